This is an optimization exercise on Yosys and OpenROAD, whose aim is small area, not a production implementation.
The RTL was checked by simulation tests, not by an equivalence proof against the original design.
The runs stand in the order in which they began. Some may have run side by side, so a run need not build on the results above it, and the first need not be the original design.
Not every run is shown, and edits may drop behaviour that the tests do not exercise.
Power and IR drop assume default switching activity.

## flow/design.v

```verilog
module adder(
	input clk,
	input [3:0] control,
	input [31:0]a,
	input [31:0]b,
	input [31:0]c,
	input [31:0]d,
	output [1:0] status,
	output [31:0] ketqua
);
reg [1:0] status_r;
reg [31:0] ketqua_r;
assign status = control[2] ? status_r : 2'h0;
assign ketqua = control[2] ? ketqua_r : 32'h0;
always@(posedge clk)
	begin
		if(~control[2])
			begin 
			ketqua_r<= 32'h0;
			status_r<= 2'h0;
			end
		else 
			begin
				if (control[3])
					begin
						if(control[1:0]==2'b00)
							begin
							ketqua_r <= a[3:0]*c[3:0]+b[3:0]*d[3:0];
							status_r <= 2'b11;
							end
						else if (control[1:0]==2'b01)
								begin
								ketqua_r <= a[7:0]*c[7:0]+b[7:0]*d[7:0];
								status_r <= 2'b11;
								end
								else if (control[1:0]==2'b11)
										begin
										status_r <= 2'b10;
										ketqua_r <= a[15:0]*c[15:0]+b[15:0]*d[15:0];
										status_r <= 2'b11;
										end
					end
				else
					begin
					status_r <= 2'b00;
					ketqua_r <= 32'h0;
					end
			end
		end
endmodule
module multiple(
 input iClk,
 input iReset_n,
 input iChipSelect_n,
 input iWrite_n,
 input iRead_n,
 input [3:0] iAddress,
 input [31:0] iData,
 output reg [31:0] oData
 );
	reg [31:0]a , b, c, d;
	reg [3:0] control;
	wire [31:0] kt;
	wire [1:0] status;
	always@(posedge iClk, negedge iReset_n)
	begin
		if(~iReset_n)
			begin
			oData <= 32'd0;
			a <= 32'd0;
			b <= 32'd0;
			c <= 32'd0;
			d <= 32'd0;
			control<=4'd0;
			end
		else 		
			begin 
				if( ~iChipSelect_n & ~iWrite_n)
					begin
						case (iAddress)
						4'd0: a[31:0] <= iData[31:0];
						4'd1: b[31:0] <= iData[31:0];
						4'd2: c[31:0] <= iData[31:0];
						4'd3: d[31:0] <= iData[31:0];
						4'd4: control[3:0]<= iData[3:0];
						endcase 
					end
					if (~iChipSelect_n & ~iRead_n)
						 begin
							case (iAddress)
							 4'd0: oData <= a;
							 4'd1: oData <= b;
							 4'd2: oData <= c;
							 4'd3: oData <= d;
							 4'd4: oData[3:0] <= control[3:0];
							 4'd5: oData <= kt;
							 4'd6: oData[1:0] <= status[1:0];
							endcase
						 end
			end
	end
	adder adder1(
	.clk(iClk),
	.control(control),
	.a(a),
	.b(b),
	.c(c),
	.d(d),
	.status(status),
	.ketqua(kt)
	);
	endmodule
```

## flow/run.sh

```bash
#!/bin/bash
# synth_recipe.tcl (not shown) runs the flow's synth.tcl, then flattens the netlist and writes it again
# the make line also repeats each setting of config.mk as NAME=value (left out here)
make -C /OpenROAD-flow-scripts/flow DESIGN_CONFIG=/design/flow/config.mk WORK_HOME=/design/flow/orfs CLKGATE_MAP_FILE= SYNTH_SCRIPT=/design/flow/synth_recipe.tcl finish
```

## flow/config.mk

```make
export PLATFORM = sky130hd
export DESIGN_NAME = multiple
export DESIGN_NICKNAME = multiple
export VERILOG_FILES = /design/flow/design.v
export SDC_FILE = /design/flow/constraint.sdc
export NUM_CORES = 4
export LEC_CHECK = 0
export CAP_MARGIN = 20
export CORE_MARGIN = 2
export CORE_UTILIZATION = 40
export SLEW_MARGIN = 20
```

## flow/constraint.sdc

```tcl
create_clock -name core_clock -period 9.0 [get_ports {iClk}]
set_input_delay 1.8000 -clock core_clock [delete_from_list [all_inputs] [get_ports {iClk}]]
set_output_delay 1.8000 -clock core_clock [all_outputs]
set_load 0.01 [all_outputs]
```

==> results of run 1 <==
## layer usage
| metal | global-route usage (%) | vias to the layer above | part of all wire, % |
|---|---|---|---|
| met1 | 29.12 | 11060 | 43 |
| met4 | 5.183 | 0 | 2.3 |
| met3 | 2.167 | 99 | 4.9 |
| li1 | - | 9678 | - |
| met2 | 37.45 | 513 | 49 |
| met5 | 0 | - | 0 |
## state kept, by name, indices dropped and copies added (netlist names)
register and count:
a 32, d 32, b 32, adder1.ketqua_r 32
oData 32, c 32, adder1.status_r 1, control 4
## critical path: stages (launching register included)
cell       delay, ns
dfrtp_1         0.90
nand2_1         0.29
fa_1            0.60
inv_1           0.05
fa_1            0.49
inv_1           0.05
fa_1            0.53
inv_1           0.05
fa_1            0.49
fa_1            0.43
fa_1            0.40
fa_1            0.56
fa_1            0.45
ha_1            0.43
a21oi_4         0.22
o2111ai_1       0.14
a221o_1         0.35
a311oi_2        0.42
o31ai_1         0.20
a41oi_1         0.30
xor2_1          0.17
o21ai_0         0.08
## layout make-up
type / count / area (um^2)
Tap cell: 969 / 1212
Fill cell: 7198 / 42170
Clock buffer: 17 / 425.4
Clock inverter: 15 / 175.2
Timing Repair Buffer: 94 / 877.1
Multi-Input combinational cell: 2115 / 22540
Inverter: 674 / 2530
Sequential cell: 197 / 4765
## synth_stat cells, types with 7 or more instances
| library cell | number |
|---|---|
| nor2_1 | 73 |
| nand2b_1 | 7 |
| fa_1 | 512 |
| a21oi_1 | 92 |
| o21bai_1 | 9 |
| and2_1 | 290 |
| nand3_1 | 11 |
| dfxtp_1 | 33 |
| buf_1 | 13 |
| a222oi_1 | 28 |
| a31oi_1 | 10 |
| a211oi_1 | 12 |
| o21ai_0 | 32 |
| clkbuf_1 | 105 |
| a21o_1 | 30 |
| nor2b_1 | 19 |
| a41oi_1 | 7 |
| nand3b_1 | 7 |
| and3_1 | 9 |
| xnor2_1 | 52 |
| mux2i_1 | 11 |
| a22o_1 | 32 |
| inv_1 | 674 |
| nor3_1 | 16 |
| mux2_2 | 165 |
| ha_1 | 298 |
| xor2_1 | 19 |
| nand2_1 | 289 |
| or3_1 | 8 |
| o21a_1 | 7 |
| dfrtp_1 | 164 |
| a22oi_1 | 8 |
## how the worst min path moves through the flow
| stage | start | to | slack (ns) | cells past startpoint |
|---|---|---|---|---|
| 2_1_floorplan | adder1.ketqua_r[24] | adder1.ketqua_r[24] | 0.42 | 2 |
| 3_3_place_gp | adder1.ketqua_r[0] | adder1.ketqua_r[0] | 0.44 | 2 |
| 3_5_place_dp | adder1.ketqua_r[0] | adder1.ketqua_r[0] | 0.44 | 2 |
| 4_1_cts | adder1.ketqua_r[0] | adder1.ketqua_r[0] | 0.46 | 2 |
| 5_1_grt | adder1.ketqua_r[0] | adder1.ketqua_r[0] | 0.48 | 2 |
| 6_report | adder1.ketqua_r[0] | adder1.ketqua_r[0] | 0.46 | 2 |
## layout by cell type, fill, tap and decap left out, types with 18 or more instances in the layout
cell type,Yosys,layout
nor2b_1,19,18
fa_1,512,512
a222oi_1,28,28
ha_1,298,298
nand2_1,289,289
a22o_1,32,32
dfxtp_1,33,33
xor2_1,19,19
and2_1,290,290
o21ai_0,32,32
mux2_2,165,165
buf_4,0,22
a21oi_1,92,92
dfrtp_1,164,164
xnor2_1,52,52
inv_1,674,674
a21o_1,30,30
nor2_1,73,71
clkdlybuf4s50_1,0,69
## stage by stage
stage | util, % | std cells | setup slack (ns)
after global placement | 42.74 | 4049 | 1.353
after floorplan | - | 3111 | 2.087
after CTS | 43.55 | 4081 | 1.294
final | 43.55 | 4081 | 1.287
after detailed placement | 42.74 | 4049 | 1.323
after global routing | 43.55 | 4081 | 1.032
## logic make-up (layout without fill, tap and decap cells)
family / after synthesis / after routing / synth area share [%]
AO/OA/AOI/OAI: 305 / 305 / 7.039
XOR/XNOR: 71 / 71 / 2.052
adder cells (fa/ha/maj): 810 / 810 / 46.12
buffers and inverters: 799 / 800 / 9.941
flip-flops: 197 / 197 / 15.72
multiplexers: 178 / 178 / 6.643
AND/OR/NAND/NOR: 751 / 751 / 12.48
==> run notes, run 1 <==
* Setup TNS at 0 ns
* Vias per inst at ~5.2
* Count of TritonRoute iterations in the first routing pass at 9
* Synth async-reset ratio at 83.25%
* Antenna violations before repair at 2
* Reg2Reg Depth at 21
* CTS max path bufs at 2
* RR Startpoint: b[7]
* Mapped Avg Cell Area at roughly 9.7 um^2
* Die Ht at around 280 um
* Hold-fix buffers, CTS at 0
* Antenna Nets Post-Route at 0
* Largest net degree at the start of global routing at 92
* WL final at 80510 um
* Number of port buffers at 72
* R2r endpoint: adder1.ketqua_r[30]
* Final Critical Period at a little under 8 ns
* # Max-Cap Violations at 0
* DRC at 0
* RSZ-0062 raised after global routing: false
* Die Width at 279.3 um
* I/O pin cnt at 73
* Area Overhead vs Synth at 7.332%
* Fmax at between 100 and 150 MHz
* Die area at slightly below 80000 um^2
* Cts repair resizes at 0
* H-tree Lvls at 4
* Initial Util at 40.57%
* Cell Area, Synth at just over 30000 um^2
* Clk Latency, worst-skew pair at around 0.46 ns
* Clock root cell: clkbuf_16
* Syn Nets at 3962
* Yosys top cell area share at 33.82%
* Ys flop type: dfrtp_1
* Total track usage at ~22%
* Tcrit/Tclk final at between 80 and 90%
* Post-synth EDFFs at 0
* NumNets Final at approximately 4000
* Synthesized flop and latch total at just under 200
* Core area at around 75000 um^2
* CP required at approximately 9.3 ns
* Slew @ Worst Pin at 1.059 ns
* Final hold vios at 0
* Sink Count at about 200
* Total gr overflow at 0
* Synth area leaders: fa_1 34%, dfrtp_1 14%, ha_1 12%, inv_1 8.3%, mux2_2 6.1%
* Wire per inst at ~20 um
* FF-to-FF setup slack at between 1 and 1.5 ns
* Relative slew slack at between 20% and 30%
* GP Congestion at 0.9031
* Finished Cell Area at approximately 33000 um^2
* YS warnings at 2
* FP Rows at 100
* Crit Path Max Fanout at 18
* CP Data Arrival Time at around 8 ns
* Clock-pin slew on the worst setup and hold paths at around 0.080 ns
* Setup Viol. Count Final at 0
* Worst setup path endpoint: adder1.ketqua_r[30]
* Post-synthesis instance total at 3111
* Number of antenna diodes at 0
* Seq/Total Area, Yosys at between 10% and 20%
* Clock Skew at 0.009500 ns
* Via count at about 21000
* DP Wirelength at around 64000 um
* Worst setup path category: flop to flop
* Crit end category: flop
* First-pass GRT wire length at approximately 130000 um
* Max Slew Vio Count at 0
* Area leader, netlist: fa_1
* Hold Slack at 0.4551 ns
* Hold crit path type: flop to flop
* CP Launch Point: b[7]
* Crit path launch type: flop
* DRT iter0 DRCs at between 1000 and 1500
* Count of different cell masters after synthesis at between 60 and 70
* TritonCTS clock tree: yes
* Status: no timing/DRC/antenna violations
* Layout cells sized above 1 at about 7.6%
* Num CTS Buffers at 17
* Buffers inserted during post-CTS setup optimization at 0
* Vias in the first global route at approximately 23000
* Dpl cell area at about 32000 um^2
Power of run 1 is not shown: default switching activity piles up to over one toggle a cycle in this logic, so the estimate is an artifact.
==> run 2: changes to the inputs <==
--- a/flow/design.v
+++ b/flow/design.v
@@ -2,50 +2,29 @@
 	input clk,
 	input [3:0] control,
-	input [31:0]a,
-	input [31:0]b,
-	input [31:0]c,
-	input [31:0]d,
+	input [31:0] a,
+	input [31:0] b,
+	input [31:0] c,
+	input [31:0] d,
 	output [1:0] status,
 	output [31:0] ketqua
 );
-reg [1:0] status_r;
+reg status_r;
 reg [31:0] ketqua_r;
-assign status = control[2] ? status_r : 2'h0;
+wire [15:0] m = {{8{control[1]}}, {4{control[0]}}, 4'hf};
+wire [15:0] am = a[15:0] & m;
+wire [15:0] bm = b[15:0] & m;
+wire [15:0] cm = c[15:0] & m;
+wire [15:0] dm = d[15:0] & m;
+assign status = {2{control[2] & status_r}};
 assign ketqua = control[2] ? ketqua_r : 32'h0;
-always@(posedge clk)
-	begin
-		if(~control[2])
-			begin 
-			ketqua_r<= 32'h0;
-			status_r<= 2'h0;
-			end
-		else 
-			begin
-				if (control[3])
-					begin
-						if(control[1:0]==2'b00)
-							begin
-							ketqua_r <= a[3:0]*c[3:0]+b[3:0]*d[3:0];
-							status_r <= 2'b11;
-							end
-						else if (control[1:0]==2'b01)
-								begin
-								ketqua_r <= a[7:0]*c[7:0]+b[7:0]*d[7:0];
-								status_r <= 2'b11;
-								end
-								else if (control[1:0]==2'b11)
-										begin
-										status_r <= 2'b10;
-										ketqua_r <= a[15:0]*c[15:0]+b[15:0]*d[15:0];
-										status_r <= 2'b11;
-										end
-					end
-				else
-					begin
-					status_r <= 2'b00;
-					ketqua_r <= 32'h0;
-					end
-			end
-		end
+always @(posedge clk) begin
+	if (~control[2] | ~control[3]) begin
+		ketqua_r <= 32'h0;
+		status_r <= 1'b0;
+	end else if (control[1:0] != 2'b10) begin
+		ketqua_r <= am * cm + bm * dm;
+		status_r <= 1'b1;
+	end
+end
 endmodule
 module multiple(
==> run 2 against run 1 <==
Net effect:
- still clean
- clock skew up 0.014 ns
- worst hold slack better by 0.012 ns
- register-to-register slack worse by 0.60 ns
- die area down 14%
- global-route usage up 3.2 points
- routed wire length up 0.11%
- non-clock buffer count up 21
- largest cell class unchanged
==> run notes, run 2 <==
* Status: no timing/DRC/antenna violations
* Vias per inst at 5.539 (+5.9%)
* CP Data Arrival Time at 8.67 ns (+0.63 ns)
* NumNets Final at 3319 (-16%)
* Seq/Total Area, Yosys at 18.33% (+2.6 points)
* Final Util at 43.65% (+0.10 points)
* Crit end category: flop
* Die area at 67030 um^2 (-14%)
* Worst setup path category: flop to flop
* Layout cells sized above 1 at 9.649% (+2.0 points)
* Clock root cell: clkbuf_16
* Cell Area, Synth at 25990 um^2 (-14%)
* Pre-CTS WS at 0.8001 ns (-0.5227 ns)
* Clock share of power at roughly 17%
* Total gr overflow at 0 (unchanged)
* Die Ht at 258.9 um (-7.3%)
* Commonest cells after routing, fill and taps aside: 491 x inv_1, 446 x fa_1, 277 x nand2_1, 199 x and3_1, 192 x ha_1
* Int Power at 2.368 mW
* Initial Util at 40.39% (-0.18 points)
* Synth top cells by count: 491 x inv_1, 446 x fa_1, 277 x nand2_1
* Area Overhead vs Synth at 8.068%
* DRC at 0 (unchanged)
* CP required at 9.36 ns (+0.03 ns)
* Yosys top cell area share at 34.35% (+0.53 points)
* R2r endpoint: adder1.ketqua_r[28]
* CP Launch Point: control[1]
* Sequential share of power at between 30% and 40%
* DRT iter0 DRCs at 1568 (+29%)
* Setup TNS at 0 ns (unchanged)
* Setup Viol. Count Final at 0 (unchanged)
* Vias in the first global route at 20960 (-8.2%)
* YS warnings at 2 (unchanged)
* CTS max path bufs at 2 (unchanged)
* Sink Count at 197 (unchanged)
* Synth area leaders: fa_1 34%, dfrtp_1 16%, ha_1 9.2%, inv_1 7.1%, mux2_2 6.9%
* Crit Path Max Fanout at 96 (+78)
* CP delay by family, top: adder cells
* First-pass GRT wire length at 126800 um (-2.8%)
* Hold Path Stages at 2 (unchanged)
* Placed cell count at 3476 (-14%)
* Number of antenna diodes at 0 (unchanged)
* Tcrit/Tclk final at 92.33% (+6.6 points)
* Post-synthesis instance total at 2678 (-14%)
* Synthesized flop and latch total at 197 (unchanged)
* Area leader, netlist: fa_1
* Reg2Reg Depth at 22 (+4.8%)
* Maximum VDD drop at approximately 110 uV
* Most used cell, CP: fa_1
* Worst setup margin at 0.6899 ns (-0.5969 ns)
* Count of different cell masters after synthesis at 64 (+4.9%)
* Via count at 19430 (-9.0%)
* Die Width at 258.9 um (-7.3%)
* Count of TritonRoute iterations in the first routing pass at 7 (-2)
* Worst-path cell chain: and2_1, nand3_1, fa_1, inv_1, fa_1, inv_1, fa_1, inv_1, fa_1, fa_1, fa_1, fa_1, fa_1, ha_1, a21o_1, a31o_2, a31oi_1, nor2_1, o311ai_1, o311ai_2, xnor2_1, a211oi_2
* RR Startpoint: control[1]
* Antenna Nets Post-Route at 0 (unchanged)
* Clock-pin slew on the worst setup and hold paths at 0.08 ns (about the same)
* Number of port buffers at 72 (unchanged)
* CP max stage delay at 1.03 ns (+0.13 ns)
* Slew @ Worst Pin at 1.077 ns (+0.01791 ns)
* Switch share at 48.29%
* Total track usage at 24.87% (+3.2 points)
* Post-synth EDFFs at 0 (unchanged)
* Largest net degree at the start of global routing at 100 (+8.7%)
* Synth async-reset ratio at 83.25% (unchanged)
* Ys flop type: dfrtp_1
* Clk Latency, worst-skew pair at 0.45 ns (about the same)
* Crit path launch type: flop
* I/O pin cnt at 73 (unchanged)
* DP Wirelength at 63500 um (-0.38%)
* Most frequent cell after synthesis: inv_1
* Syn Nets at 3357 (-15%)
* Relative slew slack at 28.19% (-1.2 points)
* FF-to-FF setup slack at 0.69 ns (-0.60 ns)
* Pwr per Cell Area at roughly 160 nW/um^2
* Commonest non-fill, non-tap cell in the layout: inv_1
* # Max-Cap Violations at 0 (unchanged)
* Non-Filler Instances at 3508 (-14%)
* Num CTS Buffers at 17 (unchanged)
* Fmax at 120.3 MHz (-7.2%)
* Crit-path slowest cell: dfrtp_4
* WP buf/inv at 3 (unchanged)
* GP Congestion at 0.9197 (+1.8%)
* Final hold vios at 0 (unchanged)
* Hold crit path type: flop to flop
* Max Slew Vio Count at 0 (unchanged)
* H-tree Lvls at 4 (unchanged)
* P_leak at ~14 nW
* Worst Hold Launch: adder1.ketqua_r[0]
* Antenna violations before repair at 11 (+9)
* TritonCTS clock tree: yes
* Wire per inst at 22.98 um (+16%)
* Core area at 64350 um^2 (-14%)
* Hold-fix buffers, CTS at 0 (unchanged)
* Clock Skew at 0.02388 ns (+0.01438 ns)
* Mapped Avg Cell Area at 9.705 um^2 (-0.37%)
* RSZ-0062 raised after global routing: false
* FP Rows at 93 (-7.0%)
* Net Sw Power at ~2.2 mW
* WL final at 80600 um (+0.11%)
* Hold Path Sink: adder1.ketqua_r[0]
* Cts repair resizes at 0 (unchanged)
* Buffers inserted during post-CTS setup optimization at 0 (unchanged)
* Combinational Power Share at approximately 52%
* Final Critical Period at 8.310 ns (+0.5969 ns)
==> run 2: routing by layer <==
| metal | track usage [%] | up-vias | routed length (um) |
|---|---|---|---|
| met5 | 0 | - | 33 |
| met4 | 7.033 | 4 | 2581 |
| met3 | 3.691 | 134 | 6273 |
| met2 | 40.57 | 830 | 37550 |
| met1 | 34.51 | 10070 | 34160 |
| li1 | - | 8399 | - |
==> run 2: stage by stage <==
stage               total power [mW]  instance area (um^2)  hold WS [ns]
finish                         4.580                 28090        0.4667
global route                   4.888                 28090        0.4918
CTS                            4.576                 28090        0.4683
detailed placement             3.764                 27480        0.4528
global placement               3.754                 27480        0.4426
floorplan                      2.759                 25990        0.4217
==> run 2: worst max-delay path by stage <==
stage | end | slack, ns | cells after the start
4_1_cts | adder1.ketqua_r[28] | 0.72 | 22
5_1_grt | adder1.ketqua_r[29] | 0.25 | 24
3_5_place_dp | adder1.ketqua_r[28] | 0.80 | 22
2_1_floorplan | adder1.ketqua_r[31] | 1.78 | 25
3_3_place_gp | adder1.ketqua_r[26] | 0.75 | 19
6_report | adder1.ketqua_r[28] | 0.69 | 22
==> run 2: cells by family after synthesis <==
| family | Yosys count | share of synthesized area (%) |
|---|---|---|
| xor+xnor | 28 | 0.9435 |
| flops | 197 | 18.33 |
| fa+ha+maj | 638 | 43.60 |
| simple gates | 766 | 14.30 |
| buf+inv | 663 | 9.628 |
| mux | 167 | 7.202 |
| compound gates | 219 | 6.003 |
==> run 2: worst register-to-register path, cell delays in order (launching register included) <==
cell and delay [ns]:
dfrtp_4 1.03, and2_1 0.81, nand3_1 0.19, fa_1 0.51
inv_1 0.06, fa_1 0.52, inv_1 0.06, fa_1 0.54
inv_1 0.06, fa_1 0.38, fa_1 0.57, fa_1 0.44
fa_1 0.53, fa_1 0.46, ha_1 0.38, a21o_1 0.22
a31o_2 0.23, a31oi_1 0.36, nor2_1 0.08, o311ai_1 0.30
o311ai_2 0.16, xnor2_1 0.16, a211oi_2 0.21
==> run 2: power groups by stage <==
stage / registers (mW) / logic [mW] / clock network (mW)
6_report: 1.42 / 2.37 / 0.785
4_1_cts: 1.41 / 2.37 / 0.794
3_5_place_dp: 1.43 / 2.33 / 0
5_1_grt: 1.44 / 2.62 / 0.829
3_3_place_gp: 1.42 / 2.33 / 0
2_1_floorplan: 1.16 / 1.60 / 0
==> run 2: final cells by class <==
cell class / count / area (um^2)
inverters: 491 / 1843
repair buffers: 115 / 1047
clock buffers: 18 / 429.2
clock inverters: 14 / 178.9
fillers: 6213 / 36260
flip-flops and latches: 197 / 4772
well taps: 855 / 1070
multi-input cells: 1818 / 18750
==> run 3: changes to the inputs <==
==> flow/design.v (replaced) <==
module fa(input a, input b, input c, output s, output co);
  assign s = a ^ b ^ c;
  assign co = (a & b) | (a & c) | (b & c);
endmodule
module dotprod(
  input [15:0] nx0, input [15:0] ny0,
  input [15:0] nx1, input [15:0] ny1,
  output [31:0] r
);
wire pp1;
wire pp2;
wire pp3;
wire pp4;
wire pp5;
wire pp6;
wire pp7;
wire pp8;
wire pp9;
wire pp10;
wire pp11;
wire pp12;
wire pp13;
wire pp14;
wire pp15;
wire pp16;
wire pp17;
wire pp18;
wire pp19;
wire pp20;
wire pp21;
wire pp22;
wire pp23;
wire pp24;
wire pp25;
wire pp26;
wire pp27;
wire pp28;
wire pp29;
wire pp30;
wire pp31;
wire pp32;
wire pp33;
wire pp34;
wire pp35;
wire pp36;
wire pp37;
wire pp38;
wire pp39;
wire pp40;
wire pp41;
wire pp42;
wire pp43;
wire pp44;
wire pp45;
wire pp46;
wire pp47;
wire pp48;
wire pp49;
wire pp50;
wire pp51;
wire pp52;
wire pp53;
wire pp54;
wire pp55;
wire pp56;
wire pp57;
wire pp58;
wire pp59;
wire pp60;
wire pp61;
wire pp62;
wire pp63;
wire pp64;
wire pp65;
wire pp66;
wire pp67;
wire pp68;
wire pp69;
wire pp70;
wire pp71;
wire pp72;
wire pp73;
wire pp74;
wire pp75;
wire pp76;
wire pp77;
wire pp78;
wire pp79;
wire pp80;
wire pp81;
wire pp82;
wire pp83;
wire pp84;
wire pp85;
wire pp86;
wire pp87;
wire pp88;
wire pp89;
wire pp90;
wire pp91;
wire pp92;
wire pp93;
wire pp94;
wire pp95;
wire pp96;
wire pp97;
wire pp98;
wire pp99;
wire pp100;
wire pp101;
wire pp102;
wire pp103;
wire pp104;
wire pp105;
wire pp106;
wire pp107;
wire pp108;
wire pp109;
wire pp110;
wire pp111;
wire pp112;
wire pp113;
wire pp114;
wire pp115;
wire pp116;
wire pp117;
wire pp118;
wire pp119;
wire pp120;
wire pp121;
wire pp122;
wire pp123;
wire pp124;
wire pp125;
wire pp126;
wire pp127;
wire pp128;
wire pp129;
wire pp130;
wire pp131;
wire pp132;
wire pp133;
wire pp134;
wire pp135;
wire pp136;
wire pp137;
wire pp138;
wire pp139;
wire pp140;
wire pp141;
wire pp142;
wire pp143;
wire pp144;
wire pp145;
wire pp146;
wire pp147;
wire pp148;
wire pp149;
wire pp150;
wire pp151;
wire pp152;
wire pp153;
wire pp154;
wire pp155;
wire pp156;
wire pp157;
wire pp158;
wire pp159;
wire pp160;
wire pp161;
wire pp162;
wire pp163;
wire pp164;
wire pp165;
wire pp166;
wire pp167;
wire pp168;
wire pp169;
wire pp170;
wire pp171;
wire pp172;
wire pp173;
wire pp174;
wire pp175;
wire pp176;
wire pp177;
wire pp178;
wire pp179;
wire pp180;
wire pp181;
wire pp182;
wire pp183;
wire pp184;
wire pp185;
wire pp186;
wire pp187;
wire pp188;
wire pp189;
wire pp190;
wire pp191;
wire pp192;
wire pp193;
wire pp194;
wire pp195;
wire pp196;
wire pp197;
wire pp198;
wire pp199;
wire pp200;
wire pp201;
wire pp202;
wire pp203;
wire pp204;
wire pp205;
wire pp206;
wire pp207;
wire pp208;
wire pp209;
wire pp210;
wire pp211;
wire pp212;
wire pp213;
wire pp214;
wire pp215;
wire pp216;
wire pp217;
wire pp218;
wire pp219;
wire pp220;
wire pp221;
wire pp222;
wire pp223;
wire pp224;
wire pp225;
wire pp226;
wire pp227;
wire pp228;
wire pp229;
wire pp230;
wire pp231;
wire pp232;
wire pp233;
wire pp234;
wire pp235;
wire pp236;
wire pp237;
wire pp238;
wire pp239;
wire pp240;
wire pp241;
wire pp242;
wire pp243;
wire pp244;
wire pp245;
wire pp246;
wire pp247;
wire pp248;
wire pp249;
wire pp250;
wire pp251;
wire pp252;
wire pp253;
wire pp254;
wire pp255;
wire pp256;
wire pp257;
wire pp258;
wire pp259;
wire pp260;
wire pp261;
wire pp262;
wire pp263;
wire pp264;
wire pp265;
wire pp266;
wire pp267;
wire pp268;
wire pp269;
wire pp270;
wire pp271;
wire pp272;
wire pp273;
wire pp274;
wire pp275;
wire pp276;
wire pp277;
wire pp278;
wire pp279;
wire pp280;
wire pp281;
wire pp282;
wire pp283;
wire pp284;
wire pp285;
wire pp286;
wire pp287;
wire pp288;
wire pp289;
wire pp290;
wire pp291;
wire pp292;
wire pp293;
wire pp294;
wire pp295;
wire pp296;
wire pp297;
wire pp298;
wire pp299;
wire pp300;
wire pp301;
wire pp302;
wire pp303;
wire pp304;
wire pp305;
wire pp306;
wire pp307;
wire pp308;
wire pp309;
wire pp310;
wire pp311;
wire pp312;
wire pp313;
wire pp314;
wire pp315;
wire pp316;
wire pp317;
wire pp318;
wire pp319;
wire pp320;
wire pp321;
wire pp322;
wire pp323;
wire pp324;
wire pp325;
wire pp326;
wire pp327;
wire pp328;
wire pp329;
wire pp330;
wire pp331;
wire pp332;
wire pp333;
wire pp334;
wire pp335;
wire pp336;
wire pp337;
wire pp338;
wire pp339;
wire pp340;
wire pp341;
wire pp342;
wire pp343;
wire pp344;
wire pp345;
wire pp346;
wire pp347;
wire pp348;
wire pp349;
wire pp350;
wire pp351;
wire pp352;
wire pp353;
wire pp354;
wire pp355;
wire pp356;
wire pp357;
wire pp358;
wire pp359;
wire pp360;
wire pp361;
wire pp362;
wire pp363;
wire pp364;
wire pp365;
wire pp366;
wire pp367;
wire pp368;
wire pp369;
wire pp370;
wire pp371;
wire pp372;
wire pp373;
wire pp374;
wire pp375;
wire pp376;
wire pp377;
wire pp378;
wire pp379;
wire pp380;
wire pp381;
wire pp382;
wire pp383;
wire pp384;
wire pp385;
wire pp386;
wire pp387;
wire pp388;
wire pp389;
wire pp390;
wire pp391;
wire pp392;
wire pp393;
wire pp394;
wire pp395;
wire pp396;
wire pp397;
wire pp398;
wire pp399;
wire pp400;
wire pp401;
wire pp402;
wire pp403;
wire pp404;
wire pp405;
wire pp406;
wire pp407;
wire pp408;
wire pp409;
wire pp410;
wire pp411;
wire pp412;
wire pp413;
wire pp414;
wire pp415;
wire pp416;
wire pp417;
wire pp418;
wire pp419;
wire pp420;
wire pp421;
wire pp422;
wire pp423;
wire pp424;
wire pp425;
wire pp426;
wire pp427;
wire pp428;
wire pp429;
wire pp430;
wire pp431;
wire pp432;
wire pp433;
wire pp434;
wire pp435;
wire pp436;
wire pp437;
wire pp438;
wire pp439;
wire pp440;
wire pp441;
wire pp442;
wire pp443;
wire pp444;
wire pp445;
wire pp446;
wire pp447;
wire pp448;
wire pp449;
wire pp450;
wire pp451;
wire pp452;
wire pp453;
wire pp454;
wire pp455;
wire pp456;
wire pp457;
wire pp458;
wire pp459;
wire pp460;
wire pp461;
wire pp462;
wire pp463;
wire pp464;
wire pp465;
wire pp466;
wire pp467;
wire pp468;
wire pp469;
wire pp470;
wire pp471;
wire pp472;
wire pp473;
wire pp474;
wire pp475;
wire pp476;
wire pp477;
wire pp478;
wire pp479;
wire pp480;
wire pp481;
wire pp482;
wire pp483;
wire pp484;
wire pp485;
wire pp486;
wire pp487;
wire pp488;
wire pp489;
wire pp490;
wire pp491;
wire pp492;
wire pp493;
wire pp494;
wire pp495;
wire pp496;
wire pp497;
wire pp498;
wire pp499;
wire pp500;
wire pp501;
wire pp502;
wire pp503;
wire pp504;
wire pp505;
wire pp506;
wire pp507;
wire pp508;
wire pp509;
wire pp510;
wire pp511;
wire pp512;
wire s513;
wire c514;
wire s515;
wire c516;
wire s517;
wire c518;
wire s519;
wire c520;
wire s521;
wire c522;
wire s523;
wire c524;
wire s525;
wire c526;
wire s527;
wire c528;
wire s529;
wire c530;
wire s531;
wire c532;
wire s533;
wire c534;
wire s535;
wire c536;
wire s537;
wire c538;
wire s539;
wire c540;
wire s541;
wire c542;
wire s543;
wire c544;
wire s545;
wire c546;
wire s547;
wire c548;
wire s549;
wire c550;
wire s551;
wire c552;
wire s553;
wire c554;
wire s555;
wire c556;
wire s557;
wire c558;
wire s559;
wire c560;
wire s561;
wire c562;
wire s563;
wire c564;
wire s565;
wire c566;
wire s567;
wire c568;
wire s569;
wire c570;
wire s571;
wire c572;
wire s573;
wire c574;
wire s575;
wire c576;
wire s577;
wire c578;
wire s579;
wire c580;
wire s581;
wire c582;
wire s583;
wire c584;
wire s585;
wire c586;
wire s587;
wire c588;
wire s589;
wire c590;
wire s591;
wire c592;
wire s593;
wire c594;
wire s595;
wire c596;
wire s597;
wire c598;
wire s599;
wire c600;
wire s601;
wire c602;
wire s603;
wire c604;
wire s605;
wire c606;
wire s607;
wire c608;
wire s609;
wire c610;
wire s611;
wire c612;
wire s613;
wire c614;
wire s615;
wire c616;
wire s617;
wire c618;
wire s619;
wire c620;
wire s621;
wire c622;
wire s623;
wire c624;
wire s625;
wire c626;
wire s627;
wire c628;
wire s629;
wire c630;
wire s631;
wire c632;
wire s633;
wire c634;
wire s635;
wire c636;
wire s637;
wire c638;
wire s639;
wire c640;
wire s641;
wire c642;
wire s643;
wire c644;
wire s645;
wire c646;
wire s647;
wire c648;
wire s649;
wire c650;
wire s651;
wire c652;
wire s653;
wire c654;
wire s655;
wire c656;
wire s657;
wire c658;
wire s659;
wire c660;
wire s661;
wire c662;
wire s663;
wire c664;
wire s665;
wire c666;
wire s667;
wire c668;
wire s669;
wire c670;
wire s671;
wire c672;
wire s673;
wire c674;
wire s675;
wire c676;
wire s677;
wire c678;
wire s679;
wire c680;
wire s681;
wire c682;
wire s683;
wire c684;
wire s685;
wire c686;
wire s687;
wire c688;
wire s689;
wire c690;
wire s691;
wire c692;
wire s693;
wire c694;
wire s695;
wire c696;
wire s697;
wire c698;
wire s699;
wire c700;
wire s701;
wire c702;
wire s703;
wire c704;
wire s705;
wire c706;
wire s707;
wire c708;
wire s709;
wire c710;
wire s711;
wire c712;
wire s713;
wire c714;
wire s715;
wire c716;
wire s717;
wire c718;
wire s719;
wire c720;
wire s721;
wire c722;
wire s723;
wire c724;
wire s725;
wire c726;
wire s727;
wire c728;
wire s729;
wire c730;
wire s731;
wire c732;
wire s733;
wire c734;
wire s735;
wire c736;
wire s737;
wire c738;
wire s739;
wire c740;
wire s741;
wire c742;
wire s743;
wire c744;
wire s745;
wire c746;
wire s747;
wire c748;
wire s749;
wire c750;
wire s751;
wire c752;
wire s753;
wire c754;
wire s755;
wire c756;
wire s757;
wire c758;
wire s759;
wire c760;
wire s761;
wire c762;
wire s763;
wire c764;
wire s765;
wire c766;
wire s767;
wire c768;
wire s769;
wire c770;
wire s771;
wire c772;
wire s773;
wire c774;
wire s775;
wire c776;
wire s777;
wire c778;
wire s779;
wire c780;
wire s781;
wire c782;
wire s783;
wire c784;
wire s785;
wire c786;
wire s787;
wire c788;
wire s789;
wire c790;
wire s791;
wire c792;
wire s793;
wire c794;
wire s795;
wire c796;
wire s797;
wire c798;
wire s799;
wire c800;
wire s801;
wire c802;
wire s803;
wire c804;
wire s805;
wire c806;
wire s807;
wire c808;
wire s809;
wire c810;
wire s811;
wire c812;
wire s813;
wire c814;
wire s815;
wire c816;
wire s817;
wire c818;
wire s819;
wire c820;
wire s821;
wire c822;
wire s823;
wire c824;
wire s825;
wire c826;
wire s827;
wire c828;
wire s829;
wire c830;
wire s831;
wire c832;
wire s833;
wire c834;
wire s835;
wire c836;
wire s837;
wire c838;
wire s839;
wire c840;
wire s841;
wire c842;
wire s843;
wire c844;
wire s845;
wire c846;
wire s847;
wire c848;
wire s849;
wire c850;
wire s851;
wire c852;
wire s853;
wire c854;
wire s855;
wire c856;
wire s857;
wire c858;
wire s859;
wire c860;
wire s861;
wire c862;
wire s863;
wire c864;
wire s865;
wire c866;
wire s867;
wire c868;
wire s869;
wire c870;
wire s871;
wire c872;
wire s873;
wire c874;
wire s875;
wire c876;
wire s877;
wire c878;
wire s879;
wire c880;
wire s881;
wire c882;
wire s883;
wire c884;
wire s885;
wire c886;
wire s887;
wire c888;
wire s889;
wire c890;
wire s891;
wire c892;
wire s893;
wire c894;
wire s895;
wire c896;
wire s897;
wire c898;
wire s899;
wire c900;
wire s901;
wire c902;
wire s903;
wire c904;
wire s905;
wire c906;
wire s907;
wire c908;
wire s909;
wire c910;
wire s911;
wire c912;
wire s913;
wire c914;
wire s915;
wire c916;
wire s917;
wire c918;
wire s919;
wire c920;
wire s921;
wire c922;
wire s923;
wire c924;
wire s925;
wire c926;
wire s927;
wire c928;
wire s929;
wire c930;
wire s931;
wire c932;
wire s933;
wire c934;
wire s935;
wire c936;
wire s937;
wire c938;
wire s939;
wire c940;
wire s941;
wire c942;
wire s943;
wire c944;
wire s945;
wire c946;
wire s947;
wire c948;
wire s949;
wire c950;
wire s951;
wire c952;
wire s953;
wire c954;
wire s955;
wire c956;
wire s957;
wire c958;
wire s959;
wire c960;
wire s961;
wire c962;
wire s963;
wire c964;
wire s965;
wire c966;
wire s967;
wire c968;
wire s969;
wire c970;
wire s971;
wire c972;
wire s973;
wire c974;
wire s975;
wire c976;
wire s977;
wire c978;
wire s979;
wire c980;
wire s981;
wire c982;
wire s983;
wire c984;
wire s985;
wire c986;
wire s987;
wire c988;
wire s989;
wire c990;
wire s991;
wire c992;
wire s993;
wire c994;
wire s995;
wire c996;
wire s997;
wire c998;
wire s999;
wire c1000;
wire s1001;
wire c1002;
wire s1003;
wire c1004;
wire s1005;
wire c1006;
wire s1007;
wire c1008;
wire s1009;
wire c1010;
wire s1011;
wire c1012;
wire s1013;
wire c1014;
wire s1015;
wire c1016;
wire s1017;
wire c1018;
wire s1019;
wire c1020;
wire s1021;
wire c1022;
wire s1023;
wire c1024;
wire s1025;
wire c1026;
wire s1027;
wire c1028;
wire s1029;
wire c1030;
wire s1031;
wire c1032;
wire s1033;
wire c1034;
wire s1035;
wire c1036;
wire s1037;
wire c1038;
wire s1039;
wire c1040;
wire s1041;
wire c1042;
wire s1043;
wire c1044;
wire s1045;
wire c1046;
wire s1047;
wire c1048;
wire s1049;
wire c1050;
wire s1051;
wire c1052;
wire s1053;
wire c1054;
wire s1055;
wire c1056;
wire s1057;
wire c1058;
wire s1059;
wire c1060;
wire s1061;
wire c1062;
wire s1063;
wire c1064;
wire s1065;
wire c1066;
wire s1067;
wire c1068;
wire s1069;
wire c1070;
wire s1071;
wire c1072;
wire s1073;
wire c1074;
wire s1075;
wire c1076;
wire s1077;
wire c1078;
wire s1079;
wire c1080;
wire s1081;
wire c1082;
wire s1083;
wire c1084;
wire s1085;
wire c1086;
wire s1087;
wire c1088;
wire s1089;
wire c1090;
wire s1091;
wire c1092;
wire s1093;
wire c1094;
wire s1095;
wire c1096;
wire s1097;
wire c1098;
wire s1099;
wire c1100;
wire s1101;
wire c1102;
wire s1103;
wire c1104;
wire s1105;
wire c1106;
wire s1107;
wire c1108;
wire s1109;
wire c1110;
wire s1111;
wire c1112;
wire s1113;
wire c1114;
wire s1115;
wire c1116;
wire s1117;
wire c1118;
wire s1119;
wire c1120;
wire s1121;
wire c1122;
wire s1123;
wire c1124;
wire s1125;
wire c1126;
wire s1127;
wire c1128;
wire s1129;
wire c1130;
wire s1131;
wire c1132;
wire s1133;
wire c1134;
wire s1135;
wire c1136;
wire s1137;
wire c1138;
wire s1139;
wire c1140;
wire s1141;
wire c1142;
wire s1143;
wire c1144;
wire s1145;
wire c1146;
wire s1147;
wire c1148;
wire s1149;
wire c1150;
wire s1151;
wire c1152;
wire s1153;
wire c1154;
wire s1155;
wire c1156;
wire s1157;
wire c1158;
wire s1159;
wire c1160;
wire s1161;
wire c1162;
wire s1163;
wire c1164;
wire s1165;
wire c1166;
wire s1167;
wire c1168;
wire s1169;
wire c1170;
wire s1171;
wire c1172;
wire s1173;
wire c1174;
wire s1175;
wire c1176;
wire s1177;
wire c1178;
wire s1179;
wire c1180;
wire s1181;
wire c1182;
wire s1183;
wire c1184;
wire s1185;
wire c1186;
wire s1187;
wire c1188;
wire s1189;
wire c1190;
wire s1191;
wire c1192;
wire s1193;
wire c1194;
wire s1195;
wire c1196;
wire s1197;
wire c1198;
wire s1199;
wire c1200;
wire s1201;
wire c1202;
wire s1203;
wire c1204;
wire s1205;
wire c1206;
wire s1207;
wire c1208;
wire s1209;
wire c1210;
wire s1211;
wire c1212;
wire s1213;
wire c1214;
wire s1215;
wire c1216;
wire s1217;
wire c1218;
wire s1219;
wire c1220;
wire s1221;
wire c1222;
wire s1223;
wire c1224;
wire s1225;
wire c1226;
wire s1227;
wire c1228;
wire s1229;
wire c1230;
wire s1231;
wire c1232;
wire s1233;
wire c1234;
wire s1235;
wire c1236;
wire s1237;
wire c1238;
wire s1239;
wire c1240;
wire s1241;
wire c1242;
wire s1243;
wire c1244;
wire s1245;
wire c1246;
wire s1247;
wire c1248;
wire s1249;
wire c1250;
wire s1251;
wire c1252;
wire s1253;
wire c1254;
wire s1255;
wire c1256;
wire s1257;
wire c1258;
wire s1259;
wire c1260;
wire s1261;
wire c1262;
wire s1263;
wire c1264;
wire s1265;
wire c1266;
wire s1267;
wire c1268;
wire s1269;
wire c1270;
wire s1271;
wire c1272;
wire s1273;
wire c1274;
wire s1275;
wire c1276;
wire s1277;
wire c1278;
wire s1279;
wire c1280;
wire s1281;
wire c1282;
wire s1283;
wire c1284;
wire s1285;
wire c1286;
wire s1287;
wire c1288;
wire s1289;
wire c1290;
wire s1291;
wire c1292;
wire s1293;
wire c1294;
wire s1295;
wire c1296;
wire s1297;
wire c1298;
wire s1299;
wire c1300;
wire s1301;
wire c1302;
wire s1303;
wire c1304;
wire s1305;
wire c1306;
wire s1307;
wire c1308;
wire s1309;
wire c1310;
wire s1311;
wire c1312;
wire s1313;
wire c1314;
wire s1315;
wire c1316;
wire s1317;
wire c1318;
wire s1319;
wire c1320;
wire s1321;
wire c1322;
wire s1323;
wire c1324;
wire s1325;
wire c1326;
wire s1327;
wire c1328;
wire s1329;
wire c1330;
wire s1331;
wire c1332;
wire s1333;
wire c1334;
wire s1335;
wire c1336;
wire s1337;
wire c1338;
wire s1339;
wire c1340;
wire s1341;
wire c1342;
wire s1343;
wire c1344;
wire s1345;
wire c1346;
wire s1347;
wire c1348;
wire s1349;
wire c1350;
wire s1351;
wire c1352;
wire s1353;
wire c1354;
wire s1355;
wire c1356;
wire s1357;
wire c1358;
wire s1359;
wire c1360;
wire s1361;
wire c1362;
wire s1363;
wire c1364;
wire s1365;
wire c1366;
wire s1367;
wire c1368;
wire s1369;
wire c1370;
wire s1371;
wire c1372;
wire s1373;
wire c1374;
wire s1375;
wire c1376;
wire s1377;
wire c1378;
wire s1379;
wire c1380;
wire s1381;
wire c1382;
wire s1383;
wire c1384;
wire s1385;
wire c1386;
wire s1387;
wire c1388;
wire s1389;
wire c1390;
wire s1391;
wire c1392;
wire s1393;
wire c1394;
wire s1395;
wire c1396;
wire s1397;
wire c1398;
wire s1399;
wire c1400;
wire s1401;
wire c1402;
wire s1403;
wire c1404;
wire s1405;
wire c1406;
wire s1407;
wire c1408;
wire s1409;
wire c1410;
wire s1411;
wire c1412;
wire s1413;
wire c1414;
wire s1415;
wire c1416;
wire s1417;
wire c1418;
wire s1419;
wire c1420;
wire s1421;
wire c1422;
wire s1423;
wire c1424;
wire s1425;
wire c1426;
wire s1427;
wire c1428;
wire s1429;
wire c1430;
wire s1431;
wire c1432;
wire s1433;
wire c1434;
wire s1435;
wire c1436;
wire s1437;
wire c1438;
wire s1439;
wire c1440;
wire s1441;
wire c1442;
wire s1443;
wire c1444;
wire s1445;
wire c1446;
wire s1447;
wire c1448;
wire s1449;
wire c1450;
wire s1451;
wire c1452;
wire s1453;
wire c1454;
wire g1455;
wire p1456;
wire g1457;
wire p1458;
wire g1459;
wire p1460;
wire g1461;
wire p1462;
wire g1463;
wire p1464;
wire g1465;
wire p1466;
wire g1467;
wire p1468;
wire g1469;
wire p1470;
wire g1471;
wire p1472;
wire g1473;
wire p1474;
wire g1475;
wire p1476;
wire g1477;
wire p1478;
wire g1479;
wire p1480;
wire g1481;
wire p1482;
wire g1483;
wire p1484;
wire g1485;
wire p1486;
wire g1487;
wire p1488;
wire g1489;
wire p1490;
wire g1491;
wire p1492;
wire g1493;
wire p1494;
wire g1495;
wire p1496;
wire g1497;
wire p1498;
wire g1499;
wire p1500;
wire g1501;
wire p1502;
wire g1503;
wire p1504;
wire G1505;
wire P1506;
wire G1507;
wire P1508;
wire G1509;
wire P1510;
wire G1511;
wire P1512;
wire G1513;
wire P1514;
wire G1515;
wire P1516;
wire G1517;
wire P1518;
wire G1519;
wire P1520;
wire G1521;
wire P1522;
wire G1523;
wire P1524;
wire G1525;
wire P1526;
wire G1527;
wire P1528;
wire G1529;
wire P1530;
wire G1531;
wire P1532;
wire G1533;
wire P1534;
wire G1535;
wire P1536;
wire G1537;
wire P1538;
wire G1539;
wire P1540;
wire G1541;
wire P1542;
wire G1543;
wire P1544;
wire G1545;
wire P1546;
wire G1547;
wire P1548;
wire G1549;
wire P1550;
wire G1551;
wire P1552;
wire G1553;
wire P1554;
wire G1555;
wire P1556;
wire G1557;
wire P1558;
wire G1559;
wire P1560;
wire G1561;
wire P1562;
wire G1563;
wire P1564;
wire G1565;
wire P1566;
wire G1567;
wire P1568;
wire G1569;
wire P1570;
wire G1571;
wire P1572;
wire G1573;
wire P1574;
wire G1575;
wire P1576;
wire G1577;
wire P1578;
wire G1579;
wire P1580;
wire G1581;
wire P1582;
wire G1583;
wire P1584;
wire G1585;
wire P1586;
wire G1587;
wire P1588;
wire G1589;
wire P1590;
wire G1591;
wire P1592;
wire r1593;
wire r1594;
wire r1595;
wire r1596;
wire r1597;
wire r1598;
wire r1599;
wire r1600;
wire r1601;
wire r1602;
wire r1603;
wire r1604;
wire r1605;
wire r1606;
wire r1607;
wire r1608;
wire r1609;
wire r1610;
wire r1611;
wire r1612;
wire r1613;
wire r1614;
wire r1615;
wire r1616;
wire r1617;
wire r1618;
assign pp1 = ~(nx0[0] | ny0[0]);
assign pp2 = ~(nx0[0] | ny0[1]);
assign pp3 = ~(nx0[0] | ny0[2]);
assign pp4 = ~(nx0[0] | ny0[3]);
assign pp5 = ~(nx0[0] | ny0[4]);
assign pp6 = ~(nx0[0] | ny0[5]);
assign pp7 = ~(nx0[0] | ny0[6]);
assign pp8 = ~(nx0[0] | ny0[7]);
assign pp9 = ~(nx0[0] | ny0[8]);
assign pp10 = ~(nx0[0] | ny0[9]);
assign pp11 = ~(nx0[0] | ny0[10]);
assign pp12 = ~(nx0[0] | ny0[11]);
assign pp13 = ~(nx0[0] | ny0[12]);
assign pp14 = ~(nx0[0] | ny0[13]);
assign pp15 = ~(nx0[0] | ny0[14]);
assign pp16 = ~(nx0[0] | ny0[15]);
assign pp17 = ~(nx0[1] | ny0[0]);
assign pp18 = ~(nx0[1] | ny0[1]);
assign pp19 = ~(nx0[1] | ny0[2]);
assign pp20 = ~(nx0[1] | ny0[3]);
assign pp21 = ~(nx0[1] | ny0[4]);
assign pp22 = ~(nx0[1] | ny0[5]);
assign pp23 = ~(nx0[1] | ny0[6]);
assign pp24 = ~(nx0[1] | ny0[7]);
assign pp25 = ~(nx0[1] | ny0[8]);
assign pp26 = ~(nx0[1] | ny0[9]);
assign pp27 = ~(nx0[1] | ny0[10]);
assign pp28 = ~(nx0[1] | ny0[11]);
assign pp29 = ~(nx0[1] | ny0[12]);
assign pp30 = ~(nx0[1] | ny0[13]);
assign pp31 = ~(nx0[1] | ny0[14]);
assign pp32 = ~(nx0[1] | ny0[15]);
assign pp33 = ~(nx0[2] | ny0[0]);
assign pp34 = ~(nx0[2] | ny0[1]);
assign pp35 = ~(nx0[2] | ny0[2]);
assign pp36 = ~(nx0[2] | ny0[3]);
assign pp37 = ~(nx0[2] | ny0[4]);
assign pp38 = ~(nx0[2] | ny0[5]);
assign pp39 = ~(nx0[2] | ny0[6]);
assign pp40 = ~(nx0[2] | ny0[7]);
assign pp41 = ~(nx0[2] | ny0[8]);
assign pp42 = ~(nx0[2] | ny0[9]);
assign pp43 = ~(nx0[2] | ny0[10]);
assign pp44 = ~(nx0[2] | ny0[11]);
assign pp45 = ~(nx0[2] | ny0[12]);
assign pp46 = ~(nx0[2] | ny0[13]);
assign pp47 = ~(nx0[2] | ny0[14]);
assign pp48 = ~(nx0[2] | ny0[15]);
assign pp49 = ~(nx0[3] | ny0[0]);
assign pp50 = ~(nx0[3] | ny0[1]);
assign pp51 = ~(nx0[3] | ny0[2]);
assign pp52 = ~(nx0[3] | ny0[3]);
assign pp53 = ~(nx0[3] | ny0[4]);
assign pp54 = ~(nx0[3] | ny0[5]);
assign pp55 = ~(nx0[3] | ny0[6]);
assign pp56 = ~(nx0[3] | ny0[7]);
assign pp57 = ~(nx0[3] | ny0[8]);
assign pp58 = ~(nx0[3] | ny0[9]);
assign pp59 = ~(nx0[3] | ny0[10]);
assign pp60 = ~(nx0[3] | ny0[11]);
assign pp61 = ~(nx0[3] | ny0[12]);
assign pp62 = ~(nx0[3] | ny0[13]);
assign pp63 = ~(nx0[3] | ny0[14]);
assign pp64 = ~(nx0[3] | ny0[15]);
assign pp65 = ~(nx0[4] | ny0[0]);
assign pp66 = ~(nx0[4] | ny0[1]);
assign pp67 = ~(nx0[4] | ny0[2]);
assign pp68 = ~(nx0[4] | ny0[3]);
assign pp69 = ~(nx0[4] | ny0[4]);
assign pp70 = ~(nx0[4] | ny0[5]);
assign pp71 = ~(nx0[4] | ny0[6]);
assign pp72 = ~(nx0[4] | ny0[7]);
assign pp73 = ~(nx0[4] | ny0[8]);
assign pp74 = ~(nx0[4] | ny0[9]);
assign pp75 = ~(nx0[4] | ny0[10]);
assign pp76 = ~(nx0[4] | ny0[11]);
assign pp77 = ~(nx0[4] | ny0[12]);
assign pp78 = ~(nx0[4] | ny0[13]);
assign pp79 = ~(nx0[4] | ny0[14]);
assign pp80 = ~(nx0[4] | ny0[15]);
assign pp81 = ~(nx0[5] | ny0[0]);
assign pp82 = ~(nx0[5] | ny0[1]);
assign pp83 = ~(nx0[5] | ny0[2]);
assign pp84 = ~(nx0[5] | ny0[3]);
assign pp85 = ~(nx0[5] | ny0[4]);
assign pp86 = ~(nx0[5] | ny0[5]);
assign pp87 = ~(nx0[5] | ny0[6]);
assign pp88 = ~(nx0[5] | ny0[7]);
assign pp89 = ~(nx0[5] | ny0[8]);
assign pp90 = ~(nx0[5] | ny0[9]);
assign pp91 = ~(nx0[5] | ny0[10]);
assign pp92 = ~(nx0[5] | ny0[11]);
assign pp93 = ~(nx0[5] | ny0[12]);
assign pp94 = ~(nx0[5] | ny0[13]);
assign pp95 = ~(nx0[5] | ny0[14]);
assign pp96 = ~(nx0[5] | ny0[15]);
assign pp97 = ~(nx0[6] | ny0[0]);
assign pp98 = ~(nx0[6] | ny0[1]);
assign pp99 = ~(nx0[6] | ny0[2]);
assign pp100 = ~(nx0[6] | ny0[3]);
assign pp101 = ~(nx0[6] | ny0[4]);
assign pp102 = ~(nx0[6] | ny0[5]);
assign pp103 = ~(nx0[6] | ny0[6]);
assign pp104 = ~(nx0[6] | ny0[7]);
assign pp105 = ~(nx0[6] | ny0[8]);
assign pp106 = ~(nx0[6] | ny0[9]);
assign pp107 = ~(nx0[6] | ny0[10]);
assign pp108 = ~(nx0[6] | ny0[11]);
assign pp109 = ~(nx0[6] | ny0[12]);
assign pp110 = ~(nx0[6] | ny0[13]);
assign pp111 = ~(nx0[6] | ny0[14]);
assign pp112 = ~(nx0[6] | ny0[15]);
assign pp113 = ~(nx0[7] | ny0[0]);
assign pp114 = ~(nx0[7] | ny0[1]);
assign pp115 = ~(nx0[7] | ny0[2]);
assign pp116 = ~(nx0[7] | ny0[3]);
assign pp117 = ~(nx0[7] | ny0[4]);
assign pp118 = ~(nx0[7] | ny0[5]);
assign pp119 = ~(nx0[7] | ny0[6]);
assign pp120 = ~(nx0[7] | ny0[7]);
assign pp121 = ~(nx0[7] | ny0[8]);
assign pp122 = ~(nx0[7] | ny0[9]);
assign pp123 = ~(nx0[7] | ny0[10]);
assign pp124 = ~(nx0[7] | ny0[11]);
assign pp125 = ~(nx0[7] | ny0[12]);
assign pp126 = ~(nx0[7] | ny0[13]);
assign pp127 = ~(nx0[7] | ny0[14]);
assign pp128 = ~(nx0[7] | ny0[15]);
assign pp129 = ~(nx0[8] | ny0[0]);
assign pp130 = ~(nx0[8] | ny0[1]);
assign pp131 = ~(nx0[8] | ny0[2]);
assign pp132 = ~(nx0[8] | ny0[3]);
assign pp133 = ~(nx0[8] | ny0[4]);
assign pp134 = ~(nx0[8] | ny0[5]);
assign pp135 = ~(nx0[8] | ny0[6]);
assign pp136 = ~(nx0[8] | ny0[7]);
assign pp137 = ~(nx0[8] | ny0[8]);
assign pp138 = ~(nx0[8] | ny0[9]);
assign pp139 = ~(nx0[8] | ny0[10]);
assign pp140 = ~(nx0[8] | ny0[11]);
assign pp141 = ~(nx0[8] | ny0[12]);
assign pp142 = ~(nx0[8] | ny0[13]);
assign pp143 = ~(nx0[8] | ny0[14]);
assign pp144 = ~(nx0[8] | ny0[15]);
assign pp145 = ~(nx0[9] | ny0[0]);
assign pp146 = ~(nx0[9] | ny0[1]);
assign pp147 = ~(nx0[9] | ny0[2]);
assign pp148 = ~(nx0[9] | ny0[3]);
assign pp149 = ~(nx0[9] | ny0[4]);
assign pp150 = ~(nx0[9] | ny0[5]);
assign pp151 = ~(nx0[9] | ny0[6]);
assign pp152 = ~(nx0[9] | ny0[7]);
assign pp153 = ~(nx0[9] | ny0[8]);
assign pp154 = ~(nx0[9] | ny0[9]);
assign pp155 = ~(nx0[9] | ny0[10]);
assign pp156 = ~(nx0[9] | ny0[11]);
assign pp157 = ~(nx0[9] | ny0[12]);
assign pp158 = ~(nx0[9] | ny0[13]);
assign pp159 = ~(nx0[9] | ny0[14]);
assign pp160 = ~(nx0[9] | ny0[15]);
assign pp161 = ~(nx0[10] | ny0[0]);
assign pp162 = ~(nx0[10] | ny0[1]);
assign pp163 = ~(nx0[10] | ny0[2]);
assign pp164 = ~(nx0[10] | ny0[3]);
assign pp165 = ~(nx0[10] | ny0[4]);
assign pp166 = ~(nx0[10] | ny0[5]);
assign pp167 = ~(nx0[10] | ny0[6]);
assign pp168 = ~(nx0[10] | ny0[7]);
assign pp169 = ~(nx0[10] | ny0[8]);
assign pp170 = ~(nx0[10] | ny0[9]);
assign pp171 = ~(nx0[10] | ny0[10]);
assign pp172 = ~(nx0[10] | ny0[11]);
assign pp173 = ~(nx0[10] | ny0[12]);
assign pp174 = ~(nx0[10] | ny0[13]);
assign pp175 = ~(nx0[10] | ny0[14]);
assign pp176 = ~(nx0[10] | ny0[15]);
assign pp177 = ~(nx0[11] | ny0[0]);
assign pp178 = ~(nx0[11] | ny0[1]);
assign pp179 = ~(nx0[11] | ny0[2]);
assign pp180 = ~(nx0[11] | ny0[3]);
assign pp181 = ~(nx0[11] | ny0[4]);
assign pp182 = ~(nx0[11] | ny0[5]);
assign pp183 = ~(nx0[11] | ny0[6]);
assign pp184 = ~(nx0[11] | ny0[7]);
assign pp185 = ~(nx0[11] | ny0[8]);
assign pp186 = ~(nx0[11] | ny0[9]);
assign pp187 = ~(nx0[11] | ny0[10]);
assign pp188 = ~(nx0[11] | ny0[11]);
assign pp189 = ~(nx0[11] | ny0[12]);
assign pp190 = ~(nx0[11] | ny0[13]);
assign pp191 = ~(nx0[11] | ny0[14]);
assign pp192 = ~(nx0[11] | ny0[15]);
assign pp193 = ~(nx0[12] | ny0[0]);
assign pp194 = ~(nx0[12] | ny0[1]);
assign pp195 = ~(nx0[12] | ny0[2]);
assign pp196 = ~(nx0[12] | ny0[3]);
assign pp197 = ~(nx0[12] | ny0[4]);
assign pp198 = ~(nx0[12] | ny0[5]);
assign pp199 = ~(nx0[12] | ny0[6]);
assign pp200 = ~(nx0[12] | ny0[7]);
assign pp201 = ~(nx0[12] | ny0[8]);
assign pp202 = ~(nx0[12] | ny0[9]);
assign pp203 = ~(nx0[12] | ny0[10]);
assign pp204 = ~(nx0[12] | ny0[11]);
assign pp205 = ~(nx0[12] | ny0[12]);
assign pp206 = ~(nx0[12] | ny0[13]);
assign pp207 = ~(nx0[12] | ny0[14]);
assign pp208 = ~(nx0[12] | ny0[15]);
assign pp209 = ~(nx0[13] | ny0[0]);
assign pp210 = ~(nx0[13] | ny0[1]);
assign pp211 = ~(nx0[13] | ny0[2]);
assign pp212 = ~(nx0[13] | ny0[3]);
assign pp213 = ~(nx0[13] | ny0[4]);
assign pp214 = ~(nx0[13] | ny0[5]);
assign pp215 = ~(nx0[13] | ny0[6]);
assign pp216 = ~(nx0[13] | ny0[7]);
assign pp217 = ~(nx0[13] | ny0[8]);
assign pp218 = ~(nx0[13] | ny0[9]);
assign pp219 = ~(nx0[13] | ny0[10]);
assign pp220 = ~(nx0[13] | ny0[11]);
assign pp221 = ~(nx0[13] | ny0[12]);
assign pp222 = ~(nx0[13] | ny0[13]);
assign pp223 = ~(nx0[13] | ny0[14]);
assign pp224 = ~(nx0[13] | ny0[15]);
assign pp225 = ~(nx0[14] | ny0[0]);
assign pp226 = ~(nx0[14] | ny0[1]);
assign pp227 = ~(nx0[14] | ny0[2]);
assign pp228 = ~(nx0[14] | ny0[3]);
assign pp229 = ~(nx0[14] | ny0[4]);
assign pp230 = ~(nx0[14] | ny0[5]);
assign pp231 = ~(nx0[14] | ny0[6]);
assign pp232 = ~(nx0[14] | ny0[7]);
assign pp233 = ~(nx0[14] | ny0[8]);
assign pp234 = ~(nx0[14] | ny0[9]);
assign pp235 = ~(nx0[14] | ny0[10]);
assign pp236 = ~(nx0[14] | ny0[11]);
assign pp237 = ~(nx0[14] | ny0[12]);
assign pp238 = ~(nx0[14] | ny0[13]);
assign pp239 = ~(nx0[14] | ny0[14]);
assign pp240 = ~(nx0[14] | ny0[15]);
assign pp241 = ~(nx0[15] | ny0[0]);
assign pp242 = ~(nx0[15] | ny0[1]);
assign pp243 = ~(nx0[15] | ny0[2]);
assign pp244 = ~(nx0[15] | ny0[3]);
assign pp245 = ~(nx0[15] | ny0[4]);
assign pp246 = ~(nx0[15] | ny0[5]);
assign pp247 = ~(nx0[15] | ny0[6]);
assign pp248 = ~(nx0[15] | ny0[7]);
assign pp249 = ~(nx0[15] | ny0[8]);
assign pp250 = ~(nx0[15] | ny0[9]);
assign pp251 = ~(nx0[15] | ny0[10]);
assign pp252 = ~(nx0[15] | ny0[11]);
assign pp253 = ~(nx0[15] | ny0[12]);
assign pp254 = ~(nx0[15] | ny0[13]);
assign pp255 = ~(nx0[15] | ny0[14]);
assign pp256 = ~(nx0[15] | ny0[15]);
assign pp257 = ~(nx1[0] | ny1[0]);
assign pp258 = ~(nx1[0] | ny1[1]);
assign pp259 = ~(nx1[0] | ny1[2]);
assign pp260 = ~(nx1[0] | ny1[3]);
assign pp261 = ~(nx1[0] | ny1[4]);
assign pp262 = ~(nx1[0] | ny1[5]);
assign pp263 = ~(nx1[0] | ny1[6]);
assign pp264 = ~(nx1[0] | ny1[7]);
assign pp265 = ~(nx1[0] | ny1[8]);
assign pp266 = ~(nx1[0] | ny1[9]);
assign pp267 = ~(nx1[0] | ny1[10]);
assign pp268 = ~(nx1[0] | ny1[11]);
assign pp269 = ~(nx1[0] | ny1[12]);
assign pp270 = ~(nx1[0] | ny1[13]);
assign pp271 = ~(nx1[0] | ny1[14]);
assign pp272 = ~(nx1[0] | ny1[15]);
assign pp273 = ~(nx1[1] | ny1[0]);
assign pp274 = ~(nx1[1] | ny1[1]);
assign pp275 = ~(nx1[1] | ny1[2]);
assign pp276 = ~(nx1[1] | ny1[3]);
assign pp277 = ~(nx1[1] | ny1[4]);
assign pp278 = ~(nx1[1] | ny1[5]);
assign pp279 = ~(nx1[1] | ny1[6]);
assign pp280 = ~(nx1[1] | ny1[7]);
assign pp281 = ~(nx1[1] | ny1[8]);
assign pp282 = ~(nx1[1] | ny1[9]);
assign pp283 = ~(nx1[1] | ny1[10]);
assign pp284 = ~(nx1[1] | ny1[11]);
assign pp285 = ~(nx1[1] | ny1[12]);
assign pp286 = ~(nx1[1] | ny1[13]);
assign pp287 = ~(nx1[1] | ny1[14]);
assign pp288 = ~(nx1[1] | ny1[15]);
assign pp289 = ~(nx1[2] | ny1[0]);
assign pp290 = ~(nx1[2] | ny1[1]);
assign pp291 = ~(nx1[2] | ny1[2]);
assign pp292 = ~(nx1[2] | ny1[3]);
assign pp293 = ~(nx1[2] | ny1[4]);
assign pp294 = ~(nx1[2] | ny1[5]);
assign pp295 = ~(nx1[2] | ny1[6]);
assign pp296 = ~(nx1[2] | ny1[7]);
assign pp297 = ~(nx1[2] | ny1[8]);
assign pp298 = ~(nx1[2] | ny1[9]);
assign pp299 = ~(nx1[2] | ny1[10]);
assign pp300 = ~(nx1[2] | ny1[11]);
assign pp301 = ~(nx1[2] | ny1[12]);
assign pp302 = ~(nx1[2] | ny1[13]);
assign pp303 = ~(nx1[2] | ny1[14]);
assign pp304 = ~(nx1[2] | ny1[15]);
assign pp305 = ~(nx1[3] | ny1[0]);
assign pp306 = ~(nx1[3] | ny1[1]);
assign pp307 = ~(nx1[3] | ny1[2]);
assign pp308 = ~(nx1[3] | ny1[3]);
assign pp309 = ~(nx1[3] | ny1[4]);
assign pp310 = ~(nx1[3] | ny1[5]);
assign pp311 = ~(nx1[3] | ny1[6]);
assign pp312 = ~(nx1[3] | ny1[7]);
assign pp313 = ~(nx1[3] | ny1[8]);
assign pp314 = ~(nx1[3] | ny1[9]);
assign pp315 = ~(nx1[3] | ny1[10]);
assign pp316 = ~(nx1[3] | ny1[11]);
assign pp317 = ~(nx1[3] | ny1[12]);
assign pp318 = ~(nx1[3] | ny1[13]);
assign pp319 = ~(nx1[3] | ny1[14]);
assign pp320 = ~(nx1[3] | ny1[15]);
assign pp321 = ~(nx1[4] | ny1[0]);
assign pp322 = ~(nx1[4] | ny1[1]);
assign pp323 = ~(nx1[4] | ny1[2]);
assign pp324 = ~(nx1[4] | ny1[3]);
assign pp325 = ~(nx1[4] | ny1[4]);
assign pp326 = ~(nx1[4] | ny1[5]);
assign pp327 = ~(nx1[4] | ny1[6]);
assign pp328 = ~(nx1[4] | ny1[7]);
assign pp329 = ~(nx1[4] | ny1[8]);
assign pp330 = ~(nx1[4] | ny1[9]);
assign pp331 = ~(nx1[4] | ny1[10]);
assign pp332 = ~(nx1[4] | ny1[11]);
assign pp333 = ~(nx1[4] | ny1[12]);
assign pp334 = ~(nx1[4] | ny1[13]);
assign pp335 = ~(nx1[4] | ny1[14]);
assign pp336 = ~(nx1[4] | ny1[15]);
assign pp337 = ~(nx1[5] | ny1[0]);
assign pp338 = ~(nx1[5] | ny1[1]);
assign pp339 = ~(nx1[5] | ny1[2]);
assign pp340 = ~(nx1[5] | ny1[3]);
assign pp341 = ~(nx1[5] | ny1[4]);
assign pp342 = ~(nx1[5] | ny1[5]);
assign pp343 = ~(nx1[5] | ny1[6]);
assign pp344 = ~(nx1[5] | ny1[7]);
assign pp345 = ~(nx1[5] | ny1[8]);
assign pp346 = ~(nx1[5] | ny1[9]);
assign pp347 = ~(nx1[5] | ny1[10]);
assign pp348 = ~(nx1[5] | ny1[11]);
assign pp349 = ~(nx1[5] | ny1[12]);
assign pp350 = ~(nx1[5] | ny1[13]);
assign pp351 = ~(nx1[5] | ny1[14]);
assign pp352 = ~(nx1[5] | ny1[15]);
assign pp353 = ~(nx1[6] | ny1[0]);
assign pp354 = ~(nx1[6] | ny1[1]);
assign pp355 = ~(nx1[6] | ny1[2]);
assign pp356 = ~(nx1[6] | ny1[3]);
assign pp357 = ~(nx1[6] | ny1[4]);
assign pp358 = ~(nx1[6] | ny1[5]);
assign pp359 = ~(nx1[6] | ny1[6]);
assign pp360 = ~(nx1[6] | ny1[7]);
assign pp361 = ~(nx1[6] | ny1[8]);
assign pp362 = ~(nx1[6] | ny1[9]);
assign pp363 = ~(nx1[6] | ny1[10]);
assign pp364 = ~(nx1[6] | ny1[11]);
assign pp365 = ~(nx1[6] | ny1[12]);
assign pp366 = ~(nx1[6] | ny1[13]);
assign pp367 = ~(nx1[6] | ny1[14]);
assign pp368 = ~(nx1[6] | ny1[15]);
assign pp369 = ~(nx1[7] | ny1[0]);
assign pp370 = ~(nx1[7] | ny1[1]);
assign pp371 = ~(nx1[7] | ny1[2]);
assign pp372 = ~(nx1[7] | ny1[3]);
assign pp373 = ~(nx1[7] | ny1[4]);
assign pp374 = ~(nx1[7] | ny1[5]);
assign pp375 = ~(nx1[7] | ny1[6]);
assign pp376 = ~(nx1[7] | ny1[7]);
assign pp377 = ~(nx1[7] | ny1[8]);
assign pp378 = ~(nx1[7] | ny1[9]);
assign pp379 = ~(nx1[7] | ny1[10]);
assign pp380 = ~(nx1[7] | ny1[11]);
assign pp381 = ~(nx1[7] | ny1[12]);
assign pp382 = ~(nx1[7] | ny1[13]);
assign pp383 = ~(nx1[7] | ny1[14]);
assign pp384 = ~(nx1[7] | ny1[15]);
assign pp385 = ~(nx1[8] | ny1[0]);
assign pp386 = ~(nx1[8] | ny1[1]);
assign pp387 = ~(nx1[8] | ny1[2]);
assign pp388 = ~(nx1[8] | ny1[3]);
assign pp389 = ~(nx1[8] | ny1[4]);
assign pp390 = ~(nx1[8] | ny1[5]);
assign pp391 = ~(nx1[8] | ny1[6]);
assign pp392 = ~(nx1[8] | ny1[7]);
assign pp393 = ~(nx1[8] | ny1[8]);
assign pp394 = ~(nx1[8] | ny1[9]);
assign pp395 = ~(nx1[8] | ny1[10]);
assign pp396 = ~(nx1[8] | ny1[11]);
assign pp397 = ~(nx1[8] | ny1[12]);
assign pp398 = ~(nx1[8] | ny1[13]);
assign pp399 = ~(nx1[8] | ny1[14]);
assign pp400 = ~(nx1[8] | ny1[15]);
assign pp401 = ~(nx1[9] | ny1[0]);
assign pp402 = ~(nx1[9] | ny1[1]);
assign pp403 = ~(nx1[9] | ny1[2]);
assign pp404 = ~(nx1[9] | ny1[3]);
assign pp405 = ~(nx1[9] | ny1[4]);
assign pp406 = ~(nx1[9] | ny1[5]);
assign pp407 = ~(nx1[9] | ny1[6]);
assign pp408 = ~(nx1[9] | ny1[7]);
assign pp409 = ~(nx1[9] | ny1[8]);
assign pp410 = ~(nx1[9] | ny1[9]);
assign pp411 = ~(nx1[9] | ny1[10]);
assign pp412 = ~(nx1[9] | ny1[11]);
assign pp413 = ~(nx1[9] | ny1[12]);
assign pp414 = ~(nx1[9] | ny1[13]);
assign pp415 = ~(nx1[9] | ny1[14]);
assign pp416 = ~(nx1[9] | ny1[15]);
assign pp417 = ~(nx1[10] | ny1[0]);
assign pp418 = ~(nx1[10] | ny1[1]);
assign pp419 = ~(nx1[10] | ny1[2]);
assign pp420 = ~(nx1[10] | ny1[3]);
assign pp421 = ~(nx1[10] | ny1[4]);
assign pp422 = ~(nx1[10] | ny1[5]);
assign pp423 = ~(nx1[10] | ny1[6]);
assign pp424 = ~(nx1[10] | ny1[7]);
assign pp425 = ~(nx1[10] | ny1[8]);
assign pp426 = ~(nx1[10] | ny1[9]);
assign pp427 = ~(nx1[10] | ny1[10]);
assign pp428 = ~(nx1[10] | ny1[11]);
assign pp429 = ~(nx1[10] | ny1[12]);
assign pp430 = ~(nx1[10] | ny1[13]);
assign pp431 = ~(nx1[10] | ny1[14]);
assign pp432 = ~(nx1[10] | ny1[15]);
assign pp433 = ~(nx1[11] | ny1[0]);
assign pp434 = ~(nx1[11] | ny1[1]);
assign pp435 = ~(nx1[11] | ny1[2]);
assign pp436 = ~(nx1[11] | ny1[3]);
assign pp437 = ~(nx1[11] | ny1[4]);
assign pp438 = ~(nx1[11] | ny1[5]);
assign pp439 = ~(nx1[11] | ny1[6]);
assign pp440 = ~(nx1[11] | ny1[7]);
assign pp441 = ~(nx1[11] | ny1[8]);
assign pp442 = ~(nx1[11] | ny1[9]);
assign pp443 = ~(nx1[11] | ny1[10]);
assign pp444 = ~(nx1[11] | ny1[11]);
assign pp445 = ~(nx1[11] | ny1[12]);
assign pp446 = ~(nx1[11] | ny1[13]);
assign pp447 = ~(nx1[11] | ny1[14]);
assign pp448 = ~(nx1[11] | ny1[15]);
assign pp449 = ~(nx1[12] | ny1[0]);
assign pp450 = ~(nx1[12] | ny1[1]);
assign pp451 = ~(nx1[12] | ny1[2]);
assign pp452 = ~(nx1[12] | ny1[3]);
assign pp453 = ~(nx1[12] | ny1[4]);
assign pp454 = ~(nx1[12] | ny1[5]);
assign pp455 = ~(nx1[12] | ny1[6]);
assign pp456 = ~(nx1[12] | ny1[7]);
assign pp457 = ~(nx1[12] | ny1[8]);
assign pp458 = ~(nx1[12] | ny1[9]);
assign pp459 = ~(nx1[12] | ny1[10]);
assign pp460 = ~(nx1[12] | ny1[11]);
assign pp461 = ~(nx1[12] | ny1[12]);
assign pp462 = ~(nx1[12] | ny1[13]);
assign pp463 = ~(nx1[12] | ny1[14]);
assign pp464 = ~(nx1[12] | ny1[15]);
assign pp465 = ~(nx1[13] | ny1[0]);
assign pp466 = ~(nx1[13] | ny1[1]);
assign pp467 = ~(nx1[13] | ny1[2]);
assign pp468 = ~(nx1[13] | ny1[3]);
assign pp469 = ~(nx1[13] | ny1[4]);
assign pp470 = ~(nx1[13] | ny1[5]);
assign pp471 = ~(nx1[13] | ny1[6]);
assign pp472 = ~(nx1[13] | ny1[7]);
assign pp473 = ~(nx1[13] | ny1[8]);
assign pp474 = ~(nx1[13] | ny1[9]);
assign pp475 = ~(nx1[13] | ny1[10]);
assign pp476 = ~(nx1[13] | ny1[11]);
assign pp477 = ~(nx1[13] | ny1[12]);
assign pp478 = ~(nx1[13] | ny1[13]);
assign pp479 = ~(nx1[13] | ny1[14]);
assign pp480 = ~(nx1[13] | ny1[15]);
assign pp481 = ~(nx1[14] | ny1[0]);
assign pp482 = ~(nx1[14] | ny1[1]);
assign pp483 = ~(nx1[14] | ny1[2]);
assign pp484 = ~(nx1[14] | ny1[3]);
assign pp485 = ~(nx1[14] | ny1[4]);
assign pp486 = ~(nx1[14] | ny1[5]);
assign pp487 = ~(nx1[14] | ny1[6]);
assign pp488 = ~(nx1[14] | ny1[7]);
assign pp489 = ~(nx1[14] | ny1[8]);
assign pp490 = ~(nx1[14] | ny1[9]);
assign pp491 = ~(nx1[14] | ny1[10]);
assign pp492 = ~(nx1[14] | ny1[11]);
assign pp493 = ~(nx1[14] | ny1[12]);
assign pp494 = ~(nx1[14] | ny1[13]);
assign pp495 = ~(nx1[14] | ny1[14]);
assign pp496 = ~(nx1[14] | ny1[15]);
assign pp497 = ~(nx1[15] | ny1[0]);
assign pp498 = ~(nx1[15] | ny1[1]);
assign pp499 = ~(nx1[15] | ny1[2]);
assign pp500 = ~(nx1[15] | ny1[3]);
assign pp501 = ~(nx1[15] | ny1[4]);
assign pp502 = ~(nx1[15] | ny1[5]);
assign pp503 = ~(nx1[15] | ny1[6]);
assign pp504 = ~(nx1[15] | ny1[7]);
assign pp505 = ~(nx1[15] | ny1[8]);
assign pp506 = ~(nx1[15] | ny1[9]);
assign pp507 = ~(nx1[15] | ny1[10]);
assign pp508 = ~(nx1[15] | ny1[11]);
assign pp509 = ~(nx1[15] | ny1[12]);
assign pp510 = ~(nx1[15] | ny1[13]);
assign pp511 = ~(nx1[15] | ny1[14]);
assign pp512 = ~(nx1[15] | ny1[15]);
fa u514 (.a(pp105), .b(pp120), .c(pp135), .s(s513), .co(c514));
fa u516 (.a(pp106), .b(pp121), .c(pp136), .s(s515), .co(c516));
fa u518 (.a(pp151), .b(pp16), .c(pp166), .s(s517), .co(c518));
assign s519 = pp181 ^ pp196;
assign c520 = pp181 & pp196;
fa u522 (.a(pp107), .b(pp122), .c(pp137), .s(s521), .co(c522));
fa u524 (.a(pp152), .b(pp167), .c(pp182), .s(s523), .co(c524));
assign s525 = pp197 ^ pp212;
assign c526 = pp197 & pp212;
fa u528 (.a(pp108), .b(pp123), .c(pp138), .s(s527), .co(c528));
assign s529 = pp153 ^ pp168;
assign c530 = pp153 & pp168;
assign s531 = pp10 ^ pp100;
assign c532 = pp10 & pp100;
fa u534 (.a(pp101), .b(pp11), .c(pp116), .s(s533), .co(c534));
fa u536 (.a(pp131), .b(pp146), .c(pp161), .s(s535), .co(c536));
fa u538 (.a(pp102), .b(pp117), .c(pp12), .s(s537), .co(c538));
fa u540 (.a(pp132), .b(pp147), .c(pp162), .s(s539), .co(c540));
fa u542 (.a(pp177), .b(pp268), .c(pp27), .s(s541), .co(c542));
assign s543 = pp283 ^ pp298;
assign c544 = pp283 & pp298;
fa u546 (.a(pp103), .b(pp118), .c(pp13), .s(s545), .co(c546));
fa u548 (.a(pp133), .b(pp148), .c(pp163), .s(s547), .co(c548));
fa u550 (.a(pp178), .b(pp193), .c(pp269), .s(s549), .co(c550));
fa u552 (.a(pp28), .b(pp284), .c(pp299), .s(s551), .co(c552));
fa u554 (.a(pp314), .b(pp329), .c(pp344), .s(s553), .co(c554));
assign s555 = pp359 ^ pp374;
assign c556 = pp359 & pp374;
fa u558 (.a(pp104), .b(pp119), .c(pp134), .s(s557), .co(c558));
fa u560 (.a(pp14), .b(pp149), .c(pp164), .s(s559), .co(c560));
fa u562 (.a(pp179), .b(pp194), .c(pp209), .s(s561), .co(c562));
fa u564 (.a(pp270), .b(pp285), .c(pp29), .s(s563), .co(c564));
fa u566 (.a(pp300), .b(pp315), .c(pp330), .s(s565), .co(c566));
fa u568 (.a(pp345), .b(pp360), .c(pp375), .s(s567), .co(c568));
fa u570 (.a(pp390), .b(pp405), .c(pp420), .s(s569), .co(c570));
assign s571 = pp435 ^ pp44;
assign c572 = pp435 & pp44;
fa u574 (.a(pp15), .b(pp150), .c(pp165), .s(s573), .co(c574));
fa u576 (.a(pp180), .b(pp195), .c(pp210), .s(s575), .co(c576));
fa u578 (.a(pp225), .b(pp271), .c(pp286), .s(s577), .co(c578));
fa u580 (.a(pp30), .b(pp301), .c(pp316), .s(s579), .co(c580));
fa u582 (.a(pp331), .b(pp346), .c(pp361), .s(s581), .co(c582));
fa u584 (.a(pp376), .b(pp391), .c(pp406), .s(s583), .co(c584));
fa u586 (.a(pp421), .b(pp436), .c(pp45), .s(s585), .co(c586));
fa u588 (.a(pp451), .b(pp466), .c(pp481), .s(s587), .co(c588));
assign s589 = pp60 ^ pp75;
assign c590 = pp60 & pp75;
fa u592 (.a(pp211), .b(pp226), .c(pp241), .s(s591), .co(c592));
fa u594 (.a(pp272), .b(pp287), .c(pp302), .s(s593), .co(c594));
fa u596 (.a(pp31), .b(pp317), .c(pp332), .s(s595), .co(c596));
fa u598 (.a(pp347), .b(pp362), .c(pp377), .s(s597), .co(c598));
fa u600 (.a(pp392), .b(pp407), .c(pp422), .s(s599), .co(c600));
fa u602 (.a(pp437), .b(pp452), .c(pp46), .s(s601), .co(c602));
fa u604 (.a(pp467), .b(pp482), .c(pp497), .s(s603), .co(c604));
fa u606 (.a(pp61), .b(pp76), .c(pp91), .s(s605), .co(c606));
fa u608 (.a(s519), .b(c514), .c(s515), .s(s607), .co(c608));
fa u610 (.a(pp227), .b(pp242), .c(pp288), .s(s609), .co(c610));
fa u612 (.a(pp303), .b(pp318), .c(pp32), .s(s611), .co(c612));
fa u614 (.a(pp333), .b(pp348), .c(pp363), .s(s613), .co(c614));
fa u616 (.a(pp378), .b(pp393), .c(pp408), .s(s615), .co(c616));
fa u618 (.a(pp423), .b(pp438), .c(pp453), .s(s617), .co(c618));
fa u620 (.a(pp468), .b(pp47), .c(pp483), .s(s619), .co(c620));
fa u622 (.a(pp498), .b(pp62), .c(pp77), .s(s621), .co(c622));
fa u624 (.a(pp92), .b(c520), .c(s525), .s(s623), .co(c624));
fa u626 (.a(c516), .b(c518), .c(s521), .s(s625), .co(c626));
fa u628 (.a(pp183), .b(pp198), .c(pp213), .s(s627), .co(c628));
fa u630 (.a(pp228), .b(pp243), .c(pp304), .s(s629), .co(c630));
fa u632 (.a(pp319), .b(pp334), .c(pp349), .s(s631), .co(c632));
fa u634 (.a(pp364), .b(pp379), .c(pp394), .s(s633), .co(c634));
fa u636 (.a(pp409), .b(pp424), .c(pp439), .s(s635), .co(c636));
fa u638 (.a(pp454), .b(pp469), .c(pp48), .s(s637), .co(c638));
fa u640 (.a(pp484), .b(pp499), .c(pp63), .s(s639), .co(c640));
fa u642 (.a(pp78), .b(pp93), .c(c526), .s(s641), .co(c642));
fa u644 (.a(s529), .b(c522), .c(c524), .s(s643), .co(c644));
fa u646 (.a(pp109), .b(pp124), .c(pp139), .s(s645), .co(c646));
fa u648 (.a(pp154), .b(pp169), .c(pp184), .s(s647), .co(c648));
fa u650 (.a(pp199), .b(pp214), .c(pp229), .s(s649), .co(c650));
fa u652 (.a(pp244), .b(pp320), .c(pp335), .s(s651), .co(c652));
fa u654 (.a(pp350), .b(pp365), .c(pp380), .s(s653), .co(c654));
fa u656 (.a(pp395), .b(pp410), .c(pp425), .s(s655), .co(c656));
fa u658 (.a(pp440), .b(pp455), .c(pp470), .s(s657), .co(c658));
fa u660 (.a(pp485), .b(pp500), .c(pp64), .s(s659), .co(c660));
fa u662 (.a(pp79), .b(pp94), .c(c530), .s(s661), .co(c662));
fa u664 (.a(pp110), .b(pp125), .c(pp140), .s(s663), .co(c664));
fa u666 (.a(pp155), .b(pp170), .c(pp185), .s(s665), .co(c666));
fa u668 (.a(pp200), .b(pp215), .c(pp230), .s(s667), .co(c668));
fa u670 (.a(pp245), .b(pp336), .c(pp351), .s(s669), .co(c670));
fa u672 (.a(pp366), .b(pp381), .c(pp396), .s(s671), .co(c672));
fa u674 (.a(pp411), .b(pp426), .c(pp441), .s(s673), .co(c674));
fa u676 (.a(pp456), .b(pp471), .c(pp486), .s(s675), .co(c676));
fa u678 (.a(pp111), .b(pp126), .c(pp141), .s(s677), .co(c678));
fa u680 (.a(pp156), .b(pp171), .c(pp186), .s(s679), .co(c680));
fa u682 (.a(pp201), .b(pp216), .c(pp231), .s(s681), .co(c682));
fa u684 (.a(pp246), .b(pp352), .c(pp367), .s(s683), .co(c684));
fa u686 (.a(pp382), .b(pp397), .c(pp412), .s(s685), .co(c686));
fa u688 (.a(pp112), .b(pp127), .c(pp142), .s(s687), .co(c688));
fa u690 (.a(pp157), .b(pp172), .c(pp187), .s(s689), .co(c690));
fa u692 (.a(pp202), .b(pp217), .c(pp232), .s(s691), .co(c692));
fa u694 (.a(pp128), .b(pp143), .c(pp158), .s(s693), .co(c694));
assign s695 = pp22 ^ pp263;
assign c696 = pp22 & pp263;
fa u698 (.a(pp113), .b(pp23), .c(pp264), .s(s697), .co(c698));
fa u700 (.a(pp279), .b(pp294), .c(pp309), .s(s699), .co(c700));
fa u702 (.a(pp114), .b(pp129), .c(pp24), .s(s701), .co(c702));
fa u704 (.a(pp265), .b(pp280), .c(pp295), .s(s703), .co(c704));
fa u706 (.a(pp310), .b(pp325), .c(pp340), .s(s705), .co(c706));
assign s707 = pp355 ^ pp370;
assign c708 = pp355 & pp370;
fa u710 (.a(pp115), .b(pp130), .c(pp145), .s(s709), .co(c710));
fa u712 (.a(pp25), .b(pp266), .c(pp281), .s(s711), .co(c712));
fa u714 (.a(pp296), .b(pp311), .c(pp326), .s(s713), .co(c714));
fa u716 (.a(pp341), .b(pp356), .c(pp371), .s(s715), .co(c716));
fa u718 (.a(pp386), .b(pp40), .c(pp401), .s(s717), .co(c718));
fa u720 (.a(pp26), .b(pp267), .c(pp282), .s(s719), .co(c720));
fa u722 (.a(pp297), .b(pp312), .c(pp327), .s(s721), .co(c722));
fa u724 (.a(pp342), .b(pp357), .c(pp372), .s(s723), .co(c724));
fa u726 (.a(pp387), .b(pp402), .c(pp41), .s(s725), .co(c726));
fa u728 (.a(pp417), .b(pp56), .c(pp71), .s(s727), .co(c728));
assign s729 = pp86 ^ c532;
assign c730 = pp86 & c532;
fa u732 (.a(pp313), .b(pp328), .c(pp343), .s(s731), .co(c732));
fa u734 (.a(pp358), .b(pp373), .c(pp388), .s(s733), .co(c734));
fa u736 (.a(pp403), .b(pp418), .c(pp42), .s(s735), .co(c736));
fa u738 (.a(pp433), .b(pp57), .c(pp72), .s(s737), .co(c738));
fa u740 (.a(pp87), .b(s543), .c(c534), .s(s739), .co(c740));
fa u742 (.a(c536), .b(s537), .c(s539), .s(s741), .co(c742));
fa u744 (.a(pp389), .b(pp404), .c(pp419), .s(s743), .co(c744));
fa u746 (.a(pp43), .b(pp434), .c(pp449), .s(s745), .co(c746));
fa u748 (.a(pp58), .b(pp73), .c(pp88), .s(s747), .co(c748));
fa u750 (.a(c544), .b(s555), .c(c538), .s(s749), .co(c750));
fa u752 (.a(c540), .b(c542), .c(s545), .s(s751), .co(c752));
fa u754 (.a(s547), .b(s549), .c(s551), .s(s753), .co(c754));
fa u756 (.a(pp450), .b(pp465), .c(pp59), .s(s755), .co(c756));
fa u758 (.a(pp74), .b(pp89), .c(c556), .s(s757), .co(c758));
fa u760 (.a(s571), .b(c546), .c(c548), .s(s759), .co(c760));
fa u762 (.a(c550), .b(c552), .c(c554), .s(s761), .co(c762));
fa u764 (.a(s557), .b(s559), .c(s561), .s(s763), .co(c764));
fa u766 (.a(s563), .b(s565), .c(s567), .s(s765), .co(c766));
fa u768 (.a(pp90), .b(c572), .c(s589), .s(s767), .co(c768));
fa u770 (.a(c558), .b(c560), .c(c562), .s(s769), .co(c770));
fa u772 (.a(c564), .b(c566), .c(c568), .s(s771), .co(c772));
fa u774 (.a(c570), .b(s513), .c(s573), .s(s773), .co(c774));
fa u776 (.a(s575), .b(s577), .c(s579), .s(s775), .co(c776));
fa u778 (.a(s581), .b(s583), .c(s585), .s(s777), .co(c778));
fa u780 (.a(c590), .b(c574), .c(c576), .s(s779), .co(c780));
fa u782 (.a(c578), .b(c580), .c(c582), .s(s781), .co(c782));
fa u784 (.a(c584), .b(c586), .c(c588), .s(s783), .co(c784));
fa u786 (.a(s517), .b(s591), .c(s593), .s(s785), .co(c786));
fa u788 (.a(s595), .b(s597), .c(s599), .s(s787), .co(c788));
fa u790 (.a(s601), .b(s603), .c(s605), .s(s789), .co(c790));
fa u792 (.a(c592), .b(c594), .c(c596), .s(s791), .co(c792));
fa u794 (.a(c598), .b(c600), .c(c602), .s(s793), .co(c794));
fa u796 (.a(c604), .b(c606), .c(s523), .s(s795), .co(c796));
fa u798 (.a(s609), .b(s611), .c(s613), .s(s797), .co(c798));
fa u800 (.a(s615), .b(s617), .c(s619), .s(s799), .co(c800));
fa u802 (.a(s621), .b(s623), .c(c608), .s(s801), .co(c802));
fa u804 (.a(c610), .b(c612), .c(c614), .s(s803), .co(c804));
fa u806 (.a(c616), .b(c618), .c(c620), .s(s805), .co(c806));
fa u808 (.a(c622), .b(s527), .c(s627), .s(s807), .co(c808));
fa u810 (.a(s629), .b(s631), .c(s633), .s(s809), .co(c810));
fa u812 (.a(s635), .b(s637), .c(s639), .s(s811), .co(c812));
fa u814 (.a(c624), .b(s641), .c(c626), .s(s813), .co(c814));
fa u816 (.a(c528), .b(c628), .c(c630), .s(s815), .co(c816));
fa u818 (.a(c632), .b(c634), .c(c636), .s(s817), .co(c818));
fa u820 (.a(c638), .b(c640), .c(s645), .s(s819), .co(c820));
fa u822 (.a(s647), .b(s649), .c(s651), .s(s821), .co(c822));
fa u824 (.a(s653), .b(s655), .c(s657), .s(s823), .co(c824));
fa u826 (.a(s659), .b(c642), .c(s661), .s(s825), .co(c826));
fa u828 (.a(pp501), .b(pp80), .c(pp95), .s(s827), .co(c828));
fa u830 (.a(c646), .b(c648), .c(c650), .s(s829), .co(c830));
fa u832 (.a(c652), .b(c654), .c(c656), .s(s831), .co(c832));
fa u834 (.a(c658), .b(c660), .c(s663), .s(s833), .co(c834));
fa u836 (.a(s665), .b(s667), .c(s669), .s(s835), .co(c836));
fa u838 (.a(s671), .b(s673), .c(s675), .s(s837), .co(c838));
fa u840 (.a(pp427), .b(pp442), .c(pp457), .s(s839), .co(c840));
fa u842 (.a(pp472), .b(pp487), .c(pp502), .s(s841), .co(c842));
fa u844 (.a(pp96), .b(c664), .c(c666), .s(s843), .co(c844));
fa u846 (.a(c668), .b(c670), .c(c672), .s(s845), .co(c846));
fa u848 (.a(c674), .b(c676), .c(s677), .s(s847), .co(c848));
fa u850 (.a(s679), .b(s681), .c(s683), .s(s849), .co(c850));
fa u852 (.a(pp247), .b(pp368), .c(pp383), .s(s851), .co(c852));
fa u854 (.a(pp398), .b(pp413), .c(pp428), .s(s853), .co(c854));
fa u856 (.a(pp443), .b(pp458), .c(pp473), .s(s855), .co(c856));
fa u858 (.a(pp488), .b(pp503), .c(c678), .s(s857), .co(c858));
fa u860 (.a(c680), .b(c682), .c(c684), .s(s859), .co(c860));
fa u862 (.a(c686), .b(s687), .c(s689), .s(s861), .co(c862));
fa u864 (.a(pp173), .b(pp188), .c(pp203), .s(s863), .co(c864));
fa u866 (.a(pp218), .b(pp233), .c(pp248), .s(s865), .co(c866));
fa u868 (.a(pp384), .b(pp399), .c(pp414), .s(s867), .co(c868));
fa u870 (.a(pp429), .b(pp444), .c(pp459), .s(s869), .co(c870));
fa u872 (.a(pp474), .b(pp489), .c(pp504), .s(s871), .co(c872));
fa u874 (.a(c688), .b(c690), .c(c692), .s(s873), .co(c874));
fa u876 (.a(pp144), .b(pp159), .c(pp174), .s(s875), .co(c876));
fa u878 (.a(pp189), .b(pp204), .c(pp219), .s(s877), .co(c878));
fa u880 (.a(pp234), .b(pp249), .c(pp400), .s(s879), .co(c880));
fa u882 (.a(pp415), .b(pp430), .c(pp445), .s(s881), .co(c882));
fa u884 (.a(pp460), .b(pp475), .c(pp490), .s(s883), .co(c884));
fa u886 (.a(pp160), .b(pp175), .c(pp190), .s(s885), .co(c886));
fa u888 (.a(pp205), .b(pp220), .c(pp235), .s(s887), .co(c888));
fa u890 (.a(pp250), .b(pp416), .c(pp431), .s(s889), .co(c890));
fa u892 (.a(pp176), .b(pp191), .c(pp206), .s(s891), .co(c892));
assign s893 = pp20 ^ pp261;
assign c894 = pp20 & pp261;
fa u896 (.a(pp21), .b(pp262), .c(pp277), .s(s895), .co(c896));
fa u898 (.a(pp292), .b(pp307), .c(pp322), .s(s897), .co(c898));
fa u900 (.a(pp278), .b(pp293), .c(pp308), .s(s899), .co(c900));
fa u902 (.a(pp323), .b(pp338), .c(pp353), .s(s901), .co(c902));
fa u904 (.a(pp37), .b(pp52), .c(pp67), .s(s903), .co(c904));
fa u906 (.a(pp324), .b(pp339), .c(pp354), .s(s905), .co(c906));
fa u908 (.a(pp369), .b(pp38), .c(pp53), .s(s907), .co(c908));
fa u910 (.a(pp68), .b(pp8), .c(pp83), .s(s909), .co(c910));
assign s911 = pp98 ^ c696;
assign c912 = pp98 & c696;
fa u914 (.a(pp385), .b(pp39), .c(pp54), .s(s913), .co(c914));
fa u916 (.a(pp69), .b(pp84), .c(pp9), .s(s915), .co(c916));
fa u918 (.a(pp99), .b(s707), .c(c698), .s(s917), .co(c918));
fa u920 (.a(c700), .b(s701), .c(s703), .s(s919), .co(c920));
fa u922 (.a(pp55), .b(pp70), .c(pp85), .s(s921), .co(c922));
fa u924 (.a(c708), .b(s531), .c(c702), .s(s923), .co(c924));
fa u926 (.a(c704), .b(c706), .c(s709), .s(s925), .co(c926));
fa u928 (.a(s711), .b(s713), .c(s715), .s(s927), .co(c928));
fa u930 (.a(c710), .b(c712), .c(c714), .s(s929), .co(c930));
fa u932 (.a(c716), .b(c718), .c(s533), .s(s931), .co(c932));
fa u934 (.a(s535), .b(s719), .c(s721), .s(s933), .co(c934));
fa u936 (.a(s723), .b(s725), .c(s727), .s(s935), .co(c936));
fa u938 (.a(c720), .b(c722), .c(c724), .s(s937), .co(c938));
fa u940 (.a(c726), .b(c728), .c(c730), .s(s939), .co(c940));
fa u942 (.a(s541), .b(s731), .c(s733), .s(s941), .co(c942));
fa u944 (.a(s735), .b(s737), .c(s739), .s(s943), .co(c944));
fa u946 (.a(c732), .b(c734), .c(c736), .s(s945), .co(c946));
fa u948 (.a(c738), .b(s553), .c(s743), .s(s947), .co(c948));
fa u950 (.a(s745), .b(s747), .c(c740), .s(s949), .co(c950));
fa u952 (.a(c742), .b(s749), .c(s751), .s(s951), .co(c952));
fa u954 (.a(c744), .b(c746), .c(c748), .s(s953), .co(c954));
fa u956 (.a(s569), .b(s755), .c(s757), .s(s955), .co(c956));
fa u958 (.a(c750), .b(c752), .c(c754), .s(s957), .co(c958));
fa u960 (.a(s759), .b(s761), .c(s763), .s(s959), .co(c960));
fa u962 (.a(c756), .b(s587), .c(c758), .s(s961), .co(c962));
fa u964 (.a(c760), .b(c762), .c(s767), .s(s963), .co(c964));
fa u966 (.a(c764), .b(c766), .c(s769), .s(s965), .co(c966));
fa u968 (.a(s771), .b(s773), .c(s775), .s(s967), .co(c968));
fa u970 (.a(c768), .b(c770), .c(c772), .s(s969), .co(c970));
fa u972 (.a(c774), .b(c776), .c(c778), .s(s971), .co(c972));
fa u974 (.a(s779), .b(s781), .c(s783), .s(s973), .co(c974));
fa u976 (.a(s607), .b(s785), .c(s787), .s(s975), .co(c976));
fa u978 (.a(c780), .b(c782), .c(c784), .s(s977), .co(c978));
fa u980 (.a(c786), .b(c788), .c(c790), .s(s979), .co(c980));
fa u982 (.a(s791), .b(s793), .c(s625), .s(s981), .co(c982));
fa u984 (.a(s795), .b(s797), .c(s799), .s(s983), .co(c984));
fa u986 (.a(c792), .b(c794), .c(c796), .s(s985), .co(c986));
fa u988 (.a(c798), .b(c800), .c(s643), .s(s987), .co(c988));
fa u990 (.a(s803), .b(s805), .c(s807), .s(s989), .co(c990));
fa u992 (.a(s809), .b(s811), .c(c802), .s(s991), .co(c992));
fa u994 (.a(c644), .b(c804), .c(c806), .s(s993), .co(c994));
fa u996 (.a(c808), .b(c810), .c(c812), .s(s995), .co(c996));
fa u998 (.a(s815), .b(s817), .c(s819), .s(s997), .co(c998));
fa u1000 (.a(s821), .b(s823), .c(s825), .s(s999), .co(c1000));
fa u1002 (.a(s827), .b(c662), .c(c816), .s(s1001), .co(c1002));
fa u1004 (.a(c818), .b(c820), .c(c822), .s(s1003), .co(c1004));
fa u1006 (.a(c824), .b(s829), .c(s831), .s(s1005), .co(c1006));
fa u1008 (.a(s833), .b(s835), .c(s837), .s(s1007), .co(c1008));
fa u1010 (.a(c828), .b(s685), .c(s839), .s(s1009), .co(c1010));
fa u1012 (.a(s841), .b(c830), .c(c832), .s(s1011), .co(c1012));
fa u1014 (.a(c834), .b(c836), .c(c838), .s(s1013), .co(c1014));
fa u1016 (.a(s843), .b(s845), .c(s847), .s(s1015), .co(c1016));
fa u1018 (.a(c840), .b(c842), .c(s691), .s(s1017), .co(c1018));
fa u1020 (.a(s851), .b(s853), .c(s855), .s(s1019), .co(c1020));
fa u1022 (.a(c844), .b(c846), .c(c848), .s(s1021), .co(c1022));
fa u1024 (.a(c850), .b(s857), .c(s859), .s(s1023), .co(c1024));
fa u1026 (.a(c852), .b(c854), .c(c856), .s(s1025), .co(c1026));
fa u1028 (.a(s693), .b(s863), .c(s865), .s(s1027), .co(c1028));
fa u1030 (.a(s867), .b(s869), .c(s871), .s(s1029), .co(c1030));
fa u1032 (.a(c858), .b(c860), .c(c862), .s(s1031), .co(c1032));
fa u1034 (.a(pp505), .b(c694), .c(c864), .s(s1033), .co(c1034));
fa u1036 (.a(c866), .b(c868), .c(c870), .s(s1035), .co(c1036));
fa u1038 (.a(c872), .b(s875), .c(s877), .s(s1037), .co(c1038));
fa u1040 (.a(s879), .b(s881), .c(s883), .s(s1039), .co(c1040));
fa u1042 (.a(pp446), .b(pp461), .c(pp476), .s(s1041), .co(c1042));
fa u1044 (.a(pp491), .b(pp506), .c(c876), .s(s1043), .co(c1044));
fa u1046 (.a(c878), .b(c880), .c(c882), .s(s1045), .co(c1046));
fa u1048 (.a(c884), .b(s885), .c(s887), .s(s1047), .co(c1048));
fa u1050 (.a(pp221), .b(pp236), .c(pp251), .s(s1049), .co(c1050));
fa u1052 (.a(pp432), .b(pp447), .c(pp462), .s(s1051), .co(c1052));
fa u1054 (.a(pp477), .b(pp492), .c(pp507), .s(s1053), .co(c1054));
fa u1056 (.a(c886), .b(c888), .c(c890), .s(s1055), .co(c1056));
fa u1058 (.a(pp192), .b(pp207), .c(pp222), .s(s1057), .co(c1058));
fa u1060 (.a(pp237), .b(pp252), .c(pp448), .s(s1059), .co(c1060));
fa u1062 (.a(pp463), .b(pp478), .c(pp493), .s(s1061), .co(c1062));
fa u1064 (.a(pp208), .b(pp223), .c(pp238), .s(s1063), .co(c1064));
fa u1066 (.a(pp19), .b(pp260), .c(pp275), .s(s1065), .co(c1066));
fa u1068 (.a(pp276), .b(pp291), .c(pp306), .s(s1067), .co(c1068));
fa u1070 (.a(pp321), .b(pp35), .c(pp5), .s(s1069), .co(c1070));
fa u1072 (.a(pp337), .b(pp36), .c(pp51), .s(s1071), .co(c1072));
fa u1074 (.a(pp6), .b(pp66), .c(pp81), .s(s1073), .co(c1074));
assign s1075 = c894 ^ s895;
assign c1076 = c894 & s895;
fa u1078 (.a(pp7), .b(pp82), .c(pp97), .s(s1077), .co(c1078));
fa u1080 (.a(s695), .b(c896), .c(c898), .s(s1079), .co(c1080));
fa u1082 (.a(s899), .b(s901), .c(s903), .s(s1081), .co(c1082));
fa u1084 (.a(c900), .b(c902), .c(c904), .s(s1083), .co(c1084));
fa u1086 (.a(s697), .b(s699), .c(s905), .s(s1085), .co(c1086));
fa u1088 (.a(s907), .b(s909), .c(s911), .s(s1087), .co(c1088));
fa u1090 (.a(c906), .b(c908), .c(c910), .s(s1089), .co(c1090));
fa u1092 (.a(c912), .b(s705), .c(s913), .s(s1091), .co(c1092));
fa u1094 (.a(s915), .b(s917), .c(s919), .s(s1093), .co(c1094));
fa u1096 (.a(c914), .b(c916), .c(s717), .s(s1095), .co(c1096));
fa u1098 (.a(s921), .b(c918), .c(c920), .s(s1097), .co(c1098));
fa u1100 (.a(s923), .b(s925), .c(s927), .s(s1099), .co(c1100));
fa u1102 (.a(c922), .b(s729), .c(c924), .s(s1101), .co(c1102));
fa u1104 (.a(c926), .b(c928), .c(s929), .s(s1103), .co(c1104));
fa u1106 (.a(s931), .b(s933), .c(s935), .s(s1105), .co(c1106));
fa u1108 (.a(c930), .b(c932), .c(c934), .s(s1107), .co(c1108));
fa u1110 (.a(c936), .b(s937), .c(s741), .s(s1109), .co(c1110));
fa u1112 (.a(s939), .b(s941), .c(s943), .s(s1111), .co(c1112));
fa u1114 (.a(c938), .b(c940), .c(c942), .s(s1113), .co(c1114));
fa u1116 (.a(s945), .b(s753), .c(s947), .s(s1115), .co(c1116));
fa u1118 (.a(c944), .b(s949), .c(s951), .s(s1117), .co(c1118));
fa u1120 (.a(c946), .b(c948), .c(s953), .s(s1119), .co(c1120));
fa u1122 (.a(s765), .b(c950), .c(s955), .s(s1121), .co(c1122));
fa u1124 (.a(c952), .b(s957), .c(s959), .s(s1123), .co(c1124));
fa u1126 (.a(c954), .b(s777), .c(c956), .s(s1125), .co(c1126));
fa u1128 (.a(s961), .b(c958), .c(s963), .s(s1127), .co(c1128));
fa u1130 (.a(c960), .b(s965), .c(s967), .s(s1129), .co(c1130));
fa u1132 (.a(s789), .b(c962), .c(c964), .s(s1131), .co(c1132));
fa u1134 (.a(c966), .b(s969), .c(c968), .s(s1133), .co(c1134));
fa u1136 (.a(s971), .b(s973), .c(s975), .s(s1135), .co(c1136));
fa u1138 (.a(c970), .b(c972), .c(c974), .s(s1137), .co(c1138));
fa u1140 (.a(s977), .b(c976), .c(s801), .s(s1139), .co(c1140));
fa u1142 (.a(s979), .b(s981), .c(s983), .s(s1141), .co(c1142));
fa u1144 (.a(c978), .b(c980), .c(c982), .s(s1143), .co(c1144));
fa u1146 (.a(c984), .b(s813), .c(s985), .s(s1145), .co(c1146));
fa u1148 (.a(s987), .b(s989), .c(s991), .s(s1147), .co(c1148));
fa u1150 (.a(c814), .b(c986), .c(c988), .s(s1149), .co(c1150));
fa u1152 (.a(s993), .b(c990), .c(s995), .s(s1151), .co(c1152));
fa u1154 (.a(s997), .b(c992), .c(s999), .s(s1153), .co(c1154));
fa u1156 (.a(c826), .b(c994), .c(c996), .s(s1155), .co(c1156));
fa u1158 (.a(s1001), .b(c998), .c(s1003), .s(s1157), .co(c1158));
fa u1160 (.a(s1005), .b(s1007), .c(c1000), .s(s1159), .co(c1160));
fa u1162 (.a(s1009), .b(s849), .c(c1002), .s(s1161), .co(c1162));
fa u1164 (.a(c1004), .b(c1006), .c(s1011), .s(s1163), .co(c1164));
fa u1166 (.a(c1008), .b(s1013), .c(s1015), .s(s1165), .co(c1166));
fa u1168 (.a(c1010), .b(s1017), .c(s1019), .s(s1167), .co(c1168));
fa u1170 (.a(s861), .b(c1012), .c(c1014), .s(s1169), .co(c1170));
fa u1172 (.a(c1016), .b(s1021), .c(s1023), .s(s1171), .co(c1172));
fa u1174 (.a(c1018), .b(c1020), .c(s1025), .s(s1173), .co(c1174));
fa u1176 (.a(s873), .b(s1027), .c(s1029), .s(s1175), .co(c1176));
fa u1178 (.a(c1022), .b(c1024), .c(s1031), .s(s1177), .co(c1178));
fa u1180 (.a(c1026), .b(c874), .c(c1028), .s(s1179), .co(c1180));
fa u1182 (.a(c1030), .b(s1033), .c(s1035), .s(s1181), .co(c1182));
fa u1184 (.a(s1037), .b(s1039), .c(c1032), .s(s1183), .co(c1184));
fa u1186 (.a(s1041), .b(s889), .c(c1034), .s(s1185), .co(c1186));
fa u1188 (.a(c1036), .b(c1038), .c(c1040), .s(s1187), .co(c1188));
fa u1190 (.a(s1043), .b(s1045), .c(s1047), .s(s1189), .co(c1190));
fa u1192 (.a(c1042), .b(s1049), .c(s1051), .s(s1191), .co(c1192));
fa u1194 (.a(s1053), .b(s891), .c(c1044), .s(s1193), .co(c1194));
fa u1196 (.a(c1046), .b(c1048), .c(s1055), .s(s1195), .co(c1196));
fa u1198 (.a(pp508), .b(c1050), .c(c1052), .s(s1197), .co(c1198));
fa u1200 (.a(c1054), .b(c892), .c(s1057), .s(s1199), .co(c1200));
fa u1202 (.a(s1059), .b(s1061), .c(c1056), .s(s1201), .co(c1202));
fa u1204 (.a(pp253), .b(pp464), .c(pp479), .s(s1203), .co(c1204));
fa u1206 (.a(pp494), .b(pp509), .c(c1058), .s(s1205), .co(c1206));
fa u1208 (.a(c1060), .b(c1062), .c(s1063), .s(s1207), .co(c1208));
fa u1210 (.a(pp224), .b(pp239), .c(pp254), .s(s1209), .co(c1210));
fa u1212 (.a(pp480), .b(pp495), .c(pp510), .s(s1211), .co(c1212));
fa u1214 (.a(pp18), .b(pp259), .c(pp274), .s(s1213), .co(c1214));
fa u1216 (.a(pp290), .b(pp305), .c(pp34), .s(s1215), .co(c1216));
assign s1217 = pp4 ^ pp49;
assign c1218 = pp4 & pp49;
fa u1220 (.a(pp50), .b(pp65), .c(s893), .s(s1219), .co(c1220));
fa u1222 (.a(c1066), .b(s1067), .c(s1069), .s(s1221), .co(c1222));
fa u1224 (.a(c1068), .b(c1070), .c(s1071), .s(s1223), .co(c1224));
fa u1226 (.a(s1073), .b(s897), .c(s1075), .s(s1225), .co(c1226));
fa u1228 (.a(c1072), .b(c1074), .c(s1077), .s(s1227), .co(c1228));
fa u1230 (.a(c1076), .b(s1079), .c(s1081), .s(s1229), .co(c1230));
fa u1232 (.a(c1078), .b(c1080), .c(c1082), .s(s1231), .co(c1232));
fa u1234 (.a(s1083), .b(s1085), .c(s1087), .s(s1233), .co(c1234));
fa u1236 (.a(c1084), .b(c1086), .c(s1089), .s(s1235), .co(c1236));
fa u1238 (.a(c1088), .b(s1091), .c(s1093), .s(s1237), .co(c1238));
fa u1240 (.a(c1090), .b(c1092), .c(s1095), .s(s1239), .co(c1240));
fa u1242 (.a(c1094), .b(s1097), .c(s1099), .s(s1241), .co(c1242));
fa u1244 (.a(c1096), .b(c1098), .c(s1101), .s(s1243), .co(c1244));
fa u1246 (.a(c1100), .b(s1103), .c(s1105), .s(s1245), .co(c1246));
fa u1248 (.a(c1102), .b(c1104), .c(c1106), .s(s1247), .co(c1248));
fa u1250 (.a(s1107), .b(s1109), .c(s1111), .s(s1249), .co(c1250));
fa u1252 (.a(c1108), .b(c1110), .c(s1113), .s(s1251), .co(c1252));
fa u1254 (.a(s1115), .b(c1112), .c(s1117), .s(s1253), .co(c1254));
fa u1256 (.a(c1114), .b(c1116), .c(s1119), .s(s1255), .co(c1256));
fa u1258 (.a(s1121), .b(c1118), .c(s1123), .s(s1257), .co(c1258));
fa u1260 (.a(c1120), .b(c1122), .c(s1125), .s(s1259), .co(c1260));
fa u1262 (.a(s1127), .b(c1124), .c(s1129), .s(s1261), .co(c1262));
fa u1264 (.a(c1126), .b(c1128), .c(s1131), .s(s1263), .co(c1264));
fa u1266 (.a(c1130), .b(s1133), .c(s1135), .s(s1265), .co(c1266));
fa u1268 (.a(c1132), .b(c1134), .c(s1137), .s(s1267), .co(c1268));
fa u1270 (.a(c1136), .b(s1139), .c(s1141), .s(s1269), .co(c1270));
fa u1272 (.a(c1138), .b(c1140), .c(c1142), .s(s1271), .co(c1272));
fa u1274 (.a(s1143), .b(s1145), .c(s1147), .s(s1273), .co(c1274));
fa u1276 (.a(c1144), .b(c1146), .c(s1149), .s(s1275), .co(c1276));
fa u1278 (.a(s1151), .b(c1148), .c(s1153), .s(s1277), .co(c1278));
fa u1280 (.a(c1150), .b(c1152), .c(s1155), .s(s1279), .co(c1280));
fa u1282 (.a(s1157), .b(c1154), .c(s1159), .s(s1281), .co(c1282));
fa u1284 (.a(c1156), .b(s1161), .c(c1158), .s(s1283), .co(c1284));
fa u1286 (.a(s1163), .b(s1165), .c(c1160), .s(s1285), .co(c1286));
fa u1288 (.a(s1167), .b(c1162), .c(c1164), .s(s1287), .co(c1288));
fa u1290 (.a(s1169), .b(c1166), .c(s1171), .s(s1289), .co(c1290));
fa u1292 (.a(c1168), .b(s1173), .c(s1175), .s(s1291), .co(c1292));
fa u1294 (.a(c1170), .b(c1172), .c(s1177), .s(s1293), .co(c1294));
fa u1296 (.a(c1174), .b(c1176), .c(s1179), .s(s1295), .co(c1296));
fa u1298 (.a(s1181), .b(c1178), .c(s1183), .s(s1297), .co(c1298));
fa u1300 (.a(c1180), .b(c1182), .c(s1185), .s(s1299), .co(c1300));
fa u1302 (.a(s1187), .b(s1189), .c(c1184), .s(s1301), .co(c1302));
fa u1304 (.a(s1191), .b(c1186), .c(c1188), .s(s1303), .co(c1304));
fa u1306 (.a(s1193), .b(c1190), .c(s1195), .s(s1305), .co(c1306));
fa u1308 (.a(c1192), .b(s1197), .c(s1199), .s(s1307), .co(c1308));
fa u1310 (.a(c1194), .b(c1196), .c(s1201), .s(s1309), .co(c1310));
fa u1312 (.a(s1203), .b(c1198), .c(c1200), .s(s1311), .co(c1312));
fa u1314 (.a(s1205), .b(s1207), .c(c1202), .s(s1313), .co(c1314));
fa u1316 (.a(c1064), .b(c1204), .c(s1209), .s(s1315), .co(c1316));
fa u1318 (.a(s1211), .b(c1206), .c(c1208), .s(s1317), .co(c1318));
fa u1320 (.a(pp240), .b(pp255), .c(pp496), .s(s1319), .co(c1320));
fa u1322 (.a(pp511), .b(c1210), .c(c1212), .s(s1321), .co(c1322));
assign s1323 = pp17 ^ pp2;
assign c1324 = pp17 & pp2;
fa u1326 (.a(pp289), .b(pp3), .c(pp33), .s(s1325), .co(c1326));
fa u1328 (.a(s1217), .b(c1214), .c(s1065), .s(s1327), .co(c1328));
fa u1330 (.a(c1218), .b(c1216), .c(s1219), .s(s1329), .co(c1330));
fa u1332 (.a(c1220), .b(c1222), .c(s1223), .s(s1331), .co(c1332));
fa u1334 (.a(c1224), .b(s1227), .c(c1226), .s(s1333), .co(c1334));
fa u1336 (.a(c1228), .b(c1230), .c(s1231), .s(s1335), .co(c1336));
fa u1338 (.a(c1232), .b(s1235), .c(c1234), .s(s1337), .co(c1338));
fa u1340 (.a(c1236), .b(s1239), .c(c1238), .s(s1339), .co(c1340));
fa u1342 (.a(c1240), .b(s1243), .c(c1242), .s(s1341), .co(c1342));
fa u1344 (.a(c1244), .b(c1246), .c(s1247), .s(s1343), .co(c1344));
fa u1346 (.a(c1248), .b(s1251), .c(c1250), .s(s1345), .co(c1346));
fa u1348 (.a(c1252), .b(s1255), .c(c1254), .s(s1347), .co(c1348));
fa u1350 (.a(c1256), .b(s1259), .c(c1258), .s(s1349), .co(c1350));
fa u1352 (.a(c1260), .b(s1263), .c(c1262), .s(s1351), .co(c1352));
fa u1354 (.a(c1264), .b(s1267), .c(c1266), .s(s1353), .co(c1354));
fa u1356 (.a(c1268), .b(c1270), .c(s1271), .s(s1355), .co(c1356));
fa u1358 (.a(c1272), .b(s1275), .c(c1274), .s(s1357), .co(c1358));
fa u1360 (.a(c1276), .b(s1279), .c(c1278), .s(s1359), .co(c1360));
fa u1362 (.a(c1280), .b(s1283), .c(c1282), .s(s1361), .co(c1362));
fa u1364 (.a(c1284), .b(s1287), .c(s1289), .s(s1363), .co(c1364));
fa u1366 (.a(s1291), .b(c1288), .c(c1290), .s(s1365), .co(c1366));
fa u1368 (.a(c1292), .b(s1295), .c(c1294), .s(s1367), .co(c1368));
fa u1370 (.a(c1296), .b(s1299), .c(c1298), .s(s1369), .co(c1370));
fa u1372 (.a(c1300), .b(s1303), .c(s1305), .s(s1371), .co(c1372));
fa u1374 (.a(s1307), .b(c1304), .c(c1306), .s(s1373), .co(c1374));
fa u1376 (.a(c1308), .b(s1311), .c(c1310), .s(s1375), .co(c1376));
fa u1378 (.a(s1315), .b(c1312), .c(s1317), .s(s1377), .co(c1378));
fa u1380 (.a(s1319), .b(c1316), .c(s1321), .s(s1379), .co(c1380));
fa u1382 (.a(pp256), .b(pp512), .c(c1320), .s(s1381), .co(c1382));
assign s1383 = pp258 ^ pp273;
assign c1384 = pp258 & pp273;
fa u1386 (.a(c1324), .b(s1213), .c(s1325), .s(s1385), .co(c1386));
fa u1388 (.a(c1326), .b(s1215), .c(s1327), .s(s1387), .co(c1388));
fa u1390 (.a(c1328), .b(s1221), .c(s1329), .s(s1389), .co(c1390));
fa u1392 (.a(c1330), .b(s1225), .c(s1331), .s(s1391), .co(c1392));
fa u1394 (.a(c1332), .b(s1229), .c(s1333), .s(s1393), .co(c1394));
fa u1396 (.a(s1233), .b(c1334), .c(s1335), .s(s1395), .co(c1396));
fa u1398 (.a(c1336), .b(s1337), .c(s1237), .s(s1397), .co(c1398));
fa u1400 (.a(c1338), .b(s1241), .c(s1339), .s(s1399), .co(c1400));
fa u1402 (.a(s1245), .b(c1340), .c(s1341), .s(s1401), .co(c1402));
fa u1404 (.a(c1342), .b(s1249), .c(s1343), .s(s1403), .co(c1404));
fa u1406 (.a(c1344), .b(s1253), .c(s1345), .s(s1405), .co(c1406));
fa u1408 (.a(s1257), .b(c1346), .c(s1347), .s(s1407), .co(c1408));
fa u1410 (.a(s1261), .b(c1348), .c(s1349), .s(s1409), .co(c1410));
fa u1412 (.a(s1265), .b(c1350), .c(s1351), .s(s1411), .co(c1412));
fa u1414 (.a(s1269), .b(c1352), .c(s1353), .s(s1413), .co(c1414));
fa u1416 (.a(c1354), .b(s1273), .c(s1355), .s(s1415), .co(c1416));
fa u1418 (.a(s1277), .b(c1356), .c(s1357), .s(s1417), .co(c1418));
fa u1420 (.a(s1281), .b(c1358), .c(s1359), .s(s1419), .co(c1420));
fa u1422 (.a(s1285), .b(c1360), .c(s1361), .s(s1421), .co(c1422));
fa u1424 (.a(c1286), .b(s1363), .c(c1362), .s(s1423), .co(c1424));
fa u1426 (.a(s1293), .b(c1364), .c(s1365), .s(s1425), .co(c1426));
fa u1428 (.a(s1297), .b(c1366), .c(s1367), .s(s1427), .co(c1428));
fa u1430 (.a(s1301), .b(c1368), .c(s1369), .s(s1429), .co(c1430));
fa u1432 (.a(c1302), .b(s1371), .c(c1370), .s(s1431), .co(c1432));
fa u1434 (.a(s1309), .b(c1372), .c(s1373), .s(s1433), .co(c1434));
fa u1436 (.a(s1313), .b(c1374), .c(s1375), .s(s1435), .co(c1436));
fa u1438 (.a(c1314), .b(s1377), .c(c1376), .s(s1437), .co(c1438));
fa u1440 (.a(c1318), .b(s1379), .c(c1378), .s(s1439), .co(c1440));
fa u1442 (.a(c1322), .b(s1381), .c(c1380), .s(s1441), .co(c1442));
assign s1443 = pp1 ^ pp257;
assign c1444 = pp1 & pp257;
fa u1446 (.a(s1323), .b(s1383), .c(c1444), .s(s1445), .co(c1446));
fa u1448 (.a(c1384), .b(s1385), .c(c1446), .s(s1447), .co(c1448));
fa u1450 (.a(c1386), .b(s1387), .c(c1448), .s(s1449), .co(c1450));
fa u1452 (.a(c1388), .b(s1389), .c(c1450), .s(s1451), .co(c1452));
fa u1454 (.a(c1390), .b(s1391), .c(c1452), .s(s1453), .co(c1454));
assign g1455 = s1393 & c1392;
assign p1456 = s1393 ^ c1392;
assign g1457 = s1395 & c1394;
assign p1458 = s1395 ^ c1394;
assign g1459 = s1397 & c1396;
assign p1460 = s1397 ^ c1396;
assign g1461 = s1399 & c1398;
assign p1462 = s1399 ^ c1398;
assign g1463 = s1401 & c1400;
assign p1464 = s1401 ^ c1400;
assign g1465 = s1403 & c1402;
assign p1466 = s1403 ^ c1402;
assign g1467 = s1405 & c1404;
assign p1468 = s1405 ^ c1404;
assign g1469 = s1407 & c1406;
assign p1470 = s1407 ^ c1406;
assign g1471 = s1409 & c1408;
assign p1472 = s1409 ^ c1408;
assign g1473 = s1411 & c1410;
assign p1474 = s1411 ^ c1410;
assign g1475 = s1413 & c1412;
assign p1476 = s1413 ^ c1412;
assign g1477 = s1415 & c1414;
assign p1478 = s1415 ^ c1414;
assign g1479 = s1417 & c1416;
assign p1480 = s1417 ^ c1416;
assign g1481 = s1419 & c1418;
assign p1482 = s1419 ^ c1418;
assign g1483 = s1421 & c1420;
assign p1484 = s1421 ^ c1420;
assign g1485 = s1423 & c1422;
assign p1486 = s1423 ^ c1422;
assign g1487 = s1425 & c1424;
assign p1488 = s1425 ^ c1424;
assign g1489 = s1427 & c1426;
assign p1490 = s1427 ^ c1426;
assign g1491 = s1429 & c1428;
assign p1492 = s1429 ^ c1428;
assign g1493 = s1431 & c1430;
assign p1494 = s1431 ^ c1430;
assign g1495 = s1433 & c1432;
assign p1496 = s1433 ^ c1432;
assign g1497 = s1435 & c1434;
assign p1498 = s1435 ^ c1434;
assign g1499 = s1437 & c1436;
assign p1500 = s1437 ^ c1436;
assign g1501 = s1439 & c1438;
assign p1502 = s1439 ^ c1438;
assign g1503 = s1441 & c1440;
assign p1504 = s1441 ^ c1440;
assign G1505 = g1455 | (p1456 & c1454);
assign P1506 = p1456 & 1'b0;
assign G1507 = g1459 | (p1460 & g1457);
assign P1508 = p1460 & p1458;
assign G1509 = g1463 | (p1464 & g1461);
assign P1510 = p1464 & p1462;
assign G1511 = g1467 | (p1468 & g1465);
assign P1512 = p1468 & p1466;
assign G1513 = g1471 | (p1472 & g1469);
assign P1514 = p1472 & p1470;
assign G1515 = g1475 | (p1476 & g1473);
assign P1516 = p1476 & p1474;
assign G1517 = g1479 | (p1480 & g1477);
assign P1518 = p1480 & p1478;
assign G1519 = g1483 | (p1484 & g1481);
assign P1520 = p1484 & p1482;
assign G1521 = g1487 | (p1488 & g1485);
assign P1522 = p1488 & p1486;
assign G1523 = g1491 | (p1492 & g1489);
assign P1524 = p1492 & p1490;
assign G1525 = g1495 | (p1496 & g1493);
assign P1526 = p1496 & p1494;
assign G1527 = g1499 | (p1500 & g1497);
assign P1528 = p1500 & p1498;
assign G1529 = g1503 | (p1504 & g1501);
assign P1530 = p1504 & p1502;
assign G1531 = G1507 | (P1508 & G1505);
assign P1532 = P1508 & P1506;
assign G1533 = G1511 | (P1512 & G1509);
assign P1534 = P1512 & P1510;
assign G1535 = G1515 | (P1516 & G1513);
assign P1536 = P1516 & P1514;
assign G1537 = G1519 | (P1520 & G1517);
assign P1538 = P1520 & P1518;
assign G1539 = G1523 | (P1524 & G1521);
assign P1540 = P1524 & P1522;
assign G1541 = G1527 | (P1528 & G1525);
assign P1542 = P1528 & P1526;
assign G1543 = G1533 | (P1534 & G1531);
assign P1544 = P1534 & P1532;
assign G1545 = G1537 | (P1538 & G1535);
assign P1546 = P1538 & P1536;
assign G1547 = G1541 | (P1542 & G1539);
assign P1548 = P1542 & P1540;
assign G1549 = G1545 | (P1546 & G1543);
assign P1550 = P1546 & P1544;
assign G1551 = G1547 | (P1548 & G1549);
assign P1552 = P1548 & P1550;
assign G1553 = G1535 | (P1536 & G1543);
assign P1554 = P1536 & P1544;
assign G1555 = G1539 | (P1540 & G1549);
assign P1556 = P1540 & P1550;
assign G1557 = G1509 | (P1510 & G1531);
assign P1558 = P1510 & P1532;
assign G1559 = G1513 | (P1514 & G1543);
assign P1560 = P1514 & P1544;
assign G1561 = G1517 | (P1518 & G1553);
assign P1562 = P1518 & P1554;
assign G1563 = G1521 | (P1522 & G1549);
assign P1564 = P1522 & P1550;
assign G1565 = G1525 | (P1526 & G1555);
assign P1566 = P1526 & P1556;
assign G1567 = G1529 | (P1530 & G1551);
assign P1568 = P1530 & P1552;
assign G1569 = g1457 | (p1458 & G1505);
assign P1570 = p1458 & P1506;
assign G1571 = g1461 | (p1462 & G1531);
assign P1572 = p1462 & P1532;
assign G1573 = g1465 | (p1466 & G1557);
assign P1574 = p1466 & P1558;
assign G1575 = g1469 | (p1470 & G1543);
assign P1576 = p1470 & P1544;
assign G1577 = g1473 | (p1474 & G1559);
assign P1578 = p1474 & P1560;
assign G1579 = g1477 | (p1478 & G1553);
assign P1580 = p1478 & P1554;
assign G1581 = g1481 | (p1482 & G1561);
assign P1582 = p1482 & P1562;
assign G1583 = g1485 | (p1486 & G1549);
assign P1584 = p1486 & P1550;
assign G1585 = g1489 | (p1490 & G1563);
assign P1586 = p1490 & P1564;
assign G1587 = g1493 | (p1494 & G1555);
assign P1588 = p1494 & P1556;
assign G1589 = g1497 | (p1498 & G1565);
assign P1590 = p1498 & P1566;
assign G1591 = g1501 | (p1502 & G1551);
assign P1592 = p1502 & P1552;
assign r1593 = p1456 ^ c1454;
assign r1594 = p1458 ^ G1505;
assign r1595 = p1460 ^ G1569;
assign r1596 = p1462 ^ G1531;
assign r1597 = p1464 ^ G1571;
assign r1598 = p1466 ^ G1557;
assign r1599 = p1468 ^ G1573;
assign r1600 = p1470 ^ G1543;
assign r1601 = p1472 ^ G1575;
assign r1602 = p1474 ^ G1559;
assign r1603 = p1476 ^ G1577;
assign r1604 = p1478 ^ G1553;
assign r1605 = p1480 ^ G1579;
assign r1606 = p1482 ^ G1561;
assign r1607 = p1484 ^ G1581;
assign r1608 = p1486 ^ G1549;
assign r1609 = p1488 ^ G1583;
assign r1610 = p1490 ^ G1563;
assign r1611 = p1492 ^ G1585;
assign r1612 = p1494 ^ G1555;
assign r1613 = p1496 ^ G1587;
assign r1614 = p1498 ^ G1565;
assign r1615 = p1500 ^ G1589;
assign r1616 = p1502 ^ G1551;
assign r1617 = p1504 ^ G1591;
assign r1618 = c1382 ^ c1442 ^ G1567;
assign r = {r1618, r1617, r1616, r1615, r1614, r1613, r1612, r1611, r1610, r1609, r1608, r1607, r1606, r1605, r1604, r1603, r1602, r1601, r1600, r1599, r1598, r1597, r1596, r1595, r1594, r1593, s1453, s1451, s1449, s1447, s1445, s1443};
endmodule
module multiple(
 input iClk,
 input iReset_n,
 input iChipSelect_n,
 input iWrite_n,
 input iRead_n,
 input [3:0] iAddress,
 input [31:0] iData,
 output reg [31:0] oData
 );
	reg [31:0] a, b, c, d;
	reg za, zb, zc, zd;
	reg [3:0] control;
	reg [31:0] r;
	reg v;
	wire wr = ~iChipSelect_n & ~iWrite_n;
	wire rd = ~iChipSelect_n & ~iRead_n;
	always @(posedge iClk, negedge iReset_n)
		if (~iReset_n) begin
			za <= 1'b1; zb <= 1'b1; zc <= 1'b1; zd <= 1'b1;
			control <= 4'd0;
		end else if (wr) begin
			case (iAddress)
			4'd0: za <= 1'b0;
			4'd1: zb <= 1'b0;
			4'd2: zc <= 1'b0;
			4'd3: zd <= 1'b0;
			4'd4: control <= iData[3:0];
			default: ;
			endcase
		end
	always @(posedge iClk)
		if (wr) begin
			case (iAddress)
			4'd0: a <= iData;
			4'd1: b <= iData;
			4'd2: c <= iData;
			4'd3: d <= iData;
			default: ;
			endcase
		end
	wire [15:0] mlo = {{8{control[1]}}, {4{control[0]}}, 4'hf};
	wire [15:0] na = ~(a[15:0] & mlo & {16{~za}});
	wire [15:0] nb = ~(b[15:0] & mlo & {16{~zb}});
	wire [15:0] nc = ~(c[15:0] & mlo & {16{~zc}});
	wire [15:0] nd = ~(d[15:0] & mlo & {16{~zd}});
	wire [31:0] sum;
	dotprod dp(.nx0(na), .ny0(nc), .nx1(nb), .ny1(nd), .r(sum));
	wire hold = control[1] & ~control[0];
	wire run = control[2] & control[3];
	always @(posedge iClk) begin
		if (~hold)
			r <= sum;
		if (~run)
			v <= 1'b0;
		else if (~hold)
			v <= 1'b1;
	end
	wire vis = control[2] & v;
	always @(posedge iClk, negedge iReset_n)
		if (~iReset_n)
			oData <= 32'd0;
		else if (rd) begin
			case (iAddress)
			4'd0: oData <= za ? 32'd0 : a;
			4'd1: oData <= zb ? 32'd0 : b;
			4'd2: oData <= zc ? 32'd0 : c;
			4'd3: oData <= zd ? 32'd0 : d;
			4'd4: oData[3:0] <= control;
			4'd5: oData <= vis ? r : 32'd0;
			4'd6: oData[1:0] <= {2{vis}};
			default: ;
			endcase
		end
endmodule
--- a/flow/config.mk
+++ b/flow/config.mk
@@ -10,2 +10,3 @@
 export CORE_UTILIZATION = 40
 export SLEW_MARGIN = 20
+export SYNTH_HIERARCHICAL = 1
==> run 3 against run 2 <==
Net effect:
- area after synthesis shrank 19%
- cell count decreased by 28%
- sequential share of layout area up 8.2 points
- still clean
==> run notes, run 3 <==
* GP Congestion at 0.9780 (+6.3%)
* CP required at 9.25 ns (-0.11 ns)
* Crit end category: flop
* Total track usage at 26.55% (+1.7 points)
* Clock-pin slew on the worst setup and hold paths at 0.06 ns (-0.02 ns)
* # Max-Cap Violations at 0 (unchanged)
* DRC at 0 (unchanged)
* Number of antenna diodes at 0 (unchanged)
* Clk Latency, worst-skew pair at 0.51 ns (+0.06 ns)
* DP Wirelength at 50670 um (-20%)
* Syn Nets at 2390 (-29%)
* DRT iter0 DRCs at 1486 (-5.2%)
* Routed wl met3 at 7109 um (+13%)
* Pre-CTS WS at 1.066 ns (+0.2654 ns)
* Initial Util at 40.32% (-0.070 points)
* Non-Filler Instances at 2518 (-28%)
* Vias per inst at 5.890 (+6.3%)
* Number of port buffers at 72 (unchanged)
* Max Slew Vio Count at 0 (unchanged)
* Tcrit/Tclk final at 89.34% (-3.0 points)
* Wire per inst at 27.84 um (+21%)
* Pwr per Cell Area at 179.0 nW/um^2 (+9.7%)
* Sink Count at 201 (+2.0%)
* Num CTS Buffers at 24 (+7)
* Final Critical Period at 8.041 ns (-0.2691 ns)
* Cell Area, Synth at 21150 um^2 (-19%)
* Synth async-reset ratio at 19.90% (-63 points)
* Total gr overflow at 0 (unchanged)
* WL final at 70090 um (-13%)
* FP Rows at 84 (-9.7%)
* Worst setup margin at 0.9590 ns (+0.2691 ns)
* Antenna violations before repair at 0 (-11)
* Worst setup path category: flop to flop
* Synth area leaders: fa_1 44%, edfxtp_1 23%, nor2_1 9.7%, dfrtp_1 4.3%, clkbuf_1 2.5%
* Fill count at 4823 (-22%)
* Via count at 14830 (-24%)
* Hold-fix buffers, CTS at 0 (unchanged)
* P_leak at 10.36 nW (-28%)
* Yosys top cell area share at 44.12% (+9.8 points)
* Maximum VDD drop at 140.0 uV (+23%)
* Wire length on met2 at 33210 um (-12%)
* Antenna Nets Post-Route at 0 (unchanged)
* Dpl cell area at 22420 um^2 (-18%)
* Mapped Avg Cell Area at 11.49 um^2 (+18%)
* Most frequent cell after synthesis: nor2_1
* Synth top cells by count: 547 x nor2_1, 466 x fa_1, 160 x edfxtp_1
* Die Width at 233.9 um (-9.6%)
* Fmax at 124.4 MHz (+3.3%)
* Slew @ Worst Pin at 1.198 ns (+0.1212 ns)
* Clock root cell: clkbuf_16
* Core area at 52450 um^2 (-18%)
* Setup Viol. Count Final at 0 (unchanged)
* Finished Cell Area at 23190 um^2 (-17%)
* Clock Skew at 0.01027 ns (-0.01361 ns)
* Ys flop type: edfxtp_1
* Area leader, netlist: fa_1
* Crit path launch type: flop
* Met1 Wirelength at 26980 um (-21%)
* Synthesized flop and latch total at 201 (+2.0%)
* Setup TNS at 0 ns (unchanged)
* Count of different cell masters after synthesis at 57 (-11%)
* Commonest non-fill, non-tap cell in the layout: nor2_1
* H-tree Lvls at 1 (-3)
* Post-synth EDFFs at 160 (+160)
* Buffers inserted during post-CTS setup optimization at 0 (unchanged)
* Placed cell count at 2474 (-29%)
* CTS max path bufs at 3 (+1)
* Die area at 54720 um^2 (-18%)
* Cts repair resizes at 0 (unchanged)
* RSZ-0062 raised after global routing: false
* Uppermost layer routed: met4
* Post-synthesis instance total at 1841 (-31%)
* Relative slew slack at 19.91% (-8.3 points)
* Seq/Total Area, Yosys at 27.57% (+9.2 points)
* YS warnings at 7 (+5)
* TritonCTS clock tree: yes
* Status: no timing/DRC/antenna violations
* Vias in the first global route at 16150 (-23%)
* Layout cells sized above 1 at 7.760% (-1.9 points)
* First-pass GRT wire length at 105600 um (-17%)
* Commonest cells after routing, fill and taps aside: 547 x nor2_1, 466 x fa_1, 160 x edfxtp_1, 71 x clkdlybuf4s50_1
* Count of TritonRoute iterations in the first routing pass at 6 (-1)
* CP Data Arrival Time at 8.29 ns (-0.38 ns)
* Final hold vios at 0 (unchanged)
* Largest net degree at the start of global routing at 34 (-66%)
* Area Overhead vs Synth at 9.650%
* Die Ht at 233.9 um (-9.6%)
* Crit Path Max Fanout at 20 (-79%)
* NumNets Final at 2361 (-29%)
* Hold crit path type: flop to flop
* I/O pin cnt at 73 (unchanged)
-- run 3: cell count changes after synthesis, sizes merged, moves of 150 or more --
cell    before  now
inv        491   19
nor2       135  548
nand2      277   70
and3       200    3
edfxtp       0  160
mux2       160    4
ha         192   42
-- run 3: cell type report --
class                   count  area [um^2]  area share (%)
clock buffers              36        706.9           3.049
well taps                 688        860.8           3.713
clock inverters             8        65.06          0.2806
multi-input cells        1421        14380           62.03
repair buffers            143         1261           5.439
inverters                  21        78.83          0.3400
flip-flops and latches    201         5831           25.15
-- run 3: final timing paths --
path / slack (ns) / endpoint / from / cells after the start
max: 0.96 / r[24] / control[1] / 20
min: 0.49 / oData[8] / oData[8] / 2
max reg2reg: 0.96 / r[24] / control[1] / 20
min reg2reg: 0.49 / oData[8] / oData[8] / 2
max in group asynchronous: 7.06 / zc / iReset_n / 2
min in group asynchronous: 1.31 / oData[21] / iReset_n / 1
-- run 3: power by group --
| group | leakage (nW) | total (mW) | internal, mW | switching (mW) |
|---|---|---|---|---|
| registers | 1.98 | 1.29 | 1.19 | 0.100 |
| logic | 7.99 | 1.92 | 0.738 | 1.18 |
| clock network | 0.380 | 0.940 | 0.570 | 0.370 |
| total | 10.4 | 4.15 | 2.50 | 1.65 |
-- run 3: stage by stage --
step | util (%) | hold WS (ns) | total power [mW]
after global placement | 42.68 | 0.4739 | 3.158
after floorplan | - | 0.4867 | 2.715
after CTS | 44.21 | 0.4936 | 4.145
after global routing | 44.21 | 0.5075 | 4.347
final | 44.21 | 0.4892 | 4.150
after detailed placement | 42.74 | 0.4810 | 3.205
-- run 3: critical path, cell delays in order, from the launching register on --
cell and delay [ns]:
dfrtp_1 0.74, buf_4 0.27, nor2b_1 0.48, nand2_1 0.65, nor2_1 0.36, fa_1 0.45, fa_1 0.54, fa_1 0.46
fa_1 0.48, fa_1 0.39, fa_1 0.50, fa_1 0.42, ha_1 0.35, a21oi_1 0.20, o21ai_0 0.13, a21oi_1 0.25
nand2_1 0.17, a21o_1 0.21, a21o_1 0.18, fa_1 0.37, xor2_1 0.17
-- run 3: kinds of logic (layout without fill, tap and decap cells) --
kind of cell,count (synthesis),in the layout,synth area share [%]
AOI/OAI and AO/OA,168,168,5.769
xor gates and xnor gates,14,14,0.5799
adders and majority gates,508,508,46.60
buffers and inverters,219,208,4.615
DFF,201,201,27.57
muxes,4,4,0.2130
and+or+nand+nor,727,727,14.65
-- run 3: metal layers --
metal	GRT usage, %	vias to the layer above
met5	0	-
met4	8.663	0
li1	-	5885
met3	6.651	208
met1	35.01	7871
met2	43.16	866
-- run 3: Yosys stat by module (local to each module, per instance) --
module	cell area (um^2)	copies in the design	cells
fa	20.02	453	1
multiple	8154	1	578
dotprod	3924	1	810
==> run 4: changes to the inputs <==
--- a/flow/config.mk
+++ b/flow/config.mk
@@ -9,4 +9,6 @@
 export CORE_MARGIN = 2
 export CORE_UTILIZATION = 40
+export CTS_BUF_LIST = sky130_fd_sc_hd__clkbuf_4
+export GPL_TIMING_DRIVEN = 0
 export SLEW_MARGIN = 20
 export SYNTH_HIERARCHICAL = 1
==> run 4 against run 3 <==
Net effect:
- critical path type unchanged
- die area did not move
- flip-flop and latch count is the same
- sequential share of layout area decreased by 0.47 points
- fmax is 8.2% lower
==> run notes, run 4 <==
* TritonCTS clock tree: yes
* Largest family of logic cells by synthesized area: adder cells
* FP Rows at 84 (unchanged)
* Initial Util at 40.32% (unchanged)
* Reg2Reg Depth at 23 (+15%)
* Ys flop type: edfxtp_1
* DP Wirelength at 55940 um (+10%)
* Hold Path Stages at 2 (unchanged)
* Most frequent cell after synthesis: nor2_1
* Num CTS Buffers at 51 (+110%)
* Synth area leaders: fa_1 44%, edfxtp_1 23%, nor2_1 9.7%, dfrtp_1 4.3%, clkbuf_1 2.5%
* CP required at 9.39 ns (+0.14 ns)
* Fmax at 114.2 MHz (-8.2%)
* Slew @ Worst Pin at 0.9146 ns (-0.2838 ns)
* Crit Path Max Fanout at 10 (-50%)
* Final hold vios at 0 (unchanged)
* Commonest non-fill, non-tap cell in the layout: nor2_1
* FF-to-FF setup slack at 0.24 ns (-0.72 ns)
* Die area at 54720 um^2 (unchanged)
* Largest net degree at the start of global routing at 26 (-24%)
* Mapped Avg Cell Area at 11.49 um^2 (unchanged)
* Crit end category: flop
* Number of port buffers at 72 (unchanged)
* Synthesized flop and latch total at 201 (unchanged)
* Hold crit path type: flop to flop
* Total gr overflow at 0 (unchanged)
* Vias per inst at 5.711 (-3.0%)
* Compound-gate portion of the synthesized area at 5.769% (unchanged)
* Synth top cells by count: 547 x nor2_1, 466 x fa_1, 160 x edfxtp_1
* Area Overhead vs Synth at 11.72%
* Via count at 15450 (+4.2%)
* Pwr per Cell Area at 187.8 nW/um^2 (+4.9%)
* Worst Hold Launch: b[29]
* CP Launch Point: zd
* Maximum VDD drop at 186.2 uV (+33%)
* Total power at 4.436 mW (+6.9%)
* Die Ht at 233.9 um (unchanged)
* YS warnings at 7 (unchanged)
* Mux share of post-synthesis cell area at 0.2130% (unchanged)
* Sink Count at 201 (unchanged)
* DRT iter0 DRCs at 1617 (+8.8%)
* Syn Nets at 2390 (unchanged)
* Crit path launch type: flop
* Post-Synth Adder-Cell Area at 46.60% (unchanged)
* Total track usage at 26.76% (+0.21 points)
* Die Width at 233.9 um (unchanged)
* Synth async-reset ratio at 19.90% (unchanged)
* Commonest cells after routing, fill and taps aside: 547 x nor2_1, 466 x fa_1, 160 x edfxtp_1, 111 x clkbuf_1, 79 x clkbuf_4
* # Max-Cap Violations at 0 (unchanged)
* Post-synthesis instance total at 1841 (unchanged)
* Count of TritonRoute iterations in the first routing pass at 5 (-1)
* Core area at 52450 um^2 (unchanged)
* Area leader, netlist: fa_1
* Post-Synth XOR/XNOR Area at 0.5798% (unchanged)
* Clock Skew at 0.1005 ns (+0.09019 ns)
* Setup TNS at 0 ns (unchanged)
* Clock-pin slew on the worst setup and hold paths at 0.07 ns (about the same)
* Seq/Total Area, Yosys at 27.57% (unchanged)
* Buffers inserted during post-CTS setup optimization at 0 (unchanged)
* Clock root cell: clkbuf_4
* NumNets Final at 2525 (+6.9%)
* CTS max path bufs at 3 (unchanged)
* Status: no timing/DRC/antenna violations
* Max Slew Vio Count at 0 (unchanged)
* Cell Area, Synth at 21150 um^2 (unchanged)
* Antenna violations before repair at 2 (+2)
* Hold Path Sink: oData[29]
* Clk Latency, worst-skew pair at 0.69 ns (+0.18 ns)
* Setup Viol. Count Final at 0 (unchanged)
* Yosys top cell area share at 44.12% (unchanged)
* Wire per inst at 26.11 um (-6.2%)
* Worst setup path category: flop to flop
* Count of different cell masters after synthesis at 57 (unchanged)
* DRC at 0 (unchanged)
* First-pass GRT wire length at 106800 um (+1.1%)
* RR Startpoint: zd
* GP Congestion at 0.9331 (-4.6%)
* Hold-fix buffers, CTS at 0 (unchanged)
* P_leak at 10.63 nW (+2.6%)
* Post-synth EDFFs at 160 (unchanged)
* WL final at 70630 um (+0.77%)
* Relative slew slack at 39.03% (+19 points)
* R2r endpoint: r[29]
* Antenna Nets Post-Route at 0 (unchanged)
* CP Data Arrival Time at 9.15 ns (+0.86 ns)
* I/O pin cnt at 73 (unchanged)
* Layout cells sized above 1 at 10.63% (+2.9 points)
* Simple-Gate Fraction of Synth Area at 14.65% (unchanged)
* Fill count at 4883 (+1.2%)
* Vias in the first global route at 16920 (+4.8%)
* Tcrit/Tclk final at 97.30% (+8.0 points)
* Final Critical Period at 8.757 ns (+0.7156 ns)
* H-tree Lvls at 2 (+1)
* RSZ-0062 raised after global routing: false
-- run 4: cell counts after synthesis --
No cell type changed its count.
-- run 4: final cells by class --
class,instances,area [um^2],share of cell area (%)
diodes,3,7.507,0.03178
plain buffers,193,912.1,3.861
clock buffers,79,593.1,2.510
clock inverters,12,108.9,0.4608
inverters,21,80.08,0.3389
multi-input cells,1421,14360,60.79
flip-flops and latches,201,5831,24.68
well taps,688,860.8,3.644
repair buffers,87,869.6,3.681
-- run 4: through the flow --
stage                     std cells  worst slack (ns)  utilization (%)  instance area (um^2)  hold WS, ns
final                          2705            0.2434            45.05                 23630       0.5146
after global routing           2704          0.006948            45.04                 23620       0.5391
after CTS                      2705          0.001917            45.01                 23610       0.5043
after detailed placement       2616           -0.3530            43.66                 22900       0.5043
after global placement         2601           -0.3304            43.34                 22730       0.4932
after floorplan                1841             1.846                -                 21150       0.4867
-- run 4: worst max-delay path by stage --
stage | end | slack, ns | depth (start not counted)
3_5_place_dp | r[24] | -0.35 | 23
5_1_grt | r[29] | 0.007 | 22
4_1_cts | r[24] | 0.002 | 23
3_3_place_gp | r[24] | -0.33 | 23
2_1_floorplan | r[24] | 1.85 | 24
6_report | r[29] | 0.24 | 23
-- run 4: modules after synthesis, one instance, submodules excluded --
| module | area [um^2] | flip-flops and latches | cells inside |
|---|---|---|---|
| fa | 20.02 | 0 | 1 |
| dotprod | 3924 | 0 | 810 |
| multiple | 8154 | 201 | 578 |
-- run 4: metal layers --
layer / global-route usage [%] / share of wire [%] / up-vias / wire length, um
met3: 5.022 / 9.3 / 142 / 6555
met1: 38.22 / 41 / 8164 / 29260
li1: - / - / 6264 / -
met4: 7.971 / 2.8 / 0 / 1999
met2: 41.77 / 46 / 877 / 32810
met5: 0 / 0 / - / 0
-- run 4: critical path, stage by stage (launching register included) --
cell       delay, ns
dfstp_2         0.62
clkbuf_1        0.33
clkbuf_1        0.37
nor2b_1         0.16
nand2_1         0.10
clkbuf_1        0.47
buf_2           0.48
nor2_1          0.12
fa_1            0.57
fa_1            0.45
fa_1            0.55
fa_1            0.46
fa_1            0.40
fa_1            0.58
fa_1            0.53
ha_1            0.32
nand2_1         0.09
nor3_1          0.28
o2111ai_2       0.33
nand2_1         0.22
inv_1           0.09
o21ai_0         0.32
fa_1            0.49
buf_4           0.14
-- run 4: kinds of logic (layout without fill, tap and decap cells) --
| logic type | Yosys count | count (layout) |
|---|---|---|
| simple gates | 727 | 727 |
| fa+ha+maj | 508 | 508 |
| buf+inv | 219 | 392 |
| flops | 201 | 201 |
| compound gates | 168 | 168 |
| xor+xnor | 14 | 14 |
| mux | 4 | 4 |
| other cells | 0 | 3 |
-- run 4: power breakdown --
| group | internal (mW) | total [mW] | switching (mW) | leakage, nW |
|---|---|---|---|---|
| clock network | 0.457 | 0.832 | 0.375 | 0.419 |
| registers | 1.19 | 1.27 | 0.0837 | 1.98 |
| logic | 0.992 | 2.33 | 1.34 | 8.23 |
| total | 2.64 | 4.44 | 1.80 | 10.6 |
-- run 4: timing repair --
action	in CTS	in global routing
endpoints found under the hold margin	0	0
gates resized for setup	14	33
endpoints found under the setup margin	8	10
==> run 5: changes to the inputs <==
--- a/flow/config.mk
+++ b/flow/config.mk
@@ -9,5 +9,6 @@
 export CORE_MARGIN = 2
 export CORE_UTILIZATION = 40
-export CTS_BUF_LIST = sky130_fd_sc_hd__clkbuf_4
+export CTS_BUF_LIST = sky130_fd_sc_hd__clkbuf_8
+export CTS_CLUSTER_SIZE = 30
 export GPL_TIMING_DRIVEN = 0
 export SLEW_MARGIN = 20
==> run 5 against run 4 <==
Net effect:
- critical path depth stayed put
- synthesized cell count stayed put
- area after synthesis stayed put
- die area stayed put
- fmax is 0.23% higher
- worst setup slack better by 0.020 ns
- clock-buffer cell count is 40 lower
- critical path type unchanged
==> run notes, run 5 <==
* Initial Util at 40.32% (unchanged)
* Hold Slack at 0.5160 ns (+0.001433 ns)
* Synth top cells by count: 547 x nor2_1, 466 x fa_1, 160 x edfxtp_1
* Dpl cell area at 22900 um^2 (unchanged)
* Post-synth EDFFs at 160 (unchanged)
* RR Startpoint: zd
* CP Data Arrival Time at 9.02 ns (-0.13 ns)
* Antenna violations before repair at 0 (-2)
* Worst-path cell chain: clkbuf_1, clkbuf_1, nor2b_1, nand2_1, clkbuf_1, nor2_1, fa_1, fa_1, fa_1, fa_1, fa_1, fa_1, fa_1, ha_1, a21oi_1, o21ai_0, a21oi_2, nand2_1, a21o_1, a21o_1, fa_1, xor2_1, buf_4
* P_leak at 10.62 nW (-0.16%)
* Reg area at 5831 um^2 (unchanged)
* WL final at 70420 um (-0.30%)
* Mux share of post-synthesis cell area at 0.2130% (unchanged)
* Post-synthesis instance total at 1841 (unchanged)
* GRT met2 Usage at 41.83% (+0.055 points)
* Hold Path Sink: oData[30]
* Cell Area, Synth at 21150 um^2 (unchanged)
* Commonest cells after routing, fill and taps aside: 547 x nor2_1, 466 x fa_1, 160 x edfxtp_1, 113 x clkbuf_1, 71 x clkdlybuf4s50_1
* Clock-pin slew on the worst setup and hold paths at 0.06 ns (about the same)
* Post-Synth XOR/XNOR Area at 0.5798% (unchanged)
* Maximum VDD drop at 197.4 uV (+6.0%)
* I/O pin cnt at 73 (unchanged)
* Global Route met3 Usage at 5.168% (+0.15 points)
* Count of TritonRoute iterations in the first routing pass at 8 (+3)
* Num CTS Buffers at 35 (-31%)
* Clock root cell: clkbuf_8
* H-tree Lvls at 2 (unchanged)
* Worst setup margin at 0.2630 ns (+0.01966 ns)
* Die Ht at 233.9 um (unchanged)
* Syn Nets at 2390 (unchanged)
* DRT iter0 DRCs at 1764 (+9.1%)
* Fmax at 114.5 MHz (+0.23%)
* Synth area leaders: fa_1 44%, edfxtp_1 23%, nor2_1 9.7%, dfrtp_1 4.3%, clkbuf_1 2.5%
* TritonCTS clock tree: yes
* Antenna Nets Post-Route at 0 (unchanged)
* Hold Path Stages at 2 (unchanged)
* Crit end category: flop
* Seq/Total Area, Yosys at 27.57% (unchanged)
* FF-to-FF setup slack at 0.26 ns (+0.02 ns)
* Total track usage at 26.76% (about the same)
* Clock Skew at 0.04467 ns (-0.05579 ns)
* GP Congestion at 0.9331 (unchanged)
* DRC at 0 (unchanged)
* Crit Path Max Fanout at 10 (unchanged)
* Tcrit/Tclk final at 97.08% (-0.22 points)
* Synth async-reset ratio at 19.90% (unchanged)
* Area Overhead vs Synth at 11.74% (about the same)
* Via count at 15240 (-1.4%)
* Final Critical Period at 8.737 ns (-0.01966 ns)
* CP max stage delay at 0.62 ns (about the same)
* Largest family of logic cells by synthesized area: adder cells
* YS warnings at 7 (unchanged)
* Sink Count at 201 (unchanged)
* Most frequent cell after synthesis: nor2_1
* CP required at 9.28 ns (-0.11 ns)
* Wire per inst at 26.31 um (+0.78%)
* Crit-path slowest cell: dfstp_2
* Met1 usage at 38.15% (-0.074 points)
* Vias per inst at 5.694 (-0.28%)
* Relative slew slack at 40.04% (+1.0 points)
* Compound-gate portion of the synthesized area at 5.769% (unchanged)
* Die Width at 233.9 um (unchanged)
* Number of port buffers at 72 (unchanged)
* Count of different cell masters after synthesis at 57 (unchanged)
* Setup Viol. Count Final at 0 (unchanged)
* Simple-Gate Fraction of Synth Area at 14.65% (unchanged)
* Slew @ Worst Pin at 0.8994 ns (-0.01518 ns)
* NumNets Final at 2509 (-0.63%)
* Gr busiest metal: met2
* Clk Latency, worst-skew pair at 0.54 ns (-0.15 ns)
* Most used cell, CP: fa_1
* RSZ-0062 raised after global routing: false
* Vias in the first global route at 16780 (-0.85%)
* Largest net degree at the start of global routing at 26 (unchanged)
* Status: no timing/DRC/antenna violations
* Fill count at 4870 (-0.27%)
* DP Wirelength at 55940 um (unchanged)
* Area leader, netlist: fa_1
* Max Slew Vio Count at 0 (unchanged)
* Die area at 54720 um^2 (unchanged)
* Commonest non-fill, non-tap cell in the layout: nor2_1
* Layout cells sized above 1 at 8.807% (-1.8 points)
* Crit path launch type: flop
* Mapped Avg Cell Area at 11.49 um^2 (unchanged)
* # Max-Cap Violations at 0 (unchanged)
* First-pass GRT wire length at 106700 um (about the same)
* Reg2Reg Depth at 23 (unchanged)
* Synthesized flop and latch total at 201 (unchanged)
* Finished Cell Area at 23630 um^2 (about the same)
* Final hold vios at 0 (unchanged)
* Pre-CTS WS at -0.3530 ns (unchanged)
* Total gr overflow at 0 (unchanged)
* R2r endpoint: r[24]
* Ys flop type: edfxtp_1
* CTS max path bufs at 3 (unchanged)
* Worst Hold Launch: b[30]
* Worst setup path category: flop to flop
* Hold crit path type: flop to flop
* FP Rows at 84 (unchanged)
* Core area at 52450 um^2 (unchanged)
* Pwr per Cell Area at 188.2 nW/um^2 (+0.26%)
* Post-Synth Adder-Cell Area at 46.60% (unchanged)
* Multi-input gate area at 14360 um^2 (unchanged)
* Yosys top cell area share at 44.12% (unchanged)
run 5: worst max-delay path by stage:
stage	start	to	cells past startpoint
2_1_floorplan	za	r[24]	24
3_3_place_gp	za	r[24]	23
5_1_grt	zd	r[24]	23
3_5_place_dp	za	r[24]	23
6_report	zd	r[24]	23
4_1_cts	zb	r[24]	24
run 5: repair_timing:
action,CTS,global route
endpoints found under the setup margin,8,10
buffers inserted,0,0
gates resized for setup,13,31
hold buffers,0,0
run 5: routing by layer:
layer	vias to the layer above	share of wire (%)
li1	6201	-
met1	8017	41
met2	871	46
met3	149	9.4
met4	0	3.0
met5	-	0
run 5: per-module statistics from Yosys (local to each module, per instance):
module / area (um^2) / times used / flip-flops and latches / cells
multiple: 8154 / 1 / 201 / 578
dotprod: 3924 / 1 / 0 / 810
fa: 20.02 / 453 / 0 / 1
run 5: kinds of logic after synthesis:
logic type / after synthesis
xor gates and xnor gates: 14
DFF: 201
muxes: 4
AOI/OAI and AO/OA: 168
adders and majority gates: 508
buffers and inverters: 219
and+or+nand+nor: 727
run 5: power breakdown:
| group | internal [mW] | switching (mW) | total (mW) |
|---|---|---|---|
| logic | 0.992 | 1.34 | 2.33 |
| clock network | 0.461 | 0.378 | 0.839 |
| registers | 1.19 | 0.0846 | 1.28 |
| total | 2.64 | 1.80 | 4.45 |
run 5: worst max-delay path: cells and delay by family, from the launching register on:
family | cells | cell delay (ns)
adder cells (fa/ha/maj) | 9 | 4.15
buffers and inverters | 4 | 1.43
AO/OA/AOI/OAI | 5 | 1.07
AND/OR/NAND/NOR | 4 | 1.03
flip-flops | 1 | 0.62
XOR/XNOR | 1 | 0.20
run 5: cell type report:
type / instances / share of cell area (%)
Multi-Input combinational cell: 1421 / 60.78
Inverter: 21 / 0.3389
Buffer: 193 / 3.850
Clock inverter: 25 / 0.7466
Clock buffer: 39 / 2.272
Timing Repair Buffer: 87 / 3.680
Tap cell: 688 / 3.643
Sequential cell: 201 / 24.68
Antenna cell: 1 / 0.01059
run 5: through the flow:
stage / instances / TNS, ns / util (%) / power [mW]
final: 2676 / 0 / 45.05 / 4.448
after global routing: 2675 / 0 / 45.05 / 4.685
after CTS: 2679 / 0 / 45.04 / 4.448
after detailed placement: 2616 / -1.687 / 43.66 / 3.591
after global placement: 2601 / -1.567 / 43.34 / 3.566
after floorplan: 1841 / 0 / - / 2.715
==> run 6: changes to the inputs <==
==> flow/design.v (replaced) <==
module fa(input a, input b, input c, output s, output co);
  assign s = a ^ b ^ c;
  assign co = (a & b) | (a & c) | (b & c);
endmodule
module mul3(
  input [15:0] nx, input [15:0] ny,
  output [31:0] p16, output [7:0] p8h, output [3:0] p4h
);
wire pp1;
wire pp2;
wire pp3;
wire pp4;
wire pp5;
wire pp6;
wire pp7;
wire pp8;
wire pp9;
wire pp10;
wire pp11;
wire pp12;
wire pp13;
wire pp14;
wire pp15;
wire pp16;
wire pp17;
wire pp18;
wire pp19;
wire pp20;
wire pp21;
wire pp22;
wire pp23;
wire pp24;
wire pp25;
wire pp26;
wire pp27;
wire pp28;
wire pp29;
wire pp30;
wire pp31;
wire pp32;
wire pp33;
wire pp34;
wire pp35;
wire pp36;
wire pp37;
wire pp38;
wire pp39;
wire pp40;
wire pp41;
wire pp42;
wire pp43;
wire pp44;
wire pp45;
wire pp46;
wire pp47;
wire pp48;
wire pp49;
wire pp50;
wire pp51;
wire pp52;
wire pp53;
wire pp54;
wire pp55;
wire pp56;
wire pp57;
wire pp58;
wire pp59;
wire pp60;
wire pp61;
wire pp62;
wire pp63;
wire pp64;
wire pp65;
wire pp66;
wire pp67;
wire pp68;
wire pp69;
wire pp70;
wire pp71;
wire pp72;
wire pp73;
wire pp74;
wire pp75;
wire pp76;
wire pp77;
wire pp78;
wire pp79;
wire pp80;
wire pp81;
wire pp82;
wire pp83;
wire pp84;
wire pp85;
wire pp86;
wire pp87;
wire pp88;
wire pp89;
wire pp90;
wire pp91;
wire pp92;
wire pp93;
wire pp94;
wire pp95;
wire pp96;
wire pp97;
wire pp98;
wire pp99;
wire pp100;
wire pp101;
wire pp102;
wire pp103;
wire pp104;
wire pp105;
wire pp106;
wire pp107;
wire pp108;
wire pp109;
wire pp110;
wire pp111;
wire pp112;
wire pp113;
wire pp114;
wire pp115;
wire pp116;
wire pp117;
wire pp118;
wire pp119;
wire pp120;
wire pp121;
wire pp122;
wire pp123;
wire pp124;
wire pp125;
wire pp126;
wire pp127;
wire pp128;
wire pp129;
wire pp130;
wire pp131;
wire pp132;
wire pp133;
wire pp134;
wire pp135;
wire pp136;
wire pp137;
wire pp138;
wire pp139;
wire pp140;
wire pp141;
wire pp142;
wire pp143;
wire pp144;
wire pp145;
wire pp146;
wire pp147;
wire pp148;
wire pp149;
wire pp150;
wire pp151;
wire pp152;
wire pp153;
wire pp154;
wire pp155;
wire pp156;
wire pp157;
wire pp158;
wire pp159;
wire pp160;
wire pp161;
wire pp162;
wire pp163;
wire pp164;
wire pp165;
wire pp166;
wire pp167;
wire pp168;
wire pp169;
wire pp170;
wire pp171;
wire pp172;
wire pp173;
wire pp174;
wire pp175;
wire pp176;
wire pp177;
wire pp178;
wire pp179;
wire pp180;
wire pp181;
wire pp182;
wire pp183;
wire pp184;
wire pp185;
wire pp186;
wire pp187;
wire pp188;
wire pp189;
wire pp190;
wire pp191;
wire pp192;
wire pp193;
wire pp194;
wire pp195;
wire pp196;
wire pp197;
wire pp198;
wire pp199;
wire pp200;
wire pp201;
wire pp202;
wire pp203;
wire pp204;
wire pp205;
wire pp206;
wire pp207;
wire pp208;
wire pp209;
wire pp210;
wire pp211;
wire pp212;
wire pp213;
wire pp214;
wire pp215;
wire pp216;
wire pp217;
wire pp218;
wire pp219;
wire pp220;
wire pp221;
wire pp222;
wire pp223;
wire pp224;
wire pp225;
wire pp226;
wire pp227;
wire pp228;
wire pp229;
wire pp230;
wire pp231;
wire pp232;
wire pp233;
wire pp234;
wire pp235;
wire pp236;
wire pp237;
wire pp238;
wire pp239;
wire pp240;
wire pp241;
wire pp242;
wire pp243;
wire pp244;
wire pp245;
wire pp246;
wire pp247;
wire pp248;
wire pp249;
wire pp250;
wire pp251;
wire pp252;
wire pp253;
wire pp254;
wire pp255;
wire pp256;
wire s257;
wire c258;
wire s259;
wire c260;
wire s261;
wire c262;
wire s263;
wire c264;
wire s265;
wire c266;
wire s267;
wire c268;
wire s269;
wire c270;
wire s271;
wire c272;
wire s273;
wire c274;
wire s275;
wire c276;
wire s277;
wire c278;
wire s279;
wire c280;
wire s281;
wire c282;
wire s283;
wire c284;
wire s285;
wire c286;
wire s287;
wire c288;
wire s289;
wire c290;
wire s291;
wire c292;
wire s293;
wire c294;
wire s295;
wire c296;
wire s297;
wire c298;
wire s299;
wire c300;
wire s301;
wire c302;
wire s303;
wire c304;
wire s305;
wire c306;
wire s307;
wire c308;
wire s309;
wire c310;
wire s311;
wire c312;
wire s313;
wire c314;
wire s315;
wire c316;
wire s317;
wire c318;
wire s319;
wire c320;
wire s321;
wire c322;
wire s323;
wire c324;
wire s325;
wire c326;
wire s327;
wire c328;
wire s329;
wire c330;
wire s331;
wire c332;
wire s333;
wire c334;
wire s335;
wire c336;
wire s337;
wire c338;
wire s339;
wire c340;
wire s341;
wire c342;
wire s343;
wire c344;
wire s345;
wire c346;
wire s347;
wire c348;
wire s349;
wire c350;
wire s351;
wire c352;
wire s353;
wire c354;
wire s355;
wire c356;
wire s357;
wire c358;
wire s359;
wire c360;
wire s361;
wire c362;
wire g363;
wire p364;
wire g365;
wire p366;
wire g367;
wire p368;
wire g369;
wire p370;
wire g371;
wire p372;
wire g373;
wire p374;
wire g375;
wire p376;
wire G377;
wire P378;
wire G379;
wire P380;
wire G381;
wire P382;
wire G383;
wire P384;
wire G385;
wire P386;
wire G387;
wire P388;
wire G389;
wire P390;
wire G391;
wire P392;
wire G393;
wire P394;
wire G395;
wire P396;
wire G397;
wire P398;
wire r399;
wire r400;
wire r401;
wire r402;
wire r403;
wire r404;
wire r405;
wire r406;
wire s407;
wire c408;
wire s409;
wire c410;
wire s411;
wire c412;
wire s413;
wire c414;
wire s415;
wire c416;
wire s417;
wire c418;
wire s419;
wire c420;
wire s421;
wire c422;
wire s423;
wire c424;
wire s425;
wire c426;
wire s427;
wire c428;
wire s429;
wire c430;
wire s431;
wire c432;
wire s433;
wire c434;
wire s435;
wire c436;
wire s437;
wire c438;
wire s439;
wire c440;
wire s441;
wire c442;
wire s443;
wire c444;
wire s445;
wire c446;
wire s447;
wire c448;
wire s449;
wire c450;
wire s451;
wire c452;
wire s453;
wire c454;
wire s455;
wire c456;
wire s457;
wire c458;
wire s459;
wire c460;
wire s461;
wire c462;
wire s463;
wire c464;
wire s465;
wire c466;
wire s467;
wire c468;
wire s469;
wire c470;
wire s471;
wire c472;
wire s473;
wire c474;
wire s475;
wire c476;
wire s477;
wire c478;
wire s479;
wire c480;
wire s481;
wire c482;
wire s483;
wire c484;
wire s485;
wire c486;
wire s487;
wire c488;
wire s489;
wire c490;
wire s491;
wire c492;
wire s493;
wire c494;
wire s495;
wire c496;
wire s497;
wire c498;
wire s499;
wire c500;
wire s501;
wire c502;
wire s503;
wire c504;
wire s505;
wire c506;
wire s507;
wire c508;
wire s509;
wire c510;
wire s511;
wire c512;
wire s513;
wire c514;
wire s515;
wire c516;
wire s517;
wire c518;
wire s519;
wire c520;
wire s521;
wire c522;
wire s523;
wire c524;
wire s525;
wire c526;
wire s527;
wire c528;
wire s529;
wire c530;
wire s531;
wire c532;
wire s533;
wire c534;
wire s535;
wire c536;
wire s537;
wire c538;
wire s539;
wire c540;
wire s541;
wire c542;
wire s543;
wire c544;
wire s545;
wire c546;
wire s547;
wire c548;
wire s549;
wire c550;
wire s551;
wire c552;
wire s553;
wire c554;
wire s555;
wire c556;
wire s557;
wire c558;
wire s559;
wire c560;
wire s561;
wire c562;
wire s563;
wire c564;
wire s565;
wire c566;
wire s567;
wire c568;
wire s569;
wire c570;
wire s571;
wire c572;
wire s573;
wire c574;
wire s575;
wire c576;
wire s577;
wire c578;
wire s579;
wire c580;
wire s581;
wire c582;
wire s583;
wire c584;
wire s585;
wire c586;
wire s587;
wire c588;
wire s589;
wire c590;
wire s591;
wire c592;
wire s593;
wire c594;
wire s595;
wire c596;
wire s597;
wire c598;
wire s599;
wire c600;
wire s601;
wire c602;
wire s603;
wire c604;
wire s605;
wire c606;
wire s607;
wire c608;
wire s609;
wire c610;
wire s611;
wire c612;
wire s613;
wire c614;
wire s615;
wire c616;
wire s617;
wire c618;
wire s619;
wire c620;
wire s621;
wire c622;
wire s623;
wire c624;
wire s625;
wire c626;
wire s627;
wire c628;
wire s629;
wire c630;
wire s631;
wire c632;
wire s633;
wire c634;
wire s635;
wire c636;
wire s637;
wire c638;
wire s639;
wire c640;
wire s641;
wire c642;
wire s643;
wire c644;
wire s645;
wire c646;
wire s647;
wire c648;
wire s649;
wire c650;
wire s651;
wire c652;
wire s653;
wire c654;
wire s655;
wire c656;
wire s657;
wire c658;
wire s659;
wire c660;
wire s661;
wire c662;
wire s663;
wire c664;
wire s665;
wire c666;
wire s667;
wire c668;
wire s669;
wire c670;
wire s671;
wire c672;
wire s673;
wire c674;
wire s675;
wire c676;
wire s677;
wire c678;
wire s679;
wire c680;
wire s681;
wire c682;
wire s683;
wire c684;
wire s685;
wire c686;
wire s687;
wire c688;
wire s689;
wire c690;
wire s691;
wire c692;
wire s693;
wire c694;
wire s695;
wire c696;
wire s697;
wire c698;
wire s699;
wire c700;
wire s701;
wire c702;
wire s703;
wire c704;
wire s705;
wire c706;
wire s707;
wire c708;
wire s709;
wire c710;
wire s711;
wire c712;
wire s713;
wire c714;
wire s715;
wire c716;
wire s717;
wire c718;
wire s719;
wire c720;
wire s721;
wire c722;
wire s723;
wire c724;
wire s725;
wire c726;
wire s727;
wire c728;
wire s729;
wire c730;
wire s731;
wire c732;
wire s733;
wire c734;
wire s735;
wire c736;
wire s737;
wire c738;
wire s739;
wire c740;
wire s741;
wire c742;
wire s743;
wire c744;
wire g745;
wire p746;
wire g747;
wire p748;
wire g749;
wire p750;
wire g751;
wire p752;
wire g753;
wire p754;
wire g755;
wire p756;
wire g757;
wire p758;
wire g759;
wire p760;
wire g761;
wire p762;
wire g763;
wire p764;
wire g765;
wire p766;
wire g767;
wire p768;
wire g769;
wire p770;
wire g771;
wire p772;
wire g773;
wire p774;
wire g775;
wire p776;
wire g777;
wire p778;
wire g779;
wire p780;
wire g781;
wire p782;
wire g783;
wire p784;
wire g785;
wire p786;
wire g787;
wire p788;
wire g789;
wire p790;
wire G791;
wire P792;
wire G793;
wire P794;
wire G795;
wire P796;
wire G797;
wire P798;
wire G799;
wire P800;
wire G801;
wire P802;
wire G803;
wire P804;
wire G805;
wire P806;
wire G807;
wire P808;
wire G809;
wire P810;
wire G811;
wire P812;
wire G813;
wire P814;
wire G815;
wire P816;
wire G817;
wire P818;
wire G819;
wire P820;
wire G821;
wire P822;
wire G823;
wire P824;
wire G825;
wire P826;
wire G827;
wire P828;
wire G829;
wire P830;
wire G831;
wire P832;
wire G833;
wire P834;
wire G835;
wire P836;
wire G837;
wire P838;
wire G839;
wire P840;
wire G841;
wire P842;
wire G843;
wire P844;
wire G845;
wire P846;
wire G847;
wire P848;
wire G849;
wire P850;
wire G851;
wire P852;
wire G853;
wire P854;
wire G855;
wire P856;
wire G857;
wire P858;
wire G859;
wire P860;
wire G861;
wire P862;
wire G863;
wire P864;
wire G865;
wire P866;
wire G867;
wire P868;
wire G869;
wire P870;
wire G871;
wire P872;
wire r873;
wire r874;
wire r875;
wire r876;
wire r877;
wire r878;
wire r879;
wire r880;
wire r881;
wire r882;
wire r883;
wire r884;
wire r885;
wire r886;
wire r887;
wire r888;
wire r889;
wire r890;
wire r891;
wire r892;
wire r893;
wire r894;
wire r895;
wire r896;
assign pp1 = ~(nx[0] | ny[0]);
assign pp2 = ~(nx[0] | ny[1]);
assign pp3 = ~(nx[0] | ny[2]);
assign pp4 = ~(nx[0] | ny[3]);
assign pp5 = ~(nx[0] | ny[4]);
assign pp6 = ~(nx[0] | ny[5]);
assign pp7 = ~(nx[0] | ny[6]);
assign pp8 = ~(nx[0] | ny[7]);
assign pp9 = ~(nx[0] | ny[8]);
assign pp10 = ~(nx[0] | ny[9]);
assign pp11 = ~(nx[0] | ny[10]);
assign pp12 = ~(nx[0] | ny[11]);
assign pp13 = ~(nx[0] | ny[12]);
assign pp14 = ~(nx[0] | ny[13]);
assign pp15 = ~(nx[0] | ny[14]);
assign pp16 = ~(nx[0] | ny[15]);
assign pp17 = ~(nx[1] | ny[0]);
assign pp18 = ~(nx[1] | ny[1]);
assign pp19 = ~(nx[1] | ny[2]);
assign pp20 = ~(nx[1] | ny[3]);
assign pp21 = ~(nx[1] | ny[4]);
assign pp22 = ~(nx[1] | ny[5]);
assign pp23 = ~(nx[1] | ny[6]);
assign pp24 = ~(nx[1] | ny[7]);
assign pp25 = ~(nx[1] | ny[8]);
assign pp26 = ~(nx[1] | ny[9]);
assign pp27 = ~(nx[1] | ny[10]);
assign pp28 = ~(nx[1] | ny[11]);
assign pp29 = ~(nx[1] | ny[12]);
assign pp30 = ~(nx[1] | ny[13]);
assign pp31 = ~(nx[1] | ny[14]);
assign pp32 = ~(nx[1] | ny[15]);
assign pp33 = ~(nx[2] | ny[0]);
assign pp34 = ~(nx[2] | ny[1]);
assign pp35 = ~(nx[2] | ny[2]);
assign pp36 = ~(nx[2] | ny[3]);
assign pp37 = ~(nx[2] | ny[4]);
assign pp38 = ~(nx[2] | ny[5]);
assign pp39 = ~(nx[2] | ny[6]);
assign pp40 = ~(nx[2] | ny[7]);
assign pp41 = ~(nx[2] | ny[8]);
assign pp42 = ~(nx[2] | ny[9]);
assign pp43 = ~(nx[2] | ny[10]);
assign pp44 = ~(nx[2] | ny[11]);
assign pp45 = ~(nx[2] | ny[12]);
assign pp46 = ~(nx[2] | ny[13]);
assign pp47 = ~(nx[2] | ny[14]);
assign pp48 = ~(nx[2] | ny[15]);
assign pp49 = ~(nx[3] | ny[0]);
assign pp50 = ~(nx[3] | ny[1]);
assign pp51 = ~(nx[3] | ny[2]);
assign pp52 = ~(nx[3] | ny[3]);
assign pp53 = ~(nx[3] | ny[4]);
assign pp54 = ~(nx[3] | ny[5]);
assign pp55 = ~(nx[3] | ny[6]);
assign pp56 = ~(nx[3] | ny[7]);
assign pp57 = ~(nx[3] | ny[8]);
assign pp58 = ~(nx[3] | ny[9]);
assign pp59 = ~(nx[3] | ny[10]);
assign pp60 = ~(nx[3] | ny[11]);
assign pp61 = ~(nx[3] | ny[12]);
assign pp62 = ~(nx[3] | ny[13]);
assign pp63 = ~(nx[3] | ny[14]);
assign pp64 = ~(nx[3] | ny[15]);
assign pp65 = ~(nx[4] | ny[0]);
assign pp66 = ~(nx[4] | ny[1]);
assign pp67 = ~(nx[4] | ny[2]);
assign pp68 = ~(nx[4] | ny[3]);
assign pp69 = ~(nx[4] | ny[4]);
assign pp70 = ~(nx[4] | ny[5]);
assign pp71 = ~(nx[4] | ny[6]);
assign pp72 = ~(nx[4] | ny[7]);
assign pp73 = ~(nx[4] | ny[8]);
assign pp74 = ~(nx[4] | ny[9]);
assign pp75 = ~(nx[4] | ny[10]);
assign pp76 = ~(nx[4] | ny[11]);
assign pp77 = ~(nx[4] | ny[12]);
assign pp78 = ~(nx[4] | ny[13]);
assign pp79 = ~(nx[4] | ny[14]);
assign pp80 = ~(nx[4] | ny[15]);
assign pp81 = ~(nx[5] | ny[0]);
assign pp82 = ~(nx[5] | ny[1]);
assign pp83 = ~(nx[5] | ny[2]);
assign pp84 = ~(nx[5] | ny[3]);
assign pp85 = ~(nx[5] | ny[4]);
assign pp86 = ~(nx[5] | ny[5]);
assign pp87 = ~(nx[5] | ny[6]);
assign pp88 = ~(nx[5] | ny[7]);
assign pp89 = ~(nx[5] | ny[8]);
assign pp90 = ~(nx[5] | ny[9]);
assign pp91 = ~(nx[5] | ny[10]);
assign pp92 = ~(nx[5] | ny[11]);
assign pp93 = ~(nx[5] | ny[12]);
assign pp94 = ~(nx[5] | ny[13]);
assign pp95 = ~(nx[5] | ny[14]);
assign pp96 = ~(nx[5] | ny[15]);
assign pp97 = ~(nx[6] | ny[0]);
assign pp98 = ~(nx[6] | ny[1]);
assign pp99 = ~(nx[6] | ny[2]);
assign pp100 = ~(nx[6] | ny[3]);
assign pp101 = ~(nx[6] | ny[4]);
assign pp102 = ~(nx[6] | ny[5]);
assign pp103 = ~(nx[6] | ny[6]);
assign pp104 = ~(nx[6] | ny[7]);
assign pp105 = ~(nx[6] | ny[8]);
assign pp106 = ~(nx[6] | ny[9]);
assign pp107 = ~(nx[6] | ny[10]);
assign pp108 = ~(nx[6] | ny[11]);
assign pp109 = ~(nx[6] | ny[12]);
assign pp110 = ~(nx[6] | ny[13]);
assign pp111 = ~(nx[6] | ny[14]);
assign pp112 = ~(nx[6] | ny[15]);
assign pp113 = ~(nx[7] | ny[0]);
assign pp114 = ~(nx[7] | ny[1]);
assign pp115 = ~(nx[7] | ny[2]);
assign pp116 = ~(nx[7] | ny[3]);
assign pp117 = ~(nx[7] | ny[4]);
assign pp118 = ~(nx[7] | ny[5]);
assign pp119 = ~(nx[7] | ny[6]);
assign pp120 = ~(nx[7] | ny[7]);
assign pp121 = ~(nx[7] | ny[8]);
assign pp122 = ~(nx[7] | ny[9]);
assign pp123 = ~(nx[7] | ny[10]);
assign pp124 = ~(nx[7] | ny[11]);
assign pp125 = ~(nx[7] | ny[12]);
assign pp126 = ~(nx[7] | ny[13]);
assign pp127 = ~(nx[7] | ny[14]);
assign pp128 = ~(nx[7] | ny[15]);
assign pp129 = ~(nx[8] | ny[0]);
assign pp130 = ~(nx[8] | ny[1]);
assign pp131 = ~(nx[8] | ny[2]);
assign pp132 = ~(nx[8] | ny[3]);
assign pp133 = ~(nx[8] | ny[4]);
assign pp134 = ~(nx[8] | ny[5]);
assign pp135 = ~(nx[8] | ny[6]);
assign pp136 = ~(nx[8] | ny[7]);
assign pp137 = ~(nx[8] | ny[8]);
assign pp138 = ~(nx[8] | ny[9]);
assign pp139 = ~(nx[8] | ny[10]);
assign pp140 = ~(nx[8] | ny[11]);
assign pp141 = ~(nx[8] | ny[12]);
assign pp142 = ~(nx[8] | ny[13]);
assign pp143 = ~(nx[8] | ny[14]);
assign pp144 = ~(nx[8] | ny[15]);
assign pp145 = ~(nx[9] | ny[0]);
assign pp146 = ~(nx[9] | ny[1]);
assign pp147 = ~(nx[9] | ny[2]);
assign pp148 = ~(nx[9] | ny[3]);
assign pp149 = ~(nx[9] | ny[4]);
assign pp150 = ~(nx[9] | ny[5]);
assign pp151 = ~(nx[9] | ny[6]);
assign pp152 = ~(nx[9] | ny[7]);
assign pp153 = ~(nx[9] | ny[8]);
assign pp154 = ~(nx[9] | ny[9]);
assign pp155 = ~(nx[9] | ny[10]);
assign pp156 = ~(nx[9] | ny[11]);
assign pp157 = ~(nx[9] | ny[12]);
assign pp158 = ~(nx[9] | ny[13]);
assign pp159 = ~(nx[9] | ny[14]);
assign pp160 = ~(nx[9] | ny[15]);
assign pp161 = ~(nx[10] | ny[0]);
assign pp162 = ~(nx[10] | ny[1]);
assign pp163 = ~(nx[10] | ny[2]);
assign pp164 = ~(nx[10] | ny[3]);
assign pp165 = ~(nx[10] | ny[4]);
assign pp166 = ~(nx[10] | ny[5]);
assign pp167 = ~(nx[10] | ny[6]);
assign pp168 = ~(nx[10] | ny[7]);
assign pp169 = ~(nx[10] | ny[8]);
assign pp170 = ~(nx[10] | ny[9]);
assign pp171 = ~(nx[10] | ny[10]);
assign pp172 = ~(nx[10] | ny[11]);
assign pp173 = ~(nx[10] | ny[12]);
assign pp174 = ~(nx[10] | ny[13]);
assign pp175 = ~(nx[10] | ny[14]);
assign pp176 = ~(nx[10] | ny[15]);
assign pp177 = ~(nx[11] | ny[0]);
assign pp178 = ~(nx[11] | ny[1]);
assign pp179 = ~(nx[11] | ny[2]);
assign pp180 = ~(nx[11] | ny[3]);
assign pp181 = ~(nx[11] | ny[4]);
assign pp182 = ~(nx[11] | ny[5]);
assign pp183 = ~(nx[11] | ny[6]);
assign pp184 = ~(nx[11] | ny[7]);
assign pp185 = ~(nx[11] | ny[8]);
assign pp186 = ~(nx[11] | ny[9]);
assign pp187 = ~(nx[11] | ny[10]);
assign pp188 = ~(nx[11] | ny[11]);
assign pp189 = ~(nx[11] | ny[12]);
assign pp190 = ~(nx[11] | ny[13]);
assign pp191 = ~(nx[11] | ny[14]);
assign pp192 = ~(nx[11] | ny[15]);
assign pp193 = ~(nx[12] | ny[0]);
assign pp194 = ~(nx[12] | ny[1]);
assign pp195 = ~(nx[12] | ny[2]);
assign pp196 = ~(nx[12] | ny[3]);
assign pp197 = ~(nx[12] | ny[4]);
assign pp198 = ~(nx[12] | ny[5]);
assign pp199 = ~(nx[12] | ny[6]);
assign pp200 = ~(nx[12] | ny[7]);
assign pp201 = ~(nx[12] | ny[8]);
assign pp202 = ~(nx[12] | ny[9]);
assign pp203 = ~(nx[12] | ny[10]);
assign pp204 = ~(nx[12] | ny[11]);
assign pp205 = ~(nx[12] | ny[12]);
assign pp206 = ~(nx[12] | ny[13]);
assign pp207 = ~(nx[12] | ny[14]);
assign pp208 = ~(nx[12] | ny[15]);
assign pp209 = ~(nx[13] | ny[0]);
assign pp210 = ~(nx[13] | ny[1]);
assign pp211 = ~(nx[13] | ny[2]);
assign pp212 = ~(nx[13] | ny[3]);
assign pp213 = ~(nx[13] | ny[4]);
assign pp214 = ~(nx[13] | ny[5]);
assign pp215 = ~(nx[13] | ny[6]);
assign pp216 = ~(nx[13] | ny[7]);
assign pp217 = ~(nx[13] | ny[8]);
assign pp218 = ~(nx[13] | ny[9]);
assign pp219 = ~(nx[13] | ny[10]);
assign pp220 = ~(nx[13] | ny[11]);
assign pp221 = ~(nx[13] | ny[12]);
assign pp222 = ~(nx[13] | ny[13]);
assign pp223 = ~(nx[13] | ny[14]);
assign pp224 = ~(nx[13] | ny[15]);
assign pp225 = ~(nx[14] | ny[0]);
assign pp226 = ~(nx[14] | ny[1]);
assign pp227 = ~(nx[14] | ny[2]);
assign pp228 = ~(nx[14] | ny[3]);
assign pp229 = ~(nx[14] | ny[4]);
assign pp230 = ~(nx[14] | ny[5]);
assign pp231 = ~(nx[14] | ny[6]);
assign pp232 = ~(nx[14] | ny[7]);
assign pp233 = ~(nx[14] | ny[8]);
assign pp234 = ~(nx[14] | ny[9]);
assign pp235 = ~(nx[14] | ny[10]);
assign pp236 = ~(nx[14] | ny[11]);
assign pp237 = ~(nx[14] | ny[12]);
assign pp238 = ~(nx[14] | ny[13]);
assign pp239 = ~(nx[14] | ny[14]);
assign pp240 = ~(nx[14] | ny[15]);
assign pp241 = ~(nx[15] | ny[0]);
assign pp242 = ~(nx[15] | ny[1]);
assign pp243 = ~(nx[15] | ny[2]);
assign pp244 = ~(nx[15] | ny[3]);
assign pp245 = ~(nx[15] | ny[4]);
assign pp246 = ~(nx[15] | ny[5]);
assign pp247 = ~(nx[15] | ny[6]);
assign pp248 = ~(nx[15] | ny[7]);
assign pp249 = ~(nx[15] | ny[8]);
assign pp250 = ~(nx[15] | ny[9]);
assign pp251 = ~(nx[15] | ny[10]);
assign pp252 = ~(nx[15] | ny[11]);
assign pp253 = ~(nx[15] | ny[12]);
assign pp254 = ~(nx[15] | ny[13]);
assign pp255 = ~(nx[15] | ny[14]);
assign pp256 = ~(nx[15] | ny[15]);
assign s257 = pp19 ^ pp34;
assign c258 = pp19 & pp34;
assign s259 = pp20 ^ pp35;
assign c260 = pp20 & pp35;
assign s261 = pp18 ^ pp3;
assign c262 = pp18 & pp3;
fa u264 (.a(pp4), .b(pp49), .c(s257), .s(s263), .co(c264));
fa u266 (.a(pp50), .b(c258), .c(s259), .s(s265), .co(c266));
fa u268 (.a(pp36), .b(pp51), .c(c260), .s(s267), .co(c268));
assign s269 = pp17 ^ pp2;
assign c270 = pp17 & pp2;
fa u272 (.a(s261), .b(pp33), .c(c270), .s(s271), .co(c272));
fa u274 (.a(s263), .b(c262), .c(c272), .s(s273), .co(c274));
fa u276 (.a(s265), .b(c264), .c(c274), .s(s275), .co(c276));
fa u278 (.a(s267), .b(c266), .c(c276), .s(s277), .co(c278));
fa u280 (.a(pp52), .b(c268), .c(c278), .s(s279), .co(c280));
fa u282 (.a(pp22), .b(pp37), .c(pp52), .s(s281), .co(c282));
fa u284 (.a(pp113), .b(pp23), .c(pp38), .s(s283), .co(c284));
assign s285 = pp53 ^ pp68;
assign c286 = pp53 & pp68;
fa u288 (.a(pp114), .b(pp24), .c(pp39), .s(s287), .co(c288));
assign s289 = pp54 ^ pp69;
assign c290 = pp54 & pp69;
fa u292 (.a(pp100), .b(pp115), .c(pp40), .s(s291), .co(c292));
fa u294 (.a(pp21), .b(pp6), .c(pp66), .s(s293), .co(c294));
fa u296 (.a(pp67), .b(pp7), .c(pp82), .s(s295), .co(c296));
assign s297 = pp97 ^ s281;
assign c298 = pp97 & s281;
fa u300 (.a(pp8), .b(pp83), .c(pp98), .s(s299), .co(c300));
fa u302 (.a(s285), .b(c282), .c(s283), .s(s301), .co(c302));
fa u304 (.a(pp84), .b(pp99), .c(c286), .s(s303), .co(c304));
fa u306 (.a(s289), .b(c284), .c(s287), .s(s305), .co(c306));
fa u308 (.a(pp55), .b(pp70), .c(pp85), .s(s307), .co(c308));
fa u310 (.a(c290), .b(c288), .c(s291), .s(s309), .co(c310));
fa u312 (.a(pp101), .b(pp116), .c(pp56), .s(s311), .co(c312));
fa u314 (.a(pp71), .b(pp86), .c(c292), .s(s313), .co(c314));
fa u316 (.a(pp102), .b(pp117), .c(pp72), .s(s315), .co(c316));
assign s317 = pp5 ^ pp65;
assign c318 = pp5 & pp65;
fa u320 (.a(pp81), .b(s293), .c(c266), .s(s319), .co(c320));
fa u322 (.a(c294), .b(s295), .c(c268), .s(s321), .co(c322));
fa u324 (.a(c296), .b(s299), .c(c298), .s(s323), .co(c324));
fa u326 (.a(c300), .b(s303), .c(c302), .s(s325), .co(c326));
fa u328 (.a(s307), .b(c304), .c(c306), .s(s327), .co(c328));
fa u330 (.a(c308), .b(s311), .c(c310), .s(s329), .co(c330));
fa u332 (.a(pp87), .b(c312), .c(s315), .s(s331), .co(c332));
fa u334 (.a(pp103), .b(pp118), .c(pp88), .s(s333), .co(c334));
assign s335 = s317 ^ c264;
assign c336 = s317 & c264;
fa u338 (.a(c318), .b(s267), .c(s319), .s(s337), .co(c338));
fa u340 (.a(s297), .b(c320), .c(s321), .s(s339), .co(c340));
fa u342 (.a(s301), .b(c322), .c(s323), .s(s341), .co(c342));
fa u344 (.a(s305), .b(c324), .c(s325), .s(s343), .co(c344));
fa u346 (.a(s309), .b(c326), .c(s327), .s(s345), .co(c346));
fa u348 (.a(s313), .b(c328), .c(s329), .s(s347), .co(c348));
fa u350 (.a(c314), .b(s331), .c(c330), .s(s349), .co(c350));
fa u352 (.a(c316), .b(s333), .c(c332), .s(s351), .co(c352));
fa u354 (.a(pp104), .b(pp119), .c(c334), .s(s353), .co(c354));
fa u356 (.a(s335), .b(s265), .c(c274), .s(s355), .co(c356));
fa u358 (.a(s337), .b(c336), .c(c356), .s(s357), .co(c358));
fa u360 (.a(s339), .b(c338), .c(c358), .s(s359), .co(c360));
fa u362 (.a(s341), .b(c340), .c(c360), .s(s361), .co(c362));
assign g363 = s343 & c342;
assign p364 = s343 ^ c342;
assign g365 = s345 & c344;
assign p366 = s345 ^ c344;
assign g367 = s347 & c346;
assign p368 = s347 ^ c346;
assign g369 = s349 & c348;
assign p370 = s349 ^ c348;
assign g371 = s351 & c350;
assign p372 = s351 ^ c350;
assign g373 = s353 & c352;
assign p374 = s353 ^ c352;
assign g375 = pp120 & c354;
assign p376 = pp120 ^ c354;
assign G377 = g363 | (p364 & c362);
assign P378 = p364 & 1'b0;
assign G379 = g367 | (p368 & g365);
assign P380 = p368 & p366;
assign G381 = g371 | (p372 & g369);
assign P382 = p372 & p370;
assign G383 = g375 | (p376 & g373);
assign P384 = p376 & p374;
assign G385 = G379 | (P380 & G377);
assign P386 = P380 & P378;
assign G387 = G383 | (P384 & G381);
assign P388 = P384 & P382;
assign G389 = G387 | (P388 & G385);
assign P390 = P388 & P386;
assign G391 = G381 | (P382 & G385);
assign P392 = P382 & P386;
assign G393 = g365 | (p366 & G377);
assign P394 = p366 & P378;
assign G395 = g369 | (p370 & G385);
assign P396 = p370 & P386;
assign G397 = g373 | (p374 & G391);
assign P398 = p374 & P392;
assign r399 = p364 ^ c362;
assign r400 = p366 ^ G377;
assign r401 = p368 ^ G393;
assign r402 = p370 ^ G385;
assign r403 = p372 ^ G395;
assign r404 = p374 ^ G391;
assign r405 = p376 ^ G397;
assign r406 = 1'b0 ^ G389;
assign s407 = pp134 ^ pp14;
assign c408 = pp134 & pp14;
fa u410 (.a(pp105), .b(pp120), .c(pp135), .s(s409), .co(c410));
fa u412 (.a(pp15), .b(pp150), .c(pp165), .s(s411), .co(c412));
fa u414 (.a(pp106), .b(pp121), .c(pp136), .s(s413), .co(c414));
fa u416 (.a(pp151), .b(pp16), .c(pp166), .s(s415), .co(c416));
assign s417 = pp181 ^ pp196;
assign c418 = pp181 & pp196;
fa u420 (.a(pp107), .b(pp122), .c(pp137), .s(s419), .co(c420));
fa u422 (.a(pp152), .b(pp167), .c(pp182), .s(s421), .co(c422));
assign s423 = pp197 ^ pp212;
assign c424 = pp197 & pp212;
fa u426 (.a(pp108), .b(pp123), .c(pp138), .s(s425), .co(c426));
fa u428 (.a(pp153), .b(pp168), .c(pp183), .s(s427), .co(c428));
fa u430 (.a(pp109), .b(pp124), .c(pp139), .s(s429), .co(c430));
assign s431 = pp12 ^ pp132;
assign c432 = pp12 & pp132;
fa u434 (.a(pp13), .b(pp133), .c(pp148), .s(s433), .co(c434));
fa u436 (.a(pp163), .b(pp178), .c(pp193), .s(s435), .co(c436));
fa u438 (.a(pp149), .b(pp164), .c(pp179), .s(s437), .co(c438));
fa u440 (.a(pp194), .b(pp209), .c(pp29), .s(s439), .co(c440));
fa u442 (.a(pp44), .b(pp59), .c(pp74), .s(s441), .co(c442));
fa u444 (.a(pp180), .b(pp195), .c(pp210), .s(s443), .co(c444));
fa u446 (.a(pp225), .b(pp30), .c(pp45), .s(s445), .co(c446));
fa u448 (.a(pp60), .b(pp75), .c(pp90), .s(s447), .co(c448));
assign s449 = c408 ^ s409;
assign c450 = c408 & s409;
fa u452 (.a(pp211), .b(pp226), .c(pp241), .s(s451), .co(c452));
fa u454 (.a(pp31), .b(pp46), .c(pp61), .s(s453), .co(c454));
fa u456 (.a(pp76), .b(pp91), .c(s417), .s(s455), .co(c456));
fa u458 (.a(c410), .b(c412), .c(s413), .s(s457), .co(c458));
fa u460 (.a(pp227), .b(pp242), .c(pp32), .s(s459), .co(c460));
fa u462 (.a(pp47), .b(pp62), .c(pp77), .s(s461), .co(c462));
fa u464 (.a(pp92), .b(c418), .c(s423), .s(s463), .co(c464));
fa u466 (.a(c414), .b(c416), .c(s419), .s(s465), .co(c466));
fa u468 (.a(pp198), .b(pp213), .c(pp228), .s(s467), .co(c468));
fa u470 (.a(pp243), .b(pp48), .c(pp63), .s(s469), .co(c470));
fa u472 (.a(pp78), .b(pp93), .c(c424), .s(s471), .co(c472));
fa u474 (.a(c420), .b(c422), .c(s425), .s(s473), .co(c474));
fa u476 (.a(pp154), .b(pp169), .c(pp184), .s(s475), .co(c476));
fa u478 (.a(pp199), .b(pp214), .c(pp229), .s(s477), .co(c478));
fa u480 (.a(pp244), .b(pp64), .c(pp79), .s(s479), .co(c480));
fa u482 (.a(pp94), .b(c426), .c(c428), .s(s481), .co(c482));
fa u484 (.a(pp110), .b(pp125), .c(pp140), .s(s483), .co(c484));
fa u486 (.a(pp155), .b(pp170), .c(pp185), .s(s485), .co(c486));
fa u488 (.a(pp200), .b(pp215), .c(pp230), .s(s487), .co(c488));
fa u490 (.a(pp245), .b(pp80), .c(pp95), .s(s489), .co(c490));
fa u492 (.a(pp111), .b(pp126), .c(pp141), .s(s491), .co(c492));
fa u494 (.a(pp156), .b(pp171), .c(pp186), .s(s493), .co(c494));
fa u496 (.a(pp201), .b(pp216), .c(pp231), .s(s495), .co(c496));
fa u498 (.a(pp112), .b(pp127), .c(pp142), .s(s497), .co(c498));
fa u500 (.a(pp157), .b(pp172), .c(pp187), .s(s499), .co(c500));
fa u502 (.a(pp128), .b(pp143), .c(pp158), .s(s501), .co(c502));
fa u504 (.a(pp11), .b(pp131), .c(pp146), .s(s503), .co(c504));
fa u506 (.a(pp147), .b(pp162), .c(pp177), .s(s505), .co(c506));
fa u508 (.a(pp27), .b(pp42), .c(pp57), .s(s507), .co(c508));
fa u510 (.a(pp28), .b(pp43), .c(pp58), .s(s509), .co(c510));
fa u512 (.a(pp73), .b(c432), .c(s433), .s(s511), .co(c512));
assign s513 = s435 ^ s351;
assign c514 = s435 & s351;
fa u516 (.a(pp89), .b(s407), .c(c434), .s(s515), .co(c516));
fa u518 (.a(c436), .b(s437), .c(s439), .s(s517), .co(c518));
fa u520 (.a(s441), .b(s353), .c(c352), .s(s519), .co(c520));
fa u522 (.a(c438), .b(c440), .c(c442), .s(s521), .co(c522));
fa u524 (.a(s411), .b(s443), .c(s445), .s(s523), .co(c524));
fa u526 (.a(s447), .b(c354), .c(s449), .s(s525), .co(c526));
fa u528 (.a(c444), .b(c446), .c(c448), .s(s527), .co(c528));
fa u530 (.a(s415), .b(s451), .c(s453), .s(s529), .co(c530));
fa u532 (.a(c450), .b(s455), .c(s457), .s(s531), .co(c532));
fa u534 (.a(c452), .b(c454), .c(s421), .s(s533), .co(c534));
fa u536 (.a(s459), .b(s461), .c(c456), .s(s535), .co(c536));
fa u538 (.a(s463), .b(c458), .c(s465), .s(s537), .co(c538));
fa u540 (.a(c460), .b(c462), .c(s427), .s(s539), .co(c540));
fa u542 (.a(s467), .b(s469), .c(c464), .s(s541), .co(c542));
fa u544 (.a(s471), .b(c466), .c(s473), .s(s543), .co(c544));
fa u546 (.a(c468), .b(c470), .c(s429), .s(s545), .co(c546));
fa u548 (.a(s475), .b(s477), .c(s479), .s(s547), .co(c548));
fa u550 (.a(c472), .b(c474), .c(s481), .s(s549), .co(c550));
fa u552 (.a(c430), .b(c476), .c(c478), .s(s551), .co(c552));
fa u554 (.a(c480), .b(s483), .c(s485), .s(s553), .co(c554));
fa u556 (.a(s487), .b(s489), .c(c482), .s(s555), .co(c556));
fa u558 (.a(pp246), .b(pp96), .c(c484), .s(s557), .co(c558));
fa u560 (.a(c486), .b(c488), .c(c490), .s(s559), .co(c560));
fa u562 (.a(s491), .b(s493), .c(s495), .s(s561), .co(c562));
fa u564 (.a(pp202), .b(pp217), .c(pp232), .s(s563), .co(c564));
fa u566 (.a(pp247), .b(c492), .c(c494), .s(s565), .co(c566));
fa u568 (.a(c496), .b(s497), .c(s499), .s(s567), .co(c568));
fa u570 (.a(pp173), .b(pp188), .c(pp203), .s(s569), .co(c570));
fa u572 (.a(pp218), .b(pp233), .c(pp248), .s(s571), .co(c572));
fa u574 (.a(c498), .b(c500), .c(s501), .s(s573), .co(c574));
fa u576 (.a(pp144), .b(pp159), .c(pp174), .s(s575), .co(c576));
fa u578 (.a(pp189), .b(pp204), .c(pp219), .s(s577), .co(c578));
fa u580 (.a(pp234), .b(pp249), .c(c502), .s(s579), .co(c580));
fa u582 (.a(pp160), .b(pp175), .c(pp190), .s(s581), .co(c582));
fa u584 (.a(pp205), .b(pp220), .c(pp235), .s(s583), .co(c584));
fa u586 (.a(pp176), .b(pp191), .c(pp206), .s(s585), .co(c586));
fa u588 (.a(pp10), .b(pp130), .c(pp145), .s(s587), .co(c588));
fa u590 (.a(pp161), .b(pp26), .c(pp41), .s(s589), .co(c590));
assign s591 = s503 ^ c346;
assign c592 = s503 & c346;
fa u594 (.a(s431), .b(c504), .c(s505), .s(s593), .co(c594));
fa u596 (.a(s507), .b(c348), .c(s349), .s(s595), .co(c596));
fa u598 (.a(c506), .b(c508), .c(s509), .s(s597), .co(c598));
fa u600 (.a(s511), .b(c350), .c(s513), .s(s599), .co(c600));
fa u602 (.a(c510), .b(c512), .c(s515), .s(s601), .co(c602));
fa u604 (.a(s517), .b(c514), .c(s519), .s(s603), .co(c604));
fa u606 (.a(c516), .b(c518), .c(s521), .s(s605), .co(c606));
fa u608 (.a(s523), .b(s525), .c(c520), .s(s607), .co(c608));
fa u610 (.a(c522), .b(c524), .c(s527), .s(s609), .co(c610));
fa u612 (.a(s529), .b(c526), .c(s531), .s(s611), .co(c612));
fa u614 (.a(c528), .b(c530), .c(s533), .s(s613), .co(c614));
fa u616 (.a(s535), .b(c532), .c(s537), .s(s615), .co(c616));
fa u618 (.a(c534), .b(s539), .c(c536), .s(s617), .co(c618));
fa u620 (.a(s541), .b(c538), .c(s543), .s(s619), .co(c620));
fa u622 (.a(c540), .b(s545), .c(s547), .s(s621), .co(c622));
fa u624 (.a(c542), .b(c544), .c(s549), .s(s623), .co(c624));
fa u626 (.a(c546), .b(c548), .c(s551), .s(s625), .co(c626));
fa u628 (.a(s553), .b(c550), .c(s555), .s(s627), .co(c628));
fa u630 (.a(c552), .b(c554), .c(s557), .s(s629), .co(c630));
fa u632 (.a(s559), .b(s561), .c(c556), .s(s631), .co(c632));
fa u634 (.a(s563), .b(c558), .c(c560), .s(s633), .co(c634));
fa u636 (.a(c562), .b(s565), .c(s567), .s(s635), .co(c636));
fa u638 (.a(c564), .b(s569), .c(s571), .s(s637), .co(c638));
fa u640 (.a(c566), .b(c568), .c(s573), .s(s639), .co(c640));
fa u642 (.a(c570), .b(c572), .c(s575), .s(s641), .co(c642));
fa u644 (.a(s577), .b(c574), .c(s579), .s(s643), .co(c644));
fa u646 (.a(pp250), .b(c576), .c(c578), .s(s645), .co(c646));
fa u648 (.a(s581), .b(s583), .c(c580), .s(s647), .co(c648));
fa u650 (.a(pp221), .b(pp236), .c(pp251), .s(s649), .co(c650));
fa u652 (.a(c582), .b(c584), .c(s585), .s(s651), .co(c652));
fa u654 (.a(pp192), .b(pp207), .c(pp222), .s(s653), .co(c654));
fa u656 (.a(pp237), .b(pp252), .c(c586), .s(s655), .co(c656));
fa u658 (.a(pp208), .b(pp223), .c(pp238), .s(s657), .co(c658));
assign s659 = pp129 ^ pp9;
assign c660 = pp129 & pp9;
fa u662 (.a(pp25), .b(s587), .c(c344), .s(s661), .co(c662));
fa u664 (.a(c588), .b(s589), .c(s347), .s(s663), .co(c664));
fa u666 (.a(c590), .b(s593), .c(c592), .s(s665), .co(c666));
fa u668 (.a(c594), .b(s597), .c(c596), .s(s667), .co(c668));
fa u670 (.a(c598), .b(s601), .c(c600), .s(s669), .co(c670));
fa u672 (.a(c602), .b(s605), .c(c604), .s(s671), .co(c672));
fa u674 (.a(c606), .b(s609), .c(s611), .s(s673), .co(c674));
fa u676 (.a(c610), .b(s613), .c(c612), .s(s675), .co(c676));
fa u678 (.a(c614), .b(s617), .c(c616), .s(s677), .co(c678));
fa u680 (.a(c618), .b(s621), .c(c620), .s(s679), .co(c680));
fa u682 (.a(c622), .b(s625), .c(c624), .s(s681), .co(c682));
fa u684 (.a(c626), .b(s629), .c(c628), .s(s683), .co(c684));
fa u686 (.a(c630), .b(s633), .c(s635), .s(s685), .co(c686));
fa u688 (.a(s637), .b(c634), .c(c636), .s(s687), .co(c688));
fa u690 (.a(c638), .b(s641), .c(c640), .s(s689), .co(c690));
fa u692 (.a(c642), .b(s645), .c(c644), .s(s691), .co(c692));
fa u694 (.a(s649), .b(c646), .c(s651), .s(s693), .co(c694));
fa u696 (.a(c650), .b(s653), .c(c652), .s(s695), .co(c696));
fa u698 (.a(pp253), .b(c654), .c(s657), .s(s697), .co(c698));
fa u700 (.a(pp224), .b(pp239), .c(pp254), .s(s699), .co(c700));
assign s701 = s659 ^ c342;
assign c702 = s659 & c342;
fa u704 (.a(c660), .b(s345), .c(s661), .s(s703), .co(c704));
fa u706 (.a(s591), .b(c662), .c(s663), .s(s705), .co(c706));
fa u708 (.a(c664), .b(s595), .c(s665), .s(s707), .co(c708));
fa u710 (.a(s599), .b(c666), .c(s667), .s(s709), .co(c710));
fa u712 (.a(s603), .b(c668), .c(s669), .s(s711), .co(c712));
fa u714 (.a(s607), .b(c670), .c(s671), .s(s713), .co(c714));
fa u716 (.a(c608), .b(s673), .c(c672), .s(s715), .co(c716));
fa u718 (.a(s615), .b(c674), .c(s675), .s(s717), .co(c718));
fa u720 (.a(s619), .b(c676), .c(s677), .s(s719), .co(c720));
fa u722 (.a(s623), .b(c678), .c(s679), .s(s721), .co(c722));
fa u724 (.a(s627), .b(c680), .c(s681), .s(s723), .co(c724));
fa u726 (.a(s631), .b(c682), .c(s683), .s(s725), .co(c726));
fa u728 (.a(c632), .b(s685), .c(c684), .s(s727), .co(c728));
fa u730 (.a(s639), .b(c686), .c(s687), .s(s729), .co(c730));
fa u732 (.a(s643), .b(c688), .c(s689), .s(s731), .co(c732));
fa u734 (.a(s647), .b(c690), .c(s691), .s(s733), .co(c734));
fa u736 (.a(c648), .b(s693), .c(c692), .s(s735), .co(c736));
fa u738 (.a(s655), .b(c694), .c(s695), .s(s737), .co(c738));
fa u740 (.a(c656), .b(s697), .c(c696), .s(s739), .co(c740));
fa u742 (.a(c658), .b(s699), .c(c698), .s(s741), .co(c742));
fa u744 (.a(pp240), .b(pp255), .c(c700), .s(s743), .co(c744));
assign g745 = s701 & s343;
assign p746 = s701 ^ s343;
assign g747 = s703 & c702;
assign p748 = s703 ^ c702;
assign g749 = s705 & c704;
assign p750 = s705 ^ c704;
assign g751 = s707 & c706;
assign p752 = s707 ^ c706;
assign g753 = s709 & c708;
assign p754 = s709 ^ c708;
assign g755 = s711 & c710;
assign p756 = s711 ^ c710;
assign g757 = s713 & c712;
assign p758 = s713 ^ c712;
assign g759 = s715 & c714;
assign p760 = s715 ^ c714;
assign g761 = s717 & c716;
assign p762 = s717 ^ c716;
assign g763 = s719 & c718;
assign p764 = s719 ^ c718;
assign g765 = s721 & c720;
assign p766 = s721 ^ c720;
assign g767 = s723 & c722;
assign p768 = s723 ^ c722;
assign g769 = s725 & c724;
assign p770 = s725 ^ c724;
assign g771 = s727 & c726;
assign p772 = s727 ^ c726;
assign g773 = s729 & c728;
assign p774 = s729 ^ c728;
assign g775 = s731 & c730;
assign p776 = s731 ^ c730;
assign g777 = s733 & c732;
assign p778 = s733 ^ c732;
assign g779 = s735 & c734;
assign p780 = s735 ^ c734;
assign g781 = s737 & c736;
assign p782 = s737 ^ c736;
assign g783 = s739 & c738;
assign p784 = s739 ^ c738;
assign g785 = s741 & c740;
assign p786 = s741 ^ c740;
assign g787 = s743 & c742;
assign p788 = s743 ^ c742;
assign g789 = pp256 & c744;
assign p790 = pp256 ^ c744;
assign G791 = g745 | (p746 & c362);
assign P792 = p746 & 1'b0;
assign G793 = g749 | (p750 & g747);
assign P794 = p750 & p748;
assign G795 = g753 | (p754 & g751);
assign P796 = p754 & p752;
assign G797 = g757 | (p758 & g755);
assign P798 = p758 & p756;
assign G799 = g761 | (p762 & g759);
assign P800 = p762 & p760;
assign G801 = g765 | (p766 & g763);
assign P802 = p766 & p764;
assign G803 = g769 | (p770 & g767);
assign P804 = p770 & p768;
assign G805 = g773 | (p774 & g771);
assign P806 = p774 & p772;
assign G807 = g777 | (p778 & g775);
assign P808 = p778 & p776;
assign G809 = g781 | (p782 & g779);
assign P810 = p782 & p780;
assign G811 = g785 | (p786 & g783);
assign P812 = p786 & p784;
assign G813 = g789 | (p790 & g787);
assign P814 = p790 & p788;
assign G815 = G793 | (P794 & G791);
assign P816 = P794 & P792;
assign G817 = G797 | (P798 & G795);
assign P818 = P798 & P796;
assign G819 = G801 | (P802 & G799);
assign P820 = P802 & P800;
assign G821 = G805 | (P806 & G803);
assign P822 = P806 & P804;
assign G823 = G809 | (P810 & G807);
assign P824 = P810 & P808;
assign G825 = G813 | (P814 & G811);
assign P826 = P814 & P812;
assign G827 = G817 | (P818 & G815);
assign P828 = P818 & P816;
assign G829 = G821 | (P822 & G819);
assign P830 = P822 & P820;
assign G831 = G825 | (P826 & G823);
assign P832 = P826 & P824;
assign G833 = G829 | (P830 & G827);
assign P834 = P830 & P828;
assign G835 = G831 | (P832 & G833);
assign P836 = P832 & P834;
assign G837 = G819 | (P820 & G827);
assign P838 = P820 & P828;
assign G839 = G823 | (P824 & G833);
assign P840 = P824 & P834;
assign G841 = G795 | (P796 & G815);
assign P842 = P796 & P816;
assign G843 = G799 | (P800 & G827);
assign P844 = P800 & P828;
assign G845 = G803 | (P804 & G837);
assign P846 = P804 & P838;
assign G847 = G807 | (P808 & G833);
assign P848 = P808 & P834;
assign G849 = G811 | (P812 & G839);
assign P850 = P812 & P840;
assign G851 = g747 | (p748 & G791);
assign P852 = p748 & P792;
assign G853 = g751 | (p752 & G815);
assign P854 = p752 & P816;
assign G855 = g755 | (p756 & G841);
assign P856 = p756 & P842;
assign G857 = g759 | (p760 & G827);
assign P858 = p760 & P828;
assign G859 = g763 | (p764 & G843);
assign P860 = p764 & P844;
assign G861 = g767 | (p768 & G837);
assign P862 = p768 & P838;
assign G863 = g771 | (p772 & G845);
assign P864 = p772 & P846;
assign G865 = g775 | (p776 & G833);
assign P866 = p776 & P834;
assign G867 = g779 | (p780 & G847);
assign P868 = p780 & P848;
assign G869 = g783 | (p784 & G839);
assign P870 = p784 & P840;
assign G871 = g787 | (p788 & G849);
assign P872 = p788 & P850;
assign r873 = p746 ^ c362;
assign r874 = p748 ^ G791;
assign r875 = p750 ^ G851;
assign r876 = p752 ^ G815;
assign r877 = p754 ^ G853;
assign r878 = p756 ^ G841;
assign r879 = p758 ^ G855;
assign r880 = p760 ^ G827;
assign r881 = p762 ^ G857;
assign r882 = p764 ^ G843;
assign r883 = p766 ^ G859;
assign r884 = p768 ^ G837;
assign r885 = p770 ^ G861;
assign r886 = p772 ^ G845;
assign r887 = p774 ^ G863;
assign r888 = p776 ^ G833;
assign r889 = p778 ^ G865;
assign r890 = p780 ^ G847;
assign r891 = p782 ^ G867;
assign r892 = p784 ^ G839;
assign r893 = p786 ^ G869;
assign r894 = p788 ^ G849;
assign r895 = p790 ^ G871;
assign r896 = 1'b0 ^ G835;
assign p16 = {r896, r895, r894, r893, r892, r891, r890, r889, r888, r887, r886, r885, r884, r883, r882, r881, r880, r879, r878, r877, r876, r875, r874, r873, s361, s359, s357, s355, s273, s271, s269, pp1};
assign p8h = {r406, r405, r404, r403, r402, r401, r400, r399};
assign p4h = {c280, s279, s277, s275};
endmodule
module add32(
  input [31:0] x, input [31:0] y,
  output [31:0] s
);
wire s1;
wire c2;
wire s3;
wire c4;
wire s5;
wire c6;
wire s7;
wire c8;
wire s9;
wire c10;
wire s11;
wire c12;
wire g13;
wire p14;
wire g15;
wire p16;
wire g17;
wire p18;
wire g19;
wire p20;
wire g21;
wire p22;
wire g23;
wire p24;
wire g25;
wire p26;
wire g27;
wire p28;
wire g29;
wire p30;
wire g31;
wire p32;
wire g33;
wire p34;
wire g35;
wire p36;
wire g37;
wire p38;
wire g39;
wire p40;
wire g41;
wire p42;
wire g43;
wire p44;
wire g45;
wire p46;
wire g47;
wire p48;
wire g49;
wire p50;
wire g51;
wire p52;
wire g53;
wire p54;
wire g55;
wire p56;
wire g57;
wire p58;
wire g59;
wire p60;
wire g61;
wire p62;
wire g63;
wire p64;
wire G65;
wire P66;
wire G67;
wire P68;
wire G69;
wire P70;
wire G71;
wire P72;
wire G73;
wire P74;
wire G75;
wire P76;
wire G77;
wire P78;
wire G79;
wire P80;
wire G81;
wire P82;
wire G83;
wire P84;
wire G85;
wire P86;
wire G87;
wire P88;
wire G89;
wire P90;
wire G91;
wire P92;
wire G93;
wire P94;
wire G95;
wire P96;
wire G97;
wire P98;
wire G99;
wire P100;
wire G101;
wire P102;
wire G103;
wire P104;
wire G105;
wire P106;
wire G107;
wire P108;
wire G109;
wire P110;
wire G111;
wire P112;
wire G113;
wire P114;
wire G115;
wire P116;
wire G117;
wire P118;
wire G119;
wire P120;
wire G121;
wire P122;
wire G123;
wire P124;
wire G125;
wire P126;
wire G127;
wire P128;
wire G129;
wire P130;
wire G131;
wire P132;
wire G133;
wire P134;
wire G135;
wire P136;
wire G137;
wire P138;
wire G139;
wire P140;
wire G141;
wire P142;
wire G143;
wire P144;
wire G145;
wire P146;
wire G147;
wire P148;
wire G149;
wire P150;
wire G151;
wire P152;
wire r153;
wire r154;
wire r155;
wire r156;
wire r157;
wire r158;
wire r159;
wire r160;
wire r161;
wire r162;
wire r163;
wire r164;
wire r165;
wire r166;
wire r167;
wire r168;
wire r169;
wire r170;
wire r171;
wire r172;
wire r173;
wire r174;
wire r175;
wire r176;
wire r177;
wire r178;
assign s1 = x[0] ^ y[0];
assign c2 = x[0] & y[0];
fa u4 (.a(x[1]), .b(y[1]), .c(c2), .s(s3), .co(c4));
fa u6 (.a(x[2]), .b(y[2]), .c(c4), .s(s5), .co(c6));
fa u8 (.a(x[3]), .b(y[3]), .c(c6), .s(s7), .co(c8));
fa u10 (.a(x[4]), .b(y[4]), .c(c8), .s(s9), .co(c10));
fa u12 (.a(x[5]), .b(y[5]), .c(c10), .s(s11), .co(c12));
assign g13 = x[6] & y[6];
assign p14 = x[6] ^ y[6];
assign g15 = x[7] & y[7];
assign p16 = x[7] ^ y[7];
assign g17 = x[8] & y[8];
assign p18 = x[8] ^ y[8];
assign g19 = x[9] & y[9];
assign p20 = x[9] ^ y[9];
assign g21 = x[10] & y[10];
assign p22 = x[10] ^ y[10];
assign g23 = x[11] & y[11];
assign p24 = x[11] ^ y[11];
assign g25 = x[12] & y[12];
assign p26 = x[12] ^ y[12];
assign g27 = x[13] & y[13];
assign p28 = x[13] ^ y[13];
assign g29 = x[14] & y[14];
assign p30 = x[14] ^ y[14];
assign g31 = x[15] & y[15];
assign p32 = x[15] ^ y[15];
assign g33 = x[16] & y[16];
assign p34 = x[16] ^ y[16];
assign g35 = x[17] & y[17];
assign p36 = x[17] ^ y[17];
assign g37 = x[18] & y[18];
assign p38 = x[18] ^ y[18];
assign g39 = x[19] & y[19];
assign p40 = x[19] ^ y[19];
assign g41 = x[20] & y[20];
assign p42 = x[20] ^ y[20];
assign g43 = x[21] & y[21];
assign p44 = x[21] ^ y[21];
assign g45 = x[22] & y[22];
assign p46 = x[22] ^ y[22];
assign g47 = x[23] & y[23];
assign p48 = x[23] ^ y[23];
assign g49 = x[24] & y[24];
assign p50 = x[24] ^ y[24];
assign g51 = x[25] & y[25];
assign p52 = x[25] ^ y[25];
assign g53 = x[26] & y[26];
assign p54 = x[26] ^ y[26];
assign g55 = x[27] & y[27];
assign p56 = x[27] ^ y[27];
assign g57 = x[28] & y[28];
assign p58 = x[28] ^ y[28];
assign g59 = x[29] & y[29];
assign p60 = x[29] ^ y[29];
assign g61 = x[30] & y[30];
assign p62 = x[30] ^ y[30];
assign g63 = x[31] & y[31];
assign p64 = x[31] ^ y[31];
assign G65 = g13 | (p14 & c12);
assign P66 = p14 & 1'b0;
assign G67 = g17 | (p18 & g15);
assign P68 = p18 & p16;
assign G69 = g21 | (p22 & g19);
assign P70 = p22 & p20;
assign G71 = g25 | (p26 & g23);
assign P72 = p26 & p24;
assign G73 = g29 | (p30 & g27);
assign P74 = p30 & p28;
assign G75 = g33 | (p34 & g31);
assign P76 = p34 & p32;
assign G77 = g37 | (p38 & g35);
assign P78 = p38 & p36;
assign G79 = g41 | (p42 & g39);
assign P80 = p42 & p40;
assign G81 = g45 | (p46 & g43);
assign P82 = p46 & p44;
assign G83 = g49 | (p50 & g47);
assign P84 = p50 & p48;
assign G85 = g53 | (p54 & g51);
assign P86 = p54 & p52;
assign G87 = g57 | (p58 & g55);
assign P88 = p58 & p56;
assign G89 = g61 | (p62 & g59);
assign P90 = p62 & p60;
assign G91 = G67 | (P68 & G65);
assign P92 = P68 & P66;
assign G93 = G71 | (P72 & G69);
assign P94 = P72 & P70;
assign G95 = G75 | (P76 & G73);
assign P96 = P76 & P74;
assign G97 = G79 | (P80 & G77);
assign P98 = P80 & P78;
assign G99 = G83 | (P84 & G81);
assign P100 = P84 & P82;
assign G101 = G87 | (P88 & G85);
assign P102 = P88 & P86;
assign G103 = G93 | (P94 & G91);
assign P104 = P94 & P92;
assign G105 = G97 | (P98 & G95);
assign P106 = P98 & P96;
assign G107 = G101 | (P102 & G99);
assign P108 = P102 & P100;
assign G109 = G105 | (P106 & G103);
assign P110 = P106 & P104;
assign G111 = G107 | (P108 & G109);
assign P112 = P108 & P110;
assign G113 = G95 | (P96 & G103);
assign P114 = P96 & P104;
assign G115 = G99 | (P100 & G109);
assign P116 = P100 & P110;
assign G117 = G69 | (P70 & G91);
assign P118 = P70 & P92;
assign G119 = G73 | (P74 & G103);
assign P120 = P74 & P104;
assign G121 = G77 | (P78 & G113);
assign P122 = P78 & P114;
assign G123 = G81 | (P82 & G109);
assign P124 = P82 & P110;
assign G125 = G85 | (P86 & G115);
assign P126 = P86 & P116;
assign G127 = G89 | (P90 & G111);
assign P128 = P90 & P112;
assign G129 = g15 | (p16 & G65);
assign P130 = p16 & P66;
assign G131 = g19 | (p20 & G91);
assign P132 = p20 & P92;
assign G133 = g23 | (p24 & G117);
assign P134 = p24 & P118;
assign G135 = g27 | (p28 & G103);
assign P136 = p28 & P104;
assign G137 = g31 | (p32 & G119);
assign P138 = p32 & P120;
assign G139 = g35 | (p36 & G113);
assign P140 = p36 & P114;
assign G141 = g39 | (p40 & G121);
assign P142 = p40 & P122;
assign G143 = g43 | (p44 & G109);
assign P144 = p44 & P110;
assign G145 = g47 | (p48 & G123);
assign P146 = p48 & P124;
assign G147 = g51 | (p52 & G115);
assign P148 = p52 & P116;
assign G149 = g55 | (p56 & G125);
assign P150 = p56 & P126;
assign G151 = g59 | (p60 & G111);
assign P152 = p60 & P112;
assign r153 = p14 ^ c12;
assign r154 = p16 ^ G65;
assign r155 = p18 ^ G129;
assign r156 = p20 ^ G91;
assign r157 = p22 ^ G131;
assign r158 = p24 ^ G117;
assign r159 = p26 ^ G133;
assign r160 = p28 ^ G103;
assign r161 = p30 ^ G135;
assign r162 = p32 ^ G119;
assign r163 = p34 ^ G137;
assign r164 = p36 ^ G113;
assign r165 = p38 ^ G139;
assign r166 = p40 ^ G121;
assign r167 = p42 ^ G141;
assign r168 = p44 ^ G109;
assign r169 = p46 ^ G143;
assign r170 = p48 ^ G123;
assign r171 = p50 ^ G145;
assign r172 = p52 ^ G115;
assign r173 = p54 ^ G147;
assign r174 = p56 ^ G125;
assign r175 = p58 ^ G149;
assign r176 = p60 ^ G111;
assign r177 = p62 ^ G151;
assign r178 = p64 ^ G127;
assign s = {r178, r177, r176, r175, r174, r173, r172, r171, r170, r169, r168, r167, r166, r165, r164, r163, r162, r161, r160, r159, r158, r157, r156, r155, r154, r153, s11, s9, s7, s5, s3, s1};
endmodule
module multiple(
 input iClk,
 input iReset_n,
 input iChipSelect_n,
 input iWrite_n,
 input iRead_n,
 input [3:0] iAddress,
 input [31:0] iData,
 output reg [31:0] oData
 );
	reg [31:0] a, b, c, d;
	reg za, zb, zc, zd;
	reg [3:0] control;
	wire wr = ~iChipSelect_n & ~iWrite_n;
	wire rd = ~iChipSelect_n & ~iRead_n;
	always @(posedge iClk, negedge iReset_n)
		if (~iReset_n) begin
			za <= 1'b1; zb <= 1'b1; zc <= 1'b1; zd <= 1'b1;
			control <= 4'd0;
		end else if (wr) begin
			case (iAddress)
			4'd0: za <= 1'b0;
			4'd1: zb <= 1'b0;
			4'd2: zc <= 1'b0;
			4'd3: zd <= 1'b0;
			4'd4: control <= iData[3:0];
			default: ;
			endcase
		end
	reg pac;
	always @(posedge iClk)
		if (wr) begin
			case (iAddress)
			4'd0: begin a <= iData; pac <= 1'b1; end
			4'd1: begin b <= iData; pac <= 1'b0; end
			4'd2: begin c <= iData; pac <= 1'b1; end
			4'd3: begin d <= iData; pac <= 1'b0; end
			default: ;
			endcase
		end
	wire [15:0] nx = ~(pac ? a[15:0] : b[15:0]);
	wire [15:0] ny = ~(pac ? c[15:0] : d[15:0]);
	wire [31:0] m16;
	wire [7:0] m8h;
	wire [3:0] m4h;
	mul3 mul(.nx(nx), .ny(ny), .p16(m16), .p8h(m8h), .p4h(m4h));
	reg [31:0] ac16, bd16;
	reg [7:0] ac8h, bd8h;
	reg [3:0] ac4h, bd4h;
	reg zac, zbd;
	always @(posedge iClk) begin
		if (pac) begin
			ac16 <= m16; ac8h <= m8h; ac4h <= m4h;
		end else begin
			bd16 <= m16; bd8h <= m8h; bd4h <= m4h;
		end
	end
	always @(posedge iClk, negedge iReset_n)
		if (~iReset_n) begin
			zac <= 1'b1; zbd <= 1'b1;
		end else begin
			zac <= za | zc; zbd <= zb | zd;
		end
	reg hd, rn, md1, md0;
	always @(posedge iClk) begin
		hd <= control[2] & control[3] & control[1] & ~control[0];
		rn <= control[2] & control[3];
		md1 <= control[1];
		md0 <= control[0];
	end
	function [31:0] msel(input [31:0] p16, input [7:0] p8h, input [3:0] p4h, input z);
		msel = z ? 32'd0 : {p16[31:16] & {16{md1}},
		                    md0 ? (md1 ? p16[15:8] : p8h) : 8'd0,
		                    md0 ? p16[7:4] : p4h,
		                    p16[3:0]};
	endfunction
	wire [31:0] sum;
	add32 add(.x(msel(ac16, ac8h, ac4h, zac)), .y(msel(bd16, bd8h, bd4h, zbd)), .s(sum));
	reg [31:0] rst;
	reg vst;
	wire [31:0] res = hd ? rst : sum;
	wire val = hd ? vst : rn;
	always @(posedge iClk) begin
		rst <= res;
		vst <= val;
	end
	wire vis = control[2] & val;
	always @(posedge iClk, negedge iReset_n)
		if (~iReset_n)
			oData <= 32'd0;
		else if (rd) begin
			case (iAddress)
			4'd0: oData <= za ? 32'd0 : a;
			4'd1: oData <= zb ? 32'd0 : b;
			4'd2: oData <= zc ? 32'd0 : c;
			4'd3: oData <= zd ? 32'd0 : d;
			4'd4: oData[3:0] <= control;
			4'd5: oData <= vis ? res : 32'd0;
			4'd6: oData[1:0] <= {2{vis}};
			default: ;
			endcase
		end
endmodule
--- a/flow/config.mk
+++ b/flow/config.mk
@@ -9,7 +9,4 @@
 export CORE_MARGIN = 2
 export CORE_UTILIZATION = 40
-export CTS_BUF_LIST = sky130_fd_sc_hd__clkbuf_8
-export CTS_CLUSTER_SIZE = 30
-export GPL_TIMING_DRIVEN = 0
 export SLEW_MARGIN = 20
 export SYNTH_HIERARCHICAL = 1
==> run 6 against run 5 <==
Net effect:
- fmax rose by 17%
- largest cell class unchanged
- non-clock buffer count fell by 160
- clock skew fell by 0.020 ns
- clock-buffer cell count rose by 1
- global-route usage fell by 7.1 points
- sequential power rose by 54%
- via count fell by 22%
- power rose by 18%
==> run notes, run 6 <==
* Die Width at 225.9 um (-3.4%)
* Wire per inst at 21.90 um (-17%)
* Count of TritonRoute iterations in the first routing pass at 5 (-3)
* Synth top cells by count: 327 x nor2_1, 238 x fa_1, 217 x edfxtp_1
* CP required at 9.31 ns (+0.03 ns)
* Final Util at 44.39% (-0.66 points)
* WP buf/inv at 1 (-3)
* CP max stage delay at 0.72 ns (+0.10 ns)
* Synthesized flop and latch total at 296 (+47%)
* Reg2Reg Depth at 19 (-17%)
* H-tree Lvls at 1 (-1)
* Max Slew Vio Count at 0 (unchanged)
* Clock Skew at 0.02510 ns (-0.01956 ns)
* FP Rows at 81 (-3.6%)
* CTS max path bufs at 3 (unchanged)
* Synth async-reset ratio at 14.19% (-5.7 points)
* Clk Latency, worst-skew pair at 0.58 ns (+0.04 ns)
* Hold Path Stages at 0 (-2)
* Post-synth EDFFs at 217 (+36%)
* Syn Nets at 1921 (-20%)
* Vias per inst at 5.353 (-6.0%)
* Count of different cell masters after synthesis at 65 (+14%)
* Core area at 48750 um^2 (-7.0%)
* DP Wirelength at 35930 um (-36%)
* Seq/Total Area, Yosys at 42.23% (+15 points)
* Total gr overflow at 0 (unchanged)
* DRT iter0 DRCs at 864 (-51%)
* Cts repair resizes at 0 (-13)
* YS warnings at 7 (unchanged)
* Hold crit path type: flop to flop
* DRC at 0 (unchanged)
* Ys flop type: edfxtp_1
* Final hold vios at 0 (unchanged)
* Pre-CTS WS at 1.545 ns (+1.898 ns)
* Die area at 51020 um^2 (-6.8%)
* Initial Util at 40.39% (+0.073 points)
* Area Overhead vs Synth at 9.893%
* Relative slew slack at 22.68% (-17 points)
* Slew @ Worst Pin at 1.127 ns (+0.2281 ns)
* First-pass GRT wire length at 74660 um (-30%)
* Setup Viol. Count Final at 0 (unchanged)
* Cell Area, Synth at 19690 um^2 (-6.9%)
* Yosys top cell area share at 33.09% (-11 points)
* NumNets Final at 1890 (-25%)
* Clock root cell: clkbuf_16
* Status: no timing/DRC/antenna violations
* Crit-path slowest cell: mux2i_1
* Most used cell, CP: fa_1
* Placed cell count at 2171 (-17%)
* Most frequent cell after synthesis: nor2_1
* Area leader, netlist: edfxtp_1
* Via count at 11930 (-22%)
* P_leak at 8.562 nW (-19%)
* Tcrit/Tclk final at 83.07% (-14 points)
* Crit path launch type: flop
* CP Data Arrival Time at 7.79 ns (-1.23 ns)
* CP delay by family, top: adder cells
* Die Ht at 225.9 um (-3.4%)
* Worst setup margin at 1.523 ns (+1.260 ns)
* Crit Path Max Fanout at 10 (unchanged)
* Num CTS Buffers at 30 (-14%)
* Total track usage at 19.63% (-7.1 points)
* Antenna Nets Post-Route at 0 (unchanged)
* Maximum VDD drop at 201.4 uV (+2.0%)
* WL final at 48810 um (-31%)
* Setup TNS at 0 ns (unchanged)
* Fmax at 133.8 MHz (+17%)
* Post-synthesis instance total at 1571 (-15%)
* Largest net degree at the start of global routing at 46 (+77%)
* Final Critical Period at 7.477 ns (-1.260 ns)
* Worst-path cell chain: mux2i_1, buf_4, nor2_1, ha_1, fa_1, fa_1, fa_1, fa_1, fa_1, fa_1, fa_1, a211oi_2, o21ai_1, o2111ai_1, o21ai_2, a211oi_1, o31ai_1, fa_1, xor2_1
* GP Congestion at 0.9129 (-2.2%)
* Sink Count at 296 (+47%)
* Worst setup path category: flop to flop
* Clock-pin slew on the worst setup and hold paths at 0.06 ns (about the same)
* Hold Slack at 0.4554 ns (-0.06056 ns)
* Non-Filler Instances at 2229 (-17%)
* Buffers inserted during post-CTS setup optimization at 0 (unchanged)
* Crit end category: flop
* TritonCTS clock tree: yes
* Vias in the first global route at 12410 (-26%)
* Layout cells sized above 1 at 11.51% (+2.7 points)
* # Max-Cap Violations at 0 (unchanged)
* RSZ-0062 raised after global routing: false
* Commonest cells after routing, fill and taps aside: 324 x nor2_1, 238 x fa_1, 217 x edfxtp_1, 71 x ha_1, 71 x clkdlybuf4s50_1
* Synth area leaders: edfxtp_1 33%, fa_1 24%, nor2_1 6.2%, dfrtp_1 4.6%, ha_1 4.5%
* Commonest non-fill, non-tap cell in the layout: nor2_1
* Hold-fix buffers, CTS at 0 (unchanged)
* Levels on crit path at 19 (-17%)
* Pwr per Cell Area at 241.8 nW/um^2 (+28%)
* I/O pin cnt at 73 (unchanged)
* Mapped Avg Cell Area at 12.53 um^2 (+9.1%)
* Number of port buffers at 72 (unchanged)
* Antenna violations before repair at 2 (+2)
## run 6: cell count changes after synthesis, sizes merged, moves of 50 or more
cell,delta
nor2,-221
buf,+50
edfxtp,+57
fa,-228
clkbuf,-65
mux2i,+56
## run 6: cell type report
cell class | instances | area, um^2
clock inverters | 16 | 202.7
fillers | 4454 | 27110
diodes | 1 | 2.502
well taps | 664 | 830.8
clock buffers | 40 | 829.5
multi-input cells | 1054 | 10220
flip-flops and latches | 296 | 8317
inverters | 38 | 142.6
repair buffers | 120 | 1092
## run 6: worst reg2reg max path, cell delays in order (launching register included)
cell and delay (ns):
edfxtp_1 0.71, mux2i_1 0.73, buf_4 0.31, nor2_1 0.07, ha_1 0.33, fa_1 0.44
fa_1 0.52, fa_1 0.44, fa_1 0.45, fa_1 0.40, fa_1 0.43, fa_1 0.44
a211oi_2 0.21, o21ai_1 0.17, o2111ai_1 0.31, o21ai_2 0.17, a211oi_1 0.35, o31ai_1 0.14
fa_1 0.44, xor2_1 0.16
## run 6: power breakdown
part	internal (mW)	switching, mW
clock network	0.764	0.516
registers	1.88	0.0929
logic	0.806	1.18
total	3.45	1.79
## run 6: path summary, 6_finish.rpt
check	slack, ns	to	startpoint
min reg2reg	0.46	md1	control[1]
max	1.52	bd16[28]	pac
min	0.46	md1	control[1]
max in group asynchronous	7.17	oData[9]	iReset_n
min in group asynchronous	1.34	oData[23]	iReset_n
max reg2reg	1.52	bd16[28]	pac
## run 6: logic make-up (layout without fill, tap and decap cells)
kind of cell | Yosys count | in the layout | share of synthesized area [%]
mux | 93 | 93 | 4.963
buf+inv | 221 | 214 | 6.049
compound gates | 203 | 203 | 7.587
other cells | 0 | 1 | 0
xor+xnor | 28 | 28 | 1.245
flops | 296 | 296 | 42.23
simple gates | 421 | 421 | 9.220
fa+ha+maj | 309 | 309 | 28.71
## run 6: modules after synthesis, one instance, submodules excluded
| module | times used | flops+latches | cells | cell area (um^2) |
|---|---|---|---|---|
| fa | 209 | 0 | 1 | 20.02 |
| multiple | 1 | 296 | 705 | 11270 |
| mul3 | 1 | 0 | 502 | 2914 |
| add32 | 1 | 0 | 155 | 1325 |
## run 6: routing by layer
| layer | track usage, % | up-vias | part of all wire (%) |
|---|---|---|---|
| met4 | 4.678 | 0 | 2.1 |
| li1 | - | 5238 | - |
| met3 | 4.320 | 75 | 7.4 |
| met2 | 31.64 | 444 | 47 |
| met5 | 0 | - | 0 |
| met1 | 27.08 | 6175 | 43 |
## run 6: through the flow
stage                     cell area, um^2  power, mW
after floorplan                     19690      3.638
after global placement              20590      3.905
after detailed placement            20590      3.964
after CTS                           21620      5.254
after global routing                21640      5.567
final                               21640      5.233
==> run 7: changes to the inputs <==
--- a/flow/design.v
+++ b/flow/design.v
@@ -1615,16 +1615,16 @@
 wire s11;
 wire c12;
-wire g13;
-wire p14;
-wire g15;
-wire p16;
-wire g17;
-wire p18;
-wire g19;
-wire p20;
-wire g21;
-wire p22;
-wire g23;
-wire p24;
+wire s13;
+wire c14;
+wire s15;
+wire c16;
+wire s17;
+wire c18;
+wire s19;
+wire c20;
+wire s21;
+wire c22;
+wire s23;
+wire c24;
 wire g25;
 wire p26;
@@ -1733,52 +1733,24 @@
 wire G129;
 wire P130;
-wire G131;
-wire P132;
-wire G133;
-wire P134;
-wire G135;
-wire P136;
-wire G137;
-wire P138;
-wire G139;
-wire P140;
-wire G141;
-wire P142;
-wire G143;
-wire P144;
-wire G145;
-wire P146;
-wire G147;
-wire P148;
-wire G149;
-wire P150;
-wire G151;
-wire P152;
-wire r153;
-wire r154;
-wire r155;
-wire r156;
-wire r157;
-wire r158;
-wire r159;
-wire r160;
-wire r161;
-wire r162;
-wire r163;
-wire r164;
-wire r165;
-wire r166;
-wire r167;
-wire r168;
-wire r169;
-wire r170;
-wire r171;
-wire r172;
-wire r173;
-wire r174;
-wire r175;
-wire r176;
-wire r177;
-wire r178;
+wire r131;
+wire r132;
+wire r133;
+wire r134;
+wire r135;
+wire r136;
+wire r137;
+wire r138;
+wire r139;
+wire r140;
+wire r141;
+wire r142;
+wire r143;
+wire r144;
+wire r145;
+wire r146;
+wire r147;
+wire r148;
+wire r149;
+wire r150;
 assign s1 = x[0] ^ y[0];
 assign c2 = x[0] & y[0];
@@ -1788,16 +1760,10 @@
 fa u10 (.a(x[4]), .b(y[4]), .c(c8), .s(s9), .co(c10));
 fa u12 (.a(x[5]), .b(y[5]), .c(c10), .s(s11), .co(c12));
-assign g13 = x[6] & y[6];
-assign p14 = x[6] ^ y[6];
-assign g15 = x[7] & y[7];
-assign p16 = x[7] ^ y[7];
-assign g17 = x[8] & y[8];
-assign p18 = x[8] ^ y[8];
-assign g19 = x[9] & y[9];
-assign p20 = x[9] ^ y[9];
-assign g21 = x[10] & y[10];
-assign p22 = x[10] ^ y[10];
-assign g23 = x[11] & y[11];
-assign p24 = x[11] ^ y[11];
+fa u14 (.a(x[6]), .b(y[6]), .c(c12), .s(s13), .co(c14));
+fa u16 (.a(x[7]), .b(y[7]), .c(c14), .s(s15), .co(c16));
+fa u18 (.a(x[8]), .b(y[8]), .c(c16), .s(s17), .co(c18));
+fa u20 (.a(x[9]), .b(y[9]), .c(c18), .s(s19), .co(c20));
+fa u22 (.a(x[10]), .b(y[10]), .c(c20), .s(s21), .co(c22));
+fa u24 (.a(x[11]), .b(y[11]), .c(c22), .s(s23), .co(c24));
 assign g25 = x[12] & y[12];
 assign p26 = x[12] ^ y[12];
@@ -1840,119 +1806,91 @@
 assign g63 = x[31] & y[31];
 assign p64 = x[31] ^ y[31];
-assign G65 = g13 | (p14 & c12);
-assign P66 = p14 & 1'b0;
-assign G67 = g17 | (p18 & g15);
-assign P68 = p18 & p16;
-assign G69 = g21 | (p22 & g19);
-assign P70 = p22 & p20;
-assign G71 = g25 | (p26 & g23);
-assign P72 = p26 & p24;
-assign G73 = g29 | (p30 & g27);
-assign P74 = p30 & p28;
-assign G75 = g33 | (p34 & g31);
-assign P76 = p34 & p32;
-assign G77 = g37 | (p38 & g35);
-assign P78 = p38 & p36;
-assign G79 = g41 | (p42 & g39);
-assign P80 = p42 & p40;
-assign G81 = g45 | (p46 & g43);
-assign P82 = p46 & p44;
-assign G83 = g49 | (p50 & g47);
-assign P84 = p50 & p48;
-assign G85 = g53 | (p54 & g51);
-assign P86 = p54 & p52;
-assign G87 = g57 | (p58 & g55);
-assign P88 = p58 & p56;
-assign G89 = g61 | (p62 & g59);
-assign P90 = p62 & p60;
-assign G91 = G67 | (P68 & G65);
-assign P92 = P68 & P66;
-assign G93 = G71 | (P72 & G69);
-assign P94 = P72 & P70;
-assign G95 = G75 | (P76 & G73);
-assign P96 = P76 & P74;
-assign G97 = G79 | (P80 & G77);
-assign P98 = P80 & P78;
-assign G99 = G83 | (P84 & G81);
-assign P100 = P84 & P82;
-assign G101 = G87 | (P88 & G85);
-assign P102 = P88 & P86;
-assign G103 = G93 | (P94 & G91);
-assign P104 = P94 & P92;
-assign G105 = G97 | (P98 & G95);
-assign P106 = P98 & P96;
-assign G107 = G101 | (P102 & G99);
-assign P108 = P102 & P100;
-assign G109 = G105 | (P106 & G103);
-assign P110 = P106 & P104;
-assign G111 = G107 | (P108 & G109);
-assign P112 = P108 & P110;
-assign G113 = G95 | (P96 & G103);
-assign P114 = P96 & P104;
-assign G115 = G99 | (P100 & G109);
-assign P116 = P100 & P110;
-assign G117 = G69 | (P70 & G91);
-assign P118 = P70 & P92;
-assign G119 = G73 | (P74 & G103);
-assign P120 = P74 & P104;
-assign G121 = G77 | (P78 & G113);
-assign P122 = P78 & P114;
-assign G123 = G81 | (P82 & G109);
-assign P124 = P82 & P110;
-assign G125 = G85 | (P86 & G115);
-assign P126 = P86 & P116;
-assign G127 = G89 | (P90 & G111);
-assign P128 = P90 & P112;
-assign G129 = g15 | (p16 & G65);
-assign P130 = p16 & P66;
-assign G131 = g19 | (p20 & G91);
-assign P132 = p20 & P92;
-assign G133 = g23 | (p24 & G117);
-assign P134 = p24 & P118;
-assign G135 = g27 | (p28 & G103);
-assign P136 = p28 & P104;
-assign G137 = g31 | (p32 & G119);
-assign P138 = p32 & P120;
-assign G139 = g35 | (p36 & G113);
-assign P140 = p36 & P114;
-assign G141 = g39 | (p40 & G121);
-assign P142 = p40 & P122;
-assign G143 = g43 | (p44 & G109);
-assign P144 = p44 & P110;
-assign G145 = g47 | (p48 & G123);
-assign P146 = p48 & P124;
-assign G147 = g51 | (p52 & G115);
-assign P148 = p52 & P116;
-assign G149 = g55 | (p56 & G125);
-assign P150 = p56 & P126;
-assign G151 = g59 | (p60 & G111);
-assign P152 = p60 & P112;
-assign r153 = p14 ^ c12;
-assign r154 = p16 ^ G65;
-assign r155 = p18 ^ G129;
-assign r156 = p20 ^ G91;
-assign r157 = p22 ^ G131;
-assign r158 = p24 ^ G117;
-assign r159 = p26 ^ G133;
-assign r160 = p28 ^ G103;
-assign r161 = p30 ^ G135;
-assign r162 = p32 ^ G119;
-assign r163 = p34 ^ G137;
-assign r164 = p36 ^ G113;
-assign r165 = p38 ^ G139;
-assign r166 = p40 ^ G121;
-assign r167 = p42 ^ G141;
-assign r168 = p44 ^ G109;
-assign r169 = p46 ^ G143;
-assign r170 = p48 ^ G123;
-assign r171 = p50 ^ G145;
-assign r172 = p52 ^ G115;
-assign r173 = p54 ^ G147;
-assign r174 = p56 ^ G125;
-assign r175 = p58 ^ G149;
-assign r176 = p60 ^ G111;
-assign r177 = p62 ^ G151;
-assign r178 = p64 ^ G127;
-assign s = {r178, r177, r176, r175, r174, r173, r172, r171, r170, r169, r168, r167, r166, r165, r164, r163, r162, r161, r160, r159, r158, r157, r156, r155, r154, r153, s11, s9, s7, s5, s3, s1};
+assign G65 = g25 | (p26 & c24);
+assign P66 = p26 & 1'b0;
+assign G67 = g29 | (p30 & g27);
+assign P68 = p30 & p28;
+assign G69 = g33 | (p34 & g31);
+assign P70 = p34 & p32;
+assign G71 = g37 | (p38 & g35);
+assign P72 = p38 & p36;
+assign G73 = g41 | (p42 & g39);
+assign P74 = p42 & p40;
+assign G75 = g45 | (p46 & g43);
+assign P76 = p46 & p44;
+assign G77 = g49 | (p50 & g47);
+assign P78 = p50 & p48;
+assign G79 = g53 | (p54 & g51);
+assign P80 = p54 & p52;
+assign G81 = g57 | (p58 & g55);
+assign P82 = p58 & p56;
+assign G83 = g61 | (p62 & g59);
+assign P84 = p62 & p60;
+assign G85 = G67 | (P68 & G65);
+assign P86 = P68 & P66;
+assign G87 = G71 | (P72 & G69);
+assign P88 = P72 & P70;
+assign G89 = G75 | (P76 & G73);
+assign P90 = P76 & P74;
+assign G91 = G79 | (P80 & G77);
+assign P92 = P80 & P78;
+assign G93 = G83 | (P84 & G81);
+assign P94 = P84 & P82;
+assign G95 = G87 | (P88 & G85);
+assign P96 = P88 & P86;
+assign G97 = G91 | (P92 & G89);
+assign P98 = P92 & P90;
+assign G99 = G97 | (P98 & G95);
+assign P100 = P98 & P96;
+assign G101 = G89 | (P90 & G95);
+assign P102 = P90 & P96;
+assign G103 = G93 | (P94 & G99);
+assign P104 = P94 & P100;
+assign G105 = G69 | (P70 & G85);
+assign P106 = P70 & P86;
+assign G107 = G73 | (P74 & G95);
+assign P108 = P74 & P96;
+assign G109 = G77 | (P78 & G101);
+assign P110 = P78 & P102;
+assign G111 = G81 | (P82 & G99);
+assign P112 = P82 & P100;
+assign G113 = g27 | (p28 & G65);
+assign P114 = p28 & P66;
+assign G115 = g31 | (p32 & G85);
+assign P116 = p32 & P86;
+assign G117 = g35 | (p36 & G105);
+assign P118 = p36 & P106;
+assign G119 = g39 | (p40 & G95);
+assign P120 = p40 & P96;
+assign G121 = g43 | (p44 & G107);
+assign P122 = p44 & P108;
+assign G123 = g47 | (p48 & G101);
+assign P124 = p48 & P102;
+assign G125 = g51 | (p52 & G109);
+assign P126 = p52 & P110;
+assign G127 = g55 | (p56 & G99);
+assign P128 = p56 & P100;
+assign G129 = g59 | (p60 & G111);
+assign P130 = p60 & P112;
+assign r131 = p26 ^ c24;
+assign r132 = p28 ^ G65;
+assign r133 = p30 ^ G113;
+assign r134 = p32 ^ G85;
+assign r135 = p34 ^ G115;
+assign r136 = p36 ^ G105;
+assign r137 = p38 ^ G117;
+assign r138 = p40 ^ G95;
+assign r139 = p42 ^ G119;
+assign r140 = p44 ^ G107;
+assign r141 = p46 ^ G121;
+assign r142 = p48 ^ G101;
+assign r143 = p50 ^ G123;
+assign r144 = p52 ^ G109;
+assign r145 = p54 ^ G125;
+assign r146 = p56 ^ G99;
+assign r147 = p58 ^ G127;
+assign r148 = p60 ^ G111;
+assign r149 = p62 ^ G129;
+assign r150 = p64 ^ G103;
+assign s = {r150, r149, r148, r147, r146, r145, r144, r143, r142, r141, r140, r139, r138, r137, r136, r135, r134, r133, r132, r131, s23, s21, s19, s17, s15, s13, s11, s9, s7, s5, s3, s1};
 endmodule
 module multiple(
@@ -2002,20 +1940,23 @@
 	wire [3:0] m4h;
 	mul3 mul(.nx(nx), .ny(ny), .p16(m16), .p8h(m8h), .p4h(m4h));
-	reg [31:0] ac16, bd16;
-	reg [7:0] ac8h, bd8h;
-	reg [3:0] ac4h, bd4h;
-	reg zac, zbd;
+	reg pacd;
+	reg [31:0] l16, o16;
+	reg [7:0] l8h, o8h;
+	reg [3:0] l4h, o4h;
+	wire sw = pac ^ pacd;
 	always @(posedge iClk) begin
-		if (pac) begin
-			ac16 <= m16; ac8h <= m8h; ac4h <= m4h;
-		end else begin
-			bd16 <= m16; bd8h <= m8h; bd4h <= m4h;
+		pacd <= pac;
+		l16 <= m16; l8h <= m8h; l4h <= m4h;
+		if (sw) begin
+			o16 <= l16; o8h <= l8h; o4h <= l4h;
 		end
 	end
+	reg zl, zo;
 	always @(posedge iClk, negedge iReset_n)
 		if (~iReset_n) begin
-			zac <= 1'b1; zbd <= 1'b1;
+			zl <= 1'b1; zo <= 1'b1;
 		end else begin
-			zac <= za | zc; zbd <= zb | zd;
+			zl <= pac ? (za | zc) : (zb | zd);
+			zo <= pac ? (zb | zd) : (za | zc);
 		end
 	reg hd, rn, md1, md0;
@@ -2032,9 +1973,8 @@
 		                    p16[3:0]};
 	endfunction
-	wire [31:0] sum;
-	add32 add(.x(msel(ac16, ac8h, ac4h, zac)), .y(msel(bd16, bd8h, bd4h, zbd)), .s(sum));
 	reg [31:0] rst;
 	reg vst;
-	wire [31:0] res = hd ? rst : sum;
+	wire [31:0] res;
+	add32 add(.x(hd ? rst : msel(l16, l8h, l4h, zl)), .y(msel(o16, o8h, o4h, zo | hd)), .s(res));
 	wire val = hd ? vst : rn;
 	always @(posedge iClk) begin
==> run 7 against run 6 <==
Net effect:
- combinational power is 16% lower
- die area down 3.9%
- largest cell class unchanged
- non-clock buffer count up 3
- critical endpoint is now oData[26]
- sequential power fell by 8%
- still clean on timing, DRC and antenna
==> run notes, run 7 <==
* Clock root cell: clkbuf_16
* Pwr per Cell Area at 228.3 nW/um^2 (-5.6%)
* CP Data Arrival Time at 8.36 ns (+0.57 ns)
* NumNets Final at 1839 (-2.7%)
* Total gr overflow at 0 (unchanged)
* Yosys top cell area share at 27.48% (-5.6 points)
* YS warnings at 7 (unchanged)
* Cts repair resizes at 0 (unchanged)
* Crit end category: flop
* Sink Count at 297 (+0.34%)
* Post-synth EDFFs at 173 (-20%)
* Number of antenna diodes at 0 (-1)
* I/O pin cnt at 73 (unchanged)
* Clk Latency, worst-skew pair at 0.55 ns (-0.03 ns)
* Relative slew slack at 34.98% (+12 points)
* Commonest cells after routing, fill and taps aside: 306 x nor2_1, 241 x fa_1, 173 x edfxtp_1, 82 x dfxtp_1, 71 x clkdlybuf4s50_1
* Initial Util at 40.61% (+0.21 points)
* Vias per inst at 5.510 (+2.9%)
* Buffers inserted during post-CTS setup optimization at 0 (unchanged)
* Die area at 49020 um^2 (-3.9%)
* Slew @ Worst Pin at 0.9482 ns (-0.1792 ns)
* Most frequent cell after synthesis: nor2_1
* Antenna violations before repair at 2 (unchanged)
* Setup TNS at 0 ns (unchanged)
* CP required at 9.39 ns (+0.08 ns)
* Synth async-reset ratio at 14.14% (-0.048 points)
* Largest net degree at the start of global routing at 57 (+24%)
* Max Slew Vio Count at 0 (unchanged)
* Synth top cells by count: 311 x nor2_1, 241 x fa_1, 173 x edfxtp_1
* Reg2Reg Depth at 26 (+7)
* Crit path launch type: flop
* Non-Filler Instances at 2123 (-4.8%)
* CTS max path bufs at 3 (unchanged)
* First-pass GRT wire length at 76190 um (+2.1%)
* Seq/Total Area, Yosys at 41.76% (-0.47 points)
* Crit Path Max Fanout at 21 (+11)
* Tcrit/Tclk final at 88.49% (+5.4 points)
* Total track usage at 20.09% (+0.47 points)
* Core area at 46560 um^2 (-4.5%)
* Commonest non-fill, non-tap cell in the layout: nor2_1
* RSZ-0062 raised after global routing: false
* Worst setup path category: flop to flop
* Synth area leaders: edfxtp_1 27%, fa_1 26%, dfxtp_1 8.7%, nor2_1 6.2%, dfrtp_1 4.8%
* Clock Skew at 0.01675 ns (-0.008355 ns)
* Area Overhead vs Synth at 10.10%
* Synthesized flop and latch total at 297 (+0.34%)
* Mapped Avg Cell Area at 12.47 um^2 (-0.51%)
* Area leader, netlist: edfxtp_1
* TritonCTS clock tree: yes
* Fmax at 125.6 MHz (-6.1%)
* Count of TritonRoute iterations in the first routing pass at 6 (+1)
* Hold crit path type: flop to flop
* DP Wirelength at 35360 um (-1.6%)
* P_leak at 8.403 nW (-1.9%)
* H-tree Lvls at 1 (unchanged)
* Final Critical Period at 7.964 ns (+0.4879 ns)
* DRT iter0 DRCs at 802 (-7.2%)
* Placed cell count at 2067 (-4.8%)
* Maximum VDD drop at 173.7 uV (-14%)
* Hold Path Stages at 0 (unchanged)
* Post-synthesis instance total at 1516 (-3.5%)
* Layout cells sized above 1 at 9.499% (-2.0 points)
* Num CTS Buffers at 30 (unchanged)
* Syn Nets at 1863 (-3.0%)
* Clock-pin slew on the worst setup and hold paths at 0.06 ns (about the same)
* Via count at 11700 (-2.0%)
* Hold-fix buffers, CTS at 0 (unchanged)
* Vias in the first global route at 12960 (+4.4%)
* Ys flop type: edfxtp_1
* Die Ht at 221.4 um (-2.0%)
* GP Congestion at 0.8343 (-8.6%)
* Die Width at 221.4 um (-2.0%)
* Status: no timing/DRC/antenna violations
* Count of different cell masters after synthesis at 63 (-3.1%)
* # Max-Cap Violations at 0 (unchanged)
* Number of port buffers at 72 (unchanged)
* WL final at 47910 um (-1.9%)
* Wire per inst at 22.57 um (+3.0%)
* Antenna Nets Post-Route at 0 (unchanged)
* Setup Viol. Count Final at 0 (unchanged)
* DRC at 0 (unchanged)
* Final hold vios at 0 (unchanged)
* Cell Area, Synth at 18900 um^2 (-4.0%)
* FP Rows at 79 (-2.5%)
==> run 7: cell types whose count changed in the layout (fill, tap and decap cells not counted), sizes merged, moves of 16 or more <==
cell / delta
a22o: +20
and2: -28
nor2: -16
dfxtp: +45
a21oi: -26
mux2: -33
a22oi: -25
edfxtp: -44
a222oi: +27
==> run 7: cell families after synthesis <==
kind of cell             Yosys count  synth area share (%)
multiplexers                      61                 3.256
buffers and inverters            219                 6.347
AND/OR/NAND/NOR                  402                 9.173
AO/OA/AOI/OAI                    206                 8.478
adder cells (fa/ha/maj)          306                 29.82
flip-flops                       297                 41.76
XOR/XNOR                          25                 1.158
==> run 7: cell type report <==
class / count / area, um^2
fill: 4191 / 25740
multi-input combinational: 1000 / 9874
sequential: 297 / 7895
timing repair buffer: 123 / 1099
clock buffer: 46 / 912.1
tap: 607 / 759.5
inverter: 40 / 150.1
clock inverter: 10 / 123.9
==> run 7: through the flow <==
| step | util (%) | instance area (um^2) | worst slack, ns | hold slack (ns) | power (mW) |
|---|---|---|---|---|---|
| after CTS | 44.70 | 20810 | 0.8799 | 0.4192 | 4.807 |
| after floorplan | - | 18900 | 1.470 | 0.3462 | 3.316 |
| after detailed placement | 42.48 | 19780 | 0.8813 | 0.4068 | 3.520 |
| after global routing | 44.71 | 20810 | 0.6883 | 0.4214 | 5.060 |
| final | 44.71 | 20810 | 1.036 | 0.4190 | 4.751 |
| after global placement | 42.48 | 19780 | 1.049 | 0.4136 | 3.478 |
==> run 7: where the power goes <==
group	switching (mW)	internal (mW)	total (mW)
Combinational	0.951	0.705	1.66
Clock	0.510	0.779	1.29
Sequential	0.116	1.69	1.81
Total	1.58	3.17	4.75
==> run 7: layer usage <==
metal	routed length (um)	global-route usage (%)	share of wire, %
met5	38	0	0.079
met4	1610	6.149	3.4
met3	2658	2.483	5.5
met2	23420	34.26	49
met1	20180	26.86	42
==> run 7: worst max-delay path, cell delays in order (launching register included) <==
cell	delay [ns]
dfxtp_1	0.33
buf_4	0.26
nor2_2	0.20
and2_1	0.21
ha_1	0.20
fa_1	0.38
fa_1	0.40
fa_1	0.40
fa_1	0.40
fa_1	0.40
fa_1	0.39
fa_1	0.38
fa_1	0.39
fa_1	0.39
fa_1	0.39
fa_1	0.39
fa_1	0.44
a211oi_2	0.29
o211ai_1	0.15
nand2_1	0.11
o21ai_1	0.10
a21o_1	0.21
a21o_1	0.19
fa_1	0.37
xor2_1	0.16
a22oi_1	0.18
a31oi_1	0.12
==> run 7: final timing paths <==
| kind | startpoint | to | slack (ns) |
|---|---|---|---|
| max | hd | oData[26] | 1.04 |
| min | control[0] | md0 | 0.42 |
| max reg2reg | hd | oData[26] | 1.04 |
| min reg2reg | control[0] | md0 | 0.42 |
| max in group asynchronous | iReset_n | oData[12] | 7.19 |
| min in group asynchronous | iReset_n | oData[31] | 1.38 |
==> run 7: Yosys stat by module, one instance, submodules excluded <==
module | cell area [um^2] | times used | cells
add32 | 1121 | 1 | 131
fa | 20.02 | 215 | 1
mul3 | 2938 | 1 | 505
multiple | 10540 | 1 | 665
==> run 8: changes to the inputs <==
--- a/flow/config.mk
+++ b/flow/config.mk
@@ -9,4 +9,6 @@
 export CORE_MARGIN = 2
 export CORE_UTILIZATION = 40
+export CTS_CLUSTER_DIAMETER = 100
+export CTS_CLUSTER_SIZE = 20
 export SLEW_MARGIN = 20
 export SYNTH_HIERARCHICAL = 1
==> run 8 against run 7 <==
Net effect:
- sequential power is essentially flat
- largest power group unchanged
- still clean
- via count decreased by 0.37%
- worst hold slack improved by 0.0063 ns
- sequential share of layout area grew 0.95 points
- clock skew about the same
- highest routed layer unchanged
- synthesized cell count unchanged
- cell area down 2.5%
- combinational power is essentially flat
==> run notes, run 8 <==
* Status: no timing/DRC/antenna violations
* GP Congestion at 0.8343 (unchanged)
* Mux share of post-synthesis cell area at 3.256% (unchanged)
* H-tree Lvls at 1 (unchanged)
* Layout cells sized above 1 at 7.976% (-1.5 points)
* Clk Latency, worst-skew pair at 0.51 ns (-0.04 ns)
* Largest net degree at the start of global routing at 57 (unchanged)
* Commonest non-fill, non-tap cell in the layout: nor2_1
* Number of port buffers at 72 (unchanged)
* Synth area leaders: edfxtp_1 27%, fa_1 26%, dfxtp_1 8.7%, nor2_1 6.2%, dfrtp_1 4.8%
* Commonest cells after routing, fill and taps aside: 306 x nor2_1, 241 x fa_1, 173 x edfxtp_1, 82 x dfxtp_1, 71 x clkdlybuf4s50_1
* Post-synth EDFFs at 173 (unchanged)
* Synth top cells by count: 311 x nor2_1, 241 x fa_1, 173 x edfxtp_1
* Antenna violations before repair at 2 (unchanged)
* Cts repair resizes at 0 (unchanged)
* FF-to-FF setup slack at 1.06 ns (+0.02 ns)
* CP required at 9.36 ns (-0.03 ns)
* Clock-pin slew on the worst setup and hold paths at 0.09 ns (+0.03 ns)
* Yosys top cell area share at 27.48% (unchanged)
* Largest family of logic cells by synthesized area: adder cells
* DRC at 0 (unchanged)
* Hold Path Stages at 0 (unchanged)
* YS warnings at 7 (unchanged)
* Fmax at 125.9 MHz (+0.27%)
* Mapped Avg Cell Area at 12.47 um^2 (unchanged)
* RSZ-0062 raised after global routing: false
* WL final at 47630 um (-0.59%)
* # Max-Cap Violations at 0 (unchanged)
* Vias per inst at 5.552 (+0.77%)
* Hold Path Sink: md0
* Maximum VDD drop at 153.9 uV (-11%)
* Clock Skew at 0.01699 ns (+0.0002358 ns)
* P_leak at 8.147 nW (-3.0%)
* Number of antenna diodes at 0 (unchanged)
* Syn Nets at 1863 (unchanged)
* Pwr per Cell Area at 211.8 nW/um^2 (-7.2%)
* Ys flop type: edfxtp_1
* Final Critical Period at 7.943 ns (-0.02122 ns)
* Post-synthesis instance total at 1516 (unchanged)
* Max Slew Vio Count at 0 (unchanged)
* Core area at 46560 um^2 (unchanged)
* FP Rows at 79 (unchanged)
* Count of different cell masters after synthesis at 63 (unchanged)
* Compound-gate portion of the synthesized area at 8.478% (unchanged)
* Pre-CTS WS at 0.8813 ns (unchanged)
* NumNets Final at 1827 (-0.65%)
* Die Ht at 221.4 um (unchanged)
* Wire per inst at 22.69 um (+0.55%)
* Sink Count at 297 (unchanged)
* Relative slew slack at 34.05% (-0.93 points)
* Via count at 11650 (-0.37%)
* Total gr overflow at 0 (unchanged)
* Num CTS Buffers at 18 (-40%)
* Total track usage at 20.00% (-0.095 points)
* CTS max path bufs at 3 (unchanged)
* Worst Hold Launch: control[0]
* Crit path launch type: flop
* CP Data Arrival Time at 8.31 ns (-0.05 ns)
* Die Width at 221.4 um (unchanged)
* CP Launch Point: hd
* Final hold vios at 0 (unchanged)
* Crit Path Max Fanout at 21 (unchanged)
* DRT iter0 DRCs at 947 (+18%)
* RR Startpoint: hd
* Antenna Nets Post-Route at 0 (unchanged)
* Cell Area, Synth at 18900 um^2 (unchanged)
* Hold-fix buffers, CTS at 0 (unchanged)
* Reg2Reg Depth at 26 (unchanged)
* Worst setup margin at 1.057 ns (+0.02122 ns)
* Tcrit/Tclk final at 88.26% (-0.24 points)
* Worst setup path category: flop to flop
* Area Overhead vs Synth at 7.399%
* Hold crit path type: flop to flop
* Post-Synth Adder-Cell Area at 29.82% (unchanged)
* Setup Viol. Count Final at 0 (unchanged)
* R2r endpoint: oData[26]
* Crit end category: flop
* Count of TritonRoute iterations in the first routing pass at 5 (-1)
* Setup TNS at 0 ns (unchanged)
* Die area at 49020 um^2 (unchanged)
* Buffers inserted during post-CTS setup optimization at 0 (unchanged)
* Post-Synth XOR/XNOR Area at 1.158% (unchanged)
* Synthesized flop and latch total at 297 (unchanged)
* Synth async-reset ratio at 14.14% (unchanged)
* Seq/Total Area, Yosys at 41.76% (unchanged)
* Clock root cell: clkbuf_16
* TritonCTS clock tree: yes
* Simple-Gate Fraction of Synth Area at 9.173% (unchanged)
* Most frequent cell after synthesis: nor2_1
* I/O pin cnt at 73 (unchanged)
* Vias in the first global route at 12930 (-0.23%)
* First-pass GRT wire length at 75950 um (-0.32%)
* Slew @ Worst Pin at 0.9871 ns (+0.03881 ns)
* Area leader, netlist: edfxtp_1
* DP Wirelength at 35360 um (unchanged)
* Initial Util at 40.61% (unchanged)
==> run 8: how the worst max path moves through the flow <==
stage,slack [ns],endpoint
5_1_grt,0.69,oData[26]
3_5_place_dp,0.88,oData[26]
2_1_floorplan,1.47,oData[26]
4_1_cts,0.88,oData[26]
3_3_place_gp,1.05,oData[26]
6_report,1.06,oData[26]
==> run 8: final cells by class <==
class                   count  area (um^2)
fillers                  4243        26250
multi-input cells        1000         9874
flip-flops and latches    297         7895
repair buffers            123         1099
well taps                 607        759.5
clock buffers              31        520.5
inverters                  40        150.1
clock inverters             1        5.005
==> run 8: Yosys stat by module (local to each module, per instance) <==
module | area (um^2) | cells inside | copies in the design | flip-flops and latches
add32 | 1121 | 131 | 1 | 0
mul3 | 2938 | 505 | 1 | 0
multiple | 10540 | 665 | 1 | 297
fa | 20.02 | 1 | 215 | 0
==> run 8: through the flow <==
| step | cells | area, um^2 | power [mW] | util (%) | hold slack (ns) |
|---|---|---|---|---|---|
| final | 2099 | 20300 | 4.300 | 43.61 | 0.4253 |
| after global routing | 2099 | 20300 | 4.596 | 43.61 | 0.4342 |
| after CTS | 2099 | 20300 | 4.354 | 43.61 | 0.4258 |
| after detailed placement | 2067 | 19780 | 3.520 | 42.48 | 0.4068 |
| after global placement | 2067 | 19780 | 3.478 | 42.48 | 0.4136 |
| after floorplan | 1516 | 18900 | 3.316 | - | 0.3462 |
==> run 8: cell families after synthesis <==
family / Yosys count
fa+ha+maj: 306
compound gates: 206
buf+inv: 219
simple gates: 402
mux: 61
flops: 297
xor+xnor: 25
==> run 8: report_power, final <==
group / internal, mW / switching (mW) / total [mW] / leakage, nW
sequential: 1.69 / 0.116 / 1.80 / 2.75
clock: 0.397 / 0.440 / 0.838 / 0.252
combinational: 0.705 / 0.955 / 1.66 / 5.15
==> run 8: critical path, cell delays in order (launching register included) <==
cell,delay [ns]
dfxtp_1,0.34
buf_4,0.26
nor2_2,0.20
and2_1,0.21
ha_1,0.20
fa_1,0.38
fa_1,0.40
fa_1,0.39
fa_1,0.40
fa_1,0.39
fa_1,0.39
fa_1,0.38
fa_1,0.39
fa_1,0.39
fa_1,0.39
fa_1,0.39
fa_1,0.44
a211oi_2,0.28
o211ai_1,0.15
nand2_1,0.11
o21ai_1,0.10
a21o_1,0.21
a21o_1,0.18
fa_1,0.37
xor2_1,0.16
a22oi_1,0.18
a31oi_1,0.12
==> run 8: metal layers <==
| metal | track usage [%] | share of wire [%] | up-vias |
|---|---|---|---|
| met2 | 34.23 | 49 | 376 |
| li1 | - | - | 5042 |
| met3 | 2.390 | 5.4 | 99 |
| met4 | 5.845 | 3.2 | 6 |
| met5 | 0 | 0.067 | - |
| met1 | 26.79 | 42 | 6131 |
==> run 9: changes to the inputs <==
--- a/flow/config.mk
+++ b/flow/config.mk
@@ -9,6 +9,6 @@
 export CORE_MARGIN = 2
 export CORE_UTILIZATION = 40
-export CTS_CLUSTER_DIAMETER = 100
-export CTS_CLUSTER_SIZE = 20
+export CTS_CLUSTER_DIAMETER = 120
+export CTS_CLUSTER_SIZE = 26
 export SLEW_MARGIN = 20
 export SYNTH_HIERARCHICAL = 1
==> run 9 against run 8 <==
Net effect:
- worst setup slack got worse by 0.032 ns
- register-to-register slack got worse by 0.03 ns
- worst hold slack improved by 0.0020 ns
- flip-flop and latch count did not move
- area after synthesis did not move
- global-route usage fell by 0.075 points
- clock power fell by 11%
- critical endpoint unchanged
- die area did not move
- highest routed layer unchanged
- sequential power barely moved
- clock skew fell by 0.0069 ns
==> run notes, run 9 <==
* Hold Path Sink: md0
* Maximum VDD drop at 155.0 uV (+0.76%)
* Hold Path Stages at 0 (unchanged)
* DP Wirelength at 35360 um (unchanged)
* Number of antenna diodes at 0 (unchanged)
* Via count at 11610 (-0.36%)
* Die Width at 221.4 um (unchanged)
* Post-synth EDFFs at 173 (unchanged)
* Yosys top cell area share at 27.48% (unchanged)
* Status: no timing/DRC/antenna violations
* Fill count at 4233 (-0.24%)
* Die area at 49020 um^2 (unchanged)
* RSZ-0062 raised after global routing: false
* Crit Path Max Fanout at 21 (unchanged)
* Hold Slack at 0.4273 ns (+0.002026 ns)
* R2r endpoint: oData[26]
* Tcrit/Tclk final at 88.62% (+0.36 points)
* YS warnings at 7 (unchanged)
* Wire per inst at 22.66 um (-0.12%)
* Reg2Reg Depth at 26 (unchanged)
* Non-Filler Instances at 2092 (-0.33%)
* Num CTS Buffers at 15 (-3)
* Largest net degree at the start of global routing at 57 (unchanged)
* Final Util at 43.40% (-0.21 points)
* RR Startpoint: hd
* Cell Area, Synth at 18900 um^2 (unchanged)
* Buffers inserted during post-CTS setup optimization at 0 (unchanged)
* Crit end category: flop
* Sink Count at 297 (unchanged)
* Post-synthesis instance total at 1516 (unchanged)
* CP Data Arrival Time at 8.38 ns (+0.07 ns)
* Total track usage at 19.92% (-0.075 points)
* NumNets Final at 1824 (-0.16%)
* Syn Nets at 1863 (unchanged)
* Vias in the first global route at 12830 (-0.81%)
* Crit path launch type: flop
* Most frequent cell after synthesis: nor2_1
* Setup TNS at 0 ns (unchanged)
* # Max-Cap Violations at 0 (unchanged)
* Synth area leaders: edfxtp_1 27%, fa_1 26%, dfxtp_1 8.7%, nor2_1 6.2%, dfrtp_1 4.8%
* Vias per inst at 5.551 (about the same)
* First-pass GRT wire length at 75600 um (-0.45%)
* Slew @ Worst Pin at 0.9761 ns (-0.01097 ns)
* Area Overhead vs Synth at 6.870%
* GP Congestion at 0.8343 (unchanged)
* DRT iter0 DRCs at 776 (-18%)
* Initial Util at 40.61% (unchanged)
* Commonest cells after routing, fill and taps aside: 306 x nor2_1, 241 x fa_1, 173 x edfxtp_1, 82 x dfxtp_1, 71 x clkdlybuf4s50_1
* Seq/Total Area, Yosys at 41.76% (unchanged)
* Hold-fix buffers, CTS at 0 (unchanged)
* WL final at 47410 um (-0.45%)
* Area leader, netlist: edfxtp_1
* Mapped Avg Cell Area at 12.47 um^2 (unchanged)
* Synthesized flop and latch total at 297 (unchanged)
* Pwr per Cell Area at 208.1 nW/um^2 (-1.8%)
* Die Ht at 221.4 um (unchanged)
* Worst setup margin at 1.024 ns (-0.03235 ns)
* FF-to-FF setup slack at 1.02 ns (-0.03 ns)
* Antenna violations before repair at 3 (+1)
* Pre-CTS WS at 0.8813 ns (unchanged)
* CP required at 9.41 ns (+0.05 ns)
* H-tree Lvls at 1 (unchanged)
* Placed cell count at 2067 (unchanged)
* Clk Latency, worst-skew pair at 0.49 ns (-0.02 ns)
* DRC at 0 (unchanged)
* Clock-pin slew on the worst setup and hold paths at 0.10 ns (about the same)
* Fmax at 125.4 MHz (-0.41%)
* Cts repair resizes at 0 (unchanged)
* Layout cells sized above 1 at 7.811% (-0.16 points)
* Relative slew slack at 34.78% (+0.73 points)
* Count of different cell masters after synthesis at 63 (unchanged)
* Total gr overflow at 0 (unchanged)
* Synth top cells by count: 311 x nor2_1, 241 x fa_1, 173 x edfxtp_1
* Count of TritonRoute iterations in the first routing pass at 8 (+3)
* Final hold vios at 0 (unchanged)
* Final Critical Period at 7.976 ns (+0.03235 ns)
* Core area at 46560 um^2 (unchanged)
* Clock root cell: clkbuf_16
* Worst Hold Launch: control[0]
* Synth async-reset ratio at 14.14% (unchanged)
* Max Slew Vio Count at 0 (unchanged)
* Antenna Nets Post-Route at 0 (unchanged)
* TritonCTS clock tree: yes
* Ys flop type: edfxtp_1
* Hold crit path type: flop to flop
* Clock Skew at 0.01008 ns (-0.006903 ns)
* Setup Viol. Count Final at 0 (unchanged)
* Commonest non-fill, non-tap cell in the layout: nor2_1
* Worst setup path category: flop to flop
* FP Rows at 79 (unchanged)
* Number of port buffers at 72 (unchanged)
* I/O pin cnt at 73 (unchanged)
* P_leak at 8.099 nW (-0.59%)
* CTS max path bufs at 3 (unchanged)
run 9: how the worst max path moves through the flow:
| stage | from | endpoint | slack, ns | cells after the start |
|---|---|---|---|---|
| 3_3_place_gp | hd | oData[26] | 1.05 | 26 |
| 4_1_cts | hd | oData[26] | 0.87 | 26 |
| 6_report | hd | oData[26] | 1.02 | 26 |
| 5_1_grt | hd | oData[26] | 0.66 | 26 |
| 2_1_floorplan | zo | oData[26] | 1.47 | 27 |
| 3_5_place_dp | hd | oData[26] | 0.88 | 26 |
run 9: logic make-up (layout without fill, tap and decap cells):
logic type,count (synthesis),count (layout),share of synthesized area (%)
AOI/OAI and AO/OA,206,206,8.478
xor gates and xnor gates,25,25,1.158
adders and majority gates,306,306,29.82
buffers and inverters,219,188,6.347
DFF,297,297,41.76
muxes,61,61,3.256
and+or+nand+nor,402,402,9.173
run 9: critical path: stages (launching register included):
cell and delay [ns]:
dfxtp_1 0.34, buf_4 0.26, nor2_2 0.20, and2_1 0.21, ha_1 0.20, fa_1 0.39, fa_1 0.40, fa_1 0.40
fa_1 0.40, fa_1 0.39, fa_1 0.39, fa_1 0.38, fa_1 0.39, fa_1 0.39, fa_1 0.39, fa_1 0.39
fa_1 0.44, a211oi_2 0.28, o211ai_1 0.15, nand2_1 0.11, o21ai_1 0.10, a21o_1 0.21, a21o_1 0.18, fa_1 0.37
xor2_1 0.17, a22oi_1 0.11, a31oi_1 0.24
run 9: Yosys stat by module (local to each module, per instance):
module    cells inside  flip-flops and latches
add32              131                       0
fa                   1                       0
multiple           665                     297
mul3               505                       0
run 9: through the flow:
stage	power, mW	cell area [um^2]
final	4.204	20200
after global routing	4.504	20200
after CTS	4.256	20200
after detailed placement	3.520	19780
after global placement	3.478	19780
after floorplan	3.316	18900
run 9: layout make-up:
cell class | count | area (um^2) | area share (%)
well taps | 607 | 759.5 | 3.759
inverters | 40 | 150.1 | 0.7432
flip-flops and latches | 297 | 7895 | 39.08
clock buffers | 23 | 405.4 | 2.007
repair buffers | 123 | 1099 | 5.438
multi-input cells | 1000 | 9874 | 48.88
clock inverters | 2 | 20.02 | 0.09909
run 9: layer usage:
layer	global-route usage [%]	routed length [um]	vias to the layer above
met5	0	38	-
met4	5.369	1374	6
met3	2.218	2471	86
met2	34.14	23370	356
met1	26.95	20160	6127
li1	-	-	5037
run 9: where the power goes:
part / switching, mW / internal (mW)
sequential: 0.117 / 1.69
clock: 0.424 / 0.320
combinational: 0.951 / 0.704
total: 1.49 / 2.71
==> run 10: changes to the inputs <==
--- a/flow/config.mk
+++ b/flow/config.mk
@@ -8,7 +8,8 @@
 export CAP_MARGIN = 20
 export CORE_MARGIN = 2
-export CORE_UTILIZATION = 40
+export CORE_UTILIZATION = 60
 export CTS_CLUSTER_DIAMETER = 120
 export CTS_CLUSTER_SIZE = 26
+export PLACE_DENSITY = 0.72
 export SLEW_MARGIN = 20
 export SYNTH_HIERARCHICAL = 1
==> run 10 against run 9 <==
Net effect:
- via count up 1.3%
- worst hold slack better by 0.010 ns
- die area down 33%
- clock-buffer cell count up 1
- routed wire length down 3.8%
- non-clock buffer count down 2
- sequential share of layout area up 0.44 points
- worst setup slack worse by 0.073 ns
- largest power group unchanged
==> run notes, run 10 <==
* I/O pin cnt at 73 (unchanged)
* DRT iter0 DRCs at 1068 (+38%)
* FF-to-FF setup slack at 0.95 ns (-0.07 ns)
* Wire per inst at 24.26 um (+7.0%)
* Switch share at 35.39% (-0.11 points)
* Hold-fix buffers, CTS at 0 (unchanged)
* Die Ht at 181.5 um (-18%)
* Largest net degree at the start of global routing at 57 (unchanged)
* Clk Latency, worst-skew pair at 0.50 ns (about the same)
* Ys flop type: edfxtp_1
* Area leader, netlist: edfxtp_1
* NumNets Final at 1822 (-0.11%)
* Setup Viol. Count Final at 0 (unchanged)
* CP Data Arrival Time at 8.47 ns (+0.09 ns)
* Net Sw Power at 1.486 mW (-0.38%)
* YS warnings at 7 (unchanged)
* Reg2Reg Depth at 26 (unchanged)
* Worst setup path category: flop to flop
* Crit end category: flop
* FP Rows at 64 (-19%)
* Hold Path Stages at 0 (unchanged)
* GP Congestion at 0.9241 (+11%)
* Clock-pin slew on the worst setup and hold paths at 0.11 ns (about the same)
* Vias in the first global route at 12940 (+0.87%)
* Syn Nets at 1863 (unchanged)
* Crit-path slowest cell: dfstp_2
* Cts repair resizes at 0 (unchanged)
* Antenna violations before repair at 2 (-1)
* Buffers inserted during post-CTS setup optimization at 0 (unchanged)
* Vias per inst at 6.260 (+13%)
* Hold Path Sink: md0
* Post-synthesis instance total at 1516 (unchanged)
* Pre-CTS WS at 0.9650 ns (+0.08378 ns)
* Tcrit/Tclk final at 89.43% (+0.81 points)
* Num CTS Buffers at 15 (unchanged)
* CP required at 9.42 ns (about the same)
* DP Wirelength at 33170 um (-6.2%)
* Final Critical Period at 8.049 ns (+0.07306 ns)
* Max Slew Vio Count at 0 (unchanged)
* Clock Skew at 0.01334 ns (+0.003255 ns)
* Int Power at 2.714 mW (about the same)
* Die area at 32940 um^2 (-33%)
* Combinational Power Share at 39.3% (about the same)
* Count of different cell masters after synthesis at 63 (unchanged)
* Sink Count at 297 (unchanged)
* Antenna Nets Post-Route at 0 (unchanged)
* Area Overhead vs Synth at 5.679%
* Setup TNS at 0 ns (unchanged)
* Most frequent cell after synthesis: nor2_1
* Finished Cell Area at 19980 um^2 (-1.1%)
* CP max stage delay at 0.58 ns (+0.14 ns)
* Final Util at 64.80% (+21 points)
* Layout cells sized above 1 at 7.620% (-0.19 points)
* Synth top cells by count: 311 x nor2_1, 241 x fa_1, 173 x edfxtp_1
* Relative slew slack at 28.43% (-6.4 points)
* Status: no timing/DRC/antenna violations
* Hold crit path type: flop to flop
* Initial Util at 61.32% (+21 points)
* Synthesized flop and latch total at 297 (unchanged)
* R2r endpoint: oData[26]
* P_leak at 8.097 nW (about the same)
* Count of TritonRoute iterations in the first routing pass at 6 (-2)
* Number of port buffers at 72 (unchanged)
* H-tree Lvls at 1 (unchanged)
* Levels on crit path at 26 (unchanged)
* CP delay by family, top: adder cells
* Crit path launch type: flop
* Fmax at 124.2 MHz (-0.91%)
* Clock share of power at 17.7% (about the same)
* WL final at 45610 um (-3.8%)
* Seq/Total Area, Yosys at 41.76% (unchanged)
* Total power at 4.200 mW (about the same)
* Synth async-reset ratio at 14.14% (unchanged)
* Synth area leaders: edfxtp_1 27%, fa_1 26%, dfxtp_1 8.7%, nor2_1 6.2%, dfrtp_1 4.8%
* Worst Hold Launch: control[0]
* Commonest cells after routing, fill and taps aside: 307 x nor2_1, 241 x fa_1, 173 x edfxtp_1, 82 x dfxtp_1, 71 x clkdlybuf4s50_1
* WP buf/inv at 1 (unchanged)
* Crit Path Max Fanout at 17 (-19%)
* CTS max path bufs at 3 (unchanged)
* DRC at 0 (unchanged)
* Worst setup margin at 0.9514 ns (-0.07306 ns)
* Slew @ Worst Pin at 1.044 ns (+0.06758 ns)
* Total track usage at 29.11% (+9.2 points)
* Die Width at 181.5 um (-18%)
* Mapped Avg Cell Area at 12.47 um^2 (unchanged)
* Maximum VDD drop at 152.8 uV (-1.5%)
* Post-synth EDFFs at 173 (unchanged)
* RSZ-0062 raised after global routing: false
* Sequential share of power at 43.0% (about the same)
* # Max-Cap Violations at 0 (unchanged)
* Core area at 30830 um^2 (-34%)
* Yosys top cell area share at 27.48% (unchanged)
* TritonCTS clock tree: yes
* Clock root cell: clkbuf_16
* Via count at 11770 (+1.3%)
* Total gr overflow at 0 (unchanged)
* Final hold vios at 0 (unchanged)
* RR Startpoint: zo
* Pwr per Cell Area at 210.2 nW/um^2 (+1.0%)
* Cell Area, Synth at 18900 um^2 (unchanged)
* First-pass GRT wire length at 72770 um (-3.8%)
* Dpl cell area at 19520 um^2 (-1.3%)
* Commonest non-fill, non-tap cell in the layout: nor2_1
* Most used cell, CP: fa_1
[run 10: cell counts after synthesis]
Identical to the previous run, type by type.
[run 10: metal layers]
layer | global-route usage (%) | up-vias | part of all wire, %
li1 | - | 5044 | -
met1 | 40.35 | 6070 | 40
met2 | 47.46 | 549 | 48
met3 | 5.676 | 103 | 8.5
met4 | 8.423 | 2 | 2.9
met5 | 0 | - | 0.029
[run 10: area by class of cell]
class,instances,area [um^2]
diodes,1,2.502
repair buffers,121,1134
inverters,40,150.1
flip-flops and latches,297,7895
fillers,2241,10850
well taps,396,495.5
clock buffers,24,409.1
multi-input cells,1000,9876
clock inverters,1,16.27
[run 10: power by group through the flow]
stage / registers, mW / clock network [mW] / logic [mW]
final: 1.81 / 0.743 / 1.65
after CTS: 1.81 / 0.748 / 1.65
after detailed placement: 1.83 / 0 / 1.64
after global placement: 1.83 / 0 / 1.61
after global routing: 1.82 / 0.796 / 1.87
after floorplan: 1.79 / 0 / 1.52
[run 10: worst max path at each step]
stage	startpoint	endpoint	slack [ns]
2_1_floorplan	zo	oData[26]	1.47
3_3_place_gp	zo	oData[26]	1.15
3_5_place_dp	zo	oData[26]	0.97
4_1_cts	zo	oData[26]	0.96
5_1_grt	zo	oData[26]	0.64
6_report	zo	oData[26]	0.95
[run 10: kinds of logic after synthesis]
family	after synthesis	share of synthesized area (%)
AO/OA/AOI/OAI	206	8.478
XOR/XNOR	25	1.158
adder cells (fa/ha/maj)	306	29.82
buffers and inverters	219	6.347
flip-flops	297	41.76
multiplexers	61	3.256
AND/OR/NAND/NOR	402	9.173
[run 10: through the flow]
| step | std cells | hold slack (ns) |
|---|---|---|
| after floorplan | 1516 | 0.3462 |
| after global placement | 1849 | 0.4080 |
| after detailed placement | 1852 | 0.4044 |
| after CTS | 1877 | 0.4336 |
| after global routing | 1880 | 0.4392 |
| final | 1880 | 0.4375 |
[run 10: modules after synthesis, one instance, submodules excluded]
module,copies in the design,cells
multiple,1,665
mul3,1,505
add32,1,131
fa,215,1
==> run 11: changes to the inputs <==
--- a/flow/config.mk
+++ b/flow/config.mk
@@ -8,8 +8,8 @@
 export CAP_MARGIN = 20
 export CORE_MARGIN = 2
-export CORE_UTILIZATION = 60
+export CORE_UTILIZATION = 40
 export CTS_CLUSTER_DIAMETER = 120
 export CTS_CLUSTER_SIZE = 26
-export PLACE_DENSITY = 0.72
+export GPL_TIMING_DRIVEN = 0
 export SLEW_MARGIN = 20
 export SYNTH_HIERARCHICAL = 1
==> run 11 against run 10 <==
Net effect:
- via count increased by 3.0%
- first-iteration DRC count decreased by 11%
- routed wire length increased by 8.9%
- combinational power increased by 26%
- area after synthesis unchanged
- sequential power about the same
- clock power about the same
- largest power group is now combinational cells
==> run notes, run 11 <==
* Status: no timing/DRC/antenna violations
* GRT met2 Usage at 34.99% (-12 points)
* Area Overhead vs Synth at 11.09%
* FF-to-FF setup slack at 0.54 ns (-0.41 ns)
* Total power at 4.618 mW (+10%)
* Clock-pin slew on the worst setup and hold paths at 0.10 ns (about the same)
* Core area at 46560 um^2 (+51%)
* Crit path launch type: flop
* Synth top cells by count: 311 x nor2_1, 241 x fa_1, 173 x edfxtp_1
* Syn Nets at 1863 (unchanged)
* Total track usage at 20.54% (-8.6 points)
* Num CTS Buffers at 15 (unchanged)
* Cts repair resizes at 0 (unchanged)
* Global Route met3 Usage at 2.457% (-3.2 points)
* Seq/Total Area, Yosys at 41.76% (unchanged)
* GP Congestion at 0.8860 (-4.1%)
* H-tree Lvls at 1 (unchanged)
* CTS max path bufs at 3 (unchanged)
* Antenna Nets Post-Route at 0 (unchanged)
* CP required at 9.41 ns (about the same)
* Count of TritonRoute iterations in the first routing pass at 8 (+2)
* Die Width at 221.4 um (+22%)
* R2r endpoint: l16[30]
* Setup Viol. Count Final at 0 (unchanged)
* WL final at 49670 um (+8.9%)
* Gr busiest metal: met2
* NumNets Final at 1957 (+7.4%)
* RSZ-0062 raised after global routing: false
* Fmax at 118.3 MHz (-4.8%)
* Cell Area, Synth at 18900 um^2 (unchanged)
* Number of antenna diodes at 0 (-1)
* Final hold vios at 0 (unchanged)
* Initial Util at 40.61% (-21 points)
* Sequential share of power at 38.8% (-4.2 points)
* Layout cells sized above 1 at 10.75% (+3.1 points)
* Non-Filler Instances at 2225 (+18%)
* Int Power at 3.075 mW (+13%)
* Area leader, netlist: edfxtp_1
* Hold crit path type: flop to flop
* Switch share at 33.41% (-2.0 points)
* # Max-Cap Violations at 0 (unchanged)
* Crit Path Max Fanout at 11 (-6)
* Commonest cells after routing, fill and taps aside: 307 x nor2_1, 241 x fa_1, 173 x edfxtp_1, 82 x dfxtp_1, 80 x clkbuf_1
* Synth async-reset ratio at 14.14% (unchanged)
* Post-synth EDFFs at 173 (unchanged)
* Sink Count at 297 (unchanged)
* Slew @ Worst Pin at 0.7836 ns (-0.2601 ns)
* Number of port buffers at 71 (-1.4%)
* Vias in the first global route at 13360 (+3.2%)
* Antenna violations before repair at 0 (-2)
* Count of different cell masters after synthesis at 63 (unchanged)
* Crit end category: flop
* Net Sw Power at 1.543 mW (+3.8%)
* Worst Hold Launch: l16[10]
* Tcrit/Tclk final at 93.96% (+4.5 points)
* Max Slew Vio Count at 0 (unchanged)
* TritonCTS clock tree: yes
* Worst setup path category: flop to flop
* Yosys top cell area share at 27.48% (unchanged)
* Maximum VDD drop at 138.7 uV (-9.2%)
* DP Wirelength at 38850 um (+17%)
* Relative slew slack at 47.76% (+19 points)
* Most frequent cell after synthesis: nor2_1
* Largest net degree at the start of global routing at 43 (-25%)
* RR Startpoint: pac
* Reg2Reg Depth at 22 (-15%)
* Hold Path Stages at 0 (unchanged)
* Wire per inst at 22.32 um (-8.0%)
* Clock root cell: clkbuf_16
* Hold Slack at 0.4358 ns (-0.001677 ns)
* Clock Skew at 0.01456 ns (+0.001222 ns)
* Synthesized flop and latch total at 297 (unchanged)
* Vias per inst at 5.448 (-13%)
* Placed cell count at 2201 (+19%)
* Combinational Power Share at 45.1% (+5.8 points)
* I/O pin cnt at 73 (unchanged)
* Via count at 12120 (+3.0%)
* Post-synthesis instance total at 1516 (unchanged)
* Buffers inserted during post-CTS setup optimization at 0 (unchanged)
* DRT iter0 DRCs at 952 (-11%)
* First-pass GRT wire length at 77490 um (+6.5%)
* P_leak at 8.513 nW (+5.1%)
* Setup TNS at 0 ns (unchanged)
* Die area at 49020 um^2 (+49%)
* Clock share of power at 16.1% (-1.6 points)
* YS warnings at 7 (unchanged)
* CP Data Arrival Time at 8.87 ns (+0.40 ns)
* Met1 usage at 27.41% (-13 points)
* Mapped Avg Cell Area at 12.47 um^2 (unchanged)
* Pwr per Cell Area at 219.9 nW/um^2 (+4.6%)
* Final Critical Period at 8.456 ns (+0.4077 ns)
* Die Ht at 221.4 um (+22%)
* FP Rows at 79 (+23%)
* Total gr overflow at 0 (unchanged)
* Hold Path Sink: o16[10]
* DRC at 0 (unchanged)
* Commonest non-fill, non-tap cell in the layout: nor2_1
* Ys flop type: edfxtp_1
* Clk Latency, worst-skew pair at 0.50 ns (about the same)
* Hold-fix buffers, CTS at 0 (unchanged)
* Synth area leaders: edfxtp_1 27%, fa_1 26%, dfxtp_1 8.7%, nor2_1 6.2%, dfrtp_1 4.8%
[run 11: cell types whose count changed in the layout (fill, tap and decap cells not counted), moves of 3 or more]
cell / before / now
buf_2: 1 / 17
buf_6: 0 / 9
buf_1: 0 / 3
buf_4: 44 / 78
buf_16: 0 / 3
clkbuf_1: 9 / 80
[run 11: how the worst max path moves through the flow]
stage	startpoint	endpoint	slack, ns	depth (start not counted)
2_1_floorplan	zo	oData[26]	1.47	27
3_3_place_gp	pac	l16[30]	0.45	23
3_5_place_dp	pac	l16[30]	0.34	23
4_1_cts	pac	l16[30]	0.29	23
5_1_grt	pac	l16[30]	0.17	22
6_report	pac	l16[30]	0.54	22
[run 11: cell families after synthesis]
| group | synth area share [%] |
|---|---|
| AND/OR/NAND/NOR | 9.173 |
| adder cells (fa/ha/maj) | 29.82 |
| flip-flops | 41.76 |
| buffers and inverters | 6.347 |
| AO/OA/AOI/OAI | 8.478 |
| multiplexers | 3.256 |
| XOR/XNOR | 1.158 |
[run 11: worst max-delay path: stages (launching register included)]
cell	delay, ns
edfxtp_1	0.86
buf_2	0.56
mux2i_1	0.37
clkbuf_1	0.47
clkbuf_1	0.56
nor2_1	0.15
fa_1	0.51
fa_1	0.39
fa_1	0.46
fa_1	0.49
fa_1	0.45
fa_1	0.52
fa_1	0.42
ha_1	0.33
a21oi_1	0.18
o21ai_2	0.12
o2111ai_2	0.25
o21ai_2	0.14
a211oi_2	0.32
o21ai_1	0.14
fa_1	0.38
xor2_1	0.16
buf_4	0.13
[run 11: final cells by class]
| class | instances | area (um^2) |
|---|---|---|
| timing repair buffer | 78 | 865.8 |
| clock buffer | 23 | 405.4 |
| clock inverter | 2 | 20.02 |
| buffer | 178 | 1046 |
| inverter | 40 | 150.1 |
| sequential | 297 | 7895 |
| fill | 4171 | 25560 |
| multi-input combinational | 1000 | 9858 |
| tap | 607 | 759.5 |
[run 11: power groups by stage]
stage / registers (mW) / logic [mW] / clock network [mW]
2_1_floorplan: 1.79 / 1.52 / 0
3_3_place_gp: 1.82 / 2.08 / 0
3_5_place_dp: 1.82 / 2.11 / 0
4_1_cts: 1.79 / 2.12 / 0.763
5_1_grt: 1.81 / 2.33 / 0.809
6_report: 1.79 / 2.08 / 0.744
[run 11: per-module statistics from Yosys, one instance, submodules excluded]
module    flops+latches  cells inside  area [um^2]
add32                 0           131         1121
mul3                  0           505         2938
fa                    0             1        20.02
multiple            297           665        10540
[run 11: through the flow]
stage	instance area (um^2)	utilization, %	worst slack (ns)
after floorplan	18900	-	1.470
after global placement	20370	43.76	0.4544
after detailed placement	20580	44.20	0.3355
after CTS	21000	45.12	0.2872
after global routing	21000	45.11	0.1657
final	21000	45.11	0.5437
[run 11: routing by layer]
layer	wire length, um	share of wire (%)
met1	21200	43
met2	24630	50
met3	2288	4.6
met4	1544	3.1
met5	0	0
==> run 12: changes to the inputs <==
--- a/flow/design.v
+++ b/flow/design.v
@@ -751,10 +751,10 @@
 wire s743;
 wire c744;
-wire g745;
-wire p746;
-wire g747;
-wire p748;
-wire g749;
-wire p750;
+wire s745;
+wire c746;
+wire s747;
+wire c748;
+wire s749;
+wire c750;
 wire g751;
 wire p752;
@@ -865,18 +865,18 @@
 wire G857;
 wire P858;
-wire G859;
-wire P860;
-wire G861;
-wire P862;
-wire G863;
-wire P864;
-wire G865;
-wire P866;
-wire G867;
-wire P868;
-wire G869;
-wire P870;
-wire G871;
-wire P872;
+wire r859;
+wire r860;
+wire r861;
+wire r862;
+wire r863;
+wire r864;
+wire r865;
+wire r866;
+wire r867;
+wire r868;
+wire r869;
+wire r870;
+wire r871;
+wire r872;
 wire r873;
 wire r874;
@@ -886,21 +886,4 @@
 wire r878;
 wire r879;
-wire r880;
-wire r881;
-wire r882;
-wire r883;
-wire r884;
-wire r885;
-wire r886;
-wire r887;
-wire r888;
-wire r889;
-wire r890;
-wire r891;
-wire r892;
-wire r893;
-wire r894;
-wire r895;
-wire r896;
 assign pp1 = ~(nx[0] | ny[0]);
 assign pp2 = ~(nx[0] | ny[1]);
@@ -1443,10 +1426,7 @@
 fa u742 (.a(c658), .b(s699), .c(c698), .s(s741), .co(c742));
 fa u744 (.a(pp240), .b(pp255), .c(c700), .s(s743), .co(c744));
-assign g745 = s701 & s343;
-assign p746 = s701 ^ s343;
-assign g747 = s703 & c702;
-assign p748 = s703 ^ c702;
-assign g749 = s705 & c704;
-assign p750 = s705 ^ c704;
+fa u746 (.a(s701), .b(s343), .c(c362), .s(s745), .co(c746));
+fa u748 (.a(s703), .b(c702), .c(c746), .s(s747), .co(c748));
+fa u750 (.a(s705), .b(c704), .c(c748), .s(s749), .co(c750));
 assign g751 = s707 & c706;
 assign p752 = s707 ^ c706;
@@ -1489,111 +1469,94 @@
 assign g789 = pp256 & c744;
 assign p790 = pp256 ^ c744;
-assign G791 = g745 | (p746 & c362);
-assign P792 = p746 & 1'b0;
-assign G793 = g749 | (p750 & g747);
-assign P794 = p750 & p748;
-assign G795 = g753 | (p754 & g751);
-assign P796 = p754 & p752;
-assign G797 = g757 | (p758 & g755);
-assign P798 = p758 & p756;
-assign G799 = g761 | (p762 & g759);
-assign P800 = p762 & p760;
-assign G801 = g765 | (p766 & g763);
-assign P802 = p766 & p764;
-assign G803 = g769 | (p770 & g767);
-assign P804 = p770 & p768;
-assign G805 = g773 | (p774 & g771);
-assign P806 = p774 & p772;
-assign G807 = g777 | (p778 & g775);
-assign P808 = p778 & p776;
-assign G809 = g781 | (p782 & g779);
-assign P810 = p782 & p780;
-assign G811 = g785 | (p786 & g783);
-assign P812 = p786 & p784;
-assign G813 = g789 | (p790 & g787);
-assign P814 = p790 & p788;
-assign G815 = G793 | (P794 & G791);
-assign P816 = P794 & P792;
-assign G817 = G797 | (P798 & G795);
-assign P818 = P798 & P796;
-assign G819 = G801 | (P802 & G799);
-assign P820 = P802 & P800;
-assign G821 = G805 | (P806 & G803);
-assign P822 = P806 & P804;
-assign G823 = G809 | (P810 & G807);
-assign P824 = P810 & P808;
-assign G825 = G813 | (P814 & G811);
-assign P826 = P814 & P812;
-assign G827 = G817 | (P818 & G815);
-assign P828 = P818 & P816;
-assign G829 = G821 | (P822 & G819);
-assign P830 = P822 & P820;
-assign G831 = G825 | (P826 & G823);
-assign P832 = P826 & P824;
-assign G833 = G829 | (P830 & G827);
-assign P834 = P830 & P828;
-assign G835 = G831 | (P832 & G833);
-assign P836 = P832 & P834;
-assign G837 = G819 | (P820 & G827);
-assign P838 = P820 & P828;
-assign G839 = G823 | (P824 & G833);
-assign P840 = P824 & P834;
-assign G841 = G795 | (P796 & G815);
-assign P842 = P796 & P816;
-assign G843 = G799 | (P800 & G827);
-assign P844 = P800 & P828;
-assign G845 = G803 | (P804 & G837);
-assign P846 = P804 & P838;
-assign G847 = G807 | (P808 & G833);
-assign P848 = P808 & P834;
-assign G849 = G811 | (P812 & G839);
-assign P850 = P812 & P840;
-assign G851 = g747 | (p748 & G791);
-assign P852 = p748 & P792;
-assign G853 = g751 | (p752 & G815);
-assign P854 = p752 & P816;
-assign G855 = g755 | (p756 & G841);
-assign P856 = p756 & P842;
-assign G857 = g759 | (p760 & G827);
-assign P858 = p760 & P828;
-assign G859 = g763 | (p764 & G843);
-assign P860 = p764 & P844;
-assign G861 = g767 | (p768 & G837);
-assign P862 = p768 & P838;
-assign G863 = g771 | (p772 & G845);
-assign P864 = p772 & P846;
-assign G865 = g775 | (p776 & G833);
-assign P866 = p776 & P834;
-assign G867 = g779 | (p780 & G847);
-assign P868 = p780 & P848;
-assign G869 = g783 | (p784 & G839);
-assign P870 = p784 & P840;
-assign G871 = g787 | (p788 & G849);
-assign P872 = p788 & P850;
-assign r873 = p746 ^ c362;
-assign r874 = p748 ^ G791;
-assign r875 = p750 ^ G851;
-assign r876 = p752 ^ G815;
-assign r877 = p754 ^ G853;
-assign r878 = p756 ^ G841;
-assign r879 = p758 ^ G855;
-assign r880 = p760 ^ G827;
-assign r881 = p762 ^ G857;
-assign r882 = p764 ^ G843;
-assign r883 = p766 ^ G859;
-assign r884 = p768 ^ G837;
-assign r885 = p770 ^ G861;
-assign r886 = p772 ^ G845;
-assign r887 = p774 ^ G863;
-assign r888 = p776 ^ G833;
-assign r889 = p778 ^ G865;
-assign r890 = p780 ^ G847;
-assign r891 = p782 ^ G867;
-assign r892 = p784 ^ G839;
-assign r893 = p786 ^ G869;
-assign r894 = p788 ^ G849;
-assign r895 = p790 ^ G871;
-assign r896 = 1'b0 ^ G835;
-assign p16 = {r896, r895, r894, r893, r892, r891, r890, r889, r888, r887, r886, r885, r884, r883, r882, r881, r880, r879, r878, r877, r876, r875, r874, r873, s361, s359, s357, s355, s273, s271, s269, pp1};
+assign G791 = g751 | (p752 & c750);
+assign P792 = p752 & 1'b0;
+assign G793 = g755 | (p756 & g753);
+assign P794 = p756 & p754;
+assign G795 = g759 | (p760 & g757);
+assign P796 = p760 & p758;
+assign G797 = g763 | (p764 & g761);
+assign P798 = p764 & p762;
+assign G799 = g767 | (p768 & g765);
+assign P800 = p768 & p766;
+assign G801 = g771 | (p772 & g769);
+assign P802 = p772 & p770;
+assign G803 = g775 | (p776 & g773);
+assign P804 = p776 & p774;
+assign G805 = g779 | (p780 & g777);
+assign P806 = p780 & p778;
+assign G807 = g783 | (p784 & g781);
+assign P808 = p784 & p782;
+assign G809 = g787 | (p788 & g785);
+assign P810 = p788 & p786;
+assign G811 = G793 | (P794 & G791);
+assign P812 = P794 & P792;
+assign G813 = G797 | (P798 & G795);
+assign P814 = P798 & P796;
+assign G815 = G801 | (P802 & G799);
+assign P816 = P802 & P800;
+assign G817 = G805 | (P806 & G803);
+assign P818 = P806 & P804;
+assign G819 = G809 | (P810 & G807);
+assign P820 = P810 & P808;
+assign G821 = G813 | (P814 & G811);
+assign P822 = P814 & P812;
+assign G823 = G817 | (P818 & G815);
+assign P824 = P818 & P816;
+assign G825 = G823 | (P824 & G821);
+assign P826 = P824 & P822;
+assign G827 = G815 | (P816 & G821);
+assign P828 = P816 & P822;
+assign G829 = G819 | (P820 & G825);
+assign P830 = P820 & P826;
+assign G831 = G795 | (P796 & G811);
+assign P832 = P796 & P812;
+assign G833 = G799 | (P800 & G821);
+assign P834 = P800 & P822;
+assign G835 = G803 | (P804 & G827);
+assign P836 = P804 & P828;
+assign G837 = G807 | (P808 & G825);
+assign P838 = P808 & P826;
+assign G839 = g753 | (p754 & G791);
+assign P840 = p754 & P792;
+assign G841 = g757 | (p758 & G811);
+assign P842 = p758 & P812;
+assign G843 = g761 | (p762 & G831);
+assign P844 = p762 & P832;
+assign G845 = g765 | (p766 & G821);
+assign P846 = p766 & P822;
+assign G847 = g769 | (p770 & G833);
+assign P848 = p770 & P834;
+assign G849 = g773 | (p774 & G827);
+assign P850 = p774 & P828;
+assign G851 = g777 | (p778 & G835);
+assign P852 = p778 & P836;
+assign G853 = g781 | (p782 & G825);
+assign P854 = p782 & P826;
+assign G855 = g785 | (p786 & G837);
+assign P856 = p786 & P838;
+assign G857 = g789 | (p790 & G829);
+assign P858 = p790 & P830;
+assign r859 = p752 ^ c750;
+assign r860 = p754 ^ G791;
+assign r861 = p756 ^ G839;
+assign r862 = p758 ^ G811;
+assign r863 = p760 ^ G841;
+assign r864 = p762 ^ G831;
+assign r865 = p764 ^ G843;
+assign r866 = p766 ^ G821;
+assign r867 = p768 ^ G845;
+assign r868 = p770 ^ G833;
+assign r869 = p772 ^ G847;
+assign r870 = p774 ^ G827;
+assign r871 = p776 ^ G849;
+assign r872 = p778 ^ G835;
+assign r873 = p780 ^ G851;
+assign r874 = p782 ^ G825;
+assign r875 = p784 ^ G853;
+assign r876 = p786 ^ G837;
+assign r877 = p788 ^ G855;
+assign r878 = p790 ^ G829;
+assign r879 = 1'b0 ^ G857;
+assign p16 = {r879, r878, r877, r876, r875, r874, r873, r872, r871, r870, r869, r868, r867, r866, r865, r864, r863, r862, r861, r860, r859, s749, s747, s745, s361, s359, s357, s355, s273, s271, s269, pp1};
 assign p8h = {r406, r405, r404, r403, r402, r401, r400, r399};
 assign p4h = {c280, s279, s277, s275};
@@ -1627,6 +1590,6 @@
 wire s23;
 wire c24;
-wire g25;
-wire p26;
+wire s25;
+wire c26;
 wire g27;
 wire p28;
@@ -1727,10 +1690,10 @@
 wire G123;
 wire P124;
-wire G125;
-wire P126;
-wire G127;
-wire P128;
-wire G129;
-wire P130;
+wire r125;
+wire r126;
+wire r127;
+wire r128;
+wire r129;
+wire r130;
 wire r131;
 wire r132;
@@ -1746,11 +1709,4 @@
 wire r142;
 wire r143;
-wire r144;
-wire r145;
-wire r146;
-wire r147;
-wire r148;
-wire r149;
-wire r150;
 assign s1 = x[0] ^ y[0];
 assign c2 = x[0] & y[0];
@@ -1766,6 +1722,5 @@
 fa u22 (.a(x[10]), .b(y[10]), .c(c20), .s(s21), .co(c22));
 fa u24 (.a(x[11]), .b(y[11]), .c(c22), .s(s23), .co(c24));
-assign g25 = x[12] & y[12];
-assign p26 = x[12] ^ y[12];
+fa u26 (.a(x[12]), .b(y[12]), .c(c24), .s(s25), .co(c26));
 assign g27 = x[13] & y[13];
 assign p28 = x[13] ^ y[13];
@@ -1806,91 +1761,84 @@
 assign g63 = x[31] & y[31];
 assign p64 = x[31] ^ y[31];
-assign G65 = g25 | (p26 & c24);
-assign P66 = p26 & 1'b0;
-assign G67 = g29 | (p30 & g27);
-assign P68 = p30 & p28;
-assign G69 = g33 | (p34 & g31);
-assign P70 = p34 & p32;
-assign G71 = g37 | (p38 & g35);
-assign P72 = p38 & p36;
-assign G73 = g41 | (p42 & g39);
-assign P74 = p42 & p40;
-assign G75 = g45 | (p46 & g43);
-assign P76 = p46 & p44;
-assign G77 = g49 | (p50 & g47);
-assign P78 = p50 & p48;
-assign G79 = g53 | (p54 & g51);
-assign P80 = p54 & p52;
-assign G81 = g57 | (p58 & g55);
-assign P82 = p58 & p56;
-assign G83 = g61 | (p62 & g59);
-assign P84 = p62 & p60;
-assign G85 = G67 | (P68 & G65);
-assign P86 = P68 & P66;
-assign G87 = G71 | (P72 & G69);
-assign P88 = P72 & P70;
-assign G89 = G75 | (P76 & G73);
-assign P90 = P76 & P74;
-assign G91 = G79 | (P80 & G77);
-assign P92 = P80 & P78;
-assign G93 = G83 | (P84 & G81);
-assign P94 = P84 & P82;
-assign G95 = G87 | (P88 & G85);
-assign P96 = P88 & P86;
-assign G97 = G91 | (P92 & G89);
-assign P98 = P92 & P90;
-assign G99 = G97 | (P98 & G95);
-assign P100 = P98 & P96;
-assign G101 = G89 | (P90 & G95);
-assign P102 = P90 & P96;
-assign G103 = G93 | (P94 & G99);
-assign P104 = P94 & P100;
-assign G105 = G69 | (P70 & G85);
-assign P106 = P70 & P86;
-assign G107 = G73 | (P74 & G95);
-assign P108 = P74 & P96;
-assign G109 = G77 | (P78 & G101);
-assign P110 = P78 & P102;
-assign G111 = G81 | (P82 & G99);
-assign P112 = P82 & P100;
-assign G113 = g27 | (p28 & G65);
-assign P114 = p28 & P66;
-assign G115 = g31 | (p32 & G85);
-assign P116 = p32 & P86;
-assign G117 = g35 | (p36 & G105);
-assign P118 = p36 & P106;
-assign G119 = g39 | (p40 & G95);
-assign P120 = p40 & P96;
-assign G121 = g43 | (p44 & G107);
-assign P122 = p44 & P108;
-assign G123 = g47 | (p48 & G101);
-assign P124 = p48 & P102;
-assign G125 = g51 | (p52 & G109);
-assign P126 = p52 & P110;
-assign G127 = g55 | (p56 & G99);
-assign P128 = p56 & P100;
-assign G129 = g59 | (p60 & G111);
-assign P130 = p60 & P112;
-assign r131 = p26 ^ c24;
-assign r132 = p28 ^ G65;
-assign r133 = p30 ^ G113;
-assign r134 = p32 ^ G85;
-assign r135 = p34 ^ G115;
-assign r136 = p36 ^ G105;
-assign r137 = p38 ^ G117;
-assign r138 = p40 ^ G95;
-assign r139 = p42 ^ G119;
-assign r140 = p44 ^ G107;
-assign r141 = p46 ^ G121;
-assign r142 = p48 ^ G101;
-assign r143 = p50 ^ G123;
-assign r144 = p52 ^ G109;
-assign r145 = p54 ^ G125;
-assign r146 = p56 ^ G99;
-assign r147 = p58 ^ G127;
-assign r148 = p60 ^ G111;
-assign r149 = p62 ^ G129;
-assign r150 = p64 ^ G103;
-assign s = {r150, r149, r148, r147, r146, r145, r144, r143, r142, r141, r140, r139, r138, r137, r136, r135, r134, r133, r132, r131, s23, s21, s19, s17, s15, s13, s11, s9, s7, s5, s3, s1};
+assign G65 = g27 | (p28 & c26);
+assign P66 = p28 & 1'b0;
+assign G67 = g31 | (p32 & g29);
+assign P68 = p32 & p30;
+assign G69 = g35 | (p36 & g33);
+assign P70 = p36 & p34;
+assign G71 = g39 | (p40 & g37);
+assign P72 = p40 & p38;
+assign G73 = g43 | (p44 & g41);
+assign P74 = p44 & p42;
+assign G75 = g47 | (p48 & g45);
+assign P76 = p48 & p46;
+assign G77 = g51 | (p52 & g49);
+assign P78 = p52 & p50;
+assign G79 = g55 | (p56 & g53);
+assign P80 = p56 & p54;
+assign G81 = g59 | (p60 & g57);
+assign P82 = p60 & p58;
+assign G83 = G67 | (P68 & G65);
+assign P84 = P68 & P66;
+assign G85 = G71 | (P72 & G69);
+assign P86 = P72 & P70;
+assign G87 = G75 | (P76 & G73);
+assign P88 = P76 & P74;
+assign G89 = G79 | (P80 & G77);
+assign P90 = P80 & P78;
+assign G91 = G85 | (P86 & G83);
+assign P92 = P86 & P84;
+assign G93 = G89 | (P90 & G87);
+assign P94 = P90 & P88;
+assign G95 = G93 | (P94 & G91);
+assign P96 = P94 & P92;
+assign G97 = G87 | (P88 & G91);
+assign P98 = P88 & P92;
+assign G99 = G69 | (P70 & G83);
+assign P100 = P70 & P84;
+assign G101 = G73 | (P74 & G91);
+assign P102 = P74 & P92;
+assign G103 = G77 | (P78 & G97);
+assign P104 = P78 & P98;
+assign G105 = G81 | (P82 & G95);
+assign P106 = P82 & P96;
+assign G107 = g29 | (p30 & G65);
+assign P108 = p30 & P66;
+assign G109 = g33 | (p34 & G83);
+assign P110 = p34 & P84;
+assign G111 = g37 | (p38 & G99);
+assign P112 = p38 & P100;
+assign G113 = g41 | (p42 & G91);
+assign P114 = p42 & P92;
+assign G115 = g45 | (p46 & G101);
+assign P116 = p46 & P102;
+assign G117 = g49 | (p50 & G97);
+assign P118 = p50 & P98;
+assign G119 = g53 | (p54 & G103);
+assign P120 = p54 & P104;
+assign G121 = g57 | (p58 & G95);
+assign P122 = p58 & P96;
+assign G123 = g61 | (p62 & G105);
+assign P124 = p62 & P106;
+assign r125 = p28 ^ c26;
+assign r126 = p30 ^ G65;
+assign r127 = p32 ^ G107;
+assign r128 = p34 ^ G83;
+assign r129 = p36 ^ G109;
+assign r130 = p38 ^ G99;
+assign r131 = p40 ^ G111;
+assign r132 = p42 ^ G91;
+assign r133 = p44 ^ G113;
+assign r134 = p46 ^ G101;
+assign r135 = p48 ^ G115;
+assign r136 = p50 ^ G97;
+assign r137 = p52 ^ G117;
+assign r138 = p54 ^ G103;
+assign r139 = p56 ^ G119;
+assign r140 = p58 ^ G95;
+assign r141 = p60 ^ G121;
+assign r142 = p62 ^ G105;
+assign r143 = p64 ^ G123;
+assign s = {r143, r142, r141, r140, r139, r138, r137, r136, r135, r134, r133, r132, r131, r130, r129, r128, r127, r126, r125, s25, s23, s21, s19, s17, s15, s13, s11, s9, s7, s5, s3, s1};
 endmodule
 module multiple(
--- a/flow/config.mk
+++ b/flow/config.mk
@@ -11,5 +11,4 @@
 export CTS_CLUSTER_DIAMETER = 120
 export CTS_CLUSTER_SIZE = 26
-export GPL_TIMING_DRIVEN = 0
 export SLEW_MARGIN = 20
 export SYNTH_HIERARCHICAL = 1
==> run 12 against run 11 <==
Net effect:
- clock power increased by 1%
- register-to-register slack better by 0.26 ns
- die area is 0.80% lower
- area after synthesis is 0.81% lower
- worst setup slack improved by 0.26 ns
- global-route usage fell by 0.35 points
- largest power group is now sequential cells
- highest routed layer is now met5
==> run notes, run 12 <==
* Net Sw Power at 1.436 mW (-7.0%)
* Max Slew Vio Count at 0 (unchanged)
* Area Overhead vs Synth at 6.900%
* Via count at 11350 (-6.4%)
* GP Congestion at 0.8800 (-0.68%)
* Fill count at 4341 (+4.1%)
* DRT iter0 DRCs at 916 (-3.8%)
* I/O pin cnt at 73 (unchanged)
* Syn Nets at 1849 (-0.75%)
* Total track usage at 20.19% (-0.35 points)
* Dpl cell area at 19610 um^2 (-4.7%)
* Status: no timing/DRC/antenna violations
* Number of port buffers at 72 (+1.4%)
* Tcrit/Tclk final at 91.11% (-2.8 points)
* Final Critical Period at 8.200 ns (-0.2562 ns)
* Relative slew slack at 23.11% (-25 points)
* CP required at 9.44 ns (+0.03 ns)
* Number of antenna diodes at 0 (unchanged)
* Seq/Total Area, Yosys at 42.11% (+0.34 points)
* Hold Path Stages at 0 (unchanged)
* YS warnings at 7 (unchanged)
* DRC at 0 (unchanged)
* R2r endpoint: oData[31]
* Cts repair resizes at 0 (unchanged)
* Total gr overflow at 0 (unchanged)
* Buffers inserted during post-CTS setup optimization at 0 (unchanged)
* Count of different cell masters after synthesis at 61 (-3.2%)
* Yosys top cell area share at 27.71% (+0.23 points)
* Ys flop type: edfxtp_1
* Synthesized flop and latch total at 297 (unchanged)
* Final hold vios at 0 (unchanged)
* Post-synthesis instance total at 1505 (-0.73%)
* Synth area leaders: edfxtp_1 28%, fa_1 26%, dfxtp_1 8.8%, nor2_1 6.2%, dfrtp_1 4.8%
* CTS max path bufs at 3 (unchanged)
* Layout cells sized above 1 at 6.852% (-3.9 points)
* Setup Viol. Count Final at 0 (unchanged)
* Wire per inst at 22.57 um (+1.1%)
* Maximum VDD drop at 195.2 uV (+41%)
* Largest net degree at the start of global routing at 45 (+4.7%)
* Antenna Nets Post-Route at 0 (unchanged)
* H-tree Lvls at 1 (unchanged)
* Clk Latency, worst-skew pair at 0.51 ns (about the same)
* Pwr per Cell Area at 207.0 nW/um^2 (-5.9%)
* Hold Path Sink: o16[12]
* Die Width at 220.5 um (-0.40%)
* Finished Cell Area at 20040 um^2 (-4.6%)
* RR Startpoint: zo
* Area leader, netlist: edfxtp_1
* Count of TritonRoute iterations in the first routing pass at 6 (-2)
* First-pass GRT wire length at 73370 um (-5.3%)
* Crit path launch type: flop
* DP Wirelength at 34990 um (-9.9%)
* Int Power at 2.713 mW (-12%)
* Initial Util at 40.36% (-0.24 points)
* Mapped Avg Cell Area at 12.46 um^2 (about the same)
* Worst setup path category: flop to flop
* Post-synth EDFFs at 173 (unchanged)
* Die area at 48620 um^2 (-0.80%)
* P_leak at 8.051 nW (-5.4%)
* Switch share at 34.61% (+1.2 points)
* Fmax at 122.0 MHz (+3.1%)
* Num CTS Buffers at 15 (unchanged)
* Reg2Reg Depth at 25 (+14%)
* Vias per inst at 5.454 (+0.11%)
* Sink Count at 297 (unchanged)
* WL final at 46970 um (-5.4%)
* Clock-pin slew on the worst setup and hold paths at 0.10 ns (about the same)
* Antenna violations before repair at 2 (+2)
* Combinational Power Share at 38.3% (-6.8 points)
* FF-to-FF setup slack at 0.80 ns (+0.26 ns)
* Hold-fix buffers, CTS at 0 (unchanged)
* Synth async-reset ratio at 14.14% (unchanged)
* Vias in the first global route at 12210 (-8.6%)
* RSZ-0062 raised after global routing: false
* Crit Path Max Fanout at 20 (+9)
* Commonest non-fill, non-tap cell in the layout: nor2_1
* Clock Skew at 0.02747 ns (+0.01292 ns)
* # Max-Cap Violations at 0 (unchanged)
* Setup TNS at 0 ns (unchanged)
* Die Ht at 220.5 um (-0.40%)
* Worst Hold Launch: l16[12]
* Commonest cells after routing, fill and taps aside: 306 x nor2_1, 244 x fa_1, 173 x edfxtp_1, 82 x dfxtp_1, 71 x clkdlybuf4s50_1
* FP Rows at 79 (unchanged)
* NumNets Final at 1809 (-7.6%)
* Crit end category: flop
* Hold Slack at 0.4213 ns (-0.01457 ns)
* Synth top cells by count: 310 x nor2_1, 244 x fa_1, 173 x edfxtp_1
* Core area at 46460 um^2 (-0.21%)
* Hold crit path type: flop to flop
* Slew @ Worst Pin at 1.145 ns (+0.3612 ns)
* Most frequent cell after synthesis: nor2_1
* Clock root cell: clkbuf_16
* Clock share of power at 18.1% (+2.0 points)
* CP Data Arrival Time at 8.64 ns (-0.23 ns)
* Sequential share of power at 43.5% (+4.7 points)
* TritonCTS clock tree: yes
* Cell Area, Synth at 18750 um^2 (-0.81%)
-- run 12: cell types whose count changed in the layout (fill, tap and decap cells not counted), moves of 9 or more --
| cell | before | now |
|---|---|---|
| clkbuf_1 | 80 | 9 |
| buf_4 | 78 | 48 |
| buf_2 | 17 | 1 |
| inv_1 | 40 | 50 |
| buf_6 | 9 | 0 |
-- run 12: critical path, cell delays in order, from the launching register on --
cell and delay, ns:
dfstp_2 0.58, nor2_1 0.06, buf_4 0.21, and2_1 0.19
fa_1 0.40, fa_1 0.40, fa_1 0.39, fa_1 0.39
fa_1 0.38, fa_1 0.39, fa_1 0.39, fa_1 0.40
fa_1 0.39, fa_1 0.38, fa_1 0.40, fa_1 0.39
fa_1 0.43, a211oi_2 0.32, o211ai_2 0.16, a31oi_1 0.27
a32oi_1 0.16, fa_1 0.39, xnor2_1 0.14, xnor2_1 0.20
a22oi_1 0.12, a31oi_1 0.21
-- run 12: per-layer routing --
layer / vias to the layer above / wire [um] / track usage, %
met2: 338 / 23670 / 35.34
met3: 81 / 2404 / 2.818
met4: 4 / 1624 / 6.200
li1: 4984 / - / -
met1: 5942 / 19240 / 26.05
met5: - / 27 / 0
-- run 12: worst max path at each step --
stage | slack, ns | start | to
floorplan | 1.14 | zo | oData[31]
global placement | 0.88 | zo | oData[31]
detailed placement | 0.71 | zo | oData[31]
CTS | 0.76 | zo | oData[31]
global route | 0.36 | hd | oData[31]
finish | 0.80 | zo | oData[31]
-- run 12: final cells by class --
class	instances	area, um^2	share of cell area, %
repair buffers	120	1076	5.368
multi-input cells	981	9692	48.35
clock inverters	2	25.02	0.1248
inverters	50	187.7	0.9363
well taps	607	759.5	3.789
clock buffers	24	409.1	2.041
flip-flops and latches	297	7895	39.39
-- run 12: logic make-up (layout without fill, tap and decap cells) --
group / count (synthesis) / in the layout / synth area share, %
multiplexers: 61 / 61 / 3.283
AND/OR/NAND/NOR: 405 / 405 / 9.416
buffers and inverters: 227 / 196 / 6.559
AO/OA/AOI/OAI: 189 / 189 / 7.574
flip-flops: 297 / 297 / 42.11
XOR/XNOR: 23 / 23 / 1.074
adder cells (fa/ha/maj): 303 / 303 / 29.99
-- run 12: power groups by stage --
| stage | logic, mW | clock network [mW] | registers (mW) |
|---|---|---|---|
| floorplan | 1.49 | 0 | 1.79 |
| global placement | 1.60 | 0 | 1.84 |
| detailed placement | 1.62 | 0 | 1.84 |
| CTS | 1.62 | 0.773 | 1.81 |
| global route | 1.80 | 0.818 | 1.83 |
| finish | 1.59 | 0.752 | 1.81 |
-- run 12: per-module statistics from Yosys (local to each module, per instance) --
module    cells  cell area [um^2]  times used  flip-flops and latches
add32       116             982.2           1                       0
fa            1             20.02         219                       0
mul3        505              2843           1                       0
multiple    665             10540           1                     297
-- run 12: metrics by stage --
stage          utilization, %  power (mW)  worst slack [ns]  std cells
2_1_floorplan               -       3.280             1.143       1505
3_3_place_gp            42.21       3.431            0.8787       2055
3_5_place_dp            42.21       3.457            0.7053       2055
4_1_cts                 43.15       4.206            0.7552       2081
5_1_grt                 43.15       4.444            0.3614       2081
6_report                43.15       4.148            0.7999       2081
==> run 13: changes to the inputs <==
==> flow/flow/run.sh (new file) <==
#!/bin/bash
# The standard layout, with the input and output port buffers made of the
# smallest buffer cell (every port still gets its own buffer).
set -euo pipefail
export BUFFER_PORTS_ARGS="-buffer_cell sky130_fd_sc_hd__buf_1"
bash standard.sh > standard_flow.log 2>&1
==> flow/standard.sh (new file) <==
#!/bin/bash
# synth_recipe.tcl (not shown) runs the flow's synth.tcl, then flattens the netlist and writes it again
# the make line also repeats each setting of config.mk as NAME=value (left out here)
make -C /OpenROAD-flow-scripts/flow DESIGN_CONFIG=/design/flow/config.mk WORK_HOME=/design/flow/orfs CLKGATE_MAP_FILE= SYNTH_SCRIPT=/design/flow/synth_recipe.tcl "${@:-finish}"
removed: flow/run.sh
==> run 13 against run 12 <==
Net effect:
- non-clock buffer count down 1
- combinational power hardly changed
- still clean on timing, DRC and antenna
- largest cell class unchanged
- sequential power hardly changed
- routed wire length rose by 0.82%
- sequential share of layout area up 0.93 points
==> run notes, run 13 <==
* Status: no timing/DRC/antenna violations
* Placed cell count at 2054 (-0.049%)
* Vias per inst at 5.493 (+0.71%)
* Final Critical Period at 8.267 ns (+0.06694 ns)
* Area leader, netlist: edfxtp_1
* Most used cell, CP: fa_1
* Non-Filler Instances at 2079 (-0.096%)
* Maximum VDD drop at 190.6 uV (-2.3%)
* Crit-path slowest cell: dfstp_2
* Setup Viol. Count Final at 0 (unchanged)
* Hold Slack at 0.4365 ns (+0.01522 ns)
* YS warnings at 7 (unchanged)
* TritonCTS clock tree: yes
* FP Rows at 79 (unchanged)
* RSZ-0062 raised after global routing: false
* Via count at 11420 (+0.62%)
* FF-to-FF setup slack at 0.73 ns (-0.07 ns)
* Area Overhead vs Synth at 4.444%
* Mapped Avg Cell Area at 12.46 um^2 (unchanged)
* CP required at 9.42 ns (-0.02 ns)
* Die Width at 220.5 um (unchanged)
* Core area at 46460 um^2 (unchanged)
* WL final at 47350 um (+0.82%)
* DRT iter0 DRCs at 1040 (+14%)
* H-tree Lvls at 1 (unchanged)
* Buffers inserted during post-CTS setup optimization at 0 (unchanged)
* Reg area at 7895 um^2 (unchanged)
* First-pass GRT wire length at 73780 um (+0.55%)
* Yosys top cell area share at 27.71% (unchanged)
* Relative slew slack at 26.03% (+2.9 points)
* Die area at 48620 um^2 (unchanged)
* Cts repair resizes at 0 (unchanged)
* CP delay by family, top: adder cells
* Fill count at 4368 (+0.62%)
* WP buf/inv at 0 (-1)
* Antenna Nets Post-Route at 0 (unchanged)
* Synthesized flop and latch total at 297 (unchanged)
* # Max-Cap Violations at 0 (unchanged)
* Total track usage at 20.32% (+0.13 points)
* Setup TNS at 0 ns (unchanged)
* Multi-input gate area at 9692 um^2 (unchanged)
* Final Util at 42.15% (-0.99 points)
* Number of antenna diodes at 0 (unchanged)
* Count of TritonRoute iterations in the first routing pass at 7 (+1)
* Clock Skew at 0.01829 ns (-0.009181 ns)
* Initial Util at 40.36% (unchanged)
* Synth area leaders: edfxtp_1 28%, fa_1 26%, dfxtp_1 8.8%, nor2_1 6.2%, dfrtp_1 4.8%
* Antenna violations before repair at 5 (+3)
* Clock-pin slew on the worst setup and hold paths at 0.10 ns (about the same)
* NumNets Final at 1808 (-0.055%)
* R2r endpoint: oData[31]
* Ys flop type: edfxtp_1
* Hold-fix buffers, CTS at 0 (unchanged)
* Count of different cell masters after synthesis at 61 (unchanged)
* Most frequent cell after synthesis: nor2_1
* Commonest non-fill, non-tap cell in the layout: nor2_1
* Hold Path Sink: o16[14]
* Reg2Reg Depth at 25 (unchanged)
* Layout cells sized above 1 at 6.726% (-0.13 points)
* Syn Nets at 1849 (unchanged)
* Synth async-reset ratio at 14.14% (unchanged)
* Fmax at 121.0 MHz (-0.81%)
* Vias in the first global route at 12420 (+1.7%)
* Slew @ Worst Pin at 1.107 ns (-0.03778 ns)
* Total gr overflow at 0 (unchanged)
* RR Startpoint: zo
* Worst Hold Launch: l16[14]
* Crit end category: flop
* Hold Path Stages at 0 (unchanged)
* Number of port buffers at 72 (unchanged)
* Synth top cells by count: 310 x nor2_1, 244 x fa_1, 173 x edfxtp_1
* Crit path launch type: flop
* GP Congestion at 0.8696 (-1.2%)
* Sink Count at 297 (unchanged)
* Pwr per Cell Area at 209.4 nW/um^2 (+1.2%)
* CTS max path bufs at 3 (unchanged)
* Largest net degree at the start of global routing at 43 (-4.4%)
* DP Wirelength at 35520 um (+1.5%)
* I/O pin cnt at 73 (unchanged)
* Die Ht at 220.5 um (unchanged)
* Final hold vios at 0 (unchanged)
* Crit Path Max Fanout at 5 (-75%)
* Max Slew Vio Count at 0 (unchanged)
* CP max stage delay at 0.58 ns (about the same)
* Wire per inst at 22.78 um (+0.91%)
* Post-synth EDFFs at 173 (unchanged)
* Post-synthesis instance total at 1505 (unchanged)
* Cell Area, Synth at 18750 um^2 (unchanged)
* Seq/Total Area, Yosys at 42.11% (unchanged)
* Clk Latency, worst-skew pair at 0.50 ns (about the same)
* DRC at 0 (unchanged)
* Hold crit path type: flop to flop
* CP Data Arrival Time at 8.68 ns (+0.04 ns)
* Clock root cell: clkbuf_16
* Num CTS Buffers at 15 (unchanged)
* Commonest cells after routing, fill and taps aside: 306 x nor2_1, 244 x fa_1, 173 x edfxtp_1, 82 x dfxtp_1, 71 x buf_1
* P_leak at 7.845 nW (-2.6%)
* Tcrit/Tclk final at 91.86% (+0.74 points)
* Worst setup path category: flop to flop
==> run 13: changes by cell type in the layout (fill, tap and decap cells not counted), sizes merged <==
cell / change
buf: +69
clkbuf: +1
clkdlybuf4s50: -71
inv: -1
==> run 13: per-module statistics from Yosys, one instance, submodules excluded <==
module    cells  flops+latches  cell area (um^2)  copies in the design
fa            1              0             20.02                   219
multiple    665            297             10540                     1
mul3        505              0              2843                     1
add32       116              0             982.2                     1
==> run 13: final cells by class <==
| type | instances | share of cell area (%) |
|---|---|---|
| Clock buffer | 24 | 2.089 |
| Clock inverter | 1 | 0.08306 |
| Inverter | 50 | 0.9583 |
| Multi-Input combinational cell | 981 | 49.49 |
| Sequential cell | 297 | 40.31 |
| Tap cell | 607 | 3.878 |
| Timing Repair Buffer | 119 | 3.188 |
==> run 13: how the worst max path moves through the flow <==
stage               from   endpoint  slack [ns]  cells after the start
global placement      zo  oData[31]        0.86                     25
CTS                   zo  oData[31]        0.73                     25
finish                zo  oData[31]        0.73                     25
detailed placement    zo  oData[31]        0.70                     25
global route          hd  oData[31]        0.29                     25
floorplan             zo  oData[31]        1.14                     27
==> run 13: power breakdown <==
part           leakage (nW)  total [mW]  internal [mW]  switching [mW]
clock                 0.203       0.739          0.322           0.417
sequential             2.75        1.81           1.69           0.118
combinational          4.89        1.56          0.654           0.903
==> run 13: logic make-up (layout without fill, tap and decap cells) <==
logic type	after synthesis	after routing	share of synthesized area, %
adders and majority gates	303	303	29.99
buffers and inverters	227	194	6.559
xor gates and xnor gates	23	23	1.074
AOI/OAI and AO/OA	189	189	7.574
and+or+nand+nor	405	405	9.416
muxes	61	61	3.283
DFF	297	297	42.11
==> run 13: worst register-to-register path: cells and delay by family, from the launching register on <==
kind	cells	cell delay, ns
AO/OA/AOI/OAI	6	1.25
AND/OR/NAND/NOR	2	0.27
XOR/XNOR	2	0.35
flip-flops	1	0.58
adder cells (fa/ha/maj)	15	5.77
==> run 13: routing by layer <==
metal | vias to the layer above | GRT usage (%) | wire, um
li1 | 4974 | - | -
met1 | 5955 | 25.99 | 18770
met2 | 408 | 35.21 | 23730
met3 | 78 | 3.725 | 3232
met4 | 4 | 6.111 | 1590
met5 | - | 0 | 27
==> run 13: stage by stage <==
| stage | area (um^2) | setup WS (ns) | power [mW] |
|---|---|---|---|
| 4_1_cts | 19580 | 0.7342 | 4.137 |
| 3_5_place_dp | 19160 | 0.7011 | 3.402 |
| 3_3_place_gp | 19160 | 0.8571 | 3.369 |
| 6_report | 19580 | 0.7330 | 4.101 |
| 2_1_floorplan | 18750 | 1.143 | 3.280 |
| 5_1_grt | 19580 | 0.2882 | 4.384 |
==> run 14: changes to the inputs <==
--- a/flow/design.v
+++ b/flow/design.v
@@ -369,48 +369,48 @@
 wire s361;
 wire c362;
-wire g363;
-wire p364;
-wire g365;
-wire p366;
-wire g367;
-wire p368;
-wire g369;
-wire p370;
-wire g371;
-wire p372;
-wire g373;
-wire p374;
-wire g375;
-wire p376;
-wire G377;
-wire P378;
-wire G379;
-wire P380;
-wire G381;
-wire P382;
-wire G383;
-wire P384;
-wire G385;
-wire P386;
-wire G387;
-wire P388;
-wire G389;
-wire P390;
-wire G391;
-wire P392;
-wire G393;
-wire P394;
-wire G395;
-wire P396;
-wire G397;
-wire P398;
-wire r399;
-wire r400;
-wire r401;
-wire r402;
-wire r403;
-wire r404;
-wire r405;
-wire r406;
+wire s363;
+wire c364;
+wire s365;
+wire c366;
+wire s367;
+wire c368;
+wire s369;
+wire c370;
+wire s371;
+wire c372;
+wire s373;
+wire c374;
+wire s375;
+wire c376;
+wire s377;
+wire c378;
+wire s379;
+wire c380;
+wire s381;
+wire c382;
+wire s383;
+wire c384;
+wire s385;
+wire c386;
+wire s387;
+wire c388;
+wire s389;
+wire c390;
+wire s391;
+wire c392;
+wire s393;
+wire c394;
+wire s395;
+wire c396;
+wire s397;
+wire c398;
+wire s399;
+wire c400;
+wire s401;
+wire c402;
+wire s403;
+wire c404;
+wire s405;
+wire c406;
 wire s407;
 wire c408;
@@ -727,34 +727,34 @@
 wire s719;
 wire c720;
-wire s721;
-wire c722;
-wire s723;
-wire c724;
-wire s725;
-wire c726;
-wire s727;
-wire c728;
-wire s729;
-wire c730;
-wire s731;
-wire c732;
-wire s733;
-wire c734;
-wire s735;
-wire c736;
-wire s737;
-wire c738;
-wire s739;
-wire c740;
-wire s741;
-wire c742;
-wire s743;
-wire c744;
-wire s745;
-wire c746;
-wire s747;
-wire c748;
-wire s749;
-wire c750;
+wire g721;
+wire p722;
+wire g723;
+wire p724;
+wire g725;
+wire p726;
+wire g727;
+wire p728;
+wire g729;
+wire p730;
+wire g731;
+wire p732;
+wire g733;
+wire p734;
+wire g735;
+wire p736;
+wire g737;
+wire p738;
+wire g739;
+wire p740;
+wire g741;
+wire p742;
+wire g743;
+wire p744;
+wire g745;
+wire p746;
+wire g747;
+wire p748;
+wire g749;
+wire p750;
 wire g751;
 wire p752;
@@ -767,34 +767,34 @@
 wire g759;
 wire p760;
-wire g761;
-wire p762;
-wire g763;
-wire p764;
-wire g765;
-wire p766;
-wire g767;
-wire p768;
-wire g769;
-wire p770;
-wire g771;
-wire p772;
-wire g773;
-wire p774;
-wire g775;
-wire p776;
-wire g777;
-wire p778;
-wire g779;
-wire p780;
-wire g781;
-wire p782;
-wire g783;
-wire p784;
-wire g785;
-wire p786;
-wire g787;
-wire p788;
-wire g789;
-wire p790;
+wire G761;
+wire P762;
+wire G763;
+wire P764;
+wire G765;
+wire P766;
+wire G767;
+wire P768;
+wire G769;
+wire P770;
+wire G771;
+wire P772;
+wire G773;
+wire P774;
+wire G775;
+wire P776;
+wire G777;
+wire P778;
+wire G779;
+wire P780;
+wire G781;
+wire P782;
+wire G783;
+wire P784;
+wire G785;
+wire P786;
+wire G787;
+wire P788;
+wire G789;
+wire P790;
 wire G791;
 wire P792;
@@ -835,55 +835,25 @@
 wire G827;
 wire P828;
-wire G829;
-wire P830;
-wire G831;
-wire P832;
-wire G833;
-wire P834;
-wire G835;
-wire P836;
-wire G837;
-wire P838;
-wire G839;
-wire P840;
-wire G841;
-wire P842;
-wire G843;
-wire P844;
-wire G845;
-wire P846;
-wire G847;
-wire P848;
-wire G849;
-wire P850;
-wire G851;
-wire P852;
-wire G853;
-wire P854;
-wire G855;
-wire P856;
-wire G857;
-wire P858;
-wire r859;
-wire r860;
-wire r861;
-wire r862;
-wire r863;
-wire r864;
-wire r865;
-wire r866;
-wire r867;
-wire r868;
-wire r869;
-wire r870;
-wire r871;
-wire r872;
-wire r873;
-wire r874;
-wire r875;
-wire r876;
-wire r877;
-wire r878;
-wire r879;
+wire r829;
+wire r830;
+wire r831;
+wire r832;
+wire r833;
+wire r834;
+wire r835;
+wire r836;
+wire r837;
+wire r838;
+wire r839;
+wire r840;
+wire r841;
+wire r842;
+wire r843;
+wire r844;
+wire r845;
+wire r846;
+wire r847;
+wire r848;
+wire r849;
 assign pp1 = ~(nx[0] | ny[0]);
 assign pp2 = ~(nx[0] | ny[1]);
@@ -1204,229 +1174,222 @@
 fa u360 (.a(s339), .b(c338), .c(c358), .s(s359), .co(c360));
 fa u362 (.a(s341), .b(c340), .c(c360), .s(s361), .co(c362));
-assign g363 = s343 & c342;
-assign p364 = s343 ^ c342;
-assign g365 = s345 & c344;
-assign p366 = s345 ^ c344;
-assign g367 = s347 & c346;
-assign p368 = s347 ^ c346;
-assign g369 = s349 & c348;
-assign p370 = s349 ^ c348;
-assign g371 = s351 & c350;
-assign p372 = s351 ^ c350;
-assign g373 = s353 & c352;
-assign p374 = s353 ^ c352;
-assign g375 = pp120 & c354;
-assign p376 = pp120 ^ c354;
-assign G377 = g363 | (p364 & c362);
-assign P378 = p364 & 1'b0;
-assign G379 = g367 | (p368 & g365);
-assign P380 = p368 & p366;
-assign G381 = g371 | (p372 & g369);
-assign P382 = p372 & p370;
-assign G383 = g375 | (p376 & g373);
-assign P384 = p376 & p374;
-assign G385 = G379 | (P380 & G377);
-assign P386 = P380 & P378;
-assign G387 = G383 | (P384 & G381);
-assign P388 = P384 & P382;
-assign G389 = G387 | (P388 & G385);
-assign P390 = P388 & P386;
-assign G391 = G381 | (P382 & G385);
-assign P392 = P382 & P386;
-assign G393 = g365 | (p366 & G377);
-assign P394 = p366 & P378;
-assign G395 = g369 | (p370 & G385);
-assign P396 = p370 & P386;
-assign G397 = g373 | (p374 & G391);
-assign P398 = p374 & P392;
-assign r399 = p364 ^ c362;
-assign r400 = p366 ^ G377;
-assign r401 = p368 ^ G393;
-assign r402 = p370 ^ G385;
-assign r403 = p372 ^ G395;
-assign r404 = p374 ^ G391;
-assign r405 = p376 ^ G397;
-assign r406 = 1'b0 ^ G389;
-assign s407 = pp134 ^ pp14;
-assign c408 = pp134 & pp14;
-fa u410 (.a(pp105), .b(pp120), .c(pp135), .s(s409), .co(c410));
-fa u412 (.a(pp15), .b(pp150), .c(pp165), .s(s411), .co(c412));
-fa u414 (.a(pp106), .b(pp121), .c(pp136), .s(s413), .co(c414));
-fa u416 (.a(pp151), .b(pp16), .c(pp166), .s(s415), .co(c416));
-assign s417 = pp181 ^ pp196;
-assign c418 = pp181 & pp196;
-fa u420 (.a(pp107), .b(pp122), .c(pp137), .s(s419), .co(c420));
-fa u422 (.a(pp152), .b(pp167), .c(pp182), .s(s421), .co(c422));
-assign s423 = pp197 ^ pp212;
-assign c424 = pp197 & pp212;
-fa u426 (.a(pp108), .b(pp123), .c(pp138), .s(s425), .co(c426));
-fa u428 (.a(pp153), .b(pp168), .c(pp183), .s(s427), .co(c428));
-fa u430 (.a(pp109), .b(pp124), .c(pp139), .s(s429), .co(c430));
-assign s431 = pp12 ^ pp132;
-assign c432 = pp12 & pp132;
-fa u434 (.a(pp13), .b(pp133), .c(pp148), .s(s433), .co(c434));
-fa u436 (.a(pp163), .b(pp178), .c(pp193), .s(s435), .co(c436));
-fa u438 (.a(pp149), .b(pp164), .c(pp179), .s(s437), .co(c438));
-fa u440 (.a(pp194), .b(pp209), .c(pp29), .s(s439), .co(c440));
-fa u442 (.a(pp44), .b(pp59), .c(pp74), .s(s441), .co(c442));
-fa u444 (.a(pp180), .b(pp195), .c(pp210), .s(s443), .co(c444));
-fa u446 (.a(pp225), .b(pp30), .c(pp45), .s(s445), .co(c446));
-fa u448 (.a(pp60), .b(pp75), .c(pp90), .s(s447), .co(c448));
-assign s449 = c408 ^ s409;
-assign c450 = c408 & s409;
-fa u452 (.a(pp211), .b(pp226), .c(pp241), .s(s451), .co(c452));
-fa u454 (.a(pp31), .b(pp46), .c(pp61), .s(s453), .co(c454));
-fa u456 (.a(pp76), .b(pp91), .c(s417), .s(s455), .co(c456));
-fa u458 (.a(c410), .b(c412), .c(s413), .s(s457), .co(c458));
-fa u460 (.a(pp227), .b(pp242), .c(pp32), .s(s459), .co(c460));
-fa u462 (.a(pp47), .b(pp62), .c(pp77), .s(s461), .co(c462));
-fa u464 (.a(pp92), .b(c418), .c(s423), .s(s463), .co(c464));
-fa u466 (.a(c414), .b(c416), .c(s419), .s(s465), .co(c466));
-fa u468 (.a(pp198), .b(pp213), .c(pp228), .s(s467), .co(c468));
-fa u470 (.a(pp243), .b(pp48), .c(pp63), .s(s469), .co(c470));
-fa u472 (.a(pp78), .b(pp93), .c(c424), .s(s471), .co(c472));
-fa u474 (.a(c420), .b(c422), .c(s425), .s(s473), .co(c474));
-fa u476 (.a(pp154), .b(pp169), .c(pp184), .s(s475), .co(c476));
-fa u478 (.a(pp199), .b(pp214), .c(pp229), .s(s477), .co(c478));
-fa u480 (.a(pp244), .b(pp64), .c(pp79), .s(s479), .co(c480));
-fa u482 (.a(pp94), .b(c426), .c(c428), .s(s481), .co(c482));
-fa u484 (.a(pp110), .b(pp125), .c(pp140), .s(s483), .co(c484));
-fa u486 (.a(pp155), .b(pp170), .c(pp185), .s(s485), .co(c486));
-fa u488 (.a(pp200), .b(pp215), .c(pp230), .s(s487), .co(c488));
-fa u490 (.a(pp245), .b(pp80), .c(pp95), .s(s489), .co(c490));
-fa u492 (.a(pp111), .b(pp126), .c(pp141), .s(s491), .co(c492));
-fa u494 (.a(pp156), .b(pp171), .c(pp186), .s(s493), .co(c494));
-fa u496 (.a(pp201), .b(pp216), .c(pp231), .s(s495), .co(c496));
-fa u498 (.a(pp112), .b(pp127), .c(pp142), .s(s497), .co(c498));
-fa u500 (.a(pp157), .b(pp172), .c(pp187), .s(s499), .co(c500));
-fa u502 (.a(pp128), .b(pp143), .c(pp158), .s(s501), .co(c502));
-fa u504 (.a(pp11), .b(pp131), .c(pp146), .s(s503), .co(c504));
-fa u506 (.a(pp147), .b(pp162), .c(pp177), .s(s505), .co(c506));
-fa u508 (.a(pp27), .b(pp42), .c(pp57), .s(s507), .co(c508));
-fa u510 (.a(pp28), .b(pp43), .c(pp58), .s(s509), .co(c510));
-fa u512 (.a(pp73), .b(c432), .c(s433), .s(s511), .co(c512));
-assign s513 = s435 ^ s351;
-assign c514 = s435 & s351;
-fa u516 (.a(pp89), .b(s407), .c(c434), .s(s515), .co(c516));
-fa u518 (.a(c436), .b(s437), .c(s439), .s(s517), .co(c518));
-fa u520 (.a(s441), .b(s353), .c(c352), .s(s519), .co(c520));
-fa u522 (.a(c438), .b(c440), .c(c442), .s(s521), .co(c522));
-fa u524 (.a(s411), .b(s443), .c(s445), .s(s523), .co(c524));
-fa u526 (.a(s447), .b(c354), .c(s449), .s(s525), .co(c526));
-fa u528 (.a(c444), .b(c446), .c(c448), .s(s527), .co(c528));
-fa u530 (.a(s415), .b(s451), .c(s453), .s(s529), .co(c530));
-fa u532 (.a(c450), .b(s455), .c(s457), .s(s531), .co(c532));
-fa u534 (.a(c452), .b(c454), .c(s421), .s(s533), .co(c534));
-fa u536 (.a(s459), .b(s461), .c(c456), .s(s535), .co(c536));
-fa u538 (.a(s463), .b(c458), .c(s465), .s(s537), .co(c538));
-fa u540 (.a(c460), .b(c462), .c(s427), .s(s539), .co(c540));
-fa u542 (.a(s467), .b(s469), .c(c464), .s(s541), .co(c542));
-fa u544 (.a(s471), .b(c466), .c(s473), .s(s543), .co(c544));
-fa u546 (.a(c468), .b(c470), .c(s429), .s(s545), .co(c546));
-fa u548 (.a(s475), .b(s477), .c(s479), .s(s547), .co(c548));
-fa u550 (.a(c472), .b(c474), .c(s481), .s(s549), .co(c550));
-fa u552 (.a(c430), .b(c476), .c(c478), .s(s551), .co(c552));
-fa u554 (.a(c480), .b(s483), .c(s485), .s(s553), .co(c554));
-fa u556 (.a(s487), .b(s489), .c(c482), .s(s555), .co(c556));
-fa u558 (.a(pp246), .b(pp96), .c(c484), .s(s557), .co(c558));
-fa u560 (.a(c486), .b(c488), .c(c490), .s(s559), .co(c560));
-fa u562 (.a(s491), .b(s493), .c(s495), .s(s561), .co(c562));
-fa u564 (.a(pp202), .b(pp217), .c(pp232), .s(s563), .co(c564));
-fa u566 (.a(pp247), .b(c492), .c(c494), .s(s565), .co(c566));
-fa u568 (.a(c496), .b(s497), .c(s499), .s(s567), .co(c568));
-fa u570 (.a(pp173), .b(pp188), .c(pp203), .s(s569), .co(c570));
-fa u572 (.a(pp218), .b(pp233), .c(pp248), .s(s571), .co(c572));
-fa u574 (.a(c498), .b(c500), .c(s501), .s(s573), .co(c574));
-fa u576 (.a(pp144), .b(pp159), .c(pp174), .s(s575), .co(c576));
-fa u578 (.a(pp189), .b(pp204), .c(pp219), .s(s577), .co(c578));
-fa u580 (.a(pp234), .b(pp249), .c(c502), .s(s579), .co(c580));
-fa u582 (.a(pp160), .b(pp175), .c(pp190), .s(s581), .co(c582));
-fa u584 (.a(pp205), .b(pp220), .c(pp235), .s(s583), .co(c584));
-fa u586 (.a(pp176), .b(pp191), .c(pp206), .s(s585), .co(c586));
-fa u588 (.a(pp10), .b(pp130), .c(pp145), .s(s587), .co(c588));
-fa u590 (.a(pp161), .b(pp26), .c(pp41), .s(s589), .co(c590));
-assign s591 = s503 ^ c346;
-assign c592 = s503 & c346;
-fa u594 (.a(s431), .b(c504), .c(s505), .s(s593), .co(c594));
-fa u596 (.a(s507), .b(c348), .c(s349), .s(s595), .co(c596));
-fa u598 (.a(c506), .b(c508), .c(s509), .s(s597), .co(c598));
-fa u600 (.a(s511), .b(c350), .c(s513), .s(s599), .co(c600));
-fa u602 (.a(c510), .b(c512), .c(s515), .s(s601), .co(c602));
-fa u604 (.a(s517), .b(c514), .c(s519), .s(s603), .co(c604));
-fa u606 (.a(c516), .b(c518), .c(s521), .s(s605), .co(c606));
-fa u608 (.a(s523), .b(s525), .c(c520), .s(s607), .co(c608));
-fa u610 (.a(c522), .b(c524), .c(s527), .s(s609), .co(c610));
-fa u612 (.a(s529), .b(c526), .c(s531), .s(s611), .co(c612));
-fa u614 (.a(c528), .b(c530), .c(s533), .s(s613), .co(c614));
-fa u616 (.a(s535), .b(c532), .c(s537), .s(s615), .co(c616));
-fa u618 (.a(c534), .b(s539), .c(c536), .s(s617), .co(c618));
-fa u620 (.a(s541), .b(c538), .c(s543), .s(s619), .co(c620));
-fa u622 (.a(c540), .b(s545), .c(s547), .s(s621), .co(c622));
-fa u624 (.a(c542), .b(c544), .c(s549), .s(s623), .co(c624));
-fa u626 (.a(c546), .b(c548), .c(s551), .s(s625), .co(c626));
-fa u628 (.a(s553), .b(c550), .c(s555), .s(s627), .co(c628));
-fa u630 (.a(c552), .b(c554), .c(s557), .s(s629), .co(c630));
-fa u632 (.a(s559), .b(s561), .c(c556), .s(s631), .co(c632));
-fa u634 (.a(s563), .b(c558), .c(c560), .s(s633), .co(c634));
-fa u636 (.a(c562), .b(s565), .c(s567), .s(s635), .co(c636));
-fa u638 (.a(c564), .b(s569), .c(s571), .s(s637), .co(c638));
-fa u640 (.a(c566), .b(c568), .c(s573), .s(s639), .co(c640));
-fa u642 (.a(c570), .b(c572), .c(s575), .s(s641), .co(c642));
-fa u644 (.a(s577), .b(c574), .c(s579), .s(s643), .co(c644));
-fa u646 (.a(pp250), .b(c576), .c(c578), .s(s645), .co(c646));
-fa u648 (.a(s581), .b(s583), .c(c580), .s(s647), .co(c648));
-fa u650 (.a(pp221), .b(pp236), .c(pp251), .s(s649), .co(c650));
-fa u652 (.a(c582), .b(c584), .c(s585), .s(s651), .co(c652));
-fa u654 (.a(pp192), .b(pp207), .c(pp222), .s(s653), .co(c654));
-fa u656 (.a(pp237), .b(pp252), .c(c586), .s(s655), .co(c656));
-fa u658 (.a(pp208), .b(pp223), .c(pp238), .s(s657), .co(c658));
-assign s659 = pp129 ^ pp9;
-assign c660 = pp129 & pp9;
-fa u662 (.a(pp25), .b(s587), .c(c344), .s(s661), .co(c662));
-fa u664 (.a(c588), .b(s589), .c(s347), .s(s663), .co(c664));
-fa u666 (.a(c590), .b(s593), .c(c592), .s(s665), .co(c666));
-fa u668 (.a(c594), .b(s597), .c(c596), .s(s667), .co(c668));
-fa u670 (.a(c598), .b(s601), .c(c600), .s(s669), .co(c670));
-fa u672 (.a(c602), .b(s605), .c(c604), .s(s671), .co(c672));
-fa u674 (.a(c606), .b(s609), .c(s611), .s(s673), .co(c674));
-fa u676 (.a(c610), .b(s613), .c(c612), .s(s675), .co(c676));
-fa u678 (.a(c614), .b(s617), .c(c616), .s(s677), .co(c678));
-fa u680 (.a(c618), .b(s621), .c(c620), .s(s679), .co(c680));
-fa u682 (.a(c622), .b(s625), .c(c624), .s(s681), .co(c682));
-fa u684 (.a(c626), .b(s629), .c(c628), .s(s683), .co(c684));
-fa u686 (.a(c630), .b(s633), .c(s635), .s(s685), .co(c686));
-fa u688 (.a(s637), .b(c634), .c(c636), .s(s687), .co(c688));
-fa u690 (.a(c638), .b(s641), .c(c640), .s(s689), .co(c690));
-fa u692 (.a(c642), .b(s645), .c(c644), .s(s691), .co(c692));
-fa u694 (.a(s649), .b(c646), .c(s651), .s(s693), .co(c694));
-fa u696 (.a(c650), .b(s653), .c(c652), .s(s695), .co(c696));
-fa u698 (.a(pp253), .b(c654), .c(s657), .s(s697), .co(c698));
-fa u700 (.a(pp224), .b(pp239), .c(pp254), .s(s699), .co(c700));
-assign s701 = s659 ^ c342;
-assign c702 = s659 & c342;
-fa u704 (.a(c660), .b(s345), .c(s661), .s(s703), .co(c704));
-fa u706 (.a(s591), .b(c662), .c(s663), .s(s705), .co(c706));
-fa u708 (.a(c664), .b(s595), .c(s665), .s(s707), .co(c708));
-fa u710 (.a(s599), .b(c666), .c(s667), .s(s709), .co(c710));
-fa u712 (.a(s603), .b(c668), .c(s669), .s(s711), .co(c712));
-fa u714 (.a(s607), .b(c670), .c(s671), .s(s713), .co(c714));
-fa u716 (.a(c608), .b(s673), .c(c672), .s(s715), .co(c716));
-fa u718 (.a(s615), .b(c674), .c(s675), .s(s717), .co(c718));
-fa u720 (.a(s619), .b(c676), .c(s677), .s(s719), .co(c720));
-fa u722 (.a(s623), .b(c678), .c(s679), .s(s721), .co(c722));
-fa u724 (.a(s627), .b(c680), .c(s681), .s(s723), .co(c724));
-fa u726 (.a(s631), .b(c682), .c(s683), .s(s725), .co(c726));
-fa u728 (.a(c632), .b(s685), .c(c684), .s(s727), .co(c728));
-fa u730 (.a(s639), .b(c686), .c(s687), .s(s729), .co(c730));
-fa u732 (.a(s643), .b(c688), .c(s689), .s(s731), .co(c732));
-fa u734 (.a(s647), .b(c690), .c(s691), .s(s733), .co(c734));
-fa u736 (.a(c648), .b(s693), .c(c692), .s(s735), .co(c736));
-fa u738 (.a(s655), .b(c694), .c(s695), .s(s737), .co(c738));
-fa u740 (.a(c656), .b(s697), .c(c696), .s(s739), .co(c740));
-fa u742 (.a(c658), .b(s699), .c(c698), .s(s741), .co(c742));
-fa u744 (.a(pp240), .b(pp255), .c(c700), .s(s743), .co(c744));
-fa u746 (.a(s701), .b(s343), .c(c362), .s(s745), .co(c746));
-fa u748 (.a(s703), .b(c702), .c(c746), .s(s747), .co(c748));
-fa u750 (.a(s705), .b(c704), .c(c748), .s(s749), .co(c750));
+fa u364 (.a(s343), .b(c342), .c(c362), .s(s363), .co(c364));
+fa u366 (.a(s345), .b(c344), .c(c364), .s(s365), .co(c366));
+fa u368 (.a(s347), .b(c346), .c(c366), .s(s367), .co(c368));
+fa u370 (.a(s349), .b(c348), .c(c368), .s(s369), .co(c370));
+fa u372 (.a(s351), .b(c350), .c(c370), .s(s371), .co(c372));
+fa u374 (.a(s353), .b(c352), .c(c372), .s(s373), .co(c374));
+fa u376 (.a(pp120), .b(c354), .c(c374), .s(s375), .co(c376));
+assign s377 = pp134 ^ pp14;
+assign c378 = pp134 & pp14;
+fa u380 (.a(pp105), .b(pp120), .c(pp135), .s(s379), .co(c380));
+fa u382 (.a(pp15), .b(pp150), .c(pp165), .s(s381), .co(c382));
+fa u384 (.a(pp106), .b(pp121), .c(pp136), .s(s383), .co(c384));
+fa u386 (.a(pp151), .b(pp16), .c(pp166), .s(s385), .co(c386));
+assign s387 = pp181 ^ pp196;
+assign c388 = pp181 & pp196;
+fa u390 (.a(pp107), .b(pp122), .c(pp137), .s(s389), .co(c390));
+fa u392 (.a(pp152), .b(pp167), .c(pp182), .s(s391), .co(c392));
+assign s393 = pp197 ^ pp212;
+assign c394 = pp197 & pp212;
+fa u396 (.a(pp108), .b(pp123), .c(pp138), .s(s395), .co(c396));
+fa u398 (.a(pp153), .b(pp168), .c(pp183), .s(s397), .co(c398));
+fa u400 (.a(pp109), .b(pp124), .c(pp139), .s(s399), .co(c400));
+assign s401 = pp12 ^ pp132;
+assign c402 = pp12 & pp132;
+fa u404 (.a(pp13), .b(pp133), .c(pp148), .s(s403), .co(c404));
+fa u406 (.a(pp163), .b(pp178), .c(pp193), .s(s405), .co(c406));
+fa u408 (.a(pp149), .b(pp164), .c(pp179), .s(s407), .co(c408));
+fa u410 (.a(pp194), .b(pp209), .c(pp29), .s(s409), .co(c410));
+fa u412 (.a(pp44), .b(pp59), .c(pp74), .s(s411), .co(c412));
+fa u414 (.a(pp180), .b(pp195), .c(pp210), .s(s413), .co(c414));
+fa u416 (.a(pp225), .b(pp30), .c(pp45), .s(s415), .co(c416));
+fa u418 (.a(pp60), .b(pp75), .c(pp90), .s(s417), .co(c418));
+assign s419 = c378 ^ s379;
+assign c420 = c378 & s379;
+fa u422 (.a(pp211), .b(pp226), .c(pp241), .s(s421), .co(c422));
+fa u424 (.a(pp31), .b(pp46), .c(pp61), .s(s423), .co(c424));
+fa u426 (.a(pp76), .b(pp91), .c(s387), .s(s425), .co(c426));
+fa u428 (.a(c380), .b(c382), .c(s383), .s(s427), .co(c428));
+fa u430 (.a(pp227), .b(pp242), .c(pp32), .s(s429), .co(c430));
+fa u432 (.a(pp47), .b(pp62), .c(pp77), .s(s431), .co(c432));
+fa u434 (.a(pp92), .b(c388), .c(s393), .s(s433), .co(c434));
+fa u436 (.a(c384), .b(c386), .c(s389), .s(s435), .co(c436));
+fa u438 (.a(pp198), .b(pp213), .c(pp228), .s(s437), .co(c438));
+fa u440 (.a(pp243), .b(pp48), .c(pp63), .s(s439), .co(c440));
+fa u442 (.a(pp78), .b(pp93), .c(c394), .s(s441), .co(c442));
+fa u444 (.a(c390), .b(c392), .c(s395), .s(s443), .co(c444));
+fa u446 (.a(pp154), .b(pp169), .c(pp184), .s(s445), .co(c446));
+fa u448 (.a(pp199), .b(pp214), .c(pp229), .s(s447), .co(c448));
+fa u450 (.a(pp244), .b(pp64), .c(pp79), .s(s449), .co(c450));
+fa u452 (.a(pp94), .b(c396), .c(c398), .s(s451), .co(c452));
+fa u454 (.a(pp110), .b(pp125), .c(pp140), .s(s453), .co(c454));
+fa u456 (.a(pp155), .b(pp170), .c(pp185), .s(s455), .co(c456));
+fa u458 (.a(pp200), .b(pp215), .c(pp230), .s(s457), .co(c458));
+fa u460 (.a(pp245), .b(pp80), .c(pp95), .s(s459), .co(c460));
+fa u462 (.a(pp111), .b(pp126), .c(pp141), .s(s461), .co(c462));
+fa u464 (.a(pp156), .b(pp171), .c(pp186), .s(s463), .co(c464));
+fa u466 (.a(pp201), .b(pp216), .c(pp231), .s(s465), .co(c466));
+fa u468 (.a(pp112), .b(pp127), .c(pp142), .s(s467), .co(c468));
+fa u470 (.a(pp157), .b(pp172), .c(pp187), .s(s469), .co(c470));
+fa u472 (.a(pp128), .b(pp143), .c(pp158), .s(s471), .co(c472));
+fa u474 (.a(pp11), .b(pp131), .c(pp146), .s(s473), .co(c474));
+fa u476 (.a(pp147), .b(pp162), .c(pp177), .s(s475), .co(c476));
+fa u478 (.a(pp27), .b(pp42), .c(pp57), .s(s477), .co(c478));
+fa u480 (.a(pp28), .b(pp43), .c(pp58), .s(s479), .co(c480));
+fa u482 (.a(pp73), .b(c402), .c(s403), .s(s481), .co(c482));
+assign s483 = s405 ^ s351;
+assign c484 = s405 & s351;
+fa u486 (.a(pp89), .b(s377), .c(c404), .s(s485), .co(c486));
+fa u488 (.a(c406), .b(s407), .c(s409), .s(s487), .co(c488));
+fa u490 (.a(s411), .b(s353), .c(c352), .s(s489), .co(c490));
+fa u492 (.a(c408), .b(c410), .c(c412), .s(s491), .co(c492));
+fa u494 (.a(s381), .b(s413), .c(s415), .s(s493), .co(c494));
+fa u496 (.a(s417), .b(c354), .c(s419), .s(s495), .co(c496));
+fa u498 (.a(c414), .b(c416), .c(c418), .s(s497), .co(c498));
+fa u500 (.a(s385), .b(s421), .c(s423), .s(s499), .co(c500));
+fa u502 (.a(c420), .b(s425), .c(s427), .s(s501), .co(c502));
+fa u504 (.a(c422), .b(c424), .c(s391), .s(s503), .co(c504));
+fa u506 (.a(s429), .b(s431), .c(c426), .s(s505), .co(c506));
+fa u508 (.a(s433), .b(c428), .c(s435), .s(s507), .co(c508));
+fa u510 (.a(c430), .b(c432), .c(s397), .s(s509), .co(c510));
+fa u512 (.a(s437), .b(s439), .c(c434), .s(s511), .co(c512));
+fa u514 (.a(s441), .b(c436), .c(s443), .s(s513), .co(c514));
+fa u516 (.a(c438), .b(c440), .c(s399), .s(s515), .co(c516));
+fa u518 (.a(s445), .b(s447), .c(s449), .s(s517), .co(c518));
+fa u520 (.a(c442), .b(c444), .c(s451), .s(s519), .co(c520));
+fa u522 (.a(c400), .b(c446), .c(c448), .s(s521), .co(c522));
+fa u524 (.a(c450), .b(s453), .c(s455), .s(s523), .co(c524));
+fa u526 (.a(s457), .b(s459), .c(c452), .s(s525), .co(c526));
+fa u528 (.a(pp246), .b(pp96), .c(c454), .s(s527), .co(c528));
+fa u530 (.a(c456), .b(c458), .c(c460), .s(s529), .co(c530));
+fa u532 (.a(s461), .b(s463), .c(s465), .s(s531), .co(c532));
+fa u534 (.a(pp202), .b(pp217), .c(pp232), .s(s533), .co(c534));
+fa u536 (.a(pp247), .b(c462), .c(c464), .s(s535), .co(c536));
+fa u538 (.a(c466), .b(s467), .c(s469), .s(s537), .co(c538));
+fa u540 (.a(pp173), .b(pp188), .c(pp203), .s(s539), .co(c540));
+fa u542 (.a(pp218), .b(pp233), .c(pp248), .s(s541), .co(c542));
+fa u544 (.a(c468), .b(c470), .c(s471), .s(s543), .co(c544));
+fa u546 (.a(pp144), .b(pp159), .c(pp174), .s(s545), .co(c546));
+fa u548 (.a(pp189), .b(pp204), .c(pp219), .s(s547), .co(c548));
+fa u550 (.a(pp234), .b(pp249), .c(c472), .s(s549), .co(c550));
+fa u552 (.a(pp160), .b(pp175), .c(pp190), .s(s551), .co(c552));
+fa u554 (.a(pp205), .b(pp220), .c(pp235), .s(s553), .co(c554));
+fa u556 (.a(pp176), .b(pp191), .c(pp206), .s(s555), .co(c556));
+fa u558 (.a(pp10), .b(pp130), .c(pp145), .s(s557), .co(c558));
+fa u560 (.a(pp161), .b(pp26), .c(pp41), .s(s559), .co(c560));
+assign s561 = s473 ^ c346;
+assign c562 = s473 & c346;
+fa u564 (.a(s401), .b(c474), .c(s475), .s(s563), .co(c564));
+fa u566 (.a(s477), .b(c348), .c(s349), .s(s565), .co(c566));
+fa u568 (.a(c476), .b(c478), .c(s479), .s(s567), .co(c568));
+fa u570 (.a(s481), .b(c350), .c(s483), .s(s569), .co(c570));
+fa u572 (.a(c480), .b(c482), .c(s485), .s(s571), .co(c572));
+fa u574 (.a(s487), .b(c484), .c(s489), .s(s573), .co(c574));
+fa u576 (.a(c486), .b(c488), .c(s491), .s(s575), .co(c576));
+fa u578 (.a(s493), .b(s495), .c(c490), .s(s577), .co(c578));
+fa u580 (.a(c492), .b(c494), .c(s497), .s(s579), .co(c580));
+fa u582 (.a(s499), .b(c496), .c(s501), .s(s581), .co(c582));
+fa u584 (.a(c498), .b(c500), .c(s503), .s(s583), .co(c584));
+fa u586 (.a(s505), .b(c502), .c(s507), .s(s585), .co(c586));
+fa u588 (.a(c504), .b(s509), .c(c506), .s(s587), .co(c588));
+fa u590 (.a(s511), .b(c508), .c(s513), .s(s589), .co(c590));
+fa u592 (.a(c510), .b(s515), .c(s517), .s(s591), .co(c592));
+fa u594 (.a(c512), .b(c514), .c(s519), .s(s593), .co(c594));
+fa u596 (.a(c516), .b(c518), .c(s521), .s(s595), .co(c596));
+fa u598 (.a(s523), .b(c520), .c(s525), .s(s597), .co(c598));
+fa u600 (.a(c522), .b(c524), .c(s527), .s(s599), .co(c600));
+fa u602 (.a(s529), .b(s531), .c(c526), .s(s601), .co(c602));
+fa u604 (.a(s533), .b(c528), .c(c530), .s(s603), .co(c604));
+fa u606 (.a(c532), .b(s535), .c(s537), .s(s605), .co(c606));
+fa u608 (.a(c534), .b(s539), .c(s541), .s(s607), .co(c608));
+fa u610 (.a(c536), .b(c538), .c(s543), .s(s609), .co(c610));
+fa u612 (.a(c540), .b(c542), .c(s545), .s(s611), .co(c612));
+fa u614 (.a(s547), .b(c544), .c(s549), .s(s613), .co(c614));
+fa u616 (.a(pp250), .b(c546), .c(c548), .s(s615), .co(c616));
+fa u618 (.a(s551), .b(s553), .c(c550), .s(s617), .co(c618));
+fa u620 (.a(pp221), .b(pp236), .c(pp251), .s(s619), .co(c620));
+fa u622 (.a(c552), .b(c554), .c(s555), .s(s621), .co(c622));
+fa u624 (.a(pp192), .b(pp207), .c(pp222), .s(s623), .co(c624));
+fa u626 (.a(pp237), .b(pp252), .c(c556), .s(s625), .co(c626));
+fa u628 (.a(pp208), .b(pp223), .c(pp238), .s(s627), .co(c628));
+assign s629 = pp129 ^ pp9;
+assign c630 = pp129 & pp9;
+fa u632 (.a(pp25), .b(s557), .c(c344), .s(s631), .co(c632));
+fa u634 (.a(c558), .b(s559), .c(s347), .s(s633), .co(c634));
+fa u636 (.a(c560), .b(s563), .c(c562), .s(s635), .co(c636));
+fa u638 (.a(c564), .b(s567), .c(c566), .s(s637), .co(c638));
+fa u640 (.a(c568), .b(s571), .c(c570), .s(s639), .co(c640));
+fa u642 (.a(c572), .b(s575), .c(c574), .s(s641), .co(c642));
+fa u644 (.a(c576), .b(s579), .c(s581), .s(s643), .co(c644));
+fa u646 (.a(c580), .b(s583), .c(c582), .s(s645), .co(c646));
+fa u648 (.a(c584), .b(s587), .c(c586), .s(s647), .co(c648));
+fa u650 (.a(c588), .b(s591), .c(c590), .s(s649), .co(c650));
+fa u652 (.a(c592), .b(s595), .c(c594), .s(s651), .co(c652));
+fa u654 (.a(c596), .b(s599), .c(c598), .s(s653), .co(c654));
+fa u656 (.a(c600), .b(s603), .c(s605), .s(s655), .co(c656));
+fa u658 (.a(s607), .b(c604), .c(c606), .s(s657), .co(c658));
+fa u660 (.a(c608), .b(s611), .c(c610), .s(s659), .co(c660));
+fa u662 (.a(c612), .b(s615), .c(c614), .s(s661), .co(c662));
+fa u664 (.a(s619), .b(c616), .c(s621), .s(s663), .co(c664));
+fa u666 (.a(c620), .b(s623), .c(c622), .s(s665), .co(c666));
+fa u668 (.a(pp253), .b(c624), .c(s627), .s(s667), .co(c668));
+fa u670 (.a(pp224), .b(pp239), .c(pp254), .s(s669), .co(c670));
+assign s671 = s629 ^ c342;
+assign c672 = s629 & c342;
+fa u674 (.a(c630), .b(s345), .c(s631), .s(s673), .co(c674));
+fa u676 (.a(s561), .b(c632), .c(s633), .s(s675), .co(c676));
+fa u678 (.a(c634), .b(s565), .c(s635), .s(s677), .co(c678));
+fa u680 (.a(s569), .b(c636), .c(s637), .s(s679), .co(c680));
+fa u682 (.a(s573), .b(c638), .c(s639), .s(s681), .co(c682));
+fa u684 (.a(s577), .b(c640), .c(s641), .s(s683), .co(c684));
+fa u686 (.a(c578), .b(s643), .c(c642), .s(s685), .co(c686));
+fa u688 (.a(s585), .b(c644), .c(s645), .s(s687), .co(c688));
+fa u690 (.a(s589), .b(c646), .c(s647), .s(s689), .co(c690));
+fa u692 (.a(s593), .b(c648), .c(s649), .s(s691), .co(c692));
+fa u694 (.a(s597), .b(c650), .c(s651), .s(s693), .co(c694));
+fa u696 (.a(s601), .b(c652), .c(s653), .s(s695), .co(c696));
+fa u698 (.a(c602), .b(s655), .c(c654), .s(s697), .co(c698));
+fa u700 (.a(s609), .b(c656), .c(s657), .s(s699), .co(c700));
+fa u702 (.a(s613), .b(c658), .c(s659), .s(s701), .co(c702));
+fa u704 (.a(s617), .b(c660), .c(s661), .s(s703), .co(c704));
+fa u706 (.a(c618), .b(s663), .c(c662), .s(s705), .co(c706));
+fa u708 (.a(s625), .b(c664), .c(s665), .s(s707), .co(c708));
+fa u710 (.a(c626), .b(s667), .c(c666), .s(s709), .co(c710));
+fa u712 (.a(c628), .b(s669), .c(c668), .s(s711), .co(c712));
+fa u714 (.a(pp240), .b(pp255), .c(c670), .s(s713), .co(c714));
+fa u716 (.a(s671), .b(s343), .c(c362), .s(s715), .co(c716));
+fa u718 (.a(s673), .b(c672), .c(c716), .s(s717), .co(c718));
+fa u720 (.a(s675), .b(c674), .c(c718), .s(s719), .co(c720));
+assign g721 = s677 & c676;
+assign p722 = s677 ^ c676;
+assign g723 = s679 & c678;
+assign p724 = s679 ^ c678;
+assign g725 = s681 & c680;
+assign p726 = s681 ^ c680;
+assign g727 = s683 & c682;
+assign p728 = s683 ^ c682;
+assign g729 = s685 & c684;
+assign p730 = s685 ^ c684;
+assign g731 = s687 & c686;
+assign p732 = s687 ^ c686;
+assign g733 = s689 & c688;
+assign p734 = s689 ^ c688;
+assign g735 = s691 & c690;
+assign p736 = s691 ^ c690;
+assign g737 = s693 & c692;
+assign p738 = s693 ^ c692;
+assign g739 = s695 & c694;
+assign p740 = s695 ^ c694;
+assign g741 = s697 & c696;
+assign p742 = s697 ^ c696;
+assign g743 = s699 & c698;
+assign p744 = s699 ^ c698;
+assign g745 = s701 & c700;
+assign p746 = s701 ^ c700;
+assign g747 = s703 & c702;
+assign p748 = s703 ^ c702;
+assign g749 = s705 & c704;
+assign p750 = s705 ^ c704;
 assign g751 = s707 & c706;
 assign p752 = s707 ^ c706;
@@ -1437,127 +1400,97 @@
 assign g757 = s713 & c712;
 assign p758 = s713 ^ c712;
-assign g759 = s715 & c714;
-assign p760 = s715 ^ c714;
-assign g761 = s717 & c716;
-assign p762 = s717 ^ c716;
-assign g763 = s719 & c718;
-assign p764 = s719 ^ c718;
-assign g765 = s721 & c720;
-assign p766 = s721 ^ c720;
-assign g767 = s723 & c722;
-assign p768 = s723 ^ c722;
-assign g769 = s725 & c724;
-assign p770 = s725 ^ c724;
-assign g771 = s727 & c726;
-assign p772 = s727 ^ c726;
-assign g773 = s729 & c728;
-assign p774 = s729 ^ c728;
-assign g775 = s731 & c730;
-assign p776 = s731 ^ c730;
-assign g777 = s733 & c732;
-assign p778 = s733 ^ c732;
-assign g779 = s735 & c734;
-assign p780 = s735 ^ c734;
-assign g781 = s737 & c736;
-assign p782 = s737 ^ c736;
-assign g783 = s739 & c738;
-assign p784 = s739 ^ c738;
-assign g785 = s741 & c740;
-assign p786 = s741 ^ c740;
-assign g787 = s743 & c742;
-assign p788 = s743 ^ c742;
-assign g789 = pp256 & c744;
-assign p790 = pp256 ^ c744;
-assign G791 = g751 | (p752 & c750);
-assign P792 = p752 & 1'b0;
-assign G793 = g755 | (p756 & g753);
-assign P794 = p756 & p754;
-assign G795 = g759 | (p760 & g757);
-assign P796 = p760 & p758;
-assign G797 = g763 | (p764 & g761);
-assign P798 = p764 & p762;
-assign G799 = g767 | (p768 & g765);
-assign P800 = p768 & p766;
-assign G801 = g771 | (p772 & g769);
-assign P802 = p772 & p770;
-assign G803 = g775 | (p776 & g773);
-assign P804 = p776 & p774;
-assign G805 = g779 | (p780 & g777);
-assign P806 = p780 & p778;
-assign G807 = g783 | (p784 & g781);
-assign P808 = p784 & p782;
-assign G809 = g787 | (p788 & g785);
-assign P810 = p788 & p786;
-assign G811 = G793 | (P794 & G791);
-assign P812 = P794 & P792;
-assign G813 = G797 | (P798 & G795);
-assign P814 = P798 & P796;
-assign G815 = G801 | (P802 & G799);
-assign P816 = P802 & P800;
-assign G817 = G805 | (P806 & G803);
-assign P818 = P806 & P804;
-assign G819 = G809 | (P810 & G807);
-assign P820 = P810 & P808;
-assign G821 = G813 | (P814 & G811);
-assign P822 = P814 & P812;
-assign G823 = G817 | (P818 & G815);
-assign P824 = P818 & P816;
-assign G825 = G823 | (P824 & G821);
-assign P826 = P824 & P822;
-assign G827 = G815 | (P816 & G821);
-assign P828 = P816 & P822;
-assign G829 = G819 | (P820 & G825);
-assign P830 = P820 & P826;
-assign G831 = G795 | (P796 & G811);
-assign P832 = P796 & P812;
-assign G833 = G799 | (P800 & G821);
-assign P834 = P800 & P822;
-assign G835 = G803 | (P804 & G827);
-assign P836 = P804 & P828;
-assign G837 = G807 | (P808 & G825);
-assign P838 = P808 & P826;
-assign G839 = g753 | (p754 & G791);
-assign P840 = p754 & P792;
-assign G841 = g757 | (p758 & G811);
-assign P842 = p758 & P812;
-assign G843 = g761 | (p762 & G831);
-assign P844 = p762 & P832;
-assign G845 = g765 | (p766 & G821);
-assign P846 = p766 & P822;
-assign G847 = g769 | (p770 & G833);
-assign P848 = p770 & P834;
-assign G849 = g773 | (p774 & G827);
-assign P850 = p774 & P828;
-assign G851 = g777 | (p778 & G835);
-assign P852 = p778 & P836;
-assign G853 = g781 | (p782 & G825);
-assign P854 = p782 & P826;
-assign G855 = g785 | (p786 & G837);
-assign P856 = p786 & P838;
-assign G857 = g789 | (p790 & G829);
-assign P858 = p790 & P830;
-assign r859 = p752 ^ c750;
-assign r860 = p754 ^ G791;
-assign r861 = p756 ^ G839;
-assign r862 = p758 ^ G811;
-assign r863 = p760 ^ G841;
-assign r864 = p762 ^ G831;
-assign r865 = p764 ^ G843;
-assign r866 = p766 ^ G821;
-assign r867 = p768 ^ G845;
-assign r868 = p770 ^ G833;
-assign r869 = p772 ^ G847;
-assign r870 = p774 ^ G827;
-assign r871 = p776 ^ G849;
-assign r872 = p778 ^ G835;
-assign r873 = p780 ^ G851;
-assign r874 = p782 ^ G825;
-assign r875 = p784 ^ G853;
-assign r876 = p786 ^ G837;
-assign r877 = p788 ^ G855;
-assign r878 = p790 ^ G829;
-assign r879 = 1'b0 ^ G857;
-assign p16 = {r879, r878, r877, r876, r875, r874, r873, r872, r871, r870, r869, r868, r867, r866, r865, r864, r863, r862, r861, r860, r859, s749, s747, s745, s361, s359, s357, s355, s273, s271, s269, pp1};
-assign p8h = {r406, r405, r404, r403, r402, r401, r400, r399};
+assign g759 = pp256 & c714;
+assign p760 = pp256 ^ c714;
+assign G761 = g721 | (p722 & c720);
+assign P762 = p722 & 1'b0;
+assign G763 = g725 | (p726 & g723);
+assign P764 = p726 & p724;
+assign G765 = g729 | (p730 & g727);
+assign P766 = p730 & p728;
+assign G767 = g733 | (p734 & g731);
+assign P768 = p734 & p732;
+assign G769 = g737 | (p738 & g735);
+assign P770 = p738 & p736;
+assign G771 = g741 | (p742 & g739);
+assign P772 = p742 & p740;
+assign G773 = g745 | (p746 & g743);
+assign P774 = p746 & p744;
+assign G775 = g749 | (p750 & g747);
+assign P776 = p750 & p748;
+assign G777 = g753 | (p754 & g751);
+assign P778 = p754 & p752;
+assign G779 = g757 | (p758 & g755);
+assign P780 = p758 & p756;
+assign G781 = G763 | (P764 & G761);
+assign P782 = P764 & P762;
+assign G783 = G767 | (P768 & G765);
+assign P784 = P768 & P766;
+assign G785 = G771 | (P772 & G769);
+assign P786 = P772 & P770;
+assign G787 = G775 | (P776 & G773);
+assign P788 = P776 & P774;
+assign G789 = G779 | (P780 & G777);
+assign P790 = P780 & P778;
+assign G791 = G783 | (P784 & G781);
+assign P792 = P784 & P782;
+assign G793 = G787 | (P788 & G785);
+assign P794 = P788 & P786;
+assign G795 = G793 | (P794 & G791);
+assign P796 = P794 & P792;
+assign G797 = G785 | (P786 & G791);
+assign P798 = P786 & P792;
+assign G799 = G789 | (P790 & G795);
+assign P800 = P790 & P796;
+assign G801 = G765 | (P766 & G781);
+assign P802 = P766 & P782;
+assign G803 = G769 | (P770 & G791);
+assign P804 = P770 & P792;
+assign G805 = G773 | (P774 & G797);
+assign P806 = P774 & P798;
+assign G807 = G777 | (P778 & G795);
+assign P808 = P778 & P796;
+assign G809 = g723 | (p724 & G761);
+assign P810 = p724 & P762;
+assign G811 = g727 | (p728 & G781);
+assign P812 = p728 & P782;
+assign G813 = g731 | (p732 & G801);
+assign P814 = p732 & P802;
+assign G815 = g735 | (p736 & G791);
+assign P816 = p736 & P792;
+assign G817 = g739 | (p740 & G803);
+assign P818 = p740 & P804;
+assign G819 = g743 | (p744 & G797);
+assign P820 = p744 & P798;
+assign G821 = g747 | (p748 & G805);
+assign P822 = p748 & P806;
+assign G823 = g751 | (p752 & G795);
+assign P824 = p752 & P796;
+assign G825 = g755 | (p756 & G807);
+assign P826 = p756 & P808;
+assign G827 = g759 | (p760 & G799);
+assign P828 = p760 & P800;
+assign r829 = p722 ^ c720;
+assign r830 = p724 ^ G761;
+assign r831 = p726 ^ G809;
+assign r832 = p728 ^ G781;
+assign r833 = p730 ^ G811;
+assign r834 = p732 ^ G801;
+assign r835 = p734 ^ G813;
+assign r836 = p736 ^ G791;
+assign r837 = p738 ^ G815;
+assign r838 = p740 ^ G803;
+assign r839 = p742 ^ G817;
+assign r840 = p744 ^ G797;
+assign r841 = p746 ^ G819;
+assign r842 = p748 ^ G805;
+assign r843 = p750 ^ G821;
+assign r844 = p752 ^ G795;
+assign r845 = p754 ^ G823;
+assign r846 = p756 ^ G807;
+assign r847 = p758 ^ G825;
+assign r848 = p760 ^ G799;
+assign r849 = 1'b0 ^ G827;
+assign p16 = {r849, r848, r847, r846, r845, r844, r843, r842, r841, r840, r839, r838, r837, r836, r835, r834, r833, r832, r831, r830, r829, s719, s717, s715, s361, s359, s357, s355, s273, s271, s269, pp1};
+assign p8h = {c376, s375, s373, s371, s369, s367, s365, s363};
 assign p4h = {c280, s279, s277, s275};
 endmodule
==> run 14 against run 13 <==
Net effect:
- worst setup slack better by 0.081 ns
- area after synthesis is 0.38% lower
- sequential power hardly changed
- worst hold slack better by 0.0056 ns
- non-clock buffer count is 2 higher
- combinational power is 3% higher
- clock skew is 0.0051 ns higher
- register-to-register slack better by 0.08 ns
- global-route usage hardly changed
- clock power hardly changed
- fmax is 0.99% higher
- routed wire length is 0.44% lower
- largest power group unchanged
==> run notes, run 14 <==
* Number of port buffers at 72 (unchanged)
* CP delay by family, top: adder cells
* Yosys top cell area share at 27.81% (+0.11 points)
* Setup TNS at 0 ns (unchanged)
* Slew @ Worst Pin at 1.125 ns (+0.01749 ns)
* DP Wirelength at 34660 um (-2.4%)
* Number of antenna diodes at 0 (unchanged)
* WP buf/inv at 1 (+1)
* Hold-fix buffers, CTS at 0 (unchanged)
* Post-Synth Adder-Cell Area at 30.02% (+0.034 points)
* CP Data Arrival Time at 8.60 ns (-0.08 ns)
* Max Slew Vio Count at 0 (unchanged)
* Antenna Nets Post-Route at 0 (unchanged)
* Wire per inst at 22.80 um (about the same)
* GRT met2 Usage at 34.95% (-0.27 points)
* Total gr overflow at 0 (unchanged)
* Vias per inst at 5.513 (+0.36%)
* Status: no timing/DRC/antenna violations
* Crit-path slowest cell: dfstp_2
* Count of different cell masters after synthesis at 63 (+3.3%)
* Mux share of post-synthesis cell area at 3.296% (+0.013 points)
* Antenna violations before repair at 3 (-2)
* WL final at 47150 um (-0.44%)
* Crit path launch type: flop
* Cell Area, Synth at 18680 um^2 (-0.38%)
* RSZ-0062 raised after global routing: false
* First-pass GRT wire length at 73380 um (-0.54%)
* Synth top cells by count: 310 x nor2_1, 247 x fa_1, 173 x edfxtp_1
* Most frequent cell after synthesis: nor2_1
* Die Ht at 220.1 um (-0.19%)
* Final Util at 42.12% (about the same)
* Fill count at 4253 (-2.6%)
* Most used cell, CP: fa_1
* Pwr per Cell Area at 212.9 nW/um^2 (+1.7%)
* Hold crit path type: flop to flop
* Worst setup path category: flop to flop
* Tcrit/Tclk final at 90.96% (-0.90 points)
* TritonCTS clock tree: yes
* Total track usage at 20.36% (+0.040 points)
* Crit end category: flop
* Area Overhead vs Synth at 4.542% (about the same)
* Gr busiest metal: met2
* Core area at 46360 um^2 (-0.21%)
* Crit Path Max Fanout at 20 (+15)
* CP max stage delay at 0.59 ns (about the same)
* Cts repair resizes at 0 (unchanged)
* Sink Count at 297 (unchanged)
* Commonest cells after routing, fill and taps aside: 306 x nor2_1, 247 x fa_1, 173 x edfxtp_1, 82 x dfxtp_1, 71 x buf_1
* Num CTS Buffers at 15 (unchanged)
* Clk Latency, worst-skew pair at 0.51 ns (about the same)
* CTS max path bufs at 3 (unchanged)
* I/O pin cnt at 73 (unchanged)
* Buffers inserted during post-CTS setup optimization at 0 (unchanged)
* Mapped Avg Cell Area at 12.52 um^2 (+0.49%)
* Compound-gate portion of the synthesized area at 7.596% (+0.022 points)
* Synthesized flop and latch total at 297 (unchanged)
* FP Rows at 79 (unchanged)
* Largest family of logic cells by synthesized area: adder cells
* Largest net degree at the start of global routing at 57 (+33%)
* # Max-Cap Violations at 0 (unchanged)
* Clock root cell: clkbuf_16
* Commonest non-fill, non-tap cell in the layout: nor2_1
* P_leak at 7.759 nW (-1.1%)
* Layout cells sized above 1 at 7.255% (+0.53 points)
* Die Width at 220.1 um (-0.19%)
* DRT iter0 DRCs at 927 (-11%)
* Final hold vios at 0 (unchanged)
* Met1 usage at 26.22% (+0.23 points)
* Simple-Gate Fraction of Synth Area at 9.358% (-0.058 points)
* Post-synth EDFFs at 173 (unchanged)
* Synth async-reset ratio at 14.14% (unchanged)
* NumNets Final at 1794 (-0.77%)
* Relative slew slack at 24.47% (-1.6 points)
* GP Congestion at 0.8481 (-2.5%)
* Maximum VDD drop at 172.2 uV (-9.7%)
* Post-synthesis instance total at 1492 (-0.86%)
* Setup Viol. Count Final at 0 (unchanged)
* Count of TritonRoute iterations in the first routing pass at 8 (+1)
* Final Critical Period at 8.186 ns (-0.08087 ns)
* YS warnings at 7 (unchanged)
* DRC at 0 (unchanged)
* Global Route met3 Usage at 3.244% (-0.48 points)
* Initial Util at 40.29% (-0.068 points)
* Vias in the first global route at 12390 (-0.22%)
* Ys flop type: edfxtp_1
* Post-Synth XOR/XNOR Area at 0.9378% (-0.14 points)
* Die area at 48440 um^2 (-0.38%)
* Syn Nets at 1833 (-0.87%)
* CP required at 9.41 ns (about the same)
* Synth area leaders: edfxtp_1 28%, fa_1 26%, dfxtp_1 8.8%, nor2_1 6.2%, dfrtp_1 4.8%
* Clock Skew at 0.02340 ns (+0.005107 ns)
* Via count at 11400 (-0.17%)
* Fmax at 122.2 MHz (+0.99%)
* Area leader, netlist: edfxtp_1
* H-tree Lvls at 1 (unchanged)
* Seq/Total Area, Yosys at 42.27% (+0.16 points)
* Clock-pin slew on the worst setup and hold paths at 0.11 ns (about the same)
## run 14: cell count changes in the layout (fill, tap and decap cells not counted), moves of 2 or more
cell,change
buf_4,+2
a21oi_2,+3
fa_1,+3
xor2_1,-3
o21ai_0,-2
a31oi_1,-2
a21boi_0,-2
inv_1,-3
a21o_1,-4
nand2b_1,+3
ha_1,-6
and4_1,-2
## run 14: final timing paths
check	start	endpoint	slack, ns	cells past startpoint
setup / recovery	zo	oData[31]	0.81	25
hold / removal	l8h[4]	o8h[4]	0.44	0
setup reg to reg	zo	oData[31]	0.81	25
hold reg to reg	l8h[4]	o8h[4]	0.44	0
max in group asynchronous	iReset_n	oData[7]	7.11	2
min in group asynchronous	iReset_n	oData[17]	1.43	2
## run 14: power by group
part           switching (mW)  total, mW  internal (mW)
Sequential              0.114       1.80           1.69
Combinational           0.953       1.61          0.662
Clock                   0.420      0.742          0.322
Total                    1.49       4.16           2.67
## run 14: area by class of cell
| cell class | count | area, um^2 | area share (%) |
|---|---|---|---|
| Tap cell | 607 | 759.5 | 3.889 |
| Timing Repair Buffer | 121 | 639.4 | 3.274 |
| Clock buffer | 24 | 409.1 | 2.095 |
| Multi-Input combinational cell | 971 | 9632 | 49.32 |
| Clock inverter | 1 | 16.27 | 0.08330 |
| Inverter | 47 | 176.4 | 0.9034 |
| Sequential cell | 297 | 7895 | 40.43 |
## run 14: logic make-up (layout without fill, tap and decap cells)
family | count (synthesis) | in the layout
flip-flops | 297 | 297
AND/OR/NAND/NOR | 403 | 403
AO/OA/AOI/OAI | 187 | 187
buffers and inverters | 224 | 193
multiplexers | 61 | 61
XOR/XNOR | 20 | 20
adder cells (fa/ha/maj) | 300 | 300
## run 14: Yosys stat by module (local to each module, per instance)
module / cells / cell area [um^2] / times used / flip-flops and latches
add32: 116 / 982.2 / 1 / 0
fa: 1 / 20.02 / 226 / 0
mul3: 485 / 2631 / 1 / 0
multiple: 665 / 10540 / 1 / 297
## run 14: per-layer routing
| metal | up-vias | wire, um |
|---|---|---|
| li1 | 4928 | - |
| met1 | 5963 | 19190 |
| met2 | 406 | 23350 |
| met3 | 101 | 2909 |
| met4 | 2 | 1680 |
| met5 | - | 10 |
## run 14: stage by stage
stage / worst slack (ns) / hold slack, ns / instance area, um^2 / power [mW] / std cells
2_1_floorplan: 1.143 / 0.3462 / 18680 / 3.297 / 1492
3_3_place_gp: 0.9788 / 0.4141 / 19100 / 3.417 / 2043
3_5_place_dp: 0.7856 / 0.4141 / 19100 / 3.446 / 2043
4_1_cts: 0.8179 / 0.4436 / 19530 / 4.187 / 2068
5_1_grt: 0.4699 / 0.4517 / 19530 / 4.443 / 2068
6_report: 0.8139 / 0.4420 / 19530 / 4.157 / 2068
## run 14: worst reg2reg max path: cells and delay by family, from the launching register on
kind | cells | cell delay (ns)
adders and majority gates | 14 | 5.52
AOI/OAI and AO/OA | 6 | 1.18
DFF | 1 | 0.59
xor gates and xnor gates | 2 | 0.36
and+or+nand+nor | 2 | 0.25
buffers and inverters | 1 | 0.21
==> run 15: changes to the inputs <==
==> flow/flow/run.sh (replaced) <==
#!/bin/bash
# The standard layout, with the input and output port buffers made of the
# smallest buffer cell (every port still gets its own buffer), and ORFS's
# power recovery after global routing (downsizes cells on paths with slack).
set -euo pipefail
export BUFFER_PORTS_ARGS="-buffer_cell sky130_fd_sc_hd__buf_1"
export RECOVER_POWER=100
bash standard.sh > standard_flow.log 2>&1
==> run 15 against run 14 <==
Net effect:
- the layout now fails its checks (max-capacitance violations, max-slew violations)
- via count hardly changed
- clock skew is 0.0037 ns lower
- die area unchanged
- flip-flop and latch count unchanged
- power is 0.16% lower
- non-clock buffer count unchanged
- routed wire length about the same
- worst hold slack lost 0.00073 ns
- utilization is 0.21 points lower
- critical endpoint unchanged
- largest cell class unchanged
- highest routed layer unchanged
==> run notes, run 15 <==
* Count of different cell masters after synthesis at 63 (unchanged)
* Status: complete, but fails checks
* H-tree Lvls at 1 (unchanged)
* Syn Nets at 1833 (unchanged)
* Violated checks: max-capacitance violations, max-slew violations
* Final hold vios at 0 (unchanged)
* Crit end category: flop
* Crit-path slowest cell: dfstp_1
* CP Data Arrival Time at 8.77 ns (+0.17 ns)
* Final Critical Period at 8.356 ns (+0.1698 ns)
* Die area at 48440 um^2 (unchanged)
* Seq/Total Area, Yosys at 42.27% (unchanged)
* Sink Count at 297 (unchanged)
* Total gr overflow at 0 (unchanged)
* Wire per inst at 22.79 um (about the same)
* Initial Util at 40.29% (unchanged)
* Post-synth EDFFs at 173 (unchanged)
* Synth async-reset ratio at 14.14% (unchanged)
* Sequential share of power at 43.4% (about the same)
* CTS max path bufs at 3 (unchanged)
* CP max stage delay at 0.61 ns (+0.02 ns)
* Int Power at 2.668 mW (about the same)
* NumNets Final at 1794 (unchanged)
* Hold-fix buffers, CTS at 0 (unchanged)
* Commonest non-fill, non-tap cell in the layout: nor2_1
* First-pass GRT wire length at 73380 um (unchanged)
* Clock root cell: clkbuf_16
* FP Rows at 79 (unchanged)
* Post-synthesis instance total at 1492 (unchanged)
* Relative slew slack at -134.8% (-160 points)
* Cts repair resizes at 0 (unchanged)
* I/O pin cnt at 73 (unchanged)
* Synth top cells by count: 310 x nor2_1, 247 x fa_1, 173 x edfxtp_1
* Yosys top cell area share at 27.81% (unchanged)
* Clk Latency, worst-skew pair at 0.50 ns (about the same)
* RSZ-0062 raised after global routing: false
* Fmax at 119.7 MHz (-2.0%)
* Die Width at 220.1 um (unchanged)
* Net Sw Power at 1.483 mW (-0.30%)
* DRT iter0 DRCs at 856 (-7.7%)
* Commonest cells after routing, fill and taps aside: 310 x nor2_1, 247 x fa_1, 173 x edfxtp_1, 82 x dfxtp_1, 65 x buf_1
* Worst setup path category: flop to flop
* Tcrit/Tclk final at 92.84% (+1.9 points)
* Num CTS Buffers at 15 (unchanged)
* Setup Viol. Count Final at 0 (unchanged)
* Number of antenna diodes at 0 (unchanged)
* Most used cell, CP: fa_1
* Count of TritonRoute iterations in the first routing pass at 5 (-3)
* Clock share of power at 17.9% (about the same)
* Buffers inserted during post-CTS setup optimization at 0 (unchanged)
* Antenna violations before repair at 3 (unchanged)
* P_leak at 7.717 nW (-0.54%)
* # Max-Cap Violations at 8 (+8)
* DRC at 0 (unchanged)
* Setup TNS at 0 ns (unchanged)
* Crit Path Max Fanout at 20 (unchanged)
* YS warnings at 7 (unchanged)
* Via count at 11390 (-0.061%)
* RR Startpoint: zo
* Ys flop type: edfxtp_1
* Crit path launch type: flop
* Final Util at 41.92% (-0.21 points)
* Clock-pin slew on the worst setup and hold paths at 0.11 ns (about the same)
* Core area at 46360 um^2 (unchanged)
* Area Overhead vs Synth at 4.026%
* CP Launch Point: zo
* Clock Skew at 0.01974 ns (-0.003655 ns)
* Hold crit path type: flop to flop
* Vias per inst at 5.509 (about the same)
* Antenna Nets Post-Route at 0 (unchanged)
* GP Congestion at 0.8481 (unchanged)
* Number of port buffers at 72 (unchanged)
* Die Ht at 220.1 um (unchanged)
* Layout cells sized above 1 at 6.023% (-1.2 points)
* Most frequent cell after synthesis: nor2_1
* Worst Hold Launch: l8h[1]
* Maximum VDD drop at 171.9 uV (-0.20%)
* Slew @ Worst Pin at 3.490 ns (+2.365 ns)
* Combinational Power Share at 38.7% (about the same)
* Pwr per Cell Area at 213.6 nW/um^2 (+0.33%)
* Fill count at 4276 (+0.54%)
* Largest net degree at the start of global routing at 57 (unchanged)
* Vias in the first global route at 12390 (unchanged)
* DP Wirelength at 34660 um (unchanged)
* Cell Area, Synth at 18680 um^2 (unchanged)
* Area leader, netlist: edfxtp_1
* Max Slew Vio Count at 231 (+231)
* CP required at 9.41 ns (about the same)
* Synth area leaders: edfxtp_1 28%, fa_1 26%, dfxtp_1 8.8%, nor2_1 6.2%, dfrtp_1 4.8%
* TritonCTS clock tree: yes
* WL final at 47130 um (about the same)
* Switch share at 35.73% (-0.048 points)
* Mapped Avg Cell Area at 12.52 um^2 (unchanged)
* Synthesized flop and latch total at 297 (unchanged)
* Total track usage at 20.36% (unchanged)
## run 15: cell counts after synthesis
No cell type changed its count.
## run 15: worst paths after layout
kind / endpoint / slack [ns] / cells past startpoint
setup / recovery: oData[31] / 0.64 / 25
hold / removal: o8h[1] / 0.44 / 0
setup reg to reg: oData[31] / 0.64 / 25
hold reg to reg: o8h[1] / 0.44 / 0
max in group asynchronous: oData[7] / 5.03 / 2
min in group asynchronous: oData[29] / 2.34 / 2
## run 15: metal layers
layer / vias to the layer above / GRT usage (%) / part of all wire, %
li1: 4924 / - / -
met2: 400 / 34.95 / 50
met1: 5973 / 26.22 / 40
met4: 2 / 6.980 / 3.6
met5: - / 0 / 0.021
met3: 94 / 3.244 / 6.3
## run 15: cell families after synthesis
logic type               Yosys count  share of synthesized area [%]
buffers and inverters            224                          6.524
multiplexers                      61                          3.296
XOR/XNOR                          20                         0.9378
adder cells (fa/ha/maj)          300                          30.02
flip-flops                       297                          42.27
AO/OA/AOI/OAI                    187                          7.596
AND/OR/NAND/NOR                  403                          9.358
## run 15: through the flow
stage	hold WS (ns)	power [mW]	std cells	instance area, um^2	worst slack (ns)
3_3_place_gp	0.4141	3.417	2043	19100	0.9788
2_1_floorplan	0.3462	3.297	1492	18680	1.143
4_1_cts	0.4436	4.187	2068	19530	0.8179
6_report	0.4413	4.151	2068	19430	0.6440
3_5_place_dp	0.4141	3.446	2043	19100	0.7856
5_1_grt	0.4517	4.437	2068	19430	0.2843
## run 15: Yosys stat by module, one instance, submodules excluded
module    flip-flops and latches  times used  cell area [um^2]
multiple                     297           1             10540
mul3                           0           1              2631
add32                          0           1             982.2
fa                             0         226             20.02
## run 15: cell type report
class	count	area [um^2]	share of cell area (%)
tap	607	759.5	3.909
sequential	297	7895	40.63
clock inverter	1	16.27	0.08371
clock buffer	24	409.1	2.106
timing repair buffer	121	613.1	3.155
inverter	47	176.4	0.9079
multi-input combinational	971	9562	49.21
## run 15: critical path: cells and delay by family, from the launching register on
family | cells | cell delay (ns)
xor gates and xnor gates | 2 | 0.35
AOI/OAI and AO/OA | 6 | 1.32
DFF | 1 | 0.61
buffers and inverters | 1 | 0.21
and+or+nand+nor | 2 | 0.26
adders and majority gates | 14 | 5.51
## run 15: power groups by stage
stage | Sequential, mW | Clock (mW) | Combinational, mW
2_1_floorplan | 1.79 | 0 | 1.50
3_3_place_gp | 1.83 | 0 | 1.58
3_5_place_dp | 1.83 | 0 | 1.61
4_1_cts | 1.80 | 0.757 | 1.62
5_1_grt | 1.82 | 0.807 | 1.81
6_report | 1.80 | 0.742 | 1.61
==> run 16: changes to the inputs <==
--- a/flow/design.v
+++ b/flow/design.v
@@ -1848,8 +1848,9 @@
 		md0 <= control[0];
 	end
-	function [31:0] msel(input [31:0] p16, input [7:0] p8h, input [3:0] p4h, input z);
-		msel = z ? 32'd0 : {p16[31:16] & {16{md1}},
-		                    md0 ? (md1 ? p16[15:8] : p8h) : 8'd0,
-		                    md0 ? p16[7:4] : p4h,
+	function [31:0] msel(input [31:0] p16, input [7:0] p8h, input [3:0] p4h,
+	                     input z, input m1, input m0);
+		msel = z ? 32'd0 : {p16[31:16] & {16{m1}},
+		                    m0 ? (m1 ? p16[15:8] : p8h) : 8'd0,
+		                    m0 ? p16[7:4] : p4h,
 		                    p16[3:0]};
 	endfunction
@@ -1857,5 +1858,5 @@
 	reg vst;
 	wire [31:0] res;
-	add32 add(.x(hd ? rst : msel(l16, l8h, l4h, zl)), .y(msel(o16, o8h, o4h, zo | hd)), .s(res));
+	add32 add(.x(hd ? rst : msel(l16, l8h, l4h, zl, md1, md0)), .y(msel(o16, o8h, o4h, zo | hd, md1, md0)), .s(res));
 	wire val = hd ? vst : rn;
 	always @(posedge iClk) begin
==> flow/flow/run.sh (replaced) <==
#!/bin/bash
# The standard layout, with the input and output port buffers made of the
# smallest buffer cell (every port still gets its own buffer).
set -euo pipefail
export BUFFER_PORTS_ARGS="-buffer_cell sky130_fd_sc_hd__buf_1"
bash standard.sh > standard_flow.log 2>&1
==> run 16 against run 15 <==
Net effect:
- now clean on timing, DRC and antenna
- clock-buffer cell count stayed put
- cell area is 0.50% higher
- combinational power hardly changed
- routed wire length hardly changed
- utilization is 0.21 points higher
- area after synthesis stayed put
- first-iteration DRC count is 8.3% higher
- sequential share of layout area is 0.20 points lower
- clock power hardly changed
- global-route usage stayed put
- critical endpoint unchanged
- largest cell class unchanged
==> run notes, run 16 <==
* Die area at 48440 um^2 (unchanged)
* Levels on crit path at 25 (unchanged)
* RR Startpoint: zo
* I/O pin cnt at 73 (unchanged)
* Cts repair resizes at 0 (unchanged)
* WP buf/inv at 1 (unchanged)
* Clock Skew at 0.02340 ns (+0.003655 ns)
* Hold crit path type: flop to flop
* Finished Cell Area at 19530 um^2 (+0.50%)
* Synth top cells by count: 310 x nor2_1, 247 x fa_1, 173 x edfxtp_1
* Wire per inst at 22.80 um (about the same)
* Yosys top cell area share at 27.81% (unchanged)
* Die Width at 220.1 um (unchanged)
* Synth area leaders: edfxtp_1 28%, fa_1 26%, dfxtp_1 8.8%, nor2_1 6.2%, dfrtp_1 4.8%
* Worst Hold Launch: l8h[4]
* Clock root cell: clkbuf_16
* Clock-pin slew on the worst setup and hold paths at 0.11 ns (about the same)
* Placed cell count at 2043 (unchanged)
* FP Rows at 79 (unchanged)
* Area Overhead vs Synth at 4.542%
* YS warnings at 7 (unchanged)
* DRT iter0 DRCs at 927 (+8.3%)
* CP delay by family, top: adder cells
* Mapped Avg Cell Area at 12.52 um^2 (unchanged)
* Crit-path slowest cell: dfstp_2
* Non-Filler Instances at 2068 (unchanged)
* CTS max path bufs at 3 (unchanged)
* Total gr overflow at 0 (unchanged)
* H-tree Lvls at 1 (unchanged)
* Setup TNS at 0 ns (unchanged)
* R2r endpoint: oData[31]
* Status: no timing/DRC/antenna violations
* Via count at 11400 (+0.061%)
* Antenna violations before repair at 3 (unchanged)
* Commonest non-fill, non-tap cell in the layout: nor2_1
* Crit path launch type: flop
* Cell Area, Synth at 18680 um^2 (unchanged)
* Number of port buffers at 72 (unchanged)
* Initial Util at 40.29% (unchanged)
* TritonCTS clock tree: yes
* CP Data Arrival Time at 8.60 ns (-0.17 ns)
* CP max stage delay at 0.59 ns (-0.02 ns)
* Dpl cell area at 19100 um^2 (unchanged)
* Maximum VDD drop at 172.2 uV (+0.20%)
* Num CTS Buffers at 15 (unchanged)
* Worst setup path category: flop to flop
* WL final at 47150 um (about the same)
* Count of TritonRoute iterations in the first routing pass at 8 (+3)
* Slew @ Worst Pin at 1.125 ns (-2.365 ns)
* Final hold vios at 0 (unchanged)
* Crit Path Max Fanout at 20 (unchanged)
* Clk Latency, worst-skew pair at 0.51 ns (about the same)
* Die Ht at 220.1 um (unchanged)
* Post-synthesis instance total at 1492 (unchanged)
* Pre-CTS WS at 0.7856 ns (unchanged)
* Fmax at 122.2 MHz (+2.1%)
* Sink Count at 297 (unchanged)
* Commonest cells after routing, fill and taps aside: 306 x nor2_1, 247 x fa_1, 173 x edfxtp_1, 82 x dfxtp_1, 71 x buf_1
* Tcrit/Tclk final at 90.96% (-1.9 points)
* Hold Path Stages at 0 (unchanged)
* Area leader, netlist: edfxtp_1
* Post-synth EDFFs at 173 (unchanged)
* Largest net degree at the start of global routing at 57 (unchanged)
* Pwr per Cell Area at 212.9 nW/um^2 (-0.33%)
* Final Critical Period at 8.186 ns (-0.1698 ns)
* Relative slew slack at 24.47% (+160 points)
* Worst setup margin at 0.8139 ns (+0.1698 ns)
* Layout cells sized above 1 at 7.255% (+1.2 points)
* Crit end category: flop
* Most frequent cell after synthesis: nor2_1
* Synthesized flop and latch total at 297 (unchanged)
* Most used cell, CP: fa_1
* Core area at 46360 um^2 (unchanged)
* Count of different cell masters after synthesis at 63 (unchanged)
* Seq/Total Area, Yosys at 42.27% (unchanged)
* Hold-fix buffers, CTS at 0 (unchanged)
* Synth async-reset ratio at 14.14% (unchanged)
* GP Congestion at 0.8481 (unchanged)
* Reg2Reg Depth at 25 (unchanged)
* RSZ-0062 raised after global routing: false
* Number of antenna diodes at 0 (unchanged)
* # Max-Cap Violations at 0 (-8)
* Total track usage at 20.36% (unchanged)
* Ys flop type: edfxtp_1
* CP required at 9.41 ns (about the same)
* NumNets Final at 1794 (unchanged)
* Hold Path Sink: o8h[4]
* First-pass GRT wire length at 73380 um (unchanged)
* FF-to-FF setup slack at 0.81 ns (+0.17 ns)
* Syn Nets at 1833 (unchanged)
* Vias in the first global route at 12390 (unchanged)
* DRC at 0 (unchanged)
* Antenna Nets Post-Route at 0 (unchanged)
* DP Wirelength at 34660 um (unchanged)
* P_leak at 7.759 nW (+0.54%)
* Max Slew Vio Count at 0 (-100%)
* Buffers inserted during post-CTS setup optimization at 0 (unchanged)
* Setup Viol. Count Final at 0 (unchanged)
* Vias per inst at 5.513 (about the same)
## run 16: worst max path at each step
stage / from / endpoint / slack, ns
6_report: zo / oData[31] / 0.81
5_1_grt: zo / oData[31] / 0.47
4_1_cts: zo / oData[31] / 0.82
3_5_place_dp: zo / oData[31] / 0.79
3_3_place_gp: zo / oData[31] / 0.98
2_1_floorplan: zo / oData[31] / 1.14
## run 16: layer usage
metal  up-vias  GRT usage [%]  share of wire, %
li1       4928              -                 -
met3       101          3.244               6.2
met1      5963          26.22                41
met5         -              0             0.021
met4         2          6.980               3.6
met2       406          34.95                50
## run 16: report_power, final
| group | total, mW | switching (mW) | internal (mW) |
|---|---|---|---|
| registers | 1.80 | 0.114 | 1.69 |
| logic | 1.61 | 0.953 | 0.662 |
| clock network | 0.742 | 0.420 | 0.322 |
## run 16: final cells by class
type | count | area, um^2
Sequential cell | 297 | 7895
Inverter | 47 | 176.4
Clock inverter | 1 | 16.27
Fill cell | 4253 | 26830
Clock buffer | 24 | 409.1
Multi-Input combinational cell | 971 | 9632
Tap cell | 607 | 759.5
Timing Repair Buffer | 121 | 639.4
## run 16: metrics by stage
step / utilization (%) / total power, mW / hold WS (ns)
after global placement: 41.21 / 3.417 / 0.4141
after global routing: 42.12 / 4.443 / 0.4517
after CTS: 42.12 / 4.187 / 0.4436
after floorplan: - / 3.297 / 0.3462
after detailed placement: 41.21 / 3.446 / 0.4141
final: 42.12 / 4.157 / 0.4420
## run 16: Yosys stat by module, one instance, submodules excluded
| module | cells | flops+latches | cell area, um^2 |
|---|---|---|---|
| fa | 1 | 0 | 20.02 |
| add32 | 116 | 0 | 982.2 |
| mul3 | 485 | 0 | 2631 |
| multiple | 665 | 297 | 10540 |
## run 16: cells by family (layout without fill, tap and decap cells)
logic type,Yosys count,after routing,synth area share [%]
buffers and inverters,224,193,6.524
muxes,61,61,3.296
AOI/OAI and AO/OA,187,187,7.596
and+or+nand+nor,403,403,9.358
DFF,297,297,42.27
xor gates and xnor gates,20,20,0.9378
adders and majority gates,300,300,30.02
==> run 17: changes to the inputs <==
--- a/flow/config.mk
+++ b/flow/config.mk
@@ -9,6 +9,6 @@
 export CORE_MARGIN = 2
 export CORE_UTILIZATION = 40
-export CTS_CLUSTER_DIAMETER = 120
-export CTS_CLUSTER_SIZE = 26
+export CTS_CLUSTER_DIAMETER = 150
+export CTS_CLUSTER_SIZE = 30
 export SLEW_MARGIN = 20
 export SYNTH_HIERARCHICAL = 1
==> run 17 against run 16 <==
Net effect:
- worst hold slack better by 0.0023 ns
- highest routed layer unchanged
- still clean on timing, DRC and antenna
- clock skew down 0.0093 ns
- clock-buffer cell count down 4
- non-clock buffer count unchanged
- synthesized cell count unchanged
- power down 1.5%
- register-to-register slack about the same
- largest power group unchanged
- critical path type unchanged
==> run notes, run 17 <==
* Status: no timing/DRC/antenna violations
* Clock root cell: clkbuf_16
* Final Util at 41.97% (-0.15 points)
* Wire per inst at 22.77 um (-0.11%)
* Cts repair resizes at 0 (unchanged)
* CTS max path bufs at 3 (unchanged)
* Worst Hold Launch: l16[4]
* DP Wirelength at 34660 um (unchanged)
* CP Data Arrival Time at 8.61 ns (about the same)
* Final Critical Period at 8.186 ns (+0.00001700 ns)
* Syn Nets at 1833 (unchanged)
* Hold Path Sink: o16[4]
* Crit path launch type: flop
* Non-Filler Instances at 2064 (-0.19%)
* Die Width at 220.1 um (unchanged)
* R2r endpoint: oData[31]
* Number of antenna diodes at 0 (unchanged)
* Buffers inserted during post-CTS setup optimization at 0 (unchanged)
* Count of TritonRoute iterations in the first routing pass at 6 (-2)
* Count of different cell masters after synthesis at 63 (unchanged)
* Worst setup path category: flop to flop
* Yosys top cell area share at 27.81% (unchanged)
* FF-to-FF setup slack at 0.81 ns (about the same)
* Initial Util at 40.29% (unchanged)
* Setup TNS at 0 ns (unchanged)
* Via count at 11320 (-0.70%)
* Hold crit path type: flop to flop
* Hold Slack at 0.4444 ns (+0.002324 ns)
* Crit Path Max Fanout at 20 (unchanged)
* Multi-input gate area at 9632 um^2 (unchanged)
* Area Overhead vs Synth at 4.173%
* Post-synth EDFFs at 173 (unchanged)
* Number of port buffers at 72 (unchanged)
* Placed cell count at 2043 (unchanged)
* Most frequent cell after synthesis: nor2_1
* Ys flop type: edfxtp_1
* Vias in the first global route at 12340 (-0.40%)
* YS warnings at 7 (unchanged)
* Area leader, netlist: edfxtp_1
* Clk Latency, worst-skew pair at 0.50 ns (about the same)
* Layout cells sized above 1 at 7.138% (-0.12 points)
* Die area at 48440 um^2 (unchanged)
* GP Congestion at 0.8481 (unchanged)
* Reg area at 7895 um^2 (unchanged)
* Synthesized flop and latch total at 297 (unchanged)
* I/O pin cnt at 73 (unchanged)
* NumNets Final at 1792 (-0.11%)
* Tcrit/Tclk final at 90.96% (about the same)
* First-pass GRT wire length at 73340 um (about the same)
* Relative slew slack at 25.98% (+1.5 points)
* Synth async-reset ratio at 14.14% (unchanged)
* Die Ht at 220.1 um (unchanged)
* Mapped Avg Cell Area at 12.52 um^2 (unchanged)
* CP required at 9.42 ns (about the same)
* WL final at 47000 um (-0.31%)
* Slew @ Worst Pin at 1.102 ns (-0.02246 ns)
* # Max-Cap Violations at 0 (unchanged)
* FP Rows at 79 (unchanged)
* DRC at 0 (unchanged)
* Synth top cells by count: 310 x nor2_1, 247 x fa_1, 173 x edfxtp_1
* Fill count at 4265 (+0.28%)
* Largest net degree at the start of global routing at 57 (unchanged)
* RR Startpoint: zo
* Total gr overflow at 0 (unchanged)
* Post-synthesis instance total at 1492 (unchanged)
* Final hold vios at 0 (unchanged)
* Sink Count at 297 (unchanged)
* Total track usage at 20.33% (-0.034 points)
* Clock-pin slew on the worst setup and hold paths at 0.12 ns (about the same)
* DRT iter0 DRCs at 1013 (+9.3%)
* Fmax at 122.2 MHz (about the same)
* Core area at 46360 um^2 (unchanged)
* Commonest non-fill, non-tap cell in the layout: nor2_1
* Clock Skew at 0.01411 ns (-0.009288 ns)
* Maximum VDD drop at 174.8 uV (+1.5%)
* Seq/Total Area, Yosys at 42.27% (unchanged)
* Reg2Reg Depth at 25 (unchanged)
* Hold-fix buffers, CTS at 0 (unchanged)
* Max Slew Vio Count at 0 (unchanged)
* Vias per inst at 5.484 (-0.51%)
* Crit end category: flop
* TritonCTS clock tree: yes
* Hold Path Stages at 0 (unchanged)
* Antenna violations before repair at 3 (unchanged)
* Pwr per Cell Area at 210.5 nW/um^2 (-1.1%)
* P_leak at 7.729 nW (-0.39%)
* Cell Area, Synth at 18680 um^2 (unchanged)
* H-tree Lvls at 1 (unchanged)
* Synth area leaders: edfxtp_1 28%, fa_1 26%, dfxtp_1 8.8%, nor2_1 6.2%, dfrtp_1 4.8%
* Num CTS Buffers at 13 (-2)
* Setup Viol. Count Final at 0 (unchanged)
* Commonest cells after routing, fill and taps aside: 306 x nor2_1, 247 x fa_1, 173 x edfxtp_1, 82 x dfxtp_1, 71 x buf_1
* RSZ-0062 raised after global routing: false
* Antenna Nets Post-Route at 0 (unchanged)
## run 17: cell counts after synthesis
Identical to the previous run, type by type.
## run 17: Yosys stat by module (local to each module, per instance)
module,area (um^2),times used,flops+latches,cells
add32,982.2,1,0,116
mul3,2631,1,0,485
fa,20.02,226,0,1
multiple,10540,1,297,665
## run 17: cell families (layout without fill, tap and decap cells)
| logic type | after synthesis | in the layout | synth area share, % |
|---|---|---|---|
| fa+ha+maj | 300 | 300 | 30.02 |
| xor+xnor | 20 | 20 | 0.9378 |
| flops | 297 | 297 | 42.27 |
| buf+inv | 224 | 189 | 6.524 |
| simple gates | 403 | 403 | 9.358 |
| mux | 61 | 61 | 3.296 |
| compound gates | 187 | 187 | 7.596 |
## run 17: cell type report
type | count | area share [%]
clock buffers | 20 | 1.807
clock inverters | 1 | 0.02572
inverters | 47 | 0.9066
multi-input cells | 971 | 49.50
flip-flops and latches | 297 | 40.57
well taps | 607 | 3.903
repair buffers | 121 | 3.286
## run 17: how the worst max path moves through the flow
stage	end	startpoint	slack, ns	depth (start not counted)
2_1_floorplan	oData[31]	zo	1.14	27
3_3_place_gp	oData[31]	zo	0.98	25
3_5_place_dp	oData[31]	zo	0.79	25
4_1_cts	oData[31]	zo	0.80	25
5_1_grt	oData[31]	zo	0.45	25
6_report	oData[31]	zo	0.81	25
## run 17: per-stage QoR
stage | area, um^2 | setup WS (ns) | total power [mW]
after CTS | 19460 | 0.8035 | 4.124
after floorplan | 18680 | 1.143 | 3.297
after global routing | 19460 | 0.4543 | 4.376
after global placement | 19100 | 0.9788 | 3.417
final | 19460 | 0.8138 | 4.097
after detailed placement | 19100 | 0.7856 | 3.446
## run 17: critical path, stage by stage, from the launching register on
cell and delay (ns):
dfstp_2 0.59, nor2_1 0.06, buf_4 0.21, and2_1 0.19, fa_1 0.41, fa_1 0.39, fa_1 0.39, fa_1 0.38
fa_1 0.38, fa_1 0.39, fa_1 0.39, fa_1 0.41, fa_1 0.40, fa_1 0.39, fa_1 0.38, fa_1 0.38
fa_1 0.43, a211oi_2 0.29, o211ai_2 0.16, a31oi_1 0.23, a32oi_1 0.16, fa_1 0.40, xnor2_1 0.19, xnor2_1 0.17
a22oi_1 0.12, a31oi_1 0.21
## run 17: layer usage
layer / GRT usage (%) / up-vias / routed length (um)
met5: 0 / - / 10
met4: 7.159 / 2 / 1638
met3: 3.119 / 97 / 2907
met2: 34.79 / 401 / 23250
met1: 26.27 / 5906 / 19190
li1: - / 4914 / -
## run 17: power by group
group / leakage [nW] / total [mW] / switching (mW) / internal, mW
Combinational: 4.81 / 1.62 / 0.954 / 0.661
Clock: 0.172 / 0.681 / 0.405 / 0.276
Sequential: 2.75 / 1.80 / 0.115 / 1.69
==> run 18: changes to the inputs <==
--- a/flow/config.mk
+++ b/flow/config.mk
@@ -6,9 +6,9 @@
 export NUM_CORES = 4
 export LEC_CHECK = 0
-export CAP_MARGIN = 20
+export CAP_MARGIN = 5
 export CORE_MARGIN = 2
 export CORE_UTILIZATION = 40
 export CTS_CLUSTER_DIAMETER = 150
 export CTS_CLUSTER_SIZE = 30
-export SLEW_MARGIN = 20
+export SLEW_MARGIN = 5
 export SYNTH_HIERARCHICAL = 1
==> run 18 against run 17 <==
Net effect:
- clock skew stayed put
- fmax stayed put
- synthesized cell count stayed put
- largest power group unchanged
- area after synthesis stayed put
- worst setup slack stayed put
- critical path depth stayed put
==> run notes, run 18 <==
* DRT iter0 DRCs at 1013 (unchanged)
* Crit end category: flop
* Final hold vios at 0 (unchanged)
* Fmax at 122.2 MHz (unchanged)
* Int Power at 2.624 mW (unchanged)
* WL final at 47000 um (unchanged)
* Synthesized flop and latch total at 297 (unchanged)
* Number of port buffers at 72 (unchanged)
* Initial Util at 40.29% (unchanged)
* Relative slew slack at 25.98% (unchanged)
* # Max-Cap Violations at 0 (unchanged)
* Tcrit/Tclk final at 90.96% (unchanged)
* Largest net degree at the start of global routing at 57 (unchanged)
* Post-synth EDFFs at 173 (unchanged)
* RSZ-0062 raised after global routing: false
* Seq/Total Area, Yosys at 42.27% (unchanged)
* Layout cells sized above 1 at 7.138% (unchanged)
* R2r endpoint: oData[31]
* Worst Hold Launch: l16[4]
* Setup TNS at 0 ns (unchanged)
* RR Startpoint: zo
* Setup Viol. Count Final at 0 (unchanged)
* Hold crit path type: flop to flop
* Via count at 11320 (unchanged)
* Synth async-reset ratio at 14.14% (unchanged)
* Clock share of power at 16.6% (about the same)
* Hold Path Stages at 0 (unchanged)
* Yosys top cell area share at 27.81% (unchanged)
* Pre-CTS WS at 0.7856 ns (unchanged)
* H-tree Lvls at 1 (unchanged)
* Die area at 48440 um^2 (unchanged)
* Total track usage at 20.33% (unchanged)
* Fill count at 4265 (unchanged)
* Count of different cell masters after synthesis at 63 (unchanged)
* Hold-fix buffers, CTS at 0 (unchanged)
* Max Slew Vio Count at 0 (unchanged)
* Crit path launch type: flop
* Maximum VDD drop at 174.8 uV (unchanged)
* I/O pin cnt at 73 (unchanged)
* Cell Area, Synth at 18680 um^2 (unchanged)
* FF-to-FF setup slack at 0.81 ns (about the same)
* Vias per inst at 5.484 (unchanged)
* CP Data Arrival Time at 8.61 ns (about the same)
* Total gr overflow at 0 (unchanged)
* Hold Path Sink: o16[4]
* Wire per inst at 22.77 um (unchanged)
* YS warnings at 7 (unchanged)
* Syn Nets at 1833 (unchanged)
* DRC at 0 (unchanged)
* Die Width at 220.1 um (unchanged)
* DP Wirelength at 34660 um (unchanged)
* Number of antenna diodes at 0 (unchanged)
* Commonest cells after routing, fill and taps aside: 306 x nor2_1, 247 x fa_1, 173 x edfxtp_1, 82 x dfxtp_1, 71 x buf_1
* TritonCTS clock tree: yes
* P_leak at 7.729 nW (unchanged)
* Pwr per Cell Area at 210.5 nW/um^2 (unchanged)
* Num CTS Buffers at 13 (unchanged)
* Die Ht at 220.1 um (unchanged)
* Net Sw Power at 1.473 mW (unchanged)
* Synth area leaders: edfxtp_1 28%, fa_1 26%, dfxtp_1 8.8%, nor2_1 6.2%, dfrtp_1 4.8%
* Final Critical Period at 8.186 ns (unchanged)
* Cts repair resizes at 0 (unchanged)
* Clock Skew at 0.01411 ns (unchanged)
* Commonest non-fill, non-tap cell in the layout: nor2_1
* Buffers inserted during post-CTS setup optimization at 0 (unchanged)
* First-pass GRT wire length at 73340 um (unchanged)
* Core area at 46360 um^2 (unchanged)
* Clk Latency, worst-skew pair at 0.50 ns (about the same)
* Vias in the first global route at 12340 (unchanged)
* Count of TritonRoute iterations in the first routing pass at 6 (unchanged)
* Sink Count at 297 (unchanged)
* CP required at 9.42 ns (about the same)
* GP Congestion at 0.8481 (unchanged)
* Reg2Reg Depth at 25 (unchanged)
* Worst setup margin at 0.8138 ns (unchanged)
* Slew @ Worst Pin at 1.102 ns (unchanged)
* Area Overhead vs Synth at 4.173% (unchanged)
* Most frequent cell after synthesis: nor2_1
* FP Rows at 79 (unchanged)
* Antenna Nets Post-Route at 0 (unchanged)
* Synth top cells by count: 310 x nor2_1, 247 x fa_1, 173 x edfxtp_1
* Post-synthesis instance total at 1492 (unchanged)
* Combinational Power Share at 39.4% (about the same)
* Status: no timing/DRC/antenna violations
* Area leader, netlist: edfxtp_1
* Switch share at 35.96% (unchanged)
* Clock-pin slew on the worst setup and hold paths at 0.12 ns (about the same)
* Clock root cell: clkbuf_16
* Antenna violations before repair at 3 (unchanged)
* NumNets Final at 1792 (unchanged)
* Mapped Avg Cell Area at 12.52 um^2 (unchanged)
* Crit Path Max Fanout at 20 (unchanged)
* Ys flop type: edfxtp_1
* Worst setup path category: flop to flop
* CTS max path bufs at 3 (unchanged)
* Sequential share of power at 44.0% (about the same)
[run 18: cell counts in the layout (fill, tap and decap cells not counted)]
Identical to the previous run, type by type.
[run 18: logic make-up after synthesis]
logic type / Yosys count / synth area share (%)
buffers and inverters: 224 / 6.524
AO/OA/AOI/OAI: 187 / 7.596
XOR/XNOR: 20 / 0.9378
multiplexers: 61 / 3.296
adder cells (fa/ha/maj): 300 / 30.02
AND/OR/NAND/NOR: 403 / 9.358
flip-flops: 297 / 42.27
[run 18: power by group through the flow]
stage | registers, mW | logic [mW] | clock network [mW]
6_report | 1.80 | 1.62 | 0.681
2_1_floorplan | 1.79 | 1.50 | 0
5_1_grt | 1.82 | 1.82 | 0.739
3_5_place_dp | 1.83 | 1.61 | 0
4_1_cts | 1.80 | 1.62 | 0.696
3_3_place_gp | 1.83 | 1.58 | 0
[run 18: area by class of cell]
type | count | area [um^2] | share of cell area, %
sequential | 297 | 7895 | 40.57
timing repair buffer | 121 | 639.4 | 3.286
clock inverter | 1 | 5.005 | 0.02572
tap | 607 | 759.5 | 3.903
clock buffer | 20 | 351.6 | 1.807
multi-input combinational | 971 | 9632 | 49.50
inverter | 47 | 176.4 | 0.9066
[run 18: stage by stage]
| step | hold slack [ns] | util (%) | total power, mW | instance area (um^2) | std cells |
|---|---|---|---|---|---|
| after global routing | 0.4554 | 41.97 | 4.376 | 19460 | 2064 |
| after floorplan | 0.3462 | - | 3.297 | 18680 | 1492 |
| final | 0.4444 | 41.97 | 4.097 | 19460 | 2064 |
| after global placement | 0.4141 | 41.21 | 3.417 | 19100 | 2043 |
| after CTS | 0.4444 | 41.97 | 4.124 | 19460 | 2064 |
| after detailed placement | 0.4141 | 41.21 | 3.446 | 19100 | 2043 |
[run 18: per-module statistics from Yosys (local to each module, per instance)]
module	copies in the design	cells	area [um^2]
add32	1	116	982.2
fa	226	1	20.02
mul3	1	485	2631
multiple	1	665	10540
[run 18: worst max-delay path, stage by stage, from the launching register on]
cell and delay (ns):
dfstp_2 0.59, nor2_1 0.06, buf_4 0.21, and2_1 0.19, fa_1 0.41, fa_1 0.39
fa_1 0.39, fa_1 0.38, fa_1 0.38, fa_1 0.39, fa_1 0.39, fa_1 0.41
fa_1 0.40, fa_1 0.39, fa_1 0.38, fa_1 0.38, fa_1 0.43, a211oi_2 0.29
o211ai_2 0.16, a31oi_1 0.23, a32oi_1 0.16, fa_1 0.40, xnor2_1 0.19, xnor2_1 0.17
a22oi_1 0.12, a31oi_1 0.21
[run 18: worst max-delay path by stage]
| stage | from | end | slack [ns] | cells after the start |
|---|---|---|---|---|
| floorplan | zo | oData[31] | 1.14 | 27 |
| global placement | zo | oData[31] | 0.98 | 25 |
| detailed placement | zo | oData[31] | 0.79 | 25 |
| CTS | zo | oData[31] | 0.80 | 25 |
| global route | zo | oData[31] | 0.45 | 25 |
| finish | zo | oData[31] | 0.81 | 25 |
[run 18: metal layers]
| metal | GRT usage (%) | up-vias | routed length, um |
|---|---|---|---|
| li1 | - | 4914 | - |
| met1 | 26.27 | 5906 | 19190 |
| met2 | 34.79 | 401 | 23250 |
| met3 | 3.119 | 97 | 2907 |
| met4 | 7.159 | 2 | 1638 |
| met5 | 0 | - | 10 |
==> run 19: changes to the inputs <==
--- a/flow/config.mk
+++ b/flow/config.mk
@@ -6,9 +6,10 @@
 export NUM_CORES = 4
 export LEC_CHECK = 0
-export CAP_MARGIN = 5
+export CAP_MARGIN = 20
 export CORE_MARGIN = 2
 export CORE_UTILIZATION = 40
 export CTS_CLUSTER_DIAMETER = 150
 export CTS_CLUSTER_SIZE = 30
-export SLEW_MARGIN = 5
+export PLACE_DENSITY = 0.7
+export SLEW_MARGIN = 20
 export SYNTH_HIERARCHICAL = 1
==> run 19 against run 18 <==
Net effect:
- register-to-register slack lost 0.12 ns
- sequential power about the same
- first-iteration DRC count grew 7.6%
- utilization rose by 0.051 points
- largest cell class unchanged
==> run notes, run 19 <==
* Die Width at 220.1 um (unchanged)
* Worst Hold Launch: l16[13]
* Cts repair resizes at 0 (unchanged)
* Reg2Reg Depth at 25 (unchanged)
* Relative slew slack at 26.42% (+0.44 points)
* Total power at 4.039 mW (-1.4%)
* Yosys top cell area share at 27.81% (unchanged)
* Slew @ Worst Pin at 1.073 ns (-0.02906 ns)
* GP Congestion at 0.8589 (+1.3%)
* Clock root cell: clkbuf_16
* DP Wirelength at 33150 um (-4.4%)
* Fmax at 120.4 MHz (-1.4%)
* Finished Cell Area at 19480 um^2 (+0.12%)
* Wire per inst at 21.62 um (-5.0%)
* RR Startpoint: zo
* Crit end category: flop
* # Max-Cap Violations at 0 (unchanged)
* Count of different cell masters after synthesis at 63 (unchanged)
* Die area at 48440 um^2 (unchanged)
* Buffers inserted during post-CTS setup optimization at 0 (unchanged)
* Crit Path Max Fanout at 21 (+5.0%)
* FF-to-FF setup slack at 0.69 ns (-0.12 ns)
* Setup TNS at 0 ns (unchanged)
* Most frequent cell after synthesis: nor2_1
* Die Ht at 220.1 um (unchanged)
* Final Critical Period at 8.306 ns (+0.1202 ns)
* Worst setup path category: flop to flop
* Max Slew Vio Count at 0 (unchanged)
* Synthesized flop and latch total at 297 (unchanged)
* Post-synthesis instance total at 1492 (unchanged)
* Tcrit/Tclk final at 92.29% (+1.3 points)
* RSZ-0062 raised after global routing: false
* NumNets Final at 1791 (-0.056%)
* Clock Skew at 0.01567 ns (+0.001556 ns)
* Commonest cells after routing, fill and taps aside: 305 x nor2_1, 247 x fa_1, 173 x edfxtp_1, 82 x dfxtp_1, 71 x buf_1
* Synth top cells by count: 310 x nor2_1, 247 x fa_1, 173 x edfxtp_1
* Mapped Avg Cell Area at 12.52 um^2 (unchanged)
* Total gr overflow at 0 (unchanged)
* CP Data Arrival Time at 8.71 ns (+0.10 ns)
* Initial Util at 40.29% (unchanged)
* DRC at 0 (unchanged)
* Antenna violations before repair at 5 (+2)
* Count of TritonRoute iterations in the first routing pass at 6 (unchanged)
* Area leader, netlist: edfxtp_1
* First-pass GRT wire length at 70280 um (-4.2%)
* Maximum VDD drop at 166.8 uV (-4.6%)
* Status: no timing/DRC/antenna violations
* Dpl cell area at 19110 um^2 (about the same)
* YS warnings at 7 (unchanged)
* Final Util at 42.03% (+0.051 points)
* P_leak at 7.732 nW (about the same)
* Number of port buffers at 72 (unchanged)
* WL final at 44650 um (-5.0%)
* Via count at 11500 (+1.6%)
* TritonCTS clock tree: yes
* Hold crit path type: flop to flop
* Seq/Total Area, Yosys at 42.27% (unchanged)
* Syn Nets at 1833 (unchanged)
* Hold Path Stages at 0 (unchanged)
* Area Overhead vs Synth at 4.300%
* Synth async-reset ratio at 14.14% (unchanged)
* Post-synth EDFFs at 173 (unchanged)
* Crit path launch type: flop
* Clk Latency, worst-skew pair at 0.49 ns (about the same)
* Ys flop type: edfxtp_1
* Pwr per Cell Area at 207.3 nW/um^2 (-1.5%)
* R2r endpoint: oData[31]
* Antenna Nets Post-Route at 0 (unchanged)
* Num CTS Buffers at 13 (unchanged)
* Hold-fix buffers, CTS at 0 (unchanged)
* Vias in the first global route at 12550 (+1.7%)
* Commonest non-fill, non-tap cell in the layout: nor2_1
* Cell Area, Synth at 18680 um^2 (unchanged)
* CTS max path bufs at 3 (unchanged)
* Synth area leaders: edfxtp_1 28%, fa_1 26%, dfxtp_1 8.8%, nor2_1 6.2%, dfrtp_1 4.8%
* H-tree Lvls at 1 (unchanged)
* Final hold vios at 0 (unchanged)
* Setup Viol. Count Final at 0 (unchanged)
* Vias per inst at 5.569 (+1.5%)
* Total track usage at 18.96% (-1.4 points)
* Sink Count at 297 (unchanged)
* Largest net degree at the start of global routing at 57 (unchanged)
* Layout cells sized above 1 at 7.349% (+0.21 points)
* Clock-pin slew on the worst setup and hold paths at 0.11 ns (about the same)
* DRT iter0 DRCs at 1090 (+7.6%)
* FP Rows at 79 (unchanged)
* Core area at 46360 um^2 (unchanged)
* I/O pin cnt at 73 (unchanged)
* Hold Path Sink: o16[13]
* CP required at 9.41 ns (about the same)
## run 19: cell counts after synthesis
No cell type changed its count.
## run 19: how the worst max path moves through the flow
stage | from | to | slack [ns] | depth (start not counted)
finish | zo | oData[31] | 0.69 | 25
global route | zo | oData[31] | 0.46 | 25
CTS | zo | oData[31] | 0.56 | 25
global placement | zo | oData[31] | 0.77 | 25
detailed placement | zo | oData[31] | 0.59 | 25
floorplan | zo | oData[31] | 1.14 | 27
## run 19: final cells by class
type	instances	area, um^2
fillers	4168	26880
multi-input cells	971	9646
flip-flops and latches	297	7895
well taps	607	759.5
repair buffers	120	644.4
clock buffers	20	351.6
inverters	47	176.4
clock inverters	1	5.005
diodes	2	5.005
## run 19: stage by stage
| step | hold WS [ns] | instances | setup WS (ns) |
|---|---|---|---|
| after floorplan | 0.3462 | 1492 | 1.143 |
| after global placement | 0.4127 | 2041 | 0.7730 |
| after detailed placement | 0.4127 | 2042 | 0.5899 |
| after CTS | 0.4386 | 2063 | 0.5573 |
| after global routing | 0.4546 | 2065 | 0.4575 |
| final | 0.4386 | 2065 | 0.6937 |
## run 19: critical path: stages (launching register included)
cell and delay [ns]:
dfstp_2 0.60, nor2_2 0.16, and2_1 0.22, ha_1 0.21, fa_1 0.39, fa_1 0.39, fa_1 0.40, fa_1 0.39
fa_1 0.39, fa_1 0.38, fa_1 0.39, fa_1 0.41, fa_1 0.39, fa_1 0.38, fa_1 0.40, fa_1 0.39
fa_1 0.43, a211oi_2 0.32, o211ai_2 0.17, a31oi_1 0.21, a32oi_1 0.14, fa_1 0.39, xnor2_1 0.17, xnor2_1 0.16
a22oi_1 0.11, a31oi_1 0.23
## run 19: Yosys stat by module (local to each module, per instance)
module    copies in the design  cells inside  flip-flops and latches
add32                        1           116                       0
fa                         226             1                       0
mul3                         1           485                       0
multiple                     1           665                     297
## run 19: metal layers
layer	up-vias	routed length [um]	track usage, %	part of all wire, %
met4	2	1436	6.040	3.2
met2	515	22440	32.83	50
met1	5970	17130	23.62	38
met3	105	3642	4.113	8.2
li1	4909	-	-	-
met5	-	8	0	0.018
## run 19: cells by family (layout without fill, tap and decap cells)
kind of cell | count (synthesis) | count (layout) | synth area share (%)
fa+ha+maj | 300 | 300 | 30.02
xor+xnor | 20 | 20 | 0.9378
buf+inv | 224 | 188 | 6.524
simple gates | 403 | 403 | 9.358
flops | 297 | 297 | 42.27
compound gates | 187 | 187 | 7.596
other cells | 0 | 2 | 0
mux | 61 | 61 | 3.296
## run 19: where the power goes
| group | switching (mW) | internal, mW |
|---|---|---|
| sequential | 0.115 | 1.69 |
| clock | 0.395 | 0.276 |
| combinational | 0.915 | 0.652 |
| total | 1.42 | 2.61 |
==> run 20: changes to the inputs <==
--- a/flow/config.mk
+++ b/flow/config.mk
@@ -11,5 +11,5 @@
 export CTS_CLUSTER_DIAMETER = 150
 export CTS_CLUSTER_SIZE = 30
-export PLACE_DENSITY = 0.7
+export PLACE_DENSITY = 0.85
 export SLEW_MARGIN = 20
 export SYNTH_HIERARCHICAL = 1
==> run 20 against run 19 <==
Net effect:
- still clean
- die area unchanged
- routed wire length up 0.74%
- critical path type unchanged
- critical path depth rose by 1
- clock skew up 0.012 ns
- global-route usage is 0.30 points lower
- sequential power hardly changed
==> run notes, run 20 <==
* DRT iter0 DRCs at 1461 (+34%)
* Hold Path Sink: md0
* Cts repair resizes at 0 (unchanged)
* Yosys top cell area share at 27.81% (unchanged)
* Die Width at 220.1 um (unchanged)
* # Max-Cap Violations at 0 (unchanged)
* Fill count at 4009 (-3.8%)
* DP Wirelength at 32750 um (-1.2%)
* Vias per inst at 5.777 (+3.7%)
* Sink Count at 297 (unchanged)
* Seq/Total Area, Yosys at 42.27% (unchanged)
* NumNets Final at 1787 (-0.22%)
* Maximum VDD drop at 144.0 uV (-14%)
* Area leader, netlist: edfxtp_1
* FP Rows at 79 (unchanged)
* R2r endpoint: oData[31]
* Pwr per Cell Area at 207.0 nW/um^2 (-0.16%)
* Relative slew slack at 20.74% (-5.7 points)
* Largest net degree at the start of global routing at 57 (unchanged)
* Buffers inserted during post-CTS setup optimization at 0 (unchanged)
* Pre-CTS WS at 0.4744 ns (-0.1154 ns)
* Post-synth EDFFs at 173 (unchanged)
* CP Data Arrival Time at 8.88 ns (+0.17 ns)
* Worst setup path category: flop to flop
* FF-to-FF setup slack at 0.53 ns (-0.16 ns)
* DRC at 0 (unchanged)
* Die area at 48440 um^2 (unchanged)
* Total gr overflow at 0 (unchanged)
* Setup Viol. Count Final at 0 (unchanged)
* Layout cells sized above 1 at 7.364% (+0.015 points)
* Commonest cells after routing, fill and taps aside: 305 x nor2_1, 247 x fa_1, 173 x edfxtp_1, 82 x dfxtp_1, 71 x buf_1
* Most frequent cell after synthesis: nor2_1
* Wire per inst at 21.80 um (+0.84%)
* Synthesized flop and latch total at 297 (unchanged)
* WL final at 44980 um (+0.74%)
* Clock root cell: clkbuf_16
* Reg area at 7895 um^2 (unchanged)
* Synth top cells by count: 310 x nor2_1, 247 x fa_1, 173 x edfxtp_1
* Setup TNS at 0 ns (unchanged)
* First-pass GRT wire length at 70170 um (-0.16%)
* Synth area leaders: edfxtp_1 28%, fa_1 26%, dfxtp_1 8.8%, nor2_1 6.2%, dfrtp_1 4.8%
* RSZ-0062 raised after global routing: false
* Crit end category: flop
* Via count at 11920 (+3.6%)
* Num CTS Buffers at 13 (unchanged)
* Crit Path Max Fanout at 22 (+4.8%)
* CP required at 9.41 ns (about the same)
* Hold Slack at 0.4333 ns (-0.005291 ns)
* Total track usage at 18.66% (-0.30 points)
* Core area at 46360 um^2 (unchanged)
* TritonCTS clock tree: yes
* Ys flop type: edfxtp_1
* Worst Hold Launch: control[0]
* Number of port buffers at 72 (unchanged)
* GP Congestion at 0.9008 (+4.9%)
* Count of different cell masters after synthesis at 63 (unchanged)
* Fmax at 118.1 MHz (-1.9%)
* Multi-input gate area at 9674 um^2 (+0.30%)
* Crit path launch type: flop
* I/O pin cnt at 73 (unchanged)
* CTS max path bufs at 3 (unchanged)
* Vias in the first global route at 13120 (+4.6%)
* Post-synthesis instance total at 1492 (unchanged)
* Hold crit path type: flop to flop
* Hold Path Stages at 0 (unchanged)
* H-tree Lvls at 1 (unchanged)
* Commonest non-fill, non-tap cell in the layout: nor2_1
* Count of TritonRoute iterations in the first routing pass at 8 (+2)
* Dpl cell area at 19060 um^2 (-0.30%)
* P_leak at 7.729 nW (about the same)
* Max Slew Vio Count at 0 (unchanged)
* YS warnings at 7 (unchanged)
* Clk Latency, worst-skew pair at 0.50 ns (about the same)
* Status: no timing/DRC/antenna violations
* Worst setup margin at 0.5294 ns (-0.1642 ns)
* Initial Util at 40.29% (unchanged)
* Final hold vios at 0 (unchanged)
* Clock-pin slew on the worst setup and hold paths at 0.12 ns (about the same)
* Antenna violations before repair at 3 (-2)
* Clock Skew at 0.02772 ns (+0.01205 ns)
* Slew @ Worst Pin at 1.166 ns (+0.09285 ns)
* Finished Cell Area at 19530 um^2 (+0.24%)
* Syn Nets at 1833 (unchanged)
* Mapped Avg Cell Area at 12.52 um^2 (unchanged)
* Antenna Nets Post-Route at 0 (unchanged)
* Die Ht at 220.1 um (unchanged)
* Synth async-reset ratio at 14.14% (unchanged)
* Reg2Reg Depth at 26 (+4.0%)
* Hold-fix buffers, CTS at 0 (unchanged)
* Final Critical Period at 8.471 ns (+0.1642 ns)
* RR Startpoint: hd
* Area Overhead vs Synth at 4.555%
* Cell Area, Synth at 18680 um^2 (unchanged)
* Tcrit/Tclk final at 94.12% (+1.8 points)
==> run 20: worst max-delay path, cell delays in order, from the launching register on <==
cell and delay (ns):
dfxtp_1 0.40, buf_4 0.29, nor2_2 0.21, and2_1 0.21, ha_1 0.20, fa_1 0.38
fa_1 0.39, fa_1 0.39, fa_1 0.40, fa_1 0.41, fa_1 0.39, fa_1 0.38
fa_1 0.38, fa_1 0.39, fa_1 0.40, fa_1 0.40, fa_1 0.39, fa_1 0.45
a211oi_2 0.29, o211ai_2 0.17, a31oi_1 0.23, a32oi_1 0.14, fa_1 0.39, xnor2_1 0.19
xnor2_1 0.17, a22oi_1 0.11, a31oi_1 0.22
==> run 20: layout make-up <==
class                           instances  share of cell area (%)
Antenna cell                            3                 0.03844
Clock buffer                           20                   1.800
Clock inverter                          2                 0.07047
Inverter                               47                  0.9033
Multi-Input combinational cell        971                   49.54
Sequential cell                       297                   40.43
Tap cell                              607                   3.889
Timing Repair Buffer                  116                   3.338
==> run 20: report_power, final <==
group          switching [mW]  internal (mW)
registers               0.126           1.69
clock network           0.400          0.278
logic                   0.900          0.651
==> run 20: modules after synthesis, one instance, submodules excluded <==
module | copies in the design | cell area, um^2 | flops+latches
fa | 226 | 20.02 | 0
multiple | 1 | 10540 | 297
add32 | 1 | 982.2 | 0
mul3 | 1 | 2631 | 0
==> run 20: layer usage <==
layer | share of wire [%] | global-route usage (%) | vias to the layer above
met1 | 35 | 22.16 | 6113
li1 | - | - | 4906
met3 | 9.1 | 3.464 | 148
met2 | 51 | 32.69 | 748
met4 | 4.3 | 8.747 | 2
met5 | 0.033 | 0 | -
==> run 20: how the worst max path moves through the flow <==
stage,endpoint,slack (ns),cells after the start,from
finish,oData[31],0.53,26,hd
global route,oData[31],0.14,26,hd
CTS,oData[31],0.39,26,hd
detailed placement,oData[31],0.47,26,hd
global placement,oData[31],0.70,26,hd
floorplan,oData[31],1.14,27,zo
==> run 20: kinds of logic (layout without fill, tap and decap cells) <==
| group | Yosys count | in the layout | share of synthesized area, % |
|---|---|---|---|
| AOI/OAI and AO/OA | 187 | 187 | 7.596 |
| buffers and inverters | 224 | 185 | 6.524 |
| adders and majority gates | 300 | 300 | 30.02 |
| muxes | 61 | 61 | 3.296 |
| xor gates and xnor gates | 20 | 20 | 0.9378 |
| and+or+nand+nor | 403 | 403 | 9.358 |
| DFF | 297 | 297 | 42.27 |
| other | 0 | 3 | 0 |
==> run 20: metrics by stage <==
stage               util, %  cells  power, mW
floorplan                 -   1492      3.297
global placement      41.11   2034      3.298
detailed placement    41.11   2034      3.374
CTS                   41.90   2056      4.038
global route          42.12   2062      4.300
finish                42.13   2063      4.042

## port drivers added, routing unchanged
The results above use ideal ports. As a check the final layouts listed here were re-extracted and re-timed, cells and wires unchanged. Step 1 assumes that a clkbuf_16 drives the clock port and a buf_2 every other input. Step 2, shift: input delay + t, output delay - t, t = (earliest + latest rising clock arrival at the registers) / 2. This alone moves slack from input paths to output paths. Slacks: no drivers / after step 1 / after step 2; pairs: no drivers / after step 1.
| run | t (ns) | slack for setup (ns) | worst setup path at the end | latest minus earliest clock arrival (ns) | slew at the worst register clock pin (ns) |
|---|---|---|---|---|---|
| run 1 | 0.503 | 1.287 / 1.287 / 1.287 | register to register | 0.014 / 0.014 | 0.09 / 0.09 |
| run 2 | 0.482 | 0.690 / 0.690 / 0.690 | register to register | 0.024 / 0.025 | 0.09 / 0.09 |
| run 3 | 0.554 | 0.959 / 0.959 / 0.959 | register to register | 0.011 / 0.011 | 0.06 / 0.06 |
| run 4 | 0.682 | 0.243 / 0.243 / 0.243 | register to register | 0.100 / 0.101 | 0.08 / 0.08 |
| run 5 | 0.559 | 0.263 / 0.263 / 0.263 | register to register | 0.048 / 0.047 | 0.07 / 0.07 |
| run 6 | 0.619 | 1.523 / 1.523 / 1.523 | register to register | 0.026 / 0.026 | 0.07 / 0.07 |
| run 7 | 0.595 | 1.036 / 1.036 / 1.036 | register to register | 0.019 / 0.020 | 0.06 / 0.06 |
| run 8 | 0.555 | 1.057 / 1.057 / 1.057 | register to register | 0.019 / 0.019 | 0.09 / 0.09 |
| run 9 | 0.536 | 1.024 / 1.024 / 1.024 | register to register | 0.011 / 0.011 | 0.10 / 0.10 |
| run 10 | 0.538 | 0.951 / 0.951 / 0.951 | register to register | 0.014 / 0.014 | 0.11 / 0.11 |
| run 11 | 0.544 | 0.544 / 0.544 / 0.544 | register to register | 0.016 / 0.017 | 0.10 / 0.10 |
| run 12 | 0.549 | 0.800 / 0.800 / 0.800 | register to register | 0.028 / 0.028 | 0.11 / 0.11 |
| run 13 | 0.542 | 0.733 / 0.733 / 0.733 | register to register | 0.019 / 0.019 | 0.11 / 0.11 |
| run 14 | 0.550 | 0.814 / 0.814 / 0.814 | register to register | 0.023 / 0.023 | 0.11 / 0.11 |
| run 15 | 0.548 | 0.644 / 0.644 / 0.644 | register to register | 0.021 / 0.021 | 0.11 / 0.11 |
| run 16 | 0.550 | 0.814 / 0.814 / 0.814 | register to register | 0.023 / 0.023 | 0.11 / 0.11 |
| run 17 | 0.545 | 0.814 / 0.814 / 0.814 | register to register | 0.015 / 0.014 | 0.12 / 0.12 |
| run 18 | 0.545 | 0.814 / 0.814 / 0.814 | register to register | 0.015 / 0.014 | 0.12 / 0.12 |
| run 19 | 0.530 | 0.694 / 0.694 / 0.694 | register to register | 0.016 / 0.016 | 0.12 / 0.12 |
| run 20 | 0.538 | 0.529 / 0.529 / 0.529 | register to register | 0.028 / 0.028 | 0.12 / 0.12 |
